Background: an optimization exercise with open tools, aiming at small area, a short achievable clock period and few clock cycles per item. Do not read the settings as production practice. At most, simulation tests tie the RTL to the original design; equivalence was not proved. Runs are listed by start time; runs that overlapped did not see each other's results, and the first one shown may already differ from the original design. Some runs may be left out. An edit can pass the tests and still lose a function that they never use. The RTL of runs 3, 5, 6, 8, 10, 22, 29, 30, 33 and 34 was laid out without a check of its function. Power figures rest on the tool's default switching activity, not on a simulated workload.

## flow/constraint.sdc

```tcl
create_clock -name core_clock -period 6.0 [get_ports {clk}]
set_input_delay 1.2000 -clock core_clock [delete_from_list [all_inputs] [get_ports {clk}]]
set_output_delay 1.2000 -clock core_clock [all_outputs]
set_load 0.01 [all_outputs]
```

## flow/run.sh

```bash
#!/bin/bash
# synth_recipe.tcl (not shown) runs the flow's synth.tcl, then flattens the netlist and writes it again
# the make line also repeats each setting of config.mk as NAME=value (left out here)
make -C /OpenROAD-flow-scripts/flow DESIGN_CONFIG=/design/flow/config.mk WORK_HOME=/design/flow/orfs CLKGATE_MAP_FILE= SYNTH_SCRIPT=/design/flow/synth_recipe.tcl finish
```

## flow/config.mk

```make
export PLATFORM = sky130hd
export DESIGN_NAME = HP_FP_Pipelined_Adder
export DESIGN_NICKNAME = HP_FP_Pipelined_Adder
export VERILOG_FILES = /design/flow/design.v
export SDC_FILE = /design/flow/constraint.sdc
export NUM_CORES = 4
export LEC_CHECK = 0
export CAP_MARGIN = 20
export CORE_MARGIN = 2
export CORE_UTILIZATION = 40
export SLEW_MARGIN = 20
```

## flow/design.v

```verilog
module HP_FP_Pipelined_Adder (  
	input clk,
	input rst,
	input [15:0] in1,
	input [15:0] in2,
	input enable,
	output reg done,
	output [15:0] sum
);
	parameter [2:0]			S0 = 3'b000,
							S1 = 3'b001,
							S2 = 3'b011,
							S3 = 3'b010,
							S4 = 3'b110,
							S5 = 3'b111,
							S6 = 3'b101,
							S7 = 3'b100;
	reg Sg1, Sg2;  
	reg overflow, underflow;
	reg [2:0] cur_state;
	reg [4:0] E1, E2;  
	reg [12:0] M1, M2;  
	wire fv, fu;
	wire [14:0] M1comp, M2comp;
	wire [14:0] addout, fsum;
	assign M1comp = (Sg1 == 1'b1) ? ~({2'b00, M1}) + 1 : {2'b00, M1} ;  
	assign M2comp = (Sg2 == 1'b1) ? ~({2'b00, M2}) + 1 : {2'b00, M2} ;  
	assign addout = M1comp + M2comp;  
	assign fsum = (addout[14] == 1'b0) ? addout : ~addout + 1;
	assign fv = fsum[14] ^ fsum[13];
	assign fu = ~M1[12];
	assign sum = {Sg1, E1, M1[11:2]};  
	always @ (posedge clk) begin
		if (rst) begin
			cur_state <= S0;
			done <= 1'b0;
		end
		else case (cur_state)
			S0: begin  
				if (enable == 1'b1) begin
					E1 <= in1[14:10];
					Sg1 <= in1[15];
					M1[11:0] <= {in1[9:0], 2'b00};
					if (in1[14:0] == 0) M1[12] <= 1'b0;
					else M1[12] <= 1'b1;
					done <= 1'b0;
					overflow <= 1'b0;
					underflow <= 1'b0;
					cur_state <= S1;
				end
			end
			S1: begin  
				E2 <= in2[14:10];
				Sg2 <= in2[15];
				M2[11:0] <= {in2[9:0], 2'b00};
				if (in2[14:0] == 0) M2[12] <= 1'b0;
				else M2[12] <= 1'b1;
				cur_state <= S2;
			end
			S2: begin  
				begin
					if (E1 == E2) cur_state <= S3;
					else if (E1 < E2) begin  
						M1 <= {1'b0, M1[12:1]};
						E1 <= E1 + 1;
					end
					else if (E2 < E1) begin  
						M2 <= {1'b0, M2[12:1]};
						E2 <= E2 + 1;
					end
				end
			end
			S3: begin
				Sg1 <= addout[14];
				if (fv == 1'b0) M1 <= fsum[12:0];
				else begin
					M1 <= fsum[13:1];
					E1 <= E1 + 1;
				end
				cur_state <= S4;
			end
			S4: begin  
				if (M1 == 0) begin
					E1 <= 8'h00;
					cur_state <= S6;
				end
				else cur_state <= S5;
			end
			S5: begin
				if (E1 == 0) begin
					underflow <= 1'b1;
					cur_state <= S6;
				end
				else if (fu == 1'b0) cur_state <= S6;
				else begin
					M1 <= {M1[11:0], 1'b0};
					E1 <= E1 - 1;
				end
			end
			S6: begin
				if (E1 == 31) overflow <= 1'b1;
				done <= 1'b1;
				cur_state <= S0;
			end
		endcase
	end
endmodule
```

==> summary.txt, run 1 <==
PD cells=316 nW/um2; io pins=52; DR iter-0 viols=193; Hold Worst Slack=between 0.5 and 0.6 ns; drt drc=0; Final Setup Violations=0; Crit path largest cell delay=approximately 0.72 ns; drt pass-1 iters=4; Fin. Hold Viols=0; dpl cells=661; FMAX=roughly 0.18 GHz; RR Endpoint=E1[4]$_DFFE_PP_; H-tree levels=2; Worst-Margin Slew=about 0.76 ns; switching pwr=roughly 0.68 mW; CTS Root Cell=clkbuf_8; worst-case vdd ir drop=0.122 mV; sequential share of power=28.6%; Setup TNS Final=0 ns; die height=106 um; die footprint=about 11000 um2; DP Worst Slack=0.572 ns; Clock Tree Buf Depth=2; min Tclk post-route=between 5 and 6 ns; Comb pwr share=58.4%; CP startpoint=M2[2]$_DFFE_PP_; Tcrit/Tclk final=92.2%; Synth Flop Type=edfxtp_1; DIE WIDTH=106 um; P_int=0.841 mW; core area=10200 um2; Mapped Area=4180 um2; CP Class=flop to flop; largest net degree at the start of global routing=31; Design Area, Final=4820 um2; Hold Path Stages=2; # diodes=0; CTS resizes=0; critical path arrival=5.47 ns; DP Area=approximately 4700 um2; clock-pin transition on the worst setup and hold timing paths=0.09 ns; Mapped Cells=503; first-pass GRT wire length=17600 um; post-synthesis register bit count=42; Global Route Usage Sum=19.3%; Sink Count=42; Vias/cell=5.54; Synth top area share=between 20 and 30%; Post-CTS Hold Buffers=0; most area-hungry cell type in the Yosys netlist=edfxtp_1; cell mode on critical path=a21o_1; WL per Instance=15.8 um; Syn. warnings=1; FF-to-FF Start=M2[2]$_DFFE_PP_; Finished Layout Cells=669; switch share=44.8%; worst min path class=flop to flop; routed via count=between 3000 and 4000; sequential share of the synthesized area=around 29%; Fillers=around 1000; Pins Over Slew Limit=0; largest cells by area after synthesis=edfxtp_1, ha_1, xnor2_1; maxcap violations=0; Post-DP HPWL=8110 um; Clock Latency Late Sink=approximately 0.30 ns; Starting Density=40.9%; Cell variety after synth=between 60 and 70; remaining global-route overflow=0; input/output buffers=51; final clock skew=0.00756 ns; Leakage Power=1.80 nW; crit end category=flop; Final WS setup=0.469 ns; status=no timing/DRC/antenna violations; CTS tree=built; crit path to=E1[4]$_DFFE_PP_; asr flop ratio synth=0%; FF-to-FF setup slack=0.47 ns; nets=595; CP max stage cell=a211oi_1; crit start category=flop; final WL=10600 um; Post-Syn Area per Cell=8.32 um2; cells along the critical path=or3_1, or2_1, or4_1, or2_2, o41ai_1, xnor2_1, ha_1, a21o_1, a21o_1, a21oi_1, o21ai_0, xnor2_2, a41o_1, mux2i_4, a211oi_1; Rows=37; area delta synth->final=15.3%; Max FO, Critical Path=25; ANT nets after route=0; RSZ-0062 raised after global routing=no; layout cells sized above 1=under 10%; Mapped Nets=around 570; number of synthesized flops with an enable pin=38; GPL Wtd Cong=0.827; number of global-route vias before repair=3532; Clk pwr share=13.1%; Slew headroom=approximately half; worst r2r path cells=15; Post CTS Setup Buffer Count=0; Inserted Clock Buffers=5; Critical Path RT=5.94 ns; antenna violations before repair=0
==> layer usage <==
metal | vias to the layer above | global-route usage [%] | share of wire, %
met5 | - | 0 | 0
met4 | 0 | 3.76 | 0.92
met3 | 8 | 2.27 | 4.1
met2 | 67 | 33.7 | 50
met1 | 1755 | 25.9 | 45
li1 | 1875 | - | -
==> layout by cell type, fill, tap and decap left out, drive strengths merged, types with 4 or more instances in the layout <==
cell / n
o211ai: 6
a211oi: 5
a21o: 13
xor2: 13
or2: 5
o21ai: 24
nand2: 68
a21oi: 36
or3: 5
o41ai: 4
nor3: 13
and2: 4
clkdlybuf4s50: 51
edfxtp: 38
nor4: 8
ha: 26
nand3: 13
and3: 4
or4: 5
dfxtp: 4
nor2b: 5
o31ai: 9
a31oi: 6
xnor2: 36
clkbuf: 7
o21a: 4
inv: 20
nand4: 6
mux2i: 11
nand2b: 6
nor2: 45
==> flip-flops by register name, indices dropped and copies added, names as in the netlist <==
| name | flops |
|---|---|
| E1 | 5 |
| E2 | 5 |
| Sg1 | 1 |
| M1 | 13 |
| done | 1 |
| cur_state | 3 |
| M2 | 13 |
| Sg2 | 1 |
==> power groups by stage <==
| stage | logic, mW | clock network [mW] | registers [mW] |
|---|---|---|---|
| 6_report | 0.889 | 0.199 | 0.435 |
| 5_1_grt | 0.991 | 0.214 | 0.445 |
| 4_1_cts | 0.892 | 0.205 | 0.436 |
| 3_5_place_dp | 0.886 | 0 | 0.443 |
| 3_3_place_gp | 0.868 | 0 | 0.442 |
| 2_1_floorplan | 0.706 | 0 | 0.416 |
==> logic make-up after synthesis <==
| family | Yosys count | synth area share, % |
|---|---|---|
| AO/OA/AOI/OAI | 127 | 20.4 |
| AND/OR/NAND/NOR | 192 | 21.8 |
| flip-flops | 42 | 29.2 |
| buffers and inverters | 52 | 5.80 |
| adder cells (fa/ha/maj) | 28 | 8.73 |
| XOR/XNOR | 49 | 10.6 |
| multiplexers | 13 | 3.47 |
==> synth_stat cells, types with 6 or more instances <==
cell and number:
nand2_1 67, nor2_1 45, edfxtp_1 38, a21oi_1 36, xnor2_1 34, ha_1 26, o21ai_0 23, inv_1 20
clkbuf_1 16, a21o_1 13, nand3_1 13, xor2_1 13, buf_4 12, nor3_1 12, mux2i_1 10, nor4_1 8
o31ai_1 8, a31oi_1 6, nand2b_1 6, nand4_1 6, o211ai_1 6
==> worst min path at each step <==
stage                           start                 to  slack [ns]
floorplan           done$_SDFFE_PP0P_  done$_SDFFE_PP0P_        0.54
global placement    done$_SDFFE_PP0P_  done$_SDFFE_PP0P_        0.53
finish              done$_SDFFE_PP0P_  done$_SDFFE_PP0P_        0.55
CTS                 done$_SDFFE_PP0P_  done$_SDFFE_PP0P_        0.55
global route        done$_SDFFE_PP0P_  done$_SDFFE_PP0P_        0.57
detailed placement  done$_SDFFE_PP0P_  done$_SDFFE_PP0P_        0.53
==> metrics by stage <==
step                      power [mW]  utilization, %
after global routing            1.65            47.1
final                           1.52            47.1
after detailed placement        1.33            46.2
after floorplan                 1.12               -
after CTS                       1.53            47.1
after global placement          1.31            46.2
==> area by class of cell <==
cell class | instances | area (um2) | share of cell area, %
sequential | 42 | 1220 | 25.3
timing repair buffer | 54 | 533 | 11.1
clock buffer | 7 | 86.3 | 1.79
multi-input combinational | 409 | 2730 | 56.6
tap | 136 | 170 | 3.53
inverter | 20 | 75.1 | 1.56
clock inverter | 1 | 5.00 | 0.104
==> worst max-delay path, delay by kind of cell, from the launching register on <==
| family | cells | cell delay, ns |
|---|---|---|
| simple gates | 4 | 1.45 |
| flops | 1 | 0.45 |
| mux | 1 | 0.19 |
| compound gates | 7 | 1.97 |
| xor+xnor | 2 | 0.80 |
| fa+ha+maj | 1 | 0.32 |
Testbench counts, summed over its fixed seeds: cycles 32,470, items 3,200.
==> run 2, diff against run 1 <==
==> flow/design.v (replaced) <==
module HP_FP_Pipelined_Adder (  
	input clk,
	input rst,
	input [15:0] in1,
	input [15:0] in2,
	input enable,
	output reg done,
	output [15:0] sum
);
	reg busy;
	reg [19:0] R;
	wire [15:0] x1 = R[15:0];
	wire [15:0] x2 = in2;
	wire swap = x2[14:0] > x1[14:0];
	wire [15:0] xb = swap ? x2 : x1;
	wire [15:0] xs = swap ? x1 : x2;
	wire [4:0] d = xb[14:10] - xs[14:10];
	wire [12:0] mb = {|xb[14:0], xb[9:0], 2'b00};
	wire [12:0] ms = {|xs[14:0], xs[9:0], 2'b00} >> d;
	wire sub = xb[15] ^ xs[15];
	wire [13:0] f = sub ? {1'b0, mb} - {1'b0, ms} : {1'b0, mb} + {1'b0, ms};
	wire sb = R[19];
	wire [4:0] eb = R[18:14];
	wire [13:0] fr = R[13:0];
	wire nz = |fr;
	wire [13:0] lim = (eb <= 5'd12) ? (14'd1 << (5'd12 - eb)) : 14'd0;
	wire [13:0] mm = fr | lim;
	reg [3:0] t;
	integer i;
	always @(*) begin
		t = 4'd0;
		for (i = 0; i < 14; i = i + 1)
			if (mm[i]) t = 4'd13 - i[3:0];
	end
	wire [13:0] ns = fr << t;
	wire [4:0] en = nz ? (eb + 5'd1 - {1'b0, t}) : 5'd0;
	assign sum = {sb & nz, en, ns[12:3]};
	always @(posedge clk) begin
		if (busy) R <= {x2[15] & swap | x1[15] & ~swap, xb[14:10], f};
		else if (enable) R[15:0] <= in1;
	end
	always @(posedge clk) begin
		if (rst) begin
			busy <= 1'b0;
			done <= 1'b0;
		end else if (busy) begin
			busy <= 1'b0;
			done <= 1'b1;
		end else if (enable) begin
			busy <= 1'b1;
			done <= 1'b0;
		end
	end
endmodule
==> summary.txt, run 2 <==
status=finished with violations (was no timing/DRC/antenna violations); SO Faults=negative setup slack; worst-case vdd ir drop=0.262 mV (was 0.122 mV); RSZ-0062 raised after global routing=yes (was no); layout cells sized above 1=35.2% (was 5.44%); area share of xor/xnor cells in the synthesized design=3.61% (was 10.6%); Biggest register=R; Syn. warnings=1 (unchanged); Global Route Usage Sum=27.7% (was 19.3%); number of synthesized flops with an enable pin=20 (was 38); top-count cell post-synth=nand2_1 (unchanged); post-synthesis register bit count=22 (was 42); CP max stage cell=or4_4 (was a211oi_1); area delta synth->final=53.1% (was 15.3%); worst r2r path cells=30 (was 15); final core occ=63.4% (was 47.1%); Inserted Clock Buffers=3 (was 5); DIE WIDTH=111 um (was 106 um); Rows=38 (was 37); drt pass-1 iters=5 (was 4); crit end category=flop (unchanged); sequential share of the synthesized area=14.1% (was 29.2%); Vias/cell=5.75 (was 5.54); Fillers=964 (was 1048); largest family of logic cells by synthesized area=compound AO/OA/AOI/OAI gates (was simple AND/OR/NAND/NOR gates); Mapped Area=4550 um2 (was 4180 um2); cell mode on critical path=buf_4 (was a21o_1); crit start category=input port (was flop); io pins=52 (unchanged); Clock Latency Late Sink=0.25 ns (was 0.30 ns); Clock Tree Buf Depth=2 (unchanged); Mapped Nets=692 (was 566); drt drc=0 (unchanged); most frequent cells in the layout=buf_4, nand2_1, inv_1, nor2_1, a21oi_1 (was nand2_1, clkdlybuf4s50_1, nor2_1, edfxtp_1, a21oi_1); WL per Instance=19.0 um (was 15.8 um); Starting Density=41.4% (was 40.9%); Total Power=2.51 mW (was 1.52 mW); GPL Wtd Cong=0.957 (was 0.827); most area-hungry cell type in the Yosys netlist=edfxtp_1 (unchanged); Post-CTS Hold Buffers=0 (unchanged); Mapped Cells=609 (was 503); dpl cells=911 (was 661); number of global-route vias before repair=5172 (was 3532); Hold Path Stages=2 (unchanged); Max FO, Critical Path=6 (was 25); Post-DP HPWL=14400 um (was 8110 um); # diodes=0 (unchanged); Slew headroom=27.3% (was 49.4%); FMAX=0.154 GHz (was 0.181 GHz); max reg flops=20; CTS tree=built (unchanged); most common cell after layout, fill and taps aside=buf_4 (was nand2_1); DR iter-0 viols=395 (was 193); largest cells by area after synthesis=edfxtp_1, ha_1, a21oi_1 (was edfxtp_1, ha_1, xnor2_1); ANT nets after route=0 (unchanged); Fin. Hold Viols=0 (unchanged); Final WS setup=-0.495 ns (was 0.469 ns); antenna violations before repair=0 (unchanged); Top Registers=R: 20 flops, busy: 1 flops, done: 1 flops (was M1: 13 flops, M2: 13 flops); Tcrit/Tclk final=108% (was 92.2%); nets=885 (was 595); first-pass GRT wire length=27500 um (was 17600 um); final WL=17900 um (was 10600 um); critical path arrival=6.48 ns (was 5.47 ns); core area=11000 um2 (was 10200 um2); Crit path largest cell delay=0.51 ns (was 0.72 ns); remaining global-route overflow=0 (unchanged); die height=111 um (was 106 um); maxcap violations=0 (unchanged); asr flop ratio synth=0% (unchanged); worst min path class=flop to flop (unchanged); clock-pin transition on the worst setup and hold timing paths=0.05 ns (was 0.09 ns); Post-Syn Area per Cell=7.46 um2 (was 8.32 um2); H-tree levels=1 (was 2); Synth top area share=13.2% (was 27.3%); PD cells=360 nW/um2 (was 316 nW/um2); most instantiated cells after synthesis=nand2_1, a21oi_1, inv_1 (was nand2_1, nor2_1, edfxtp_1); largest net degree at the start of global routing=27 (was 31); input/output buffers=51 (unchanged); Sink Count=22 (was 42); Synth Flop Type=edfxtp_1 (unchanged); Finished Layout Cells=941 (was 669); Worst-Margin Slew=1.08 ns (was 0.756 ns); Post-Synth Simple-Gate Area=24.1% (was 21.8%); Leakage Power=3.00 nW (was 1.80 nW); Adder-Cell Fraction of Synth Area=13.5% (was 8.73%); Critical Path RT=5.99 ns (was 5.94 ns); min Tclk post-route=6.49 ns (was 5.53 ns); Cell variety after synth=83 (was 62); multiplexer area fraction after synthesis=11.4% (was 3.47%); routed via count=5411 (was 3705); Synth Area in Compound Gates=26.2% (was 20.4%); die footprint=12200 um2 (was 11300 um2); Pins Over Slew Limit=0 (unchanged); CP Class=input port to flop (was flop to flop); CTS Root Cell=clkbuf_16 (was clkbuf_8); final clock skew=0.00238 ns (was 0.00756 ns); Final Setup Violations=6 (was 0)
==> run 2: cell count changes after synthesis, moves of 7 or more <==
cell      delta
inv_1       +33
nand3_1      +8
xnor2_1     -24
a21oi_1     +18
edfxtp_1    -18
buf_4       -10
nand2_1     -10
xor2_1       -8
mux2_2      +13
o21ai_0     +26
ha_1        +20
o21bai_1     +7
mux2i_1     +16
==> run 2: what timing repair did <==
item | in CTS | in global routing
setup endpoints to repair | 9 | 7
gates cloned | 0 | 0
gates resized for setup | 109 | 43
pin swaps | 49 | 53
setup buffers | 13 | 13
==> run 2: power by group <==
group          switching (mW)  total, mW  internal [mW]
Combinational            1.07       2.15           1.07
Sequential             0.0189      0.219          0.200
Clock                  0.0481      0.139         0.0904
==> run 2: cells by family (layout without fill, tap and decap cells) <==
family | after synthesis | in the layout
compound gates | 180 | 180
xor+xnor | 17 | 17
simple gates | 216 | 216
flops | 22 | 22
mux | 45 | 45
fa+ha+maj | 48 | 48
buf+inv | 81 | 273
==> run 2: critical path: cells and delay by family <==
kind | cells | cell delay (ns)
simple gates | 5 | 1.01
buf+inv | 6 | 0.83
xor+xnor | 1 | 0.14
compound gates | 15 | 2.60
mux | 1 | 0.21
fa+ha+maj | 2 | 0.49
==> run 2: area by class of cell <==
class	count	area, um2	area share (%)
Multi-Input combinational cell	506	4110	59.0
Clock buffer	4	78.8	1.13
Timing Repair Buffer	215	1750	25.2
Sequential cell	22	641	9.21
Tap cell	140	175	2.52
Inverter	54	205	2.95
==> run 2: through the flow <==
stage	area, um2	setup TNS, ns	hold WS [ns]	setup slack (ns)
finish	6960	-1.52	0.516	-0.495
global route	6960	-3.18	0.566	-0.790
CTS	6670	-0.923	0.518	-0.367
detailed placement	6260	-6.61	0.505	-1.13
global placement	6250	-6.15	0.468	-1.10
floorplan	4670	-2.50	0.525	-0.645
==> run 2: final timing paths <==
check / start / to / slack (ns)
min reg2reg: done$_SDFFE_PP0P_ / done$_SDFFE_PP0P_ / 0.52
max reg2reg: R[6]$_DFFE_PP_ / R[12]$_DFFE_PP_ / 0.04
max: in2[6] / R[12]$_DFFE_PP_ / -0.49
min: done$_SDFFE_PP0P_ / done$_SDFFE_PP0P_ / 0.52
==> run 2: metal layers <==
layer	share of wire (%)	up-vias	wire length [um]	track usage, %
li1	-	2612	-	-
met1	42	2544	7580	35.2
met2	48	210	8600	48.4
met3	5.7	45	1010	2.31
met4	3.9	0	707	10.9
met5	0	-	0	0
Testbench counts for the RTL of run 2, summed over its fixed seeds: cycles 6,400, items 3,200.
==> run 3, diff against run 2 <==
==> flow/design.v (replaced) <==
module HP_FP_Pipelined_Adder (  
	input clk,
	input rst,
	input [15:0] in1,
	input [15:0] in2,
	input enable,
	output reg done,
	output [15:0] sum
);
	reg busy;
	reg [19:0] R;
	wire [15:0] x1 = R[15:0];
	wire [15:0] x2 = in2;
	wire [4:0] e1 = x1[14:10];
	wire [4:0] e2 = x2[14:10];
	wire [10:0] ma1 = {|x1[14:0], x1[9:0]};
	wire [10:0] ma2 = {|x2[14:0], x2[9:0]};
	wire [5:0] d12 = {1'b0, e1} - {1'b0, e2};
	wire [4:0] d21 = e2 - e1;
	wire gt = d12[5];                  
	wire eq = (e1 == e2);
	wire [4:0] d = gt ? d21 : d12[4:0];
	wire [10:0] mb = gt ? ma2 : ma1;
	wire [10:0] msr = gt ? ma1 : ma2;
	wire [4:0] eb = gt ? e2 : e1;
	wire [12:0] ms = {msr, 2'b00} >> d;
	wire sub = x1[15] ^ x2[15];
	wire [13:0] far = sub ? {1'b0, mb, 2'b00} - {1'b0, ms} : {1'b0, mb, 2'b00} + {1'b0, ms};
	wire [11:0] nd = {1'b0, ma2} - {1'b0, ma1};
	wire neg = eq & sub & ~nd[11];
	wire [13:0] f = neg ? {1'b0, nd[10:0], 2'b00} : far;
	wire sb = (gt | neg) ? x2[15] : x1[15];
	wire [4:0] er = R[18:14];
	wire [13:0] fr = R[13:0];
	wire nz = |fr;
	wire [13:0] lim = (er <= 5'd12) ? (14'd1 << (5'd12 - er)) : 14'd0;
	wire [13:0] mm = fr | lim;
	reg [3:0] t;
	integer i;
	always @(*) begin
		t = 4'd0;
		for (i = 0; i < 14; i = i + 1)
			if (mm[i]) t = 4'd13 - i[3:0];
	end
	wire [13:0] ns = fr << t;
	wire [4:0] en = nz ? (er + 5'd1 - {1'b0, t}) : 5'd0;
	assign sum = {R[19] & nz, en, ns[12:3]};
	always @(posedge clk) begin
		if (busy) R <= {sb, eb, f};
		else if (enable) R[15:0] <= in1;
	end
	always @(posedge clk) begin
		if (rst) begin
			busy <= 1'b0;
			done <= 1'b0;
		end else if (busy) begin
			busy <= 1'b0;
			done <= 1'b1;
		end else if (enable) begin
			busy <= 1'b1;
			done <= 1'b0;
		end
	end
endmodule
--- a/flow/config.mk
+++ b/flow/config.mk
@@ -6,4 +6,5 @@
 export NUM_CORES = 4
 export LEC_CHECK = 0
+export ABC_AREA = 1
 export CAP_MARGIN = 20
 export CORE_MARGIN = 2
==> summary.txt, run 3 <==
status=no timing/DRC/antenna violations (was finished with violations); Top Registers=R: 20 flops, busy: 1 flops, done: 1 flops (unchanged); nets=969 (was 885); max reg flops=20 (unchanged); Final WS setup=0.465 ns (was -0.495 ns); Mapped Nets=917 (was 692); worst path buffer plus inverter count=3 (was 6); Slew headroom=46.6% (was 27.3%); worst min path class=flop to flop (unchanged); Tcrit/Tclk final=92.3% (was 108%); largest cells by area after synthesis=nand2_1, ha_1, edfxtp_1 (was edfxtp_1, ha_1, a21oi_1); routed via count=5591 (was 5411); asr flop ratio synth=0% (unchanged); Worst-Margin Slew=0.800 ns (was 1.08 ns); CP delay by family, top=simple AND/OR/NAND/NOR gates (was compound AO/OA/AOI/OAI gates); most common cell after layout, fill and taps aside=nand2_1 (was buf_4); input/output buffers=51 (unchanged); CTS tree=built (unchanged); Mapped Area=4900 um2 (was 4550 um2); Inserted Clock Buffers=3 (unchanged); drt drc=0 (unchanged); # diodes=0 (unchanged); DR iter-0 viols=535 (was 395); switching pwr=1.04 mW (was 1.14 mW); worst hold endpoint=done$_SDFFE_PP0P_ (unchanged); Pins Over Slew Limit=0 (unchanged); largest net degree at the start of global routing=25 (was 27); Rows=40 (was 38); RSZ-0062 raised after global routing=no (was yes); switch share=55.3% (was 45.6%); antenna violations before repair=0 (unchanged); final WL=16700 um (was 17900 um); DP Worst Slack=0.200 ns (was -1.13 ns); GPL Wtd Cong=0.916 (was 0.957); die height=115 um (was 111 um); Sink Count=22 (unchanged); DIE WIDTH=115 um (was 111 um); most instantiated cells after synthesis=nand2_1, inv_1, nand3_1 (was nand2_1, a21oi_1, inv_1); Hold Path Stages=2 (unchanged); maxcap violations=0 (unchanged); die footprint=13100 um2 (was 12200 um2); worst-case vdd ir drop=0.143 mV (was 0.262 mV); CTS Root Cell=clkbuf_16 (unchanged); Leakage Power=2.89 nW (was 3.00 nW); Biggest register=R (unchanged); sequential share of power=12.6% (was 8.7%); Cell variety after synth=46 (was 83); Post-CTS Hold Buffers=0 (unchanged); Comb pwr share=79.6% (was 85.7%); WL per Instance=16.3 um (was 19.0 um); Post-Syn Area per Cell=5.92 um2 (was 7.46 um2); number of synthesized flops with an enable pin=20 (unchanged); Hold Worst Slack=0.497 ns (was 0.516 ns); Fin. Hold Viols=0 (unchanged); top-count cell post-synth=nand2_1 (unchanged); Critical Path RT=6.01 ns (was 5.99 ns); Synth top area share=15.7% (was 13.2%); remaining global-route overflow=0 (unchanged); Starting Density=41.0% (was 41.4%); CP max stage cell=clkdlybuf4s50_1 (was or4_4); Clk pwr share=7.9% (was 5.5%); Post-DP HPWL=13600 um (was 14400 um); Clock Latency Late Sink=0.26 ns (was 0.25 ns); CP Class=input port to flop (unchanged); Global Route Usage Sum=25.6% (was 27.7%); layout cells sized above 1=7.06% (was 35.2%); Syn. warnings=1 (unchanged); most frequent cells in the layout=nand2_1, inv_1, nand3_1, nor2_1, o21ai_0 (was buf_4, nand2_1, inv_1, nor2_1, a21oi_1); Mapped Cells=827 (was 609); post-synthesis register bit count=22 (unchanged); most area-hungry cell type in the Yosys netlist=nand2_1 (was edfxtp_1); H-tree levels=1 (unchanged); min Tclk post-route=5.54 ns (was 6.49 ns); drt pass-1 iters=7 (was 5); clock-pin transition on the worst setup and hold timing paths=0.06 ns (was 0.05 ns); first-pass GRT wire length=26500 um (was 27500 um); critical path arrival=5.54 ns (was 6.48 ns); final clock skew=0.00671 ns (was 0.00238 ns); sequential share of the synthesized area=13.1% (was 14.1%); Final Setup Violations=0 (was 6); crit end category=flop (unchanged); FF-to-FF Start=R[11]$_DFFE_PP_ (was R[6]$_DFFE_PP_); PD cells=331 nW/um2 (was 360 nW/um2); area delta synth->final=16.1% (was 53.1%); Max FO, Critical Path=11 (was 6); Vias/cell=5.45 (was 5.75); FF-to-FF setup slack=1.18 ns (was 0.04 ns); Clock Tree Buf Depth=2 (unchanged); Crit path largest cell delay=0.46 ns (was 0.51 ns); P_int=0.843 mW (was 1.36 mW); Hold Path Origin=done$_SDFFE_PP0P_ (unchanged); Synth Flop Type=edfxtp_1 (unchanged); crit start category=input port (unchanged); Setup TNS Final=0 ns (was -1.52 ns); cell mode on critical path=nand2_1 (was buf_4); FMAX=0.181 GHz (was 0.154 GHz); Total Power=1.88 mW (was 2.51 mW); final core occ=47.5% (was 63.4%); RR Endpoint=R[12]$_DFFE_PP_ (unchanged); io pins=52 (unchanged); core area=12000 um2 (was 11000 um2); worst r2r path cells=26 (was 30); ANT nets after route=0 (unchanged); number of global-route vias before repair=5189 (was 5172)
-- run 3: changes by cell type after synthesis, sizes merged, moves of 8 or more --
cell and delta:
nor2 +31, mux2 -15, clkbuf -11, buf +8, a21o -8, nand3 +75
and2 -10, inv +66, nor4 -12, mux2i -26, o21ai +13, xnor2 -9
nand2 +166, nor3 -11
-- run 3: routing by layer --
| metal | vias to the layer above | track usage, % | share of wire, % |
|---|---|---|---|
| li1 | 2839 | - | - |
| met1 | 2499 | 34.6 | 45 |
| met2 | 215 | 41.9 | 44 |
| met3 | 38 | 4.45 | 7.6 |
| met4 | 0 | 7.24 | 3.5 |
| met5 | - | 0 | 0 |
-- run 3: what timing repair did --
item,CTS,global route
resized for setup,0,2
setup endpoints to repair,0,2
setup buffers,0,3
endpoints found under the hold margin,0,0
-- run 3: power by group through the flow --
stage / logic [mW] / clock network [mW] / registers (mW)
6_report: 1.50 / 0.148 / 0.237
5_1_grt: 1.69 / 0.156 / 0.239
4_1_cts: 1.47 / 0.149 / 0.236
3_5_place_dp: 1.46 / 0 / 0.239
3_3_place_gp: 1.46 / 0 / 0.239
2_1_floorplan: 1.05 / 0 / 0.215
-- run 3: cell type report --
cell class / instances / area (um2)
repair buffers: 70 / 653
multi-input cells: 660 / 3670
inverters: 122 / 460
fillers: 1267 / 6270
flip-flops and latches: 22 / 641
well taps: 147 / 184
clock buffers: 4 / 78.8
-- run 3: cell families (layout without fill, tap and decap cells) --
kind of cell | after synthesis | after routing | synth area share [%]
flip-flops | 22 | 22 | 13.1
adder cells (fa/ha/maj) | 55 | 55 | 14.8
XOR/XNOR | 14 | 14 | 2.50
buffers and inverters | 146 | 196 | 12.4
AO/OA/AOI/OAI | 156 | 156 | 17.8
AND/OR/NAND/NOR | 434 | 435 | 39.4
-- run 3: how the worst max path moves through the flow --
stage	cells past startpoint	endpoint	slack, ns	startpoint
6_report	27	R[12]$_DFFE_PP_	0.46	in2[14]
5_1_grt	35	R[12]$_DFFE_PP_	0.02	in2[14]
4_1_cts	35	R[12]$_DFFE_PP_	0.43	in2[14]
3_5_place_dp	35	R[12]$_DFFE_PP_	0.20	in2[14]
3_3_place_gp	34	R[12]$_DFFE_PP_	0.29	in2[14]
2_1_floorplan	34	R[12]$_DFFE_PP_	1.09	in2[14]
-- run 3: worst min-delay path: stages, from the launching register on --
cell and delay [ns]:
dfxtp_1 0.32, a21oi_1 0.06, nor2_1 0.08
-- run 3: through the flow --
step                      area (um2)  std cells
after global routing            5690       1025
after floorplan                 4900        827
after detailed placement        5570       1017
after global placement          5570       1017
final                           5690       1025
after CTS                       5640       1021
==> run 4, diff against run 3 <==
==> flow/design.v (replaced) <==
module HP_FP_Pipelined_Adder (  
	input clk,
	input rst,
	input [15:0] in1,
	input [15:0] in2,
	input enable,
	output reg done,
	output [15:0] sum
);
	reg busy;
	reg [19:0] R;
	wire [15:0] x1 = R[15:0];
	wire [15:0] x2 = in2;
	wire swap = x2[14:0] > x1[14:0];
	wire [15:0] xb = swap ? x2 : x1;
	wire [15:0] xs = swap ? x1 : x2;
	wire [4:0] d = xb[14:10] - xs[14:10];
	wire [12:0] mb = {|xb[14:0], xb[9:0], 2'b00};
	wire [12:0] ms = {|xs[14:0], xs[9:0], 2'b00} >> d;
	wire sub = xb[15] ^ xs[15];
	wire [13:0] f = sub ? {1'b0, mb} - {1'b0, ms} : {1'b0, mb} + {1'b0, ms};
	wire sb = R[19];
	wire [4:0] eb = R[18:14];
	wire [13:0] fr = R[13:0];
	wire nz = |fr;
	wire [13:0] lim = (eb <= 5'd12) ? (14'd1 << (5'd12 - eb)) : 14'd0;
	wire [13:0] mm = fr | lim;
	reg [3:0] t;
	integer i;
	always @(*) begin
		t = 4'd0;
		for (i = 0; i < 14; i = i + 1)
			if (mm[i]) t = 4'd13 - i[3:0];
	end
	wire [13:0] ns = fr << t;
	wire [4:0] en = nz ? (eb + 5'd1 - {1'b0, t}) : 5'd0;
	assign sum = {sb & nz, en, ns[12:3]};
	always @(posedge clk) begin
		if (busy) R <= {x2[15] & swap | x1[15] & ~swap, xb[14:10], f};
		else if (enable) R[15:0] <= in1;
	end
	always @(posedge clk) begin
		if (rst) begin
			busy <= 1'b0;
			done <= 1'b0;
		end else if (busy) begin
			busy <= 1'b0;
			done <= 1'b1;
		end else if (enable) begin
			busy <= 1'b1;
			done <= 1'b0;
		end
	end
endmodule
==> summary.txt, run 4 <==
min Tclk post-route=5.58 ns (was 5.54 ns); Final WS setup=0.422 ns (was 0.465 ns); number of synthesized flops with an enable pin=20 (unchanged); nets=960 (was 969); first-pass GRT wire length=24800 um (was 26500 um); DP Worst Slack=-0.440 ns (was 0.200 ns); CP max stage cell=a221o_1 (was clkdlybuf4s50_1); Mapped Cells=749 (was 827); worst hold endpoint=done$_SDFFE_PP0P_ (unchanged); max reg flops=20 (unchanged); CTS Root Cell=clkbuf_8 (was clkbuf_16); crit end category=flop (unchanged); largest net degree at the start of global routing=28 (was 25); Fin. Hold Viols=0 (unchanged); Top Registers=R: 20 flops, busy: 1 flops, done: 1 flops (unchanged); maxcap violations=0 (unchanged); Crit path largest cell delay=0.36 ns (was 0.46 ns); status=no timing/DRC/antenna violations (unchanged); Worst-Margin Slew=1.04 ns (was 0.800 ns); Sink Count=22 (unchanged); Global Route Usage Sum=26.5% (was 25.6%); RR Endpoint=R[12]$_DFFE_PP_ (unchanged); Hold Path Stages=2 (unchanged); most frequent cells in the layout=nand2_1, inv_1, buf_4, nand3_1, o21ai_0 (was nand2_1, inv_1, nand3_1, nor2_1, o21ai_0); DIE WIDTH=109 um (was 115 um); drt drc=0 (unchanged); FMAX=0.179 GHz (was 0.181 GHz); switching pwr=0.997 mW (was 1.04 mW); worst min path class=flop to flop (unchanged); final WL=16000 um (was 16700 um); H-tree levels=1 (unchanged); core area=10800 um2 (was 12000 um2); Leakage Power=3.12 nW (was 2.89 nW); layout cells sized above 1=19.5% (was 7.06%); die footprint=11900 um2 (was 13100 um2); Tcrit/Tclk final=93.0% (was 92.3%); Critical Path RT=6.01 ns (about the same); Clock Latency Late Sink=0.26 ns (about the same); Clk pwr share=5.3% (was 7.9%); area of the multi-input gates=3590 um2 (was 3670 um2); CTS tree=built (unchanged); Final Setup Violations=0 (unchanged); post-synthesis register bit count=22 (unchanged); Syn. warnings=1 (unchanged); Vias/cell=5.35 (was 5.45); Design Area, Final=6110 um2 (was 5690 um2); area delta synth->final=38.1% (was 16.1%); Comb pwr share=83.4% (was 79.6%); final clock skew=0.00722 ns (was 0.00671 ns); most common cell after layout, fill and taps aside=nand2_1 (unchanged); input/output buffers=51 (unchanged); RSZ-0062 raised after global routing=no (unchanged); asr flop ratio synth=0% (unchanged); sequential share of the synthesized area=14.5% (was 13.1%); Post-DP HPWL=13100 um (was 13600 um); Mapped Area=4430 um2 (was 4900 um2); Mapped Nets=832 (was 917); clock-pin transition on the worst setup and hold timing paths=0.08 ns (was 0.06 ns); antenna violations before repair=0 (unchanged); Hold Path Origin=done$_SDFFE_PP0P_ (unchanged); WL per Instance=15.8 um (was 16.3 um); # diodes=0 (unchanged); worst-case vdd ir drop=0.197 mV (was 0.143 mV); dpl cells=1009 (was 1017); DP Area=5670 um2 (was 5570 um2); Post-Syn Area per Cell=5.91 um2 (was 5.92 um2); Total Power=1.95 mW (was 1.88 mW); Hold Worst Slack=0.513 ns (was 0.497 ns); worst r2r path cells=37 (was 26); Fillers=1096 (was 1267); GPL Wtd Cong=0.931 (was 0.916); crit start category=input port (unchanged); FF-to-FF setup slack=0.82 ns (was 1.18 ns); cell mode on critical path=nand2_1 (unchanged); most area-hungry cell type in the Yosys netlist=nand2_1 (unchanged); most instantiated cells after synthesis=nand2_1, inv_1, nand3_1 (unchanged); largest cells by area after synthesis=nand2_1, edfxtp_1, ha_1 (was nand2_1, ha_1, edfxtp_1); routed via count=5440 (was 5591); register area=641 um2 (unchanged); Biggest register=R (unchanged); io pins=52 (unchanged); die height=109 um (was 115 um); Rows=38 (was 40); Clock Tree Buf Depth=2 (unchanged); top-count cell post-synth=nand2_1 (unchanged); ANT nets after route=0 (unchanged); remaining global-route overflow=0 (unchanged); CP Class=input port to flop (unchanged); P_int=0.957 mW (was 0.843 mW); Synth Flop Type=edfxtp_1 (unchanged); number of global-route vias before repair=5077 (was 5189); drt pass-1 iters=5 (was 7); Finished Layout Cells=1016 (was 1025); Synth top area share=19.3% (was 15.7%); final core occ=56.4% (was 47.5%); DR iter-0 viols=397 (was 535); PD cells=320 nW/um2 (was 331 nW/um2); Setup TNS Final=0 ns (unchanged); Slew headroom=30.0% (was 46.6%); sequential share of power=11.3% (was 12.6%); Starting Density=40.8% (was 41.0%); Pins Over Slew Limit=0 (unchanged); FF-to-FF Start=R[10]$_DFFE_PP_ (was R[11]$_DFFE_PP_); Cell variety after synth=44 (was 46); Max FO, Critical Path=8 (was 11); critical path arrival=5.59 ns (was 5.54 ns); switch share=51.0% (was 55.3%); Inserted Clock Buffers=3 (unchanged)
[run 4: changes by cell type after synthesis, moves of 5 or more]
cell | before | now
nand4_1 | 14 | 5
a21oi_1 | 57 | 40
or2_2 | 5 | 0
nand3_1 | 94 | 70
inv_1 | 117 | 101
nand2_1 | 205 | 228
xor2_1 | 12 | 6
nor2_1 | 76 | 55
o21ai_0 | 59 | 67
a31oi_1 | 9 | 4
[run 4: what timing repair did]
item                                    CTS  global route
hold buffers                              0             0
gates cloned                              0             0
resized for setup                         6            72
pin swaps                                 0            21
endpoints found under the setup margin    2             7
buffers inserted                          0             3
[run 4: layout make-up]
type	instances	share of cell area, %
Multi-Input combinational cell	601	58.7
Clock buffer	4	0.901
Sequential cell	22	10.5
Inverter	107	6.61
Tap cell	140	2.87
Timing Repair Buffer	142	20.4
[run 4: logic make-up (layout without fill, tap and decap cells)]
family                   count (synthesis)  after routing  synth area share, %
AND/OR/NAND/NOR                        398            398                 39.6
AO/OA/AOI/OAI                          141            141                 17.6
buffers and inverters                  126            253                 11.6
adder cells (fa/ha/maj)                 48             48                 13.9
flip-flops                              22             22                 14.5
XOR/XNOR                                10             10                 1.98
multiplexers                             4              4                0.905
[run 4: per-layer routing]
layer,vias to the layer above,wire (um),global-route usage (%)
li1,2712,-,-
met1,2539,6900,34.3
met2,164,8040,48.4
met3,25,806,1.55
met4,0,295,5.79
met5,-,0,0
[run 4: critical path, delay by kind of cell]
kind | cells | cell delay [ns]
XOR/XNOR | 1 | 0.09
AO/OA/AOI/OAI | 9 | 1.41
adder cells (fa/ha/maj) | 3 | 0.76
AND/OR/NAND/NOR | 17 | 1.56
buffers and inverters | 6 | 0.56
[run 4: worst max-delay path by stage]
stage	from	endpoint	slack [ns]
after global routing	in2[14]	R[12]$_DFFE_PP_	0.09
after detailed placement	in2[14]	R[12]$_DFFE_PP_	-0.44
after CTS	in2[14]	R[13]$_DFFE_PP_	0.03
after floorplan	in2[10]	R[12]$_DFFE_PP_	0.42
after global placement	in2[14]	R[12]$_DFFE_PP_	-0.38
final	in2[14]	R[12]$_DFFE_PP_	0.42
[run 4: power groups by stage]
stage	Sequential, mW	Clock, mW	Combinational (mW)
2_1_floorplan	0.211	0	0.883
3_3_place_gp	0.225	0	1.44
3_5_place_dp	0.225	0	1.44
4_1_cts	0.221	0.104	1.46
5_1_grt	0.224	0.111	1.80
6_report	0.221	0.103	1.63
Testbench counts for the RTL of run 4, summed over its fixed seeds: cycles 6,400, items 3,200.
==> run 5, diff against run 4 <==
==> flow/design.v (replaced) <==
module HP_FP_Pipelined_Adder (  
	input clk,
	input rst,
	input [15:0] in1,
	input [15:0] in2,
	input enable,
	output reg done,
	output [15:0] sum
);
	reg busy;
	reg [19:0] R;
	wire [15:0] x1 = R[15:0];
	wire [15:0] x2 = in2;
	wire [4:0] e1 = x1[14:10];
	wire [4:0] e2 = x2[14:10];
	wire [10:0] ma1 = {|x1[14:0], x1[9:0]};
	wire [10:0] ma2 = {|x2[14:0], x2[9:0]};
	wire [5:0] d12 = {1'b0, e1} - {1'b0, e2};
	wire [4:0] d21 = e2 - e1;
	wire gt = d12[5];                  
	wire eq = (e1 == e2);
	wire [4:0] d = gt ? d21 : d12[4:0];
	wire [10:0] mb = gt ? ma2 : ma1;
	wire [10:0] msr = gt ? ma1 : ma2;
	wire [4:0] eb = gt ? e2 : e1;
	wire [12:0] ms = {msr, 2'b00} >> d;
	wire sub = x1[15] ^ x2[15];
	wire [13:0] far = sub ? {1'b0, mb, 2'b00} - {1'b0, ms} : {1'b0, mb, 2'b00} + {1'b0, ms};
	wire [11:0] nd = {1'b0, ma2} - {1'b0, ma1};
	wire neg = eq & sub & ~nd[11];
	wire [13:0] f = neg ? {1'b0, nd[10:0], 2'b00} : far;
	wire sb = (gt | neg) ? x2[15] : x1[15];
	wire [4:0] er = R[18:14];
	wire [13:0] fr = R[13:0];
	wire nz = |fr;
	wire [13:0] lim = (er <= 5'd12) ? (14'd1 << (5'd12 - er)) : 14'd0;
	wire [13:0] mm = fr | lim;
	reg [3:0] t;
	integer i;
	always @(*) begin
		t = 4'd0;
		for (i = 0; i < 14; i = i + 1)
			if (mm[i]) t = 4'd13 - i[3:0];
	end
	wire [13:0] ns = fr << t;
	wire [4:0] en = nz ? (er + 5'd1 - {1'b0, t}) : 5'd0;
	assign sum = {R[19] & nz, en, ns[12:3]};
	always @(posedge clk) begin
		if (busy) R <= {sb, eb, f};
		else if (enable) R[15:0] <= in1;
	end
	always @(posedge clk) begin
		if (rst) begin
			busy <= 1'b0;
			done <= 1'b0;
		end else if (busy) begin
			busy <= 1'b0;
			done <= 1'b1;
		end else if (enable) begin
			busy <= 1'b1;
			done <= 1'b0;
		end
	end
endmodule
==> flow/flow/run.sh (new file) <==
#!/bin/bash
# Standard layout, but the port buffers use a small fast buffer instead of the
# default delay-buffer cell.
set -euo pipefail
export BUFFER_PORTS_ARGS="-buffer_cell sky130_fd_sc_hd__buf_2"
bash standard.sh > standard.log 2>&1
==> flow/standard.sh (new file) <==
#!/bin/bash
# synth_recipe.tcl (not shown) runs the flow's synth.tcl, then flattens the netlist and writes it again
# the make line also repeats each setting of config.mk as NAME=value (left out here)
make -C /OpenROAD-flow-scripts/flow DESIGN_CONFIG=/design/flow/config.mk WORK_HOME=/design/flow/orfs CLKGATE_MAP_FILE= SYNTH_SCRIPT=/design/flow/synth_recipe.tcl "${@:-finish}"
removed: flow/run.sh
==> summary.txt, run 5 <==
post-synthesis register bit count=22 (unchanged); most instantiated cells after synthesis=nand2_1, inv_1, nand3_1 (unchanged); Top Registers=R: 20 flops, busy: 1 flops, done: 1 flops (unchanged); critical path arrival=5.41 ns (was 5.59 ns); H-tree levels=1 (unchanged); FF-to-FF setup slack=0.89 ns (was 0.82 ns); GPL Wtd Cong=0.917 (was 0.931); cell mode on critical path=nand2_1 (unchanged); largest cells by area after synthesis=nand2_1, ha_1, edfxtp_1 (was nand2_1, edfxtp_1, ha_1); final clock skew=0.00500 ns (was 0.00722 ns); Hold Path Origin=done$_SDFFE_PP0P_ (unchanged); Starting Density=41.0% (was 40.8%); crit end category=flop (unchanged); Post CTS Setup Buffer Count=0 (unchanged); worst r2r path cells=34 (was 37); clock-pin transition on the worst setup and hold timing paths=0.06 ns (was 0.08 ns); Syn. warnings=1 (unchanged); WL per Instance=15.9 um (was 15.8 um); Rows=40 (was 38); Inserted Clock Buffers=3 (unchanged); core area=12000 um2 (was 10800 um2); sequential share of the synthesized area=13.1% (was 14.5%); area delta synth->final=8.81% (was 38.1%); layout cells sized above 1=11.0% (was 19.5%); largest net degree at the start of global routing=29 (was 28); Total Power=1.82 mW (was 1.95 mW); die height=115 um (was 109 um); DP Worst Slack=0.359 ns (was -0.440 ns); drt drc=0 (unchanged); io pins=52 (unchanged); Fillers=1314 (was 1096); Clock Tree Buf Depth=2 (unchanged); top-count cell post-synth=nand2_1 (unchanged); Cell variety after synth=46 (was 44); worst min path class=flop to flop (unchanged); Mapped Area=4900 um2 (was 4430 um2); input/output buffers=51 (unchanged); Synth top area share=15.7% (was 19.3%); DIE WIDTH=115 um (was 109 um); Setup TNS Final=0 ns (unchanged); CTS tree=built (unchanged); crit path to=R[12]$_DFFE_PP_ (unchanged); Post-CTS Hold Buffers=0 (unchanged); Critical Path RT=6.02 ns (was 6.01 ns); most frequent cells in the layout=nand2_1, inv_1, nand3_1, nor2_1, o21ai_0 (was nand2_1, inv_1, buf_4, nand3_1, o21ai_0); Slew headroom=43.2% (was 30.0%); first-pass GRT wire length=25700 um (was 24800 um); PD cells=342 nW/um2 (was 320 nW/um2); Sink Count=22 (unchanged); Final Setup Violations=0 (unchanged); asr flop ratio synth=0% (unchanged); status=no timing/DRC/antenna violations (unchanged); Pins Over Slew Limit=0 (unchanged); maxcap violations=0 (unchanged); Finished Layout Cells=1008 (was 1016); Clock Latency Late Sink=0.26 ns (about the same); CP Class=input port to flop (unchanged); CTS resizes=0 (was 6); Post-DP HPWL=13300 um (was 13100 um); Crit path largest cell delay=0.45 ns (was 0.36 ns); # diodes=0 (unchanged); dpl cells=1004 (was 1009); die footprint=13100 um2 (was 11900 um2); Synth Flop Type=edfxtp_1 (unchanged); Tcrit/Tclk final=90.0% (was 93.0%); DR iter-0 viols=500 (was 397); CP startpoint=in2[14] (unchanged); crit start category=input port (unchanged); ANT nets after route=0 (unchanged); FMAX=0.185 GHz (was 0.179 GHz); Mapped Cells=827 (was 749); nets=952 (was 960); FF-to-FF Start=R[13]$_DFFE_PP_ (was R[10]$_DFFE_PP_); min Tclk post-route=5.40 ns (was 5.58 ns); max reg flops=20 (unchanged); Fin. Hold Viols=0 (unchanged); number of synthesized flops with an enable pin=20 (unchanged); most area-hungry cell type in the Yosys netlist=nand2_1 (unchanged); Global Route Usage Sum=24.8% (was 26.5%); DP Area=5230 um2 (was 5670 um2); Max FO, Critical Path=18 (was 8); RSZ-0062 raised after global routing=no (unchanged); Design Area, Final=5330 um2 (was 6110 um2); Leakage Power=2.82 nW (was 3.12 nW); RR Endpoint=R[12]$_DFFE_PP_ (unchanged); Mapped Nets=917 (was 832); drt pass-1 iters=7 (was 5); CTS Root Cell=clkbuf_16 (was clkbuf_8); Final WS setup=0.603 ns (was 0.422 ns); remaining global-route overflow=0 (unchanged); worst-case vdd ir drop=0.173 mV (was 0.197 mV); Vias/cell=5.38 (was 5.35); most common cell after layout, fill and taps aside=nand2_1 (unchanged); Biggest register=R (unchanged); final WL=16000 um (about the same); Post-Syn Area per Cell=5.92 um2 (was 5.91 um2); Worst-Margin Slew=0.851 ns (was 1.04 ns); number of global-route vias before repair=4846 (was 5077); antenna violations before repair=0 (unchanged); CP max stage cell=o311ai_0 (was a221o_1); routed via count=5424 (was 5440)
==> run 5: changes by cell type after synthesis, sizes merged, moves of 6 or more <==
cell | previous run | this run
nand3 | 74 | 98
nand2 | 244 | 224
o21ai | 73 | 64
buf | 7 | 13
nand4 | 6 | 14
inv | 105 | 120
a21oi | 40 | 59
nor2 | 60 | 80
xor2 | 6 | 12
==> run 5: area by class of cell <==
type | count | area, um2 | area share, %
Inverter | 122 | 460 | 8.64
Multi-Input combinational cell | 659 | 3650 | 68.5
Tap cell | 147 | 184 | 3.45
Clock inverter | 1 | 30.0 | 0.563
Clock buffer | 3 | 75.1 | 1.41
Timing Repair Buffer | 54 | 290 | 5.45
Sequential cell | 22 | 641 | 12.0
==> run 5: how the worst min path moves through the flow <==
stage	endpoint	slack [ns]	depth (start not counted)
floorplan	R[16]$_DFFE_PP_	0.51	0
global placement	done$_SDFFE_PP0P_	0.47	2
detailed placement	done$_SDFFE_PP0P_	0.48	2
CTS	done$_SDFFE_PP0P_	0.50	2
global route	done$_SDFFE_PP0P_	0.58	2
finish	done$_SDFFE_PP0P_	0.50	2
==> run 5: through the flow <==
| step | utilization, % | hold WS, ns |
|---|---|---|
| floorplan | - | 0.507 |
| global placement | 43.7 | 0.474 |
| detailed placement | 43.7 | 0.481 |
| CTS | 44.6 | 0.497 |
| global route | 44.6 | 0.581 |
| finish | 44.6 | 0.498 |
==> run 5: metal layers <==
metal	vias to the layer above	wire length, um	GRT usage (%)
met5	-	0	0
met4	0	264	4.47
met3	20	1000	2.06
met2	178	7170	40.0
met1	2428	7610	36.4
li1	2798	-	-
==> run 5: logic make-up (layout without fill, tap and decap cells) <==
logic type	after synthesis	in the layout	synth area share [%]
AND/OR/NAND/NOR	434	434	39.4
AO/OA/AOI/OAI	156	156	17.8
buffers and inverters	146	180	12.4
adder cells (fa/ha/maj)	55	55	14.8
flip-flops	22	22	13.1
XOR/XNOR	14	14	2.50
==> run 5: power breakdown <==
group / leakage, nW / switching (mW) / internal [mW]
Sequential: 0.213 / 0.0430 / 0.196
Clock: 0.0511 / 0.0568 / 0.133
Combinational: 2.56 / 0.918 / 0.478
Total: 2.82 / 1.02 / 0.807
==> run 5: critical path, delay by kind of cell <==
family | cells | cell delay (ns)
compound gates | 8 | 1.78
buf+inv | 3 | 0.35
simple gates | 12 | 1.29
fa+ha+maj | 2 | 0.77
==> run 6, diff against run 5 <==
--- a/flow/design.v
+++ b/flow/design.v
@@ -19,20 +19,20 @@
 	wire [4:0] d21 = e2 - e1;
 	wire gt = d12[5];                  
-	wire eq = (e1 == e2);
 	wire [4:0] d = gt ? d21 : d12[4:0];
-	wire [10:0] mb = gt ? ma2 : ma1;
-	wire [10:0] msr = gt ? ma1 : ma2;
+	wire swap = x2[14:0] > x1[14:0];   
+	wire [10:0] mb = swap ? ma2 : ma1;
+	wire [10:0] msr = swap ? ma1 : ma2;
 	wire [4:0] eb = gt ? e2 : e1;
 	wire [12:0] ms = {msr, 2'b00} >> d;
 	wire sub = x1[15] ^ x2[15];
-	wire [13:0] far = sub ? {1'b0, mb, 2'b00} - {1'b0, ms} : {1'b0, mb, 2'b00} + {1'b0, ms};
-	wire [11:0] nd = {1'b0, ma2} - {1'b0, ma1};
-	wire neg = eq & sub & ~nd[11];
-	wire [13:0] f = neg ? {1'b0, nd[10:0], 2'b00} : far;
-	wire sb = (gt | neg) ? x2[15] : x1[15];
+	wire [14:0] fc = {1'b0, mb, 2'b00, 1'b1} + {{1'b0, ms} ^ {14{sub}}, sub};
+	wire [13:0] f = fc[14:1];
+	wire sb = swap ? x2[15] : x1[15];
 	wire [4:0] er = R[18:14];
 	wire [13:0] fr = R[13:0];
 	wire nz = |fr;
-	wire [13:0] lim = (er <= 5'd12) ? (14'd1 << (5'd12 - er)) : 14'd0;
+	reg [13:0] lim;
+	integer k;
+	always @(*) for (k = 0; k < 14; k = k + 1) lim[k] = (er == 5'd12 - k);
 	wire [13:0] mm = fr | lim;
 	reg [3:0] t;
==> summary.txt, run 6 <==
status=no timing/DRC/antenna violations (unchanged); die footprint=11400 um2 (was 13100 um2); Vias/cell=5.35 (was 5.38); most common cell after layout, fill and taps aside=nand2_1 (unchanged); Mapped Cells=685 (was 827); sequential share of power=13.8% (was 13.1%); antenna violations before repair=0 (unchanged); maxcap violations=0 (unchanged); crit end category=flop (unchanged); input/output buffers=51 (unchanged); asr flop ratio synth=0% (unchanged); crit start category=input port (unchanged); largest cells by area after synthesis=nand2_1, edfxtp_1, ha_1 (was nand2_1, ha_1, edfxtp_1); WL per Instance=15.6 um (was 15.9 um); CP max stage cell=ha_1 (was o311ai_0); GPL Wtd Cong=0.963 (was 0.917); Clk pwr share=7.7% (was 10.4%); Setup TNS Final=0 ns (unchanged); number of synthesized flops with an enable pin=20 (unchanged); Mapped Nets=763 (was 917); Slew headroom=52.5% (was 43.2%); Synth Area in Compound Gates=17.2% (was 17.8%); Fin. Hold Viols=0 (unchanged); ANT nets after route=0 (unchanged); CTS tree=built (unchanged); Mapped Area=4220 um2 (was 4900 um2); # diodes=0 (unchanged); cell mode on critical path=nand2_1 (unchanged); worst-case vdd ir drop=0.260 mV (was 0.173 mV); Worst-Margin Slew=0.712 ns (was 0.851 ns); Biggest register=R (unchanged); switch share=56.3% (was 55.8%); Post CTS Setup Buffer Count=0 (unchanged); sequential share of the synthesized area=15.2% (was 13.1%); largest family of logic cells by synthesized area=simple AND/OR/NAND/NOR gates (unchanged); switching pwr=0.982 mW (was 1.02 mW); final WL=13300 um (was 16000 um); most instantiated cells after synthesis=nand2_1, inv_1, nand3_1 (unchanged); Synth Flop Type=edfxtp_1 (unchanged); Clock Tree Buf Depth=2 (unchanged); multiplexer area fraction after synthesis=0.474% (was 0%); Critical Path RT=6.02 ns (about the same); CTS Root Cell=clkbuf_8 (was clkbuf_16); Synth top area share=16.4% (was 15.7%); Comb pwr share=78.5% (was 76.5%); Rows=37 (was 40); Syn. warnings=1 (unchanged); Sink Count=22 (unchanged); Final Setup Violations=0 (unchanged); Post-Synth Simple-Gate Area=38.1% (was 39.4%); remaining global-route overflow=0 (unchanged); area delta synth->final=9.21% (was 8.81%); largest net degree at the start of global routing=37 (was 29); CTS resizes=0 (unchanged); Clock Latency Late Sink=0.26 ns (about the same); first-pass GRT wire length=21900 um (was 25700 um); DIE WIDTH=107 um (was 115 um); DR iter-0 viols=363 (was 500); H-tree levels=1 (unchanged); Tcrit/Tclk final=90.9% (was 90.0%); core area=10300 um2 (was 12000 um2); drt pass-1 iters=8 (was 7); drt drc=0 (unchanged); P_int=0.763 mW (was 0.807 mW); Total Power=1.75 mW (was 1.82 mW); final clock skew=0.00342 ns (was 0.00500 ns); routed via count=4583 (was 5424); Max FO, Critical Path=36 (was 18); io pins=52 (unchanged); PD cells=378 nW/um2 (was 342 nW/um2); Global Route Usage Sum=24.0% (was 24.8%); max reg flops=20 (unchanged); Post-Syn Area per Cell=6.17 um2 (was 5.92 um2); Adder-Cell Fraction of Synth Area=13.3% (was 14.8%); post-synthesis register bit count=22 (unchanged); die height=107 um (was 115 um); Starting Density=41.1% (was 41.0%); min Tclk post-route=5.45 ns (was 5.40 ns); most frequent cells in the layout=nand2_1, inv_1, nand3_1, nor2_1, o21ai_0 (unchanged); most area-hungry cell type in the Yosys netlist=nand2_1 (unchanged); Leakage Power=2.39 nW (was 2.82 nW); layout cells sized above 1=13.3% (was 11.0%); area share of xor/xnor cells in the synthesized design=4.95% (was 2.50%); Cell variety after synth=44 (was 46); clock-pin transition on the worst setup and hold timing paths=0.07 ns (was 0.06 ns); RSZ-0062 raised after global routing=no (unchanged); number of global-route vias before repair=4293 (was 4846); top-count cell post-synth=nand2_1 (unchanged); Post-DP HPWL=11200 um (was 13300 um); worst min path class=flop to flop (unchanged); Inserted Clock Buffers=3 (unchanged); Pins Over Slew Limit=0 (unchanged); nets=800 (was 952); Post-CTS Hold Buffers=0 (unchanged); FMAX=0.183 GHz (was 0.185 GHz); CP Class=input port to flop (unchanged); Crit path largest cell delay=0.45 ns (about the same); critical path arrival=5.47 ns (was 5.41 ns); Top Registers=R: 20 flops, busy: 1 flops, done: 1 flops (unchanged)
run 6: power groups by stage:
stage | combinational [mW] | sequential, mW | clock (mW)
after floorplan | 1.04 | 0.220 | 0
after global placement | 1.34 | 0.243 | 0
after detailed placement | 1.35 | 0.243 | 0
after CTS | 1.36 | 0.240 | 0.138
after global routing | 1.54 | 0.243 | 0.145
final | 1.37 | 0.240 | 0.135
run 6: critical path, delay by kind of cell:
| kind | cells | cell delay (ns) |
|---|---|---|
| fa+ha+maj | 2 | 0.77 |
| xor+xnor | 1 | 0.17 |
| buf+inv | 3 | 0.25 |
| compound gates | 6 | 1.18 |
| simple gates | 15 | 1.89 |
run 6: worst paths after layout:
kind	end	cells past startpoint	slack, ns	startpoint
hold / removal	done$_SDFFE_PP0P_	2	0.52	done$_SDFFE_PP0P_
setup / recovery	R[13]$_DFFE_PP_	27	0.55	in2[10]
hold reg to reg	done$_SDFFE_PP0P_	2	0.52	done$_SDFFE_PP0P_
setup reg to reg	R[13]$_DFFE_PP_	27	0.98	R[14]$_DFFE_PP_
run 6: kinds of logic (layout without fill, tap and decap cells):
family / after synthesis / after routing
DFF: 22 / 22
xor gates and xnor gates: 23 / 23
and+or+nand+nor: 355 / 355
adders and majority gates: 43 / 43
buffers and inverters: 110 / 146
muxes: 2 / 2
AOI/OAI and AO/OA: 130 / 130
run 6: final cells by class:
class	count	area (um2)
Fill cell	1115	5660
Multi-Input combinational cell	553	3120
Sequential cell	22	641
Inverter	88	330
Timing Repair Buffer	54	278
Tap cell	136	170
Clock buffer	3	41.3
Clock inverter	1	30.0
run 6: metrics by stage:
| step | hold WS [ns] | utilization (%) | worst slack (ns) | instance area (um2) | instances |
|---|---|---|---|---|---|
| 6_report | 0.516 | 44.9 | 0.545 | 4610 | 857 |
| 2_1_floorplan | 0.530 | - | 1.42 | 4220 | 685 |
| 3_3_place_gp | 0.473 | 44.2 | 0.373 | 4540 | 853 |
| 3_5_place_dp | 0.496 | 44.2 | 0.364 | 4540 | 853 |
| 4_1_cts | 0.514 | 44.9 | 0.615 | 4610 | 857 |
| 5_1_grt | 0.553 | 44.9 | 0.0435 | 4610 | 857 |
run 6: metal layers:
layer  up-vias  routed length [um]  part of all wire, %  GRT usage, %
li1       2343                   -                    -             -
met1      2045                6160                   46          33.1
met2       173                6150                   46          40.3
met3        22                 720                  5.4          1.70
met4         0                 325                  2.4          6.68
met5         -                   0                    0             0
==> run 7, diff against run 6 <==
--- a/flow/design.v
+++ b/flow/design.v
@@ -8,6 +8,23 @@
 	output [15:0] sum
 );
+	function automatic [14:0] skadd14(input [13:0] a, input [13:0] b, input ci);
+		reg [13:0] g, p, G, P;
+		integer i, l, j;
+		begin
+			g = a & b; p = a ^ b;
+			G = g; P = p;
+			G[0] = g[0] | (p[0] & ci);
+			for (l = 0; l < 4; l = l + 1)
+				for (i = 0; i < 14; i = i + 1)
+					if ((i >> l) & 1) begin
+						j = ((i >> l) << l) - 1;
+						G[i] = G[i] | (P[i] & G[j]);
+						P[i] = P[i] & P[j];
+					end
+			skadd14 = {G[13], p ^ {G[12:0], ci}};
+		end
+	endfunction
 	reg busy;
-	reg [19:0] R;
+	reg [18:0] R;
 	wire [15:0] x1 = R[15:0];
 	wire [15:0] x2 = in2;
@@ -19,6 +36,7 @@
 	wire [4:0] d21 = e2 - e1;
 	wire gt = d12[5];                  
+	wire eq = (e1 == e2);
 	wire [4:0] d = gt ? d21 : d12[4:0];
-	wire swap = x2[14:0] > x1[14:0];   
+	wire swap = gt | (eq & (x2[9:0] > x1[9:0]));
 	wire [10:0] mb = swap ? ma2 : ma1;
 	wire [10:0] msr = swap ? ma1 : ma2;
@@ -26,10 +44,10 @@
 	wire [12:0] ms = {msr, 2'b00} >> d;
 	wire sub = x1[15] ^ x2[15];
-	wire [14:0] fc = {1'b0, mb, 2'b00, 1'b1} + {{1'b0, ms} ^ {14{sub}}, sub};
-	wire [13:0] f = fc[14:1];
+	wire [14:0] fc = skadd14({1'b0, mb, 2'b00}, {1'b0, ms} ^ {14{sub}}, sub);
+	wire [13:0] f = fc[13:0];
 	wire sb = swap ? x2[15] : x1[15];
-	wire [4:0] er = R[18:14];
-	wire [13:0] fr = R[13:0];
-	wire nz = |fr;
+	wire [4:0] er = R[17:13];
+	wire [13:0] fr = {R[12:0], 1'b0};
+	wire nz = |R[12:0];
 	reg [13:0] lim;
 	integer k;
@@ -45,7 +63,7 @@
 	wire [13:0] ns = fr << t;
 	wire [4:0] en = nz ? (er + 5'd1 - {1'b0, t}) : 5'd0;
-	assign sum = {R[19] & nz, en, ns[12:3]};
+	assign sum = {R[18] & nz, en, ns[12:3]};
 	always @(posedge clk) begin
-		if (busy) R <= {sb, eb, f};
+		if (busy) R <= {sb, eb, f[13:1]};
 		else if (enable) R[15:0] <= in1;
 	end
==> summary.txt, run 7 <==
CP max stage cell=xor2_2 (was ha_1); Top Registers=R: 19 flops, busy: 1 flops, done: 1 flops (was R: 20 flops, busy: 1 flops, done: 1 flops); Clock Tree Buf Depth=2 (unchanged); FMAX=0.181 GHz (was 0.183 GHz); core area=9240 um2 (was 10300 um2); worst path buffer plus inverter count=3 (unchanged); area delta synth->final=11.6% (was 9.21%); register area=611 um2 (was 641 um2); first-pass GRT wire length=18500 um (was 21900 um); Post-CTS Hold Buffers=0 (unchanged); status=no timing/DRC/antenna violations (unchanged); die footprint=10300 um2 (was 11400 um2); final clock skew=0.00802 ns (was 0.00342 ns); dpl cells=785 (was 853); Sink Count=21 (was 22); Post-Syn Area per Cell=6.14 um2 (was 6.17 um2); most area-hungry cell type in the Yosys netlist=nand2_1 (unchanged); io pins=52 (unchanged); CTS Root Cell=clkbuf_8 (unchanged); Fillers=1032 (was 1115); die height=101 um (was 107 um); worst min path class=flop to flop (unchanged); Rows=35 (was 37); drt drc=0 (unchanged); CP delay by family, top=simple AND/OR/NAND/NOR gates (unchanged); DP Area=4180 um2 (was 4540 um2); layout cells sized above 1=11.7% (was 13.3%); Synth top area share=18.0% (was 16.4%); min Tclk post-route=5.51 ns (was 5.45 ns); maxcap violations=0 (unchanged); Final WS setup=0.490 ns (was 0.545 ns); PD cells=331 nW/um2 (was 378 nW/um2); Synth Flop Type=edfxtp_1 (unchanged); remaining global-route overflow=0 (unchanged); antenna violations before repair=0 (unchanged); DIE WIDTH=101 um (was 107 um); DR iter-0 viols=307 (was 363); Global Route Usage Sum=22.6% (was 24.0%); RSZ-0062 raised after global routing=no (unchanged); most instantiated cells after synthesis=nand2_1, nand3_1, inv_1 (was nand2_1, inv_1, nand3_1); cell mode on critical path=nand2_1 (unchanged); crit end category=flop (unchanged); Mapped Nets=697 (was 763); Mapped Area=3790 um2 (was 4220 um2); crit start category=input port (unchanged); Critical Path RT=6.01 ns (was 6.02 ns); Clock Latency Late Sink=0.26 ns (about the same); sequential share of the synthesized area=16.1% (was 15.2%); critical path arrival=5.52 ns (was 5.47 ns); DP Worst Slack=0.140 ns (was 0.364 ns); worst-case vdd ir drop=0.163 mV (was 0.260 mV); Syn. warnings=1 (unchanged); CP Class=input port to flop (unchanged); CTS tree=built (unchanged); Max FO, Critical Path=28 (was 36); Inserted Clock Buffers=3 (unchanged); Vias/cell=5.30 (was 5.35); nets=740 (was 800); number of global-route vias before repair=3801 (was 4293); drt pass-1 iters=5 (was 8); Tcrit/Tclk final=91.8% (was 90.9%); routed via count=4180 (was 4583); Final Setup Violations=0 (unchanged); largest net degree at the start of global routing=31 (was 37); top-count cell post-synth=nand2_1 (unchanged); clock-pin transition on the worst setup and hold timing paths=0.08 ns (was 0.07 ns); Pins Over Slew Limit=0 (unchanged); H-tree levels=1 (unchanged); number of synthesized flops with an enable pin=19 (was 20); input/output buffers=51 (unchanged); # diodes=0 (unchanged); area of the multi-input gates=2840 um2 (was 3120 um2); Total Power=1.40 mW (was 1.75 mW); Mapped Cells=618 (was 685); Setup TNS Final=0 ns (unchanged); post-synthesis register bit count=21 (was 22); Post-DP HPWL=9550 um (was 11200 um); max reg flops=19 (was 20); most frequent cells in the layout=nand2_1, nand3_1, inv_1, buf_2, o21ai_0 (was nand2_1, inv_1, nand3_1, nor2_1, o21ai_0); Biggest register=R (unchanged); Design Area, Final=4230 um2 (was 4610 um2); final WL=11700 um (was 13300 um); Fin. Hold Viols=0 (unchanged); GPL Wtd Cong=0.944 (was 0.963); Leakage Power=2.17 nW (was 2.39 nW); Slew headroom=45.1% (was 52.5%); Cell variety after synth=36 (was 44); WL per Instance=14.8 um (was 15.6 um); asr flop ratio synth=0% (unchanged); Worst-Margin Slew=0.823 ns (was 0.712 ns); most common cell after layout, fill and taps aside=nand2_1 (unchanged); ANT nets after route=0 (unchanged); largest cells by area after synthesis=nand2_1, edfxtp_1, nand3_1 (was nand2_1, edfxtp_1, ha_1); Finished Layout Cells=789 (was 857); Starting Density=41.0% (was 41.1%); Crit path largest cell delay=0.47 ns (was 0.45 ns)
[run 7: cell count changes in the layout (fill, tap and decap cells not counted), moves of 4 or more]
| cell | change |
|---|---|
| a21oi_1 | -6 |
| a31oi_1 | -6 |
| buf_4 | +4 |
| inv_1 | -21 |
| nand2_2 | -13 |
| nand3_1 | +47 |
| nand3_2 | -8 |
| nor2_1 | -21 |
| o21ai_0 | -12 |
| o21ai_1 | -8 |
| xor2_1 | -4 |
[run 7: path summary, 6_finish.rpt]
kind	to	cells past startpoint	slack (ns)	startpoint
max reg2reg	R[12]$_DFFE_PP_	29	0.98	R[14]$_DFFE_PP_
min reg2reg	done$_SDFFE_PP0P_	2	0.45	done$_SDFFE_PP0P_
min	done$_SDFFE_PP0P_	2	0.45	done$_SDFFE_PP0P_
max	R[12]$_DFFE_PP_	31	0.49	in2[14]
[run 7: where the power goes]
part           internal, mW  switching [mW]
combinational         0.400           0.679
clock                0.0462          0.0469
sequential            0.190          0.0398
total                 0.636           0.766
[run 7: repair_timing]
| action | 4_1_cts | 5_1_grt |
|---|---|---|
| gates resized for setup | 0 | 3 |
| buffers inserted | 0 | 0 |
| endpoints found under the setup margin | 0 | 3 |
[run 7: metal layers]
layer	wire length, um	global-route usage (%)	vias to the layer above
met2	5310	38.2	151
met3	780	1.52	8
li1	-	-	2154
met5	0	0	-
met1	5460	32.0	1867
met4	123	4.37	0
[run 7: metrics by stage]
| step | util (%) | hold slack (ns) |
|---|---|---|
| finish | 45.8 | 0.454 |
| global route | 45.8 | 0.481 |
| CTS | 45.7 | 0.458 |
| detailed placement | 45.2 | 0.446 |
| global placement | 45.2 | 0.445 |
| floorplan | - | 0.477 |
[run 7: cell families (layout without fill, tap and decap cells)]
logic type / count (synthesis) / after routing / share of synthesized area (%)
AND/OR/NAND/NOR: 354 / 354 / 41.0
buffers and inverters: 89 / 131 / 9.11
XOR/XNOR: 23 / 23 / 5.71
flip-flops: 21 / 21 / 16.1
adder cells (fa/ha/maj): 44 / 44 / 15.7
AO/OA/AOI/OAI: 86 / 86 / 12.0
multiplexers: 1 / 1 / 0.363
[run 7: cell type report]
class                   count  area share, %
repair buffers             58           7.27
clock buffers               3          0.975
inverters                  69           6.21
multi-input cells         508           67.2
well taps                 129           3.81
flip-flops and latches     21           14.4
clock inverters             1          0.118
[run 7: worst reg2reg max path, delay by kind of cell (launching register included)]
family / cells / cell delay, ns
simple gates: 20 / 1.71
compound gates: 4 / 0.86
fa+ha+maj: 2 / 0.77
flops: 1 / 0.52
xor+xnor: 1 / 0.47
mux: 1 / 0.33
buf+inv: 1 / 0.12
Testbench counts for the RTL of run 7, summed over its fixed seeds: cycles 6,400, items 3,200.
==> run 8, diff against run 7 <==
--- a/flow/design.v
+++ b/flow/design.v
@@ -8,21 +8,4 @@
 	output [15:0] sum
 );
-	function automatic [14:0] skadd14(input [13:0] a, input [13:0] b, input ci);
-		reg [13:0] g, p, G, P;
-		integer i, l, j;
-		begin
-			g = a & b; p = a ^ b;
-			G = g; P = p;
-			G[0] = g[0] | (p[0] & ci);
-			for (l = 0; l < 4; l = l + 1)
-				for (i = 0; i < 14; i = i + 1)
-					if ((i >> l) & 1) begin
-						j = ((i >> l) << l) - 1;
-						G[i] = G[i] | (P[i] & G[j]);
-						P[i] = P[i] & P[j];
-					end
-			skadd14 = {G[13], p ^ {G[12:0], ci}};
-		end
-	endfunction
 	reg busy;
 	reg [18:0] R;
@@ -44,6 +27,6 @@
 	wire [12:0] ms = {msr, 2'b00} >> d;
 	wire sub = x1[15] ^ x2[15];
-	wire [14:0] fc = skadd14({1'b0, mb, 2'b00}, {1'b0, ms} ^ {14{sub}}, sub);
-	wire [13:0] f = fc[13:0];
+	wire [14:0] fc = {1'b0, mb, 2'b00, 1'b1} + {{1'b0, ms} ^ {14{sub}}, sub};
+	wire [13:0] f = fc[14:1];
 	wire sb = swap ? x2[15] : x1[15];
 	wire [4:0] er = R[17:13];
==> summary.txt, run 8 <==
Clock Latency Late Sink=0.26 ns (about the same); Biggest register=R (unchanged); Max FO, Critical Path=21 (was 28); FF-to-FF Start=R[9]$_DFFE_PP_ (was R[14]$_DFFE_PP_); global routing's busiest layer=met2 (unchanged); nets=781 (was 740); max reg flops=19 (unchanged); Fin. Hold Viols=0 (unchanged); RSZ-0062 raised after global routing=no (unchanged); H-tree levels=1 (unchanged); met1 Track Usage GR=31.5% (was 32.0%); Final Setup Violations=0 (unchanged); DIE WIDTH=105 um (was 101 um); # diodes=0 (unchanged); layout cells sized above 1=12.8% (was 11.7%); FMAX=0.188 GHz (was 0.181 GHz); first-pass GRT wire length=21100 um (was 18500 um); GPL Wtd Cong=1.01 (was 0.944); Post-Syn Area per Cell=6.16 um2 (was 6.14 um2); drt drc=0 (unchanged); CTS Root Cell=clkbuf_8 (unchanged); top-count cell post-synth=nand2_1 (unchanged); Worst-Margin Slew=0.993 ns (was 0.823 ns); input/output buffers=51 (unchanged); Mapped Area=4100 um2 (was 3790 um2); critical path arrival=5.35 ns (was 5.52 ns); PD cells=338 nW/um2 (was 331 nW/um2); final clock skew=0.000996 ns (was 0.00802 ns); core area=9860 um2 (was 9240 um2); Syn. warnings=1 (unchanged); most instantiated cells after synthesis=nand2_1, inv_1, nand3_1, o21ai_0, nor2_1 (was nand2_1, nand3_1, inv_1); final WL=13000 um (was 11700 um); antenna violations before repair=0 (unchanged); CTS resizes=0 (unchanged); Clock Tree Buf Depth=2 (unchanged); asr flop ratio synth=0% (unchanged); routed via count=4457 (was 4180); number of synthesized flops with an enable pin=19 (unchanged); worst-case vdd ir drop=0.197 mV (was 0.163 mV); CP Class=input port to flop (unchanged); WL per Instance=15.5 um (was 14.8 um); Sink Count=21 (unchanged); Synth Flop Type=edfxtp_1 (unchanged); most area-hungry cell type in the Yosys netlist=nand2_1 (unchanged); Post-CTS Hold Buffers=0 (unchanged); Hold Path Stages=2 (unchanged); crit start category=input port (unchanged); drt pass-1 iters=5 (unchanged); RR Endpoint=R[12]$_DFFE_PP_ (unchanged); die height=105 um (was 101 um); crit end category=flop (unchanged); ANT nets after route=0 (unchanged); CP startpoint=in2[14] (unchanged); Mapped Nets=741 (was 697); Pins Over Slew Limit=0 (unchanged); maxcap violations=0 (unchanged); CTS tree=built (unchanged); Hold Path Origin=done$_SDFFE_PP0P_ (unchanged); Vias/cell=5.32 (was 5.30); remaining global-route overflow=0 (unchanged); number of global-route vias before repair=4244 (was 3801); Top Registers=R: 19 flops, busy: 1 flops, done: 1 flops (unchanged); worst hold endpoint=done$_SDFFE_PP0P_ (unchanged); Synth top area share=16.8% (was 18.0%); FF-to-FF setup slack=1.08 ns (was 0.98 ns); Cell variety after synth=48 (was 36); post-synthesis register bit count=21 (unchanged); Rows=36 (was 35); Tcrit/Tclk final=88.8% (was 91.8%); io pins=52 (unchanged); met2 usage=40.2% (was 38.2%); Post CTS Setup Buffer Count=0 (unchanged); min Tclk post-route=5.33 ns (was 5.51 ns); met3 GRT Util=2.00% (was 1.52%); Fillers=1052 (was 1032); Starting Density=41.5% (was 41.0%); Leakage Power=2.26 nW (was 2.17 nW); Inserted Clock Buffers=3 (unchanged); sequential share of the synthesized area=14.9% (was 16.1%); DP Area=4430 um2 (was 4180 um2); clock-pin transition on the worst setup and hold timing paths=0.09 ns (was 0.08 ns); die footprint=11100 um2 (was 10300 um2); worst min path class=flop to flop (unchanged); most frequent cells in the layout=nand2_1, inv_1, o21ai_0, nand3_1, buf_2 (was nand2_1, nand3_1, inv_1, buf_2, o21ai_0); area delta synth->final=9.25% (was 11.6%); Global Route Usage Sum=23.4% (was 22.6%); Setup TNS Final=0 ns (unchanged); DR iter-0 viols=309 (was 307); most common cell after layout, fill and taps aside=nand2_1 (unchanged); Design Area, Final=4480 um2 (was 4230 um2); status=no timing/DRC/antenna violations (unchanged); Mapped Cells=665 (was 618); Post-DP HPWL=10900 um (was 9550 um); largest net degree at the start of global routing=26 (was 31); Critical Path RT=6.03 ns (was 6.01 ns); Slew headroom=33.2% (was 45.1%); largest cells by area after synthesis=nand2_1, edfxtp_1, ha_1 (was nand2_1, edfxtp_1, nand3_1); worst r2r path cells=28 (was 29)
[run 8: changes by cell type in the layout (fill, tap and decap cells not counted), moves of 13 or more]
cell     change
nand3_1     -49
nor2_1      +18
o21ai_0     +19
inv_1       +13
[run 8: worst max-delay path by stage]
stage / endpoint / slack (ns) / cells past startpoint
after floorplan: R[12]$_DFFE_PP_ / 1.43 / 23
after global placement: R[10]$_DFFE_PP_ / 0.50 / 25
after detailed placement: R[12]$_DFFE_PP_ / 0.47 / 28
after CTS: R[10]$_DFFE_PP_ / 0.73 / 25
after global routing: R[12]$_DFFE_PP_ / 0.19 / 27
final: R[12]$_DFFE_PP_ / 0.67 / 28
[run 8: metal layers]
layer	up-vias	wire length, um
met1	2003	5970
li1	2283	-
met4	0	285
met2	147	6110
met3	24	626
met5	-	0
[run 8: final cells by class]
cell class / count / area (um2) / area share, %
multi-input combinational: 540 / 3050 / 68.1
sequential: 21 / 611 / 13.6
inverter: 84 / 318 / 7.10
timing repair buffer: 55 / 285 / 6.37
tap: 133 / 166 / 3.72
clock buffer: 3 / 41.3 / 0.923
clock inverter: 1 / 7.51 / 0.168
[run 8: logic make-up (layout without fill, tap and decap cells)]
| logic type | count (synthesis) | count (layout) | share of synthesized area [%] |
|---|---|---|---|
| muxes | 1 | 1 | 0.244 |
| adders and majority gates | 41 | 41 | 13.1 |
| AOI/OAI and AO/OA | 126 | 126 | 17.3 |
| DFF | 21 | 21 | 14.9 |
| xor gates and xnor gates | 24 | 24 | 5.13 |
| buffers and inverters | 104 | 143 | 10.7 |
| and+or+nand+nor | 348 | 348 | 38.6 |
[run 8: metrics by stage]
stage / util, % / setup WS [ns] / cells / power (mW) / hold WS (ns)
2_1_floorplan: - / 1.43 / 665 / 1.11 / 0.530
3_3_place_gp: 44.9 / 0.496 / 833 / 1.39 / 0.468
3_5_place_dp: 44.9 / 0.465 / 833 / 1.40 / 0.479
4_1_cts: 45.4 / 0.733 / 837 / 1.50 / 0.500
5_1_grt: 45.4 / 0.187 / 837 / 1.67 / 0.544
6_report: 45.4 / 0.672 / 837 / 1.51 / 0.495
[run 8: report_power, final]
part	switching, mW	leakage, nW	internal, mW	total (mW)
Combinational	0.775	2.04	0.419	1.19
Sequential	0.0337	0.205	0.188	0.221
Clock	0.0517	0.0217	0.0469	0.0986
[run 8: worst max-delay path, stage by stage]
cell     delay [ns]
buf_2          0.10
inv_1          0.07
ha_1           0.43
nand3_1        0.11
nor2_1         0.18
nand2_1        0.07
inv_1          0.05
nand2_1        0.24
nand2_2        0.36
buf_4          0.25
nand2_1        0.09
nand2_1        0.06
nand2_1        0.04
o21ai_0        0.11
nand2_1        0.08
o21ai_1        0.11
o21ai_0        0.12
nor2_1         0.14
xor2_1         0.20
ha_1           0.33
a21oi_1        0.20
inv_1          0.07
a31oi_1        0.25
nor2_1         0.07
nor3_1         0.19
nand3_1        0.10
nand3_1        0.08
nand2_1        0.06
==> run 9, diff against run 8 <==
--- a/flow/design.v
+++ b/flow/design.v
@@ -8,4 +8,21 @@
 	output [15:0] sum
 );
+	function automatic [14:0] skadd14(input [13:0] a, input [13:0] b, input ci);
+		reg [13:0] g, p, G, P;
+		integer i, l, j;
+		begin
+			g = a & b; p = a ^ b;
+			G = g; P = p;
+			G[0] = g[0] | (p[0] & ci);
+			for (l = 0; l < 4; l = l + 1)
+				for (i = 0; i < 14; i = i + 1)
+					if ((i >> l) & 1) begin
+						j = ((i >> l) << l) - 1;
+						G[i] = G[i] | (P[i] & G[j]);
+						P[i] = P[i] & P[j];
+					end
+			skadd14 = {G[13], p ^ {G[12:0], ci}};
+		end
+	endfunction
 	reg busy;
 	reg [18:0] R;
@@ -27,6 +44,6 @@
 	wire [12:0] ms = {msr, 2'b00} >> d;
 	wire sub = x1[15] ^ x2[15];
-	wire [14:0] fc = {1'b0, mb, 2'b00, 1'b1} + {{1'b0, ms} ^ {14{sub}}, sub};
-	wire [13:0] f = fc[14:1];
+	wire [14:0] fc = skadd14({1'b0, mb, 2'b00}, {1'b0, ms} ^ {14{sub}}, sub);
+	wire [13:0] f = fc[13:0];
 	wire sb = swap ? x2[15] : x1[15];
 	wire [4:0] er = R[17:13];
--- a/flow/config.mk
+++ b/flow/config.mk
@@ -10,3 +10,4 @@
 export CORE_MARGIN = 2
 export CORE_UTILIZATION = 40
+export SETUP_SLACK_MARGIN = 1.0
 export SLEW_MARGIN = 20
==> summary.txt, run 9 <==
PD cells=343 nW/um2 (was 338 nW/um2); Biggest register=R (unchanged); CP delay by family, top=simple AND/OR/NAND/NOR gates (unchanged); input/output buffers=51 (unchanged); largest net degree at the start of global routing=31 (was 26); Sink Count=21 (unchanged); Starting Density=41.0% (was 41.5%); Clk pwr share=5.5% (was 6.5%); CP max stage cell=ha_4 (was ha_1); Clock Tree Buf Depth=2 (unchanged); DR iter-0 viols=296 (was 309); crit end category=flop (unchanged); antenna violations before repair=0 (unchanged); number of global-route vias before repair=3925 (was 4244); multiplexer area fraction after synthesis=0.363% (was 0.244%); sequential share of the synthesized area=16.1% (was 14.9%); P_int=0.788 mW (was 0.653 mW); top-count cell post-synth=nand2_1 (unchanged); io pins=52 (unchanged); final core occ=52.8% (was 45.4%); drt pass-1 iters=5 (unchanged); Max FO, Critical Path=8 (was 21); routed via count=4458 (was 4457); asr flop ratio synth=0% (unchanged); H-tree levels=1 (unchanged); Comb pwr share=80.7% (was 78.9%); die footprint=10300 um2 (was 11100 um2); GPL Wtd Cong=0.944 (was 1.01); Tcrit/Tclk final=82.4% (was 88.8%); Mapped Cells=618 (was 665); Synth top area share=18.0% (was 16.8%); Worst-Margin Slew=0.790 ns (was 0.993 ns); layout cells sized above 1=24.1% (was 12.8%); min Tclk post-route=4.94 ns (was 5.33 ns); Post-DP HPWL=9550 um (was 10900 um); Synth Flop Type=edfxtp_1 (unchanged); Clock Latency Late Sink=0.26 ns (about the same); area delta synth->final=28.6% (was 9.25%); largest cells by area after synthesis=nand2_1, edfxtp_1, nand3_1 (was nand2_1, edfxtp_1, ha_1); remaining global-route overflow=0 (unchanged); Post-Synth Simple-Gate Area=41.0% (was 38.6%); core area=9240 um2 (was 9860 um2); drt drc=0 (unchanged); Post-CTS Hold Buffers=0 (unchanged); Slew headroom=47.3% (was 33.2%); Fin. Hold Viols=0 (unchanged); FF-to-FF Start=R[12]$_DFFE_PP_ (was R[9]$_DFFE_PP_); Post-Syn Area per Cell=6.14 um2 (was 6.16 um2); crit start category=input port (unchanged); Adder-Cell Fraction of Synth Area=15.7% (was 13.1%); Setup TNS Final=0 ns (unchanged); CP Class=input port to flop (unchanged); Global Route Usage Sum=23.3% (was 23.4%); Mapped Area=3790 um2 (was 4100 um2); post-synthesis register bit count=21 (unchanged); max reg flops=19 (unchanged); Finished Layout Cells=819 (was 837); Total Power=1.67 mW (was 1.51 mW); area share of xor/xnor cells in the synthesized design=5.71% (was 5.13%); WP depth=26 (was 28); critical path arrival=4.96 ns (was 5.35 ns); clock-pin transition on the worst setup and hold timing paths=0.08 ns (was 0.09 ns); WL per Instance=15.6 um (was 15.5 um); Synth Area in Compound Gates=12.0% (was 17.3%); CTS Root Cell=clkbuf_8 (unchanged); nets=770 (was 781); Top Registers=R: 19 flops, busy: 1 flops, done: 1 flops (unchanged); first-pass GRT wire length=19100 um (was 21100 um); most area-hungry cell type in the Yosys netlist=nand2_1 (unchanged); Hold Worst Slack=0.454 ns (was 0.495 ns); Crit path largest cell delay=0.32 ns (was 0.43 ns); # diodes=0 (unchanged); Mapped Nets=697 (was 741); crit path to=R[12]$_DFFE_PP_ (unchanged); Critical Path RT=6.01 ns (was 6.03 ns); most frequent cells in the layout=nand2_1, nand3_1, inv_1, buf_2, o21ai_0 (was nand2_1, inv_1, o21ai_0, nand3_1, buf_2); worst path buffer plus inverter count=3 (was 5); cell mode on critical path=nand2_1 (unchanged); sequential share of power=13.8% (was 14.6%); switching pwr=0.883 mW (was 0.861 mW); Inserted Clock Buffers=3 (unchanged); die height=101 um (was 105 um); CP startpoint=in2[12] (was in2[14]); CTS tree=built (unchanged); RR Endpoint=R[12]$_DFFE_PP_ (unchanged); Pins Over Slew Limit=0 (unchanged); ANT nets after route=0 (unchanged); worst r2r path cells=26 (was 28); final clock skew=0.00637 ns (was 0.000996 ns); maxcap violations=0 (unchanged); Syn. warnings=1 (unchanged); worst-case vdd ir drop=0.190 mV (was 0.197 mV); DIE WIDTH=101 um (was 105 um); FF-to-FF setup slack=1.46 ns (was 1.08 ns); number of synthesized flops with an enable pin=19 (unchanged); Cell variety after synth=36 (was 48); switch share=52.9% (was 56.9%); most instantiated cells after synthesis=nand2_1, nand3_1, inv_1 (was nand2_1, inv_1, nand3_1, o21ai_0, nor2_1); RSZ-0062 raised after global routing=yes (was no); most common cell after layout, fill and taps aside=nand2_1 (unchanged); Vias/cell=5.44 (was 5.32); status=no timing/DRC/antenna violations (unchanged); Final Setup Violations=0 (unchanged); worst min path class=flop to flop (unchanged); FMAX=0.202 GHz (was 0.188 GHz); final WL=12800 um (was 13000 um); Leakage Power=2.40 nW (was 2.26 nW); Rows=35 (was 36); largest family of logic cells by synthesized area=simple AND/OR/NAND/NOR gates (unchanged); dpl cells=785 (was 833)
==> run 9: metrics by stage <==
stage,worst slack (ns),instance area (um2)
2_1_floorplan,1.05,3790
3_3_place_gp,0.207,4180
3_5_place_dp,0.140,4180
4_1_cts,0.999,4430
5_1_grt,0.835,4880
6_report,1.06,4880
==> run 9: kinds of logic (layout without fill, tap and decap cells) <==
group	count (synthesis)	in the layout
AO/OA/AOI/OAI	86	86
XOR/XNOR	23	23
adder cells (fa/ha/maj)	44	44
buffers and inverters	89	158
flip-flops	21	21
multiplexers	1	1
AND/OR/NAND/NOR	354	357
==> run 9: power by group through the flow <==
| stage | clock (mW) | sequential (mW) | combinational, mW |
|---|---|---|---|
| 3_3_place_gp | 0 | 0.233 | 1.07 |
| 6_report | 0.0923 | 0.231 | 1.35 |
| 5_1_grt | 0.0993 | 0.233 | 1.49 |
| 3_5_place_dp | 0 | 0.232 | 1.07 |
| 4_1_cts | 0.0937 | 0.229 | 1.15 |
| 2_1_floorplan | 0 | 0.211 | 0.798 |
==> run 9: final cells by class <==
class | count | area, um2
Tap cell | 129 | 161
Clock buffer | 3 | 41.3
Clock inverter | 1 | 5.00
Timing Repair Buffer | 85 | 549
Inverter | 69 | 262
Fill cell | 968 | 4360
Sequential cell | 21 | 611
Multi-Input combinational cell | 511 | 3250
==> run 9: worst min path at each step <==
stage / slack, ns / startpoint / cells past startpoint / end
after global routing: 0.48 / done$_SDFFE_PP0P_ / 2 / done$_SDFFE_PP0P_
final: 0.45 / done$_SDFFE_PP0P_ / 2 / done$_SDFFE_PP0P_
after CTS: 0.46 / done$_SDFFE_PP0P_ / 2 / done$_SDFFE_PP0P_
after global placement: 0.44 / done$_SDFFE_PP0P_ / 2 / done$_SDFFE_PP0P_
after detailed placement: 0.45 / done$_SDFFE_PP0P_ / 2 / done$_SDFFE_PP0P_
after floorplan: 0.48 / done$_SDFFE_PP0P_ / 2 / done$_SDFFE_PP0P_
==> run 9: worst min-delay path: stages, from the launching register on <==
cell	delay, ns
dfxtp_1	0.31
nand2_1	0.06
a21oi_1	0.05
==> run 9: what timing repair did <==
action | 4_1_cts | 5_1_grt
gates resized for setup | 19 | 71
endpoints found under the setup margin | 8 | 9
pin swaps | 5 | 28
cloned | 1 | 3
setup buffers | 10 | 16
==> run 9: per-layer routing <==
| metal | track usage, % | share of wire [%] | up-vias |
|---|---|---|---|
| li1 | - | - | 2216 |
| met1 | 33.4 | 45 | 2032 |
| met2 | 39.6 | 47 | 196 |
| met3 | 0.966 | 6.4 | 14 |
| met4 | 4.26 | 1.4 | 0 |
| met5 | 0 | 0 | - |
Testbench counts for the RTL of run 9, summed over its fixed seeds: cycles 6,400, items 3,200.
==> run 10, diff against run 9 <==
--- a/flow/design.v
+++ b/flow/design.v
@@ -42,7 +42,8 @@
 	wire [10:0] msr = swap ? ma1 : ma2;
 	wire [4:0] eb = gt ? e2 : e1;
-	wire [12:0] ms = {msr, 2'b00} >> d;
 	wire sub = x1[15] ^ x2[15];
-	wire [14:0] fc = skadd14({1'b0, mb, 2'b00}, {1'b0, ms} ^ {14{sub}}, sub);
+	wire signed [13:0] msi = {sub, {msr, 2'b00} ^ {13{sub}}};
+	wire [13:0] msx = msi >>> d;
+	wire [14:0] fc = skadd14({1'b0, mb, 2'b00}, msx, sub);
 	wire [13:0] f = fc[13:0];
 	wire sb = swap ? x2[15] : x1[15];
--- a/flow/config.mk
+++ b/flow/config.mk
@@ -10,4 +10,4 @@
 export CORE_MARGIN = 2
 export CORE_UTILIZATION = 40
-export SETUP_SLACK_MARGIN = 1.0
+export SETUP_SLACK_MARGIN = 0.5
 export SLEW_MARGIN = 20
==> summary.txt, run 10 <==
status=no timing/DRC/antenna violations (unchanged); min Tclk post-route=5.10 ns (was 4.94 ns); Tcrit/Tclk final=85.0% (was 82.4%); switching pwr=0.948 mW (was 0.883 mW); Pins Over Slew Limit=0 (unchanged); number of global-route vias before repair=4144 (was 3925); final clock skew=0.00563 ns (was 0.00637 ns); CP Class=input port to flop (unchanged); CP max stage cell=fa_1 (was ha_4); Synth Flop Type=edfxtp_1 (unchanged); io pins=52 (unchanged); most common cell after layout, fill and taps aside=nand2_1 (unchanged); DR iter-0 viols=360 (was 296); DP Worst Slack=0.363 ns (was 0.140 ns); Inserted Clock Buffers=3 (unchanged); Final Setup Violations=0 (unchanged); met1 Track Usage GR=34.2% (was 33.4%); most area-hungry cell type in the Yosys netlist=nand2_1 (unchanged); largest net degree at the start of global routing=31 (unchanged); worst-case vdd ir drop=0.235 mV (was 0.190 mV); critical path arrival=5.09 ns (was 4.96 ns); final core occ=46.4% (was 52.8%); Setup TNS Final=0 ns (unchanged); Design Area, Final=4510 um2 (was 4880 um2); GPL Wtd Cong=0.908 (was 0.944); max reg flops=19 (unchanged); crit start category=input port (unchanged); Critical Path RT=5.99 ns (was 6.01 ns); global routing's busiest layer=met2 (unchanged); asr flop ratio synth=0% (unchanged); Synth top area share=19.7% (was 18.0%); FF-to-FF Start=R[3]$_DFFE_PP_ (was R[12]$_DFFE_PP_); core area=9730 um2 (was 9240 um2); RSZ-0062 raised after global routing=no (was yes); Clock Latency Late Sink=0.26 ns (about the same); Mapped Cells=670 (was 618); die footprint=10800 um2 (was 10300 um2); Hold Path Origin=done$_SDFFE_PP0P_ (unchanged); sequential share of the synthesized area=15.3% (was 16.1%); Clock Tree Buf Depth=2 (unchanged); WL per Instance=15.2 um (was 15.6 um); input/output buffers=51 (unchanged); most frequent cells in the layout=nand2_1, nand3_1, inv_1, buf_2, ha_1 (was nand2_1, nand3_1, inv_1, buf_2, o21ai_0); H-tree levels=1 (unchanged); drt drc=0 (unchanged); Post-Syn Area per Cell=5.95 um2 (was 6.14 um2); Rows=36 (was 35); Worst-Margin Slew=0.803 ns (was 0.790 ns); final WL=12800 um (about the same); CP startpoint=in2[10] (was in2[12]); Global Route Usage Sum=23.7% (was 23.3%); DIE WIDTH=104 um (was 101 um); largest cells by area after synthesis=nand2_1, nand3_1, edfxtp_1 (was nand2_1, edfxtp_1, nand3_1); worst path buffer plus inverter count=4 (was 3); routed via count=4551 (was 4458); Vias/cell=5.39 (was 5.44); crit end category=flop (unchanged); Fin. Hold Viols=0 (unchanged); switch share=55.4% (was 52.9%); antenna violations before repair=0 (unchanged); post-synthesis register bit count=21 (unchanged); CTS Root Cell=clkbuf_8 (unchanged); # diodes=0 (unchanged); Clk pwr share=5.4% (was 5.5%); nets=791 (was 770); number of synthesized flops with an enable pin=19 (unchanged); Syn. warnings=1 (unchanged); Mapped Area=3990 um2 (was 3790 um2); Total Power=1.71 mW (was 1.67 mW); layout cells sized above 1=12.8% (was 24.1%); FMAX=0.196 GHz (was 0.202 GHz); Starting Density=41.0% (about the same); CP delay by family, top=simple AND/OR/NAND/NOR gates (unchanged); most instantiated cells after synthesis=nand2_1, nand3_1, inv_1 (unchanged); Leakage Power=2.41 nW (was 2.40 nW); remaining global-route overflow=0 (unchanged); cell mode on critical path=nand2_1 (unchanged); top-count cell post-synth=nand2_1 (unchanged); sequential share of power=14.6% (was 13.8%); Final WS setup=0.902 ns (was 1.06 ns); Comb pwr share=80.0% (was 80.7%); DP Area=4330 um2 (was 4180 um2); maxcap violations=0 (unchanged); die height=104 um (was 101 um); CTS tree=built (unchanged); Crit path largest cell delay=0.40 ns (was 0.32 ns); first-pass GRT wire length=20900 um (was 19100 um); Post-DP HPWL=10300 um (was 9550 um); P_int=0.763 mW (was 0.788 mW); met3 GRT Util=1.83% (was 0.966%); ANT nets after route=0 (unchanged); drt pass-1 iters=6 (was 5); clock-pin transition on the worst setup and hold timing paths=0.08 ns (about the same); area delta synth->final=13.2% (was 28.6%); Max FO, Critical Path=9 (was 8); Top Registers=R: 19 flops, busy: 1 flops, done: 1 flops (unchanged); Slew headroom=46.4% (was 47.3%); met2 usage=38.3% (was 39.6%); Biggest register=R (unchanged); worst min path class=flop to flop (unchanged); Sink Count=21 (unchanged); Mapped Nets=749 (was 697); Fillers=1089 (was 968); PD cells=379 nW/um2 (was 343 nW/um2); Cell variety after synth=37 (was 36)
run 10: cell types whose count changed after synthesis, moves of 5 or more:
cell	change
nand4_1	-6
nand2_1	+27
xor2_1	-7
nand3_1	+18
o21ai_1	+5
nor3_1	-5
inv_1	+10
run 10: per-layer routing:
layer | share of wire, % | vias up
li1 | - | 2302
met1 | 46 | 2032
met2 | 44 | 195
met3 | 7.7 | 22
met4 | 1.9 | 0
met5 | 0 | -
run 10: logic make-up (layout without fill, tap and decap cells):
kind of cell / count (synthesis) / in the layout / share of synthesized area, %
simple gates: 394 / 395 / 42.8
buf+inv: 107 / 147 / 11.1
compound gates: 89 / 89 / 12.2
fa+ha+maj: 44 / 44 / 14.9
flops: 21 / 21 / 15.3
xor+xnor: 15 / 15 / 3.67
run 10: stage by stage:
step / cells / hold slack (ns)
after floorplan: 670 / 0.477
after global placement: 837 / 0.440
after detailed placement: 837 / 0.465
after CTS: 841 / 0.477
after global routing: 844 / 0.500
final: 844 / 0.469
run 10: power groups by stage:
stage / Combinational (mW) / Sequential [mW] / Clock (mW)
3_3_place_gp: 1.30 / 0.252 / 0
2_1_floorplan: 0.982 / 0.220 / 0
5_1_grt: 1.56 / 0.251 / 0.101
6_report: 1.37 / 0.249 / 0.0925
3_5_place_dp: 1.31 / 0.251 / 0
4_1_cts: 1.32 / 0.247 / 0.0950
run 10: layout make-up:
class                           instances  area [um2]  share of cell area, %
Timing Repair Buffer                   61         368                   8.16
Clock buffer                            3        41.3                  0.915
Inverter                               82         308                   6.82
Clock inverter                          1        5.00                  0.111
Sequential cell                        21         611                   13.5
Multi-Input combinational cell        543        3010                   66.8
Tap cell                              133         166                   3.69
run 10: worst min-delay path: stages (launching register included):
cell	delay [ns]
dfxtp_1	0.32
nand2_1	0.06
a21oi_1	0.05
run 10: final timing paths:
path / cells past startpoint / slack, ns / endpoint
max: 31 / 0.90 / R[8]$_DFFE_PP_
min: 2 / 0.47 / done$_SDFFE_PP0P_
max reg2reg: 33 / 1.28 / R[8]$_DFFE_PP_
min reg2reg: 2 / 0.47 / done$_SDFFE_PP0P_
run 10: repair_timing:
item / 4_1_cts / 5_1_grt
hold buffers: 0 / 0
setup endpoints to repair: 0 / 6
buffers inserted: 0 / 1
gates resized for setup: 0 / 21
==> run 11, diff against run 10 <==
--- a/flow/design.v
+++ b/flow/design.v
@@ -42,8 +42,7 @@
 	wire [10:0] msr = swap ? ma1 : ma2;
 	wire [4:0] eb = gt ? e2 : e1;
+	wire [12:0] ms = {msr, 2'b00} >> d;
 	wire sub = x1[15] ^ x2[15];
-	wire signed [13:0] msi = {sub, {msr, 2'b00} ^ {13{sub}}};
-	wire [13:0] msx = msi >>> d;
-	wire [14:0] fc = skadd14({1'b0, mb, 2'b00}, msx, sub);
+	wire [14:0] fc = skadd14({1'b0, mb, 2'b00}, {1'b0, ms} ^ {14{sub}}, sub);
 	wire [13:0] f = fc[13:0];
 	wire sb = swap ? x2[15] : x1[15];
--- a/flow/config.mk
+++ b/flow/config.mk
@@ -9,5 +9,5 @@
 export CAP_MARGIN = 20
 export CORE_MARGIN = 2
-export CORE_UTILIZATION = 40
+export CORE_UTILIZATION = 65
 export SETUP_SLACK_MARGIN = 0.5
 export SLEW_MARGIN = 20
==> summary.txt, run 11 <==
Critical Path RT=6.02 ns (was 5.99 ns); Biggest register=R (unchanged); CTS tree=built (unchanged); nets=753 (was 791); GPL Wtd Cong=0.995 (was 0.908); largest net degree at the start of global routing=31 (unchanged); CTS Root Cell=clkbuf_8 (unchanged); Vias/cell=6.23 (was 5.39); Tcrit/Tclk final=90.9% (was 85.0%); number of global-route vias before repair=4084 (was 4144); CP Class=input port to flop (unchanged); drt drc=0 (unchanged); clock-pin transition on the worst setup and hold timing paths=0.08 ns (about the same); status=no timing/DRC/antenna violations (unchanged); number of synthesized flops with an enable pin=19 (unchanged); Clock Tree Buf Depth=2 (unchanged); Fillers=424 (was 1089); antenna violations before repair=0 (unchanged); Global Route Usage Sum=37.3% (was 23.7%); Pins Over Slew Limit=0 (unchanged); register area=611 um2 (unchanged); worst-case vdd ir drop=0.358 mV (was 0.235 mV); ANT nets after route=0 (unchanged); Synth Flop Type=edfxtp_1 (unchanged); Final Setup Violations=0 (unchanged); area of the multi-input gates=3090 um2 (was 3010 um2); maxcap violations=0 (unchanged); area delta synth->final=18.6% (was 13.2%); max reg flops=19 (unchanged); RSZ-0062 raised after global routing=no (unchanged); drt pass-1 iters=6 (unchanged); FMAX=0.183 GHz (was 0.196 GHz); Mapped Area=3790 um2 (was 3990 um2); most common cell after layout, fill and taps aside=nand2_1 (unchanged); routed via count=4640 (was 4551); Mapped Nets=697 (was 749); Cell variety after synth=36 (was 37); Mapped Cells=618 (was 670); Final WS setup=0.545 ns (was 0.902 ns); # diodes=0 (unchanged); Syn. warnings=1 (unchanged); Total Power=1.59 mW (was 1.71 mW); Hold Path Origin=done$_SDFFE_PP0P_ (unchanged); top-count cell post-synth=nand2_1 (unchanged); FF-to-FF Start=R[6]$_DFFE_PP_ (was R[3]$_DFFE_PP_); Inserted Clock Buffers=3 (unchanged); CP max stage cell=o211ai_1 (was fa_1); Synth top area share=18.0% (was 19.7%); Setup TNS Final=0 ns (unchanged); remaining global-route overflow=0 (unchanged); largest cells by area after synthesis=nand2_1, edfxtp_1, nand3_1 (was nand2_1, nand3_1, edfxtp_1); final clock skew=0.00520 ns (was 0.00563 ns); final WL=12500 um (was 12800 um); Max FO, Critical Path=6 (was 9); core area=5570 um2 (was 9730 um2); Clock Latency Late Sink=0.26 ns (about the same); asr flop ratio synth=0% (unchanged); post-synthesis register bit count=21 (unchanged); WL per Instance=16.8 um (was 15.2 um); crit end category=flop (unchanged); critical path arrival=5.48 ns (was 5.09 ns); io pins=52 (unchanged); Crit path largest cell delay=0.37 ns (was 0.40 ns); die footprint=6460 um2 (was 10800 um2); Rows=27 (was 36); worst min path class=flop to flop (unchanged); Top Registers=R: 19 flops, busy: 1 flops, done: 1 flops (unchanged); Post-CTS Hold Buffers=0 (unchanged); input/output buffers=51 (unchanged); DP Worst Slack=0.264 ns (was 0.363 ns); most instantiated cells after synthesis=nand2_1, nand3_1, inv_1 (unchanged); Leakage Power=2.28 nW (was 2.41 nW); Fin. Hold Viols=0 (unchanged); Post-DP HPWL=9710 um (was 10300 um); Slew headroom=48.6% (was 46.4%); DR iter-0 viols=716 (was 360); PD cells=353 nW/um2 (was 379 nW/um2); cell mode on critical path=nand2_1 (unchanged); min Tclk post-route=5.46 ns (was 5.10 ns); Worst-Margin Slew=0.770 ns (was 0.803 ns); first-pass GRT wire length=18800 um (was 20900 um); most frequent cells in the layout=nand2_1, nand3_1, inv_1, buf_2, o21ai_0 (was nand2_1, nand3_1, inv_1, buf_2, ha_1); Starting Density=68.0% (was 41.0%); die height=80.4 um (was 104 um); Sink Count=21 (unchanged); sequential share of the synthesized area=16.1% (was 15.3%); DIE WIDTH=80.4 um (was 104 um); Post-Syn Area per Cell=6.14 um2 (was 5.95 um2); most area-hungry cell type in the Yosys netlist=nand2_1 (unchanged); layout cells sized above 1=19.3% (was 12.8%); CP startpoint=in2[6] (was in2[10]); H-tree levels=1 (unchanged); crit start category=input port (unchanged)
## run 11: what timing repair did
action	CTS	global route
hold endpoints to repair	0	0
resized for setup	1	52
endpoints found under the setup margin	1	5
buffers inserted	0	10
pin swaps	0	15
cloned	0	2
## run 11: stage by stage
stage	hold WS (ns)	utilization (%)	cells	area [um2]
4_1_cts	0.463	74.8	733	4170
6_report	0.464	80.7	745	4500
3_5_place_dp	0.450	73.8	729	4110
2_1_floorplan	0.477	-	618	3790
5_1_grt	0.507	80.7	745	4500
3_3_place_gp	0.438	73.8	729	4110
## run 11: kinds of logic after synthesis
group	after synthesis	share of synthesized area, %
buffers and inverters	89	9.11
DFF	21	16.1
muxes	1	0.363
AOI/OAI and AO/OA	86	12.0
xor gates and xnor gates	23	5.71
and+or+nand+nor	354	41.0
adders and majority gates	44	15.7
## run 11: cell type report
cell class,instances,area share (%)
timing repair buffer,70,9.02
sequential,21,13.6
multi-input combinational,509,68.6
clock buffer,4,1.00
inverter,69,5.76
tap,72,2.00
## run 11: path summary, 6_finish.rpt
check	slack, ns	endpoint	cells after the start
worst max register to register	0.91	R[12]$_DFFE_PP_	35
worst min register to register	0.46	done$_SDFFE_PP0P_	2
worst min-delay path	0.46	done$_SDFFE_PP0P_	2
worst max-delay path	0.54	R[12]$_DFFE_PP_	35
## run 11: where the power goes
| group | total (mW) | switching, mW | internal, mW |
|---|---|---|---|
| Combinational | 1.27 | 0.792 | 0.476 |
| Sequential | 0.227 | 0.0366 | 0.190 |
| Clock | 0.0928 | 0.0455 | 0.0473 |
## run 11: per-layer routing
layer | vias to the layer above | routed length, um | global-route usage [%]
li1 | 2183 | - | -
met1 | 2080 | 4890 | 49.7
met2 | 330 | 5820 | 61.8
met3 | 47 | 1360 | 5.17
met4 | 0 | 453 | 13.1
met5 | - | 0 | 0
## run 11: critical path: cells and delay by family
family          cells  cell delay (ns)
compound gates      4             0.80
fa+ha+maj           2             0.57
simple gates       27             2.53
buf+inv             2             0.34
Testbench counts for the RTL of run 11, summed over its fixed seeds: cycles 6,400, items 3,200.
==> run 12, diff against run 11 <==
==> flow/flow/run.sh (replaced) <==
#!/bin/bash
# Standard layout, but the port buffers use a small fast buffer instead of the
# default delay-buffer cell.
set -euo pipefail
export BUFFER_PORTS_ARGS="-buffer_cell sky130_fd_sc_hd__buf_1"
bash standard.sh > standard.log 2>&1
--- a/flow/config.mk
+++ b/flow/config.mk
@@ -9,5 +9,5 @@
 export CAP_MARGIN = 20
 export CORE_MARGIN = 2
-export CORE_UTILIZATION = 65
+export CORE_UTILIZATION = 40
 export SETUP_SLACK_MARGIN = 0.5
 export SLEW_MARGIN = 20
==> summary.txt, run 12 <==
Hold Worst Slack=0.461 ns (was 0.464 ns); DP Area=4110 um2 (unchanged); worst hold endpoint=done$_SDFFE_PP0P_ (unchanged); number of synthesized flops with an enable pin=19 (unchanged); DIE WIDTH=101 um (was 80.4 um); Design Area, Final=4290 um2 (was 4500 um2); sequential share of the synthesized area=16.1% (unchanged); antenna violations before repair=0 (unchanged); Final WS setup=0.890 ns (was 0.545 ns); Global Route Usage Sum=23.8% (was 37.3%); Synth top area share=18.0% (unchanged); status=no timing/DRC/antenna violations (unchanged); Inserted Clock Buffers=3 (unchanged); FF-to-FF Start=R[13]$_DFFE_PP_ (was R[6]$_DFFE_PP_); most common cell after layout, fill and taps aside=nand2_1 (unchanged); die footprint=10300 um2 (was 6460 um2); min Tclk post-route=5.11 ns (was 5.46 ns); FF-to-FF setup slack=1.31 ns (was 0.91 ns); drt pass-1 iters=4 (was 6); io pins=52 (unchanged); switching pwr=0.800 mW (was 0.874 mW); nets=745 (was 753); Hold Path Origin=done$_SDFFE_PP0P_ (unchanged); crit start category=input port (unchanged); Starting Density=41.0% (was 68.0%); max reg flops=19 (unchanged); Mapped Nets=697 (unchanged); post-synthesis register bit count=21 (unchanged); die height=101 um (was 80.4 um); RSZ-0062 raised after global routing=no (unchanged); Biggest register=R (unchanged); WL per Instance=15.1 um (was 16.8 um); Mapped Area=3790 um2 (unchanged); H-tree levels=1 (unchanged); Post-Syn Area per Cell=6.14 um2 (unchanged); core area=9240 um2 (was 5570 um2); largest net degree at the start of global routing=31 (unchanged); PD cells=339 nW/um2 (was 353 nW/um2); Clock Tree Buf Depth=2 (unchanged); final clock skew=0.00564 ns (was 0.00520 ns); DR iter-0 viols=249 (was 716); RR Endpoint=R[8]$_DFFE_PP_ (was R[12]$_DFFE_PP_); Leakage Power=2.07 nW (was 2.28 nW); DP Worst Slack=0.165 ns (was 0.264 ns); final WL=12000 um (was 12500 um); crit end category=flop (unchanged); Rows=35 (was 27); maxcap violations=0 (unchanged); CP Class=input port to flop (unchanged); input/output buffers=51 (unchanged); top-count cell post-synth=nand2_1 (unchanged); switch share=55.0% (was 55.1%); Mapped Cells=618 (unchanged); CTS Root Cell=clkbuf_8 (unchanged); Worst-Margin Slew=0.789 ns (was 0.770 ns); Hold Path Stages=2 (unchanged); Synth Flop Type=edfxtp_1 (unchanged); first-pass GRT wire length=19300 um (was 18800 um); worst-case vdd ir drop=0.190 mV (was 0.358 mV); worst min path class=flop to flop (unchanged); largest cells by area after synthesis=nand2_1, edfxtp_1, nand3_1 (unchanged); Crit path largest cell delay=0.43 ns (was 0.37 ns); area delta synth->final=13.2% (was 18.6%); Final Setup Violations=0 (unchanged); Post-CTS Hold Buffers=0 (unchanged); worst r2r path cells=26 (was 35); Comb pwr share=77.6% (was 79.9%); number of global-route vias before repair=3813 (was 4084); Max FO, Critical Path=10 (was 6); Tcrit/Tclk final=85.2% (was 90.9%); most frequent cells in the layout=nand2_1, nand3_1, inv_1, buf_1, o21ai_0 (was nand2_1, nand3_1, inv_1, buf_2, o21ai_0); Syn. warnings=1 (unchanged); clock-pin transition on the worst setup and hold timing paths=0.08 ns (about the same); most instantiated cells after synthesis=nand2_1, nand3_1, inv_1 (unchanged); Top Registers=R: 19 flops, busy: 1 flops, done: 1 flops (unchanged); CTS tree=built (unchanged); GPL Wtd Cong=0.934 (was 0.995); Post-DP HPWL=9660 um (was 9710 um); CP max stage cell=ha_2 (was o211ai_1); remaining global-route overflow=0 (unchanged); Slew headroom=47.4% (was 48.6%); Clock Latency Late Sink=0.26 ns (about the same); Sink Count=21 (unchanged); Vias/cell=5.25 (was 6.23); FMAX=0.196 GHz (was 0.183 GHz); Clk pwr share=6.5% (was 5.8%); Cell variety after synth=36 (unchanged); Critical Path RT=5.98 ns (was 6.02 ns); asr flop ratio synth=0% (unchanged); Pins Over Slew Limit=0 (unchanged); sequential share of power=15.9% (was 14.3%); ANT nets after route=0 (unchanged); routed via count=4168 (was 4640); layout cells sized above 1=6.02% (was 19.3%); Fin. Hold Viols=0 (unchanged); drt drc=0 (unchanged); cell mode on critical path=nand2_1 (unchanged); # diodes=0 (unchanged); most area-hungry cell type in the Yosys netlist=nand2_1 (unchanged); Setup TNS Final=0 ns (unchanged); P_int=0.654 mW (was 0.713 mW); critical path arrival=5.09 ns (was 5.48 ns)
==> run 12: metal layers <==
metal,track usage (%),wire [um],part of all wire (%)
met5,0,0,0
met2,38.2,5400,45
met1,35.6,5880,49
met4,4.68,154,1.3
met3,0.897,568,4.7
==> run 12: cells by family (layout without fill, tap and decap cells) <==
family	Yosys count	in the layout	synth area share (%)
compound gates	86	86	12.0
xor+xnor	23	23	5.71
fa+ha+maj	44	44	15.7
buf+inv	89	135	9.11
flops	21	21	16.1
mux	1	1	0.363
simple gates	354	355	41.0
==> run 12: final cells by class <==
cell class	count	area (um2)
Timing Repair Buffer	62	287
Clock buffer	3	41.3
Fill cell	1043	4950
Sequential cell	21	611
Tap cell	129	161
Inverter	69	262
Clock inverter	1	5.00
Multi-Input combinational cell	509	2930
==> run 12: through the flow <==
stage	power (mW)	utilization (%)	cells
detailed placement	1.30	44.5	785
floorplan	1.01	-	618
global placement	1.29	44.5	785
global route	1.61	46.5	794
CTS	1.40	45.1	789
finish	1.45	46.5	794
==> run 12: worst max-delay path by stage <==
stage	cells after the start	from	slack, ns	to
6_report	26	in2[12]	0.89	R[8]$_DFFE_PP_
5_1_grt	34	in2[7]	0.53	R[12]$_DFFE_PP_
4_1_cts	30	in2[14]	0.56	R[12]$_DFFE_PP_
3_5_place_dp	30	in2[14]	0.16	R[12]$_DFFE_PP_
3_3_place_gp	24	in2[14]	0.18	R[8]$_DFFE_PP_
2_1_floorplan	31	in2[14]	1.05	R[12]$_DFFE_PP_
==> run 12: repair_timing <==
item	4_1_cts	5_1_grt
setup buffers	0	4
cloned	0	1
pin swaps	0	4
resized for setup	2	16
setup endpoints to repair	3	6
==> run 12: power groups by stage <==
| stage | registers [mW] | logic (mW) | clock network (mW) |
|---|---|---|---|
| after floorplan | 0.211 | 0.798 | 0 |
| after global placement | 0.232 | 1.06 | 0 |
| after detailed placement | 0.232 | 1.06 | 0 |
| after CTS | 0.229 | 1.07 | 0.0953 |
| after global routing | 0.233 | 1.27 | 0.101 |
| final | 0.231 | 1.13 | 0.0944 |
==> run 12: worst max-delay path, delay by kind of cell <==
kind                       cells  cell delay (ns)
buffers and inverters          4             0.41
AOI/OAI and AO/OA              3             0.44
muxes                          1             0.29
and+or+nand+nor               13             1.31
adders and majority gates      3             1.07
xor gates and xnor gates       2             0.38
==> run 13, diff against run 12 <==
==> flow/flow/run.sh (replaced) <==
#!/bin/bash
# Standard layout, but the port buffers use a small fast buffer instead of the
# default delay-buffer cell.
set -euo pipefail
export BUFFER_PORTS_ARGS="-buffer_cell sky130_fd_sc_hd__buf_2"
bash standard.sh > standard.log 2>&1
==> summary.txt, run 13 <==
Starting Density=41.0% (unchanged); CTS tree=built (unchanged); WL per Instance=14.9 um (was 15.1 um); CP Class=input port to flop (unchanged); drt pass-1 iters=7 (was 4); Leakage Power=2.22 nW (was 2.07 nW); Fin. Hold Viols=0 (unchanged); PD cells=335 nW/um2 (was 339 nW/um2); Slew headroom=47.4% (about the same); nets=748 (was 745); routed via count=4240 (was 4168); CP startpoint=in2[12] (unchanged); worst-case vdd ir drop=0.169 mV (was 0.190 mV); worst min path class=flop to flop (unchanged); DR iter-0 viols=332 (was 249); die footprint=10300 um2 (unchanged); number of synthesized flops with an enable pin=19 (unchanged); status=no timing/DRC/antenna violations (unchanged); input/output buffers=51 (unchanged); H-tree levels=1 (unchanged); most frequent cells in the layout=nand2_1, nand3_1, inv_1, buf_2, o21ai_0 (was nand2_1, nand3_1, inv_1, buf_1, o21ai_0); Synth top area share=18.0% (unchanged); critical path arrival=5.14 ns (was 5.09 ns); cell mode on critical path=nand2_1 (unchanged); Vias/cell=5.32 (was 5.25); final clock skew=0.0101 ns (was 0.00564 ns); Mapped Area=3790 um2 (unchanged); final WL=11900 um (was 12000 um); remaining global-route overflow=0 (unchanged); min Tclk post-route=5.16 ns (was 5.11 ns); CTS Root Cell=clkbuf_8 (unchanged); Global Route Usage Sum=22.6% (was 23.8%); dpl cells=785 (unchanged); Mapped Nets=697 (unchanged); Cell variety after synth=36 (unchanged); Hold Worst Slack=0.454 ns (was 0.461 ns); cells along the critical path=buf_2, ha_2, nand4_1, or2_1, nand3_4, mux2i_2, xor2_4, buf_4, a21oi_2, nand2_1, nand2_1, nand2_1, ha_1, a21oi_1, nand2_1, nand3_1, nand2_1, a21o_1, a21oi_2, inv_1, fa_1, xnor2_1, o21ai_0; Clock Tree Buf Depth=2 (unchanged); Inserted Clock Buffers=3 (unchanged); most area-hungry cell type in the Yosys netlist=nand2_1 (unchanged); Mapped Cells=618 (unchanged); maxcap violations=0 (unchanged); post-synthesis register bit count=21 (unchanged); asr flop ratio synth=0% (unchanged); top-count cell post-synth=nand2_1 (unchanged); first-pass GRT wire length=18500 um (was 19300 um); sequential share of the synthesized area=16.1% (unchanged); Setup TNS Final=0 ns (unchanged); most instantiated cells after synthesis=nand2_1, nand3_1, inv_1 (unchanged); area delta synth->final=14.6% (was 13.2%); Clock Latency Late Sink=0.26 ns (about the same); core area=9240 um2 (unchanged); die height=101 um (unchanged); ANT nets after route=0 (unchanged); FMAX=0.194 GHz (was 0.196 GHz); Rows=35 (unchanged); Tcrit/Tclk final=86.0% (was 85.2%); crit path to=R[8]$_DFFE_PP_ (unchanged); worst r2r path cells=23 (was 26); FF-to-FF setup slack=1.24 ns (was 1.31 ns); # diodes=0 (unchanged); Sink Count=21 (unchanged); DIE WIDTH=101 um (unchanged); Crit path largest cell delay=0.42 ns (was 0.43 ns); Finished Layout Cells=797 (was 794); Final Setup Violations=0 (unchanged); RR Endpoint=R[8]$_DFFE_PP_ (unchanged); Post-Syn Area per Cell=6.14 um2 (unchanged); io pins=52 (unchanged); drt drc=0 (unchanged); GPL Wtd Cong=0.944 (was 0.934); crit start category=input port (unchanged); Post-CTS Hold Buffers=0 (unchanged); FF-to-FF Start=R[13]$_DFFE_PP_ (unchanged); max reg flops=19 (unchanged); Syn. warnings=1 (unchanged); Biggest register=R (unchanged); Max FO, Critical Path=12 (was 10); crit end category=flop (unchanged); Synth Flop Type=edfxtp_1 (unchanged); Post-DP HPWL=9550 um (was 9660 um); most common cell after layout, fill and taps aside=nand2_1 (unchanged); Critical Path RT=5.98 ns (about the same); Pins Over Slew Limit=0 (unchanged); antenna violations before repair=0 (unchanged); Top Registers=R: 19 flops, busy: 1 flops, done: 1 flops (unchanged); CP max stage cell=ha_2 (unchanged); clock-pin transition on the worst setup and hold timing paths=0.08 ns (about the same); largest net degree at the start of global routing=31 (unchanged); RSZ-0062 raised after global routing=yes (was no); Worst-Margin Slew=0.788 ns (was 0.789 ns); layout cells sized above 1=13.6% (was 6.02%); largest cells by area after synthesis=nand2_1, edfxtp_1, nand3_1 (unchanged); number of global-route vias before repair=3801 (was 3813)
==> run 13: cells by family (layout without fill, tap and decap cells) <==
logic type	after synthesis	in the layout	share of synthesized area [%]
flip-flops	21	21	16.1
adder cells (fa/ha/maj)	44	44	15.7
buffers and inverters	89	138	9.11
multiplexers	1	1	0.363
AO/OA/AOI/OAI	86	86	12.0
XOR/XNOR	23	23	5.71
AND/OR/NAND/NOR	354	355	41.0
==> run 13: metrics by stage <==
| step | area [um2] | worst slack [ns] | utilization (%) | total power, mW |
|---|---|---|---|---|
| 2_1_floorplan | 3790 | 1.05 | - | 1.01 |
| 3_3_place_gp | 4180 | 0.207 | 45.2 | 1.30 |
| 3_5_place_dp | 4180 | 0.140 | 45.2 | 1.30 |
| 4_1_cts | 4220 | 0.516 | 45.7 | 1.40 |
| 5_1_grt | 4350 | 0.433 | 47.1 | 1.61 |
| 6_report | 4350 | 0.840 | 47.1 | 1.46 |
==> run 13: power breakdown <==
| part | leakage, nW | switching (mW) | internal (mW) |
|---|---|---|---|
| Clock | 0.0255 | 0.0468 | 0.0462 |
| Combinational | 1.99 | 0.702 | 0.431 |
| Sequential | 0.205 | 0.0409 | 0.190 |
| Total | 2.22 | 0.789 | 0.667 |
==> run 13: worst max-delay path, delay by kind of cell <==
kind / cells / cell delay, ns
adders and majority gates: 3 / 1.10
and+or+nand+nor: 9 / 1.00
AOI/OAI and AO/OA: 5 / 0.74
muxes: 1 / 0.39
buffers and inverters: 3 / 0.36
xor gates and xnor gates: 2 / 0.33
==> run 13: final cells by class <==
cell class / instances / area (um2)
Sequential cell: 21 / 611
Inverter: 69 / 262
Clock buffer: 3 / 41.3
Clock inverter: 1 / 5.00
Multi-Input combinational cell: 509 / 2910
Tap cell: 129 / 161
Timing Repair Buffer: 65 / 360
Fill cell: 1023 / 4890
==> run 13: repair_timing <==
item	in CTS	in global routing
buffers inserted	0	7
gates cloned	0	1
gates resized for setup	1	13
pin swaps	0	4
setup endpoints to repair	4	6
==> run 13: worst min-delay path by stage <==
| stage | from | endpoint | slack [ns] | depth (start not counted) |
|---|---|---|---|---|
| 6_report | done$_SDFFE_PP0P_ | done$_SDFFE_PP0P_ | 0.45 | 2 |
| 5_1_grt | done$_SDFFE_PP0P_ | done$_SDFFE_PP0P_ | 0.48 | 2 |
| 4_1_cts | done$_SDFFE_PP0P_ | done$_SDFFE_PP0P_ | 0.46 | 2 |
| 3_5_place_dp | done$_SDFFE_PP0P_ | done$_SDFFE_PP0P_ | 0.45 | 2 |
| 3_3_place_gp | done$_SDFFE_PP0P_ | done$_SDFFE_PP0P_ | 0.44 | 2 |
| 2_1_floorplan | done$_SDFFE_PP0P_ | done$_SDFFE_PP0P_ | 0.48 | 2 |
==> run 13: metal layers <==
metal  track usage [%]  up-vias  share of wire [%]
met2              38.2      139                 46
met4              4.37        0                1.1
met5                 0        -                  0
met1              32.0     1916                 48
li1                  -     2175                  -
met3              1.52       10                5.2
==> run 14, diff against run 13 <==
==> flow/flow/run.sh (replaced) <==
#!/bin/bash
# Standard layout, but the port buffers use a small fast buffer instead of the
# default delay-buffer cell.
set -euo pipefail
export BUFFER_PORTS_ARGS="-buffer_cell sky130_fd_sc_hd__buf_1"
bash standard.sh > standard.log 2>&1
--- a/flow/config.mk
+++ b/flow/config.mk
@@ -10,4 +10,4 @@
 export CORE_MARGIN = 2
 export CORE_UTILIZATION = 40
-export SETUP_SLACK_MARGIN = 0.5
+export SETUP_SLACK_MARGIN = 0.7
 export SLEW_MARGIN = 20
==> summary.txt, run 14 <==
status=no timing/DRC/antenna violations (unchanged); Mapped Cells=618 (unchanged); final core occ=49.7% (was 47.1%); largest net degree at the start of global routing=31 (unchanged); Final Setup Violations=0 (unchanged); RSZ-0062 raised after global routing=yes (unchanged); clock-pin transition on the worst setup and hold timing paths=0.08 ns (about the same); most frequent cells in the layout=nand2_1, nand3_1, inv_1, buf_1, o21ai_0 (was nand2_1, nand3_1, inv_1, buf_2, o21ai_0); met1 Track Usage GR=35.6% (was 32.0%); Tcrit/Tclk final=84.9% (was 86.0%); RR Endpoint=R[8]$_DFFE_PP_ (unchanged); drt pass-1 iters=5 (was 7); Syn. warnings=1 (unchanged); worst path buffer plus inverter count=3 (unchanged); Biggest register=R (unchanged); Post-Syn Area per Cell=6.14 um2 (unchanged); ANT nets after route=0 (unchanged); Vias/cell=5.41 (was 5.32); met2 usage=38.6% (was 38.2%); post-synthesis register bit count=21 (unchanged); crit end category=flop (unchanged); Total Power=1.57 mW (was 1.46 mW); drt drc=0 (unchanged); Clock Tree Buf Depth=2 (unchanged); number of synthesized flops with an enable pin=19 (unchanged); CP max stage cell=fa_1 (was ha_2); DP Worst Slack=0.165 ns (was 0.140 ns); Finished Layout Cells=800 (was 797); Crit path largest cell delay=0.37 ns (was 0.42 ns); Leakage Power=2.16 nW (was 2.22 nW); DIE WIDTH=101 um (unchanged); Synth Flop Type=edfxtp_1 (unchanged); FMAX=0.196 GHz (was 0.194 GHz); layout cells sized above 1=14.0% (was 13.6%); Worst-Margin Slew=0.785 ns (was 0.788 ns); worst min path class=flop to flop (unchanged); met3 GRT Util=0.966% (was 1.52%); Fin. Hold Viols=0 (unchanged); CP Class=input port to flop (unchanged); Top Registers=R: 19 flops, busy: 1 flops, done: 1 flops (unchanged); Starting Density=41.0% (unchanged); Rows=35 (unchanged); Max FO, Critical Path=6 (was 12); area delta synth->final=21.0% (was 14.6%); WP depth=24 (was 23); largest cells by area after synthesis=nand2_1, edfxtp_1, nand3_1 (unchanged); most area-hungry cell type in the Yosys netlist=nand2_1 (unchanged); worst r2r path cells=24 (was 23); Final WS setup=0.904 ns (was 0.840 ns); Setup TNS Final=0 ns (unchanged); Adder-Cell Fraction of Synth Area=15.7% (unchanged); Inserted Clock Buffers=3 (unchanged); antenna violations before repair=0 (unchanged); Cell variety after synth=36 (unchanged); FF-to-FF setup slack=1.27 ns (was 1.24 ns); first-pass GRT wire length=19400 um (was 18500 um); FF-to-FF Start=R[3]$_DFFE_PP_ (was R[13]$_DFFE_PP_); global routing's busiest layer=met2 (unchanged); multiplexer area fraction after synthesis=0.363% (unchanged); dpl cells=785 (unchanged); Slew headroom=47.6% (was 47.4%); Critical Path RT=5.99 ns (was 5.98 ns); CP startpoint=in2[9] (was in2[12]); GPL Wtd Cong=0.934 (was 0.944); crit path to=R[8]$_DFFE_PP_ (unchanged); # diodes=0 (unchanged); die height=101 um (unchanged); number of global-route vias before repair=3844 (was 3801); Post-DP HPWL=9660 um (was 9550 um); largest family of logic cells by synthesized area=simple AND/OR/NAND/NOR gates (unchanged); area share of xor/xnor cells in the synthesized design=5.71% (unchanged); final WL=12700 um (was 11900 um); CTS tree=built (unchanged); WL per Instance=15.9 um (was 14.9 um); Global Route Usage Sum=23.9% (was 22.6%); worst-case vdd ir drop=0.191 mV (was 0.169 mV); io pins=52 (unchanged); top-count cell post-synth=nand2_1 (unchanged); critical path arrival=5.08 ns (was 5.14 ns); most instantiated cells after synthesis=nand2_1, nand3_1, inv_1 (unchanged); H-tree levels=1 (unchanged); most common cell after layout, fill and taps aside=nand2_1 (unchanged); max reg flops=19 (unchanged); die footprint=10300 um2 (unchanged); PD cells=342 nW/um2 (was 335 nW/um2); Post-Synth Simple-Gate Area=41.0% (unchanged); crit start category=input port (unchanged); Mapped Nets=697 (unchanged); Post-CTS Hold Buffers=0 (unchanged); Synth top area share=18.0% (unchanged); Mapped Area=3790 um2 (unchanged); Pins Over Slew Limit=0 (unchanged); core area=9240 um2 (unchanged); Clock Latency Late Sink=0.26 ns (about the same); input/output buffers=51 (unchanged); CTS Root Cell=clkbuf_8 (unchanged); CP delay by family, top=simple AND/OR/NAND/NOR gates (was adder cells); maxcap violations=0 (unchanged); sequential share of the synthesized area=16.1% (unchanged); min Tclk post-route=5.10 ns (was 5.16 ns); Synth Area in Compound Gates=12.0% (unchanged); remaining global-route overflow=0 (unchanged); DR iter-0 viols=320 (was 332); nets=751 (was 748); Sink Count=21 (unchanged); asr flop ratio synth=0% (unchanged); cells along the critical path=buf_1, ha_1, nand2_2, nor2_4, nand4_1, o211ai_1, nand3_2, buf_6, nand3_2, nand3_1, nand2_2, nand2_1, nand3_1, nand3_1, xor2_1, ha_1, a21oi_2, nand2_2, a21o_1, a21oi_2, inv_1, fa_1, xnor2_1, o21ai_0 (was buf_2, ha_2, nand4_1, or2_1, nand3_4, mux2i_2, xor2_4, buf_4, a21oi_2, nand2_1, nand2_1, nand2_1, ha_1, a21oi_1, nand2_1, nand3_1, nand2_1, a21o_1, a21oi_2, inv_1, fa_1, xnor2_1, o21ai_0); final clock skew=0.00475 ns (was 0.0101 ns); routed via count=4328 (was 4240)
## run 14: worst min path at each step
stage                           start                end  slack [ns]  cells after the start
floorplan           done$_SDFFE_PP0P_  done$_SDFFE_PP0P_        0.48                      2
global placement    done$_SDFFE_PP0P_  done$_SDFFE_PP0P_        0.45                      2
detailed placement  done$_SDFFE_PP0P_  done$_SDFFE_PP0P_        0.45                      2
CTS                 done$_SDFFE_PP0P_  done$_SDFFE_PP0P_        0.47                      2
global route        done$_SDFFE_PP0P_  done$_SDFFE_PP0P_        0.50                      2
finish              done$_SDFFE_PP0P_  done$_SDFFE_PP0P_        0.46                      2
## run 14: what timing repair did
item                                    4_1_cts  5_1_grt
buffers inserted                              1        6
gates resized for setup                       4       73
endpoints found under the setup margin        5        8
cloned                                        1        3
pin swaps                                     2       26
## run 14: per-layer routing
metal  vias to the layer above  routed length (um)
li1                       2179                   -
met1                      1991                5980
met2                       136                5840
met3                        22                 602
met4                         0                 272
met5                         -                   0
## run 14: worst reg2reg max path: stages, from the launching register on
cell	delay, ns
edfxtp_1	0.57
inv_1	0.21
ha_1	0.34
a21oi_1	0.06
o21ai_0	0.18
nand2_1	0.07
o211ai_1	0.13
nand3_2	0.25
buf_6	0.22
nand3_2	0.08
nand3_1	0.09
nand2_2	0.13
nand2_1	0.09
nand3_1	0.10
nand3_1	0.10
xor2_1	0.16
ha_1	0.36
a21oi_2	0.16
nand2_2	0.08
a21o_1	0.21
a21oi_2	0.18
inv_1	0.07
fa_1	0.37
xnor2_1	0.15
o21ai_0	0.08
## run 14: kinds of logic after synthesis
| group | after synthesis |
|---|---|
| AND/OR/NAND/NOR | 354 |
| buffers and inverters | 89 |
| AO/OA/AOI/OAI | 86 |
| adder cells (fa/ha/maj) | 44 |
| XOR/XNOR | 23 |
| flip-flops | 21 |
| multiplexers | 1 |
## run 14: report_power, final
part / total (mW) / leakage, nW / internal [mW] / switching, mW
clock: 0.0945 / 0.0255 / 0.0463 / 0.0482
combinational: 1.25 / 1.93 / 0.469 / 0.776
sequential: 0.232 / 0.205 / 0.190 / 0.0415
total: 1.57 / 2.16 / 0.705 / 0.866
## run 14: metrics by stage
| stage | cell area, um2 | hold slack (ns) |
|---|---|---|
| 2_1_floorplan | 3790 | 0.477 |
| 3_3_place_gp | 4110 | 0.451 |
| 3_5_place_dp | 4110 | 0.453 |
| 4_1_cts | 4210 | 0.466 |
| 5_1_grt | 4590 | 0.504 |
| 6_report | 4590 | 0.461 |
## run 14: cell type report
cell class,instances,area [um2]
clock buffer,3,41.3
clock inverter,1,5.00
fill,1012,4650
inverter,69,262
multi-input combinational,511,3180
sequential,21,611
tap,129,161
timing repair buffer,66,328
==> run 15, diff against run 14 <==
--- a/flow/config.mk
+++ b/flow/config.mk
@@ -10,4 +10,4 @@
 export CORE_MARGIN = 2
 export CORE_UTILIZATION = 40
-export SETUP_SLACK_MARGIN = 0.7
+export SETUP_SLACK_MARGIN = 0.3
 export SLEW_MARGIN = 20
==> summary.txt, run 15 <==
ANT nets after route=0 (unchanged); Hold Worst Slack=0.461 ns (about the same); Finished Layout Cells=792 (was 800); worst min path class=flop to flop (unchanged); crit end category=flop (unchanged); Global Route Usage Sum=23.7% (was 23.9%); min Tclk post-route=5.26 ns (was 5.10 ns); clock-pin transition on the worst setup and hold timing paths=0.08 ns (about the same); Crit path largest cell delay=0.47 ns (was 0.37 ns); cells along the critical path=buf_1, inv_1, ha_2, nand4_1, or2_1, nand3_4, mux2i_2, xor2_4, buf_4, a21oi_1, nand2_1, nand2_1, nand2_1, ha_1, a21oi_1, nand2_1, nand3_1, nand2_1, a21o_1, a21oi_1, inv_1, fa_1, xnor2_1, o21ai_0 (was buf_1, ha_1, nand2_2, nor2_4, nand4_1, o211ai_1, nand3_2, buf_6, nand3_2, nand3_1, nand2_2, nand2_1, nand3_1, nand3_1, xor2_1, ha_1, a21oi_2, nand2_2, a21o_1, a21oi_2, inv_1, fa_1, xnor2_1, o21ai_0); Design Area, Final=4230 um2 (was 4590 um2); antenna violations before repair=0 (unchanged); nets=743 (was 751); Fin. Hold Viols=0 (unchanged); Clock Tree Buf Depth=2 (unchanged); input/output buffers=51 (unchanged); worst-case vdd ir drop=0.193 mV (was 0.191 mV); Mapped Nets=697 (unchanged); FF-to-FF Start=R[13]$_DFFE_PP_ (was R[3]$_DFFE_PP_); register area=611 um2 (unchanged); DR iter-0 viols=258 (was 320); Inserted Clock Buffers=3 (unchanged); worst path buffer plus inverter count=4 (was 3); Synth top area share=18.0% (unchanged); DP Worst Slack=0.165 ns (unchanged); core area=9240 um2 (unchanged); Rows=35 (unchanged); drt pass-1 iters=5 (unchanged); routed via count=4171 (was 4328); most area-hungry cell type in the Yosys netlist=nand2_1 (unchanged); drt drc=0 (unchanged); WL per Instance=15.2 um (was 15.9 um); final clock skew=0.00576 ns (was 0.00475 ns); Sink Count=21 (unchanged); first-pass GRT wire length=19200 um (was 19400 um); Final Setup Violations=0 (unchanged); Vias/cell=5.27 (was 5.41); Clock Latency Late Sink=0.26 ns (about the same); Critical Path RT=5.98 ns (was 5.99 ns); Mapped Area=3790 um2 (unchanged); PD cells=337 nW/um2 (was 342 nW/um2); Synth Flop Type=edfxtp_1 (unchanged); Worst-Margin Slew=0.806 ns (was 0.785 ns); critical path arrival=5.24 ns (was 5.08 ns); CTS tree=built (unchanged); status=no timing/DRC/antenna violations (unchanged); CTS Root Cell=clkbuf_8 (unchanged); CP Class=input port to flop (unchanged); Biggest register=R (unchanged); Syn. warnings=1 (unchanged); CP max stage cell=ha_2 (was fa_1); FMAX=0.190 GHz (was 0.196 GHz); most common cell after layout, fill and taps aside=nand2_1 (unchanged); Max FO, Critical Path=14 (was 6); largest net degree at the start of global routing=31 (unchanged); number of global-route vias before repair=3813 (was 3844); layout cells sized above 1=4.83% (was 14.0%); Post-Syn Area per Cell=6.14 um2 (unchanged); Mapped Cells=618 (unchanged); top-count cell post-synth=nand2_1 (unchanged); final WL=12000 um (was 12700 um); largest cells by area after synthesis=nand2_1, edfxtp_1, nand3_1 (unchanged); DIE WIDTH=101 um (unchanged); GPL Wtd Cong=0.934 (unchanged); cell mode on critical path=nand2_1; area delta synth->final=11.4% (was 21.0%); Top Registers=R: 19 flops, busy: 1 flops, done: 1 flops (unchanged); # diodes=0 (unchanged); remaining global-route overflow=0 (unchanged); Cell variety after synth=36 (unchanged); CP delay by family, top=adder cells (was simple AND/OR/NAND/NOR gates); die height=101 um (unchanged); CP startpoint=in2[14] (was in2[9]); most frequent cells in the layout=nand2_1, nand3_1, inv_1, buf_1, o21ai_0 (unchanged); H-tree levels=1 (unchanged); most instantiated cells after synthesis=nand2_1, nand3_1, inv_1 (unchanged); Slew headroom=46.2% (was 47.6%); WP depth=24 (unchanged); Starting Density=41.0% (unchanged); worst r2r path cells=23 (was 24); Setup TNS Final=0 ns (unchanged); Final WS setup=0.740 ns (was 0.904 ns); io pins=52 (unchanged); RSZ-0062 raised after global routing=no (was yes); asr flop ratio synth=0% (unchanged); Fillers=1047 (was 1012); die footprint=10300 um2 (unchanged); sequential share of the synthesized area=16.1% (unchanged); Leakage Power=2.05 nW (was 2.16 nW); FF-to-FF setup slack=1.21 ns (was 1.27 ns); crit path to=R[8]$_DFFE_PP_ (unchanged); max reg flops=19 (unchanged); Tcrit/Tclk final=87.7% (was 84.9%); RR Endpoint=R[8]$_DFFE_PP_ (unchanged); Pins Over Slew Limit=0 (unchanged); maxcap violations=0 (unchanged); number of synthesized flops with an enable pin=19 (unchanged); area of the multi-input gates=2890 um2 (was 3180 um2); Post-CTS Hold Buffers=0 (unchanged); dpl cells=785 (unchanged); post-synthesis register bit count=21 (unchanged); DP Area=4110 um2 (unchanged); Post-DP HPWL=9660 um (unchanged); crit start category=input port (unchanged)
==> run 15: through the flow <==
step / util, % / total power [mW]
floorplan: - / 1.01
global placement: 44.5 / 1.29
detailed placement: 44.5 / 1.30
CTS: 45.0 / 1.39
global route: 45.7 / 1.58
finish: 45.7 / 1.42
==> run 15: area by class of cell <==
type,count,share of cell area (%)
clock inverters,1,0.118
inverters,69,6.22
well taps,129,3.82
flip-flops and latches,21,14.5
multi-input cells,509,68.3
repair buffers,60,6.13
clock buffers,3,0.977
==> run 15: what timing repair did <==
item / 4_1_cts / 5_1_grt
buffers inserted: 0 / 2
setup endpoints to repair: 0 / 6
resized for setup: 0 / 9
==> run 15: worst register-to-register path, stage by stage (launching register included) <==
cell	delay (ns)
edfxtp_1	0.50
inv_1	0.12
ha_1	0.44
nand4_1	0.12
or2_1	0.29
nand3_4	0.21
mux2i_2	0.39
xor2_4	0.13
buf_4	0.18
a21oi_1	0.20
nand2_1	0.07
nand2_1	0.05
nand2_1	0.05
ha_1	0.31
a21oi_1	0.15
nand2_1	0.09
nand3_1	0.07
nand2_1	0.08
a21o_1	0.18
a21oi_1	0.18
inv_1	0.07
fa_1	0.37
xnor2_1	0.15
o21ai_0	0.08
==> run 15: routing by layer <==
layer | track usage, % | vias up | share of wire, %
met4 | 4.68 | 0 | 1.3
met3 | 0.897 | 11 | 5.4
met2 | 38.1 | 125 | 45
met5 | 0 | - | 0
li1 | - | 2165 | -
met1 | 35.6 | 1870 | 48
==> run 15: logic make-up after synthesis <==
family / count (synthesis) / synth area share [%]
adders and majority gates: 44 / 15.7
AOI/OAI and AO/OA: 86 / 12.0
muxes: 1 / 0.363
and+or+nand+nor: 354 / 41.0
buffers and inverters: 89 / 9.11
DFF: 21 / 16.1
xor gates and xnor gates: 23 / 5.71
==> run 15: worst min-delay path by stage <==
| stage | start | to | slack, ns | cells past startpoint |
|---|---|---|---|---|
| 2_1_floorplan | done$_SDFFE_PP0P_ | done$_SDFFE_PP0P_ | 0.48 | 2 |
| 3_3_place_gp | done$_SDFFE_PP0P_ | done$_SDFFE_PP0P_ | 0.45 | 2 |
| 3_5_place_dp | done$_SDFFE_PP0P_ | done$_SDFFE_PP0P_ | 0.45 | 2 |
| 4_1_cts | done$_SDFFE_PP0P_ | done$_SDFFE_PP0P_ | 0.47 | 2 |
| 5_1_grt | done$_SDFFE_PP0P_ | done$_SDFFE_PP0P_ | 0.50 | 2 |
| 6_report | done$_SDFFE_PP0P_ | done$_SDFFE_PP0P_ | 0.46 | 2 |
==> run 15: power breakdown <==
part           total [mW]  switching (mW)  internal [mW]
Sequential          0.231          0.0410          0.190
Combinational        1.10           0.697          0.400
Clock              0.0950          0.0486         0.0463
Total                1.42           0.787          0.636
==> run 16, diff against run 15 <==
--- a/flow/config.mk
+++ b/flow/config.mk
@@ -10,4 +10,5 @@
 export CORE_MARGIN = 2
 export CORE_UTILIZATION = 40
-export SETUP_SLACK_MARGIN = 0.3
+export CTS_CLUSTER_SIZE = 30
+export SETUP_SLACK_MARGIN = 0.5
 export SLEW_MARGIN = 20
==> summary.txt, run 16 <==
cell mode on critical path=nand2_1 (unchanged); remaining global-route overflow=0 (unchanged); most area-hungry cell type in the Yosys netlist=nand2_1 (unchanged); crit end category=flop (unchanged); Vias/cell=5.25 (was 5.27); Fillers=1043 (was 1047); nets=745 (was 743); DIE WIDTH=101 um (unchanged); area delta synth->final=13.2% (was 11.4%); Synth top area share=18.0% (unchanged); Post-Syn Area per Cell=6.14 um2 (unchanged); first-pass GRT wire length=19300 um (was 19200 um); Top Registers=R: 19 flops, busy: 1 flops, done: 1 flops (unchanged); largest cells by area after synthesis=nand2_1, edfxtp_1, nand3_1 (unchanged); most frequent cells in the layout=nand2_1, nand3_1, inv_1, buf_1, o21ai_0 (unchanged); Max FO, Critical Path=10 (was 14); core area=9240 um2 (unchanged); Synth Flop Type=edfxtp_1 (unchanged); CP max stage cell=ha_2 (unchanged); Starting Density=41.0% (unchanged); drt drc=0 (unchanged); maxcap violations=0 (unchanged); Leakage Power=2.07 nW (was 2.05 nW); Critical Path RT=5.98 ns (about the same); Post-DP HPWL=9660 um (unchanged); Clock Latency Late Sink=0.26 ns (about the same); worst-case vdd ir drop=0.190 mV (was 0.193 mV); die height=101 um (unchanged); Worst-Margin Slew=0.789 ns (was 0.806 ns); Design Area, Final=4290 um2 (was 4230 um2); top-count cell post-synth=nand2_1 (unchanged); Finished Layout Cells=794 (was 792); min Tclk post-route=5.11 ns (was 5.26 ns); PD cells=339 nW/um2 (was 337 nW/um2); dpl cells=785 (unchanged); H-tree levels=1 (unchanged); final WL=12000 um (about the same); Pins Over Slew Limit=0 (unchanged); Global Route Usage Sum=23.8% (was 23.7%); Syn. warnings=1 (unchanged); Inserted Clock Buffers=3 (unchanged); most common cell after layout, fill and taps aside=nand2_1 (unchanged); layout cells sized above 1=6.02% (was 4.83%); routed via count=4168 (was 4171); worst path buffer plus inverter count=4 (unchanged); CP Class=input port to flop (unchanged); # diodes=0 (unchanged); antenna violations before repair=0 (unchanged); input/output buffers=51 (unchanged); status=no timing/DRC/antenna violations (unchanged); Tcrit/Tclk final=85.2% (was 87.7%); Mapped Cells=618 (unchanged); ANT nets after route=0 (unchanged); Crit path largest cell delay=0.43 ns (was 0.47 ns); Fin. Hold Viols=0 (unchanged); Total Power=1.45 mW (was 1.42 mW); number of synthesized flops with an enable pin=19 (unchanged); post-synthesis register bit count=21 (unchanged); Final Setup Violations=0 (unchanged); critical path arrival=5.09 ns (was 5.24 ns); FMAX=0.196 GHz (was 0.190 GHz); Rows=35 (unchanged); Biggest register=R (unchanged); DP Area=4110 um2 (unchanged); CTS Root Cell=clkbuf_8 (unchanged); WL per Instance=15.1 um (was 15.2 um); sequential share of the synthesized area=16.1% (unchanged); number of global-route vias before repair=3813 (unchanged); die footprint=10300 um2 (unchanged); GPL Wtd Cong=0.934 (unchanged); crit start category=input port (unchanged); worst min path class=flop to flop (unchanged); CP delay by family, top=simple AND/OR/NAND/NOR gates (was adder cells); final clock skew=0.00564 ns (was 0.00576 ns); drt pass-1 iters=4 (was 5); Cell variety after synth=36 (unchanged); CTS tree=built (unchanged); Slew headroom=47.4% (was 46.2%); io pins=52 (unchanged); Mapped Nets=697 (unchanged); Setup TNS Final=0 ns (unchanged); max reg flops=19 (unchanged); Mapped Area=3790 um2 (unchanged); DR iter-0 viols=249 (was 258); asr flop ratio synth=0% (unchanged); most instantiated cells after synthesis=nand2_1, nand3_1, inv_1 (unchanged); clock-pin transition on the worst setup and hold timing paths=0.08 ns (about the same); Clock Tree Buf Depth=2 (unchanged); Sink Count=21 (unchanged); RSZ-0062 raised after global routing=no (unchanged); largest net degree at the start of global routing=31 (unchanged)
-- run 16: cell counts after synthesis --
Identical to the previous run, type by type.
-- run 16: worst paths after layout --
| kind | depth (start not counted) | endpoint | slack, ns | start |
|---|---|---|---|---|
| worst max-delay path | 26 | R[8]$_DFFE_PP_ | 0.89 | in2[12] |
| worst min-delay path | 2 | done$_SDFFE_PP0P_ | 0.46 | done$_SDFFE_PP0P_ |
| worst max register to register | 26 | R[8]$_DFFE_PP_ | 1.31 | R[13]$_DFFE_PP_ |
| worst min register to register | 2 | done$_SDFFE_PP0P_ | 0.46 | done$_SDFFE_PP0P_ |
-- run 16: metal layers --
metal,global-route usage [%],up-vias,routed length [um]
met5,0,-,0
met4,4.68,0,154
met3,0.897,11,568
met2,38.2,133,5400
met1,35.6,1856,5880
li1,-,2168,-
-- run 16: through the flow --
step                      hold WS, ns  utilization, %  worst slack, ns
after floorplan                 0.477               -             1.05
after global placement          0.451            44.5            0.183
after detailed placement        0.453            44.5            0.165
after CTS                       0.466            45.1            0.560
after global routing            0.504            46.5            0.528
final                           0.461            46.5            0.890
-- run 16: power breakdown --
part | leakage, nW | total (mW) | internal, mW | switching [mW]
logic | 1.84 | 1.13 | 0.418 | 0.711
clock network | 0.0255 | 0.0944 | 0.0463 | 0.0481
registers | 0.205 | 0.231 | 0.190 | 0.0412
-- run 16: area by class of cell --
class                      count  area (um2)  area share, %
sequential                    21         611           14.2
clock buffer                   3        41.3          0.962
timing repair buffer          62         287           6.67
inverter                      69         262           6.09
clock inverter                 1        5.00          0.117
tap                          129         161           3.76
multi-input combinational    509        2930           68.2
-- run 16: logic make-up (layout without fill, tap and decap cells) --
kind of cell	count (synthesis)	after routing	synth area share, %
simple gates	354	355	41.0
buf+inv	89	135	9.11
compound gates	86	86	12.0
fa+ha+maj	44	44	15.7
xor+xnor	23	23	5.71
flops	21	21	16.1
mux	1	1	0.363
-- run 16: tightest hold or removal path, cell delays in order, from the launching register on --
cell	delay, ns
dfxtp_1	0.32
nand2_1	0.06
a21oi_1	0.05
-- run 16: timing repair --
item                                    in CTS  in global routing
hold buffers                                 0                  0
endpoints found under the setup margin       3                  6
resized for setup                            2                 16
setup buffers                                0                  4
gates cloned                                 0                  1
pin swaps                                    0                  4
==> run 17, diff against run 16 <==
--- a/flow/design.v
+++ b/flow/design.v
@@ -8,5 +8,5 @@
 	output [15:0] sum
 );
-	function automatic [14:0] skadd14(input [13:0] a, input [13:0] b, input ci);
+	function automatic [13:0] skaddx14(input [13:0] a, input [13:0] b, input x);
 		reg [13:0] g, p, G, P;
 		integer i, l, j;
@@ -14,5 +14,4 @@
 			g = a & b; p = a ^ b;
 			G = g; P = p;
-			G[0] = g[0] | (p[0] & ci);
 			for (l = 0; l < 4; l = l + 1)
 				for (i = 0; i < 14; i = i + 1)
@@ -22,5 +21,5 @@
 						P[i] = P[i] & P[j];
 					end
-			skadd14 = {G[13], p ^ {G[12:0], ci}};
+			skaddx14 = (p ^ {14{x}}) ^ {G[12:0], 1'b0};
 		end
 	endfunction
@@ -44,6 +43,5 @@
 	wire [12:0] ms = {msr, 2'b00} >> d;
 	wire sub = x1[15] ^ x2[15];
-	wire [14:0] fc = skadd14({1'b0, mb, 2'b00}, {1'b0, ms} ^ {14{sub}}, sub);
-	wire [13:0] f = fc[13:0];
+	wire [13:0] f = skaddx14({1'b0, mb, 2'b00} ^ {14{sub}}, {1'b0, ms}, sub);
 	wire sb = swap ? x2[15] : x1[15];
 	wire [4:0] er = R[17:13];
--- a/flow/config.mk
+++ b/flow/config.mk
@@ -10,5 +10,4 @@
 export CORE_MARGIN = 2
 export CORE_UTILIZATION = 40
-export CTS_CLUSTER_SIZE = 30
 export SETUP_SLACK_MARGIN = 0.5
 export SLEW_MARGIN = 20
==> summary.txt, run 17 <==
WL per Instance=15.0 um (was 15.1 um); RR Endpoint=R[9]$_DFFE_PP_ (was R[8]$_DFFE_PP_); Synth top area share=15.9% (was 18.0%); maxcap violations=0 (unchanged); Fin. Hold Viols=0 (unchanged); final WL=12200 um (was 12000 um); Hold Path Stages=2 (unchanged); remaining global-route overflow=0 (unchanged); Mapped Cells=648 (was 618); worst min path class=flop to flop (unchanged); drt drc=0 (unchanged); most instantiated cells after synthesis=nand2_1, inv_1, nand3_1 (was nand2_1, nand3_1, inv_1); Worst-Margin Slew=0.769 ns (was 0.789 ns); routed via count=4378 (was 4168); DIE WIDTH=104 um (was 101 um); final clock skew=0.00345 ns (was 0.00564 ns); Final Setup Violations=0 (unchanged); Setup TNS Final=0 ns (unchanged); largest net degree at the start of global routing=36 (was 31); Vias/cell=5.37 (was 5.25); Slew headroom=48.6% (was 47.4%); FF-to-FF Start=R[12]$_DFFE_PP_ (was R[13]$_DFFE_PP_); Mapped Nets=724 (was 697); Post-DP HPWL=9930 um (was 9660 um); post-synthesis register bit count=21 (unchanged); drt pass-1 iters=6 (was 4); Leakage Power=2.17 nW (was 2.07 nW); Post CTS Setup Buffer Count=0 (unchanged); max reg flops=19 (unchanged); Tcrit/Tclk final=84.1% (was 85.2%); Rows=36 (was 35); most common cell after layout, fill and taps aside=nand2_1 (unchanged); CTS Root Cell=clkbuf_8 (unchanged); die footprint=10800 um2 (was 10300 um2); worst-case vdd ir drop=0.223 mV (was 0.190 mV); Clock Tree Buf Depth=2 (unchanged); Cell variety after synth=46 (was 36); Biggest register=R (unchanged); Post-CTS Hold Buffers=0 (unchanged); Syn. warnings=1 (unchanged); Mapped Area=4000 um2 (was 3790 um2); Max FO, Critical Path=25 (was 10); Sink Count=21 (unchanged); clock-pin transition on the worst setup and hold timing paths=0.09 ns (was 0.08 ns); Top Registers=R: 19 flops, busy: 1 flops, done: 1 flops (unchanged); die height=104 um (was 101 um); Fillers=1101 (was 1043); sequential share of the synthesized area=15.3% (was 16.1%); critical path arrival=5.08 ns (was 5.09 ns); # diodes=0 (unchanged); number of synthesized flops with an enable pin=19 (unchanged); Clk pwr share=7.2% (was 6.5%); Global Route Usage Sum=22.3% (was 23.8%); crit end category=flop (unchanged); Starting Density=41.2% (was 41.0%); layout cells sized above 1=5.42% (was 6.02%); register area=611 um2 (unchanged); asr flop ratio synth=0% (unchanged); worst hold endpoint=done$_SDFFE_PP0P_ (unchanged); area of the multi-input gates=2920 um2 (was 2930 um2); Inserted Clock Buffers=3 (unchanged); H-tree levels=1 (unchanged); most frequent cells in the layout=nand2_1, inv_1, nand3_1, o21ai_0, buf_1 (was nand2_1, nand3_1, inv_1, buf_1, o21ai_0); most area-hungry cell type in the Yosys netlist=nand2_1 (unchanged); worst r2r path cells=25 (was 26); ANT nets after route=0 (unchanged); P_int=0.620 mW (was 0.654 mW); Post-Syn Area per Cell=6.18 um2 (was 6.14 um2); GPL Wtd Cong=1.02 (was 0.934); Crit path largest cell delay=0.47 ns (was 0.43 ns); area delta synth->final=7.69% (was 13.2%); Hold Path Origin=done$_SDFFE_PP0P_ (unchanged); switching pwr=0.809 mW (was 0.800 mW); FMAX=0.198 GHz (was 0.196 GHz); PD cells=332 nW/um2 (was 339 nW/um2); Comb pwr share=77.5% (was 77.6%); top-count cell post-synth=nand2_1 (unchanged); min Tclk post-route=5.04 ns (was 5.11 ns); Critical Path RT=6.04 ns (was 5.98 ns); CTS tree=built (unchanged); crit start category=input port (unchanged); Synth Flop Type=edfxtp_1 (unchanged); CTS resizes=0 (was 2); FF-to-FF setup slack=1.35 ns (was 1.31 ns); antenna violations before repair=0 (unchanged); cell mode on critical path=nand2_1 (unchanged); DR iter-0 viols=303 (was 249); nets=760 (was 745); Clock Latency Late Sink=0.28 ns (was 0.26 ns); number of global-route vias before repair=3959 (was 3813); input/output buffers=51 (unchanged); core area=9730 um2 (was 9240 um2); CP Class=input port to flop (unchanged); first-pass GRT wire length=19700 um (was 19300 um); io pins=52 (unchanged); RSZ-0062 raised after global routing=no (unchanged); switch share=56.6% (was 55.0%); CP max stage cell=ha_1 (was ha_2); largest cells by area after synthesis=nand2_1, edfxtp_1, ha_1 (was nand2_1, edfxtp_1, nand3_1); final core occ=44.3% (was 46.5%); status=no timing/DRC/antenna violations (unchanged); Pins Over Slew Limit=0 (unchanged); sequential share of power=15.2% (was 15.9%)
run 17: metrics by stage:
stage               area, um2  instances  worst slack, ns  hold slack (ns)  power (mW)
finish                   4310        816            0.956            0.477        1.43
global placement         4260        812            0.762            0.444        1.30
floorplan                4000        648             1.43            0.477        1.07
global route             4310        816            0.504            0.523        1.58
CTS                      4310        816            0.986            0.482        1.42
detailed placement       4260        812            0.705            0.470        1.31
run 17: routing by layer:
layer | wire length (um) | GRT usage [%] | vias to the layer above
li1 | - | - | 2193
met1 | 5570 | 31.2 | 1990
met2 | 5590 | 35.6 | 170
met3 | 752 | 1.63 | 25
met4 | 300 | 8.78 | 0
met5 | 0 | 0 | -
run 17: worst max-delay path by stage:
stage | cells after the start | slack (ns) | startpoint | to
2_1_floorplan | 24 | 1.43 | in2[12] | R[9]$_DFFE_PP_
3_3_place_gp | 21 | 0.76 | in2[12] | R[8]$_DFFE_PP_
3_5_place_dp | 23 | 0.71 | in2[12] | R[9]$_DFFE_PP_
4_1_cts | 23 | 0.99 | in2[12] | R[10]$_DFFE_PP_
5_1_grt | 25 | 0.50 | in2[12] | R[9]$_DFFE_PP_
6_report | 25 | 0.96 | in2[12] | R[9]$_DFFE_PP_
run 17: layout make-up:
type / instances / area share [%]
clock inverters: 1 / 0.174
well taps: 133 / 3.86
repair buffers: 52 / 4.61
clock buffers: 3 / 0.958
multi-input cells: 509 / 67.8
inverters: 97 / 8.44
flip-flops and latches: 21 / 14.2
run 17: critical path, delay by kind of cell:
family                     cells  cell delay, ns
buffers and inverters          4            0.43
AOI/OAI and AO/OA              7            1.30
and+or+nand+nor               12            1.35
adders and majority gates      2            0.78
run 17: cell families (layout without fill, tap and decap cells):
group	Yosys count	count (layout)	synth area share [%]
compound gates	114	114	16.3
buf+inv	118	153	11.7
simple gates	321	321	36.1
fa+ha+maj	41	41	13.4
flops	21	21	15.3
xor+xnor	33	33	7.22
run 17: power by group through the flow:
stage	Combinational, mW	Clock [mW]	Sequential, mW
CTS	1.10	0.103	0.218
finish	1.11	0.104	0.218
global placement	1.08	0	0.221
floorplan	0.868	0	0.206
detailed placement	1.09	0	0.221
global route	1.25	0.111	0.221
Testbench counts for the RTL of run 17, summed over its fixed seeds: cycles 6,400, items 3,200.
==> run 18, diff against run 17 <==
--- a/flow/config.mk
+++ b/flow/config.mk
@@ -10,4 +10,4 @@
 export CORE_MARGIN = 2
 export CORE_UTILIZATION = 40
-export SETUP_SLACK_MARGIN = 0.5
+export SETUP_SLACK_MARGIN = 0.8
 export SLEW_MARGIN = 20
==> summary.txt, run 18 <==
Comb pwr share=77.7% (was 77.5%); area of the multi-input gates=2950 um2 (was 2920 um2); die height=104 um (unchanged); Post-CTS Hold Buffers=0 (unchanged); Worst-Margin Slew=0.746 ns (was 0.769 ns); Slew headroom=50.1% (was 48.6%); Cell variety after synth=46 (unchanged); antenna violations before repair=0 (unchanged); Hold Worst Slack=0.477 ns (unchanged); Top Registers=R: 19 flops, busy: 1 flops, done: 1 flops (unchanged); Leakage Power=2.18 nW (was 2.17 nW); most frequent cells in the layout=nand2_1, inv_1, nand3_1, o21ai_0, buf_1 (unchanged); remaining global-route overflow=0 (unchanged); DIE WIDTH=104 um (unchanged); Sink Count=21 (unchanged); Setup TNS Final=0 ns (unchanged); # diodes=0 (unchanged); crit end category=output pin (was flop); Clock Latency Late Sink=0.28 ns (about the same); Fillers=1100 (was 1101); area delta synth->final=8.47% (was 7.69%); top-count cell post-synth=nand2_1 (unchanged); nets=761 (was 760); core area=9730 um2 (unchanged); Rows=36 (unchanged); layout cells sized above 1=6.14% (was 5.42%); die footprint=10800 um2 (unchanged); max reg flops=19 (unchanged); Biggest register=R (unchanged); Clock Tree Buf Depth=2 (unchanged); Global Route Usage Sum=22.3% (unchanged); Critical Path RT=4.80 ns (was 6.04 ns); drt drc=0 (unchanged); Tcrit/Tclk final=81.7% (was 84.1%); CTS Root Cell=clkbuf_8 (unchanged); DR iter-0 viols=345 (was 303); Vias/cell=5.38 (was 5.37); most area-hungry cell type in the Yosys netlist=nand2_1 (unchanged); switch share=56.6% (about the same); CP Class=flop to output pin (was input port to flop); Inserted Clock Buffers=3 (unchanged); status=no timing/DRC/antenna violations (unchanged); post-synthesis register bit count=21 (unchanged); Pins Over Slew Limit=0 (unchanged); final WL=12300 um (was 12200 um); Fin. Hold Viols=0 (unchanged); sequential share of power=15.1% (was 15.2%); GPL Wtd Cong=1.02 (unchanged); asr flop ratio synth=0% (unchanged); Total Power=1.44 mW (was 1.43 mW); worst min path class=flop to flop (unchanged); largest net degree at the start of global routing=36 (unchanged); final clock skew=0.00288 ns (was 0.00345 ns); Clk pwr share=7.2% (about the same); Post-Syn Area per Cell=6.18 um2 (unchanged); io pins=52 (unchanged); switching pwr=0.814 mW (was 0.809 mW); maxcap violations=0 (unchanged); P_int=0.625 mW (was 0.620 mW); WL per Instance=15.1 um (was 15.0 um); worst-case vdd ir drop=0.226 mV (was 0.223 mV); most instantiated cells after synthesis=nand2_1, inv_1, nand3_1 (unchanged); sequential share of the synthesized area=15.3% (unchanged); Hold Path Stages=2 (unchanged); worst r2r path cells=20 (was 25); most common cell after layout, fill and taps aside=nand2_1 (unchanged); RSZ-0062 raised after global routing=yes (was no); critical path arrival=3.70 ns (was 5.08 ns); Final Setup Violations=0 (unchanged); dpl cells=812 (unchanged); Synth top area share=15.9% (unchanged); clock-pin transition on the worst setup and hold timing paths=0.09 ns (about the same); Syn. warnings=1 (unchanged); first-pass GRT wire length=19700 um (unchanged); H-tree levels=1 (unchanged); Mapped Nets=724 (unchanged); number of global-route vias before repair=3959 (unchanged); largest cells by area after synthesis=nand2_1, edfxtp_1, ha_1 (unchanged); FMAX=0.204 GHz (was 0.198 GHz); Starting Density=41.2% (unchanged); CTS tree=built (unchanged); Synth Flop Type=edfxtp_1 (unchanged); ANT nets after route=0 (unchanged); Mapped Cells=648 (unchanged); input/output buffers=51 (unchanged); min Tclk post-route=4.90 ns (was 5.04 ns); Post-DP HPWL=9930 um (unchanged); crit start category=flop (was input port); Mapped Area=4000 um2 (unchanged); number of synthesized flops with an enable pin=19 (unchanged); drt pass-1 iters=5 (was 6); register area=611 um2 (unchanged); Finished Layout Cells=817 (was 816); Max FO, Critical Path=12 (was 25); PD cells=331 nW/um2 (was 332 nW/um2); routed via count=4397 (was 4378)
run 18: cell counts after synthesis:
Identical to the previous run, type by type.
run 18: critical path, cell delays in order (launching register included):
cell and delay (ns):
edfxtp_1 0.53, nor2_1 0.24, inv_1 0.11, o21ai_0 0.29, inv_1 0.11, a31oi_1 0.19
o21bai_1 0.10, nand3_1 0.28, inv_1 0.25, ha_1 0.33, inv_1 0.04, ha_1 0.21
fa_1 0.38, xnor2_1 0.14, nor2_1 0.10, buf_1 0.15
run 18: through the flow:
| step | area (um2) | util, % | setup slack, ns |
|---|---|---|---|
| floorplan | 4000 | - | 1.43 |
| global placement | 4260 | 43.8 | 0.762 |
| detailed placement | 4260 | 43.8 | 0.705 |
| CTS | 4310 | 44.3 | 0.986 |
| global route | 4340 | 44.6 | 0.787 |
| finish | 4340 | 44.6 | 1.10 |
run 18: timing repair:
item / 4_1_cts / 5_1_grt
setup buffers: 0 / 0
hold endpoints to repair: 0 / 0
resized for setup: 0 / 6
endpoints found under the setup margin: 0 / 10
run 18: cell families (layout without fill, tap and decap cells):
kind of cell / after synthesis / in the layout / share of synthesized area [%]
buffers and inverters: 118 / 153 / 11.7
and+or+nand+nor: 321 / 322 / 36.1
AOI/OAI and AO/OA: 114 / 114 / 16.3
DFF: 21 / 21 / 15.3
adders and majority gates: 41 / 41 / 13.4
xor gates and xnor gates: 33 / 33 / 7.22
run 18: cell type report:
type / instances / area share, %
inverters: 97 / 8.38
repair buffers: 52 / 4.58
multi-input cells: 510 / 68.0
clock buffers: 3 / 0.951
flip-flops and latches: 21 / 14.1
clock inverters: 1 / 0.173
well taps: 133 / 3.83
run 18: per-layer routing:
metal  wire (um)  part of all wire (%)  global-route usage, %
met3         793                   6.4                   1.63
met5           0                     0                      0
met1        5580                    45                   31.2
met4         329                   2.7                   8.78
met2        5610                    46                   35.6
run 18: power groups by stage:
stage | Sequential, mW | Combinational (mW) | Clock, mW
after global routing | 0.221 | 1.26 | 0.112
after global placement | 0.221 | 1.08 | 0
after detailed placement | 0.221 | 1.09 | 0
final | 0.218 | 1.12 | 0.103
after floorplan | 0.206 | 0.868 | 0
after CTS | 0.218 | 1.10 | 0.103
run 18: final timing paths:
kind	start	to	slack, ns
max	R[13]$_DFFE_PP_	sum[13]	1.10
min reg2reg	done$_SDFFE_PP0P_	done$_SDFFE_PP0P_	0.48
min	done$_SDFFE_PP0P_	done$_SDFFE_PP0P_	0.48
max reg2reg	R[12]$_DFFE_PP_	R[9]$_DFFE_PP_	1.52
==> run 19, diff against run 18 <==
--- a/flow/config.mk
+++ b/flow/config.mk
@@ -10,4 +10,4 @@
 export CORE_MARGIN = 2
 export CORE_UTILIZATION = 40
-export SETUP_SLACK_MARGIN = 0.8
+export SETUP_SLACK_MARGIN = 1.3
 export SLEW_MARGIN = 20
==> summary.txt, run 19 <==
Total Power=1.58 mW (was 1.44 mW); ANT nets after route=0 (unchanged); number of global-route vias before repair=4016 (was 3959); nets=791 (was 761); Fillers=1056 (was 1100); DR iter-0 viols=367 (was 345); sequential share of power=13.8% (was 15.1%); cells along the critical path=buf_1, inv_1, ha_1, inv_1, fa_1, a21oi_1, o21bai_1, o21ai_1, xor2_2, buf_4, inv_1, nand2_1, nor3_1, ha_1, a21oi_2, o21ai_0, a21oi_2, nand2_4, nand2_1, nand3_1, nand3_1, nand2_1 (was nor2_1, inv_1, o21ai_0, inv_1, a31oi_1, o21bai_1, nand3_1, inv_1, ha_1, inv_1, ha_1, fa_1, xnor2_1, nor2_1, buf_1); switching pwr=0.871 mW (was 0.814 mW); DP Area=4260 um2 (unchanged); Cell variety after synth=46 (unchanged); DIE WIDTH=104 um (unchanged); die height=104 um (unchanged); Mapped Area=4000 um2 (unchanged); first-pass GRT wire length=20100 um (was 19700 um); drt drc=0 (unchanged); PD cells=331 nW/um2 (about the same); Post-Synth Simple-Gate Area=36.1% (unchanged); Synth top area share=15.9% (unchanged); Final Setup Violations=0 (unchanged); crit start category=input port (was flop); area share of xor/xnor cells in the synthesized design=7.22% (unchanged); input/output buffers=51 (unchanged); most instantiated cells after synthesis=nand2_1, inv_1, nand3_1 (unchanged); most common cell after layout, fill and taps aside=nand2_1 (unchanged); RR Endpoint=R[10]$_DFFE_PP_ (was R[9]$_DFFE_PP_); io pins=52 (unchanged); final core occ=49.1% (was 44.6%); FMAX=0.220 GHz (was 0.204 GHz); Tcrit/Tclk final=75.8% (was 81.7%); WL per Instance=15.4 um (was 15.1 um); Clk pwr share=6.6% (was 7.2%); P_int=0.711 mW (was 0.625 mW); WP depth=22 (was 15); layout cells sized above 1=14.3% (was 6.14%); crit end category=flop (was output pin); min Tclk post-route=4.55 ns (was 4.90 ns); Fin. Hold Viols=0 (unchanged); # diodes=0 (unchanged); worst r2r path cells=24 (was 20); Synth Flop Type=edfxtp_1 (unchanged); final WL=13000 um (was 12300 um); worst hold endpoint=done$_SDFFE_PP0P_ (unchanged); Hold Path Origin=done$_SDFFE_PP0P_ (unchanged); FF-to-FF Start=R[12]$_DFFE_PP_ (unchanged); Crit path largest cell delay=0.42 ns (was 0.53 ns); CTS Root Cell=clkbuf_8 (unchanged); Adder-Cell Fraction of Synth Area=13.4% (unchanged); Design Area, Final=4780 um2 (was 4340 um2); Top Registers=R: 19 flops, busy: 1 flops, done: 1 flops (unchanged); most frequent cells in the layout=nand2_1, inv_1, nand3_1, o21ai_0 (was nand2_1, inv_1, nand3_1, o21ai_0, buf_1); Clock Tree Buf Depth=2 (unchanged); CP Class=input port to flop (was flop to output pin); Leakage Power=2.35 nW (was 2.18 nW); Clock Latency Late Sink=0.28 ns (about the same); drt pass-1 iters=5 (unchanged); Vias/cell=5.38 (about the same); multiplexer area fraction after synthesis=0% (unchanged); worst path buffer plus inverter count=5 (unchanged); top-count cell post-synth=nand2_1 (unchanged); largest cells by area after synthesis=nand2_1, edfxtp_1, ha_1 (unchanged); Rows=36 (unchanged); CTS tree=built (unchanged); GPL Wtd Cong=1.02 (unchanged); largest family of logic cells by synthesized area=simple AND/OR/NAND/NOR gates (unchanged); routed via count=4558 (was 4397); post-synthesis register bit count=21 (unchanged); Pins Over Slew Limit=0 (unchanged); Critical Path RT=6.04 ns (was 4.80 ns); area delta synth->final=19.3% (was 8.47%); Hold Path Stages=2 (unchanged); sequential share of the synthesized area=15.3% (unchanged); Inserted Clock Buffers=3 (unchanged); RSZ-0062 raised after global routing=yes (unchanged); Sink Count=21 (unchanged); critical path arrival=4.59 ns (was 3.70 ns); Syn. warnings=1 (unchanged); Mapped Cells=648 (unchanged); Slew headroom=49.5% (was 50.1%); Post-DP HPWL=9930 um (unchanged); most area-hungry cell type in the Yosys netlist=nand2_1 (unchanged); Mapped Nets=724 (unchanged); CP delay by family, top=compound AO/OA/AOI/OAI gates (was adder cells); maxcap violations=0 (unchanged); clock-pin transition on the worst setup and hold timing paths=0.09 ns (about the same); Max FO, Critical Path=7 (was 12); Comb pwr share=79.7% (was 77.7%); CP max stage cell=fa_1 (was edfxtp_1); asr flop ratio synth=0% (unchanged); worst min path class=flop to flop (unchanged); Worst-Margin Slew=0.756 ns (was 0.746 ns); die footprint=10800 um2 (unchanged); antenna violations before repair=0 (unchanged); worst-case vdd ir drop=0.221 mV (was 0.226 mV); Setup TNS Final=0 ns (unchanged); status=no timing/DRC/antenna violations (unchanged); Global Route Usage Sum=22.7% (was 22.3%); core area=9730 um2 (unchanged); Post-CTS Hold Buffers=0 (unchanged); Post-Syn Area per Cell=6.18 um2 (unchanged); FF-to-FF setup slack=1.78 ns (was 1.52 ns); final clock skew=0.00304 ns (was 0.00288 ns); H-tree levels=1 (unchanged); Synth Area in Compound Gates=16.3% (unchanged); Starting Density=41.2% (unchanged); Biggest register=R (unchanged); largest net degree at the start of global routing=36 (unchanged); max reg flops=19 (unchanged); number of synthesized flops with an enable pin=19 (unchanged); Hold Worst Slack=0.478 ns (was 0.477 ns); remaining global-route overflow=0 (unchanged); switch share=55.1% (was 56.6%)
[run 19: kinds of logic after synthesis]
kind of cell,Yosys count
compound gates,114
xor+xnor,33
fa+ha+maj,41
buf+inv,118
flops,21
simple gates,321
[run 19: layout make-up]
cell class | count | area, um2 | share of cell area, %
Clock buffer | 3 | 41.3 | 0.864
Clock inverter | 1 | 7.51 | 0.157
Multi-Input combinational cell | 513 | 3160 | 66.1
Inverter | 97 | 370 | 7.75
Tap cell | 133 | 166 | 3.48
Timing Repair Buffer | 79 | 423 | 8.85
Sequential cell | 21 | 611 | 12.8
[run 19: layer usage]
layer	up-vias	GRT usage (%)	part of all wire [%]
li1	2264	-	-
met1	2069	31.6	44
met2	188	36.4	46
met3	37	1.82	6.6
met4	0	9.36	3.0
met5	-	0	0
[run 19: worst max path at each step]
stage,start,endpoint,slack [ns]
3_3_place_gp,in2[12],R[8]$_DFFE_PP_,0.76
3_5_place_dp,in2[12],R[9]$_DFFE_PP_,0.71
5_1_grt,in2[10],R[9]$_DFFE_PP_,1.23
6_report,in2[10],R[10]$_DFFE_PP_,1.45
2_1_floorplan,in2[12],R[9]$_DFFE_PP_,1.43
4_1_cts,in2[12],R[10]$_DFFE_PP_,1.32
[run 19: power groups by stage]
stage	registers (mW)	logic, mW	clock network (mW)
6_report	0.218	1.26	0.104
5_1_grt	0.220	1.40	0.112
4_1_cts	0.218	1.13	0.103
3_5_place_dp	0.221	1.09	0
3_3_place_gp	0.221	1.08	0
2_1_floorplan	0.206	0.868	0
[run 19: worst reg2reg max path: stages (launching register included)]
cell	delay, ns
edfxtp_1	0.51
inv_1	0.25
ha_4	0.38
a21o_1	0.16
nand3_2	0.16
nand3_4	0.17
inv_4	0.08
a21oi_2	0.14
nand2_1	0.06
o21ai_1	0.07
inv_1	0.09
nor2_1	0.12
a31oi_2	0.08
o21ai_2	0.20
nor2_1	0.06
nor3_1	0.18
ha_1	0.30
a21oi_2	0.19
o21ai_0	0.13
a21oi_2	0.25
nand2_4	0.10
nand2_1	0.09
nand3_1	0.07
nand3_1	0.09
nand2_1	0.06
[run 19: stage by stage]
step | worst slack (ns) | cells
3_3_place_gp | 0.762 | 812
4_1_cts | 1.32 | 821
5_1_grt | 1.23 | 847
2_1_floorplan | 1.43 | 648
3_5_place_dp | 0.705 | 812
6_report | 1.45 | 847
[run 19: what timing repair did]
item                       4_1_cts  5_1_grt
pin swaps                        1       13
gates cloned                     2        2
buffers inserted                 3       24
setup endpoints to repair       12       22
resized for setup               11       42
==> run 20, diff against run 19 <==
--- a/flow/config.mk
+++ b/flow/config.mk
@@ -10,4 +10,4 @@
 export CORE_MARGIN = 2
 export CORE_UTILIZATION = 40
-export SETUP_SLACK_MARGIN = 1.3
+export SETUP_SLACK_MARGIN = 1.6
 export SLEW_MARGIN = 20
==> summary.txt, run 20 <==
status=no timing/DRC/antenna violations (unchanged); FMAX=0.230 GHz (was 0.220 GHz); Cell variety after synth=46 (unchanged); CTS tree=built (unchanged); Inserted Clock Buffers=3 (unchanged); Rows=36 (unchanged); P_int=0.845 mW (was 0.711 mW); # diodes=0 (unchanged); Starting Density=41.2% (unchanged); final clock skew=0.00319 ns (was 0.00304 ns); post-synthesis register bit count=21 (unchanged); Post-DP HPWL=9690 um (was 9930 um); Mapped Area=4000 um2 (unchanged); max reg flops=19 (unchanged); met3 GRT Util=2.82% (was 1.82%); Hold Path Origin=done$_SDFFE_PP0P_ (unchanged); Tcrit/Tclk final=72.6% (was 75.8%); die footprint=10800 um2 (unchanged); largest cells by area after synthesis=nand2_1, edfxtp_1, ha_1 (unchanged); CP Class=input port to flop (unchanged); maxcap violations=0 (unchanged); number of global-route vias before repair=4228 (was 4016); crit start category=input port (unchanged); Mapped Nets=724 (unchanged); layout cells sized above 1=29.5% (was 14.3%); worst path buffer plus inverter count=5 (unchanged); H-tree levels=1 (unchanged); CP startpoint=in2[12] (was in2[10]); FF-to-FF setup slack=1.88 ns (was 1.78 ns); Setup TNS Final=0 ns (unchanged); routed via count=4836 (was 4558); Comb pwr share=83.0% (was 79.7%); Crit path largest cell delay=0.31 ns (was 0.42 ns); Vias/cell=5.48 (was 5.38); Global Route Usage Sum=22.9% (was 22.7%); Biggest register=R (unchanged); most common cell after layout, fill and taps aside=nand2_1 (unchanged); RSZ-0062 raised after global routing=yes (unchanged); min Tclk post-route=4.36 ns (was 4.55 ns); global routing's busiest layer=met2 (unchanged); DIE WIDTH=104 um (unchanged); PD cells=327 nW/um2 (was 331 nW/um2); remaining global-route overflow=0 (unchanged); Max FO, Critical Path=5 (was 7); CP max stage cell=ha_1 (was fa_1); met1 Track Usage GR=29.9% (was 31.6%); Syn. warnings=1 (unchanged); Synth top area share=15.9% (unchanged); asr flop ratio synth=0% (unchanged); die height=104 um (unchanged); Top Registers=R: 19 flops, busy: 1 flops, done: 1 flops (unchanged); Clk pwr share=5.2% (was 6.6%); CP delay by family, top=simple AND/OR/NAND/NOR gates (was compound AO/OA/AOI/OAI gates); switching pwr=0.971 mW (was 0.871 mW); sequential share of the synthesized area=15.3% (unchanged); CTS Root Cell=clkbuf_8 (unchanged); drt pass-1 iters=5 (unchanged); met2 usage=38.7% (was 36.4%); ANT nets after route=0 (unchanged); Critical Path RT=6.02 ns (was 6.04 ns); first-pass GRT wire length=20200 um (was 20100 um); crit end category=flop (unchanged); GPL Wtd Cong=0.933 (was 1.02); Post-Syn Area per Cell=6.18 um2 (unchanged); cell mode on critical path=nand2_1; number of synthesized flops with an enable pin=19 (unchanged); Post-CTS Hold Buffers=0 (unchanged); core area=9730 um2 (unchanged); area delta synth->final=38.8% (was 19.3%); worst min path class=flop to flop (unchanged); most frequent cells in the layout=nand2_1, inv_1, buf_4, nand3_1, o21ai_0 (was nand2_1, inv_1, nand3_1, o21ai_0); final WL=14200 um (was 13000 um); Mapped Cells=648 (unchanged); most instantiated cells after synthesis=nand2_1, inv_1, nand3_1 (unchanged); drt drc=0 (unchanged); Slew headroom=53.9% (was 49.5%); input/output buffers=51 (unchanged); clock-pin transition on the worst setup and hold timing paths=0.08 ns (was 0.09 ns); io pins=52 (unchanged); worst-case vdd ir drop=0.226 mV (was 0.221 mV); Fin. Hold Viols=0 (unchanged); top-count cell post-synth=nand2_1 (unchanged); nets=826 (was 791); Clock Tree Buf Depth=2 (unchanged); Clock Latency Late Sink=0.26 ns (was 0.28 ns); Leakage Power=2.63 nW (was 2.35 nW); largest net degree at the start of global routing=21 (was 36); sequential share of power=11.8% (was 13.8%); Final Setup Violations=0 (unchanged); Synth Flop Type=edfxtp_1 (unchanged); FF-to-FF Start=R[12]$_DFFE_PP_ (unchanged); Sink Count=21 (unchanged); Pins Over Slew Limit=0 (unchanged); final core occ=57.1% (was 49.1%); WL per Instance=16.1 um (was 15.4 um); DR iter-0 viols=357 (was 367); antenna violations before repair=0 (unchanged); critical path arrival=4.37 ns (was 4.59 ns); switch share=53.5% (was 55.1%); Worst-Margin Slew=0.690 ns (was 0.756 ns); most area-hungry cell type in the Yosys netlist=nand2_1 (unchanged)
## run 20: cell type report
| class | count | area, um2 |
|---|---|---|
| clock buffers | 4 | 45.0 |
| fillers | 922 | 4170 |
| inverters | 97 | 380 |
| multi-input cells | 514 | 3580 |
| flip-flops and latches | 21 | 611 |
| well taps | 133 | 166 |
| repair buffers | 113 | 773 |
## run 20: cell families after synthesis
family | Yosys count | share of synthesized area, %
flops | 21 | 15.3
compound gates | 114 | 16.3
buf+inv | 118 | 11.7
xor+xnor | 33 | 7.22
simple gates | 321 | 36.1
fa+ha+maj | 41 | 13.4
## run 20: layer usage
layer	up-vias	share of wire, %
li1	2343	-
met1	2253	41
met2	204	49
met3	36	7.1
met4	0	2.7
met5	-	0
## run 20: per-stage QoR
step                      cell area (um2)  setup WS [ns]  power, mW  std cells  hold slack (ns)
after CTS                            4660           1.60       1.50        842            0.471
after floorplan                      4030           1.61       1.09        648            0.477
final                                5560           1.64       1.82        882            0.471
after global placement               4290          0.902       1.31        813            0.445
after detailed placement             4290          0.828       1.32        813            0.457
after global routing                 5560           1.41       1.97        882            0.510
## run 20: what timing repair did
| item | 4_1_cts | 5_1_grt |
|---|---|---|
| gates resized for setup | 32 | 176 |
| gates cloned | 3 | 2 |
| endpoints found under the setup margin | 26 | 18 |
| pin swaps | 8 | 63 |
| buffers inserted | 22 | 38 |
## run 20: worst reg2reg max path, delay by kind of cell, from the launching register on
kind            cells  cell delay (ns)
simple gates       21             1.71
buf+inv             4             0.64
fa+ha+maj           2             0.58
flops               1             0.52
compound gates      4             0.41
## run 20: worst paths after layout
check	to	depth (start not counted)
min reg2reg	done$_SDFFE_PP0P_	2
min	done$_SDFFE_PP0P_	2
max reg2reg	R[9]$_DFFE_PP_	31
max	R[9]$_DFFE_PP_	31
## run 20: power groups by stage
stage | sequential, mW | combinational (mW) | clock [mW]
after floorplan | 0.206 | 0.883 | 0
after global placement | 0.218 | 1.09 | 0
after detailed placement | 0.218 | 1.10 | 0
after CTS | 0.211 | 1.19 | 0.0948
after global routing | 0.216 | 1.65 | 0.101
final | 0.214 | 1.51 | 0.0941
==> run 21, diff against run 20 <==
--- a/flow/config.mk
+++ b/flow/config.mk
@@ -10,4 +10,4 @@
 export CORE_MARGIN = 2
 export CORE_UTILIZATION = 40
-export SETUP_SLACK_MARGIN = 1.6
+export SETUP_SLACK_MARGIN = 1.0
 export SLEW_MARGIN = 20
==> summary.txt, run 21 <==
status=no timing/DRC/antenna violations (unchanged); Vias/cell=5.37 (was 5.48); CTS tree=built (unchanged); crit path to=R[9]$_DFFE_PP_ (unchanged); worst-case vdd ir drop=0.217 mV (was 0.226 mV); layout cells sized above 1=7.83% (was 29.5%); FF-to-FF setup slack=1.64 ns (was 1.88 ns); maxcap violations=0 (unchanged); largest net degree at the start of global routing=36 (was 21); crit start category=input port (unchanged); clock-pin transition on the worst setup and hold timing paths=0.09 ns (was 0.08 ns); WP depth=21 (was 31); CTS Root Cell=clkbuf_8 (unchanged); Final Setup Violations=0 (unchanged); CP Class=input port to flop (unchanged); Clk pwr share=7.1% (was 5.2%); area share of xor/xnor cells in the synthesized design=7.22% (unchanged); Inserted Clock Buffers=3 (unchanged); WL per Instance=15.2 um (was 16.1 um); Post-CTS Hold Buffers=0 (unchanged); asr flop ratio synth=0% (unchanged); area delta synth->final=10.3% (was 38.8%); Crit path largest cell delay=0.54 ns (was 0.31 ns); sequential share of power=14.9% (was 11.8%); switch share=56.3% (was 53.5%); largest cells by area after synthesis=nand2_1, edfxtp_1, ha_1 (unchanged); worst min path class=flop to flop (unchanged); number of synthesized flops with an enable pin=19 (unchanged); die height=104 um (unchanged); Post-Syn Area per Cell=6.18 um2 (unchanged); drt drc=0 (unchanged); Design Area, Final=4420 um2 (was 5560 um2); DR iter-0 viols=335 (was 357); RSZ-0062 raised after global routing=no (was yes); DP Area=4260 um2 (was 4290 um2); most frequent cells in the layout=nand2_1, inv_1, nand3_1, o21ai_0, buf_1 (was nand2_1, inv_1, buf_4, nand3_1, o21ai_0); Top Registers=R: 19 flops, busy: 1 flops, done: 1 flops (unchanged); met1 Track Usage GR=31.2% (was 29.9%); PD cells=331 nW/um2 (was 327 nW/um2); max reg flops=19 (unchanged); most instantiated cells after synthesis=nand2_1, inv_1, nand3_1 (unchanged); Cell variety after synth=46 (unchanged); global routing's busiest layer=met2 (unchanged); # diodes=0 (unchanged); drt pass-1 iters=5 (unchanged); die footprint=10800 um2 (unchanged); Biggest register=R (unchanged); sequential share of the synthesized area=15.3% (unchanged); Worst-Margin Slew=0.784 ns (was 0.690 ns); Fillers=1106 (was 922); met3 GRT Util=1.63% (was 2.82%); core area=9730 um2 (unchanged); final clock skew=0.00277 ns (was 0.00319 ns); remaining global-route overflow=0 (unchanged); top-count cell post-synth=nand2_1 (unchanged); ANT nets after route=0 (unchanged); routed via count=4421 (was 4836); Syn. warnings=1 (unchanged); io pins=52 (unchanged); multiplexer area fraction after synthesis=0% (unchanged); Mapped Nets=724 (unchanged); Mapped Cells=648 (unchanged); antenna violations before repair=0 (unchanged); Post-DP HPWL=9930 um (was 9690 um); switching pwr=0.823 mW (was 0.971 mW); Adder-Cell Fraction of Synth Area=13.4% (unchanged); Slew headroom=47.6% (was 53.9%); RR Endpoint=R[9]$_DFFE_PP_ (unchanged); Synth top area share=15.9% (unchanged); first-pass GRT wire length=19700 um (was 20200 um); Comb pwr share=78.0% (was 83.0%); Synth Flop Type=edfxtp_1 (unchanged); worst path buffer plus inverter count=4 (was 5); CP delay by family, top=compound AO/OA/AOI/OAI gates (was simple AND/OR/NAND/NOR gates); DIE WIDTH=104 um (unchanged); Tcrit/Tclk final=78.8% (was 72.6%); Sink Count=21 (unchanged); Clock Tree Buf Depth=2 (unchanged); cells along the critical path=buf_1, inv_1, ha_1, inv_1, fa_1, a21oi_1, o21bai_1, o21ai_1, xor2_1, inv_1, nand2_1, nor3_1, ha_1, a21oi_2, o21ai_0, a21oi_2, nand2_4, nand2_1, nand3_1, nand3_1, nand2_1; FMAX=0.211 GHz (was 0.230 GHz); Critical Path RT=6.04 ns (was 6.02 ns); most area-hungry cell type in the Yosys netlist=nand2_1 (unchanged); met2 usage=35.6% (was 38.7%); input/output buffers=51 (unchanged); Rows=36 (unchanged); Global Route Usage Sum=22.3% (was 22.9%); critical path arrival=4.77 ns (was 4.37 ns); worst r2r path cells=21 (was 31); Synth Area in Compound Gates=16.3% (unchanged); largest family of logic cells by synthesized area=simple AND/OR/NAND/NOR gates (unchanged); CP startpoint=in2[10] (was in2[12]); min Tclk post-route=4.73 ns (was 4.36 ns); GPL Wtd Cong=1.02 (was 0.933); Pins Over Slew Limit=0 (unchanged); number of global-route vias before repair=3962 (was 4228); H-tree levels=1 (unchanged); register area=611 um2 (unchanged); Mapped Area=4000 um2 (unchanged); Setup TNS Final=0 ns (unchanged); nets=767 (was 826); area of the multi-input gates=2990 um2 (was 3580 um2); final WL=12500 um (was 14200 um); Fin. Hold Viols=0 (unchanged); most common cell after layout, fill and taps aside=nand2_1 (unchanged); Clock Latency Late Sink=0.28 ns (was 0.26 ns); Starting Density=41.2% (unchanged); Leakage Power=2.21 nW (was 2.63 nW); Max FO, Critical Path=7 (was 5); crit end category=flop (unchanged); CP max stage cell=xor2_1 (was ha_1); post-synthesis register bit count=21 (unchanged); P_int=0.638 mW (was 0.845 mW); Post-Synth Simple-Gate Area=36.1% (unchanged); FF-to-FF Start=R[11]$_DFFE_PP_ (was R[12]$_DFFE_PP_)
==> run 21: cell counts after synthesis <==
No cell type changed its count.
==> run 21: what timing repair did <==
action | CTS | global route
gates cloned | 0 | 2
resized for setup | 2 | 13
pin swaps | 0 | 4
endpoints found under the setup margin | 3 | 19
buffers inserted | 0 | 5
==> run 21: worst min path at each step <==
stage                      startpoint           endpoint  cells past startpoint
detailed placement  done$_SDFFE_PP0P_  done$_SDFFE_PP0P_                      2
floorplan           done$_SDFFE_PP0P_  done$_SDFFE_PP0P_                      2
finish              done$_SDFFE_PP0P_  done$_SDFFE_PP0P_                      2
global placement    done$_SDFFE_PP0P_  done$_SDFFE_PP0P_                      2
global route        done$_SDFFE_PP0P_  done$_SDFFE_PP0P_                      2
CTS                 done$_SDFFE_PP0P_  done$_SDFFE_PP0P_                      2
==> run 21: tightest hold or removal path: stages, from the launching register on <==
cell and delay, ns:
dfxtp_1 0.32, nand2_1 0.06, a21oi_1 0.05
==> run 21: metal layers <==
layer / routed length [um] / up-vias
met4: 367 / 0
met2: 5670 / 173
met3: 803 / 36
met1: 5630 / 1998
li1: - / 2214
met5: 0 / -
==> run 21: stage by stage <==
| step | std cells | power (mW) | utilization, % | hold WS (ns) | worst slack, ns |
|---|---|---|---|---|---|
| detailed placement | 812 | 1.31 | 43.8 | 0.470 | 0.705 |
| global placement | 812 | 1.30 | 43.8 | 0.444 | 0.762 |
| global route | 823 | 1.62 | 45.4 | 0.523 | 1.01 |
| CTS | 816 | 1.42 | 44.4 | 0.482 | 1.09 |
| floorplan | 648 | 1.07 | - | 0.477 | 1.43 |
| finish | 823 | 1.46 | 45.4 | 0.478 | 1.27 |
==> run 21: final cells by class <==
type / instances / share of cell area [%]
Clock buffer: 3 / 0.935
Sequential cell: 21 / 13.8
Inverter: 97 / 8.24
Clock inverter: 1 / 0.170
Multi-Input combinational cell: 511 / 67.7
Timing Repair Buffer: 57 / 5.41
Tap cell: 133 / 3.77
==> run 21: cells by family after synthesis <==
kind of cell             count (synthesis)
AO/OA/AOI/OAI                          114
buffers and inverters                  118
AND/OR/NAND/NOR                        321
XOR/XNOR                                33
adder cells (fa/ha/maj)                 41
flip-flops                              21
==> run 21: power groups by stage <==
stage | Combinational (mW) | Clock, mW | Sequential [mW]
2_1_floorplan | 0.868 | 0 | 0.206
3_3_place_gp | 1.08 | 0 | 0.221
3_5_place_dp | 1.09 | 0 | 0.221
4_1_cts | 1.10 | 0.103 | 0.218
5_1_grt | 1.28 | 0.112 | 0.221
6_report | 1.14 | 0.103 | 0.218
==> run 22, diff against run 21 <==
--- a/flow/design.v
+++ b/flow/design.v
@@ -41,7 +41,8 @@
 	wire [10:0] msr = swap ? ma1 : ma2;
 	wire [4:0] eb = gt ? e2 : e1;
-	wire [12:0] ms = {msr, 2'b00} >> d;
+	wire [12:0] ms = {msr & {11{busy}}, 2'b00} >> d;
 	wire sub = x1[15] ^ x2[15];
-	wire [13:0] f = skaddx14({1'b0, mb, 2'b00} ^ {14{sub}}, {1'b0, ms}, sub);
+	wire [13:0] fa = busy ? {1'b0, mb, 2'b00} ^ {14{sub}} : {in1[12:0], 1'b0};
+	wire [13:0] f = skaddx14(fa, {1'b0, ms}, sub & busy);
 	wire sb = swap ? x2[15] : x1[15];
 	wire [4:0] er = R[17:13];
@@ -52,18 +53,32 @@
 	always @(*) for (k = 0; k < 14; k = k + 1) lim[k] = (er == 5'd12 - k);
 	wire [13:0] mm = fr | lim;
-	reg [3:0] t;
-	integer i;
-	always @(*) begin
-		t = 4'd0;
-		for (i = 0; i < 14; i = i + 1)
-			if (mm[i]) t = 4'd13 - i[3:0];
-	end
+	wire [15:0] m16 = {mm, 2'b11};
+	wire [7:0] v1;
+	wire [7:0] z1;
+	wire [3:0] v2;
+	wire [7:0] z2;
+	wire [1:0] v3;
+	wire [5:0] z3;
+	genvar q;
+	generate
+		for (q = 0; q < 8; q = q + 1) begin : lz1
+			assign v1[q] = m16[2*q+1] | m16[2*q];
+			assign z1[q] = ~m16[2*q+1];
+		end
+		for (q = 0; q < 4; q = q + 1) begin : lz2
+			assign v2[q] = v1[2*q+1] | v1[2*q];
+			assign z2[2*q+1:2*q] = v1[2*q+1] ? {1'b0, z1[2*q+1]} : {1'b1, z1[2*q]};
+		end
+		for (q = 0; q < 2; q = q + 1) begin : lz3
+			assign v3[q] = v2[2*q+1] | v2[2*q];
+			assign z3[3*q+2:3*q] = v2[2*q+1] ? {1'b0, z2[4*q+3:4*q+2]} : {1'b1, z2[4*q+1:4*q]};
+		end
+	endgenerate
+	wire [3:0] t = v3[1] ? {1'b0, z3[5:3]} : {1'b1, z3[2:0]};
 	wire [13:0] ns = fr << t;
 	wire [4:0] en = nz ? (er + 5'd1 - {1'b0, t}) : 5'd0;
 	assign sum = {R[18] & nz, en, ns[12:3]};
-	always @(posedge clk) begin
-		if (busy) R <= {sb, eb, f[13:1]};
-		else if (enable) R[15:0] <= in1;
-	end
+	always @(posedge clk)
+		if (busy | enable) R <= {sb, busy ? eb : {2'b00, in1[15:13]}, f[13:1]};
 	always @(posedge clk) begin
 		if (rst) begin
==> summary.txt, run 22 <==
min Tclk post-route=4.78 ns (was 4.73 ns); top-count cell post-synth=nand2_1 (unchanged); max reg flops=19 (unchanged); dpl cells=802 (was 812); largest net degree at the start of global routing=35 (was 36); Setup TNS Final=0 ns (unchanged); Slew headroom=31.1% (was 47.6%); area delta synth->final=11.6% (was 10.3%); Fillers=1033 (was 1106); Starting Density=41.6% (was 41.2%); Clock Tree Buf Depth=2 (unchanged); Mapped Cells=638 (was 648); worst path buffer plus inverter count=3 (was 4); layout cells sized above 1=11.4% (was 7.83%); Fin. Hold Viols=0 (unchanged); Cell variety after synth=50 (was 46); drt pass-1 iters=5 (unchanged); FMAX=0.209 GHz (was 0.211 GHz); most area-hungry cell type in the Yosys netlist=edfxtp_1 (was nand2_1); Inserted Clock Buffers=3 (unchanged); Final Setup Violations=0 (unchanged); status=no timing/DRC/antenna violations (unchanged); Pins Over Slew Limit=0 (unchanged); sequential share of the synthesized area=14.9% (was 15.3%); Hold Worst Slack=0.517 ns (was 0.478 ns); Tcrit/Tclk final=79.6% (was 78.8%); PD cells=367 nW/um2 (was 331 nW/um2); CTS tree=built (unchanged); worst min path class=flop to flop (unchanged); most common cell after layout, fill and taps aside=nand2_1 (unchanged); nets=769 (was 767); WL per Instance=14.8 um (was 15.2 um); core area=9860 um2 (was 9730 um2); post-synthesis register bit count=21 (unchanged); Worst-Margin Slew=1.03 ns (was 0.784 ns); DR iter-0 viols=289 (was 335); Rows=36 (unchanged); critical path arrival=3.58 ns (was 4.77 ns); global routing's busiest layer=met2 (unchanged); Max FO, Critical Path=15 (was 7); final clock skew=0.00631 ns (was 0.00277 ns); drt drc=0 (unchanged); CTS Root Cell=clkbuf_8 (unchanged); CP max stage cell=edfxtp_1 (was xor2_1); number of synthesized flops with an enable pin=19 (unchanged); Synth Flop Type=edfxtp_1 (unchanged); Crit path largest cell delay=0.46 ns (was 0.54 ns); cells along the critical path=inv_1, o21ai_0, nor2_1, inv_1, nor4_1, nand2_1, nand2_2, ha_1, ha_1, a21o_1, a21oi_1, xor2_1, nor2_1, buf_1 (was buf_1, inv_1, ha_1, inv_1, fa_1, a21oi_1, o21bai_1, o21ai_1, xor2_1, inv_1, nand2_1, nor3_1, ha_1, a21oi_2, o21ai_0, a21oi_2, nand2_4, nand2_1, nand3_1, nand3_1, nand2_1); DIE WIDTH=105 um (was 104 um); Finished Layout Cells=825 (was 823); H-tree levels=1 (unchanged); Mapped Nets=714 (was 724); Synth top area share=13.9% (was 15.9%); met3 GRT Util=1.73% (was 1.63%); Syn. warnings=1 (unchanged); Top Registers=R: 19 flops, busy: 1 flops, done: 1 flops (unchanged); most frequent cells in the layout=nand2_1, inv_1, o21ai_0, nor2_1, buf_1 (was nand2_1, inv_1, nand3_1, o21ai_0, buf_1); CP Class=flop to output pin (was input port to flop); input/output buffers=51 (unchanged); die footprint=11100 um2 (was 10800 um2); crit end category=output pin (was flop); met2 usage=34.1% (was 35.6%); RSZ-0062 raised after global routing=yes (was no); Biggest register=R (unchanged); maxcap violations=0 (unchanged); met1 Track Usage GR=30.8% (was 31.2%); routed via count=4420 (was 4421); crit start category=flop (was input port); Post-DP HPWL=9730 um (was 9930 um); CP delay by family, top=simple AND/OR/NAND/NOR gates (was compound AO/OA/AOI/OAI gates); clock-pin transition on the worst setup and hold timing paths=0.09 ns (about the same); Vias/cell=5.36 (was 5.37); largest cells by area after synthesis=edfxtp_1, nand2_1, ha_1 (was nand2_1, edfxtp_1, ha_1); most instantiated cells after synthesis=nand2_1, inv_1, o21ai_0 (was nand2_1, inv_1, nand3_1); # diodes=0 (unchanged); final WL=12200 um (was 12500 um); die height=105 um (was 104 um); Leakage Power=2.24 nW (was 2.21 nW); Sink Count=21 (unchanged); Post-Syn Area per Cell=6.43 um2 (was 6.18 um2); Clock Latency Late Sink=0.27 ns (was 0.28 ns); area of the multi-input gates=3040 um2 (was 2990 um2); Mapped Area=4100 um2 (was 4000 um2); Critical Path RT=4.80 ns (was 6.04 ns); remaining global-route overflow=0 (unchanged); number of global-route vias before repair=3946 (was 3962); antenna violations before repair=0 (unchanged); worst-case vdd ir drop=0.148 mV (was 0.217 mV); Post-CTS Hold Buffers=0 (unchanged); ANT nets after route=0 (unchanged); io pins=52 (unchanged); first-pass GRT wire length=19200 um (was 19700 um); asr flop ratio synth=0% (unchanged); Global Route Usage Sum=21.2% (was 22.3%); register area=611 um2 (unchanged); GPL Wtd Cong=0.950 (was 1.02)
run 22: cell types whose count changed in the layout (fill, tap and decap cells not counted), sizes merged, moves of 3 or more:
cell     previous run  this run
buf                55        71
nand3              60        48
nand3b              7         1
nand2             183       149
xnor2               8        12
nor3               11         7
nand4               7        25
o21ai              57        71
a31oi               8         2
o2111ai             3         0
nor2               49        57
run 22: routing by layer:
| metal | part of all wire [%] | vias to the layer above |
|---|---|---|
| met5 | 0 | - |
| met1 | 49 | 2004 |
| met2 | 44 | 148 |
| li1 | - | 2247 |
| met3 | 5.7 | 21 |
| met4 | 1.9 | 0 |
run 22: worst min-delay path: stages (launching register included):
cell	delay [ns]
dfxtp_1	0.34
a21oi_1	0.07
nor2_1	0.08
run 22: power by group:
group          leakage (nW)  switching, mW  internal (mW)
Sequential            0.208         0.0553          0.228
Clock                0.0217         0.0557         0.0471
Combinational          2.01          0.839          0.456
Total                  2.24          0.950          0.732
run 22: path summary, 6_finish.rpt:
kind | start | to | slack, ns | depth (start not counted)
max | R[8]$_DFFE_PP_ | sum[14] | 1.22 | 14
min | done$_SDFFE_PP0P_ | done$_SDFFE_PP0P_ | 0.52 | 2
min reg2reg | done$_SDFFE_PP0P_ | done$_SDFFE_PP0P_ | 0.52 | 2
max reg2reg | R[12]$_DFFE_PP_ | R[12]$_DFFE_PP_ | 1.68 | 21
run 22: cells by family after synthesis:
kind of cell               after synthesis  synth area share [%]
AOI/OAI and AO/OA                      127                  17.5
buffers and inverters                  121                  12.6
xor gates and xnor gates                37                  7.90
muxes                                    2                 0.488
and+or+nand+nor                        289                  33.6
DFF                                     21                  14.9
adders and majority gates               41                  13.0
run 22: metrics by stage:
stage | total power, mW | utilization (%) | setup WS [ns] | area [um2]
3_5_place_dp | 1.51 | 43.9 | 0.718 | 4340
4_1_cts | 1.61 | 44.4 | 1.01 | 4380
6_report | 1.68 | 46.4 | 1.22 | 4580
3_3_place_gp | 1.50 | 43.9 | 0.725 | 4340
2_1_floorplan | 1.22 | - | 1.44 | 4100
5_1_grt | 1.85 | 46.4 | 0.972 | 4580
run 22: area by class of cell:
class | count | area share (%)
Clock buffer | 3 | 0.901
Clock inverter | 1 | 0.164
Inverter | 98 | 8.11
Timing Repair Buffer | 71 | 7.45
Sequential cell | 21 | 13.3
Tap cell | 133 | 3.63
Multi-Input combinational cell | 498 | 66.4
run 22: timing repair:
item / 4_1_cts / 5_1_grt
endpoints found under the setup margin: 0 / 14
setup buffers: 0 / 17
gates resized for setup: 0 / 13
endpoints found under the hold margin: 0 / 0
==> run 23, diff against run 22 <==
--- a/flow/design.v
+++ b/flow/design.v
@@ -41,8 +41,7 @@
 	wire [10:0] msr = swap ? ma1 : ma2;
 	wire [4:0] eb = gt ? e2 : e1;
-	wire [12:0] ms = {msr & {11{busy}}, 2'b00} >> d;
+	wire [12:0] ms = {msr, 2'b00} >> d;
 	wire sub = x1[15] ^ x2[15];
-	wire [13:0] fa = busy ? {1'b0, mb, 2'b00} ^ {14{sub}} : {in1[12:0], 1'b0};
-	wire [13:0] f = skaddx14(fa, {1'b0, ms}, sub & busy);
+	wire [13:0] f = skaddx14({1'b0, mb, 2'b00} ^ {14{sub}}, {1'b0, ms}, sub);
 	wire sb = swap ? x2[15] : x1[15];
 	wire [4:0] er = R[17:13];
@@ -79,6 +78,8 @@
 	wire [4:0] en = nz ? (er + 5'd1 - {1'b0, t}) : 5'd0;
 	assign sum = {R[18] & nz, en, ns[12:3]};
-	always @(posedge clk)
-		if (busy | enable) R <= {sb, busy ? eb : {2'b00, in1[15:13]}, f[13:1]};
+	always @(posedge clk) begin
+		if (busy) R <= {sb, eb, f[13:1]};
+		else if (enable) R[15:0] <= in1;
+	end
 	always @(posedge clk) begin
 		if (rst) begin
==> summary.txt, run 23 <==
drt pass-1 iters=4 (was 5); core area=9730 um2 (was 9860 um2); worst min path class=flop to flop (unchanged); Syn. warnings=1 (unchanged); Post-CTS Hold Buffers=0 (unchanged); io pins=52 (unchanged); final core occ=46.9% (was 46.4%); most area-hungry cell type in the Yosys netlist=nand2_1 (was edfxtp_1); Leakage Power=2.25 nW (was 2.24 nW); GPL Wtd Cong=0.886 (was 0.950); Mapped Nets=722 (was 714); sequential share of the synthesized area=15.4% (was 14.9%); H-tree levels=1 (unchanged); Mapped Area=3970 um2 (was 4100 um2); Setup TNS Final=0 ns (unchanged); DP Area=4240 um2 (was 4340 um2); Final WS setup=1.29 ns (was 1.22 ns); number of synthesized flops with an enable pin=19 (unchanged); Tcrit/Tclk final=78.6% (was 79.6%); die height=104 um (was 105 um); register area=611 um2 (unchanged); final WL=12100 um (was 12200 um); max reg flops=19 (unchanged); asr flop ratio synth=0% (unchanged); DP Worst Slack=0.669 ns (was 0.718 ns); area of the multi-input gates=2960 um2 (was 3040 um2); Critical Path RT=4.80 ns (about the same); DIE WIDTH=104 um (was 105 um); most frequent cells in the layout=nand2_1, inv_1, nand3_1, o21ai_0, nor2_1 (was nand2_1, inv_1, o21ai_0, nor2_1, buf_1); clock-pin transition on the worst setup and hold timing paths=0.08 ns (was 0.09 ns); first-pass GRT wire length=19200 um (about the same); PD cells=324 nW/um2 (was 367 nW/um2); input/output buffers=51 (unchanged); nets=784 (was 769); Global Route Usage Sum=21.5% (was 21.2%); RSZ-0062 raised after global routing=yes (unchanged); worst-case vdd ir drop=0.221 mV (was 0.148 mV); switching pwr=0.819 mW (was 0.950 mW); Hold Path Stages=2 (unchanged); worst hold endpoint=done$_SDFFE_PP0P_ (unchanged); status=no timing/DRC/antenna violations (unchanged); Cell variety after synth=43 (was 50); CP Class=flop to output pin (unchanged); WL per Instance=14.4 um (was 14.8 um); area delta synth->final=14.9% (was 11.6%); largest cells by area after synthesis=nand2_1, edfxtp_1, ha_1 (was edfxtp_1, nand2_1, ha_1); Pins Over Slew Limit=0 (unchanged); maxcap violations=0 (unchanged); CTS Root Cell=clkbuf_8 (unchanged); Top Registers=R: 19 flops, busy: 1 flops, done: 1 flops (unchanged); crit end category=output pin (unchanged); Max FO, Critical Path=10 (was 15); ANT nets after route=0 (unchanged); DR iter-0 viols=250 (was 289); CP max stage cell=edfxtp_1 (unchanged); crit start category=flop (unchanged); Comb pwr share=78.9% (was 77.0%); Post-Syn Area per Cell=6.15 um2 (was 6.43 um2); Crit path largest cell delay=0.49 ns (was 0.46 ns); largest net degree at the start of global routing=34 (was 35); routed via count=4374 (was 4420); Starting Density=40.8% (was 41.6%); cell mode on critical path=inv_1; # diodes=0 (unchanged); Synth Flop Type=edfxtp_1 (unchanged); antenna violations before repair=0 (unchanged); Clock Latency Late Sink=0.26 ns (was 0.27 ns); Hold Path Origin=done$_SDFFE_PP0P_ (unchanged); cells along the critical path=inv_1, nor2_1, inv_1, o21ai_0, nor2_1, nand2_1, inv_1, nand3_2, inv_2, nand2_1, o211ai_1, inv_2, ha_1, inv_1, ha_1, fa_1, xnor2_1, nor2_1, buf_1 (was inv_1, o21ai_0, nor2_1, inv_1, nor4_1, nand2_1, nand2_2, ha_1, ha_1, a21o_1, a21oi_1, xor2_1, nor2_1, buf_1); Inserted Clock Buffers=3 (unchanged); layout cells sized above 1=10.5% (was 11.4%); FF-to-FF setup slack=1.80 ns (was 1.68 ns); Mapped Cells=646 (was 638); post-synthesis register bit count=21 (unchanged); remaining global-route overflow=0 (unchanged); Final Setup Violations=0 (unchanged); Biggest register=R (unchanged); FMAX=0.212 GHz (was 0.209 GHz); Slew headroom=50.3% (was 31.1%); top-count cell post-synth=nand2_1 (unchanged); Clk pwr share=6.4% (was 6.1%); Vias/cell=5.21 (was 5.36); critical path arrival=3.51 ns (was 3.58 ns); Fillers=1115 (was 1033); Fin. Hold Viols=0 (unchanged); most instantiated cells after synthesis=nand2_1, inv_1, nand3_1 (was nand2_1, inv_1, o21ai_0); P_int=0.663 mW (was 0.732 mW); Worst-Margin Slew=0.744 ns (was 1.03 ns); Design Area, Final=4570 um2 (was 4580 um2); Clock Tree Buf Depth=2 (unchanged); drt drc=0 (unchanged); CTS tree=built (unchanged); most common cell after layout, fill and taps aside=nand2_1 (unchanged); Synth top area share=14.7% (was 13.9%); die footprint=10700 um2 (was 11100 um2); min Tclk post-route=4.71 ns (was 4.78 ns); FF-to-FF Start=R[12]$_DFFE_PP_ (unchanged); Sink Count=21 (unchanged); number of global-route vias before repair=3918 (was 3946); Rows=36 (unchanged); switch share=55.3% (was 56.5%); final clock skew=0.00272 ns (was 0.00631 ns); worst r2r path cells=20 (was 21); Post-DP HPWL=9650 um (was 9730 um); RR Endpoint=R[8]$_DFFE_PP_ (was R[12]$_DFFE_PP_); sequential share of power=14.7% (was 16.9%)
-- run 23: logic make-up (layout without fill, tap and decap cells) --
kind of cell    after synthesis  count (layout)  share of synthesized area, %
simple gates                315             317                          35.0
fa+ha+maj                    41              41                          13.5
flops                        21              21                          15.4
xor+xnor                     32              32                          7.24
buf+inv                     121             180                          12.1
compound gates              116             116                          16.8
-- run 23: worst max-delay path by stage --
| stage | from | end | slack, ns | cells past startpoint |
|---|---|---|---|---|
| 3_5_place_dp | in2[12] | R[9]$_DFFE_PP_ | 0.67 | 29 |
| 5_1_grt | in2[13] | R[9]$_DFFE_PP_ | 0.99 | 31 |
| 3_3_place_gp | in2[12] | R[8]$_DFFE_PP_ | 0.80 | 28 |
| 4_1_cts | in2[12] | R[9]$_DFFE_PP_ | 1.01 | 28 |
| 6_report | R[13]$_DFFE_PP_ | sum[13] | 1.29 | 19 |
| 2_1_floorplan | in2[12] | R[9]$_DFFE_PP_ | 1.44 | 21 |
-- run 23: per-layer routing --
layer | track usage, % | wire length (um)
met1 | 30.4 | 5770
met2 | 36.4 | 5680
met3 | 1.38 | 480
met4 | 4.44 | 172
met5 | 0 | 0
-- run 23: worst max-delay path, delay by kind of cell, from the launching register on --
| family | cells | cell delay (ns) |
|---|---|---|
| compound gates | 2 | 0.26 |
| xor+xnor | 1 | 0.14 |
| fa+ha+maj | 3 | 0.90 |
| buf+inv | 7 | 0.86 |
| flops | 1 | 0.49 |
| simple gates | 6 | 0.62 |
-- run 23: cell type report --
class | count | share of cell area, %
clock inverter | 1 | 0.110
inverter | 101 | 8.38
clock buffer | 3 | 0.904
timing repair buffer | 75 | 8.77
multi-input combinational | 506 | 64.8
sequential | 21 | 13.4
tap | 133 | 3.64
-- run 23: stage by stage --
step	power, mW	std cells	hold slack, ns
2_1_floorplan	1.07	646	0.492
4_1_cts	1.42	817	0.530
3_5_place_dp	1.31	812	0.510
3_3_place_gp	1.30	812	0.472
5_1_grt	1.64	840	0.548
6_report	1.48	840	0.524
-- run 23: what timing repair did --
action                     4_1_cts  5_1_grt
buffers inserted                 1       21
gates resized for setup          2       20
pin swaps                        0        4
setup endpoints to repair        6       15
cloned                           0        2
-- run 23: power groups by stage --
stage | logic [mW] | clock network, mW | registers, mW
after floorplan | 0.864 | 0 | 0.205
final | 1.17 | 0.0950 | 0.217
after global routing | 1.32 | 0.102 | 0.219
after global placement | 1.08 | 0 | 0.222
after detailed placement | 1.09 | 0 | 0.222
after CTS | 1.10 | 0.0957 | 0.219
Testbench counts for the RTL of run 23, summed over its fixed seeds: cycles 6,400, items 3,200.
==> run 24, diff against run 23 <==
--- a/flow/design.v
+++ b/flow/design.v
@@ -52,27 +52,11 @@
 	always @(*) for (k = 0; k < 14; k = k + 1) lim[k] = (er == 5'd12 - k);
 	wire [13:0] mm = fr | lim;
-	wire [15:0] m16 = {mm, 2'b11};
-	wire [7:0] v1;
-	wire [7:0] z1;
-	wire [3:0] v2;
-	wire [7:0] z2;
-	wire [1:0] v3;
-	wire [5:0] z3;
-	genvar q;
-	generate
-		for (q = 0; q < 8; q = q + 1) begin : lz1
-			assign v1[q] = m16[2*q+1] | m16[2*q];
-			assign z1[q] = ~m16[2*q+1];
-		end
-		for (q = 0; q < 4; q = q + 1) begin : lz2
-			assign v2[q] = v1[2*q+1] | v1[2*q];
-			assign z2[2*q+1:2*q] = v1[2*q+1] ? {1'b0, z1[2*q+1]} : {1'b1, z1[2*q]};
-		end
-		for (q = 0; q < 2; q = q + 1) begin : lz3
-			assign v3[q] = v2[2*q+1] | v2[2*q];
-			assign z3[3*q+2:3*q] = v2[2*q+1] ? {1'b0, z2[4*q+3:4*q+2]} : {1'b1, z2[4*q+1:4*q]};
-		end
-	endgenerate
-	wire [3:0] t = v3[1] ? {1'b0, z3[5:3]} : {1'b1, z3[2:0]};
+	reg [3:0] t;
+	integer i;
+	always @(*) begin
+		t = 4'd0;
+		for (i = 0; i < 14; i = i + 1)
+			if (mm[i]) t = 4'd13 - i[3:0];
+	end
 	wire [13:0] ns = fr << t;
 	wire [4:0] en = nz ? (er + 5'd1 - {1'b0, t}) : 5'd0;
==> flow/flow/run.sh (replaced) <==
#!/bin/bash
# Standard layout with two changes:
# - synthesis is the standard synthesis script, run without ORFS's
#   full/half-adder extraction (ADDER_MAP_FILE empty), so that ABC maps the
#   arithmetic together with the rest of the logic; registers are mapped and
#   named exactly as in the standard synthesis;
# - the port buffers use a small fast buffer instead of the default
#   delay-buffer cell.
set -euo pipefail
W=$PWD
export BUFFER_PORTS_ARGS="-buffer_cell sky130_fd_sc_hd__buf_1"
make -C "$FLOW_HOME" DESIGN_CONFIG=$W/config.mk WORK_HOME=$W/orfs CLKGATE_MAP_FILE= SYNTH_SCRIPT=$W/synth_recipe.tcl ADDER_MAP_FILE= synth > synth.log 2>&1
bash standard.sh > standard.log 2>&1
==> summary.txt, run 24 <==
drt pass-1 iters=5 (was 4); GPL Wtd Cong=0.975 (was 0.886); core area=9770 um2 (was 9730 um2); Clock Tree Buf Depth=2 (unchanged); die height=105 um (was 104 um); final WL=12800 um (was 12100 um); final clock skew=0.00947 ns (was 0.00272 ns); max reg flops=19 (unchanged); FMAX=0.218 GHz (was 0.212 GHz); area of the multi-input gates=2960 um2 (about the same); nets=796 (was 784); Mapped Cells=724 (was 646); Design Area, Final=4360 um2 (was 4570 um2); most common cell after layout, fill and taps aside=nand2_1 (unchanged); drt drc=0 (unchanged); worst min path class=flop to flop (unchanged); Post-Syn Area per Cell=5.58 um2 (was 6.15 um2); Post CTS Setup Buffer Count=0 (was 1); Leakage Power=2.24 nW (was 2.25 nW); layout cells sized above 1=9.08% (was 10.5%); area delta synth->final=7.89% (was 14.9%); Inserted Clock Buffers=3 (unchanged); number of global-route vias before repair=4334 (was 3918); most instantiated cells after synthesis=nand2_1, nand3_1, inv_1 (was nand2_1, inv_1, nand3_1); DP Area=4300 um2 (was 4240 um2); most frequent cells in the layout=nand2_1, nand3_1, inv_1, buf_1, nor2_1 (was nand2_1, inv_1, nand3_1, o21ai_0, nor2_1); Biggest register=R (unchanged); Global Route Usage Sum=23.3% (was 21.5%); WL per Instance=14.3 um (was 14.4 um); Starting Density=41.3% (was 40.8%); most area-hungry cell type in the Yosys netlist=nand2_1 (unchanged); Post-DP HPWL=10500 um (was 9650 um); largest net degree at the start of global routing=34 (unchanged); maxcap violations=0 (unchanged); input/output buffers=51 (unchanged); clock-pin transition on the worst setup and hold timing paths=0.10 ns (was 0.08 ns); Critical Path RT=6.04 ns (was 4.80 ns); Fillers=1105 (was 1115); ANT nets after route=0 (unchanged); die footprint=10900 um2 (was 10700 um2); Fin. Hold Viols=0 (unchanged); Vias/cell=5.24 (was 5.21); Worst-Margin Slew=0.905 ns (was 0.744 ns); Rows=36 (unchanged); DR iter-0 viols=374 (was 250); number of synthesized flops with an enable pin=19 (unchanged); sequential share of the synthesized area=15.1% (was 15.4%); worst-case vdd ir drop=0.134 mV (was 0.221 mV); H-tree levels=1 (unchanged); antenna violations before repair=0 (unchanged); # diodes=0 (unchanged); Top Registers=R: 19 flops, busy: 1 flops, done: 1 flops (unchanged); Tcrit/Tclk final=76.3% (was 78.6%); PD cells=310 nW/um2 (was 324 nW/um2); register area=611 um2 (unchanged); critical path arrival=4.62 ns (was 3.51 ns); Sink Count=21 (unchanged); Synth top area share=23.2% (was 14.7%); asr flop ratio synth=0% (unchanged); Clock Latency Late Sink=0.28 ns (was 0.26 ns); DIE WIDTH=105 um (was 104 um); post-synthesis register bit count=21 (unchanged); first-pass GRT wire length=21200 um (was 19200 um); crit end category=flop (was output pin); Syn. warnings=1 (unchanged); Synth Flop Type=edfxtp_1 (unchanged); routed via count=4681 (was 4374); CTS Root Cell=clkbuf_8 (unchanged); largest cells by area after synthesis=nand2_1, edfxtp_1, nand3_1 (was nand2_1, edfxtp_1, ha_1); Max FO, Critical Path=33 (was 10); remaining global-route overflow=0 (unchanged); Cell variety after synth=48 (was 43); CTS tree=built (unchanged); top-count cell post-synth=nand2_1 (unchanged); crit start category=input port (was flop); Slew headroom=39.6% (was 50.3%); min Tclk post-route=4.58 ns (was 4.71 ns); RSZ-0062 raised after global routing=yes (unchanged); Mapped Nets=759 (was 722); Mapped Area=4040 um2 (was 3970 um2); CP Class=input port to flop (was flop to output pin); Setup TNS Final=0 ns (unchanged); Post-CTS Hold Buffers=0 (unchanged); status=no timing/DRC/antenna violations (unchanged); Final Setup Violations=0 (unchanged); io pins=52 (unchanged); Pins Over Slew Limit=0 (unchanged)
-- run 24: changes by cell type after synthesis, sizes merged, moves of 4 or more --
cell and delta:
a21boi +5, nand2 +99, nand3 +29, o21ai -14, nor3 -7, a211oi -4, nand4 +6, ha -38
-- run 24: cells by family after synthesis --
kind of cell | synth area share [%]
compound gates | 15.1
mux | 0.248
simple gates | 49.5
buf+inv | 12.0
flops | 15.1
xor+xnor | 8.05
-- run 24: final cells by class --
cell class	count	share of cell area, %
Multi-Input combinational cell	583	67.8
Inverter	100	8.67
Timing Repair Buffer	52	4.56
Clock buffer	3	0.947
Tap cell	133	3.82
Sequential cell	21	14.0
Clock inverter	1	0.172
-- run 24: final timing paths --
path	cells past startpoint	slack, ns	end	start
setup / recovery	26	1.42	R[10]$_DFFE_PP_	in2[10]
setup reg to reg	26	1.91	R[10]$_DFFE_PP_	R[10]$_DFFE_PP_
hold reg to reg	2	0.47	done$_SDFFE_PP0P_	done$_SDFFE_PP0P_
hold / removal	2	0.47	done$_SDFFE_PP0P_	done$_SDFFE_PP0P_
-- run 24: power breakdown --
part | internal, mW | total, mW | switching, mW
sequential | 0.186 | 0.224 | 0.0381
combinational | 0.338 | 1.02 | 0.684
clock | 0.0471 | 0.105 | 0.0582
total | 0.571 | 1.35 | 0.781
-- run 24: per-stage QoR --
step,total power [mW],util [%],hold slack [ns],worst slack [ns],cells
detailed placement,1.23,44.0,0.452,0.991,889
floorplan,1.02,-,0.477,2.33,724
CTS,1.34,44.5,0.468,1.27,893
global route,1.49,44.6,0.522,0.967,893
global placement,1.22,44.0,0.445,1.03,889
finish,1.35,44.6,0.468,1.42,893
-- run 24: metal layers --
metal	global-route usage [%]	vias to the layer above	wire length, um
li1	-	2419	-
met1	33.2	2119	6270
met2	39.7	135	5890
met3	1.44	8	511
met4	2.61	0	83
met5	0	-	0
-- run 24: what timing repair did --
item / CTS / global route
endpoints found under the setup margin: 0 / 11
gates resized for setup: 0 / 3
endpoints found under the hold margin: 0 / 0
-- run 24: worst max-delay path, cell delays in order --
cell and delay, ns:
buf_1 0.24, nor2_2 0.13, nor2_4 0.25, inv_2 0.17, nor2_1 0.11, nand3_1 0.16, a21oi_2 0.16, nand2_2 0.19
nand2_4 0.31, nand2_1 0.12, nand3_1 0.15, nand2_1 0.11, nand2_1 0.08, nand2_1 0.09, nand4_1 0.14, nand2_1 0.13
nor2_1 0.17, inv_2 0.05, nor2_2 0.12, nand2_2 0.07, nand2_4 0.10, nand2_1 0.08, nand2_1 0.07, nand2_1 0.05
nand3_1 0.06, nand2_1 0.06
Testbench counts for the RTL of run 24, summed over its fixed seeds: cycles 6,400, items 3,200.
==> run 25, diff against run 24 <==
--- a/flow/config.mk
+++ b/flow/config.mk
@@ -10,4 +10,4 @@
 export CORE_MARGIN = 2
 export CORE_UTILIZATION = 40
-export SETUP_SLACK_MARGIN = 1.0
+export SETUP_SLACK_MARGIN = 1.5
 export SLEW_MARGIN = 20
==> summary.txt, run 25 <==
status=no timing/DRC/antenna violations (unchanged); CTS tree=built (unchanged); maxcap violations=0 (unchanged); nets=813 (was 796); largest net degree at the start of global routing=34 (unchanged); Setup TNS Final=0 ns (unchanged); layout cells sized above 1=13.8% (was 9.08%); CP Class=flop to output pin (was input port to flop); DP Worst Slack=0.991 ns (unchanged); GPL Wtd Cong=0.975 (unchanged); number of synthesized flops with an enable pin=19 (unchanged); RSZ-0062 raised after global routing=yes (unchanged); worst-case vdd ir drop=0.134 mV (about the same); Syn. warnings=1 (unchanged); Cell variety after synth=48 (unchanged); Sink Count=21 (unchanged); min Tclk post-route=4.33 ns (was 4.58 ns); sequential share of the synthesized area=15.1% (unchanged); area delta synth->final=13.2% (was 7.89%); Vias/cell=5.26 (was 5.24); Inserted Clock Buffers=3 (unchanged); most instantiated cells after synthesis=nand2_1, nand3_1, inv_1 (unchanged); Synth Flop Type=edfxtp_1 (unchanged); input/output buffers=51 (unchanged); most area-hungry cell type in the Yosys netlist=nand2_1 (unchanged); CTS Root Cell=clkbuf_8 (unchanged); max reg flops=19 (unchanged); final WL=13100 um (was 12800 um); H-tree levels=1 (unchanged); crit start category=flop (was input port); post-synthesis register bit count=21 (unchanged); top-count cell post-synth=nand2_1 (unchanged); core area=9770 um2 (unchanged); clock-pin transition on the worst setup and hold timing paths=0.10 ns (about the same); Mapped Area=4040 um2 (unchanged); Critical Path RT=4.80 ns (was 6.04 ns); routed wl met2=6030 um (was 5890 um); antenna violations before repair=0 (unchanged); Design Area, Final=4570 um2 (was 4360 um2); routed via count=4786 (was 4681); largest cells by area after synthesis=nand2_1, edfxtp_1, nand3_1 (unchanged); Mapped Cells=724 (unchanged); Post-Synth Simple-Gate Area=49.5% (unchanged); Global Route Usage Sum=23.3% (about the same); met3 wire length=596 um (was 511 um); multiplexer area fraction after synthesis=0.248% (unchanged); die footprint=10900 um2 (unchanged); Tcrit/Tclk final=72.2% (was 76.3%); Synth Area in Compound Gates=15.1% (unchanged); asr flop ratio synth=0% (unchanged); # diodes=0 (unchanged); Hold Worst Slack=0.468 ns (about the same); Leakage Power=2.33 nW (was 2.24 nW); Mapped Nets=759 (unchanged); Worst-Margin Slew=0.908 ns (was 0.905 ns); Fillers=1098 (was 1105); largest family of logic cells by synthesized area=simple AND/OR/NAND/NOR gates (unchanged); top sig layer=met4 (unchanged); crit end category=output pin (was flop); DP Area=4300 um2 (unchanged); Pins Over Slew Limit=0 (unchanged); final clock skew=0.00846 ns (was 0.00947 ns); area share of xor/xnor cells in the synthesized design=8.05% (unchanged); most common cell after layout, fill and taps aside=nand2_1 (unchanged); Rows=36 (unchanged); Slew headroom=39.4% (was 39.6%); DIE WIDTH=105 um (unchanged); drt drc=0 (unchanged); Post-Syn Area per Cell=5.58 um2 (unchanged); DR iter-0 viols=313 (was 374); Clock Tree Buf Depth=2 (unchanged); WL per Instance=14.4 um (was 14.3 um); Final Setup Violations=0 (unchanged); Fin. Hold Viols=0 (unchanged); M1 WL=6270 um (about the same); Adder-Cell Fraction of Synth Area=0% (unchanged); drt pass-1 iters=5 (unchanged); first-pass GRT wire length=21200 um (about the same); Post-DP HPWL=10500 um (unchanged); worst min path class=flop to flop (unchanged); Starting Density=41.3% (unchanged); most frequent cells in the layout=nand2_1, nand3_1, inv_1, buf_1, nor2_1 (unchanged); PD cells=305 nW/um2 (was 310 nW/um2); Max FO, Critical Path=12 (was 33); FMAX=0.231 GHz (was 0.218 GHz); remaining global-route overflow=0 (unchanged); critical path arrival=3.13 ns (was 4.62 ns); die height=105 um (unchanged); ANT nets after route=0 (unchanged); Clock Latency Late Sink=0.27 ns (was 0.28 ns); Final WS setup=1.67 ns (was 1.42 ns); io pins=52 (unchanged); Top Registers=R: 19 flops, busy: 1 flops, done: 1 flops (unchanged); number of global-route vias before repair=4343 (was 4334); Synth top area share=23.2% (unchanged); Biggest register=R (unchanged)
-- run 25: cell counts after synthesis --
Identical to the previous run, type by type.
-- run 25: cell type report --
cell class,count,area [um2],area share (%)
clock buffer,3,41.3,0.903
timing repair buffer,67,315,6.89
tap,133,166,3.64
clock inverter,1,7.51,0.164
sequential,21,611,13.3
inverter,100,385,8.42
multi-input combinational,585,3050,66.6
-- run 25: stage by stage --
step | utilization (%) | total power [mW] | std cells
finish | 46.8 | 1.40 | 910
CTS | 44.7 | 1.35 | 893
floorplan | - | 1.02 | 724
global route | 46.8 | 1.53 | 910
global placement | 44.0 | 1.22 | 889
detailed placement | 44.0 | 1.23 | 889
-- run 25: final timing paths --
path                                         from           endpoint  slack, ns  cells after the start
worst max-delay path              R[13]$_DFFE_PP_             sum[9]       1.67                     14
worst min-delay path            done$_SDFFE_PP0P_  done$_SDFFE_PP0P_       0.47                      2
worst max register to register    R[10]$_DFFE_PP_    R[10]$_DFFE_PP_       2.25                     26
worst min register to register  done$_SDFFE_PP0P_  done$_SDFFE_PP0P_       0.47                      2
-- run 25: logic make-up (layout without fill, tap and decap cells) --
family                    after synthesis  in the layout
and+or+nand+nor                       445            447
buffers and inverters                 120            171
AOI/OAI and AO/OA                     102            102
xor gates and xnor gates               35             35
DFF                                    21             21
muxes                                   1              1
-- run 25: routing by layer --
metal	global-route usage, %	up-vias
met5	0	-
met4	2.61	0
met3	1.44	14
met2	39.8	156
met1	33.2	2158
li1	-	2458
-- run 25: repair_timing --
action / CTS / global route
endpoints found under the hold margin: 0 / 0
setup endpoints to repair: 17 / 23
hold buffers: 0 / 0
cloned: 0 / 2
pin swaps: 0 / 4
setup buffers: 0 / 15
resized for setup: 5 / 32
-- run 25: where the power goes --
group | switching, mW | total [mW] | leakage [nW] | internal [mW]
sequential | 0.0390 | 0.225 | 0.204 | 0.186
clock | 0.0581 | 0.105 | 0.0217 | 0.0471
combinational | 0.705 | 1.07 | 2.10 | 0.361
total | 0.802 | 1.40 | 2.33 | 0.594
-- run 25: critical path, cell delays in order (launching register included) --
cell      delay, ns
edfxtp_1       0.52
nor2_2         0.20
nand4_1        0.13
o21ai_0        0.22
a21oi_1        0.08
o21ai_0        0.13
a21boi_0       0.09
o21ai_0        0.17
nand2_1        0.08
nand2_2        0.14
nand2_2        0.18
o21ai_0        0.33
o221ai_1       0.19
a211o_1        0.25
buf_1          0.13
==> run 26, diff against run 25 <==
--- a/flow/config.mk
+++ b/flow/config.mk
@@ -10,4 +10,4 @@
 export CORE_MARGIN = 2
 export CORE_UTILIZATION = 40
-export SETUP_SLACK_MARGIN = 1.5
+export SETUP_SLACK_MARGIN = 2.0
 export SLEW_MARGIN = 20
==> summary.txt, run 26 <==
status=no timing/DRC/antenna violations (unchanged); most common cell after layout, fill and taps aside=nand2_1 (unchanged); Critical Path RT=4.80 ns (about the same); Slew headroom=37.2% (was 39.4%); most area-hungry cell type in the Yosys netlist=nand2_1 (unchanged); Inserted Clock Buffers=3 (unchanged); max reg flops=19 (unchanged); Cell variety after synth=48 (unchanged); FF-to-FF setup slack=2.34 ns (was 2.25 ns); Sink Count=21 (unchanged); core area=9770 um2 (unchanged); post-synthesis register bit count=21 (unchanged); RR Endpoint=R[7]$_DFFE_PP_ (was R[10]$_DFFE_PP_); min Tclk post-route=4.16 ns (was 4.33 ns); most instantiated cells after synthesis=nand2_1, nand3_1, inv_1 (unchanged); Rows=36 (unchanged); CP Class=flop to output pin (unchanged); critical path arrival=2.96 ns (was 3.13 ns); Vias/cell=5.39 (was 5.26); number of synthesized flops with an enable pin=19 (unchanged); nets=865 (was 813); Post-Syn Area per Cell=5.58 um2 (unchanged); Clock Tree Buf Depth=2 (unchanged); FF-to-FF Start=R[12]$_DFFE_PP_ (was R[10]$_DFFE_PP_); ANT nets after route=0 (unchanged); Synth top area share=23.2% (unchanged); GPL Wtd Cong=0.975 (unchanged); Post-DP HPWL=10500 um (unchanged); DP Worst Slack=0.991 ns (unchanged); layout cells sized above 1=30.8% (was 13.8%); Global Route Usage Sum=25.1% (was 23.3%); Top Registers=R: 19 flops, busy: 1 flops, done: 1 flops (unchanged); maxcap violations=0 (unchanged); CTS Root Cell=clkbuf_8 (unchanged); final WL=14800 um (was 13100 um); Fin. Hold Viols=0 (unchanged); RSZ-0062 raised after global routing=yes (unchanged); Total Power=1.66 mW (was 1.40 mW); Hold Path Origin=done$_SDFFE_PP0P_ (unchanged); Pins Over Slew Limit=0 (unchanged); number of global-route vias before repair=4724 (was 4343); most frequent cells in the layout=nand2_1, nand3_1, inv_1, buf_4, nand2_2 (was nand2_1, nand3_1, inv_1, buf_1, nor2_1); # diodes=0 (unchanged); Finished Layout Cells=962 (was 910); H-tree levels=1 (unchanged); DIE WIDTH=105 um (unchanged); Crit path largest cell delay=0.52 ns (about the same); die height=105 um (unchanged); drt pass-1 iters=5 (unchanged); crit start category=flop (unchanged); drt drc=0 (unchanged); remaining global-route overflow=0 (unchanged); Mapped Nets=759 (unchanged); first-pass GRT wire length=22700 um (was 21200 um); FMAX=0.240 GHz (was 0.231 GHz); worst-case vdd ir drop=0.143 mV (was 0.134 mV); CP max stage cell=edfxtp_1 (unchanged); Mapped Cells=724 (unchanged); Final WS setup=1.84 ns (was 1.67 ns); antenna violations before repair=0 (unchanged); crit path to=sum[9] (unchanged); PD cells=308 nW/um2 (was 305 nW/um2); area delta synth->final=33.7% (was 13.2%); Tcrit/Tclk final=69.3% (was 72.2%); CP startpoint=R[14]$_DFFE_PP_ (was R[13]$_DFFE_PP_); largest cells by area after synthesis=nand2_1, edfxtp_1, nand3_1 (unchanged); CTS tree=built (unchanged); Syn. warnings=1 (unchanged); Max FO, Critical Path=11 (was 12); sequential share of the synthesized area=15.1% (unchanged); Final Setup Violations=0 (unchanged); Leakage Power=2.74 nW (was 2.33 nW); cell mode on critical path=o21ai_1 (was o21ai_0); cells along the critical path=nor2_2, nand4_1, o21ai_1, a21oi_1, o21ai_1, a21boi_1, o21ai_1, nand2_1, nand2_4, buf_12, nand2_8, o21ai_2, o221ai_1, a211o_1, clkbuf_2 (was nor2_2, nand4_1, o21ai_0, a21oi_1, o21ai_0, a21boi_0, o21ai_0, nand2_1, nand2_2, nand2_2, o21ai_0, o221ai_1, a211o_1, buf_1); largest net degree at the start of global routing=25 (was 34); Worst-Margin Slew=0.940 ns (was 0.908 ns); DR iter-0 viols=397 (was 313); crit end category=output pin (unchanged); asr flop ratio synth=0% (unchanged); die footprint=10900 um2 (unchanged); WL per Instance=15.3 um (was 14.4 um); Biggest register=R (unchanged); Setup TNS Final=0 ns (unchanged); clock-pin transition on the worst setup and hold timing paths=0.10 ns (about the same); Mapped Area=4040 um2 (unchanged); input/output buffers=51 (unchanged); Starting Density=41.3% (unchanged); worst min path class=flop to flop (unchanged); routed via count=5189 (was 4786); io pins=52 (unchanged); Synth Flop Type=edfxtp_1 (unchanged); Clock Latency Late Sink=0.27 ns (about the same); dpl cells=889 (unchanged); worst r2r path cells=23 (was 26); top-count cell post-synth=nand2_1 (unchanged); final clock skew=0.00484 ns (was 0.00846 ns)
## run 26: cell counts after synthesis
Identical to the previous run, type by type.
## run 26: what timing repair did
item                       4_1_cts  5_1_grt
hold buffers                     0        0
gates resized for setup         77      106
pin swaps                       18       33
cloned                           3        3
setup buffers                   29       34
setup endpoints to repair       28       24
## run 26: worst min path at each step
stage	slack, ns	end	depth (start not counted)
after global placement	0.44	done$_SDFFE_PP0P_	2
final	0.47	done$_SDFFE_PP0P_	2
after detailed placement	0.45	done$_SDFFE_PP0P_	2
after global routing	0.52	done$_SDFFE_PP0P_	2
after CTS	0.47	done$_SDFFE_PP0P_	2
after floorplan	0.48	done$_SDFFE_PP0P_	2
## run 26: per-layer routing
| layer | GRT usage (%) | up-vias | part of all wire (%) |
|---|---|---|---|
| met5 | 0 | - | 0 |
| li1 | - | 2564 | - |
| met3 | 1.75 | 33 | 4.2 |
| met1 | 34.1 | 2408 | 45 |
| met2 | 43.1 | 184 | 48 |
| met4 | 6.37 | 0 | 2.5 |
## run 26: power breakdown
group / internal, mW / switching (mW) / leakage (nW)
Clock: 0.0472 / 0.0587 / 0.0217
Combinational: 0.502 / 0.827 / 2.51
Sequential: 0.186 / 0.0417 / 0.204
Total: 0.735 / 0.927 / 2.74
## run 26: kinds of logic (layout without fill, tap and decap cells)
logic type      Yosys count  after routing  share of synthesized area, %
simple gates            445            451                          49.5
mux                       1              1                         0.248
flops                    21             21                          15.1
buf+inv                 120            219                          12.0
xor+xnor                 35             35                          8.05
compound gates          102            102                          15.1
## run 26: area by class of cell
class / count / area, um2
flip-flops and latches: 21 / 611
repair buffers: 115 / 758
clock buffers: 3 / 41.3
inverters: 100 / 394
clock inverters: 1 / 7.51
multi-input cells: 589 / 3430
fillers: 1011 / 4370
well taps: 133 / 166
## run 26: stage by stage
step                      hold WS (ns)  instance area, um2  util [%]
after floorplan                  0.477                4040         -
after global placement           0.445                4300      44.0
after detailed placement         0.452                4300      44.0
after CTS                        0.468                4790      49.0
after global routing             0.522                5410      55.3
final                            0.468                5410      55.3
## run 26: worst max-delay path: cells and delay by family (launching register included)
family / cells / cell delay (ns)
buf+inv: 2 / 0.25
simple gates: 5 / 0.67
flops: 1 / 0.52
compound gates: 8 / 1.23
==> run 27, diff against run 26 <==
--- a/flow/design.v
+++ b/flow/design.v
@@ -52,11 +52,27 @@
 	always @(*) for (k = 0; k < 14; k = k + 1) lim[k] = (er == 5'd12 - k);
 	wire [13:0] mm = fr | lim;
-	reg [3:0] t;
-	integer i;
-	always @(*) begin
-		t = 4'd0;
-		for (i = 0; i < 14; i = i + 1)
-			if (mm[i]) t = 4'd13 - i[3:0];
-	end
+	wire [15:0] m16 = {mm, 2'b11};
+	wire [7:0] v1;
+	wire [7:0] z1;
+	wire [3:0] v2;
+	wire [7:0] z2;
+	wire [1:0] v3;
+	wire [5:0] z3;
+	genvar q;
+	generate
+		for (q = 0; q < 8; q = q + 1) begin : lz1
+			assign v1[q] = m16[2*q+1] | m16[2*q];
+			assign z1[q] = ~m16[2*q+1];
+		end
+		for (q = 0; q < 4; q = q + 1) begin : lz2
+			assign v2[q] = v1[2*q+1] | v1[2*q];
+			assign z2[2*q+1:2*q] = v1[2*q+1] ? {1'b0, z1[2*q+1]} : {1'b1, z1[2*q]};
+		end
+		for (q = 0; q < 2; q = q + 1) begin : lz3
+			assign v3[q] = v2[2*q+1] | v2[2*q];
+			assign z3[3*q+2:3*q] = v2[2*q+1] ? {1'b0, z2[4*q+3:4*q+2]} : {1'b1, z2[4*q+1:4*q]};
+		end
+	endgenerate
+	wire [3:0] t = v3[1] ? {1'b0, z3[5:3]} : {1'b1, z3[2:0]};
 	wire [13:0] ns = fr << t;
 	wire [4:0] en = nz ? (er + 5'd1 - {1'b0, t}) : 5'd0;
--- a/flow/config.mk
+++ b/flow/config.mk
@@ -10,4 +10,4 @@
 export CORE_MARGIN = 2
 export CORE_UTILIZATION = 40
-export SETUP_SLACK_MARGIN = 2.0
+export SETUP_SLACK_MARGIN = 1.5
 export SLEW_MARGIN = 20
==> summary.txt, run 27 <==
die footprint=10800 um2 (was 10900 um2); CTS Root Cell=clkbuf_8 (unchanged); Post-Syn Area per Cell=5.58 um2 (about the same); worst min path class=flop to flop (unchanged); largest net degree at the start of global routing=34 (was 25); number of synthesized flops with an enable pin=19 (unchanged); Rows=36 (unchanged); Tcrit/Tclk final=71.1% (was 69.3%); DIE WIDTH=104 um (was 105 um); Starting Density=41.0% (was 41.3%); WL per Instance=14.3 um (was 15.3 um); crit end category=output pin (unchanged); Max FO, Critical Path=7 (was 11); layout cells sized above 1=11.5% (was 30.8%); clock-pin transition on the worst setup and hold timing paths=0.08 ns (was 0.10 ns); Synth Flop Type=edfxtp_1 (unchanged); largest cells by area after synthesis=nand2_1, edfxtp_1, nand3_1 (unchanged); most area-hungry cell type in the Yosys netlist=nand2_1 (unchanged); routed via count=4667 (was 5189); Hold Path Origin=done$_SDFFE_PP0P_ (unchanged); Slew headroom=45.7% (was 37.2%); Sink Count=21 (unchanged); sequential share of the synthesized area=15.3% (was 15.1%); RSZ-0062 raised after global routing=no (was yes); Final Setup Violations=0 (unchanged); top-count cell post-synth=nand2_1 (unchanged); most common cell after layout, fill and taps aside=nand2_1 (unchanged); status=no timing/DRC/antenna violations (unchanged); Post-DP HPWL=10400 um (was 10500 um); Worst-Margin Slew=0.814 ns (was 0.940 ns); drt drc=0 (unchanged); Synth top area share=21.3% (was 23.2%); io pins=52 (unchanged); CP Class=flop to output pin (unchanged); area delta synth->final=12.6% (was 33.7%); most frequent cells in the layout=nand2_1, nand3_1, inv_1, nor2_1, buf_1 (was nand2_1, nand3_1, inv_1, buf_4, nand2_2); ANT nets after route=0 (unchanged); Biggest register=R (unchanged); drt pass-1 iters=6 (was 5); # diodes=0 (unchanged); nets=799 (was 865); max reg flops=19 (unchanged); first-pass GRT wire length=20400 um (was 22700 um); H-tree levels=1 (unchanged); Mapped Nets=749 (was 759); Leakage Power=2.25 nW (was 2.74 nW); worst-case vdd ir drop=0.147 mV (was 0.143 mV); most instantiated cells after synthesis=nand2_1, nand3_1, inv_1 (unchanged); die height=104 um (was 105 um); antenna violations before repair=0 (unchanged); Syn. warnings=1 (unchanged); Mapped Area=3990 um2 (was 4040 um2); Clock Latency Late Sink=0.26 ns (was 0.27 ns); FMAX=0.234 GHz (was 0.240 GHz); Clock Tree Buf Depth=2 (unchanged); Global Route Usage Sum=22.7% (was 25.1%); number of global-route vias before repair=4250 (was 4724); post-synthesis register bit count=21 (unchanged); Top Registers=R: 19 flops, busy: 1 flops, done: 1 flops (unchanged); core area=9730 um2 (was 9770 um2); CP startpoint=R[15]$_DFFE_PP_ (was R[14]$_DFFE_PP_); Critical Path RT=4.80 ns (about the same); remaining global-route overflow=0 (unchanged); min Tclk post-route=4.27 ns (was 4.16 ns); PD cells=301 nW/um2 (was 308 nW/um2); Final WS setup=1.73 ns (was 1.84 ns); Vias/cell=5.21 (was 5.39); DR iter-0 viols=319 (was 397); final WL=12800 um (was 14800 um); critical path arrival=3.07 ns (was 2.96 ns); GPL Wtd Cong=0.957 (was 0.975); Cell variety after synth=50 (was 48); asr flop ratio synth=0% (unchanged); FF-to-FF Start=R[10]$_DFFE_PP_ (was R[12]$_DFFE_PP_); maxcap violations=0 (unchanged); Setup TNS Final=0 ns (unchanged); CTS tree=built (unchanged); DP Worst Slack=1.17 ns (was 0.991 ns); final clock skew=0.00946 ns (was 0.00484 ns); Fin. Hold Viols=0 (unchanged); Mapped Cells=714 (was 724); Inserted Clock Buffers=3 (unchanged); input/output buffers=51 (unchanged); Post-CTS Hold Buffers=0 (unchanged); crit start category=flop (unchanged); Pins Over Slew Limit=0 (unchanged)
[run 27: cell type report]
cell class                      instances  area (um2)
Clock inverter                          1        5.00
Multi-Input combinational cell        571        2970
Timing Repair Buffer                   66         308
Tap cell                              133         166
Sequential cell                        21         611
Fill cell                            1115        5240
Clock buffer                            3        41.3
Inverter                              101         388
[run 27: stage by stage]
stage	utilization, %	hold slack, ns	instance area, um2	std cells	power (mW)
detailed placement	43.4	0.498	4220	878	1.20
floorplan	-	0.503	3990	714	1.00
finish	46.2	0.508	4490	896	1.35
global placement	43.4	0.469	4220	878	1.20
global route	46.2	0.544	4490	896	1.49
CTS	44.2	0.519	4300	883	1.31
[run 27: cell families (layout without fill, tap and decap cells)]
kind of cell | Yosys count | count (layout) | synth area share [%]
mux | 4 | 4 | 1.00
flops | 21 | 21 | 15.3
simple gates | 425 | 425 | 46.6
compound gates | 106 | 106 | 15.7
xor+xnor | 36 | 36 | 8.38
buf+inv | 122 | 171 | 12.9
[run 27: final timing paths]
path	endpoint	slack [ns]	cells past startpoint
worst min register to register	done$_SDFFE_PP0P_	0.51	2
worst min-delay path	done$_SDFFE_PP0P_	0.51	2
worst max-delay path	sum[14]	1.73	21
worst max register to register	R[8]$_DFFE_PP_	2.31	23
[run 27: power by group]
part	total (mW)	internal, mW	switching, mW
Clock	0.0934	0.0462	0.0471
Combinational	1.03	0.349	0.681
Sequential	0.228	0.186	0.0421
[run 27: what timing repair did]
item / in CTS / in global routing
pin swaps: 0 / 3
buffers inserted: 1 / 13
gates resized for setup: 9 / 24
setup endpoints to repair: 18 / 26
[run 27: worst max-delay path, stage by stage (launching register included)]
cell,delay (ns)
edfxtp_1,0.45
inv_2,0.14
nor2_1,0.12
a21oi_2,0.19
inv_1,0.05
nor2_1,0.08
inv_1,0.08
a2111oi_4,0.23
nand2_1,0.13
inv_2,0.11
nand2_1,0.10
nand2_4,0.09
clkinvlp_4,0.13
nor2_1,0.13
nor2_1,0.06
inv_1,0.10
a31oi_2,0.10
nor2_1,0.13
inv_1,0.07
a21oi_1,0.13
nor3_1,0.06
clkbuf_2,0.12
[run 27: layer usage]
metal / up-vias / GRT usage (%) / wire length, um
met2: 162 / 37.9 / 5860
met3: 16 / 1.20 / 655
met5: - / 0 / 0
li1: 2418 / - / -
met1: 2071 / 32.3 / 6120
met4: 0 / 4.92 / 153
Testbench counts for the RTL of run 27, summed over its fixed seeds: cycles 6,400, items 3,200.
==> run 28, diff against run 27 <==
--- a/flow/config.mk
+++ b/flow/config.mk
@@ -10,4 +10,4 @@
 export CORE_MARGIN = 2
 export CORE_UTILIZATION = 40
-export SETUP_SLACK_MARGIN = 1.5
+export SETUP_SLACK_MARGIN = 1.7
 export SLEW_MARGIN = 20
==> summary.txt, run 28 <==
FMAX=0.236 GHz (was 0.234 GHz); H-tree levels=1 (unchanged); area delta synth->final=22.8% (was 12.6%); Pins Over Slew Limit=0 (unchanged); most instantiated cells after synthesis=nand2_1, nand3_1, inv_1 (unchanged); critical path arrival=3.04 ns (was 3.07 ns); Mapped Area=3990 um2 (unchanged); RSZ-0062 raised after global routing=yes (was no); crit start category=flop (unchanged); FF-to-FF Start=R[10]$_DFFE_PP_ (unchanged); Leakage Power=2.45 nW (was 2.25 nW); CP Class=flop to output pin (unchanged); crit end category=output pin (unchanged); worst r2r path cells=25 (was 23); number of global-route vias before repair=4290 (was 4250); die footprint=10800 um2 (unchanged); Slew headroom=44.6% (was 45.7%); clock-pin transition on the worst setup and hold timing paths=0.08 ns (about the same); layout cells sized above 1=19.1% (was 11.5%); PD cells=298 nW/um2 (was 301 nW/um2); Synth top area share=21.3% (unchanged); most area-hungry cell type in the Yosys netlist=nand2_1 (unchanged); WL per Instance=14.8 um (was 14.3 um); Fillers=1053 (was 1115); input/output buffers=51 (unchanged); maxcap violations=0 (unchanged); Fin. Hold Viols=0 (unchanged); sequential share of the synthesized area=15.3% (unchanged); CP startpoint=R[13]$_DFFE_PP_ (was R[15]$_DFFE_PP_); Cell variety after synth=50 (unchanged); Top Registers=R: 19 flops, busy: 1 flops, done: 1 flops (unchanged); Biggest register=R (unchanged); Rows=36 (unchanged); post-synthesis register bit count=21 (unchanged); Synth Flop Type=edfxtp_1 (unchanged); remaining global-route overflow=0 (unchanged); ANT nets after route=0 (unchanged); antenna violations before repair=0 (unchanged); Hold Path Origin=done$_SDFFE_PP0P_ (unchanged); # diodes=0 (unchanged); Mapped Nets=749 (unchanged); cells along the critical path=buf_4, inv_4, nor2_1, nand2_2, o31ai_4, a2111oi_4, nand2_1, inv_2, nand2_2, nand2_4, clkinvlp_4, nor2_1, nor2_1, inv_1, a31oi_2, nor2_1, inv_1, a21oi_1, nor3_1, buf_2 (was inv_2, nor2_1, a21oi_2, inv_1, nor2_1, inv_1, a2111oi_4, nand2_1, inv_2, nand2_1, nand2_4, clkinvlp_4, nor2_1, nor2_1, inv_1, a31oi_2, nor2_1, inv_1, a21oi_1, nor3_1, clkbuf_2); CTS Root Cell=clkbuf_8 (unchanged); global routing's busiest layer=met2 (unchanged); RR Endpoint=R[9]$_DFFE_PP_ (was R[8]$_DFFE_PP_); crit path to=sum[14] (unchanged); Max FO, Critical Path=7 (unchanged); core area=9730 um2 (unchanged); routed via count=4976 (was 4667); CP max stage cell=edfxtp_1 (unchanged); DIE WIDTH=104 um (unchanged); most common cell after layout, fill and taps aside=nand2_1 (unchanged); FF-to-FF setup slack=2.38 ns (was 2.31 ns); Inserted Clock Buffers=3 (unchanged); Clock Latency Late Sink=0.26 ns (about the same); final clock skew=0.00870 ns (was 0.00946 ns); nets=832 (was 799); largest net degree at the start of global routing=34 (unchanged); first-pass GRT wire length=20600 um (was 20400 um); GPL Wtd Cong=0.957 (unchanged); Crit path largest cell delay=0.47 ns (was 0.45 ns); io pins=52 (unchanged); Global Route Usage Sum=22.8% (was 22.7%); Mapped Cells=714 (unchanged); Syn. warnings=1 (unchanged); Setup TNS Final=0 ns (unchanged); drt pass-1 iters=5 (was 6); Total Power=1.46 mW (was 1.35 mW); max reg flops=19 (unchanged); worst-case vdd ir drop=0.156 mV (was 0.147 mV); Vias/cell=5.36 (was 5.21); met2 usage=38.3% (was 37.9%); Post-Syn Area per Cell=5.58 um2 (unchanged); status=no timing/DRC/antenna violations (unchanged); number of synthesized flops with an enable pin=19 (unchanged); Clock Tree Buf Depth=2 (unchanged); worst min path class=flop to flop (unchanged); Post-DP HPWL=10400 um (unchanged); min Tclk post-route=4.24 ns (was 4.27 ns); die height=104 um (unchanged); final WL=13800 um (was 12800 um); Tcrit/Tclk final=70.7% (was 71.1%); Sink Count=21 (unchanged); Starting Density=41.0% (unchanged); Worst-Margin Slew=0.830 ns (was 0.814 ns); met1 Track Usage GR=32.3% (unchanged); top-count cell post-synth=nand2_1 (unchanged); CTS tree=built (unchanged); DR iter-0 viols=352 (was 319); met3 GRT Util=1.20% (unchanged); drt drc=0 (unchanged); largest cells by area after synthesis=nand2_1, edfxtp_1, nand3_1 (unchanged); asr flop ratio synth=0% (unchanged); most frequent cells in the layout=nand2_1, nand3_1, inv_1, nor2_1, buf_4 (was nand2_1, nand3_1, inv_1, nor2_1, buf_1); Final Setup Violations=0 (unchanged); cell mode on critical path=nor2_1 (unchanged); Critical Path RT=4.80 ns (about the same)
[run 28: cell families (layout without fill, tap and decap cells)]
group                  after synthesis  after routing  share of synthesized area [%]
AND/OR/NAND/NOR                    425            430                           46.6
XOR/XNOR                            36             36                           8.38
buffers and inverters              122            199                           12.9
flip-flops                          21             21                           15.3
multiplexers                         4              4                           1.00
AO/OA/AOI/OAI                      106            106                           15.7
[run 28: what timing repair did]
action / 4_1_cts / 5_1_grt
cloned: 0 / 5
gates resized for setup: 19 / 71
pin swaps: 1 / 17
hold buffers: 0 / 0
buffers inserted: 6 / 36
endpoints found under the setup margin: 27 / 26
[run 28: metal layers]
metal	routed length [um]	share of wire, %	vias up
met5	0	0	-
met4	308	2.2	0
met3	749	5.4	30
met2	6280	46	189
met1	6420	47	2261
li1	-	-	2496
[run 28: metrics by stage]
stage | cells | hold slack [ns] | setup slack, ns | utilization (%) | cell area, um2
2_1_floorplan | 714 | 0.503 | 2.10 | - | 3990
3_3_place_gp | 878 | 0.469 | 1.23 | 43.4 | 4220
3_5_place_dp | 878 | 0.498 | 1.17 | 43.4 | 4220
4_1_cts | 888 | 0.519 | 1.70 | 44.9 | 4370
5_1_grt | 929 | 0.544 | 1.51 | 50.3 | 4890
6_report | 929 | 0.508 | 1.76 | 50.3 | 4890
[run 28: worst min path at each step]
stage / endpoint / cells after the start
2_1_floorplan: R[16]$_DFFE_PP_ / 0
3_3_place_gp: done$_SDFFE_PP0P_ / 2
3_5_place_dp: done$_SDFFE_PP0P_ / 2
4_1_cts: done$_SDFFE_PP0P_ / 2
5_1_grt: done$_SDFFE_PP0P_ / 2
6_report: done$_SDFFE_PP0P_ / 2
[run 28: area by class of cell]
cell class                      count  area [um2]  share of cell area [%]
Multi-Input combinational cell    576        3150                    64.3
Sequential cell                    21         611                    12.5
Timing Repair Buffer               94         524                    10.7
Inverter                          101         398                    8.13
Tap cell                          133         166                    3.40
Clock buffer                        3        41.3                   0.844
Clock inverter                      1        5.00                   0.102
[run 28: power breakdown]
| group | total [mW] | internal, mW | switching [mW] | leakage (nW) |
|---|---|---|---|---|
| logic | 1.14 | 0.406 | 0.730 | 2.22 |
| registers | 0.228 | 0.186 | 0.0420 | 0.204 |
| clock network | 0.0921 | 0.0462 | 0.0459 | 0.0255 |
[run 28: critical path: cells and delay by family (launching register included)]
family / cells / cell delay [ns]
simple gates: 9 / 0.85
buf+inv: 7 / 0.83
compound gates: 4 / 0.62
flops: 1 / 0.47
==> run 29, diff against run 28 <==
--- a/flow/design.v
+++ b/flow/design.v
@@ -76,5 +76,7 @@
 	wire [3:0] t = v3[1] ? {1'b0, z3[5:3]} : {1'b1, z3[2:0]};
 	wire [13:0] ns = fr << t;
-	wire [4:0] en = nz ? (er + 5'd1 - {1'b0, t}) : 5'd0;
+	wire [4:0] er2 = er + 5'd2;
+	wire [13:0] es = skaddx14({9'd0, er2}, {9'd0, ~{1'b0, t}}, 1'b0);
+	wire [4:0] en = nz ? es[4:0] : 5'd0;
 	assign sum = {R[18] & nz, en, ns[12:3]};
 	always @(posedge clk) begin
--- a/flow/config.mk
+++ b/flow/config.mk
@@ -10,4 +10,4 @@
 export CORE_MARGIN = 2
 export CORE_UTILIZATION = 40
-export SETUP_SLACK_MARGIN = 1.7
+export SETUP_SLACK_MARGIN = 1.5
 export SLEW_MARGIN = 20
==> summary.txt, run 29 <==
Design Area, Final=4480 um2 (was 4890 um2); number of synthesized flops with an enable pin=19 (unchanged); worst min path class=flop to flop (unchanged); remaining global-route overflow=0 (unchanged); ANT nets after route=0 (unchanged); area delta synth->final=11.7% (was 22.8%); Max FO, Critical Path=11 (was 7); Hold Path Stages=2 (unchanged); routed via count=4749 (was 4976); Clk pwr share=7.3% (was 6.3%); CTS tree=built (unchanged); max reg flops=19 (unchanged); Clock Tree Buf Depth=2 (unchanged); Top Registers=R: 19 flops, busy: 1 flops, done: 1 flops (unchanged); PD cells=299 nW/um2 (was 298 nW/um2); register area=611 um2 (unchanged); io pins=52 (unchanged); Rows=36 (unchanged); antenna violations before repair=0 (unchanged); Cell variety after synth=47 (was 50); CP max stage cell=edfxtp_1 (unchanged); RSZ-0062 raised after global routing=yes (unchanged); Mapped Area=4020 um2 (was 3990 um2); Mapped Cells=721 (was 714); GPL Wtd Cong=0.936 (was 0.957); cells along the critical path=nor2_1, inv_1, nor2_4, nand2_1, nand2_1, inv_1, nand2_1, inv_1, nand2_2, nor2_1, a211oi_2, nand2_4, buf_4, nand2_1, o21ai_0, o21ai_1, o221ai_1, or2_2, buf_1 (was buf_4, inv_4, nor2_1, nand2_2, o31ai_4, a2111oi_4, nand2_1, inv_2, nand2_2, nand2_4, clkinvlp_4, nor2_1, nor2_1, inv_1, a31oi_2, nor2_1, inv_1, a21oi_1, nor3_1, buf_2); die height=104 um (about the same); Starting Density=41.1% (was 41.0%); sequential share of power=16.5% (was 15.7%); die footprint=10900 um2 (was 10800 um2); FF-to-FF setup slack=2.32 ns (was 2.38 ns); Post-CTS Hold Buffers=0 (unchanged); Hold Worst Slack=0.503 ns (was 0.508 ns); WL per Instance=13.6 um (was 14.8 um); most instantiated cells after synthesis=nand2_1, nand3_1, inv_1 (unchanged); Setup TNS Final=0 ns (unchanged); Fillers=1088 (was 1053); input/output buffers=51 (unchanged); Inserted Clock Buffers=3 (unchanged); drt drc=0 (unchanged); top-count cell post-synth=nand2_1 (unchanged); drt pass-1 iters=6 (was 5); CTS Root Cell=clkbuf_8 (unchanged); Sink Count=21 (unchanged); CP Class=flop to output pin (unchanged); asr flop ratio synth=0% (unchanged); Crit path largest cell delay=0.47 ns (about the same); cell mode on critical path=nand2_1 (was nor2_1); clock-pin transition on the worst setup and hold timing paths=0.08 ns (about the same); largest cells by area after synthesis=nand2_1, edfxtp_1, nand3_1 (unchanged); Post-DP HPWL=9970 um (was 10400 um); worst r2r path cells=23 (was 25); worst-case vdd ir drop=0.163 mV (was 0.156 mV); P_int=0.580 mW (was 0.639 mW); status=no timing/DRC/antenna violations (unchanged); Worst-Margin Slew=0.798 ns (was 0.830 ns); WP depth=19 (was 20); switching pwr=0.760 mW (was 0.818 mW); Syn. warnings=1 (unchanged); Pins Over Slew Limit=0 (unchanged); Fin. Hold Viols=0 (unchanged); most common cell after layout, fill and taps aside=nand2_1 (unchanged); Critical Path RT=4.80 ns (about the same); min Tclk post-route=4.27 ns (was 4.24 ns); CP delay by family, top=simple AND/OR/NAND/NOR gates (unchanged); Leakage Power=2.24 nW (was 2.45 nW); Biggest register=R (unchanged); Synth Flop Type=edfxtp_1 (unchanged); Comb pwr share=76.2% (was 78.0%); FMAX=0.234 GHz (was 0.236 GHz); crit end category=output pin (unchanged); sequential share of the synthesized area=15.2% (was 15.3%); layout cells sized above 1=12.4% (was 19.1%); critical path arrival=3.07 ns (was 3.04 ns); DIE WIDTH=104 um (about the same); largest net degree at the start of global routing=34 (unchanged); DR iter-0 viols=299 (was 352); first-pass GRT wire length=20400 um (was 20600 um); Post-Syn Area per Cell=5.57 um2 (was 5.58 um2); number of global-route vias before repair=4281 (was 4290); final WL=12300 um (was 13800 um); switch share=56.7% (was 56.2%); most frequent cells in the layout=nand2_1, nand3_1, inv_1, nor2_1, buf_1 (was nand2_1, nand3_1, inv_1, nor2_1, buf_4); crit start category=flop (unchanged); Total Power=1.34 mW (was 1.46 mW); Final WS setup=1.73 ns (was 1.76 ns); Global Route Usage Sum=22.4% (was 22.8%); H-tree levels=1 (unchanged); Clock Latency Late Sink=0.26 ns (about the same); final clock skew=0.00370 ns (was 0.00870 ns); worst path buffer plus inverter count=5 (was 7); post-synthesis register bit count=21 (unchanged); Mapped Nets=756 (was 749); nets=808 (was 832); Synth top area share=20.7% (was 21.3%); DP Worst Slack=1.26 ns (was 1.17 ns); Slew headroom=46.7% (was 44.6%); Tcrit/Tclk final=71.1% (was 70.7%); maxcap violations=0 (unchanged); core area=9770 um2 (was 9730 um2); DP Area=4240 um2 (was 4220 um2); Final Setup Violations=0 (unchanged); area of the multi-input gates=2970 um2 (was 3150 um2); # diodes=0 (unchanged); most area-hungry cell type in the Yosys netlist=nand2_1 (unchanged); Vias/cell=5.25 (was 5.36)
-- run 29: cell types whose count changed after synthesis, moves of 4 or more --
cell	change
clkbuf_1	-4
nand2_1	-5
nand2_2	+5
nor2_1	-7
o21ai_0	+5
o21ai_1	+7
-- run 29: cell families (layout without fill, tap and decap cells) --
| kind of cell | Yosys count | in the layout | share of synthesized area [%] |
|---|---|---|---|
| and+or+nand+nor | 426 | 427 | 47.4 |
| AOI/OAI and AO/OA | 114 | 114 | 15.7 |
| xor gates and xnor gates | 36 | 36 | 7.85 |
| buffers and inverters | 123 | 173 | 13.6 |
| DFF | 21 | 21 | 15.2 |
| muxes | 1 | 1 | 0.249 |
-- run 29: area by class of cell --
class	instances	share of cell area, %
multi-input cells	578	66.2
clock inverters	1	0.167
clock buffers	3	0.921
well taps	133	3.71
inverters	104	8.76
repair buffers	65	6.67
flip-flops and latches	21	13.6
-- run 29: routing by layer --
metal	vias up	global-route usage (%)	routed length (um)
li1	2442	-	-
met1	2115	31.1	5720
met2	170	38.4	5600
met3	22	1.44	717
met4	0	4.83	245
met5	-	0	0
-- run 29: worst paths after layout --
kind,startpoint,to
setup reg to reg,R[10]$_DFFE_PP_,R[9]$_DFFE_PP_
hold / removal,done$_SDFFE_PP0P_,done$_SDFFE_PP0P_
setup / recovery,R[13]$_DFFE_PP_,sum[8]
hold reg to reg,done$_SDFFE_PP0P_,done$_SDFFE_PP0P_
-- run 29: worst reg2reg max path: stages, from the launching register on --
cell	delay [ns]
edfxtp_1	0.53
inv_1	0.18
nor2_2	0.23
nor2_4	0.08
inv_2	0.17
nor2_1	0.06
nand3_1	0.10
a21oi_2	0.06
nand2_4	0.16
nand2_8	0.16
nand2_1	0.12
nand3_1	0.07
nand2_1	0.13
nand2_1	0.06
a21oi_1	0.23
nand3b_1	0.15
nand2_1	0.19
o21ai_0	0.12
a21oi_1	0.23
nand2_4	0.11
nand2_1	0.10
nand3_1	0.07
nand3_1	0.08
nand2_1	0.06
-- run 29: stage by stage --
step	instances	utilization, %
global route	905	45.9
detailed placement	887	43.4
CTS	898	44.6
finish	905	45.9
floorplan	721	-
global placement	887	43.4
-- run 29: repair_timing --
action	in CTS	in global routing
pin swaps	1	4
endpoints found under the setup margin	5	18
gates cloned	0	1
gates resized for setup	5	27
buffers inserted	7	6
-- run 29: power groups by stage --
| stage | combinational, mW | clock (mW) | sequential, mW |
|---|---|---|---|
| floorplan | 0.799 | 0 | 0.202 |
| global placement | 0.963 | 0 | 0.224 |
| detailed placement | 0.972 | 0 | 0.225 |
| CTS | 0.990 | 0.0996 | 0.219 |
| global route | 1.16 | 0.106 | 0.224 |
| finish | 1.02 | 0.0974 | 0.221 |
==> run 30, diff against run 29 <==
--- a/flow/design.v
+++ b/flow/design.v
@@ -41,7 +41,8 @@
 	wire [10:0] msr = swap ? ma1 : ma2;
 	wire [4:0] eb = gt ? e2 : e1;
-	wire [12:0] ms = {msr, 2'b00} >> d;
+	wire [12:0] ms = {msr & {11{busy}}, 2'b00} >> d;
 	wire sub = x1[15] ^ x2[15];
-	wire [13:0] f = skaddx14({1'b0, mb, 2'b00} ^ {14{sub}}, {1'b0, ms}, sub);
+	wire [13:0] fa = busy ? {1'b0, mb, 2'b00} ^ {14{sub}} : {in1[12:0], 1'b0};
+	wire [13:0] f = skaddx14(fa, {1'b0, ms}, sub & busy);
 	wire sb = swap ? x2[15] : x1[15];
 	wire [4:0] er = R[17:13];
@@ -76,12 +77,8 @@
 	wire [3:0] t = v3[1] ? {1'b0, z3[5:3]} : {1'b1, z3[2:0]};
 	wire [13:0] ns = fr << t;
-	wire [4:0] er2 = er + 5'd2;
-	wire [13:0] es = skaddx14({9'd0, er2}, {9'd0, ~{1'b0, t}}, 1'b0);
-	wire [4:0] en = nz ? es[4:0] : 5'd0;
+	wire [4:0] en = nz ? (er + 5'd1 - {1'b0, t}) : 5'd0;
 	assign sum = {R[18] & nz, en, ns[12:3]};
-	always @(posedge clk) begin
-		if (busy) R <= {sb, eb, f[13:1]};
-		else if (enable) R[15:0] <= in1;
-	end
+	always @(posedge clk)
+		if (busy | enable) R <= {sb, busy ? eb : {2'b00, in1[15:13]}, f[13:1]};
 	always @(posedge clk) begin
 		if (rst) begin
==> summary.txt, run 30 <==
Crit path largest cell delay=0.50 ns (was 0.47 ns); first-pass GRT wire length=21400 um (was 20400 um); CTS tree=built (unchanged); worst path buffer plus inverter count=5 (unchanged); Setup TNS Final=0 ns (unchanged); Clock Latency Late Sink=0.28 ns (was 0.26 ns); Hold Worst Slack=0.531 ns (was 0.503 ns); Starting Density=41.5% (was 41.1%); Synth Flop Type=edfxtp_1 (unchanged); DIE WIDTH=105 um (was 104 um); most area-hungry cell type in the Yosys netlist=nand2_1 (unchanged); CTS Root Cell=clkbuf_8 (unchanged); Max FO, Critical Path=11 (unchanged); cells along the critical path=nor2_2, nand2_1, o31ai_2, nor2_1, nand3_1, nor2_4, inv_1, nor2_4, nor2_4, inv_4, nand2_2, nand2_1, maj3_1, inv_1, nand2_1, clkinv_1, nor2_2, o21ai_1, a21oi_1, clkbuf_2 (was nor2_1, inv_1, nor2_4, nand2_1, nand2_1, inv_1, nand2_1, inv_1, nand2_2, nor2_1, a211oi_2, nand2_4, buf_4, nand2_1, o21ai_0, o21ai_1, o221ai_1, or2_2, buf_1); CP delay by family, top=simple AND/OR/NAND/NOR gates (unchanged); Tcrit/Tclk final=73.8% (was 71.1%); die footprint=11000 um2 (was 10900 um2); layout cells sized above 1=15.9% (was 12.4%); drt drc=0 (unchanged); sequential share of the synthesized area=15.0% (was 15.2%); critical path arrival=3.23 ns (was 3.07 ns); largest net degree at the start of global routing=35 (was 34); most common cell after layout, fill and taps aside=nand2_1 (unchanged); routed via count=4889 (was 4749); ANT nets after route=0 (unchanged); Syn. warnings=1 (unchanged); number of global-route vias before repair=4308 (was 4281); Sink Count=21 (unchanged); asr flop ratio synth=0% (unchanged); H-tree levels=1 (unchanged); Top Registers=R: 19 flops, busy: 1 flops, done: 1 flops (unchanged); top-count cell post-synth=nand2_1 (unchanged); Synth top area share=19.6% (was 20.7%); post-synthesis register bit count=21 (unchanged); Biggest register=R (unchanged); Mapped Cells=712 (was 721); most frequent cells in the layout=nand2_1, nand3_1, inv_1, buf_1, nor2_1 (was nand2_1, nand3_1, inv_1, nor2_1, buf_1); Pins Over Slew Limit=0 (unchanged); area delta synth->final=14.9% (was 11.7%); final WL=13800 um (was 12300 um); Finished Layout Cells=899 (was 905); final clock skew=0.00477 ns (was 0.00370 ns); core area=9820 um2 (was 9770 um2); die height=105 um (was 104 um); final core occ=47.6% (was 45.9%); Mapped Area=4070 um2 (was 4020 um2); PD cells=397 nW/um2 (was 299 nW/um2); FMAX=0.226 GHz (was 0.234 GHz); DP Worst Slack=1.20 ns (was 1.26 ns); CP max stage cell=edfxtp_1 (unchanged); drt pass-1 iters=5 (was 6); crit end category=output pin (unchanged); Post-Syn Area per Cell=5.72 um2 (was 5.57 um2); GPL Wtd Cong=1.02 (was 0.936); Critical Path RT=4.80 ns (about the same); worst-case vdd ir drop=0.202 mV (was 0.163 mV); largest cells by area after synthesis=nand2_1, edfxtp_1, nand3_1 (unchanged); CP Class=flop to output pin (unchanged); max reg flops=19 (unchanged); Worst-Margin Slew=0.907 ns (was 0.798 ns); clock-pin transition on the worst setup and hold timing paths=0.10 ns (was 0.08 ns); Vias/cell=5.44 (was 5.25); number of synthesized flops with an enable pin=19 (unchanged); worst min path class=flop to flop (unchanged); worst r2r path cells=22 (was 23); WL per Instance=15.4 um (was 13.6 um); Final Setup Violations=0 (unchanged); io pins=52 (unchanged); Leakage Power=2.23 nW (was 2.24 nW); Slew headroom=39.4% (was 46.7%); min Tclk post-route=4.43 ns (was 4.27 ns); Rows=36 (unchanged); remaining global-route overflow=0 (unchanged); Mapped Nets=747 (was 756); Hold Path Stages=2 (unchanged); dpl cells=878 (was 887); WP depth=20 (was 19); Fin. Hold Viols=0 (unchanged); # diodes=0 (unchanged); Cell variety after synth=51 (was 47); input/output buffers=51 (unchanged); most instantiated cells after synthesis=nand2_1, nand3_1, inv_1 (unchanged); Global Route Usage Sum=23.8% (was 22.4%); antenna violations before repair=0 (unchanged); Final WS setup=1.57 ns (was 1.73 ns); maxcap violations=0 (unchanged); Clock Tree Buf Depth=2 (unchanged); Inserted Clock Buffers=3 (unchanged); RSZ-0062 raised after global routing=yes (unchanged); crit start category=flop (unchanged); nets=802 (was 808); Post-DP HPWL=10600 um (was 9970 um); Fillers=1081 (was 1088); DR iter-0 viols=394 (was 299); status=no timing/DRC/antenna violations (unchanged)
## run 30: cell families after synthesis
group	Yosys count	share of synthesized area [%]
compound gates	115	17.2
xor+xnor	37	7.96
fa+ha+maj	1	0.246
buf+inv	115	11.6
flops	21	15.0
mux	4	0.984
simple gates	419	47.0
## run 30: final timing paths
kind	to	slack [ns]	startpoint
hold / removal	done$_SDFFE_PP0P_	0.53	done$_SDFFE_PP0P_
setup / recovery	sum[14]	1.57	R[13]$_DFFE_PP_
hold reg to reg	done$_SDFFE_PP0P_	0.53	done$_SDFFE_PP0P_
setup reg to reg	R[8]$_DFFE_PP_	2.23	R[10]$_DFFE_PP_
## run 30: final cells by class
type | instances | area [um2] | area share [%]
clock buffer | 3 | 41.3 | 0.883
clock inverter | 1 | 7.51 | 0.161
inverter | 95 | 364 | 7.78
multi-input combinational | 578 | 3170 | 67.7
sequential | 21 | 611 | 13.1
tap | 133 | 166 | 3.56
timing repair buffer | 68 | 320 | 6.85
## run 30: tightest hold or removal path, delay by kind of cell (launching register included)
family / cells / cell delay (ns)
compound gates: 1 / 0.06
flops: 1 / 0.34
simple gates: 1 / 0.09
## run 30: layer usage
| metal | global-route usage [%] | vias to the layer above | part of all wire [%] |
|---|---|---|---|
| met5 | 0 | - | 0 |
| met4 | 8.10 | 0 | 2.7 |
| met3 | 1.75 | 26 | 4.6 |
| met2 | 40.2 | 176 | 47 |
| met1 | 32.0 | 2225 | 45 |
| li1 | - | 2462 | - |
## run 30: what timing repair did
item                                   in CTS  in global routing
cloned                                      1                  1
gates resized for setup                    10                 36
setup endpoints to repair                   9                 12
pin swaps                                   1                  6
endpoints found under the hold margin       0                  0
hold buffers                                0                  0
setup buffers                               2                 13
## run 30: stage by stage
stage                     power [mW]  cell area (um2)
after global routing            2.03             4680
after global placement          1.61             4330
final                           1.86             4680
after detailed placement        1.63             4330
after floorplan                 1.32             4070
after CTS                       1.75             4440
## run 30: report_power, final
part | internal (mW) | leakage, nW | switching (mW) | total (mW)
combinational | 0.477 | 2.00 | 0.957 | 1.43
clock | 0.0472 | 0.0217 | 0.0593 | 0.107
sequential | 0.235 | 0.208 | 0.0835 | 0.318
total | 0.759 | 2.23 | 1.10 | 1.86
==> run 31, diff against run 30 <==
--- a/flow/design.v
+++ b/flow/design.v
@@ -41,8 +41,7 @@
 	wire [10:0] msr = swap ? ma1 : ma2;
 	wire [4:0] eb = gt ? e2 : e1;
-	wire [12:0] ms = {msr & {11{busy}}, 2'b00} >> d;
+	wire [12:0] ms = {msr, 2'b00} >> d;
 	wire sub = x1[15] ^ x2[15];
-	wire [13:0] fa = busy ? {1'b0, mb, 2'b00} ^ {14{sub}} : {in1[12:0], 1'b0};
-	wire [13:0] f = skaddx14(fa, {1'b0, ms}, sub & busy);
+	wire [13:0] f = skaddx14({1'b0, mb, 2'b00} ^ {14{sub}}, {1'b0, ms}, sub);
 	wire sb = swap ? x2[15] : x1[15];
 	wire [4:0] er = R[17:13];
@@ -79,6 +78,8 @@
 	wire [4:0] en = nz ? (er + 5'd1 - {1'b0, t}) : 5'd0;
 	assign sum = {R[18] & nz, en, ns[12:3]};
-	always @(posedge clk)
-		if (busy | enable) R <= {sb, busy ? eb : {2'b00, in1[15:13]}, f[13:1]};
+	always @(posedge clk) begin
+		if (busy) R <= {sb, eb, f[13:1]};
+		else if (enable) R[15:0] <= in1;
+	end
 	always @(posedge clk) begin
 		if (rst) begin
--- a/flow/config.mk
+++ b/flow/config.mk
@@ -10,4 +10,5 @@
 export CORE_MARGIN = 2
 export CORE_UTILIZATION = 40
+export GPL_TIMING_DRIVEN = 1
 export SETUP_SLACK_MARGIN = 1.5
 export SLEW_MARGIN = 20
==> summary.txt, run 31 <==
Synth top area share=21.3% (was 19.6%); Top Registers=R: 19 flops, busy: 1 flops, done: 1 flops (unchanged); layout cells sized above 1=11.5% (was 15.9%); Cell variety after synth=50 (was 51); Tcrit/Tclk final=71.1% (was 73.8%); RSZ-0062 raised after global routing=no (was yes); DIE WIDTH=104 um (was 105 um); DR iter-0 viols=319 (was 394); final clock skew=0.00946 ns (was 0.00477 ns); Mapped Area=3990 um2 (was 4070 um2); top-count cell post-synth=nand2_1 (unchanged); critical path arrival=3.07 ns (was 3.23 ns); crit end category=output pin (unchanged); Post-Syn Area per Cell=5.58 um2 (was 5.72 um2); Pins Over Slew Limit=0 (unchanged); area delta synth->final=12.6% (was 14.9%); FMAX=0.234 GHz (was 0.226 GHz); Vias/cell=5.21 (was 5.44); Mapped Cells=714 (was 712); largest net degree at the start of global routing=34 (was 35); Rows=36 (unchanged); CTS Root Cell=clkbuf_8 (unchanged); Clock Tree Buf Depth=2 (unchanged); core area=9730 um2 (was 9820 um2); input/output buffers=51 (unchanged); Post-DP HPWL=10400 um (was 10600 um); Final Setup Violations=0 (unchanged); routed wl met2=5860 um (was 6530 um); min Tclk post-route=4.27 ns (was 4.43 ns); Synth Flop Type=edfxtp_1 (unchanged); largest cells by area after synthesis=nand2_1, edfxtp_1, nand3_1 (unchanged); drt drc=0 (unchanged); most area-hungry cell type in the Yosys netlist=nand2_1 (unchanged); maxcap violations=0 (unchanged); Starting Density=41.0% (was 41.5%); Global Route Usage Sum=22.7% (was 23.8%); die height=104 um (was 105 um); Worst-Margin Slew=0.814 ns (was 0.907 ns); number of synthesized flops with an enable pin=19 (unchanged); Mapped Nets=749 (was 747); first-pass GRT wire length=20400 um (was 21400 um); Biggest register=R (unchanged); sequential share of the synthesized area=15.3% (was 15.0%); met3 wire length=655 um (was 636 um); Clock Latency Late Sink=0.26 ns (was 0.28 ns); most instantiated cells after synthesis=nand2_1, nand3_1, inv_1 (unchanged); Sink Count=21 (unchanged); drt pass-1 iters=6 (was 5); Fillers=1115 (was 1081); ANT nets after route=0 (unchanged); post-synthesis register bit count=21 (unchanged); Fin. Hold Viols=0 (unchanged); most frequent cells in the layout=nand2_1, nand3_1, inv_1, nor2_1, buf_1 (was nand2_1, nand3_1, inv_1, buf_1, nor2_1); # diodes=0 (unchanged); worst-case vdd ir drop=0.147 mV (was 0.202 mV); M1 WL=6120 um (was 6260 um); Inserted Clock Buffers=3 (unchanged); status=no timing/DRC/antenna violations (unchanged); Setup TNS Final=0 ns (unchanged); final WL=12800 um (was 13800 um); asr flop ratio synth=0% (unchanged); die footprint=10800 um2 (was 11000 um2); crit start category=flop (unchanged); WL per Instance=14.3 um (was 15.4 um); Slew headroom=45.7% (was 39.4%); clock-pin transition on the worst setup and hold timing paths=0.08 ns (was 0.10 ns); Max FO, Critical Path=7 (was 11); routed via count=4667 (was 4889); CTS tree=built (unchanged); Hold Worst Slack=0.508 ns (was 0.531 ns); GPL Wtd Cong=0.957 (was 1.02); number of global-route vias before repair=4250 (was 4308); io pins=52 (unchanged); Critical Path RT=4.80 ns (about the same); nets=799 (was 802); max reg flops=19 (unchanged); remaining global-route overflow=0 (unchanged); antenna violations before repair=0 (unchanged); CP Class=flop to output pin (unchanged); H-tree levels=1 (unchanged); most common cell after layout, fill and taps aside=nand2_1 (unchanged); FF-to-FF setup slack=2.31 ns (was 2.23 ns); Syn. warnings=1 (unchanged); worst min path class=flop to flop (unchanged); PD cells=301 nW/um2 (was 397 nW/um2); top sig layer=met4 (unchanged); Leakage Power=2.25 nW (was 2.23 nW)
-- run 31: layout make-up --
| class | count | area [um2] | share of cell area, % |
|---|---|---|---|
| clock buffer | 3 | 41.3 | 0.919 |
| clock inverter | 1 | 5.00 | 0.111 |
| inverter | 101 | 388 | 8.64 |
| multi-input combinational | 571 | 2970 | 66.2 |
| sequential | 21 | 611 | 13.6 |
| tap | 133 | 166 | 3.71 |
| timing repair buffer | 66 | 308 | 6.85 |
-- run 31: kinds of logic after synthesis --
group	synth area share (%)
AOI/OAI and AO/OA	15.7
xor gates and xnor gates	8.38
buffers and inverters	12.9
DFF	15.3
muxes	1.00
and+or+nand+nor	46.6
-- run 31: metrics by stage --
step	utilization (%)	power, mW	cell area [um2]	cells	worst slack (ns)
2_1_floorplan	-	1.00	3990	714	2.10
5_1_grt	46.2	1.49	4490	896	1.44
3_3_place_gp	43.4	1.20	4220	878	1.23
6_report	46.2	1.35	4490	896	1.73
4_1_cts	44.2	1.31	4300	883	1.50
3_5_place_dp	43.4	1.20	4220	878	1.17
-- run 31: final timing paths --
path | start | endpoint | cells after the start
hold / removal | done$_SDFFE_PP0P_ | done$_SDFFE_PP0P_ | 2
setup / recovery | R[15]$_DFFE_PP_ | sum[14] | 21
setup reg to reg | R[10]$_DFFE_PP_ | R[8]$_DFFE_PP_ | 23
hold reg to reg | done$_SDFFE_PP0P_ | done$_SDFFE_PP0P_ | 2
-- run 31: report_power, final --
part | switching [mW] | total (mW) | internal (mW)
registers | 0.0421 | 0.228 | 0.186
clock network | 0.0471 | 0.0934 | 0.0462
logic | 0.681 | 1.03 | 0.349
total | 0.770 | 1.35 | 0.581
-- run 31: critical path: stages (launching register included) --
cell,delay [ns]
edfxtp_1,0.45
inv_2,0.14
nor2_1,0.12
a21oi_2,0.19
inv_1,0.05
nor2_1,0.08
inv_1,0.08
a2111oi_4,0.23
nand2_1,0.13
inv_2,0.11
nand2_1,0.10
nand2_4,0.09
clkinvlp_4,0.13
nor2_1,0.13
nor2_1,0.06
inv_1,0.10
a31oi_2,0.10
nor2_1,0.13
inv_1,0.07
a21oi_1,0.13
nor3_1,0.06
clkbuf_2,0.12
-- run 31: timing repair --
action                     CTS  global route
resized for setup            9            24
setup endpoints to repair   18            26
pin swaps                    0             3
gates cloned                 0             0
setup buffers                1            13
hold buffers                 0             0
-- run 31: layer usage --
layer	GRT usage, %	up-vias
met4	4.92	0
met3	1.20	16
met5	0	-
met1	32.3	2071
met2	37.9	162
li1	-	2418
Testbench counts for the RTL of run 31, summed over its fixed seeds: cycles 6,400, items 3,200.
==> run 32, diff against run 31 <==
--- a/flow/config.mk
+++ b/flow/config.mk
@@ -9,6 +9,5 @@
 export CAP_MARGIN = 20
 export CORE_MARGIN = 2
-export CORE_UTILIZATION = 40
-export GPL_TIMING_DRIVEN = 1
+export CORE_UTILIZATION = 55
 export SETUP_SLACK_MARGIN = 1.5
 export SLEW_MARGIN = 20
==> summary.txt, run 32 <==
Biggest register=R (unchanged); PD cells=304 nW/um2 (was 301 nW/um2); input/output buffers=51 (unchanged); Finished Layout Cells=866 (was 896); Fillers=781 (was 1115); RSZ-0062 raised after global routing=yes (was no); DR iter-0 viols=411 (was 319); Syn. warnings=1 (unchanged); Synth top area share=21.3% (unchanged); max reg flops=19 (unchanged); Total Power=1.36 mW (was 1.35 mW); Post-DP HPWL=9770 um (was 10400 um); Final Setup Violations=0 (unchanged); FF-to-FF setup slack=2.29 ns (was 2.31 ns); area delta synth->final=12.1% (was 12.6%); Setup TNS Final=0 ns (unchanged); CP Class=flop to output pin (unchanged); first-pass GRT wire length=19300 um (was 20400 um); status=no timing/DRC/antenna violations (unchanged); Mapped Nets=749 (unchanged); Max FO, Critical Path=12 (was 7); layout cells sized above 1=11.6% (was 11.5%); nets=803 (was 799); area of the multi-input gates=2970 um2 (about the same); Top Registers=R: 19 flops, busy: 1 flops, done: 1 flops (unchanged); Starting Density=55.9% (was 41.0%); io pins=52 (unchanged); DP Worst Slack=1.17 ns (about the same); register area=611 um2 (unchanged); dpl cells=844 (was 878); worst-case vdd ir drop=0.220 mV (was 0.147 mV); Inserted Clock Buffers=3 (unchanged); sequential share of the synthesized area=15.3% (unchanged); drt drc=0 (unchanged); worst min path class=flop to flop (unchanged); post-synthesis register bit count=21 (unchanged); Mapped Area=3990 um2 (unchanged); crit start category=flop (unchanged); Leakage Power=2.26 nW (was 2.25 nW); remaining global-route overflow=0 (unchanged); H-tree levels=1 (unchanged); Rows=31 (was 36); # diodes=0 (unchanged); final clock skew=0.0101 ns (was 0.00946 ns); worst path buffer plus inverter count=6 (was 8); Pins Over Slew Limit=0 (unchanged); routed via count=4845 (was 4667); antenna violations before repair=0 (unchanged); CTS tree=built (unchanged); asr flop ratio synth=0% (unchanged); ANT nets after route=0 (unchanged); clock-pin transition on the worst setup and hold timing paths=0.09 ns (was 0.08 ns); Vias/cell=5.59 (was 5.21); most frequent cells in the layout=nand2_1, nand3_1, inv_1, nor2_1, buf_1 (unchanged); number of global-route vias before repair=4161 (was 4250); die footprint=7950 um2 (was 10800 um2); Clock Latency Late Sink=0.27 ns (was 0.26 ns); Slew headroom=48.4% (was 45.7%); Final WS setup=1.59 ns (was 1.73 ns); core area=7140 um2 (was 9730 um2); Mapped Cells=714 (unchanged); most area-hungry cell type in the Yosys netlist=nand2_1 (unchanged); largest net degree at the start of global routing=34 (unchanged); Worst-Margin Slew=0.773 ns (was 0.814 ns); Post-CTS Hold Buffers=0 (unchanged); crit end category=output pin (unchanged); most instantiated cells after synthesis=nand2_1, nand3_1, inv_1 (unchanged); top-count cell post-synth=nand2_1 (unchanged); Crit path largest cell delay=0.43 ns (was 0.45 ns); Sink Count=21 (unchanged); Synth Flop Type=edfxtp_1 (unchanged); Post-Syn Area per Cell=5.58 um2 (unchanged); GPL Wtd Cong=0.965 (was 0.957); final WL=12600 um (was 12800 um); cells along the critical path=inv_2, nor2_1, a21oi_1, inv_1, nor2_1, inv_1, a2111oi_4, nand2_1, inv_2, nand2_1, nand2_4, inv_1, nor2_2, a31oi_2, nor2_1, nor3b_1, nor3_1, clkbuf_2 (was inv_2, nor2_1, a21oi_2, inv_1, nor2_1, inv_1, a2111oi_4, nand2_1, inv_2, nand2_1, nand2_4, clkinvlp_4, nor2_1, nor2_1, inv_1, a31oi_2, nor2_1, inv_1, a21oi_1, nor3_1, clkbuf_2); most common cell after layout, fill and taps aside=nand2_1 (unchanged); CTS Root Cell=clkbuf_8 (unchanged); number of synthesized flops with an enable pin=19 (unchanged); Clock Tree Buf Depth=2 (unchanged); min Tclk post-route=4.41 ns (was 4.27 ns); Cell variety after synth=50 (unchanged); die height=89.1 um (was 104 um); maxcap violations=0 (unchanged); CP max stage cell=edfxtp_1 (unchanged); Fin. Hold Viols=0 (unchanged); critical path arrival=3.21 ns (was 3.07 ns); drt pass-1 iters=5 (was 6); FMAX=0.227 GHz (was 0.234 GHz); Global Route Usage Sum=30.6% (was 22.7%); DIE WIDTH=89.1 um (was 104 um); largest cells by area after synthesis=nand2_1, edfxtp_1, nand3_1 (unchanged); Critical Path RT=4.80 ns (about the same); WL per Instance=14.6 um (was 14.3 um); CP delay by family, top=simple AND/OR/NAND/NOR gates (unchanged); Tcrit/Tclk final=73.5% (was 71.1%)
run 32: cells by family after synthesis:
logic type / Yosys count / share of synthesized area, %
compound gates: 106 / 15.7
flops: 21 / 15.3
buf+inv: 122 / 12.9
mux: 4 / 1.00
simple gates: 425 / 46.6
xor+xnor: 36 / 8.38
run 32: area by class of cell:
cell class | instances | area share, %
clock inverter | 1 | 0.112
tap | 99 | 2.77
inverter | 101 | 8.68
sequential | 21 | 13.7
clock buffer | 3 | 0.924
timing repair buffer | 69 | 7.33
multi-input combinational | 572 | 66.5
run 32: what timing repair did:
| item | 4_1_cts | 5_1_grt |
|---|---|---|
| setup buffers | 5 | 12 |
| endpoints found under the setup margin | 18 | 26 |
| gates resized for setup | 8 | 22 |
| gates cloned | 0 | 1 |
| pin swaps | 0 | 6 |
run 32: path summary, 6_finish.rpt:
path	start	to	depth (start not counted)
setup / recovery	R[15]$_DFFE_PP_	sum[14]	18
hold / removal	done$_SDFFE_PP0P_	done$_SDFFE_PP0P_	2
setup reg to reg	R[10]$_DFFE_PP_	R[8]$_DFFE_PP_	26
hold reg to reg	done$_SDFFE_PP0P_	done$_SDFFE_PP0P_	2
run 32: power breakdown:
part | switching (mW) | internal (mW)
clock | 0.0493 | 0.0463
combinational | 0.688 | 0.353
sequential | 0.0384 | 0.186
run 32: worst min-delay path: stages (launching register included):
cell and delay (ns):
dfxtp_1 0.33, a21oi_1 0.06, nor2_1 0.08
run 32: routing by layer:
layer  global-route usage, %  up-vias  part of all wire, %
met5                       0        -                    0
met4                    10.0        0                  2.7
met3                    2.77       34                  6.7
met2                    52.5      214                   47
met1                    40.6     2169                   44
li1                        -     2428                    -
run 32: stage by stage:
step                      util (%)  area (um2)  hold slack (ns)
after floorplan                  -        3990            0.503
after global placement        58.5        4180            0.470
after detailed placement      58.5        4180            0.493
after CTS                     60.0        4290            0.512
after global routing          62.6        4470            0.532
final                         62.6        4470            0.506
==> run 33, diff against run 32 <==
--- a/flow/design.v
+++ b/flow/design.v
@@ -22,4 +22,27 @@
 					end
 			skaddx14 = (p ^ {14{x}}) ^ {G[12:0], 1'b0};
+		end
+	endfunction
+	function automatic [3:0] lz16(input [15:0] m);
+		reg [7:0] v1, z1;
+		reg [3:0] v2;
+		reg [7:0] z2;
+		reg [1:0] v3;
+		reg [5:0] z3;
+		integer q;
+		begin
+			for (q = 0; q < 8; q = q + 1) begin
+				v1[q] = m[2*q+1] | m[2*q];
+				z1[q] = ~m[2*q+1];
+			end
+			for (q = 0; q < 4; q = q + 1) begin
+				v2[q] = v1[2*q+1] | v1[2*q];
+				z2[2*q+1 -: 2] = v1[2*q+1] ? {1'b0, z1[2*q+1]} : {1'b1, z1[2*q]};
+			end
+			for (q = 0; q < 2; q = q + 1) begin
+				v3[q] = v2[2*q+1] | v2[2*q];
+				z3[3*q+2 -: 3] = v2[2*q+1] ? {1'b0, z2[4*q+3 -: 2]} : {1'b1, z2[4*q+1 -: 2]};
+			end
+			lz16 = v3[1] ? {1'b0, z3[5:3]} : {1'b1, z3[2:0]};
 		end
 	endfunction
@@ -75,6 +98,11 @@
 	endgenerate
 	wire [3:0] t = v3[1] ? {1'b0, z3[5:3]} : {1'b1, z3[2:0]};
-	wire [13:0] ns = fr << t;
-	wire [4:0] en = nz ? (er + 5'd1 - {1'b0, t}) : 5'd0;
+	wire [13:0] n8 = t[3] ? {fr[5:0], 8'd0} : fr;
+	wire [13:0] n4 = t[2] ? {n8[9:0], 4'd0} : n8;
+	wire [13:0] n2 = t[1] ? {n4[11:0], 2'd0} : n4;
+	wire [13:0] ns = t[0] ? {n2[12:0], 1'd0} : n2;
+	wire [3:0] lzf = lz16({fr, 2'b11});
+	wire [5:0] ed = {1'b0, er} + 6'd1 - {2'b00, lzf};
+	wire [4:0] en = (nz & ~ed[5]) ? ed[4:0] : 5'd0;
 	assign sum = {R[18] & nz, en, ns[12:3]};
 	always @(posedge clk) begin
--- a/flow/config.mk
+++ b/flow/config.mk
@@ -9,5 +9,5 @@
 export CAP_MARGIN = 20
 export CORE_MARGIN = 2
-export CORE_UTILIZATION = 55
+export CORE_UTILIZATION = 40
 export SETUP_SLACK_MARGIN = 1.5
 export SLEW_MARGIN = 20
==> summary.txt, run 33 <==
Mapped Nets=760 (was 749); Syn. warnings=1 (unchanged); Setup TNS Final=0 ns (unchanged); Max FO, Critical Path=5 (was 12); Mapped Area=4180 um2 (was 3990 um2); clock-pin transition on the worst setup and hold timing paths=0.08 ns (was 0.09 ns); cell mode on critical path=nor2_1; post-synthesis register bit count=21 (unchanged); Synth top area share=20.2% (was 21.3%); Hold Path Origin=done$_SDFFE_PP0P_ (unchanged); FMAX=0.231 GHz (was 0.227 GHz); sequential share of power=15.1% (was 16.5%); switching pwr=0.821 mW (was 0.776 mW); final WL=13500 um (was 12600 um); antenna violations before repair=0 (unchanged); asr flop ratio synth=0% (unchanged); io pins=52 (unchanged); drt drc=0 (unchanged); worst path buffer plus inverter count=2 (was 6); DP Worst Slack=1.09 ns (was 1.17 ns); layout cells sized above 1=20.0% (was 11.6%); Critical Path RT=4.80 ns (about the same); Slew headroom=44.2% (was 48.4%); DP Area=4420 um2 (was 4180 um2); Sink Count=21 (unchanged); CTS Root Cell=clkbuf_8 (unchanged); FF-to-FF Start=R[10]$_DFFE_PP_ (unchanged); first-pass GRT wire length=21500 um (was 19300 um); maxcap violations=0 (unchanged); Finished Layout Cells=937 (was 866); area delta synth->final=16.4% (was 12.1%); worst min path class=flop to flop (unchanged); Worst-Margin Slew=0.835 ns (was 0.773 ns); cells along the critical path=nor2_2, nand3_2, o21ai_0, nand2_1, a21oi_1, nor2_1, nor2_1, inv_1, nor2_1, nor2_1, nor2_1, nor2_1, nor2_1, a21oi_1, o21ai_2, nor3b_1, buf_1 (was inv_2, nor2_1, a21oi_1, inv_1, nor2_1, inv_1, a2111oi_4, nand2_1, inv_2, nand2_1, nand2_4, inv_1, nor2_2, a31oi_2, nor2_1, nor3b_1, nor3_1, clkbuf_2); Clk pwr share=6.9% (was 7.0%); drt pass-1 iters=5 (unchanged); top-count cell post-synth=nand2_1 (unchanged); crit start category=flop (unchanged); Cell variety after synth=55 (was 50); Biggest register=R (unchanged); CTS tree=built (unchanged); input/output buffers=51 (unchanged); RSZ-0062 raised after global routing=no (was yes); most instantiated cells after synthesis=nand2_1, nand3_1, inv_1 (unchanged); most common cell after layout, fill and taps aside=nand2_1 (unchanged); dpl cells=896 (was 844); Total Power=1.46 mW (was 1.36 mW); Final Setup Violations=0 (unchanged); largest net degree at the start of global routing=34 (unchanged); Global Route Usage Sum=23.3% (was 30.6%); Mapped Cells=725 (was 714); most area-hungry cell type in the Yosys netlist=nand2_1 (unchanged); Post-DP HPWL=10700 um (was 9770 um); Fin. Hold Viols=0 (unchanged); sequential share of the synthesized area=14.6% (was 15.3%); switch share=56.2% (was 57.0%); largest cells by area after synthesis=nand2_1, edfxtp_1, nand3_1 (unchanged); Vias/cell=5.30 (was 5.59); Clock Tree Buf Depth=2 (unchanged); Leakage Power=2.34 nW (was 2.26 nW); Design Area, Final=4870 um2 (was 4470 um2); Comb pwr share=78.0% (was 76.5%); Synth Flop Type=edfxtp_1 (unchanged); Fillers=1109 (was 781); Post-Syn Area per Cell=5.77 um2 (was 5.58 um2); worst-case vdd ir drop=0.220 mV (about the same); critical path arrival=3.12 ns (was 3.21 ns); CP startpoint=R[3]$_DFFE_PP_ (was R[15]$_DFFE_PP_); GPL Wtd Cong=0.921 (was 0.965); Top Registers=R: 19 flops, busy: 1 flops, done: 1 flops (unchanged); Crit path largest cell delay=0.52 ns (was 0.43 ns); remaining global-route overflow=0 (unchanged); CP max stage cell=edfxtp_1 (unchanged); Clock Latency Late Sink=0.27 ns (about the same); die footprint=11300 um2 (was 7950 um2); Inserted Clock Buffers=3 (unchanged); number of global-route vias before repair=4367 (was 4161); crit end category=output pin (unchanged); max reg flops=19 (unchanged); Starting Density=40.9% (was 55.9%); WL per Instance=14.4 um (was 14.6 um); Tcrit/Tclk final=72.0% (was 73.5%); P_int=0.638 mW (was 0.585 mW); Pins Over Slew Limit=0 (unchanged); ANT nets after route=0 (unchanged); Rows=37 (was 31); Post-CTS Hold Buffers=0 (unchanged); status=no timing/DRC/antenna violations (unchanged); final clock skew=0.00384 ns (was 0.0101 ns); nets=837 (was 803); routed via count=4963 (was 4845); min Tclk post-route=4.32 ns (was 4.41 ns); CP Class=flop to output pin (unchanged); # diodes=0 (unchanged); CP delay by family, top=simple AND/OR/NAND/NOR gates (unchanged); number of synthesized flops with an enable pin=19 (unchanged); most frequent cells in the layout=nand2_1, nand3_1, inv_1, nor2_1, buf_1 (unchanged); PD cells=300 nW/um2 (was 304 nW/um2); core area=10200 um2 (was 7140 um2); DR iter-0 viols=301 (was 411); die height=106 um (was 89.1 um); H-tree levels=1 (unchanged); Final WS setup=1.68 ns (was 1.59 ns); DIE WIDTH=106 um (was 89.1 um)
-- run 33: kinds of logic (layout without fill, tap and decap cells) --
logic type,after synthesis,count (layout),share of synthesized area [%]
buffers and inverters,111,186,11.5
XOR/XNOR,37,37,7.75
AND/OR/NAND/NOR,453,454,50.9
AO/OA/AOI/OAI,101,101,14.7
flip-flops,21,21,14.6
multiplexers,2,2,0.479
-- run 33: cell type report --
cell class                 instances  area (um2)  area share (%)
multi-input combinational        594        3210            65.9
sequential                        21         611            12.5
timing repair buffer              88         472            9.69
inverter                          94         359            7.38
tap                              136         170            3.50
clock buffer                       3        41.3           0.849
clock inverter                     1        7.51           0.154
-- run 33: layer usage --
layer  up-vias  global-route usage, %  routed length [um]  part of all wire [%]
li1       2522                      -                   -                     -
met1      2252                   31.3                6150                    45
met2       163                   40.8                6400                    47
met3        26                   2.15                 713                   5.3
met4         0                   4.51                 258                   1.9
met5         -                      0                   0                     0
-- run 33: power by group through the flow --
stage	Combinational (mW)	Clock, mW	Sequential, mW
floorplan	0.855	0	0.206
global placement	1.03	0	0.230
detailed placement	1.04	0	0.230
CTS	1.06	0.103	0.224
global route	1.27	0.110	0.221
finish	1.14	0.100	0.220
-- run 33: worst paths after layout --
check | cells after the start | slack [ns] | end
setup / recovery | 17 | 1.68 | sum[13]
hold reg to reg | 2 | 0.46 | done$_SDFFE_PP0P_
setup reg to reg | 29 | 2.23 | R[11]$_DFFE_PP_
hold / removal | 2 | 0.46 | done$_SDFFE_PP0P_
-- run 33: stage by stage --
step	utilization, %	hold WS [ns]
3_5_place_dp	43.2	0.456
4_1_cts	43.9	0.469
6_report	47.6	0.465
2_1_floorplan	-	0.477
3_3_place_gp	43.2	0.443
5_1_grt	47.6	0.493
-- run 33: worst min-delay path, cell delays in order, from the launching register on --
cell and delay [ns]:
dfxtp_1 0.32, nand2_1 0.06, a21oi_1 0.05
-- run 33: what timing repair did --
action	CTS	global route
endpoints found under the hold margin	0	0
cloned	0	1
resized for setup	5	30
setup endpoints to repair	24	27
buffers inserted	1	35
pin swaps	0	7
==> run 34, diff against run 33 <==
--- a/flow/design.v
+++ b/flow/design.v
@@ -22,27 +22,4 @@
 					end
 			skaddx14 = (p ^ {14{x}}) ^ {G[12:0], 1'b0};
-		end
-	endfunction
-	function automatic [3:0] lz16(input [15:0] m);
-		reg [7:0] v1, z1;
-		reg [3:0] v2;
-		reg [7:0] z2;
-		reg [1:0] v3;
-		reg [5:0] z3;
-		integer q;
-		begin
-			for (q = 0; q < 8; q = q + 1) begin
-				v1[q] = m[2*q+1] | m[2*q];
-				z1[q] = ~m[2*q+1];
-			end
-			for (q = 0; q < 4; q = q + 1) begin
-				v2[q] = v1[2*q+1] | v1[2*q];
-				z2[2*q+1 -: 2] = v1[2*q+1] ? {1'b0, z1[2*q+1]} : {1'b1, z1[2*q]};
-			end
-			for (q = 0; q < 2; q = q + 1) begin
-				v3[q] = v2[2*q+1] | v2[2*q];
-				z3[3*q+2 -: 3] = v2[2*q+1] ? {1'b0, z2[4*q+3 -: 2]} : {1'b1, z2[4*q+1 -: 2]};
-			end
-			lz16 = v3[1] ? {1'b0, z3[5:3]} : {1'b1, z3[2:0]};
 		end
 	endfunction
@@ -102,7 +79,5 @@
 	wire [13:0] n2 = t[1] ? {n4[11:0], 2'd0} : n4;
 	wire [13:0] ns = t[0] ? {n2[12:0], 1'd0} : n2;
-	wire [3:0] lzf = lz16({fr, 2'b11});
-	wire [5:0] ed = {1'b0, er} + 6'd1 - {2'b00, lzf};
-	wire [4:0] en = (nz & ~ed[5]) ? ed[4:0] : 5'd0;
+	wire [4:0] en = nz ? (er + 5'd1 - {1'b0, t}) : 5'd0;
 	assign sum = {R[18] & nz, en, ns[12:3]};
 	always @(posedge clk) begin
==> summary.txt, run 34 <==
status=no timing/DRC/antenna violations (unchanged); Clock Tree Buf Depth=2 (unchanged); Pins Over Slew Limit=0 (unchanged); worst-case vdd ir drop=0.183 mV (was 0.220 mV); Syn. warnings=1 (unchanged); largest cells by area after synthesis=nand2_1, edfxtp_1, nand3_1 (unchanged); CP Class=flop to output pin (unchanged); DR iter-0 viols=327 (was 301); Synth top area share=21.9% (was 20.2%); dpl cells=873 (was 896); Vias/cell=5.28 (was 5.30); top sig layer=met4 (unchanged); input/output buffers=51 (unchanged); most instantiated cells after synthesis=nand2_1, nand3_1, inv_1 (unchanged); remaining global-route overflow=0 (unchanged); Hold Worst Slack=0.507 ns (was 0.465 ns); met3 wire length=711 um (was 713 um); clock-pin transition on the worst setup and hold timing paths=0.08 ns (about the same); routed wl met2=5770 um (was 6400 um); Clock Latency Late Sink=0.26 ns (was 0.27 ns); cells along the critical path=buf_4, nor2_4, nand2_2, o31ai_2, inv_1, nand4_4, inv_4, nand2_1, o211ai_4, nor2_2, nor2_1, inv_1, nand2_1, maj3_2, nor2_2, nor3b_1, nor3_1, clkbuf_2 (was nor2_2, nand3_2, o21ai_0, nand2_1, a21oi_1, nor2_1, nor2_1, inv_1, nor2_1, nor2_1, nor2_1, nor2_1, nor2_1, a21oi_1, o21ai_2, nor3b_1, buf_1); most common cell after layout, fill and taps aside=nand2_1 (unchanged); PD cells=301 nW/um2 (was 300 nW/um2); Total Power=1.36 mW (was 1.46 mW); CP delay by family, top=simple AND/OR/NAND/NOR gates (unchanged); Sink Count=21 (unchanged); Starting Density=40.6% (was 40.9%); Global Route Usage Sum=23.6% (was 23.3%); sequential share of the synthesized area=15.5% (was 14.6%); CP max stage cell=edfxtp_1 (unchanged); core area=9680 um2 (was 10200 um2); top-count cell post-synth=nand2_1 (unchanged); Synth Flop Type=edfxtp_1 (unchanged); post-synthesis register bit count=21 (unchanged); WP depth=18 (was 17); CTS Root Cell=clkbuf_8 (unchanged); Biggest register=R (unchanged); Crit path largest cell delay=0.49 ns (was 0.52 ns); DIE WIDTH=103 um (was 106 um); Tcrit/Tclk final=72.0% (about the same); Setup TNS Final=0 ns (unchanged); io pins=52 (unchanged); asr flop ratio synth=0% (unchanged); Post-CTS Hold Buffers=0 (unchanged); Hold Path Stages=2 (unchanged); GPL Wtd Cong=0.978 (was 0.921); critical path arrival=3.12 ns (about the same); nets=793 (was 837); drt pass-1 iters=5 (unchanged); first-pass GRT wire length=20200 um (was 21500 um); # diodes=0 (unchanged); min Tclk post-route=4.32 ns (about the same); worst min path class=flop to flop (unchanged); Rows=36 (was 37); Slew headroom=45.1% (was 44.2%); Max FO, Critical Path=5 (unchanged); most frequent cells in the layout=nand2_1, nand3_1, inv_1, nor2_1, buf_1 (unchanged); final clock skew=0.00502 ns (was 0.00384 ns); Post-Syn Area per Cell=5.58 um2 (was 5.77 um2); RSZ-0062 raised after global routing=no (unchanged); die height=103 um (was 106 um); Critical Path RT=4.80 ns (about the same); most area-hungry cell type in the Yosys netlist=nand2_1 (unchanged); routed via count=4701 (was 4963); crit start category=flop (unchanged); worst r2r path cells=25 (was 29); FMAX=0.232 GHz (was 0.231 GHz); Post-DP HPWL=10100 um (was 10700 um); Cell variety after synth=48 (was 55); area delta synth->final=15.1% (was 16.4%); maxcap violations=0 (unchanged); drt drc=0 (unchanged); Finished Layout Cells=890 (was 937); H-tree levels=1 (unchanged); Worst-Margin Slew=0.823 ns (was 0.835 ns); WL per Instance=14.3 um (was 14.4 um); layout cells sized above 1=12.9% (was 20.0%); worst path buffer plus inverter count=5 (was 2); Final Setup Violations=0 (unchanged); number of global-route vias before repair=4250 (was 4367); Mapped Nets=741 (was 760); Mapped Cells=706 (was 725); antenna violations before repair=0 (unchanged); Fin. Hold Viols=0 (unchanged); die footprint=10700 um2 (was 11300 um2); ANT nets after route=0 (unchanged); max reg flops=19 (unchanged); final WL=12700 um (was 13500 um); Mapped Area=3940 um2 (was 4180 um2); Top Registers=R: 19 flops, busy: 1 flops, done: 1 flops (unchanged); crit end category=output pin (unchanged); M1 WL=6060 um (was 6150 um); Leakage Power=2.22 nW (was 2.34 nW); CTS tree=built (unchanged); number of synthesized flops with an enable pin=19 (unchanged); largest net degree at the start of global routing=34 (unchanged); Inserted Clock Buffers=3 (unchanged)
[run 34: stage by stage]
step	util (%)	setup slack, ns	instance area, um2
2_1_floorplan	-	2.00	3940
3_3_place_gp	43.3	1.26	4190
3_5_place_dp	43.3	1.18	4190
4_1_cts	44.9	1.48	4350
5_1_grt	46.8	1.44	4530
6_report	46.8	1.68	4530
[run 34: per-layer routing]
metal,up-vias,track usage (%)
li1,2404,-
met1,2129,33.4
met2,148,40.2
met3,20,2.02
met4,0,3.64
met5,-,0
[run 34: cells by family after synthesis]
| kind of cell | count (synthesis) | synth area share [%] |
|---|---|---|
| mux | 3 | 0.763 |
| xor+xnor | 36 | 8.01 |
| buf+inv | 116 | 12.2 |
| simple gates | 431 | 48.6 |
| fa+ha+maj | 1 | 0.254 |
| compound gates | 98 | 14.7 |
| flops | 21 | 15.5 |
[run 34: cell type report]
cell class | count | area, um2
Fill cell | 1086 | 5150
Multi-Input combinational cell | 570 | 3040
Sequential cell | 21 | 611
Inverter | 97 | 377
Timing Repair Buffer | 65 | 298
Tap cell | 133 | 166
Clock buffer | 4 | 45.0
[run 34: power by group]
group / leakage [nW] / switching, mW / total (mW) / internal [mW]
logic: 1.99 / 0.693 / 1.05 / 0.354
clock network: 0.0228 / 0.0476 / 0.0950 / 0.0473
registers: 0.204 / 0.0353 / 0.221 / 0.186
total: 2.22 / 0.776 / 1.36 / 0.588
[run 34: path summary, 6_finish.rpt]
path | startpoint | end | slack [ns]
hold reg to reg | done$_SDFFE_PP0P_ | done$_SDFFE_PP0P_ | 0.51
setup reg to reg | R[10]$_DFFE_PP_ | R[10]$_DFFE_PP_ | 2.29
hold / removal | done$_SDFFE_PP0P_ | done$_SDFFE_PP0P_ | 0.51
setup / recovery | R[14]$_DFFE_PP_ | sum[14] | 1.68
[run 34: repair_timing]
item,CTS,global route
gates cloned,0,1
gates resized for setup,13,36
setup endpoints to repair,6,14
setup buffers,7,5
pin swaps,1,6
[run 34: tightest hold or removal path, cell delays in order (launching register included)]
cell	delay, ns
dfxtp_1	0.33
a21oi_1	0.07
nor2_1	0.07
==> run 35, diff against run 34 <==
--- a/flow/design.v
+++ b/flow/design.v
@@ -75,8 +75,5 @@
 	endgenerate
 	wire [3:0] t = v3[1] ? {1'b0, z3[5:3]} : {1'b1, z3[2:0]};
-	wire [13:0] n8 = t[3] ? {fr[5:0], 8'd0} : fr;
-	wire [13:0] n4 = t[2] ? {n8[9:0], 4'd0} : n8;
-	wire [13:0] n2 = t[1] ? {n4[11:0], 2'd0} : n4;
-	wire [13:0] ns = t[0] ? {n2[12:0], 1'd0} : n2;
+	wire [13:0] ns = fr << t;
 	wire [4:0] en = nz ? (er + 5'd1 - {1'b0, t}) : 5'd0;
 	assign sum = {R[18] & nz, en, ns[12:3]};
--- a/flow/config.mk
+++ b/flow/config.mk
@@ -7,7 +7,7 @@
 export LEC_CHECK = 0
 export ABC_AREA = 1
-export CAP_MARGIN = 20
+export CAP_MARGIN = 5
 export CORE_MARGIN = 2
 export CORE_UTILIZATION = 40
 export SETUP_SLACK_MARGIN = 1.5
-export SLEW_MARGIN = 20
+export SLEW_MARGIN = 5
==> summary.txt, run 35 <==
critical path arrival=3.07 ns (was 3.12 ns); Max FO, Critical Path=7 (was 5); Vias/cell=5.21 (was 5.28); Setup TNS Final=0 ns (unchanged); Mapped Area=3990 um2 (was 3940 um2); DIE WIDTH=104 um (was 103 um); Crit path largest cell delay=0.45 ns (was 0.49 ns); Synth Flop Type=edfxtp_1 (unchanged); Post-CTS Hold Buffers=0 (unchanged); remaining global-route overflow=0 (unchanged); ANT nets after route=0 (unchanged); min Tclk post-route=4.27 ns (was 4.32 ns); nets=799 (was 793); FF-to-FF setup slack=2.31 ns (was 2.29 ns); Tcrit/Tclk final=71.1% (was 72.0%); WL per Instance=14.3 um (about the same); H-tree levels=1 (unchanged); Final Setup Violations=0 (unchanged); Global Route Usage Sum=22.7% (was 23.6%); cell mode on critical path=nor2_1; antenna violations before repair=0 (unchanged); Post-DP HPWL=10400 um (was 10100 um); Mapped Nets=749 (was 741); cells along the critical path=inv_2, nor2_1, a21oi_2, inv_1, nor2_1, inv_1, a2111oi_4, nand2_1, inv_2, nand2_1, nand2_4, clkinvlp_4, nor2_1, nor2_1, inv_1, a31oi_2, nor2_1, inv_1, a21oi_1, nor3_1, clkbuf_2 (was buf_4, nor2_4, nand2_2, o31ai_2, inv_1, nand4_4, inv_4, nand2_1, o211ai_4, nor2_2, nor2_1, inv_1, nand2_1, maj3_2, nor2_2, nor3b_1, nor3_1, clkbuf_2); layout cells sized above 1=11.5% (was 12.9%); worst hold endpoint=done$_SDFFE_PP0P_ (unchanged); CTS Root Cell=clkbuf_8 (unchanged); drt pass-1 iters=6 (was 5); die height=104 um (was 103 um); Hold Path Stages=2 (unchanged); die footprint=10800 um2 (was 10700 um2); Worst-Margin Slew=0.814 ns (was 0.823 ns); CP delay by family, top=simple AND/OR/NAND/NOR gates (unchanged); DR iter-0 viols=319 (was 327); max reg flops=19 (unchanged); Leakage Power=2.25 nW (was 2.22 nW); Rows=36 (unchanged); Inserted Clock Buffers=3 (unchanged); Clock Latency Late Sink=0.26 ns (about the same); post-synthesis register bit count=21 (unchanged); Slew headroom=45.7% (was 45.1%); # diodes=0 (unchanged); crit end category=output pin (unchanged); sequential share of the synthesized area=15.3% (was 15.5%); Cell variety after synth=50 (was 48); largest cells by area after synthesis=nand2_1, edfxtp_1, nand3_1 (unchanged); input/output buffers=51 (unchanged); drt drc=0 (unchanged); status=no timing/DRC/antenna violations (unchanged); most area-hungry cell type in the Yosys netlist=nand2_1 (unchanged); final WL=12800 um (was 12700 um); worst-case vdd ir drop=0.147 mV (was 0.183 mV); PD cells=301 nW/um2 (about the same); final clock skew=0.00946 ns (was 0.00502 ns); Biggest register=R (unchanged); asr flop ratio synth=0% (unchanged); area delta synth->final=12.6% (was 15.1%); core area=9730 um2 (was 9680 um2); Hold Worst Slack=0.508 ns (was 0.507 ns); Starting Density=41.0% (was 40.6%); Critical Path RT=4.80 ns (about the same); Top Registers=R: 19 flops, busy: 1 flops, done: 1 flops (unchanged); RR Endpoint=R[8]$_DFFE_PP_ (was R[10]$_DFFE_PP_); number of global-route vias before repair=4250 (unchanged); Fin. Hold Viols=0 (unchanged); routed via count=4667 (was 4701); number of synthesized flops with an enable pin=19 (unchanged); most instantiated cells after synthesis=nand2_1, nand3_1, inv_1 (unchanged); CTS tree=built (unchanged); crit start category=flop (unchanged); first-pass GRT wire length=20400 um (was 20200 um); Post-Syn Area per Cell=5.58 um2 (about the same); RSZ-0062 raised after global routing=no (unchanged); FF-to-FF Start=R[10]$_DFFE_PP_ (unchanged); worst r2r path cells=23 (was 25); Syn. warnings=1 (unchanged); Synth top area share=21.3% (was 21.9%); most common cell after layout, fill and taps aside=nand2_1 (unchanged); worst path buffer plus inverter count=8 (was 5); Total Power=1.35 mW (was 1.36 mW); io pins=52 (unchanged); Clock Tree Buf Depth=2 (unchanged); final core occ=46.2% (was 46.8%); top-count cell post-synth=nand2_1 (unchanged); CP max stage cell=edfxtp_1 (unchanged); worst min path class=flop to flop (unchanged); Pins Over Slew Limit=0 (unchanged); FMAX=0.234 GHz (was 0.232 GHz); Sink Count=21 (unchanged); GPL Wtd Cong=0.957 (was 0.978); maxcap violations=0 (unchanged); Hold Path Origin=done$_SDFFE_PP0P_ (unchanged); Mapped Cells=714 (was 706); CP Class=flop to output pin (unchanged); clock-pin transition on the worst setup and hold timing paths=0.08 ns (about the same); largest net degree at the start of global routing=34 (unchanged); most frequent cells in the layout=nand2_1, nand3_1, inv_1, nor2_1, buf_1 (unchanged)
==> run 35: changes by cell type after synthesis, sizes merged, moves of 2 or more <==
cell,before,now
a31oi,8,4
nand4,12,8
nand3,93,89
a21oi,26,28
buf,12,14
nor2,68,70
a211oi,0,2
o21ai,47,51
inv,96,101
o22ai,4,1
==> run 35: power breakdown <==
group	leakage, nW	switching [mW]	internal, mW
combinational	2.02	0.681	0.349
clock	0.0255	0.0471	0.0462
sequential	0.204	0.0421	0.186
total	2.25	0.770	0.581
==> run 35: logic make-up (layout without fill, tap and decap cells) <==
kind of cell           after synthesis  in the layout  synth area share (%)
AND/OR/NAND/NOR                    425            425                  46.6
multiplexers                         4              4                  1.00
XOR/XNOR                            36             36                  8.38
flip-flops                          21             21                  15.3
buffers and inverters              122            171                  12.9
AO/OA/AOI/OAI                      106            106                  15.7
==> run 35: how the worst max path moves through the flow <==
| stage | from | endpoint | slack (ns) | cells past startpoint |
|---|---|---|---|---|
| global route | R[15]$_DFFE_PP_ | sum[14] | 1.44 | 20 |
| CTS | R[15]$_DFFE_PP_ | sum[9] | 1.50 | 16 |
| detailed placement | in2[10] | R[11]$_DFFE_PP_ | 1.17 | 26 |
| finish | R[15]$_DFFE_PP_ | sum[14] | 1.73 | 21 |
| floorplan | R[15]$_DFFE_PP_ | sum[14] | 2.10 | 20 |
| global placement | in2[10] | R[11]$_DFFE_PP_ | 1.23 | 27 |
==> run 35: layout make-up <==
type	instances	area, um2
well taps	133	166
multi-input cells	571	2970
clock inverters	1	5.00
flip-flops and latches	21	611
fillers	1115	5240
repair buffers	66	308
inverters	101	388
clock buffers	3	41.3
==> run 35: metrics by stage <==
| stage | instances | cell area (um2) | setup WS, ns |
|---|---|---|---|
| after detailed placement | 878 | 4220 | 1.17 |
| after global routing | 896 | 4490 | 1.44 |
| after global placement | 878 | 4220 | 1.23 |
| final | 896 | 4490 | 1.73 |
| after floorplan | 714 | 3990 | 2.10 |
| after CTS | 883 | 4300 | 1.50 |
==> run 35: repair_timing <==
| action | in CTS | in global routing |
|---|---|---|
| setup buffers | 1 | 13 |
| gates resized for setup | 9 | 24 |
| pin swaps | 0 | 3 |
| setup endpoints to repair | 18 | 26 |
==> run 35: metal layers <==
| metal | part of all wire, % | vias up | global-route usage (%) |
|---|---|---|---|
| met5 | 0 | - | 0 |
| met1 | 48 | 2071 | 32.3 |
| met4 | 1.2 | 0 | 4.92 |
| met2 | 46 | 162 | 37.9 |
| li1 | - | 2418 | - |
| met3 | 5.1 | 16 | 1.20 |
==> run 35: worst reg2reg max path, cell delays in order, from the launching register on <==
cell and delay [ns]:
edfxtp_1 0.55, inv_1 0.17, nor2_2 0.23, nor2_4 0.08, inv_2 0.17, nor2_1 0.06, nand3_1 0.10, a21oi_2 0.06
nand2_4 0.16, nand2_8 0.16, o21ai_0 0.41, xor2_1 0.22, inv_1 0.06, nand2_1 0.10, nand2_1 0.08, nand3b_1 0.21
nor2_1 0.11, nand2_1 0.07, nand2_2 0.13, nand2_1 0.09, nand2_1 0.06, nand2_1 0.04, nand3_1 0.06, nand2_1 0.06
Testbench counts for the RTL of run 35, summed over its fixed seeds: cycles 6,400, items 3,200.
==> run 36, diff against run 35 <==
--- a/flow/config.mk
+++ b/flow/config.mk
@@ -7,7 +7,7 @@
 export LEC_CHECK = 0
 export ABC_AREA = 1
-export CAP_MARGIN = 5
+export CAP_MARGIN = 20
 export CORE_MARGIN = 2
 export CORE_UTILIZATION = 40
-export SETUP_SLACK_MARGIN = 1.5
-export SLEW_MARGIN = 5
+export SETUP_SLACK_MARGIN = 1.4
+export SLEW_MARGIN = 20
==> summary.txt, run 36 <==
post-synthesis register bit count=21 (unchanged); input/output buffers=51 (unchanged); top-count cell post-synth=nand2_1 (unchanged); H-tree levels=1 (unchanged); final clock skew=0.00914 ns (was 0.00946 ns); Hold Path Origin=done$_SDFFE_PP0P_ (unchanged); worst-case vdd ir drop=0.147 mV (about the same); Synth top area share=21.3% (unchanged); Cell variety after synth=50 (unchanged); Max FO, Critical Path=24 (was 7); Clock Latency Late Sink=0.26 ns (about the same); Synth Flop Type=edfxtp_1 (unchanged); Slew headroom=44.3% (was 45.7%); CTS Root Cell=clkbuf_8 (unchanged); Hold Path Stages=2 (unchanged); RR Endpoint=R[8]$_DFFE_PP_ (unchanged); DIE WIDTH=104 um (unchanged); layout cells sized above 1=10.4% (was 11.5%); Mapped Nets=749 (unchanged); core area=9730 um2 (unchanged); CP Class=flop to output pin (unchanged); remaining global-route overflow=0 (unchanged); Post-DP HPWL=10400 um (unchanged); Biggest register=R (unchanged); number of global-route vias before repair=4240 (was 4250); drt drc=0 (unchanged); FF-to-FF Start=R[10]$_DFFE_PP_ (unchanged); GPL Wtd Cong=0.957 (unchanged); most instantiated cells after synthesis=nand2_1, nand3_1, inv_1 (unchanged); final core occ=45.7% (was 46.2%); Inserted Clock Buffers=3 (unchanged); worst hold endpoint=done$_SDFFE_PP0P_ (unchanged); Sink Count=21 (unchanged); die footprint=10800 um2 (unchanged); FF-to-FF setup slack=2.27 ns (was 2.31 ns); asr flop ratio synth=0% (unchanged); PD cells=301 nW/um2 (about the same); WL per Instance=14.3 um (about the same); ANT nets after route=0 (unchanged); crit start category=flop (unchanged); DR iter-0 viols=311 (was 319); sequential share of the synthesized area=15.3% (unchanged); worst r2r path cells=20 (was 23); number of synthesized flops with an enable pin=19 (unchanged); # diodes=0 (unchanged); Tcrit/Tclk final=72.6% (was 71.1%); Syn. warnings=1 (unchanged); antenna violations before repair=0 (unchanged); Critical Path RT=4.80 ns (about the same); largest cells by area after synthesis=nand2_1, edfxtp_1, nand3_1 (unchanged); final WL=12800 um (about the same); Top Registers=R: 19 flops, busy: 1 flops, done: 1 flops (unchanged); Vias/cell=5.24 (was 5.21); Fillers=1108 (was 1115); critical path arrival=3.16 ns (was 3.07 ns); Worst-Margin Slew=0.834 ns (was 0.814 ns); RSZ-0062 raised after global routing=no (unchanged); Post-Syn Area per Cell=5.58 um2 (unchanged); first-pass GRT wire length=20400 um (about the same); largest net degree at the start of global routing=34 (unchanged); Fin. Hold Viols=0 (unchanged); routed via count=4681 (was 4667); status=no timing/DRC/antenna violations (unchanged); maxcap violations=0 (unchanged); CTS tree=built (unchanged); most area-hungry cell type in the Yosys netlist=nand2_1 (unchanged); Mapped Area=3990 um2 (unchanged); worst min path class=flop to flop (unchanged); die height=104 um (unchanged); Rows=36 (unchanged); nets=797 (was 799); min Tclk post-route=4.36 ns (was 4.27 ns); Setup TNS Final=0 ns (unchanged); most frequent cells in the layout=nand2_1, nand3_1, inv_1, nor2_1, buf_1 (unchanged); Clock Tree Buf Depth=2 (unchanged); crit end category=output pin (unchanged); Mapped Cells=714 (unchanged); Post-CTS Hold Buffers=0 (unchanged); max reg flops=19 (unchanged); drt pass-1 iters=5 (was 6); area delta synth->final=11.6% (was 12.6%); io pins=52 (unchanged); most common cell after layout, fill and taps aside=nand2_1 (unchanged); Leakage Power=2.23 nW (was 2.25 nW); Global Route Usage Sum=22.6% (was 22.7%); Starting Density=41.0% (unchanged); FMAX=0.229 GHz (was 0.234 GHz); clock-pin transition on the worst setup and hold timing paths=0.08 ns (about the same); Final Setup Violations=0 (unchanged); Pins Over Slew Limit=0 (unchanged)
run 36: changes by cell type in the layout (fill, tap and decap cells not counted), sizes merged:
cell    delta
clkbuf     -2
run 36: power breakdown:
| group | switching [mW] | total (mW) | internal [mW] | leakage (nW) |
|---|---|---|---|---|
| sequential | 0.0419 | 0.228 | 0.186 | 0.204 |
| clock | 0.0468 | 0.0930 | 0.0462 | 0.0255 |
| combinational | 0.675 | 1.02 | 0.344 | 2.00 |
| total | 0.764 | 1.34 | 0.577 | 2.23 |
run 36: cell type report:
| type | count | area (um2) | share of cell area [%] |
|---|---|---|---|
| Multi-Input combinational cell | 571 | 2950 | 66.2 |
| Sequential cell | 21 | 611 | 13.7 |
| Inverter | 101 | 388 | 8.72 |
| Timing Repair Buffer | 64 | 290 | 6.53 |
| Tap cell | 133 | 166 | 3.74 |
| Clock buffer | 3 | 41.3 | 0.928 |
| Clock inverter | 1 | 5.00 | 0.113 |
run 36: repair_timing:
| action | 4_1_cts | 5_1_grt |
|---|---|---|
| pin swaps | 0 | 2 |
| hold endpoints to repair | 0 | 0 |
| resized for setup | 4 | 20 |
| endpoints found under the setup margin | 7 | 26 |
| buffers inserted | 0 | 12 |
run 36: worst max-delay path, stage by stage, from the launching register on:
cell and delay, ns:
edfxtp_1 0.48, buf_4 0.18, inv_2 0.08, nor2_1 0.07, nand2_1 0.10, o21ai_0 0.11
a211oi_1 0.26, nand2_1 0.16, o211ai_1 0.21, nand2_1 0.12, nand2_4 0.19, inv_1 0.08
nor2_1 0.20, a31oi_1 0.14, nor2_1 0.13, nor3b_1 0.06, nor3_1 0.16, buf_1 0.17
run 36: kinds of logic (layout without fill, tap and decap cells):
group                  after synthesis  after routing  synth area share (%)
AO/OA/AOI/OAI                      106            106                  15.7
multiplexers                         4              4                  1.00
AND/OR/NAND/NOR                    425            425                  46.6
flip-flops                          21             21                  15.3
buffers and inverters              122            169                  12.9
XOR/XNOR                            36             36                  8.38
run 36: stage by stage:
step	std cells	setup WS, ns	total power, mW	cell area, um2	hold slack, ns
finish	894	1.64	1.34	4450	0.509
global route	894	1.35	1.48	4450	0.544
floorplan	714	2.10	1.00	3990	0.503
detailed placement	878	1.17	1.20	4220	0.498
CTS	882	1.44	1.30	4280	0.519
global placement	878	1.23	1.20	4220	0.469
run 36: worst max-delay path by stage:
stage	startpoint	endpoint	slack (ns)
6_report	R[13]$_DFFE_PP_	sum[14]	1.64
5_1_grt	R[13]$_DFFE_PP_	sum[14]	1.35
4_1_cts	in2[10]	R[8]$_DFFE_PP_	1.44
3_5_place_dp	in2[10]	R[11]$_DFFE_PP_	1.17
3_3_place_gp	in2[10]	R[11]$_DFFE_PP_	1.23
2_1_floorplan	R[15]$_DFFE_PP_	sum[14]	2.10
run 36: metal layers:
layer | global-route usage (%) | part of all wire [%] | up-vias
met5 | 0 | 0 | -
met4 | 4.92 | 1.1 | 0
met3 | 1.20 | 5.3 | 12
met2 | 37.7 | 45 | 155
met1 | 32.4 | 48 | 2098
li1 | - | - | 2416
==> run 37, diff against run 36 <==
==> flow/run.sh (new file) <==
#!/bin/bash
# synth_recipe.tcl (not shown) runs the flow's synth.tcl, then flattens the netlist and writes it again
# the make line also repeats each setting of config.mk as NAME=value (left out here)
make -C /OpenROAD-flow-scripts/flow DESIGN_CONFIG=/design/flow/config.mk WORK_HOME=/design/flow/orfs CLKGATE_MAP_FILE= SYNTH_SCRIPT=/design/flow/synth_recipe.tcl finish
--- a/flow/config.mk
+++ b/flow/config.mk
@@ -10,4 +10,4 @@
 export CORE_MARGIN = 2
 export CORE_UTILIZATION = 40
-export SETUP_SLACK_MARGIN = 1.4
+export SETUP_SLACK_MARGIN = 0.8
 export SLEW_MARGIN = 20
removed: flow/flow/run.sh
removed: flow/standard.sh
==> summary.txt, run 37 <==
die footprint=10700 um2 (was 10800 um2); antenna violations before repair=0 (unchanged); Starting Density=40.8% (was 41.0%); Hold Path Origin=done$_SDFFE_PP0P_ (unchanged); Inserted Clock Buffers=3 (unchanged); Mapped Nets=722 (was 749); worst r2r path cells=25 (was 20); multiplexer area fraction after synthesis=0% (was 1.00%); dpl cells=816 (was 878); remaining global-route overflow=0 (unchanged); nets=795 (was 797); Vias/cell=5.20 (was 5.24); Mapped Cells=646 (was 714); Synth Flop Type=edfxtp_1 (unchanged); Top Registers=R: 19 flops, busy: 1 flops, done: 1 flops (unchanged); area delta synth->final=26.9% (was 11.6%); crit path to=R[10]$_DFFE_PP_ (was sum[14]); # diodes=0 (unchanged); DIE WIDTH=104 um (about the same); RR Endpoint=R[10]$_DFFE_PP_ (was R[8]$_DFFE_PP_); WL per Instance=14.6 um (was 14.3 um); Worst-Margin Slew=0.725 ns (was 0.834 ns); FF-to-FF Start=R[14]$_DFFE_PP_ (was R[10]$_DFFE_PP_); most area-hungry cell type in the Yosys netlist=nand2_1 (unchanged); crit start category=input port (was flop); most frequent cells in the layout=nand2_1, inv_1, nand3_1, o21ai_0, nor2_1 (was nand2_1, nand3_1, inv_1, nor2_1, buf_1); die height=104 um (about the same); area share of xor/xnor cells in the synthesized design=7.24% (was 8.38%); Adder-Cell Fraction of Synth Area=13.5% (was 0%); min Tclk post-route=5.01 ns (was 4.36 ns); asr flop ratio synth=0% (unchanged); routed via count=4421 (was 4681); Post-Syn Area per Cell=6.15 um2 (was 5.58 um2); Pins Over Slew Limit=0 (unchanged); Finished Layout Cells=851 (was 894); final clock skew=0.00937 ns (was 0.00914 ns); ANT nets after route=0 (unchanged); post-synthesis register bit count=21 (unchanged); most common cell after layout, fill and taps aside=nand2_1 (unchanged); CTS Root Cell=clkbuf_8 (unchanged); layout cells sized above 1=13.2% (was 10.4%); Max FO, Critical Path=12 (was 24); Setup TNS Final=0 ns (unchanged); Rows=36 (unchanged); Fin. Hold Viols=0 (unchanged); Syn. warnings=1 (unchanged); FF-to-FF setup slack=1.76 ns (was 2.27 ns); Total Power=1.58 mW (was 1.34 mW); CP startpoint=in2[14] (was R[13]$_DFFE_PP_); Mapped Area=3970 um2 (was 3990 um2); clock-pin transition on the worst setup and hold timing paths=0.09 ns (was 0.08 ns); DR iter-0 viols=249 (was 311); register area=611 um2 (unchanged); core area=9730 um2 (unchanged); top-count cell post-synth=nand2_1 (unchanged); CP Class=input port to flop (was flop to output pin); drt pass-1 iters=5 (unchanged); critical path arrival=5.04 ns (was 3.16 ns); max reg flops=19 (unchanged); maxcap violations=0 (unchanged); FMAX=0.200 GHz (was 0.229 GHz); RSZ-0062 raised after global routing=yes (was no); final core occ=51.8% (was 45.7%); Clock Tree Buf Depth=2 (unchanged); Fillers=1020 (was 1108); first-pass GRT wire length=19700 um (was 20400 um); Final Setup Violations=0 (unchanged); drt drc=0 (unchanged); Critical Path RT=6.03 ns (was 4.80 ns); area of the multi-input gates=3020 um2 (was 2950 um2); Leakage Power=2.50 nW (was 2.23 nW); H-tree levels=1 (unchanged); Synth Area in Compound Gates=16.8% (was 15.7%); Slew headroom=51.5% (was 44.3%); largest family of logic cells by synthesized area=simple AND/OR/NAND/NOR gates (unchanged); status=no timing/DRC/antenna violations (unchanged); sequential share of the synthesized area=15.4% (was 15.3%); io pins=52 (unchanged); worst-case vdd ir drop=0.172 mV (was 0.147 mV); most instantiated cells after synthesis=nand2_1, inv_1, nand3_1 (was nand2_1, nand3_1, inv_1); Biggest register=R (unchanged); Sink Count=21 (unchanged); crit end category=flop (was output pin); largest cells by area after synthesis=nand2_1, edfxtp_1, ha_1 (was nand2_1, edfxtp_1, nand3_1); Cell variety after synth=43 (was 50); input/output buffers=51 (unchanged); largest net degree at the start of global routing=26 (was 34); GPL Wtd Cong=0.953 (was 0.957); Tcrit/Tclk final=83.4% (was 72.6%); Global Route Usage Sum=22.3% (was 22.6%); final WL=12400 um (was 12800 um); Post-Synth Simple-Gate Area=35.0% (was 46.6%); number of synthesized flops with an enable pin=19 (unchanged); Synth top area share=14.7% (was 21.3%); number of global-route vias before repair=4054 (was 4240); worst min path class=flop to flop (unchanged); Post-DP HPWL=9710 um (was 10400 um); PD cells=314 nW/um2 (was 301 nW/um2); CTS tree=built (unchanged); Clock Latency Late Sink=0.27 ns (was 0.26 ns)
-- run 37: power by group --
group	internal (mW)	total, mW	switching, mW	leakage, nW
Combinational	0.516	1.27	0.757	2.27
Clock	0.0464	0.0960	0.0496	0.0255
Sequential	0.189	0.214	0.0248	0.205
Total	0.751	1.58	0.831	2.50
-- run 37: cell type report --
class,instances,area share [%]
Multi-Input combinational cell,505,59.9
Timing Repair Buffer,87,16.1
Sequential cell,21,12.1
Inverter,101,7.69
Tap cell,133,3.30
Clock buffer,3,0.819
Clock inverter,1,0.0992
-- run 37: per-stage QoR --
step | area [um2] | setup WS, ns | hold WS, ns
finish | 5040 | 0.993 | 0.515
floorplan | 3970 | 1.44 | 0.492
global route | 5040 | 0.719 | 0.576
global placement | 4590 | 0.355 | 0.473
detailed placement | 4590 | 0.349 | 0.500
CTS | 4730 | 0.796 | 0.521
-- run 37: how the worst min path moves through the flow --
stage                              endpoint  slack [ns]  cells past startpoint
after global placement    done$_SDFFE_PP0P_        0.47                      2
final                     done$_SDFFE_PP0P_        0.51                      2
after floorplan             R[16]$_DFFE_PP_        0.49                      0
after CTS                 done$_SDFFE_PP0P_        0.52                      2
after global routing      done$_SDFFE_PP0P_        0.58                      2
after detailed placement  done$_SDFFE_PP0P_        0.50                      2
-- run 37: repair_timing --
| item | in CTS | in global routing |
|---|---|---|
| gates cloned | 1 | 0 |
| pin swaps | 1 | 7 |
| hold buffers | 0 | 0 |
| gates resized for setup | 8 | 34 |
| endpoints found under the setup margin | 13 | 15 |
| setup buffers | 7 | 23 |
-- run 37: cell families (layout without fill, tap and decap cells) --
logic type / Yosys count / in the layout
buffers and inverters: 121 / 192
adder cells (fa/ha/maj): 41 / 41
AND/OR/NAND/NOR: 315 / 316
XOR/XNOR: 32 / 32
AO/OA/AOI/OAI: 116 / 116
flip-flops: 21 / 21
-- run 37: per-layer routing --
| layer | routed length, um | vias up | global-route usage, % |
|---|---|---|---|
| li1 | - | 2272 | - |
| met1 | 5680 | 1984 | 30.0 |
| met2 | 5690 | 138 | 37.3 |
| met3 | 670 | 27 | 2.08 |
| met4 | 353 | 0 | 8.11 |
| met5 | 0 | - | 0 |
-- run 37: worst max-delay path, stage by stage --
cell	delay, ns
clkdlybuf4s50_1	0.45
inv_1	0.08
ha_4	0.31
nand3_1	0.12
nor2_4	0.18
nand2_1	0.07
inv_1	0.09
nand2_4	0.10
nand2_8	0.13
clkinvlp_4	0.15
nand2_1	0.13
o21ai_4	0.08
nor2_1	0.13
a31oi_2	0.08
o21ai_2	0.15
nor2_1	0.05
a211oi_1	0.21
ha_1	0.32
a21oi_2	0.20
o21ai_0	0.10
a21oi_1	0.28
nand2_4	0.11
nand2_1	0.10
nand3_1	0.08
nand3_1	0.09
nand2_1	0.06
==> run 38, diff against run 37 <==
==> flow/flow/run.sh (new file) <==
#!/bin/bash
# Standard layout with two changes:
# - synthesis is the standard synthesis script, run without ORFS's
#   full/half-adder extraction (ADDER_MAP_FILE empty), so that ABC maps the
#   arithmetic together with the rest of the logic; registers are mapped and
#   named exactly as in the standard synthesis;
# - the port buffers use a small fast buffer instead of the default
#   delay-buffer cell.
set -euo pipefail
W=$PWD
export BUFFER_PORTS_ARGS="-buffer_cell sky130_fd_sc_hd__buf_2"
make -C "$FLOW_HOME" DESIGN_CONFIG=$W/config.mk WORK_HOME=$W/orfs CLKGATE_MAP_FILE= SYNTH_SCRIPT=$W/synth_recipe.tcl ADDER_MAP_FILE= synth > synth.log 2>&1
bash standard.sh > standard.log 2>&1
==> flow/standard.sh (new file) <==
#!/bin/bash
# synth_recipe.tcl (not shown) runs the flow's synth.tcl, then flattens the netlist and writes it again
# the make line also repeats each setting of config.mk as NAME=value (left out here)
make -C /OpenROAD-flow-scripts/flow DESIGN_CONFIG=/design/flow/config.mk WORK_HOME=/design/flow/orfs CLKGATE_MAP_FILE= SYNTH_SCRIPT=/design/flow/synth_recipe.tcl "${@:-finish}"
--- a/flow/config.mk
+++ b/flow/config.mk
@@ -10,4 +10,4 @@
 export CORE_MARGIN = 2
 export CORE_UTILIZATION = 40
-export SETUP_SLACK_MARGIN = 0.8
+export SETUP_SLACK_MARGIN = 1.5
 export SLEW_MARGIN = 20
removed: flow/run.sh
==> summary.txt, run 38 <==
status=no timing/DRC/antenna violations (unchanged); Syn. warnings=1 (unchanged); Slew headroom=44.9% (was 51.5%); Worst-Margin Slew=0.826 ns (was 0.725 ns); die footprint=10800 um2 (was 10700 um2); Total Power=1.38 mW (was 1.58 mW); top-count cell post-synth=nand2_1 (unchanged); # diodes=0 (unchanged); Vias/cell=5.28 (was 5.20); Comb pwr share=76.2% (was 80.4%); asr flop ratio synth=0% (unchanged); GPL Wtd Cong=0.973 (was 0.953); remaining global-route overflow=0 (unchanged); Final WS setup=1.69 ns (was 0.993 ns); drt drc=0 (unchanged); CTS tree=built (unchanged); Top Registers=R: 19 flops, busy: 1 flops, done: 1 flops (unchanged); Final Setup Violations=0 (unchanged); switching pwr=0.781 mW (was 0.831 mW); DP Worst Slack=1.15 ns (was 0.349 ns); most common cell after layout, fill and taps aside=nand2_1 (unchanged); Clk pwr share=7.4% (was 6.1%); Synth Area in Compound Gates=15.7% (was 16.8%); Rows=36 (unchanged); area delta synth->final=15.9% (was 26.9%); FF-to-FF Start=R[10]$_DFFE_PP_ (was R[14]$_DFFE_PP_); RR Endpoint=R[8]$_DFFE_PP_ (was R[10]$_DFFE_PP_); Setup TNS Final=0 ns (unchanged); worst r2r path cells=26 (was 25); first-pass GRT wire length=20800 um (was 19700 um); WL per Instance=14.5 um (was 14.6 um); Hold Path Origin=done$_SDFFE_PP0P_ (unchanged); DP Area=4280 um2 (was 4590 um2); io pins=52 (unchanged); Clock Tree Buf Depth=2 (unchanged); core area=9730 um2 (unchanged); most instantiated cells after synthesis=nand2_1, nand3_1, inv_1 (was nand2_1, inv_1, nand3_1); sequential share of the synthesized area=15.3% (was 15.4%); final WL=13100 um (was 12400 um); antenna violations before repair=0 (unchanged); Post-DP HPWL=10500 um (was 9710 um); DR iter-0 viols=331 (was 249); number of synthesized flops with an enable pin=19 (unchanged); ANT nets after route=0 (unchanged); Mapped Cells=714 (was 646); routed via count=4776 (was 4421); Pins Over Slew Limit=0 (unchanged); final core occ=47.5% (was 51.8%); FMAX=0.232 GHz (was 0.200 GHz); Cell variety after synth=50 (was 43); RSZ-0062 raised after global routing=yes (unchanged); Fin. Hold Viols=0 (unchanged); sequential share of power=16.4% (was 13.5%); DIE WIDTH=104 um (about the same); max reg flops=19 (unchanged); Hold Path Stages=2 (unchanged); Mapped Nets=749 (was 722); Inserted Clock Buffers=3 (unchanged); Biggest register=R (unchanged); Synth top area share=21.3% (was 14.7%); most area-hungry cell type in the Yosys netlist=nand2_1 (unchanged); largest cells by area after synthesis=nand2_1, edfxtp_1, nand3_1 (was nand2_1, edfxtp_1, ha_1); Leakage Power=2.42 nW (was 2.50 nW); Adder-Cell Fraction of Synth Area=0% (was 13.5%); largest family of logic cells by synthesized area=simple AND/OR/NAND/NOR gates (unchanged); CP Class=flop to output pin (was input port to flop); min Tclk post-route=4.31 ns (was 5.01 ns); Design Area, Final=4620 um2 (was 5040 um2); worst-case vdd ir drop=0.156 mV (was 0.172 mV); most frequent cells in the layout=nand2_1, nand3_1, inv_1, nor2_1, buf_2 (was nand2_1, inv_1, nand3_1, o21ai_0, nor2_1); input/output buffers=51 (unchanged); drt pass-1 iters=7 (was 5); CTS Root Cell=clkbuf_8 (unchanged); nets=807 (was 795); Mapped Area=3990 um2 (was 3970 um2); Sink Count=21 (unchanged); dpl cells=878 (was 816); layout cells sized above 1=18.8% (was 13.2%); Clock Latency Late Sink=0.28 ns (was 0.27 ns); multiplexer area fraction after synthesis=1.00% (was 0%); maxcap violations=0 (unchanged); worst hold endpoint=done$_SDFFE_PP0P_ (unchanged); Hold Worst Slack=0.535 ns (was 0.515 ns); Synth Flop Type=edfxtp_1 (unchanged); post-synthesis register bit count=21 (unchanged); Max FO, Critical Path=12 (unchanged); number of global-route vias before repair=4357 (was 4054); worst min path class=flop to flop (unchanged); switch share=56.5% (was 52.5%); FF-to-FF setup slack=2.20 ns (was 1.76 ns); clock-pin transition on the worst setup and hold timing paths=0.10 ns (was 0.09 ns); final clock skew=0.0224 ns (was 0.00937 ns); Global Route Usage Sum=23.2% (was 22.3%); Starting Density=41.0% (was 40.8%); die height=104 um (about the same); Post-Synth Simple-Gate Area=46.6% (was 35.0%); Tcrit/Tclk final=71.9% (was 83.4%); largest net degree at the start of global routing=34 (was 26); PD cells=299 nW/um2 (was 314 nW/um2); P_int=0.601 mW (was 0.751 mW); Finished Layout Cells=904 (was 851); Critical Path RT=4.80 ns (was 6.03 ns); area share of xor/xnor cells in the synthesized design=8.38% (was 7.24%); Post-Syn Area per Cell=5.58 um2 (was 6.15 um2); H-tree levels=1 (unchanged); crit end category=output pin (was flop); crit start category=flop (was input port); critical path arrival=3.11 ns (was 5.04 ns)
## run 38: cell count changes in the layout (fill, tap and decap cells not counted), sizes merged, moves of 6 or more
cell           previous run  this run
nor3                     11         5
ha                       38         0
o21ai                    63        51
nand3                    69        89
nor2                     55        70
clkdlybuf4s50            44         0
buf                      36        72
nand2                   167       245
dlymetal6s2s              7         0
## run 38: logic make-up after synthesis
| kind of cell | after synthesis |
|---|---|
| and+or+nand+nor | 425 |
| buffers and inverters | 122 |
| AOI/OAI and AO/OA | 106 |
| xor gates and xnor gates | 36 |
| DFF | 21 |
| muxes | 4 |
## run 38: layout make-up
type | count | area, um2
clock buffer | 3 | 41.3
timing repair buffer | 72 | 413
fill | 1064 | 5110
multi-input combinational | 573 | 2990
inverter | 101 | 388
tap | 133 | 166
clock inverter | 1 | 7.51
sequential | 21 | 611
## run 38: power by group through the flow
| stage | Sequential (mW) | Clock, mW | Combinational, mW |
|---|---|---|---|
| final | 0.227 | 0.102 | 1.05 |
| after global routing | 0.229 | 0.108 | 1.18 |
| after CTS | 0.225 | 0.104 | 1.00 |
| after detailed placement | 0.229 | 0 | 0.983 |
| after global placement | 0.229 | 0 | 0.975 |
| after floorplan | 0.206 | 0 | 0.794 |
## run 38: worst max-delay path by stage
stage               startpoint              end  slack, ns  cells past startpoint
2_1_floorplan  R[15]$_DFFE_PP_          sum[14]       2.10                     20
3_3_place_gp           in2[10]  R[10]$_DFFE_PP_       1.22                     27
3_5_place_dp           in2[10]   R[8]$_DFFE_PP_       1.15                     27
4_1_cts        R[14]$_DFFE_PP_          sum[14]       1.55                     21
5_1_grt        R[15]$_DFFE_PP_          sum[14]       1.45                     21
6_report       R[15]$_DFFE_PP_           sum[9]       1.69                     16
## run 38: what timing repair did
action                                  CTS  global route
pin swaps                                 0             6
gates cloned                              0             2
endpoints found under the setup margin   18            21
buffers inserted                          3            17
hold buffers                              0             0
resized for setup                         9            23
hold endpoints to repair                  0             0
## run 38: worst max-delay path: stages (launching register included)
cell and delay, ns:
edfxtp_1 0.43, buf_4 0.18, nor2_1 0.18, nand2_1 0.10, o21ai_1 0.21, nor2_2 0.07
nand2_1 0.09, nor2_1 0.06, a211oi_2 0.25, buf_4 0.17, nand2_4 0.09, nand2_1 0.08
o21ai_0 0.14, mux2i_1 0.23, nor2_1 0.06, a2111o_1 0.34, buf_2 0.14
## run 38: layer usage
| metal | wire length (um) | track usage, % | vias to the layer above | part of all wire [%] |
|---|---|---|---|---|
| li1 | - | - | 2427 | - |
| met1 | 6210 | 31.9 | 2180 | 47 |
| met2 | 6060 | 39.8 | 156 | 46 |
| met3 | 691 | 1.38 | 13 | 5.3 |
| met4 | 160 | 5.31 | 0 | 1.2 |
| met5 | 0 | 0 | - | 0 |
==> run 39, diff against run 38 <==
--- a/flow/flow/run.sh
+++ b/flow/flow/run.sh
@@ -9,5 +9,5 @@
 set -euo pipefail
 W=$PWD
-export BUFFER_PORTS_ARGS="-buffer_cell sky130_fd_sc_hd__buf_2"
+export BUFFER_PORTS_ARGS="-buffer_cell sky130_fd_sc_hd__buf_1"
 make -C "$FLOW_HOME" DESIGN_CONFIG=$W/config.mk WORK_HOME=$W/orfs CLKGATE_MAP_FILE= SYNTH_SCRIPT=$W/synth_recipe.tcl ADDER_MAP_FILE= synth > synth.log 2>&1
 bash standard.sh > standard.log 2>&1
--- a/flow/config.mk
+++ b/flow/config.mk
@@ -9,5 +9,5 @@
 export CAP_MARGIN = 20
 export CORE_MARGIN = 2
-export CORE_UTILIZATION = 40
+export CORE_UTILIZATION = 30
 export SETUP_SLACK_MARGIN = 1.5
 export SLEW_MARGIN = 20
==> summary.txt, run 39 <==
critical path arrival=3.05 ns (was 3.11 ns); area delta synth->final=15.3% (was 15.9%); status=no timing/DRC/antenna violations (unchanged); Post-DP HPWL=9940 um (was 10500 um); Slew headroom=50.8% (was 44.9%); largest cells by area after synthesis=nand2_1, edfxtp_1, nand3_1 (unchanged); Post-Syn Area per Cell=5.58 um2 (unchanged); most frequent cells in the layout=nand2_1, nand3_1, inv_1, nor2_1, buf_1 (was nand2_1, nand3_1, inv_1, nor2_1, buf_2); Leakage Power=2.28 nW (was 2.42 nW); crit start category=flop (unchanged); CP Class=flop to output pin (unchanged); post-synthesis register bit count=21 (unchanged); Clock Tree Buf Depth=2 (unchanged); Final Setup Violations=0 (unchanged); multiplexer area fraction after synthesis=1.00% (unchanged); # diodes=0 (unchanged); final WL=12300 um (was 13100 um); Critical Path RT=4.80 ns (about the same); H-tree levels=1 (unchanged); Rows=42 (was 36); sequential share of the synthesized area=15.3% (unchanged); io pins=52 (unchanged); nets=801 (was 807); FF-to-FF setup slack=2.33 ns (was 2.20 ns); GPL Wtd Cong=0.963 (was 0.973); Vias/cell=4.83 (was 5.28); Pins Over Slew Limit=0 (unchanged); worst-case vdd ir drop=0.126 mV (was 0.156 mV); Mapped Area=3990 um2 (unchanged); min Tclk post-route=4.25 ns (was 4.31 ns); Top Registers=R: 19 flops, busy: 1 flops, done: 1 flops (unchanged); die footprint=14200 um2 (was 10800 um2); Inserted Clock Buffers=3 (unchanged); Biggest register=R (unchanged); Mapped Nets=749 (unchanged); PD cells=303 nW/um2 (was 299 nW/um2); layout cells sized above 1=12.2% (was 18.8%); largest family of logic cells by synthesized area=simple AND/OR/NAND/NOR gates (unchanged); Starting Density=30.5% (was 41.0%); asr flop ratio synth=0% (unchanged); Post-Synth Simple-Gate Area=46.6% (unchanged); most area-hungry cell type in the Yosys netlist=nand2_1 (unchanged); Global Route Usage Sum=17.2% (was 23.2%); DR iter-0 viols=346 (was 331); Sink Count=21 (unchanged); core area=13100 um2 (was 9730 um2); DIE WIDTH=119 um (was 104 um); Fin. Hold Viols=0 (unchanged); Mapped Cells=714 (unchanged); routed via count=4541 (was 4776); Setup TNS Final=0 ns (unchanged); input/output buffers=51 (unchanged); CTS Root Cell=clkbuf_16 (was clkbuf_8); most common cell after layout, fill and taps aside=nand2_1 (unchanged); antenna violations before repair=0 (unchanged); largest net degree at the start of global routing=34 (unchanged); clock-pin transition on the worst setup and hold timing paths=0.06 ns (was 0.10 ns); final core occ=35.1% (was 47.5%); Fillers=1484 (was 1064); max reg flops=19 (unchanged); Post-CTS Hold Buffers=0 (unchanged); remaining global-route overflow=0 (unchanged); area share of xor/xnor cells in the synthesized design=8.38% (unchanged); Adder-Cell Fraction of Synth Area=0% (unchanged); drt drc=0 (unchanged); drt pass-1 iters=4 (was 7); Synth Area in Compound Gates=15.7% (unchanged); most instantiated cells after synthesis=nand2_1, nand3_1, inv_1 (unchanged); number of global-route vias before repair=4183 (was 4357); first-pass GRT wire length=20400 um (was 20800 um); Synth top area share=21.3% (unchanged); Synth Flop Type=edfxtp_1 (unchanged); Cell variety after synth=50 (unchanged); Worst-Margin Slew=0.736 ns (was 0.826 ns); Tcrit/Tclk final=70.8% (was 71.9%); crit end category=output pin (unchanged); RSZ-0062 raised after global routing=yes (unchanged); ANT nets after route=0 (unchanged); WL per Instance=13.1 um (was 14.5 um); number of synthesized flops with an enable pin=19 (unchanged); Max FO, Critical Path=12 (unchanged); top-count cell post-synth=nand2_1 (unchanged); Syn. warnings=1 (unchanged); die height=119 um (was 104 um); maxcap violations=0 (unchanged); Clock Latency Late Sink=0.25 ns (was 0.28 ns); final clock skew=0.00434 ns (was 0.0224 ns); worst min path class=flop to flop (unchanged); FMAX=0.235 GHz (was 0.232 GHz); CTS tree=built (unchanged)
## run 39: changes by cell type in the layout (fill, tap and decap cells not counted), sizes merged
cell / change
buf: -11
nand2: -1
clkbuf: +6
clkinv: +1
clkinvlp: -1
## run 39: final timing paths
path / start / endpoint / depth (start not counted)
worst min register to register: done$_SDFFE_PP0P_ / done$_SDFFE_PP0P_ / 2
worst min-delay path: done$_SDFFE_PP0P_ / done$_SDFFE_PP0P_ / 2
worst max-delay path: R[15]$_DFFE_PP_ / sum[9] / 17
worst max register to register: R[10]$_DFFE_PP_ / R[11]$_DFFE_PP_ / 26
## run 39: metal layers
layer / GRT usage [%] / share of wire, % / vias up
met5: 0 / 0 / -
met4: 3.87 / 1.6 / 0
met3: 1.39 / 4.8 / 16
met2: 27.9 / 44 / 120
met1: 25.0 / 50 / 1983
li1: - / - / 2422
## run 39: logic make-up after synthesis
family,Yosys count
AO/OA/AOI/OAI,106
XOR/XNOR,36
buffers and inverters,122
flip-flops,21
multiplexers,4
AND/OR/NAND/NOR,425
## run 39: cell type report
class                      count  area [um2]  area share [%]
clock inverter                 1        5.00           0.109
multi-input combinational    572        2980            64.8
sequential                    21         611            13.3
timing repair buffer          67         319            6.94
tap                          176         220            4.79
inverter                     101         388            8.44
clock buffer                   3        75.1            1.63
## run 39: report_power, final
| part | internal [mW] | total [mW] | switching, mW |
|---|---|---|---|
| logic | 0.352 | 1.02 | 0.673 |
| registers | 0.186 | 0.223 | 0.0367 |
| clock network | 0.0895 | 0.142 | 0.0526 |
## run 39: repair_timing
action | 4_1_cts | 5_1_grt
gates resized for setup | 5 | 32
gates cloned | 0 | 1
endpoints found under the setup margin | 16 | 26
setup buffers | 0 | 14
pin swaps | 0 | 3
## run 39: stage by stage
stage	setup WS (ns)	power, mW	std cells	cell area (um2)	hold WS, ns
finish	1.75	1.39	941	4590	0.494
global route	1.48	1.55	941	4590	0.578
CTS	1.51	1.35	926	4380	0.503
detailed placement	1.15	1.19	922	4280	0.488
global placement	1.20	1.19	922	4280	0.477
floorplan	2.10	1.00	714	3990	0.503
## run 39: worst max-delay path, cell delays in order, from the launching register on
cell       delay [ns]
edfxtp_1         0.40
buf_4            0.17
nor2_1           0.18
nand2_1          0.09
o21ai_0          0.24
nor2_1           0.08
inv_1            0.11
a2111oi_4        0.05
nand2_1          0.12
inv_2            0.07
nand2_1          0.15
nand2_2          0.17
nand2_1          0.09
o21ai_0          0.11
mux2i_1          0.22
nor2_1           0.06
a2111o_1         0.34
buf_1            0.13

[afterwards: timing with drivers on the ports]
No port has a modelled driver above. Below, the same layouts with a new extraction and two added sets of constraints.
Step 1, drivers: a clkbuf_16 drives clk and a buf_2 each remaining input, both assumed.
Step 2, shift: input delay + t, output delay - t, t = (earliest + latest rising clock arrival at the registers) / 2. This alone moves slack from input paths to output paths.
Slacks: no drivers / after step 1 / after step 2; pairs: no drivers / after step 1.
run | t, ns | setup slack, ns | worst setup path after step 2 | worst data-port slew with drivers (ns) | cell pins on the clock port's net
run 1 | 0.327 | 0.469 / 0.469 / 0.469 | register to register | 0.04 | 1
run 2 | 0.277 | -0.495 / -0.505 / -0.781 | input to register | 0.05 | 1
run 3 | 0.286 | 0.465 / 0.461 / 0.175 | input to register | 0.04 | 1
run 4 | 0.277 | 0.422 / 0.429 / 0.153 | input to register | 0.04 | 1
run 5 | 0.286 | 0.603 / 0.612 / 0.325 | input to register | 0.04 | 1
run 6 | 0.283 | 0.545 / 0.550 / 0.266 | input to register | 0.03 | 1
run 7 | 0.281 | 0.490 / 0.494 / 0.213 | input to register | 0.03 | 1
run 8 | 0.286 | 0.672 / 0.676 / 0.390 | input to register | 0.04 | 1
run 9 | 0.280 | 1.057 / 1.063 / 0.783 | input to register | 0.04 | 1
run 10 | 0.284 | 0.902 / 0.907 / 0.623 | input to register | 0.03 | 1
run 11 | 0.281 | 0.545 / 0.548 / 0.267 | input to register | 0.04 | 1
run 12 | 0.283 | 0.890 / 0.889 / 0.606 | input to register | 0.04 | 1
run 13 | 0.280 | 0.840 / 0.845 / 0.565 | input to register | 0.03 | 1
run 14 | 0.283 | 0.904 / 0.907 / 0.623 | input to register | 0.04 | 1
run 15 | 0.284 | 0.740 / 0.739 / 0.455 | input to register | 0.04 | 1
run 16 | 0.283 | 0.890 / 0.889 / 0.606 | input to register | 0.04 | 1
run 17 | 0.301 | 0.956 / 0.959 / 0.658 | input to register | 0.04 | 1
run 18 | 0.300 | 1.098 / 1.071 / 0.836 | input to register | 0.04 | 1
run 19 | 0.301 | 1.452 / 1.455 / 1.154 | input to register | 0.04 | 1
run 20 | 0.282 | 1.644 / 1.628 / 1.346 | input to register | 0.05 | 1
run 21 | 0.300 | 1.271 / 1.274 / 0.974 | input to register | 0.04 | 1
run 22 | 0.296 | 1.224 / 1.198 / 0.974 | input to register | 0.04 | 1
run 23 | 0.286 | 1.285 / 1.259 / 1.052 | input to register | 0.03 | 1
run 24 | 0.301 | 1.420 / 1.400 / 1.127 | input to register | 0.04 | 1
run 25 | 0.300 | 1.667 / 1.638 / 1.513 | input to register | 0.03 | 1
run 26 | 0.301 | 1.841 / 1.811 / 1.701 | input to register | 0.03 | 1
run 27 | 0.283 | 1.733 / 1.708 / 1.573 | input to register | 0.04 | 1
run 28 | 0.281 | 1.755 / 1.730 / 1.680 | input to register | 0.04 | 1
run 29 | 0.287 | 1.734 / 1.710 / 1.530 | input to register | 0.04 | 1
run 30 | 0.304 | 1.573 / 1.543 / 1.521 | input to register | 0.04 | 1
run 31 | 0.283 | 1.733 / 1.708 / 1.573 | input to register | 0.04 | 1
run 32 | 0.288 | 1.593 / 1.566 / 1.496 | input to register | 0.04 | 1
run 33 | 0.292 | 1.679 / 1.654 / 1.475 | input to register | 0.04 | 1
run 34 | 0.282 | 1.681 / 1.658 / 1.562 | input to register | 0.04 | 1
run 35 | 0.283 | 1.733 / 1.708 / 1.573 | input to register | 0.04 | 1
run 36 | 0.282 | 1.641 / 1.617 / 1.485 | input to register | 0.04 | 1
run 37 | 0.288 | 0.993 / 0.988 / 0.700 | input to register | 0.04 | 1
run 38 | 0.295 | 1.686 / 1.658 / 1.564 | input to register | 0.03 | 1
run 39 | 0.282 | 1.751 / 1.720 / 1.618 | input to register | 0.04 | 1
